Background: an optimization exercise with open tools, aiming at small area and a short achievable clock period. Do not read the settings as production practice. Function was checked by simulation only, so behaviour that the tests miss may differ from the original. Order is by start time. A run may have started before the one above it ended, and the first run may already hold edits. Some runs may be left out. An edit can pass the tests and still lose a function that they never use. Power figures rest on the tool's default switching activity, not on a simulated workload.

==> design.v <==
module buffer #(parameter size = 8)(
    input clk,
    input rst,
    input en,
    input [size-1:0] D,
    output reg [size-1:0] Q
);
always @(posedge clk)
begin
    if (rst)
        Q <= 'b0;
    else if (en)
        Q <= D;
end
endmodule
module CSA (
    input [63:0] in1, 
	input [63:0] in2,
	input [63:0] in3,
	output [63:0] sum,
	output [63:0] c
);
assign sum = in1 ^ in2 ^ in3;
assign c[0] = 0;
assign c[63:1] = (in1&in2) | (in2&in3) | (in3&in1);
endmodule
module simple_Adder (
    input  [63:0] a,
    input  [63:0] b,
    input cin,
    output [63:0] S
);
    wire [64:0] sum;
    assign sum = a + b + cin;
    assign S = sum[63:0];
endmodule
module wallace (
    input [31:0] a,
    input [31:0] b,
    output [63:0] c
);
reg [63:0] p [32:0];
integer i;
always @(*)
begin
    for(i = 0; i < 32; i = i + 1)begin
        if (i == 31) begin
            p[i] = 0;
			p[i + 1] = 0;
            if(b[i] == 1) begin
			    p[i] = {{1{!a[31]}}, ~a, 31'b0} ;
			    p[i + 1] = 0;
			    p[i + 1][31] = 1'b1;
		    end
        end
        else begin
            if (b[i] == 1) begin
                p[i] = {{32{a[31]}}, a};  
                p[i] = p[i] << i;  
            end
            else p[i] = 0;
        end
    end
end
wire [63:0] s1 [9:0];
wire [63:0] c1 [9:0];
CSA A1_1 (p[0], p[1], p[2], s1[0], c1[0]);
CSA A1_2 (p[3], p[4], p[5], s1[1], c1[1]);
CSA A1_3 (p[6], p[7], p[8], s1[2], c1[2]);
CSA A1_4 (p[9], p[10], p[11], s1[3], c1[3]);
CSA A1_5 (p[12], p[13], p[14], s1[4], c1[4]);
CSA A1_6 (p[15], p[16], p[17], s1[5], c1[5]);
CSA A1_7 (p[18], p[19], p[20], s1[6], c1[6]);
CSA A1_8 (p[21], p[22], p[23], s1[7], c1[7]);
CSA A1_9 (p[24], p[25], p[26], s1[8], c1[8]);
CSA A1_10 (p[27], p[28], p[29], s1[9], c1[9]);
wire [63:0] s2 [6:0];
wire [63:0] c2 [6:0];
CSA A2_1 (s1[0], c1[0], s1[1], s2[0], c2[0]);
CSA A2_2 (c1[1], s1[2], c1[2], s2[1], c2[1]);
CSA A2_3 (s1[3], c1[3], s1[4], s2[2], c2[2]);
CSA A2_4 (c1[4], s1[5], c1[5], s2[3], c2[3]);
CSA A2_5 (s1[6], c1[6], s1[7], s2[4], c2[4]);
CSA A2_6 (c1[7], s1[8], c1[8], s2[5], c2[5]);
CSA A2_7 (s1[9], c1[9], p[30], s2[6], c2[6]);
wire [63:0] s3 [4:0];
wire [63:0] c3 [4:0];
CSA A3_1 (s2[0], c2[0], s2[1], s3[0], c3[0]);
CSA A3_2 (c2[1], s2[2], c2[2], s3[1], c3[1]);
CSA A3_3 (s2[3], c2[3], s2[4], s3[2], c3[2]);
CSA A3_4 (c2[4], s2[5], c2[5], s3[3], c3[3]);
CSA A3_5 (s2[6], c2[6], p[31], s3[4], c3[4]);
wire [63:0] s4 [2:0];
wire [63:0] c4 [2:0];
CSA A4_1 (s3[0], c3[0], s3[1], s4[0], c4[0]);
CSA A4_2 (c3[1], s3[2], c3[2], s4[1], c4[1]);
CSA A4_3 (s3[3], c3[3], s3[4], s4[2], c4[2]);
wire [63:0] s5 [1:0];
wire [63:0] c5 [1:0];
CSA A5_1 (s4[0], c4[0], s4[1], s5[0], c5[0]);
CSA A5_2 (c4[1], s4[2], c4[2], s5[1], c5[1]);
wire [63:0] s6;
wire [63:0] c6;
CSA A6 (s5[0], c5[0], s5[1], s6, c6);
wire [63:0] s7;
wire [63:0] c7;
CSA A7 (s6, c6, c5[1], s7, c7);
wire [63:0] s8;
wire [63:0] c8;
CSA A8 (s7, c7, c3[4], s8, c8);
wire [63:0] s9;
wire [63:0] c9;
CSA A9 (s8, c8, p[32], s9, c9);
simple_Adder RESULT (s9, c9, 1'b0, c);
endmodule
module multiplierTree (
    input clk,
    input rst,
    input en,
    input [31:0] a,
    input [31:0] b,
    output [63:0] c
);
wire [31:0] a_out;
wire [31:0] b_out;
wire [63:0] c_out;
buffer #(32) inRegA (clk, rst, en, a, a_out);
buffer #(32) inRegB (clk, rst, en, b, b_out);
wallace M64 (a_out, b_out, c_out);
buffer #(64) outReg (clk, rst, en, c_out, c);
endmodule
==> run.sh <==
#!/bin/bash
# synth_recipe.tcl (not shown) runs the flow's synth.tcl, then flattens the netlist and writes it again
# the make line also repeats each setting of config.mk as NAME=value (left out here)
make -C /OpenROAD-flow-scripts/flow DESIGN_CONFIG=/design/flow/config.mk WORK_HOME=/design/flow/orfs CLKGATE_MAP_FILE= SYNTH_SCRIPT=/design/flow/synth_recipe.tcl finish
==> config.mk <==
export PLATFORM = sky130hd
export DESIGN_NAME = multiplierTree
export DESIGN_NICKNAME = multiplierTree
export VERILOG_FILES = /design/flow/design.v
export SDC_FILE = /design/flow/constraint.sdc
export NUM_CORES = 4
export LEC_CHECK = 0
export CAP_MARGIN = 20
export CORE_MARGIN = 2
export CORE_UTILIZATION = 40
export SLEW_MARGIN = 20
==> constraint.sdc <==
create_clock -name core_clock -period 9.0 [get_ports {clk}]
set_input_delay 1.8000 -clock core_clock [delete_from_list [all_inputs] [get_ports {clk}]]
set_output_delay 1.8000 -clock core_clock [all_outputs]
set_load 0.01 [all_outputs]
==> impl_metrics.json, run 1 <==
{
  "dr_total_vias": 28100,
  "postCtsSetupBuffers": 0,
  "final_nets": 5654,
  "fp.dieW_um": 323,
  "port-buffer-count": 130,
  "met3_usage": 0.0370,
  "cts_tree": "done",
  "grt_pass1_wl_um": 179000,
  "grt.met1_usage": 0.348,
  "pwr_density_cell_nw_per_um2": 160,
  "drt_first_iter_violations": 1873,
  "end_kind": "flip-flop",
  "synth_xor_xnor_area_share": 0.0110,
  "final_common_cell": "fa_1",
  "cp_max_fo": 13,
  "post_synth_arst_share": 0,
  "crit_type": "reg2reg",
  "route.detailed.wl_per_inst_um": 19.3,
  "yosys.area_share.simple": 0.170,
  "first_global_vias": 30100,
  "grt_start_max_net_pins": 56,
  "grtUsageTotal": 0.225,
  "cp_data_required_time_ns": 9.37,
  "gr-usage-met2": 0.336,
  "synthAdderAreaFrac": 0.580,
  "ys_warn_count": 5,
  "ant_nets": 0,
  "detail_route.drc_violations": 0,
  "synth.distinct_cells": 71,
  "detail_route.vias_per_cell": 4.92,
  "hp-class": "reg2reg",
  "post_synthesis_sequential_area_ratio": 0.0631,
  "post_synth_mux_area_share": 0.0232,
  "antenna_found_initial": 0,
  "synthesized_flop_and_latch_total": 128,
  "globalRoute.busiestLayer": "met1",
  "maxClockFrequency_mhz": 117,
  "post_synth_inst_count": 4327,
  "skew_ns": 0.0331,
  "design.die.area_um2": 104000,
  "drt_first_pass_iters": 6,
  "area_delta_synth_final_pct": 8.70,
  "cts_clock_pin_slew_for_the_worst_setup_and_hold_paths_ns": 0.11,
  "status": "no timing/DRC/antenna violations",
  "post-route-util": 0.440,
  "vdd.ir_drop.worst_mv": 0.194,
  "clock_sink_count": 128,
  "cp.arrival_ns": 8.94,
  "later_pin_clock_latency_in_the_skew_report_ns": 0.52,
  "rsz_0062_raised_after_global_routing": "no",
  "cts_repair_resized_insts": 0,
  "ys_dominant_reg_cell": "dfxtp_1",
  "drv_cap": 0,
  "core.rowCount": 116,
  "number_of_flops_mapped_to_enable_cells_by_yosys": 0,
  "worst_slew_margin_rel": 0.268,
  "routed_wirelength_um": 110000,
  "static-leakage-power_uw": 0.0197,
  "height_of_the_die_um": 323,
  "fin_hold_ws_ns": 0.471,
  "slew_viol_final": 0,
  "post_synth_instance_area_um2": 40600,
  "most-common-layout-cells": "1,050 x fa_1, 1,005 x inv_1, 657 x and2_1",
  "ctsHtreeMaxLevel": 4,
  "drive_gt1_frac": 0.0386,
  "timing.final.crit_period_ns": 8.57,
  "fin_setup_tns_ns": 0,
  "ctsHoldBuffers": 0,
  "gp_routability_congestion": 0.871,
  "place.detailed.hpwl_um": 92600,
  "synthesized_area_fraction_occupied_by_ao_oa_aoi_and_oai_cells": 0.0356,
  "timing.final.crit_share": 0.952,
  "report.final.hold_viol_count": 0,
  "cp-start-kind": "flip-flop",
  "synthesis.area_per_instance_um2": 9.38,
  "cts_bufs_inserted": 17,
  "design.portCount": 131,
  "cts.path.max_buffers": 2,
  "setup_viol": 0,
  "grt_overflow": 0,
  "cts-root-buf": "clkbuf_16",
  "synth_top_family_by_area": "adder cells",
  "initial_core_util": 0.405,
  "worstMarginPinSlew_ns": 1.10,
  "core_area_um2": 100000
}
## synthesized netlist by cell type (18+ instances only)
| cell | count | area, um2 |
|---|---|---|
| and2_1 | 657 | 4110 |
| fa_1 | 1050 | 21000 |
| inv_1 | 1005 | 3770 |
| a21o_1 | 18 | 135 |
| ha_1 | 203 | 2540 |
| nor2_1 | 133 | 499 |
| o21ai_0 | 58 | 290 |
| nand2b_1 | 35 | 219 |
| dfxtp_1 | 128 | 2560 |
| xnor2_1 | 38 | 333 |
| nand2_1 | 415 | 1560 |
| nand4_1 | 19 | 119 |
| mux2i_1 | 94 | 941 |
| clkbuf_1 | 228 | 856 |
| a21oi_1 | 71 | 355 |
## critical path, cell delays in order, from the launching register on
cell and delay, ns:
dfxtp_1 0.78, nand2_1 0.20, fa_1 0.54, fa_1 0.59, inv_1 0.06, fa_1 0.55, inv_1 0.14, fa_1 0.68
inv_1 0.28, fa_1 0.54, inv_1 0.05, fa_1 0.49, fa_1 0.43, fa_1 0.51, inv_1 0.08, ha_1 0.28
ha_1 0.42, inv_1 0.09, o21bai_1 0.07, a21oi_1 0.40, o211ai_1 0.16, a21oi_1 0.42, or3_1 0.17, o211ai_1 0.11
xnor2_1 0.24, o21ai_0 0.11
## final timing paths
path / from / end / slack [ns] / cells after the start
worst min register to register: outReg.Q[43] / outReg.Q[43] / 0.47 / 2
worst max register to register: inRegB.Q[4] / outReg.Q[57] / 0.43 / 25
worst max-delay path: inRegB.Q[4] / outReg.Q[57] / 0.43 / 25
worst min-delay path: outReg.Q[43] / outReg.Q[43] / 0.47 / 2
## metal layers
layer,up-vias,routed length [um],share of wire
met5,-,0,0
met3,60,7620,0.069
li1,12500,-,-
met4,0,990,0.0090
met2,817,48500,0.44
met1,14700,52800,0.48
## report_power, final
| part | switching [uW] | internal [uW] | total (uW) | leakage (uW) |
|---|---|---|---|---|
| clock | 399 | 402 | 801 | 0.000303 |
| combinational | 3360 | 2110 | 5470 | 0.0183 |
| sequential | 120 | 667 | 786 | 0.00105 |
## registers in the layout, summed over array words and instances (netlist names)
register / flops
outReg.Q: 64
inRegA.Q: 32
inRegB.Q: 32
## cell type report
cell class | count | area [um2]
antenna | 1 | 2.50
clock buffer | 17 | 425
clock inverter | 15 | 190
fill | 9795 | 56200
inverter | 1005 | 3770
multi-input combinational | 2943 | 33300
sequential | 128 | 2560
tap | 1357 | 1700
timing repair buffer | 239 | 2180
## cell families after synthesis
kind of cell | after synthesis
buffers and inverters | 1256
adder cells (fa/ha/maj) | 1253
flip-flops | 128
AO/OA/AOI/OAI | 226
AND/OR/NAND/NOR | 1319
multiplexers | 94
XOR/XNOR | 51
## through the flow
step	area, um2	std cells	worst slack [ns]	total power, uW
5_1_grt	44100	5704	0.110	7690
3_3_place_gp	43500	5672	0.355	6200
6_report	44100	5705	0.429	7060
2_1_floorplan	40600	4327	1.15	4330
4_1_cts	44100	5704	0.345	7080
3_5_place_dp	43500	5672	0.426	6170
==> inputs of run 2 (changes only) <==
==> design.v (replaced) <==
module booth_enc (
    input  b2,
    input  b1,
    input  b0,
    output one,
    output two,
    output neg
);
assign one = b1 ^ b0;
assign two = (b2 & ~b1 & ~b0) | (~b2 & b1 & b0);
assign neg = b2;
endmodule
module booth_sel (
    input  one,
    input  two,
    input  neg,
    input  x1,
    input  x0,
    output pp
);
assign pp = ((one & x1) | (two & x0)) ^ neg;
endmodule
module booth_sel_n (
    input  one,
    input  two,
    input  neg,
    input  x1,
    input  x0,
    output pp
);
assign pp = ~(((one & x1) | (two & x0)) ^ neg);
endmodule
module CSA (
    input  x,
    input  y,
    input  z,
    output sum,
    output c
);
assign sum = x ^ y ^ z;
assign c = (x & y) | (y & z) | (z & x);
endmodule
module HADD (
    input  x,
    input  y,
    output sum,
    output c
);
assign sum = x ^ y;
assign c = x & y;
endmodule
module simple_Adder (
    input  [63:0] a,
    input  [63:0] b,
    output [63:0] S
);
assign S = a + b;
endmodule
module wallace (
    input [31:0] a,
    input [31:0] b,
    output [63:0] c
);
wire one0;
wire two0;
wire neg0;
booth_enc e0 (b[1], b[0], 1'b0, one0, two0, neg0);
wire pp0_0;
booth_sel s0_0 (one0, two0, neg0, a[0], 1'b0, pp0_0);
wire pp0_1;
booth_sel s0_1 (one0, two0, neg0, a[1], a[0], pp0_1);
wire pp0_2;
booth_sel s0_2 (one0, two0, neg0, a[2], a[1], pp0_2);
wire pp0_3;
booth_sel s0_3 (one0, two0, neg0, a[3], a[2], pp0_3);
wire pp0_4;
booth_sel s0_4 (one0, two0, neg0, a[4], a[3], pp0_4);
wire pp0_5;
booth_sel s0_5 (one0, two0, neg0, a[5], a[4], pp0_5);
wire pp0_6;
booth_sel s0_6 (one0, two0, neg0, a[6], a[5], pp0_6);
wire pp0_7;
booth_sel s0_7 (one0, two0, neg0, a[7], a[6], pp0_7);
wire pp0_8;
booth_sel s0_8 (one0, two0, neg0, a[8], a[7], pp0_8);
wire pp0_9;
booth_sel s0_9 (one0, two0, neg0, a[9], a[8], pp0_9);
wire pp0_10;
booth_sel s0_10 (one0, two0, neg0, a[10], a[9], pp0_10);
wire pp0_11;
booth_sel s0_11 (one0, two0, neg0, a[11], a[10], pp0_11);
wire pp0_12;
booth_sel s0_12 (one0, two0, neg0, a[12], a[11], pp0_12);
wire pp0_13;
booth_sel s0_13 (one0, two0, neg0, a[13], a[12], pp0_13);
wire pp0_14;
booth_sel s0_14 (one0, two0, neg0, a[14], a[13], pp0_14);
wire pp0_15;
booth_sel s0_15 (one0, two0, neg0, a[15], a[14], pp0_15);
wire pp0_16;
booth_sel s0_16 (one0, two0, neg0, a[16], a[15], pp0_16);
wire pp0_17;
booth_sel s0_17 (one0, two0, neg0, a[17], a[16], pp0_17);
wire pp0_18;
booth_sel s0_18 (one0, two0, neg0, a[18], a[17], pp0_18);
wire pp0_19;
booth_sel s0_19 (one0, two0, neg0, a[19], a[18], pp0_19);
wire pp0_20;
booth_sel s0_20 (one0, two0, neg0, a[20], a[19], pp0_20);
wire pp0_21;
booth_sel s0_21 (one0, two0, neg0, a[21], a[20], pp0_21);
wire pp0_22;
booth_sel s0_22 (one0, two0, neg0, a[22], a[21], pp0_22);
wire pp0_23;
booth_sel s0_23 (one0, two0, neg0, a[23], a[22], pp0_23);
wire pp0_24;
booth_sel s0_24 (one0, two0, neg0, a[24], a[23], pp0_24);
wire pp0_25;
booth_sel s0_25 (one0, two0, neg0, a[25], a[24], pp0_25);
wire pp0_26;
booth_sel s0_26 (one0, two0, neg0, a[26], a[25], pp0_26);
wire pp0_27;
booth_sel s0_27 (one0, two0, neg0, a[27], a[26], pp0_27);
wire pp0_28;
booth_sel s0_28 (one0, two0, neg0, a[28], a[27], pp0_28);
wire pp0_29;
booth_sel s0_29 (one0, two0, neg0, a[29], a[28], pp0_29);
wire pp0_30;
booth_sel s0_30 (one0, two0, neg0, a[30], a[29], pp0_30);
wire pp0_31;
booth_sel s0_31 (one0, two0, neg0, a[31], a[30], pp0_31);
wire pp0_32;
booth_sel_n s0_32 (one0, two0, neg0, a[31], a[31], pp0_32);
wire one1;
wire two1;
wire neg1;
booth_enc e1 (b[3], b[2], b[1], one1, two1, neg1);
wire pp1_0;
booth_sel s1_0 (one1, two1, neg1, a[0], 1'b0, pp1_0);
wire pp1_1;
booth_sel s1_1 (one1, two1, neg1, a[1], a[0], pp1_1);
wire pp1_2;
booth_sel s1_2 (one1, two1, neg1, a[2], a[1], pp1_2);
wire pp1_3;
booth_sel s1_3 (one1, two1, neg1, a[3], a[2], pp1_3);
wire pp1_4;
booth_sel s1_4 (one1, two1, neg1, a[4], a[3], pp1_4);
wire pp1_5;
booth_sel s1_5 (one1, two1, neg1, a[5], a[4], pp1_5);
wire pp1_6;
booth_sel s1_6 (one1, two1, neg1, a[6], a[5], pp1_6);
wire pp1_7;
booth_sel s1_7 (one1, two1, neg1, a[7], a[6], pp1_7);
wire pp1_8;
booth_sel s1_8 (one1, two1, neg1, a[8], a[7], pp1_8);
wire pp1_9;
booth_sel s1_9 (one1, two1, neg1, a[9], a[8], pp1_9);
wire pp1_10;
booth_sel s1_10 (one1, two1, neg1, a[10], a[9], pp1_10);
wire pp1_11;
booth_sel s1_11 (one1, two1, neg1, a[11], a[10], pp1_11);
wire pp1_12;
booth_sel s1_12 (one1, two1, neg1, a[12], a[11], pp1_12);
wire pp1_13;
booth_sel s1_13 (one1, two1, neg1, a[13], a[12], pp1_13);
wire pp1_14;
booth_sel s1_14 (one1, two1, neg1, a[14], a[13], pp1_14);
wire pp1_15;
booth_sel s1_15 (one1, two1, neg1, a[15], a[14], pp1_15);
wire pp1_16;
booth_sel s1_16 (one1, two1, neg1, a[16], a[15], pp1_16);
wire pp1_17;
booth_sel s1_17 (one1, two1, neg1, a[17], a[16], pp1_17);
wire pp1_18;
booth_sel s1_18 (one1, two1, neg1, a[18], a[17], pp1_18);
wire pp1_19;
booth_sel s1_19 (one1, two1, neg1, a[19], a[18], pp1_19);
wire pp1_20;
booth_sel s1_20 (one1, two1, neg1, a[20], a[19], pp1_20);
wire pp1_21;
booth_sel s1_21 (one1, two1, neg1, a[21], a[20], pp1_21);
wire pp1_22;
booth_sel s1_22 (one1, two1, neg1, a[22], a[21], pp1_22);
wire pp1_23;
booth_sel s1_23 (one1, two1, neg1, a[23], a[22], pp1_23);
wire pp1_24;
booth_sel s1_24 (one1, two1, neg1, a[24], a[23], pp1_24);
wire pp1_25;
booth_sel s1_25 (one1, two1, neg1, a[25], a[24], pp1_25);
wire pp1_26;
booth_sel s1_26 (one1, two1, neg1, a[26], a[25], pp1_26);
wire pp1_27;
booth_sel s1_27 (one1, two1, neg1, a[27], a[26], pp1_27);
wire pp1_28;
booth_sel s1_28 (one1, two1, neg1, a[28], a[27], pp1_28);
wire pp1_29;
booth_sel s1_29 (one1, two1, neg1, a[29], a[28], pp1_29);
wire pp1_30;
booth_sel s1_30 (one1, two1, neg1, a[30], a[29], pp1_30);
wire pp1_31;
booth_sel s1_31 (one1, two1, neg1, a[31], a[30], pp1_31);
wire pp1_32;
booth_sel_n s1_32 (one1, two1, neg1, a[31], a[31], pp1_32);
wire one2;
wire two2;
wire neg2;
booth_enc e2 (b[5], b[4], b[3], one2, two2, neg2);
wire pp2_0;
booth_sel s2_0 (one2, two2, neg2, a[0], 1'b0, pp2_0);
wire pp2_1;
booth_sel s2_1 (one2, two2, neg2, a[1], a[0], pp2_1);
wire pp2_2;
booth_sel s2_2 (one2, two2, neg2, a[2], a[1], pp2_2);
wire pp2_3;
booth_sel s2_3 (one2, two2, neg2, a[3], a[2], pp2_3);
wire pp2_4;
booth_sel s2_4 (one2, two2, neg2, a[4], a[3], pp2_4);
wire pp2_5;
booth_sel s2_5 (one2, two2, neg2, a[5], a[4], pp2_5);
wire pp2_6;
booth_sel s2_6 (one2, two2, neg2, a[6], a[5], pp2_6);
wire pp2_7;
booth_sel s2_7 (one2, two2, neg2, a[7], a[6], pp2_7);
wire pp2_8;
booth_sel s2_8 (one2, two2, neg2, a[8], a[7], pp2_8);
wire pp2_9;
booth_sel s2_9 (one2, two2, neg2, a[9], a[8], pp2_9);
wire pp2_10;
booth_sel s2_10 (one2, two2, neg2, a[10], a[9], pp2_10);
wire pp2_11;
booth_sel s2_11 (one2, two2, neg2, a[11], a[10], pp2_11);
wire pp2_12;
booth_sel s2_12 (one2, two2, neg2, a[12], a[11], pp2_12);
wire pp2_13;
booth_sel s2_13 (one2, two2, neg2, a[13], a[12], pp2_13);
wire pp2_14;
booth_sel s2_14 (one2, two2, neg2, a[14], a[13], pp2_14);
wire pp2_15;
booth_sel s2_15 (one2, two2, neg2, a[15], a[14], pp2_15);
wire pp2_16;
booth_sel s2_16 (one2, two2, neg2, a[16], a[15], pp2_16);
wire pp2_17;
booth_sel s2_17 (one2, two2, neg2, a[17], a[16], pp2_17);
wire pp2_18;
booth_sel s2_18 (one2, two2, neg2, a[18], a[17], pp2_18);
wire pp2_19;
booth_sel s2_19 (one2, two2, neg2, a[19], a[18], pp2_19);
wire pp2_20;
booth_sel s2_20 (one2, two2, neg2, a[20], a[19], pp2_20);
wire pp2_21;
booth_sel s2_21 (one2, two2, neg2, a[21], a[20], pp2_21);
wire pp2_22;
booth_sel s2_22 (one2, two2, neg2, a[22], a[21], pp2_22);
wire pp2_23;
booth_sel s2_23 (one2, two2, neg2, a[23], a[22], pp2_23);
wire pp2_24;
booth_sel s2_24 (one2, two2, neg2, a[24], a[23], pp2_24);
wire pp2_25;
booth_sel s2_25 (one2, two2, neg2, a[25], a[24], pp2_25);
wire pp2_26;
booth_sel s2_26 (one2, two2, neg2, a[26], a[25], pp2_26);
wire pp2_27;
booth_sel s2_27 (one2, two2, neg2, a[27], a[26], pp2_27);
wire pp2_28;
booth_sel s2_28 (one2, two2, neg2, a[28], a[27], pp2_28);
wire pp2_29;
booth_sel s2_29 (one2, two2, neg2, a[29], a[28], pp2_29);
wire pp2_30;
booth_sel s2_30 (one2, two2, neg2, a[30], a[29], pp2_30);
wire pp2_31;
booth_sel s2_31 (one2, two2, neg2, a[31], a[30], pp2_31);
wire pp2_32;
booth_sel_n s2_32 (one2, two2, neg2, a[31], a[31], pp2_32);
wire one3;
wire two3;
wire neg3;
booth_enc e3 (b[7], b[6], b[5], one3, two3, neg3);
wire pp3_0;
booth_sel s3_0 (one3, two3, neg3, a[0], 1'b0, pp3_0);
wire pp3_1;
booth_sel s3_1 (one3, two3, neg3, a[1], a[0], pp3_1);
wire pp3_2;
booth_sel s3_2 (one3, two3, neg3, a[2], a[1], pp3_2);
wire pp3_3;
booth_sel s3_3 (one3, two3, neg3, a[3], a[2], pp3_3);
wire pp3_4;
booth_sel s3_4 (one3, two3, neg3, a[4], a[3], pp3_4);
wire pp3_5;
booth_sel s3_5 (one3, two3, neg3, a[5], a[4], pp3_5);
wire pp3_6;
booth_sel s3_6 (one3, two3, neg3, a[6], a[5], pp3_6);
wire pp3_7;
booth_sel s3_7 (one3, two3, neg3, a[7], a[6], pp3_7);
wire pp3_8;
booth_sel s3_8 (one3, two3, neg3, a[8], a[7], pp3_8);
wire pp3_9;
booth_sel s3_9 (one3, two3, neg3, a[9], a[8], pp3_9);
wire pp3_10;
booth_sel s3_10 (one3, two3, neg3, a[10], a[9], pp3_10);
wire pp3_11;
booth_sel s3_11 (one3, two3, neg3, a[11], a[10], pp3_11);
wire pp3_12;
booth_sel s3_12 (one3, two3, neg3, a[12], a[11], pp3_12);
wire pp3_13;
booth_sel s3_13 (one3, two3, neg3, a[13], a[12], pp3_13);
wire pp3_14;
booth_sel s3_14 (one3, two3, neg3, a[14], a[13], pp3_14);
wire pp3_15;
booth_sel s3_15 (one3, two3, neg3, a[15], a[14], pp3_15);
wire pp3_16;
booth_sel s3_16 (one3, two3, neg3, a[16], a[15], pp3_16);
wire pp3_17;
booth_sel s3_17 (one3, two3, neg3, a[17], a[16], pp3_17);
wire pp3_18;
booth_sel s3_18 (one3, two3, neg3, a[18], a[17], pp3_18);
wire pp3_19;
booth_sel s3_19 (one3, two3, neg3, a[19], a[18], pp3_19);
wire pp3_20;
booth_sel s3_20 (one3, two3, neg3, a[20], a[19], pp3_20);
wire pp3_21;
booth_sel s3_21 (one3, two3, neg3, a[21], a[20], pp3_21);
wire pp3_22;
booth_sel s3_22 (one3, two3, neg3, a[22], a[21], pp3_22);
wire pp3_23;
booth_sel s3_23 (one3, two3, neg3, a[23], a[22], pp3_23);
wire pp3_24;
booth_sel s3_24 (one3, two3, neg3, a[24], a[23], pp3_24);
wire pp3_25;
booth_sel s3_25 (one3, two3, neg3, a[25], a[24], pp3_25);
wire pp3_26;
booth_sel s3_26 (one3, two3, neg3, a[26], a[25], pp3_26);
wire pp3_27;
booth_sel s3_27 (one3, two3, neg3, a[27], a[26], pp3_27);
wire pp3_28;
booth_sel s3_28 (one3, two3, neg3, a[28], a[27], pp3_28);
wire pp3_29;
booth_sel s3_29 (one3, two3, neg3, a[29], a[28], pp3_29);
wire pp3_30;
booth_sel s3_30 (one3, two3, neg3, a[30], a[29], pp3_30);
wire pp3_31;
booth_sel s3_31 (one3, two3, neg3, a[31], a[30], pp3_31);
wire pp3_32;
booth_sel_n s3_32 (one3, two3, neg3, a[31], a[31], pp3_32);
wire one4;
wire two4;
wire neg4;
booth_enc e4 (b[9], b[8], b[7], one4, two4, neg4);
wire pp4_0;
booth_sel s4_0 (one4, two4, neg4, a[0], 1'b0, pp4_0);
wire pp4_1;
booth_sel s4_1 (one4, two4, neg4, a[1], a[0], pp4_1);
wire pp4_2;
booth_sel s4_2 (one4, two4, neg4, a[2], a[1], pp4_2);
wire pp4_3;
booth_sel s4_3 (one4, two4, neg4, a[3], a[2], pp4_3);
wire pp4_4;
booth_sel s4_4 (one4, two4, neg4, a[4], a[3], pp4_4);
wire pp4_5;
booth_sel s4_5 (one4, two4, neg4, a[5], a[4], pp4_5);
wire pp4_6;
booth_sel s4_6 (one4, two4, neg4, a[6], a[5], pp4_6);
wire pp4_7;
booth_sel s4_7 (one4, two4, neg4, a[7], a[6], pp4_7);
wire pp4_8;
booth_sel s4_8 (one4, two4, neg4, a[8], a[7], pp4_8);
wire pp4_9;
booth_sel s4_9 (one4, two4, neg4, a[9], a[8], pp4_9);
wire pp4_10;
booth_sel s4_10 (one4, two4, neg4, a[10], a[9], pp4_10);
wire pp4_11;
booth_sel s4_11 (one4, two4, neg4, a[11], a[10], pp4_11);
wire pp4_12;
booth_sel s4_12 (one4, two4, neg4, a[12], a[11], pp4_12);
wire pp4_13;
booth_sel s4_13 (one4, two4, neg4, a[13], a[12], pp4_13);
wire pp4_14;
booth_sel s4_14 (one4, two4, neg4, a[14], a[13], pp4_14);
wire pp4_15;
booth_sel s4_15 (one4, two4, neg4, a[15], a[14], pp4_15);
wire pp4_16;
booth_sel s4_16 (one4, two4, neg4, a[16], a[15], pp4_16);
wire pp4_17;
booth_sel s4_17 (one4, two4, neg4, a[17], a[16], pp4_17);
wire pp4_18;
booth_sel s4_18 (one4, two4, neg4, a[18], a[17], pp4_18);
wire pp4_19;
booth_sel s4_19 (one4, two4, neg4, a[19], a[18], pp4_19);
wire pp4_20;
booth_sel s4_20 (one4, two4, neg4, a[20], a[19], pp4_20);
wire pp4_21;
booth_sel s4_21 (one4, two4, neg4, a[21], a[20], pp4_21);
wire pp4_22;
booth_sel s4_22 (one4, two4, neg4, a[22], a[21], pp4_22);
wire pp4_23;
booth_sel s4_23 (one4, two4, neg4, a[23], a[22], pp4_23);
wire pp4_24;
booth_sel s4_24 (one4, two4, neg4, a[24], a[23], pp4_24);
wire pp4_25;
booth_sel s4_25 (one4, two4, neg4, a[25], a[24], pp4_25);
wire pp4_26;
booth_sel s4_26 (one4, two4, neg4, a[26], a[25], pp4_26);
wire pp4_27;
booth_sel s4_27 (one4, two4, neg4, a[27], a[26], pp4_27);
wire pp4_28;
booth_sel s4_28 (one4, two4, neg4, a[28], a[27], pp4_28);
wire pp4_29;
booth_sel s4_29 (one4, two4, neg4, a[29], a[28], pp4_29);
wire pp4_30;
booth_sel s4_30 (one4, two4, neg4, a[30], a[29], pp4_30);
wire pp4_31;
booth_sel s4_31 (one4, two4, neg4, a[31], a[30], pp4_31);
wire pp4_32;
booth_sel_n s4_32 (one4, two4, neg4, a[31], a[31], pp4_32);
wire one5;
wire two5;
wire neg5;
booth_enc e5 (b[11], b[10], b[9], one5, two5, neg5);
wire pp5_0;
booth_sel s5_0 (one5, two5, neg5, a[0], 1'b0, pp5_0);
wire pp5_1;
booth_sel s5_1 (one5, two5, neg5, a[1], a[0], pp5_1);
wire pp5_2;
booth_sel s5_2 (one5, two5, neg5, a[2], a[1], pp5_2);
wire pp5_3;
booth_sel s5_3 (one5, two5, neg5, a[3], a[2], pp5_3);
wire pp5_4;
booth_sel s5_4 (one5, two5, neg5, a[4], a[3], pp5_4);
wire pp5_5;
booth_sel s5_5 (one5, two5, neg5, a[5], a[4], pp5_5);
wire pp5_6;
booth_sel s5_6 (one5, two5, neg5, a[6], a[5], pp5_6);
wire pp5_7;
booth_sel s5_7 (one5, two5, neg5, a[7], a[6], pp5_7);
wire pp5_8;
booth_sel s5_8 (one5, two5, neg5, a[8], a[7], pp5_8);
wire pp5_9;
booth_sel s5_9 (one5, two5, neg5, a[9], a[8], pp5_9);
wire pp5_10;
booth_sel s5_10 (one5, two5, neg5, a[10], a[9], pp5_10);
wire pp5_11;
booth_sel s5_11 (one5, two5, neg5, a[11], a[10], pp5_11);
wire pp5_12;
booth_sel s5_12 (one5, two5, neg5, a[12], a[11], pp5_12);
wire pp5_13;
booth_sel s5_13 (one5, two5, neg5, a[13], a[12], pp5_13);
wire pp5_14;
booth_sel s5_14 (one5, two5, neg5, a[14], a[13], pp5_14);
wire pp5_15;
booth_sel s5_15 (one5, two5, neg5, a[15], a[14], pp5_15);
wire pp5_16;
booth_sel s5_16 (one5, two5, neg5, a[16], a[15], pp5_16);
wire pp5_17;
booth_sel s5_17 (one5, two5, neg5, a[17], a[16], pp5_17);
wire pp5_18;
booth_sel s5_18 (one5, two5, neg5, a[18], a[17], pp5_18);
wire pp5_19;
booth_sel s5_19 (one5, two5, neg5, a[19], a[18], pp5_19);
wire pp5_20;
booth_sel s5_20 (one5, two5, neg5, a[20], a[19], pp5_20);
wire pp5_21;
booth_sel s5_21 (one5, two5, neg5, a[21], a[20], pp5_21);
wire pp5_22;
booth_sel s5_22 (one5, two5, neg5, a[22], a[21], pp5_22);
wire pp5_23;
booth_sel s5_23 (one5, two5, neg5, a[23], a[22], pp5_23);
wire pp5_24;
booth_sel s5_24 (one5, two5, neg5, a[24], a[23], pp5_24);
wire pp5_25;
booth_sel s5_25 (one5, two5, neg5, a[25], a[24], pp5_25);
wire pp5_26;
booth_sel s5_26 (one5, two5, neg5, a[26], a[25], pp5_26);
wire pp5_27;
booth_sel s5_27 (one5, two5, neg5, a[27], a[26], pp5_27);
wire pp5_28;
booth_sel s5_28 (one5, two5, neg5, a[28], a[27], pp5_28);
wire pp5_29;
booth_sel s5_29 (one5, two5, neg5, a[29], a[28], pp5_29);
wire pp5_30;
booth_sel s5_30 (one5, two5, neg5, a[30], a[29], pp5_30);
wire pp5_31;
booth_sel s5_31 (one5, two5, neg5, a[31], a[30], pp5_31);
wire pp5_32;
booth_sel_n s5_32 (one5, two5, neg5, a[31], a[31], pp5_32);
wire one6;
wire two6;
wire neg6;
booth_enc e6 (b[13], b[12], b[11], one6, two6, neg6);
wire pp6_0;
booth_sel s6_0 (one6, two6, neg6, a[0], 1'b0, pp6_0);
wire pp6_1;
booth_sel s6_1 (one6, two6, neg6, a[1], a[0], pp6_1);
wire pp6_2;
booth_sel s6_2 (one6, two6, neg6, a[2], a[1], pp6_2);
wire pp6_3;
booth_sel s6_3 (one6, two6, neg6, a[3], a[2], pp6_3);
wire pp6_4;
booth_sel s6_4 (one6, two6, neg6, a[4], a[3], pp6_4);
wire pp6_5;
booth_sel s6_5 (one6, two6, neg6, a[5], a[4], pp6_5);
wire pp6_6;
booth_sel s6_6 (one6, two6, neg6, a[6], a[5], pp6_6);
wire pp6_7;
booth_sel s6_7 (one6, two6, neg6, a[7], a[6], pp6_7);
wire pp6_8;
booth_sel s6_8 (one6, two6, neg6, a[8], a[7], pp6_8);
wire pp6_9;
booth_sel s6_9 (one6, two6, neg6, a[9], a[8], pp6_9);
wire pp6_10;
booth_sel s6_10 (one6, two6, neg6, a[10], a[9], pp6_10);
wire pp6_11;
booth_sel s6_11 (one6, two6, neg6, a[11], a[10], pp6_11);
wire pp6_12;
booth_sel s6_12 (one6, two6, neg6, a[12], a[11], pp6_12);
wire pp6_13;
booth_sel s6_13 (one6, two6, neg6, a[13], a[12], pp6_13);
wire pp6_14;
booth_sel s6_14 (one6, two6, neg6, a[14], a[13], pp6_14);
wire pp6_15;
booth_sel s6_15 (one6, two6, neg6, a[15], a[14], pp6_15);
wire pp6_16;
booth_sel s6_16 (one6, two6, neg6, a[16], a[15], pp6_16);
wire pp6_17;
booth_sel s6_17 (one6, two6, neg6, a[17], a[16], pp6_17);
wire pp6_18;
booth_sel s6_18 (one6, two6, neg6, a[18], a[17], pp6_18);
wire pp6_19;
booth_sel s6_19 (one6, two6, neg6, a[19], a[18], pp6_19);
wire pp6_20;
booth_sel s6_20 (one6, two6, neg6, a[20], a[19], pp6_20);
wire pp6_21;
booth_sel s6_21 (one6, two6, neg6, a[21], a[20], pp6_21);
wire pp6_22;
booth_sel s6_22 (one6, two6, neg6, a[22], a[21], pp6_22);
wire pp6_23;
booth_sel s6_23 (one6, two6, neg6, a[23], a[22], pp6_23);
wire pp6_24;
booth_sel s6_24 (one6, two6, neg6, a[24], a[23], pp6_24);
wire pp6_25;
booth_sel s6_25 (one6, two6, neg6, a[25], a[24], pp6_25);
wire pp6_26;
booth_sel s6_26 (one6, two6, neg6, a[26], a[25], pp6_26);
wire pp6_27;
booth_sel s6_27 (one6, two6, neg6, a[27], a[26], pp6_27);
wire pp6_28;
booth_sel s6_28 (one6, two6, neg6, a[28], a[27], pp6_28);
wire pp6_29;
booth_sel s6_29 (one6, two6, neg6, a[29], a[28], pp6_29);
wire pp6_30;
booth_sel s6_30 (one6, two6, neg6, a[30], a[29], pp6_30);
wire pp6_31;
booth_sel s6_31 (one6, two6, neg6, a[31], a[30], pp6_31);
wire pp6_32;
booth_sel_n s6_32 (one6, two6, neg6, a[31], a[31], pp6_32);
wire one7;
wire two7;
wire neg7;
booth_enc e7 (b[15], b[14], b[13], one7, two7, neg7);
wire pp7_0;
booth_sel s7_0 (one7, two7, neg7, a[0], 1'b0, pp7_0);
wire pp7_1;
booth_sel s7_1 (one7, two7, neg7, a[1], a[0], pp7_1);
wire pp7_2;
booth_sel s7_2 (one7, two7, neg7, a[2], a[1], pp7_2);
wire pp7_3;
booth_sel s7_3 (one7, two7, neg7, a[3], a[2], pp7_3);
wire pp7_4;
booth_sel s7_4 (one7, two7, neg7, a[4], a[3], pp7_4);
wire pp7_5;
booth_sel s7_5 (one7, two7, neg7, a[5], a[4], pp7_5);
wire pp7_6;
booth_sel s7_6 (one7, two7, neg7, a[6], a[5], pp7_6);
wire pp7_7;
booth_sel s7_7 (one7, two7, neg7, a[7], a[6], pp7_7);
wire pp7_8;
booth_sel s7_8 (one7, two7, neg7, a[8], a[7], pp7_8);
wire pp7_9;
booth_sel s7_9 (one7, two7, neg7, a[9], a[8], pp7_9);
wire pp7_10;
booth_sel s7_10 (one7, two7, neg7, a[10], a[9], pp7_10);
wire pp7_11;
booth_sel s7_11 (one7, two7, neg7, a[11], a[10], pp7_11);
wire pp7_12;
booth_sel s7_12 (one7, two7, neg7, a[12], a[11], pp7_12);
wire pp7_13;
booth_sel s7_13 (one7, two7, neg7, a[13], a[12], pp7_13);
wire pp7_14;
booth_sel s7_14 (one7, two7, neg7, a[14], a[13], pp7_14);
wire pp7_15;
booth_sel s7_15 (one7, two7, neg7, a[15], a[14], pp7_15);
wire pp7_16;
booth_sel s7_16 (one7, two7, neg7, a[16], a[15], pp7_16);
wire pp7_17;
booth_sel s7_17 (one7, two7, neg7, a[17], a[16], pp7_17);
wire pp7_18;
booth_sel s7_18 (one7, two7, neg7, a[18], a[17], pp7_18);
wire pp7_19;
booth_sel s7_19 (one7, two7, neg7, a[19], a[18], pp7_19);
wire pp7_20;
booth_sel s7_20 (one7, two7, neg7, a[20], a[19], pp7_20);
wire pp7_21;
booth_sel s7_21 (one7, two7, neg7, a[21], a[20], pp7_21);
wire pp7_22;
booth_sel s7_22 (one7, two7, neg7, a[22], a[21], pp7_22);
wire pp7_23;
booth_sel s7_23 (one7, two7, neg7, a[23], a[22], pp7_23);
wire pp7_24;
booth_sel s7_24 (one7, two7, neg7, a[24], a[23], pp7_24);
wire pp7_25;
booth_sel s7_25 (one7, two7, neg7, a[25], a[24], pp7_25);
wire pp7_26;
booth_sel s7_26 (one7, two7, neg7, a[26], a[25], pp7_26);
wire pp7_27;
booth_sel s7_27 (one7, two7, neg7, a[27], a[26], pp7_27);
wire pp7_28;
booth_sel s7_28 (one7, two7, neg7, a[28], a[27], pp7_28);
wire pp7_29;
booth_sel s7_29 (one7, two7, neg7, a[29], a[28], pp7_29);
wire pp7_30;
booth_sel s7_30 (one7, two7, neg7, a[30], a[29], pp7_30);
wire pp7_31;
booth_sel s7_31 (one7, two7, neg7, a[31], a[30], pp7_31);
wire pp7_32;
booth_sel_n s7_32 (one7, two7, neg7, a[31], a[31], pp7_32);
wire one8;
wire two8;
wire neg8;
booth_enc e8 (b[17], b[16], b[15], one8, two8, neg8);
wire pp8_0;
booth_sel s8_0 (one8, two8, neg8, a[0], 1'b0, pp8_0);
wire pp8_1;
booth_sel s8_1 (one8, two8, neg8, a[1], a[0], pp8_1);
wire pp8_2;
booth_sel s8_2 (one8, two8, neg8, a[2], a[1], pp8_2);
wire pp8_3;
booth_sel s8_3 (one8, two8, neg8, a[3], a[2], pp8_3);
wire pp8_4;
booth_sel s8_4 (one8, two8, neg8, a[4], a[3], pp8_4);
wire pp8_5;
booth_sel s8_5 (one8, two8, neg8, a[5], a[4], pp8_5);
wire pp8_6;
booth_sel s8_6 (one8, two8, neg8, a[6], a[5], pp8_6);
wire pp8_7;
booth_sel s8_7 (one8, two8, neg8, a[7], a[6], pp8_7);
wire pp8_8;
booth_sel s8_8 (one8, two8, neg8, a[8], a[7], pp8_8);
wire pp8_9;
booth_sel s8_9 (one8, two8, neg8, a[9], a[8], pp8_9);
wire pp8_10;
booth_sel s8_10 (one8, two8, neg8, a[10], a[9], pp8_10);
wire pp8_11;
booth_sel s8_11 (one8, two8, neg8, a[11], a[10], pp8_11);
wire pp8_12;
booth_sel s8_12 (one8, two8, neg8, a[12], a[11], pp8_12);
wire pp8_13;
booth_sel s8_13 (one8, two8, neg8, a[13], a[12], pp8_13);
wire pp8_14;
booth_sel s8_14 (one8, two8, neg8, a[14], a[13], pp8_14);
wire pp8_15;
booth_sel s8_15 (one8, two8, neg8, a[15], a[14], pp8_15);
wire pp8_16;
booth_sel s8_16 (one8, two8, neg8, a[16], a[15], pp8_16);
wire pp8_17;
booth_sel s8_17 (one8, two8, neg8, a[17], a[16], pp8_17);
wire pp8_18;
booth_sel s8_18 (one8, two8, neg8, a[18], a[17], pp8_18);
wire pp8_19;
booth_sel s8_19 (one8, two8, neg8, a[19], a[18], pp8_19);
wire pp8_20;
booth_sel s8_20 (one8, two8, neg8, a[20], a[19], pp8_20);
wire pp8_21;
booth_sel s8_21 (one8, two8, neg8, a[21], a[20], pp8_21);
wire pp8_22;
booth_sel s8_22 (one8, two8, neg8, a[22], a[21], pp8_22);
wire pp8_23;
booth_sel s8_23 (one8, two8, neg8, a[23], a[22], pp8_23);
wire pp8_24;
booth_sel s8_24 (one8, two8, neg8, a[24], a[23], pp8_24);
wire pp8_25;
booth_sel s8_25 (one8, two8, neg8, a[25], a[24], pp8_25);
wire pp8_26;
booth_sel s8_26 (one8, two8, neg8, a[26], a[25], pp8_26);
wire pp8_27;
booth_sel s8_27 (one8, two8, neg8, a[27], a[26], pp8_27);
wire pp8_28;
booth_sel s8_28 (one8, two8, neg8, a[28], a[27], pp8_28);
wire pp8_29;
booth_sel s8_29 (one8, two8, neg8, a[29], a[28], pp8_29);
wire pp8_30;
booth_sel s8_30 (one8, two8, neg8, a[30], a[29], pp8_30);
wire pp8_31;
booth_sel s8_31 (one8, two8, neg8, a[31], a[30], pp8_31);
wire pp8_32;
booth_sel_n s8_32 (one8, two8, neg8, a[31], a[31], pp8_32);
wire one9;
wire two9;
wire neg9;
booth_enc e9 (b[19], b[18], b[17], one9, two9, neg9);
wire pp9_0;
booth_sel s9_0 (one9, two9, neg9, a[0], 1'b0, pp9_0);
wire pp9_1;
booth_sel s9_1 (one9, two9, neg9, a[1], a[0], pp9_1);
wire pp9_2;
booth_sel s9_2 (one9, two9, neg9, a[2], a[1], pp9_2);
wire pp9_3;
booth_sel s9_3 (one9, two9, neg9, a[3], a[2], pp9_3);
wire pp9_4;
booth_sel s9_4 (one9, two9, neg9, a[4], a[3], pp9_4);
wire pp9_5;
booth_sel s9_5 (one9, two9, neg9, a[5], a[4], pp9_5);
wire pp9_6;
booth_sel s9_6 (one9, two9, neg9, a[6], a[5], pp9_6);
wire pp9_7;
booth_sel s9_7 (one9, two9, neg9, a[7], a[6], pp9_7);
wire pp9_8;
booth_sel s9_8 (one9, two9, neg9, a[8], a[7], pp9_8);
wire pp9_9;
booth_sel s9_9 (one9, two9, neg9, a[9], a[8], pp9_9);
wire pp9_10;
booth_sel s9_10 (one9, two9, neg9, a[10], a[9], pp9_10);
wire pp9_11;
booth_sel s9_11 (one9, two9, neg9, a[11], a[10], pp9_11);
wire pp9_12;
booth_sel s9_12 (one9, two9, neg9, a[12], a[11], pp9_12);
wire pp9_13;
booth_sel s9_13 (one9, two9, neg9, a[13], a[12], pp9_13);
wire pp9_14;
booth_sel s9_14 (one9, two9, neg9, a[14], a[13], pp9_14);
wire pp9_15;
booth_sel s9_15 (one9, two9, neg9, a[15], a[14], pp9_15);
wire pp9_16;
booth_sel s9_16 (one9, two9, neg9, a[16], a[15], pp9_16);
wire pp9_17;
booth_sel s9_17 (one9, two9, neg9, a[17], a[16], pp9_17);
wire pp9_18;
booth_sel s9_18 (one9, two9, neg9, a[18], a[17], pp9_18);
wire pp9_19;
booth_sel s9_19 (one9, two9, neg9, a[19], a[18], pp9_19);
wire pp9_20;
booth_sel s9_20 (one9, two9, neg9, a[20], a[19], pp9_20);
wire pp9_21;
booth_sel s9_21 (one9, two9, neg9, a[21], a[20], pp9_21);
wire pp9_22;
booth_sel s9_22 (one9, two9, neg9, a[22], a[21], pp9_22);
wire pp9_23;
booth_sel s9_23 (one9, two9, neg9, a[23], a[22], pp9_23);
wire pp9_24;
booth_sel s9_24 (one9, two9, neg9, a[24], a[23], pp9_24);
wire pp9_25;
booth_sel s9_25 (one9, two9, neg9, a[25], a[24], pp9_25);
wire pp9_26;
booth_sel s9_26 (one9, two9, neg9, a[26], a[25], pp9_26);
wire pp9_27;
booth_sel s9_27 (one9, two9, neg9, a[27], a[26], pp9_27);
wire pp9_28;
booth_sel s9_28 (one9, two9, neg9, a[28], a[27], pp9_28);
wire pp9_29;
booth_sel s9_29 (one9, two9, neg9, a[29], a[28], pp9_29);
wire pp9_30;
booth_sel s9_30 (one9, two9, neg9, a[30], a[29], pp9_30);
wire pp9_31;
booth_sel s9_31 (one9, two9, neg9, a[31], a[30], pp9_31);
wire pp9_32;
booth_sel_n s9_32 (one9, two9, neg9, a[31], a[31], pp9_32);
wire one10;
wire two10;
wire neg10;
booth_enc e10 (b[21], b[20], b[19], one10, two10, neg10);
wire pp10_0;
booth_sel s10_0 (one10, two10, neg10, a[0], 1'b0, pp10_0);
wire pp10_1;
booth_sel s10_1 (one10, two10, neg10, a[1], a[0], pp10_1);
wire pp10_2;
booth_sel s10_2 (one10, two10, neg10, a[2], a[1], pp10_2);
wire pp10_3;
booth_sel s10_3 (one10, two10, neg10, a[3], a[2], pp10_3);
wire pp10_4;
booth_sel s10_4 (one10, two10, neg10, a[4], a[3], pp10_4);
wire pp10_5;
booth_sel s10_5 (one10, two10, neg10, a[5], a[4], pp10_5);
wire pp10_6;
booth_sel s10_6 (one10, two10, neg10, a[6], a[5], pp10_6);
wire pp10_7;
booth_sel s10_7 (one10, two10, neg10, a[7], a[6], pp10_7);
wire pp10_8;
booth_sel s10_8 (one10, two10, neg10, a[8], a[7], pp10_8);
wire pp10_9;
booth_sel s10_9 (one10, two10, neg10, a[9], a[8], pp10_9);
wire pp10_10;
booth_sel s10_10 (one10, two10, neg10, a[10], a[9], pp10_10);
wire pp10_11;
booth_sel s10_11 (one10, two10, neg10, a[11], a[10], pp10_11);
wire pp10_12;
booth_sel s10_12 (one10, two10, neg10, a[12], a[11], pp10_12);
wire pp10_13;
booth_sel s10_13 (one10, two10, neg10, a[13], a[12], pp10_13);
wire pp10_14;
booth_sel s10_14 (one10, two10, neg10, a[14], a[13], pp10_14);
wire pp10_15;
booth_sel s10_15 (one10, two10, neg10, a[15], a[14], pp10_15);
wire pp10_16;
booth_sel s10_16 (one10, two10, neg10, a[16], a[15], pp10_16);
wire pp10_17;
booth_sel s10_17 (one10, two10, neg10, a[17], a[16], pp10_17);
wire pp10_18;
booth_sel s10_18 (one10, two10, neg10, a[18], a[17], pp10_18);
wire pp10_19;
booth_sel s10_19 (one10, two10, neg10, a[19], a[18], pp10_19);
wire pp10_20;
booth_sel s10_20 (one10, two10, neg10, a[20], a[19], pp10_20);
wire pp10_21;
booth_sel s10_21 (one10, two10, neg10, a[21], a[20], pp10_21);
wire pp10_22;
booth_sel s10_22 (one10, two10, neg10, a[22], a[21], pp10_22);
wire pp10_23;
booth_sel s10_23 (one10, two10, neg10, a[23], a[22], pp10_23);
wire pp10_24;
booth_sel s10_24 (one10, two10, neg10, a[24], a[23], pp10_24);
wire pp10_25;
booth_sel s10_25 (one10, two10, neg10, a[25], a[24], pp10_25);
wire pp10_26;
booth_sel s10_26 (one10, two10, neg10, a[26], a[25], pp10_26);
wire pp10_27;
booth_sel s10_27 (one10, two10, neg10, a[27], a[26], pp10_27);
wire pp10_28;
booth_sel s10_28 (one10, two10, neg10, a[28], a[27], pp10_28);
wire pp10_29;
booth_sel s10_29 (one10, two10, neg10, a[29], a[28], pp10_29);
wire pp10_30;
booth_sel s10_30 (one10, two10, neg10, a[30], a[29], pp10_30);
wire pp10_31;
booth_sel s10_31 (one10, two10, neg10, a[31], a[30], pp10_31);
wire pp10_32;
booth_sel_n s10_32 (one10, two10, neg10, a[31], a[31], pp10_32);
wire one11;
wire two11;
wire neg11;
booth_enc e11 (b[23], b[22], b[21], one11, two11, neg11);
wire pp11_0;
booth_sel s11_0 (one11, two11, neg11, a[0], 1'b0, pp11_0);
wire pp11_1;
booth_sel s11_1 (one11, two11, neg11, a[1], a[0], pp11_1);
wire pp11_2;
booth_sel s11_2 (one11, two11, neg11, a[2], a[1], pp11_2);
wire pp11_3;
booth_sel s11_3 (one11, two11, neg11, a[3], a[2], pp11_3);
wire pp11_4;
booth_sel s11_4 (one11, two11, neg11, a[4], a[3], pp11_4);
wire pp11_5;
booth_sel s11_5 (one11, two11, neg11, a[5], a[4], pp11_5);
wire pp11_6;
booth_sel s11_6 (one11, two11, neg11, a[6], a[5], pp11_6);
wire pp11_7;
booth_sel s11_7 (one11, two11, neg11, a[7], a[6], pp11_7);
wire pp11_8;
booth_sel s11_8 (one11, two11, neg11, a[8], a[7], pp11_8);
wire pp11_9;
booth_sel s11_9 (one11, two11, neg11, a[9], a[8], pp11_9);
wire pp11_10;
booth_sel s11_10 (one11, two11, neg11, a[10], a[9], pp11_10);
wire pp11_11;
booth_sel s11_11 (one11, two11, neg11, a[11], a[10], pp11_11);
wire pp11_12;
booth_sel s11_12 (one11, two11, neg11, a[12], a[11], pp11_12);
wire pp11_13;
booth_sel s11_13 (one11, two11, neg11, a[13], a[12], pp11_13);
wire pp11_14;
booth_sel s11_14 (one11, two11, neg11, a[14], a[13], pp11_14);
wire pp11_15;
booth_sel s11_15 (one11, two11, neg11, a[15], a[14], pp11_15);
wire pp11_16;
booth_sel s11_16 (one11, two11, neg11, a[16], a[15], pp11_16);
wire pp11_17;
booth_sel s11_17 (one11, two11, neg11, a[17], a[16], pp11_17);
wire pp11_18;
booth_sel s11_18 (one11, two11, neg11, a[18], a[17], pp11_18);
wire pp11_19;
booth_sel s11_19 (one11, two11, neg11, a[19], a[18], pp11_19);
wire pp11_20;
booth_sel s11_20 (one11, two11, neg11, a[20], a[19], pp11_20);
wire pp11_21;
booth_sel s11_21 (one11, two11, neg11, a[21], a[20], pp11_21);
wire pp11_22;
booth_sel s11_22 (one11, two11, neg11, a[22], a[21], pp11_22);
wire pp11_23;
booth_sel s11_23 (one11, two11, neg11, a[23], a[22], pp11_23);
wire pp11_24;
booth_sel s11_24 (one11, two11, neg11, a[24], a[23], pp11_24);
wire pp11_25;
booth_sel s11_25 (one11, two11, neg11, a[25], a[24], pp11_25);
wire pp11_26;
booth_sel s11_26 (one11, two11, neg11, a[26], a[25], pp11_26);
wire pp11_27;
booth_sel s11_27 (one11, two11, neg11, a[27], a[26], pp11_27);
wire pp11_28;
booth_sel s11_28 (one11, two11, neg11, a[28], a[27], pp11_28);
wire pp11_29;
booth_sel s11_29 (one11, two11, neg11, a[29], a[28], pp11_29);
wire pp11_30;
booth_sel s11_30 (one11, two11, neg11, a[30], a[29], pp11_30);
wire pp11_31;
booth_sel s11_31 (one11, two11, neg11, a[31], a[30], pp11_31);
wire pp11_32;
booth_sel_n s11_32 (one11, two11, neg11, a[31], a[31], pp11_32);
wire one12;
wire two12;
wire neg12;
booth_enc e12 (b[25], b[24], b[23], one12, two12, neg12);
wire pp12_0;
booth_sel s12_0 (one12, two12, neg12, a[0], 1'b0, pp12_0);
wire pp12_1;
booth_sel s12_1 (one12, two12, neg12, a[1], a[0], pp12_1);
wire pp12_2;
booth_sel s12_2 (one12, two12, neg12, a[2], a[1], pp12_2);
wire pp12_3;
booth_sel s12_3 (one12, two12, neg12, a[3], a[2], pp12_3);
wire pp12_4;
booth_sel s12_4 (one12, two12, neg12, a[4], a[3], pp12_4);
wire pp12_5;
booth_sel s12_5 (one12, two12, neg12, a[5], a[4], pp12_5);
wire pp12_6;
booth_sel s12_6 (one12, two12, neg12, a[6], a[5], pp12_6);
wire pp12_7;
booth_sel s12_7 (one12, two12, neg12, a[7], a[6], pp12_7);
wire pp12_8;
booth_sel s12_8 (one12, two12, neg12, a[8], a[7], pp12_8);
wire pp12_9;
booth_sel s12_9 (one12, two12, neg12, a[9], a[8], pp12_9);
wire pp12_10;
booth_sel s12_10 (one12, two12, neg12, a[10], a[9], pp12_10);
wire pp12_11;
booth_sel s12_11 (one12, two12, neg12, a[11], a[10], pp12_11);
wire pp12_12;
booth_sel s12_12 (one12, two12, neg12, a[12], a[11], pp12_12);
wire pp12_13;
booth_sel s12_13 (one12, two12, neg12, a[13], a[12], pp12_13);
wire pp12_14;
booth_sel s12_14 (one12, two12, neg12, a[14], a[13], pp12_14);
wire pp12_15;
booth_sel s12_15 (one12, two12, neg12, a[15], a[14], pp12_15);
wire pp12_16;
booth_sel s12_16 (one12, two12, neg12, a[16], a[15], pp12_16);
wire pp12_17;
booth_sel s12_17 (one12, two12, neg12, a[17], a[16], pp12_17);
wire pp12_18;
booth_sel s12_18 (one12, two12, neg12, a[18], a[17], pp12_18);
wire pp12_19;
booth_sel s12_19 (one12, two12, neg12, a[19], a[18], pp12_19);
wire pp12_20;
booth_sel s12_20 (one12, two12, neg12, a[20], a[19], pp12_20);
wire pp12_21;
booth_sel s12_21 (one12, two12, neg12, a[21], a[20], pp12_21);
wire pp12_22;
booth_sel s12_22 (one12, two12, neg12, a[22], a[21], pp12_22);
wire pp12_23;
booth_sel s12_23 (one12, two12, neg12, a[23], a[22], pp12_23);
wire pp12_24;
booth_sel s12_24 (one12, two12, neg12, a[24], a[23], pp12_24);
wire pp12_25;
booth_sel s12_25 (one12, two12, neg12, a[25], a[24], pp12_25);
wire pp12_26;
booth_sel s12_26 (one12, two12, neg12, a[26], a[25], pp12_26);
wire pp12_27;
booth_sel s12_27 (one12, two12, neg12, a[27], a[26], pp12_27);
wire pp12_28;
booth_sel s12_28 (one12, two12, neg12, a[28], a[27], pp12_28);
wire pp12_29;
booth_sel s12_29 (one12, two12, neg12, a[29], a[28], pp12_29);
wire pp12_30;
booth_sel s12_30 (one12, two12, neg12, a[30], a[29], pp12_30);
wire pp12_31;
booth_sel s12_31 (one12, two12, neg12, a[31], a[30], pp12_31);
wire pp12_32;
booth_sel_n s12_32 (one12, two12, neg12, a[31], a[31], pp12_32);
wire one13;
wire two13;
wire neg13;
booth_enc e13 (b[27], b[26], b[25], one13, two13, neg13);
wire pp13_0;
booth_sel s13_0 (one13, two13, neg13, a[0], 1'b0, pp13_0);
wire pp13_1;
booth_sel s13_1 (one13, two13, neg13, a[1], a[0], pp13_1);
wire pp13_2;
booth_sel s13_2 (one13, two13, neg13, a[2], a[1], pp13_2);
wire pp13_3;
booth_sel s13_3 (one13, two13, neg13, a[3], a[2], pp13_3);
wire pp13_4;
booth_sel s13_4 (one13, two13, neg13, a[4], a[3], pp13_4);
wire pp13_5;
booth_sel s13_5 (one13, two13, neg13, a[5], a[4], pp13_5);
wire pp13_6;
booth_sel s13_6 (one13, two13, neg13, a[6], a[5], pp13_6);
wire pp13_7;
booth_sel s13_7 (one13, two13, neg13, a[7], a[6], pp13_7);
wire pp13_8;
booth_sel s13_8 (one13, two13, neg13, a[8], a[7], pp13_8);
wire pp13_9;
booth_sel s13_9 (one13, two13, neg13, a[9], a[8], pp13_9);
wire pp13_10;
booth_sel s13_10 (one13, two13, neg13, a[10], a[9], pp13_10);
wire pp13_11;
booth_sel s13_11 (one13, two13, neg13, a[11], a[10], pp13_11);
wire pp13_12;
booth_sel s13_12 (one13, two13, neg13, a[12], a[11], pp13_12);
wire pp13_13;
booth_sel s13_13 (one13, two13, neg13, a[13], a[12], pp13_13);
wire pp13_14;
booth_sel s13_14 (one13, two13, neg13, a[14], a[13], pp13_14);
wire pp13_15;
booth_sel s13_15 (one13, two13, neg13, a[15], a[14], pp13_15);
wire pp13_16;
booth_sel s13_16 (one13, two13, neg13, a[16], a[15], pp13_16);
wire pp13_17;
booth_sel s13_17 (one13, two13, neg13, a[17], a[16], pp13_17);
wire pp13_18;
booth_sel s13_18 (one13, two13, neg13, a[18], a[17], pp13_18);
wire pp13_19;
booth_sel s13_19 (one13, two13, neg13, a[19], a[18], pp13_19);
wire pp13_20;
booth_sel s13_20 (one13, two13, neg13, a[20], a[19], pp13_20);
wire pp13_21;
booth_sel s13_21 (one13, two13, neg13, a[21], a[20], pp13_21);
wire pp13_22;
booth_sel s13_22 (one13, two13, neg13, a[22], a[21], pp13_22);
wire pp13_23;
booth_sel s13_23 (one13, two13, neg13, a[23], a[22], pp13_23);
wire pp13_24;
booth_sel s13_24 (one13, two13, neg13, a[24], a[23], pp13_24);
wire pp13_25;
booth_sel s13_25 (one13, two13, neg13, a[25], a[24], pp13_25);
wire pp13_26;
booth_sel s13_26 (one13, two13, neg13, a[26], a[25], pp13_26);
wire pp13_27;
booth_sel s13_27 (one13, two13, neg13, a[27], a[26], pp13_27);
wire pp13_28;
booth_sel s13_28 (one13, two13, neg13, a[28], a[27], pp13_28);
wire pp13_29;
booth_sel s13_29 (one13, two13, neg13, a[29], a[28], pp13_29);
wire pp13_30;
booth_sel s13_30 (one13, two13, neg13, a[30], a[29], pp13_30);
wire pp13_31;
booth_sel s13_31 (one13, two13, neg13, a[31], a[30], pp13_31);
wire pp13_32;
booth_sel_n s13_32 (one13, two13, neg13, a[31], a[31], pp13_32);
wire one14;
wire two14;
wire neg14;
booth_enc e14 (b[29], b[28], b[27], one14, two14, neg14);
wire pp14_0;
booth_sel s14_0 (one14, two14, neg14, a[0], 1'b0, pp14_0);
wire pp14_1;
booth_sel s14_1 (one14, two14, neg14, a[1], a[0], pp14_1);
wire pp14_2;
booth_sel s14_2 (one14, two14, neg14, a[2], a[1], pp14_2);
wire pp14_3;
booth_sel s14_3 (one14, two14, neg14, a[3], a[2], pp14_3);
wire pp14_4;
booth_sel s14_4 (one14, two14, neg14, a[4], a[3], pp14_4);
wire pp14_5;
booth_sel s14_5 (one14, two14, neg14, a[5], a[4], pp14_5);
wire pp14_6;
booth_sel s14_6 (one14, two14, neg14, a[6], a[5], pp14_6);
wire pp14_7;
booth_sel s14_7 (one14, two14, neg14, a[7], a[6], pp14_7);
wire pp14_8;
booth_sel s14_8 (one14, two14, neg14, a[8], a[7], pp14_8);
wire pp14_9;
booth_sel s14_9 (one14, two14, neg14, a[9], a[8], pp14_9);
wire pp14_10;
booth_sel s14_10 (one14, two14, neg14, a[10], a[9], pp14_10);
wire pp14_11;
booth_sel s14_11 (one14, two14, neg14, a[11], a[10], pp14_11);
wire pp14_12;
booth_sel s14_12 (one14, two14, neg14, a[12], a[11], pp14_12);
wire pp14_13;
booth_sel s14_13 (one14, two14, neg14, a[13], a[12], pp14_13);
wire pp14_14;
booth_sel s14_14 (one14, two14, neg14, a[14], a[13], pp14_14);
wire pp14_15;
booth_sel s14_15 (one14, two14, neg14, a[15], a[14], pp14_15);
wire pp14_16;
booth_sel s14_16 (one14, two14, neg14, a[16], a[15], pp14_16);
wire pp14_17;
booth_sel s14_17 (one14, two14, neg14, a[17], a[16], pp14_17);
wire pp14_18;
booth_sel s14_18 (one14, two14, neg14, a[18], a[17], pp14_18);
wire pp14_19;
booth_sel s14_19 (one14, two14, neg14, a[19], a[18], pp14_19);
wire pp14_20;
booth_sel s14_20 (one14, two14, neg14, a[20], a[19], pp14_20);
wire pp14_21;
booth_sel s14_21 (one14, two14, neg14, a[21], a[20], pp14_21);
wire pp14_22;
booth_sel s14_22 (one14, two14, neg14, a[22], a[21], pp14_22);
wire pp14_23;
booth_sel s14_23 (one14, two14, neg14, a[23], a[22], pp14_23);
wire pp14_24;
booth_sel s14_24 (one14, two14, neg14, a[24], a[23], pp14_24);
wire pp14_25;
booth_sel s14_25 (one14, two14, neg14, a[25], a[24], pp14_25);
wire pp14_26;
booth_sel s14_26 (one14, two14, neg14, a[26], a[25], pp14_26);
wire pp14_27;
booth_sel s14_27 (one14, two14, neg14, a[27], a[26], pp14_27);
wire pp14_28;
booth_sel s14_28 (one14, two14, neg14, a[28], a[27], pp14_28);
wire pp14_29;
booth_sel s14_29 (one14, two14, neg14, a[29], a[28], pp14_29);
wire pp14_30;
booth_sel s14_30 (one14, two14, neg14, a[30], a[29], pp14_30);
wire pp14_31;
booth_sel s14_31 (one14, two14, neg14, a[31], a[30], pp14_31);
wire pp14_32;
booth_sel_n s14_32 (one14, two14, neg14, a[31], a[31], pp14_32);
wire one15;
wire two15;
wire neg15;
booth_enc e15 (b[31], b[30], b[29], one15, two15, neg15);
wire pp15_0;
booth_sel s15_0 (one15, two15, neg15, a[0], 1'b0, pp15_0);
wire pp15_1;
booth_sel s15_1 (one15, two15, neg15, a[1], a[0], pp15_1);
wire pp15_2;
booth_sel s15_2 (one15, two15, neg15, a[2], a[1], pp15_2);
wire pp15_3;
booth_sel s15_3 (one15, two15, neg15, a[3], a[2], pp15_3);
wire pp15_4;
booth_sel s15_4 (one15, two15, neg15, a[4], a[3], pp15_4);
wire pp15_5;
booth_sel s15_5 (one15, two15, neg15, a[5], a[4], pp15_5);
wire pp15_6;
booth_sel s15_6 (one15, two15, neg15, a[6], a[5], pp15_6);
wire pp15_7;
booth_sel s15_7 (one15, two15, neg15, a[7], a[6], pp15_7);
wire pp15_8;
booth_sel s15_8 (one15, two15, neg15, a[8], a[7], pp15_8);
wire pp15_9;
booth_sel s15_9 (one15, two15, neg15, a[9], a[8], pp15_9);
wire pp15_10;
booth_sel s15_10 (one15, two15, neg15, a[10], a[9], pp15_10);
wire pp15_11;
booth_sel s15_11 (one15, two15, neg15, a[11], a[10], pp15_11);
wire pp15_12;
booth_sel s15_12 (one15, two15, neg15, a[12], a[11], pp15_12);
wire pp15_13;
booth_sel s15_13 (one15, two15, neg15, a[13], a[12], pp15_13);
wire pp15_14;
booth_sel s15_14 (one15, two15, neg15, a[14], a[13], pp15_14);
wire pp15_15;
booth_sel s15_15 (one15, two15, neg15, a[15], a[14], pp15_15);
wire pp15_16;
booth_sel s15_16 (one15, two15, neg15, a[16], a[15], pp15_16);
wire pp15_17;
booth_sel s15_17 (one15, two15, neg15, a[17], a[16], pp15_17);
wire pp15_18;
booth_sel s15_18 (one15, two15, neg15, a[18], a[17], pp15_18);
wire pp15_19;
booth_sel s15_19 (one15, two15, neg15, a[19], a[18], pp15_19);
wire pp15_20;
booth_sel s15_20 (one15, two15, neg15, a[20], a[19], pp15_20);
wire pp15_21;
booth_sel s15_21 (one15, two15, neg15, a[21], a[20], pp15_21);
wire pp15_22;
booth_sel s15_22 (one15, two15, neg15, a[22], a[21], pp15_22);
wire pp15_23;
booth_sel s15_23 (one15, two15, neg15, a[23], a[22], pp15_23);
wire pp15_24;
booth_sel s15_24 (one15, two15, neg15, a[24], a[23], pp15_24);
wire pp15_25;
booth_sel s15_25 (one15, two15, neg15, a[25], a[24], pp15_25);
wire pp15_26;
booth_sel s15_26 (one15, two15, neg15, a[26], a[25], pp15_26);
wire pp15_27;
booth_sel s15_27 (one15, two15, neg15, a[27], a[26], pp15_27);
wire pp15_28;
booth_sel s15_28 (one15, two15, neg15, a[28], a[27], pp15_28);
wire pp15_29;
booth_sel s15_29 (one15, two15, neg15, a[29], a[28], pp15_29);
wire pp15_30;
booth_sel s15_30 (one15, two15, neg15, a[30], a[29], pp15_30);
wire pp15_31;
booth_sel s15_31 (one15, two15, neg15, a[31], a[30], pp15_31);
wire pp15_32;
booth_sel_n s15_32 (one15, two15, neg15, a[31], a[31], pp15_32);
wire s1;
wire c2;
HADD hs1 (neg1, pp0_2, s1, c2);
wire s3;
wire c4;
HADD hs3 (pp0_3, pp1_1, s3, c4);
wire s5;
wire c6;
CSA us5 (neg2, pp0_4, pp1_2, s5, c6);
wire s7;
wire c8;
HADD hs7 (pp2_0, c4, s7, c8);
wire s9;
wire c10;
CSA us9 (pp0_5, pp1_3, pp2_1, s9, c10);
wire s11;
wire c12;
HADD hs11 (c6, c8, s11, c12);
wire s13;
wire c14;
CSA us13 (neg3, pp0_6, pp1_4, s13, c14);
wire s15;
wire c16;
CSA us15 (pp2_2, pp3_0, c10, s15, c16);
wire s17;
wire c18;
HADD hs17 (s13, c12, s17, c18);
wire s19;
wire c20;
CSA us19 (pp0_7, pp1_5, pp2_3, s19, c20);
wire s21;
wire c22;
CSA us21 (pp3_1, c14, s19, s21, c22);
wire s23;
wire c24;
HADD hs23 (c16, c18, s23, c24);
wire s25;
wire c26;
CSA us25 (neg4, pp0_8, pp1_6, s25, c26);
wire s27;
wire c28;
CSA us27 (pp2_4, pp3_2, pp4_0, s27, c28);
wire s29;
wire c30;
CSA us29 (c20, s25, s27, s29, c30);
wire s31;
wire c32;
HADD hs31 (c22, s29, s31, c32);
wire s33;
wire c34;
CSA us33 (pp0_9, pp1_7, pp2_5, s33, c34);
wire s35;
wire c36;
CSA us35 (pp3_3, pp4_1, c26, s35, c36);
wire s37;
wire c38;
CSA us37 (c28, s33, c30, s37, c38);
wire s39;
wire c40;
HADD hs39 (s35, c32, s39, c40);
wire s41;
wire c42;
CSA us41 (neg5, pp0_10, pp1_8, s41, c42);
wire s43;
wire c44;
CSA us43 (pp2_6, pp3_4, pp4_2, s43, c44);
wire s45;
wire c46;
CSA us45 (pp5_0, c34, s41, s45, c46);
wire s47;
wire c48;
CSA us47 (s43, c36, s45, s47, c48);
wire s49;
wire c50;
HADD hs49 (c38, c40, s49, c50);
wire s51;
wire c52;
CSA us51 (pp0_11, pp1_9, pp2_7, s51, c52);
wire s53;
wire c54;
CSA us53 (pp3_5, pp4_3, pp5_1, s53, c54);
wire s55;
wire c56;
CSA us55 (c42, c44, s51, s55, c56);
wire s57;
wire c58;
CSA us57 (s53, c46, s55, s57, c58);
wire s59;
wire c60;
HADD hs59 (c48, s57, s59, c60);
wire s61;
wire c62;
CSA us61 (neg6, pp0_12, pp1_10, s61, c62);
wire s63;
wire c64;
CSA us63 (pp2_8, pp3_6, pp4_4, s63, c64);
wire s65;
wire c66;
CSA us65 (pp5_2, pp6_0, c52, s65, c66);
wire s67;
wire c68;
CSA us67 (c54, s61, s63, s67, c68);
wire s69;
wire c70;
CSA us69 (c56, s65, s67, s69, c70);
wire s71;
wire c72;
HADD hs71 (c58, s69, s71, c72);
wire s73;
wire c74;
CSA us73 (pp0_13, pp1_11, pp2_9, s73, c74);
wire s75;
wire c76;
CSA us75 (pp3_7, pp4_5, pp5_3, s75, c76);
wire s77;
wire c78;
CSA us77 (pp6_1, c62, c64, s77, c78);
wire s79;
wire c80;
CSA us79 (s73, s75, c66, s79, c80);
wire s81;
wire c82;
CSA us81 (c68, s77, s79, s81, c82);
wire s83;
wire c84;
HADD hs83 (c70, c72, s83, c84);
wire s85;
wire c86;
CSA us85 (neg7, pp0_14, pp1_12, s85, c86);
wire s87;
wire c88;
CSA us87 (pp2_10, pp3_8, pp4_6, s87, c88);
wire s89;
wire c90;
CSA us89 (pp5_4, pp6_2, pp7_0, s89, c90);
wire s91;
wire c92;
CSA us91 (c74, c76, s85, s91, c92);
wire s93;
wire c94;
CSA us93 (s87, s89, c78, s93, c94);
wire s95;
wire c96;
CSA us95 (s91, c80, s93, s95, c96);
wire s97;
wire c98;
HADD hs97 (c82, s95, s97, c98);
wire s99;
wire c100;
CSA us99 (pp0_15, pp1_13, pp2_11, s99, c100);
wire s101;
wire c102;
CSA us101 (pp3_9, pp4_7, pp5_5, s101, c102);
wire s103;
wire c104;
CSA us103 (pp6_3, pp7_1, c86, s103, c104);
wire s105;
wire c106;
CSA us105 (c88, c90, s101, s105, c106);
wire s107;
wire c108;
CSA us107 (s99, c92, s103, s107, c108);
wire s109;
wire c110;
CSA us109 (s105, c94, s107, s109, c110);
wire s111;
wire c112;
HADD hs111 (c96, s109, s111, c112);
wire s113;
wire c114;
CSA us113 (neg8, pp0_16, pp1_14, s113, c114);
wire s115;
wire c116;
CSA us115 (pp2_12, pp3_10, pp4_8, s115, c116);
wire s117;
wire c118;
CSA us117 (pp5_6, pp6_4, pp7_2, s117, c118);
wire s119;
wire c120;
CSA us119 (pp8_0, c100, c102, s119, c120);
wire s121;
wire c122;
CSA us121 (s113, s115, s117, s121, c122);
wire s123;
wire c124;
CSA us123 (c104, c106, s119, s123, c124);
wire s125;
wire c126;
CSA us125 (s121, c108, s123, s125, c126);
wire s127;
wire c128;
HADD hs127 (c110, s125, s127, c128);
wire s129;
wire c130;
CSA us129 (pp0_17, pp1_15, pp2_13, s129, c130);
wire s131;
wire c132;
CSA us131 (pp3_11, pp4_9, pp5_7, s131, c132);
wire s133;
wire c134;
CSA us133 (pp6_5, pp7_3, pp8_1, s133, c134);
wire s135;
wire c136;
CSA us135 (c114, c116, c118, s135, c136);
wire s137;
wire c138;
CSA us137 (s129, s131, s133, s137, c138);
wire s139;
wire c140;
CSA us139 (c120, c122, s135, s139, c140);
wire s141;
wire c142;
CSA us141 (s137, c124, s139, s141, c142);
wire s143;
wire c144;
HADD hs143 (c126, s141, s143, c144);
wire s145;
wire c146;
CSA us145 (neg9, pp0_18, pp1_16, s145, c146);
wire s147;
wire c148;
CSA us147 (pp2_14, pp3_12, pp4_10, s147, c148);
wire s149;
wire c150;
CSA us149 (pp5_8, pp6_6, pp7_4, s149, c150);
wire s151;
wire c152;
CSA us151 (pp8_2, pp9_0, c130, s151, c152);
wire s153;
wire c154;
CSA us153 (c132, c134, s145, s153, c154);
wire s155;
wire c156;
CSA us155 (s147, s149, c136, s155, c156);
wire s157;
wire c158;
CSA us157 (c138, s151, s153, s157, c158);
wire s159;
wire c160;
CSA us159 (s155, c140, s157, s159, c160);
wire s161;
wire c162;
HADD hs161 (c142, s159, s161, c162);
wire s163;
wire c164;
CSA us163 (pp0_19, pp1_17, pp2_15, s163, c164);
wire s165;
wire c166;
CSA us165 (pp3_13, pp4_11, pp5_9, s165, c166);
wire s167;
wire c168;
CSA us167 (pp6_7, pp7_5, pp8_3, s167, c168);
wire s169;
wire c170;
CSA us169 (pp9_1, c146, c148, s169, c170);
wire s171;
wire c172;
CSA us171 (c150, s163, s165, s171, c172);
wire s173;
wire c174;
CSA us173 (s167, c152, c154, s173, c174);
wire s175;
wire c176;
CSA us175 (s169, s171, c156, s175, c176);
wire s177;
wire c178;
CSA us177 (c158, s173, s175, s177, c178);
wire s179;
wire c180;
HADD hs179 (c160, c162, s179, c180);
wire s181;
wire c182;
CSA us181 (neg10, pp0_20, pp10_0, s181, c182);
wire s183;
wire c184;
CSA us183 (pp1_18, pp2_16, pp3_14, s183, c184);
wire s185;
wire c186;
CSA us185 (pp4_12, pp5_10, pp6_8, s185, c186);
wire s187;
wire c188;
CSA us187 (pp7_6, pp8_4, pp9_2, s187, c188);
wire s189;
wire c190;
CSA us189 (c164, c166, c168, s189, c190);
wire s191;
wire c192;
CSA us191 (s181, s183, s185, s191, c192);
wire s193;
wire c194;
CSA us193 (s187, c170, c172, s193, c194);
wire s195;
wire c196;
CSA us195 (s189, s191, c174, s195, c196);
wire s197;
wire c198;
CSA us197 (s193, c176, s195, s197, c198);
wire s199;
wire c200;
HADD hs199 (c178, s197, s199, c200);
wire s201;
wire c202;
CSA us201 (pp0_21, pp10_1, pp1_19, s201, c202);
wire s203;
wire c204;
CSA us203 (pp2_17, pp3_15, pp4_13, s203, c204);
wire s205;
wire c206;
CSA us205 (pp5_11, pp6_9, pp7_7, s205, c206);
wire s207;
wire c208;
CSA us207 (pp8_5, pp9_3, c182, s207, c208);
wire s209;
wire c210;
CSA us209 (c184, c186, c188, s209, c210);
wire s211;
wire c212;
CSA us211 (s201, s203, s205, s211, c212);
wire s213;
wire c214;
CSA us213 (c190, c192, s207, s213, c214);
wire s215;
wire c216;
CSA us215 (s209, s211, c194, s215, c216);
wire s217;
wire c218;
CSA us217 (s213, c196, s215, s217, c218);
wire s219;
wire c220;
HADD hs219 (c198, s217, s219, c220);
wire s221;
wire c222;
CSA us221 (neg11, pp0_22, pp10_2, s221, c222);
wire s223;
wire c224;
CSA us223 (pp11_0, pp1_20, pp2_18, s223, c224);
wire s225;
wire c226;
CSA us225 (pp3_16, pp4_14, pp5_12, s225, c226);
wire s227;
wire c228;
CSA us227 (pp6_10, pp7_8, pp8_6, s227, c228);
wire s229;
wire c230;
CSA us229 (pp9_4, c202, c204, s229, c230);
wire s231;
wire c232;
CSA us231 (c206, s221, s223, s231, c232);
wire s233;
wire c234;
CSA us233 (s225, s227, c208, s233, c234);
wire s235;
wire c236;
CSA us235 (c210, c212, s229, s235, c236);
wire s237;
wire c238;
CSA us237 (s231, s233, c214, s237, c238);
wire s239;
wire c240;
CSA us239 (s235, c216, s237, s239, c240);
wire s241;
wire c242;
HADD hs241 (c218, s239, s241, c242);
wire s243;
wire c244;
CSA us243 (pp0_23, pp10_3, pp11_1, s243, c244);
wire s245;
wire c246;
CSA us245 (pp1_21, pp2_19, pp3_17, s245, c246);
wire s247;
wire c248;
CSA us247 (pp4_15, pp5_13, pp6_11, s247, c248);
wire s249;
wire c250;
CSA us249 (pp7_9, pp8_7, pp9_5, s249, c250);
wire s251;
wire c252;
CSA us251 (c222, c224, c226, s251, c252);
wire s253;
wire c254;
CSA us253 (c228, s243, s245, s253, c254);
wire s255;
wire c256;
CSA us255 (s247, s249, c230, s255, c256);
wire s257;
wire c258;
CSA us257 (c232, s251, s253, s257, c258);
wire s259;
wire c260;
CSA us259 (c234, s255, c236, s259, c260);
wire s261;
wire c262;
CSA us261 (s257, c238, s259, s261, c262);
wire s263;
wire c264;
HADD hs263 (c240, s261, s263, c264);
wire s265;
wire c266;
CSA us265 (neg12, pp0_24, pp10_4, s265, c266);
wire s267;
wire c268;
CSA us267 (pp11_2, pp12_0, pp1_22, s267, c268);
wire s269;
wire c270;
CSA us269 (pp2_20, pp3_18, pp4_16, s269, c270);
wire s271;
wire c272;
CSA us271 (pp5_14, pp6_12, pp7_10, s271, c272);
wire s273;
wire c274;
CSA us273 (pp8_8, pp9_6, c244, s273, c274);
wire s275;
wire c276;
CSA us275 (c246, c248, c250, s275, c276);
wire s277;
wire c278;
CSA us277 (s265, s267, s269, s277, c278);
wire s279;
wire c280;
CSA us279 (s271, c252, c254, s279, c280);
wire s281;
wire c282;
CSA us281 (s273, s275, s277, s281, c282);
wire s283;
wire c284;
CSA us283 (c256, c258, s279, s283, c284);
wire s285;
wire c286;
CSA us285 (s281, c260, s283, s285, c286);
wire s287;
wire c288;
HADD hs287 (c262, s285, s287, c288);
wire s289;
wire c290;
CSA us289 (pp0_25, pp10_5, pp11_3, s289, c290);
wire s291;
wire c292;
CSA us291 (pp12_1, pp1_23, pp2_21, s291, c292);
wire s293;
wire c294;
CSA us293 (pp3_19, pp4_17, pp5_15, s293, c294);
wire s295;
wire c296;
CSA us295 (pp6_13, pp7_11, pp8_9, s295, c296);
wire s297;
wire c298;
CSA us297 (pp9_7, c266, c268, s297, c298);
wire s299;
wire c300;
CSA us299 (c270, c272, s289, s299, c300);
wire s301;
wire c302;
CSA us301 (s291, s293, s295, s301, c302);
wire s303;
wire c304;
CSA us303 (c274, c276, c278, s303, c304);
wire s305;
wire c306;
CSA us305 (s297, s299, s301, s305, c306);
wire s307;
wire c308;
CSA us307 (c280, c282, s303, s307, c308);
wire s309;
wire c310;
CSA us309 (s305, c284, s307, s309, c310);
wire s311;
wire c312;
HADD hs311 (c286, s309, s311, c312);
wire s313;
wire c314;
CSA us313 (neg13, pp0_26, pp10_6, s313, c314);
wire s315;
wire c316;
CSA us315 (pp11_4, pp12_2, pp13_0, s315, c316);
wire s317;
wire c318;
CSA us317 (pp1_24, pp2_22, pp3_20, s317, c318);
wire s319;
wire c320;
CSA us319 (pp4_18, pp5_16, pp6_14, s319, c320);
wire s321;
wire c322;
CSA us321 (pp7_12, pp8_10, pp9_8, s321, c322);
wire s323;
wire c324;
CSA us323 (c290, c292, c294, s323, c324);
wire s325;
wire c326;
CSA us325 (c296, s313, s315, s325, c326);
wire s327;
wire c328;
CSA us327 (s317, s319, s321, s327, c328);
wire s329;
wire c330;
CSA us329 (c298, c300, c302, s329, c330);
wire s331;
wire c332;
CSA us331 (s323, s325, s327, s331, c332);
wire s333;
wire c334;
CSA us333 (c304, c306, s329, s333, c334);
wire s335;
wire c336;
CSA us335 (s331, c308, s333, s335, c336);
wire s337;
wire c338;
HADD hs337 (c310, s335, s337, c338);
wire s339;
wire c340;
CSA us339 (pp0_27, pp10_7, pp11_5, s339, c340);
wire s341;
wire c342;
CSA us341 (pp12_3, pp13_1, pp1_25, s341, c342);
wire s343;
wire c344;
CSA us343 (pp2_23, pp3_21, pp4_19, s343, c344);
wire s345;
wire c346;
CSA us345 (pp5_17, pp6_15, pp7_13, s345, c346);
wire s347;
wire c348;
CSA us347 (pp8_11, pp9_9, c314, s347, c348);
wire s349;
wire c350;
CSA us349 (c316, c318, c320, s349, c350);
wire s351;
wire c352;
CSA us351 (c322, s339, s341, s351, c352);
wire s353;
wire c354;
CSA us353 (s343, s345, c324, s353, c354);
wire s355;
wire c356;
CSA us355 (c326, c328, s347, s355, c356);
wire s357;
wire c358;
CSA us357 (s349, s351, s353, s357, c358);
wire s359;
wire c360;
CSA us359 (c330, c332, s355, s359, c360);
wire s361;
wire c362;
CSA us361 (s357, c334, s359, s361, c362);
wire s363;
wire c364;
HADD hs363 (c336, s361, s363, c364);
wire s365;
wire c366;
CSA us365 (neg14, pp0_28, pp10_8, s365, c366);
wire s367;
wire c368;
CSA us367 (pp11_6, pp12_4, pp13_2, s367, c368);
wire s369;
wire c370;
CSA us369 (pp14_0, pp1_26, pp2_24, s369, c370);
wire s371;
wire c372;
CSA us371 (pp3_22, pp4_20, pp5_18, s371, c372);
wire s373;
wire c374;
CSA us373 (pp6_16, pp7_14, pp8_12, s373, c374);
wire s375;
wire c376;
CSA us375 (pp9_10, c340, c342, s375, c376);
wire s377;
wire c378;
CSA us377 (c344, c346, s365, s377, c378);
wire s379;
wire c380;
CSA us379 (s367, s369, s371, s379, c380);
wire s381;
wire c382;
CSA us381 (s373, c348, c350, s381, c382);
wire s383;
wire c384;
CSA us383 (c352, s375, s377, s383, c384);
wire s385;
wire c386;
CSA us385 (s379, c354, s381, s385, c386);
wire s387;
wire c388;
CSA us387 (c356, s383, c358, s387, c388);
wire s389;
wire c390;
CSA us389 (s385, c360, s387, s389, c390);
wire s391;
wire c392;
HADD hs391 (c362, c364, s391, c392);
wire s393;
wire c394;
CSA us393 (pp0_29, pp10_9, pp11_7, s393, c394);
wire s395;
wire c396;
CSA us395 (pp12_5, pp13_3, pp14_1, s395, c396);
wire s397;
wire c398;
CSA us397 (pp1_27, pp2_25, pp3_23, s397, c398);
wire s399;
wire c400;
CSA us399 (pp4_21, pp5_19, pp6_17, s399, c400);
wire s401;
wire c402;
CSA us401 (pp7_15, pp8_13, pp9_11, s401, c402);
wire s403;
wire c404;
CSA us403 (c366, c368, c370, s403, c404);
wire s405;
wire c406;
CSA us405 (c372, c374, s393, s405, c406);
wire s407;
wire c408;
CSA us407 (s395, s397, s399, s407, c408);
wire s409;
wire c410;
CSA us409 (s401, c376, c378, s409, c410);
wire s411;
wire c412;
CSA us411 (c380, s403, s405, s411, c412);
wire s413;
wire c414;
CSA us413 (s407, c382, c384, s413, c414);
wire s415;
wire c416;
CSA us415 (s409, s411, c386, s415, c416);
wire s417;
wire c418;
CSA us417 (s413, c388, s415, s417, c418);
wire s419;
wire c420;
HADD hs419 (c390, s417, s419, c420);
wire s421;
wire c422;
CSA us421 (neg15, pp0_30, pp10_10, s421, c422);
wire s423;
wire c424;
CSA us423 (pp11_8, pp12_6, pp13_4, s423, c424);
wire s425;
wire c426;
CSA us425 (pp14_2, pp15_0, pp1_28, s425, c426);
wire s427;
wire c428;
CSA us427 (pp2_26, pp3_24, pp4_22, s427, c428);
wire s429;
wire c430;
CSA us429 (pp5_20, pp6_18, pp7_16, s429, c430);
wire s431;
wire c432;
CSA us431 (pp8_14, pp9_12, c394, s431, c432);
wire s433;
wire c434;
CSA us433 (c396, c398, c400, s433, c434);
wire s435;
wire c436;
CSA us435 (c402, s421, s423, s435, c436);
wire s437;
wire c438;
CSA us437 (s425, s427, s429, s437, c438);
wire s439;
wire c440;
CSA us439 (c404, c406, c408, s439, c440);
wire s441;
wire c442;
CSA us441 (s431, s433, s435, s441, c442);
wire s443;
wire c444;
CSA us443 (s437, c410, c412, s443, c444);
wire s445;
wire c446;
CSA us445 (s439, s441, c414, s445, c446);
wire s447;
wire c448;
CSA us447 (s443, c416, s445, s447, c448);
wire s449;
wire c450;
HADD hs449 (c418, s447, s449, c450);
wire s451;
wire c452;
CSA us451 (pp0_31, pp10_11, pp11_9, s451, c452);
wire s453;
wire c454;
CSA us453 (pp12_7, pp13_5, pp14_3, s453, c454);
wire s455;
wire c456;
CSA us455 (pp15_1, pp1_29, pp2_27, s455, c456);
wire s457;
wire c458;
CSA us457 (pp3_25, pp4_23, pp5_21, s457, c458);
wire s459;
wire c460;
CSA us459 (pp6_19, pp7_17, pp8_15, s459, c460);
wire s461;
wire c462;
CSA us461 (pp9_13, c422, c424, s461, c462);
wire s463;
wire c464;
CSA us463 (c426, c428, c430, s463, c464);
wire s465;
wire c466;
CSA us465 (s451, s453, s455, s465, c466);
wire s467;
wire c468;
CSA us467 (s457, s459, c432, s467, c468);
wire s469;
wire c470;
CSA us469 (c434, c436, c438, s469, c470);
wire s471;
wire c472;
CSA us471 (s461, s463, s465, s471, c472);
wire s473;
wire c474;
CSA us473 (s467, c440, c442, s473, c474);
wire s475;
wire c476;
CSA us475 (s469, s471, c444, s475, c476);
wire s477;
wire c478;
CSA us477 (s473, c446, s475, s477, c478);
wire s479;
wire c480;
HADD hs479 (c448, s477, s479, c480);
wire s481;
wire c482;
assign s481 = ~(pp0_32 ^ pp10_12);
assign c482 = pp0_32 | pp10_12;
wire s483;
wire c484;
CSA us483 (pp11_10, pp12_8, pp13_6, s483, c484);
wire s485;
wire c486;
CSA us485 (pp14_4, pp15_2, pp1_30, s485, c486);
wire s487;
wire c488;
CSA us487 (pp2_28, pp3_26, pp4_24, s487, c488);
wire s489;
wire c490;
CSA us489 (pp5_22, pp6_20, pp7_18, s489, c490);
wire s491;
wire c492;
CSA us491 (pp8_16, pp9_14, s481, s491, c492);
wire s493;
wire c494;
CSA us493 (c452, c454, c456, s493, c494);
wire s495;
wire c496;
CSA us495 (c458, c460, s483, s495, c496);
wire s497;
wire c498;
CSA us497 (s485, s487, s489, s497, c498);
wire s499;
wire c500;
CSA us499 (s491, c462, c464, s499, c500);
wire s501;
wire c502;
CSA us501 (c466, s493, s495, s501, c502);
wire s503;
wire c504;
CSA us503 (s497, c468, s499, s503, c504);
wire s505;
wire c506;
CSA us505 (c470, c472, s501, s505, c506);
wire s507;
wire c508;
CSA us507 (s503, c474, s505, s507, c508);
wire s509;
wire c510;
CSA us509 (c476, s507, c478, s509, c510);
wire s511;
wire c512;
assign s511 = ~(pp10_13 ^ pp11_11);
assign c512 = pp10_13 | pp11_11;
wire s513;
wire c514;
CSA us513 (pp12_9, pp13_7, pp14_5, s513, c514);
wire s515;
wire c516;
CSA us515 (pp15_3, pp1_31, pp2_29, s515, c516);
wire s517;
wire c518;
CSA us517 (pp3_27, pp4_25, pp5_23, s517, c518);
wire s519;
wire c520;
CSA us519 (pp6_21, pp7_19, pp8_17, s519, c520);
wire s521;
wire c522;
CSA us521 (pp9_15, c482, s511, s521, c522);
wire s523;
wire c524;
CSA us523 (c484, c486, c488, s523, c524);
wire s525;
wire c526;
CSA us525 (c490, s513, s515, s525, c526);
wire s527;
wire c528;
CSA us527 (s517, s519, c492, s527, c528);
wire s529;
wire c530;
CSA us529 (s521, c494, c496, s529, c530);
wire s531;
wire c532;
CSA us531 (c498, s523, s525, s531, c532);
wire s533;
wire c534;
CSA us533 (s527, c500, c502, s533, c534);
wire s535;
wire c536;
CSA us535 (s529, s531, c504, s535, c536);
wire s537;
wire c538;
CSA us537 (s533, c506, s535, s537, c538);
wire s539;
wire c540;
HADD hs539 (c508, s537, s539, c540);
wire s541;
wire c542;
CSA us541 (pp10_14, pp11_12, pp12_10, s541, c542);
wire s543;
wire c544;
CSA us543 (pp13_8, pp14_6, pp15_4, s543, c544);
wire s545;
wire c546;
CSA us545 (pp1_32, pp2_30, pp3_28, s545, c546);
wire s547;
wire c548;
CSA us547 (pp4_26, pp5_24, pp6_22, s547, c548);
wire s549;
wire c550;
CSA us549 (pp7_20, pp8_18, pp9_16, s549, c550);
wire s551;
wire c552;
CSA us551 (c512, c514, c516, s551, c552);
wire s553;
wire c554;
CSA us553 (c518, c520, s541, s553, c554);
wire s555;
wire c556;
CSA us555 (s543, s545, s547, s555, c556);
wire s557;
wire c558;
CSA us557 (s549, c522, c524, s557, c558);
wire s559;
wire c560;
CSA us559 (c526, s551, s553, s559, c560);
wire s561;
wire c562;
CSA us561 (s555, c528, s557, s561, c562);
wire s563;
wire c564;
CSA us563 (c530, c532, s559, s563, c564);
wire s565;
wire c566;
CSA us565 (s561, c534, s563, s565, c566);
wire s567;
wire c568;
CSA us567 (c536, s565, c538, s567, c568);
wire s569;
wire c570;
assign s569 = ~(pp10_15 ^ pp11_13);
assign c570 = pp10_15 | pp11_13;
wire s571;
wire c572;
CSA us571 (pp12_11, pp13_9, pp14_7, s571, c572);
wire s573;
wire c574;
CSA us573 (pp15_5, pp2_31, pp3_29, s573, c574);
wire s575;
wire c576;
CSA us575 (pp4_27, pp5_25, pp6_23, s575, c576);
wire s577;
wire c578;
CSA us577 (pp7_21, pp8_19, pp9_17, s577, c578);
wire s579;
wire c580;
CSA us579 (s569, c542, c544, s579, c580);
wire s581;
wire c582;
CSA us581 (c546, c548, c550, s581, c582);
wire s583;
wire c584;
CSA us583 (s571, s573, s575, s583, c584);
wire s585;
wire c586;
CSA us585 (s577, c552, c554, s585, c586);
wire s587;
wire c588;
CSA us587 (c556, s579, s581, s587, c588);
wire s589;
wire c590;
CSA us589 (s583, c558, c560, s589, c590);
wire s591;
wire c592;
CSA us591 (s585, s587, c562, s591, c592);
wire s593;
wire c594;
CSA us593 (s589, c564, s591, s593, c594);
wire s595;
wire c596;
HADD hs595 (c566, s593, s595, c596);
wire s597;
wire c598;
CSA us597 (pp10_16, pp11_14, pp12_12, s597, c598);
wire s599;
wire c600;
CSA us599 (pp13_10, pp14_8, pp15_6, s599, c600);
wire s601;
wire c602;
CSA us601 (pp2_32, pp3_30, pp4_28, s601, c602);
wire s603;
wire c604;
CSA us603 (pp5_26, pp6_24, pp7_22, s603, c604);
wire s605;
wire c606;
CSA us605 (pp8_20, pp9_18, c570, s605, c606);
wire s607;
wire c608;
CSA us607 (c572, c574, c576, s607, c608);
wire s609;
wire c610;
CSA us609 (c578, s597, s599, s609, c610);
wire s611;
wire c612;
CSA us611 (s601, s603, s605, s611, c612);
wire s613;
wire c614;
CSA us613 (c580, c582, c584, s613, c614);
wire s615;
wire c616;
CSA us615 (s607, s609, s611, s615, c616);
wire s617;
wire c618;
CSA us617 (c586, c588, s613, s617, c618);
wire s619;
wire c620;
CSA us619 (s615, c590, s617, s619, c620);
wire s621;
wire c622;
CSA us621 (c592, s619, c594, s621, c622);
wire s623;
wire c624;
assign s623 = ~(pp10_17 ^ pp11_15);
assign c624 = pp10_17 | pp11_15;
wire s625;
wire c626;
CSA us625 (pp12_13, pp13_11, pp14_9, s625, c626);
wire s627;
wire c628;
CSA us627 (pp15_7, pp3_31, pp4_29, s627, c628);
wire s629;
wire c630;
CSA us629 (pp5_27, pp6_25, pp7_23, s629, c630);
wire s631;
wire c632;
CSA us631 (pp8_21, pp9_19, s623, s631, c632);
wire s633;
wire c634;
CSA us633 (c598, c600, c602, s633, c634);
wire s635;
wire c636;
CSA us635 (c604, s625, s627, s635, c636);
wire s637;
wire c638;
CSA us637 (s629, c606, s631, s637, c638);
wire s639;
wire c640;
CSA us639 (c608, c610, s633, s639, c640);
wire s641;
wire c642;
CSA us641 (s635, c612, s637, s641, c642);
wire s643;
wire c644;
CSA us643 (c614, s639, c616, s643, c644);
wire s645;
wire c646;
CSA us645 (s641, c618, s643, s645, c646);
wire s647;
wire c648;
HADD hs647 (c620, s645, s647, c648);
wire s649;
wire c650;
CSA us649 (pp10_18, pp11_16, pp12_14, s649, c650);
wire s651;
wire c652;
CSA us651 (pp13_12, pp14_10, pp15_8, s651, c652);
wire s653;
wire c654;
CSA us653 (pp3_32, pp4_30, pp5_28, s653, c654);
wire s655;
wire c656;
CSA us655 (pp6_26, pp7_24, pp8_22, s655, c656);
wire s657;
wire c658;
CSA us657 (pp9_20, c624, c626, s657, c658);
wire s659;
wire c660;
CSA us659 (c628, c630, s649, s659, c660);
wire s661;
wire c662;
CSA us661 (s651, s653, s655, s661, c662);
wire s663;
wire c664;
CSA us663 (c632, c634, c636, s663, c664);
wire s665;
wire c666;
CSA us665 (s657, s659, s661, s665, c666);
wire s667;
wire c668;
CSA us667 (c638, c640, s663, s667, c668);
wire s669;
wire c670;
CSA us669 (s665, c642, s667, s669, c670);
wire s671;
wire c672;
CSA us671 (c644, s669, c646, s671, c672);
wire s673;
wire c674;
assign s673 = ~(pp10_19 ^ pp11_17);
assign c674 = pp10_19 | pp11_17;
wire s675;
wire c676;
CSA us675 (pp12_15, pp13_13, pp14_11, s675, c676);
wire s677;
wire c678;
CSA us677 (pp15_9, pp4_31, pp5_29, s677, c678);
wire s679;
wire c680;
CSA us679 (pp6_27, pp7_25, pp8_23, s679, c680);
wire s681;
wire c682;
CSA us681 (pp9_21, s673, c650, s681, c682);
wire s683;
wire c684;
CSA us683 (c652, c654, c656, s683, c684);
wire s685;
wire c686;
CSA us685 (s675, s677, s679, s685, c686);
wire s687;
wire c688;
CSA us687 (c658, c660, c662, s687, c688);
wire s689;
wire c690;
CSA us689 (s681, s683, s685, s689, c690);
wire s691;
wire c692;
CSA us691 (c664, c666, s687, s691, c692);
wire s693;
wire c694;
CSA us693 (s689, c668, s691, s693, c694);
wire s695;
wire c696;
HADD hs695 (c670, s693, s695, c696);
wire s697;
wire c698;
CSA us697 (pp10_20, pp11_18, pp12_16, s697, c698);
wire s699;
wire c700;
CSA us699 (pp13_14, pp14_12, pp15_10, s699, c700);
wire s701;
wire c702;
CSA us701 (pp4_32, pp5_30, pp6_28, s701, c702);
wire s703;
wire c704;
CSA us703 (pp7_26, pp8_24, pp9_22, s703, c704);
wire s705;
wire c706;
CSA us705 (c674, c676, c678, s705, c706);
wire s707;
wire c708;
CSA us707 (c680, s697, s699, s707, c708);
wire s709;
wire c710;
CSA us709 (s701, s703, c682, s709, c710);
wire s711;
wire c712;
CSA us711 (c684, c686, s705, s711, c712);
wire s713;
wire c714;
CSA us713 (s707, s709, c688, s713, c714);
wire s715;
wire c716;
CSA us715 (c690, s711, c692, s715, c716);
wire s717;
wire c718;
CSA us717 (s713, c694, s715, s717, c718);
wire s719;
wire c720;
assign s719 = ~(pp10_21 ^ pp11_19);
assign c720 = pp10_21 | pp11_19;
wire s721;
wire c722;
CSA us721 (pp12_17, pp13_15, pp14_13, s721, c722);
wire s723;
wire c724;
CSA us723 (pp15_11, pp5_31, pp6_29, s723, c724);
wire s725;
wire c726;
CSA us725 (pp7_27, pp8_25, pp9_23, s725, c726);
wire s727;
wire c728;
CSA us727 (s719, c698, c700, s727, c728);
wire s729;
wire c730;
CSA us729 (c702, c704, s721, s729, c730);
wire s731;
wire c732;
CSA us731 (s723, s725, c706, s731, c732);
wire s733;
wire c734;
CSA us733 (c708, s727, s729, s733, c734);
wire s735;
wire c736;
CSA us735 (c710, s731, c712, s735, c736);
wire s737;
wire c738;
CSA us737 (s733, c714, s735, s737, c738);
wire s739;
wire c740;
HADD hs739 (c716, s737, s739, c740);
wire s741;
wire c742;
CSA us741 (pp10_22, pp11_20, pp12_18, s741, c742);
wire s743;
wire c744;
CSA us743 (pp13_16, pp14_14, pp15_12, s743, c744);
wire s745;
wire c746;
CSA us745 (pp5_32, pp6_30, pp7_28, s745, c746);
wire s747;
wire c748;
CSA us747 (pp8_26, pp9_24, c720, s747, c748);
wire s749;
wire c750;
CSA us749 (c722, c724, c726, s749, c750);
wire s751;
wire c752;
CSA us751 (s741, s743, s745, s751, c752);
wire s753;
wire c754;
CSA us753 (s747, c728, c730, s753, c754);
wire s755;
wire c756;
CSA us755 (s749, s751, c732, s755, c756);
wire s757;
wire c758;
CSA us757 (c734, s753, s755, s757, c758);
wire s759;
wire c760;
CSA us759 (c736, s757, c738, s759, c760);
wire s761;
wire c762;
assign s761 = ~(pp10_23 ^ pp11_21);
assign c762 = pp10_23 | pp11_21;
wire s763;
wire c764;
CSA us763 (pp12_19, pp13_17, pp14_15, s763, c764);
wire s765;
wire c766;
CSA us765 (pp15_13, pp6_31, pp7_29, s765, c766);
wire s767;
wire c768;
CSA us767 (pp8_27, pp9_25, s761, s767, c768);
wire s769;
wire c770;
CSA us769 (c742, c744, c746, s769, c770);
wire s771;
wire c772;
CSA us771 (s763, s765, c748, s771, c772);
wire s773;
wire c774;
CSA us773 (s767, c750, c752, s773, c774);
wire s775;
wire c776;
CSA us775 (s769, s771, c754, s775, c776);
wire s777;
wire c778;
CSA us777 (s773, c756, s775, s777, c778);
wire s779;
wire c780;
HADD hs779 (c758, s777, s779, c780);
wire s781;
wire c782;
CSA us781 (pp10_24, pp11_22, pp12_20, s781, c782);
wire s783;
wire c784;
CSA us783 (pp13_18, pp14_16, pp15_14, s783, c784);
wire s785;
wire c786;
CSA us785 (pp6_32, pp7_30, pp8_28, s785, c786);
wire s787;
wire c788;
CSA us787 (pp9_26, c762, c764, s787, c788);
wire s789;
wire c790;
CSA us789 (c766, s781, s783, s789, c790);
wire s791;
wire c792;
CSA us791 (s785, c768, c770, s791, c792);
wire s793;
wire c794;
CSA us793 (s787, s789, c772, s793, c794);
wire s795;
wire c796;
CSA us795 (s791, c774, s793, s795, c796);
wire s797;
wire c798;
CSA us797 (c776, s795, c778, s797, c798);
wire s799;
wire c800;
assign s799 = ~(pp10_25 ^ pp11_23);
assign c800 = pp10_25 | pp11_23;
wire s801;
wire c802;
CSA us801 (pp12_21, pp13_19, pp14_17, s801, c802);
wire s803;
wire c804;
CSA us803 (pp15_15, pp7_31, pp8_29, s803, c804);
wire s805;
wire c806;
CSA us805 (pp9_27, s799, c782, s805, c806);
wire s807;
wire c808;
CSA us807 (c784, c786, s801, s807, c808);
wire s809;
wire c810;
CSA us809 (s803, c788, c790, s809, c810);
wire s811;
wire c812;
CSA us811 (s805, s807, c792, s811, c812);
wire s813;
wire c814;
CSA us813 (s809, c794, s811, s813, c814);
wire s815;
wire c816;
HADD hs815 (c796, s813, s815, c816);
wire s817;
wire c818;
CSA us817 (pp10_26, pp11_24, pp12_22, s817, c818);
wire s819;
wire c820;
CSA us819 (pp13_20, pp14_18, pp15_16, s819, c820);
wire s821;
wire c822;
CSA us821 (pp7_32, pp8_30, pp9_28, s821, c822);
wire s823;
wire c824;
CSA us823 (c800, c802, c804, s823, c824);
wire s825;
wire c826;
CSA us825 (s817, s819, s821, s825, c826);
wire s827;
wire c828;
CSA us827 (c806, c808, s823, s827, c828);
wire s829;
wire c830;
CSA us829 (s825, c810, s827, s829, c830);
wire s831;
wire c832;
CSA us831 (c812, s829, c814, s831, c832);
wire s833;
wire c834;
assign s833 = ~(pp10_27 ^ pp11_25);
assign c834 = pp10_27 | pp11_25;
wire s835;
wire c836;
CSA us835 (pp12_23, pp13_21, pp14_19, s835, c836);
wire s837;
wire c838;
CSA us837 (pp15_17, pp8_31, pp9_29, s837, c838);
wire s839;
wire c840;
CSA us839 (s833, c818, c820, s839, c840);
wire s841;
wire c842;
CSA us841 (c822, s835, s837, s841, c842);
wire s843;
wire c844;
CSA us843 (c824, c826, s839, s843, c844);
wire s845;
wire c846;
CSA us845 (s841, c828, s843, s845, c846);
wire s847;
wire c848;
HADD hs847 (c830, s845, s847, c848);
wire s849;
wire c850;
CSA us849 (pp10_28, pp11_26, pp12_24, s849, c850);
wire s851;
wire c852;
CSA us851 (pp13_22, pp14_20, pp15_18, s851, c852);
wire s853;
wire c854;
CSA us853 (pp8_32, pp9_30, c834, s853, c854);
wire s855;
wire c856;
CSA us855 (c836, c838, s849, s855, c856);
wire s857;
wire c858;
CSA us857 (s851, s853, c840, s857, c858);
wire s859;
wire c860;
CSA us859 (c842, s855, s857, s859, c860);
wire s861;
wire c862;
CSA us861 (c844, s859, c846, s861, c862);
wire s863;
wire c864;
assign s863 = ~(pp10_29 ^ pp11_27);
assign c864 = pp10_29 | pp11_27;
wire s865;
wire c866;
CSA us865 (pp12_25, pp13_23, pp14_21, s865, c866);
wire s867;
wire c868;
CSA us867 (pp15_19, pp9_31, s863, s867, c868);
wire s869;
wire c870;
CSA us869 (c850, c852, s865, s869, c870);
wire s871;
wire c872;
CSA us871 (c854, s867, c856, s871, c872);
wire s873;
wire c874;
CSA us873 (s869, c858, s871, s873, c874);
wire s875;
wire c876;
HADD hs875 (c860, s873, s875, c876);
wire s877;
wire c878;
CSA us877 (pp10_30, pp11_28, pp12_26, s877, c878);
wire s879;
wire c880;
CSA us879 (pp13_24, pp14_22, pp15_20, s879, c880);
wire s881;
wire c882;
CSA us881 (pp9_32, c864, c866, s881, c882);
wire s883;
wire c884;
CSA us883 (s877, s879, c868, s883, c884);
wire s885;
wire c886;
CSA us885 (c870, s881, s883, s885, c886);
wire s887;
wire c888;
CSA us887 (c872, s885, c874, s887, c888);
wire s889;
wire c890;
assign s889 = ~(pp10_31 ^ pp11_29);
assign c890 = pp10_31 | pp11_29;
wire s891;
wire c892;
CSA us891 (pp12_27, pp13_25, pp14_23, s891, c892);
wire s893;
wire c894;
CSA us893 (pp15_21, s889, c878, s893, c894);
wire s895;
wire c896;
CSA us895 (c880, s891, c882, s895, c896);
wire s897;
wire c898;
CSA us897 (s893, c884, s895, s897, c898);
wire s899;
wire c900;
HADD hs899 (c886, s897, s899, c900);
wire s901;
wire c902;
CSA us901 (pp10_32, pp11_30, pp12_28, s901, c902);
wire s903;
wire c904;
CSA us903 (pp13_26, pp14_24, pp15_22, s903, c904);
wire s905;
wire c906;
CSA us905 (c890, c892, s901, s905, c906);
wire s907;
wire c908;
CSA us907 (s903, c894, s905, s907, c908);
wire s909;
wire c910;
CSA us909 (c896, s907, c898, s909, c910);
wire s911;
wire c912;
assign s911 = ~(pp11_31 ^ pp12_29);
assign c912 = pp11_31 | pp12_29;
wire s913;
wire c914;
CSA us913 (pp13_27, pp14_25, pp15_23, s913, c914);
wire s915;
wire c916;
CSA us915 (s911, c902, c904, s915, c916);
wire s917;
wire c918;
CSA us917 (s913, c906, s915, s917, c918);
wire s919;
wire c920;
HADD hs919 (c908, s917, s919, c920);
wire s921;
wire c922;
CSA us921 (pp11_32, pp12_30, pp13_28, s921, c922);
wire s923;
wire c924;
CSA us923 (pp14_26, pp15_24, c912, s923, c924);
wire s925;
wire c926;
CSA us925 (c914, s921, s923, s925, c926);
wire s927;
wire c928;
CSA us927 (c916, s925, c918, s927, c928);
wire s929;
wire c930;
assign s929 = ~(pp12_31 ^ pp13_29);
assign c930 = pp12_31 | pp13_29;
wire s931;
wire c932;
CSA us931 (pp14_27, pp15_25, s929, s931, c932);
wire s933;
wire c934;
CSA us933 (c922, c924, s931, s933, c934);
wire s935;
wire c936;
HADD hs935 (c926, s933, s935, c936);
wire s937;
wire c938;
CSA us937 (pp12_32, pp13_30, pp14_28, s937, c938);
wire s939;
wire c940;
CSA us939 (pp15_26, c930, s937, s939, c940);
wire s941;
wire c942;
CSA us941 (c932, s939, c934, s941, c942);
wire s943;
wire c944;
assign s943 = ~(pp13_31 ^ pp14_29);
assign c944 = pp13_31 | pp14_29;
wire s945;
wire c946;
CSA us945 (pp15_27, s943, c938, s945, c946);
wire s947;
wire c948;
HADD hs947 (c940, s945, s947, c948);
wire s949;
wire c950;
CSA us949 (pp13_32, pp14_30, pp15_28, s949, c950);
wire s951;
wire c952;
CSA us951 (c944, s949, c946, s951, c952);
wire s953;
wire c954;
assign s953 = ~(pp14_31 ^ pp15_29);
assign c954 = pp14_31 | pp15_29;
wire s955;
wire c956;
HADD hs955 (s953, c950, s955, c956);
wire s957;
wire c958;
CSA us957 (pp14_32, pp15_30, c954, s957, c958);
wire s959;
wire c960;
assign s959 = ~(pp15_31 ^ c958);
assign c960 = pp15_31 | c958;
wire [63:0] x = {1'b1, pp15_32, s959, c956, s955, c948, s947, c936, s935, c920, s919, c900, s899, c876, s875, c848, s847, c816, s815, c780, s779, c740, s739, c696, s695, c648, s647, c596, s595, c540, s539, c480, c450, c420, c392, s389, c338, c312, c288, c264, c242, c220, c200, c180, s177, c144, c128, c112, c98, c84, s81, c60, c50, s47, s37, c24, s21, s15, s9, s5, c2, pp1_0, pp0_1, neg0};
wire [63:0] y = {1'b0, c960, 1'b0, s957, c952, s951, c942, s941, c928, s927, c910, s909, c888, s887, c862, s861, c832, s831, c798, s797, c760, s759, c718, s717, c672, s671, c622, s621, c568, s567, c510, s509, s479, s449, s419, s391, s363, s337, s311, s287, s263, s241, s219, s199, s179, s161, s143, s127, s111, s97, s83, s71, s59, s49, s39, s31, s23, s17, s11, s7, s3, s1, 1'b0, pp0_0};
simple_Adder cpa (.a(x), .b(y), .S(c));
endmodule
module multiplierTree (
    input clk,
    input rst,
    input en,
    input [31:0] a,
    input [31:0] b,
    output reg [63:0] c
);
reg [31:0] A;
reg [31:0] B;
wire [63:0] prod;
always @(posedge clk)
begin
    if (rst) begin
        A <= 32'b0;
        B <= 32'b0;
        c <= 64'b0;
    end
    else if (en) begin
        A <= a;
        B <= b;
        c <= prod;
    end
end
wallace M64 (A, B, prod);
endmodule
--- a/config.mk
+++ b/config.mk
@@ -11 +11,2 @@
 export SLEW_MARGIN = 20
+export SYNTH_HIERARCHICAL = 1
==> run 2 against run 1 <==
Net effect:
- still clean on timing, DRC and antenna
- area after synthesis is 27% lower
- first-iteration DRC count down 6.1%
- worst setup slack gained 0.40 ns
- sequential share of layout area grew 2.0 points
- non-clock buffer count is 11 higher
- global-route usage up 4.1 points
- clock skew decreased by 0.014 ns
- final area is 24% lower
- worst hold slack better by 0.019 ns
- flip-flop and latch count unchanged
==> impl_metrics.json, run 2 <==
{
  "status": "no timing/DRC/antenna violations",
  "ctsHoldBuffers": 0,
  "ys_dominant_reg_cell": "dfxtp_1",
  "setup_viol": 0,
  "finalNonFillerCells": 3847,
  "fillers": 6761,
  "holdPathStages": 2,
  "end_point_of_the_most_critical_hold_path": "c[58]",
  "hold_start": "c[58]",
  "skew_ns": 0.0192,
  "final_nets": 3486,
  "final_common_cell": "xnor2_1",
  "post_synth_inst_count": 2649,
  "synthTopCellsByArea": "fa_1 28%, a22oi_2 22%, xnor2_1 16%, dfxtp_1 8.6%, ha_1 5.2%",
  "number_of_flops_mapped_to_enable_cells_by_yosys": 0,
  "dpl_cell_area_um2": 33200,
  "cts-root-buf": "clkbuf_16",
  "topRoutingLayerUsed": "met4",
  "cp_data_required_time_ns": 9.40,
  "worstRegToRegCells": 23,
  "report.final.hold_viol_count": 0,
  "cp.arrival_ns": 8.57,
  "core_area_um2": 73200,
  "area_delta_synth_final_pct": 13.5,
  "place.detailed.hpwl_um": 78200,
  "ys_warn_count": 7,
  "height_of_the_die_um": 277,
  "seq_cell_area_um2": 2620,
  "antenna_cells_inserted": 0,
  "most-common-layout-cells": "549 x xnor2_1, 528 x a22oi_2, 421 x fa_1",
  "cp_cell_sequence": "buf_4, xor2_4, buf_4, a22oi_2, xnor2_1, fa_1, fa_1, fa_1, fa_1, fa_1, ha_1, ha_1, nand2_2, nor2_2, nand3_1, a311oi_1, o31ai_2, a21boi_2, a21boi_2, o21ai_1, xor2_1, mux2i_1, nor2_1",
  "design.portCount": 131,
  "cts_bufs_inserted": 17,
  "drv_cap": 0,
  "detail_route.drc_violations": 0,
  "synthMostInstantiatedCell": "xnor2_1",
  "route.detailed.wl_per_inst_um": 26.5,
  "worstMarginPinSlew_ns": 1.12,
  "placed_cells": 3814,
  "largest_reg_flops": 64,
  "later_pin_clock_latency_in_the_skew_report_ns": 0.48,
  "cts_clock_pin_slew_for_the_worst_setup_and_hold_paths_ns": 0.07,
  "detailroute.wirelength.met2_um": 49800,
  "post_synth_arst_share": 0,
  "synthesized_flop_and_latch_total": 128,
  "ctsHtreeMaxLevel": 4,
  "rsz_0062_raised_after_global_routing": "no",
  "wl_met1_um": 40000,
  "multi_input_area_um2": 26800,
  "worst_path_largest_cell_delay_ns": 0.73,
  "core.rowCount": 99,
  "post_synthesis_sequential_area_ratio": 0.0862,
  "detail_route.vias_per_cell": 6.04,
  "postCtsSetupBuffers": 0,
  "hp-class": "reg2reg",
  "yosysTopAreaCell": "fa_1",
  "slew_viol_final": 0,
  "clock_sink_count": 128,
  "r2r_end": "c[49]",
  "timing.final.crit_share": 0.908,
  "wl_met3_um": 6150,
  "antenna_found_initial": 0,
  "rr_startpoint": "B[3]",
  "drt_first_iter_violations": 1759,
  "fin_area_um2": 33700,
  "grt_pass1_wl_um": 156000,
  "cp_max_fo": 30,
  "end_kind": "flip-flop",
  "ant_nets": 0,
  "cts_repair_resized_insts": 0,
  "cts.path.max_buffers": 2,
  "timing.final.crit_period_ns": 8.17,
  "worstPathBufferInverterCount": 2,
  "routed_wirelength_um": 102000,
  "synth_top_area_frac": 0.284,
  "maxClockFrequency_mhz": 122,
  "drt_first_pass_iters": 6,
  "grt_overflow": 0,
  "dr_total_vias": 23300,
  "commonest_cells_post_synth": "549 x xnor2_1, 528 x a22oi_2, 421 x fa_1, 167 x nor2_1",
  "grtUsageTotal": 0.266,
  "drive_gt1_frac": 0.272,
  "registers.top_by_ff_count": "c",
  "path_common_cell": "fa_1",
  "synthesis.area_per_instance_um2": 11.2,
  "cp-start-kind": "flip-flop",
  "port-buffer-count": 130,
  "synth.distinct_cells": 72,
  "crit_type": "reg2reg",
  "design.die.area_um2": 76500,
  "gp_routability_congestion": 0.933,
  "grt_start_max_net_pins": 83,
  "regToRegSetupSlack_ns": 0.83,
  "critPathSlowestCell": "xor2_4",
  "worst_slew_margin_rel": 0.253,
  "largest_registers": "c x64, A x32, B x32",
  "initial_core_util": 0.406,
  "post-route-util": 0.461,
  "cp_top_family": "adder cells",
  "fin_setup_tns_ns": 0,
  "cts_tree": "done",
  "critPathLaunch": "B[3]",
  "post_synth_instance_area_um2": 29700,
  "fp.dieW_um": 277,
  "first_global_vias": 24800
}
## run 2: cell count changes after synthesis, moves of 18 or more
cell      before  now
a22oi_2        0  528
nand2_1      415   68
xnor2_1       38  549
mux2i_1       94  128
ha_1         203  123
o21ai_0       58   23
xor2_1        13   55
clkbuf_1     228   15
buf_4          1   19
nor2_1       133  167
inv_1       1005   78
fa_1        1050  421
and2_1       657    3
## run 2: worst max path at each step
stage | end | cells past startpoint
2_1_floorplan | c[60] | 22
4_1_cts | c[49] | 23
3_3_place_gp | c[49] | 23
6_report | c[49] | 23
5_1_grt | c[49] | 23
3_5_place_dp | c[49] | 23
## run 2: worst register-to-register path: stages (launching register included)
cell and delay, ns:
dfxtp_2 0.53, buf_4 0.52, xor2_4 0.74, buf_4 0.30
a22oi_2 0.09, xnor2_1 0.20, fa_1 0.64, fa_1 0.47
fa_1 0.45, fa_1 0.48, fa_1 0.68, ha_1 0.27
ha_1 0.41, nand2_2 0.12, nor2_2 0.23, nand3_1 0.25
a311oi_1 0.56, o31ai_2 0.17, a21boi_2 0.30, a21boi_2 0.13
o21ai_1 0.17, xor2_1 0.19, mux2i_1 0.10, nor2_1 0.11
## run 2: per-layer routing
layer / up-vias / track usage
li1: 9985 / -
met1: 12000 / 0.328
met2: 1012 / 0.447
met3: 273 / 0.0384
met4: 0 / 0.149
met5: - / 0
## run 2: per-module statistics from Yosys (local to each module, per instance)
module | flip-flops and latches | times used
CSA | 0 | 420
booth_sel_n | 0 | 16
wallace | 0 | 1
HADD | 0 | 44
booth_enc | 0 | 16
simple_Adder | 0 | 1
multiplierTree | 128 | 1
booth_sel | 0 | 512
## run 2: per-stage QoR
step | setup WS [ns] | hold slack [ns]
finish | 0.832 | 0.491
global route | 0.586 | 0.520
CTS | 0.933 | 0.500
detailed placement | 0.964 | 0.485
global placement | 1.03 | 0.477
floorplan | 0.644 | 0.517
## run 2: kinds of logic (layout without fill, tap and decap cells)
logic type	Yosys count	after routing	synth area share
buffers and inverters	143	360	0.0285
multiplexers	128	128	0.0431
other	2	24	0.000253
XOR/XNOR	604	604	0.178
flip-flops	128	128	0.0862
adder cells (fa/ha/maj)	544	544	0.335
AND/OR/NAND/NOR	339	339	0.0519
AO/OA/AOI/OAI	761	761	0.277
## run 2: layout make-up
type | instances | share of cell area
well taps | 959 | 0.0356
clock buffers | 17 | 0.0126
inverters | 78 | 0.00868
clock inverters | 15 | 0.00408
repair buffers | 250 | 0.0666
flip-flops and latches | 128 | 0.0777
multi-input cells | 2400 | 0.795
Power of run 2 is left out: the tool's default activity adds up to more than one toggle a clock period on the data nets, which glitch-free logic cannot reach.
## Run 3: large edit since run 2, in outline
design.v: 2669 -> 3782 lines; modules unchanged: 5
  booth_enc0: new, 11 lines
  booth_sel0: new, 8 lines
  booth_sel_n: edited, 10 -> 9 lines
  CSA1: new, 9 lines
  simple_Adder: edited, 7 -> 1102 lines, not shown
  k_nand2: new, 1 line
  k_nor2: new, 1 line
  k_xor2: new, 1 line
  k_xnor2: new, 1 line
  k_inv: new, 1 line
  k_aoi21: new, 1 line
  k_oai21: new, 1 line
  wallace: edited, 2585 -> 2569 lines, shown in part
==> module booth_enc0 as of run 3 <==
module booth_enc0 (
    input  b2,
    input  b1,
    output one,
    output two,
    output neg
);
assign one = b1;
assign two = b2 & ~b1;
assign neg = b2;
endmodule
==> module booth_sel0 as of run 3 <==
module booth_sel0 (
    input  one,
    input  neg,
    input  x1,
    output pp
);
assign pp = (one & x1) ^ neg;
endmodule
==> module booth_sel_n as of run 3 <==
module booth_sel_n (
    input  one,
    input  two,
    input  neg,
    input  x,
    output pp
);
assign pp = ~(((one | two) & x) ^ neg);
endmodule
==> module CSA1 as of run 3 <==
module CSA1 (
    input  x,
    input  y,
    output sum,
    output c
);
assign sum = ~(x ^ y);
assign c = x | y;
endmodule
==> module k_nand2 as of run 3 <==
module k_nand2 (input a, input b, output y); assign y = ~(a & b); endmodule
==> module k_nor2 as of run 3 <==
module k_nor2 (input a, input b, output y); assign y = ~(a | b); endmodule
==> module k_xor2 as of run 3 <==
module k_xor2 (input a, input b, output y); assign y = a ^ b; endmodule
==> module k_xnor2 as of run 3 <==
module k_xnor2 (input a, input b, output y); assign y = ~(a ^ b); endmodule
==> module k_inv as of run 3 <==
module k_inv (input a, output y); assign y = ~a; endmodule
==> module k_aoi21 as of run 3 <==
module k_aoi21 (input a, input b, input c, output y); assign y = ~((a & b) | c); endmodule
==> module k_oai21 as of run 3 <==
module k_oai21 (input a, input b, input c, output y); assign y = ~((a | b) & c); endmodule
==> module wallace, changes in run 3, first 45 of 4424 lines <==
@@ -8,69 +8,69 @@
 wire neg0;
-booth_enc e0 (b[1], b[0], 1'b0, one0, two0, neg0);
+booth_enc0 u1 (b[1], b[0], one0, two0, neg0);
 wire pp0_0;
-booth_sel s0_0 (one0, two0, neg0, a[0], 1'b0, pp0_0);
+booth_sel0 u2 (one0, neg0, a[0], pp0_0);
 wire pp0_1;
-booth_sel s0_1 (one0, two0, neg0, a[1], a[0], pp0_1);
+booth_sel u3 (one0, two0, neg0, a[1], a[0], pp0_1);
 wire pp0_2;
-booth_sel s0_2 (one0, two0, neg0, a[2], a[1], pp0_2);
+booth_sel u4 (one0, two0, neg0, a[2], a[1], pp0_2);
 wire pp0_3;
-booth_sel s0_3 (one0, two0, neg0, a[3], a[2], pp0_3);
+booth_sel u5 (one0, two0, neg0, a[3], a[2], pp0_3);
 wire pp0_4;
-booth_sel s0_4 (one0, two0, neg0, a[4], a[3], pp0_4);
+booth_sel u6 (one0, two0, neg0, a[4], a[3], pp0_4);
 wire pp0_5;
-booth_sel s0_5 (one0, two0, neg0, a[5], a[4], pp0_5);
+booth_sel u7 (one0, two0, neg0, a[5], a[4], pp0_5);
 wire pp0_6;
-booth_sel s0_6 (one0, two0, neg0, a[6], a[5], pp0_6);
+booth_sel u8 (one0, two0, neg0, a[6], a[5], pp0_6);
 wire pp0_7;
-booth_sel s0_7 (one0, two0, neg0, a[7], a[6], pp0_7);
+booth_sel u9 (one0, two0, neg0, a[7], a[6], pp0_7);
 wire pp0_8;
-booth_sel s0_8 (one0, two0, neg0, a[8], a[7], pp0_8);
+booth_sel u10 (one0, two0, neg0, a[8], a[7], pp0_8);
 wire pp0_9;
-booth_sel s0_9 (one0, two0, neg0, a[9], a[8], pp0_9);
+booth_sel u11 (one0, two0, neg0, a[9], a[8], pp0_9);
 wire pp0_10;
-booth_sel s0_10 (one0, two0, neg0, a[10], a[9], pp0_10);
+booth_sel u12 (one0, two0, neg0, a[10], a[9], pp0_10);
 wire pp0_11;
-booth_sel s0_11 (one0, two0, neg0, a[11], a[10], pp0_11);
+booth_sel u13 (one0, two0, neg0, a[11], a[10], pp0_11);
 wire pp0_12;
-booth_sel s0_12 (one0, two0, neg0, a[12], a[11], pp0_12);
+booth_sel u14 (one0, two0, neg0, a[12], a[11], pp0_12);
 wire pp0_13;
-booth_sel s0_13 (one0, two0, neg0, a[13], a[12], pp0_13);
removed: run.sh
==> flow/run.sh (new file) <==
#!/bin/bash
# Standard synthesis and layout; before placement every cell is set to its
# smallest drive (flow/downsize.tcl) so that repair sizes up only what timing needs.
set -euo pipefail
here=$(pwd)
bash standard.sh synth > synth.log 2>&1
export POST_FLOORPLAN_TCL=$here/flow/downsize.tcl
bash standard.sh finish POST_FLOORPLAN_TCL=$here/flow/downsize.tcl > layout.log 2>&1
==> flow/downsize.tcl (new file) <==
# Set every standard cell to the smallest drive of its function before
# placement; repair_design and repair_timing then size up what needs it.
set db [ord::get_db]
set smallest [dict create]
foreach lib [$db getLibs] {
  foreach m [$lib getMasters] {
    set n [$m getName]
    if {![regexp {^(sky130_fd_sc_hd__[a-z0-9]+)_([0-9]+)$} $n -> base drv]} { continue }
    if {[string match "*lpflow*" $n] || [string match "*probe*" $n]} { continue }
    set a [expr {[$m getWidth] * [$m getHeight]}]
    if {![dict exists $smallest $base]} {
      dict set smallest $base [list $m $a $drv]
    } else {
      lassign [dict get $smallest $base] bm ba bd
      if {$a < $ba || ($a == $ba && $drv > $bd)} {
        dict set smallest $base [list $m $a $drv]
      }
    }
  }
}
set count 0
foreach inst [[ord::get_db_block] getInsts] {
  set m [$inst getMaster]
  set n [$m getName]
  if {![regexp {^(sky130_fd_sc_hd__[a-z0-9]+)_([0-9]+)$} $n -> base drv]} { continue }
  if {[string match "*df*" $base] || [string match "*clkbuf*" $base]} { continue }
  if {![dict exists $smallest $base]} { continue }
  set sm [lindex [dict get $smallest $base] 0]
  if {[$sm getName] ne $n} {
    $inst swapMaster $sm
    incr count
  }
}
puts "downsize: swapped $count instances"
==> standard.sh (new file) <==
#!/bin/bash
# synth_recipe.tcl (not shown) runs the flow's synth.tcl, then flattens the netlist and writes it again
# the make line also repeats each setting of config.mk as NAME=value (left out here)
make -C /OpenROAD-flow-scripts/flow DESIGN_CONFIG=/design/flow/config.mk WORK_HOME=/design/flow/orfs CLKGATE_MAP_FILE= SYNTH_SCRIPT=/design/flow/synth_recipe.tcl "${@:-finish}"
==> run 3 against run 2 <==
Net effect:
- core utilization shrank 4.9 points
- flip-flop and latch count is the same
- clock skew grew 0.00092 ns
- via count shrank 7.1%
- first-iteration DRC count grew 69%
- wire length shrank 11%
- still clean on timing, DRC and antenna
- sequential share of layout area grew 0.96 points
- global-route usage shrank 2.1 points
- die area shrank 2.0%
==> impl_metrics.json, run 3 <==
{
  "grt_overflow": 0,
  "first_global_vias": 21600,
  "postCtsSetupBuffers": 0,
  "clock_sink_count": 128,
  "critPathSlowestCell": "dfxtp_2",
  "wl_met1_um": 38000,
  "largest_registers": "c x64, A x32, B x32",
  "worstMarginPinSlew_ns": 1.13,
  "later_pin_clock_latency_in_the_skew_report_ns": 0.49,
  "post_synth_instance_area_um2": 29100,
  "ctsHoldBuffers": 0,
  "ant_nets": 0,
  "worst_slew_margin_rel": 0.244,
  "fin_area_um2": 29600,
  "most-common-layout-cells": "609 x xnor2_1, 496 x a22oi_1, 420 x fa_1",
  "route.detailed.wl_per_inst_um": 23.9,
  "cts.path.max_buffers": 2,
  "ys_warn_count": 7,
  "worst_path_largest_cell_delay_ns": 0.65,
  "drive_gt1_frac": 0.125,
  "rsz_0062_raised_after_global_routing": "no",
  "gp_routability_congestion": 0.908,
  "cp-start-kind": "flip-flop",
  "design.portCount": 131,
  "wl_met3_um": 8630,
  "topRoutingLayerUsed": "met4",
  "drt_first_iter_violations": 2972,
  "place.detailed.hpwl_um": 66300,
  "cts_clock_pin_slew_for_the_worst_setup_and_hold_paths_ns": 0.07,
  "fin_setup_tns_ns": 0,
  "skew_ns": 0.0201,
  "antenna_cells_inserted": 0,
  "setup_viol": 0,
  "cts-root-buf": "clkbuf_16",
  "largest_reg_flops": 64,
  "antenna_found_initial": 0,
  "initial_core_util": 0.406,
  "detail_route.vias_per_cell": 5.70,
  "report.final.hold_viol_count": 0,
  "core.rowCount": 98,
  "end_kind": "flip-flop",
  "grtUsageTotal": 0.245,
  "final_nets": 3375,
  "post_synth_inst_count": 2670,
  "timing.final.crit_period_ns": 7.97,
  "drt_first_pass_iters": 6,
  "hp-class": "reg2reg",
  "path_common_cell": "fa_1",
  "grt_start_max_net_pins": 89,
  "dr_total_vias": 21600,
  "fp.dieW_um": 274,
  "final_common_cell": "xnor2_1",
  "height_of_the_die_um": 274,
  "cp_max_fo": 23,
  "slew_viol_final": 0,
  "design.die.area_um2": 75000,
  "port-buffer-count": 130,
  "cp_cell_sequence": "nand2b_1, o22ai_2, buf_4, a22oi_1, xnor2_1, fa_1, fa_1, fa_1, fa_1, fa_1, fa_1, fa_1, xnor2_1, nor2_1, nand2_1, nor2_1, nand2_1, o21ai_1, buf_4, a21oi_1, xor2_1, mux2i_1, nor2_1",
  "synthesis.area_per_instance_um2": 10.9,
  "grt_pass1_wl_um": 139000,
  "detail_route.drc_violations": 0,
  "detailroute.wirelength.met2_um": 40700,
  "core_area_um2": 71700,
  "ctsHtreeMaxLevel": 4,
  "cts_bufs_inserted": 17,
  "drv_cap": 0,
  "registers.top_by_ff_count": "c",
  "maxClockFrequency_mhz": 125,
  "cts_tree": "done",
  "cp_data_required_time_ns": 9.34,
  "timing.final.crit_share": 0.886,
  "crit_type": "reg2reg",
  "status": "no timing/DRC/antenna violations",
  "area_delta_synth_final_pct": 1.50,
  "cts_repair_resized_insts": 0,
  "cp.arrival_ns": 8.31,
  "routed_wirelength_um": 90400,
  "dpl_cell_area_um2": 29000
}
==> run 3: worst max-delay path: cells and delay by family (launching register included) <==
family                   cells  cell delay [ns]
buffers and inverters        2             0.81
XOR/XNOR                     3             0.59
AO/OA/AOI/OAI                4             1.43
multiplexers                 1             0.17
flip-flops                   1             0.65
AND/OR/NAND/NOR              6             0.87
adder cells (fa/ha/maj)      7             3.27
==> run 3: stage by stage <==
step	setup slack (ns)	hold slack (ns)	cells	utilization
6_report	1.03	0.491	3791	0.412
5_1_grt	0.583	0.520	3791	0.412
4_1_cts	1.13	0.498	3791	0.412
3_5_place_dp	1.17	0.481	3759	0.404
3_3_place_gp	1.19	0.472	3759	0.404
2_1_floorplan	0.0138	0.517	2670	-
==> run 3: worst paths after layout <==
kind	from	to	slack, ns	cells past startpoint
hold / removal	c[34]	c[34]	0.49	2
hold reg to reg	c[34]	c[34]	0.49	2
setup / recovery	B[17]	c[57]	1.03	23
setup reg to reg	B[17]	c[57]	1.03	23
==> run 3: area by class of cell <==
type                            instances  area (um2)
Inverter                              157         589
Tap cell                              950        1190
Multi-Input combinational cell       2276       22400
Timing Repair Buffer                  248        2200
Clock inverter                         14         171
Fill cell                            7074       42200
Clock buffer                           18         429
Sequential cell                       128        2580
==> run 3: per-layer routing <==
metal	vias to the layer above	track usage
li1	9491	-
met1	10700	0.339
met2	1192	0.380
met3	189	0.0485
met4	0	0.0863
met5	-	0
Power of run 3 is left out for the same reason.
==> inputs of run 4 (changes only) <==
==> run.sh (new file) <==
#!/bin/bash
# synth_recipe.tcl (not shown) runs the flow's synth.tcl, then flattens the netlist and writes it again
# the make line also repeats each setting of config.mk as NAME=value (left out here)
make -C /OpenROAD-flow-scripts/flow DESIGN_CONFIG=/design/flow/config.mk WORK_HOME=/design/flow/orfs CLKGATE_MAP_FILE= SYNTH_SCRIPT=/design/flow/synth_recipe.tcl finish
removed: flow/run.sh
removed: flow/downsize.tcl
removed: standard.sh
==> run 4 against run 3 <==
Net effect:
- synthesized cell count unchanged
- final area increased by 10%
- final cell count decreased by 0.11%
- sequential share of layout area decreased by 0.69 points
- flip-flop and latch count unchanged
- wire length increased by 7.6%
- critical path type unchanged
- largest cell class unchanged
==> impl_metrics.json, run 4 <==
{
  "drt_first_pass_iters": 5,
  "cp-start-kind": "flip-flop",
  "post_synth_inst_count": 2670,
  "holdPathStages": 2,
  "drv_cap": 0,
  "largest_registers": "c x64, A x32, B x32",
  "design.die.area_um2": 75000,
  "place.detailed.hpwl_um": 70600,
  "grt_overflow": 0,
  "setup_viol": 0,
  "ctsHtreeMaxLevel": 4,
  "antenna_cells_inserted": 0,
  "grtUsageTotal": 0.266,
  "cts_bufs_inserted": 17,
  "globalRoute.busiestLayer": "met2",
  "gp_routability_congestion": 0.918,
  "later_pin_clock_latency_in_the_skew_report_ns": 0.51,
  "status": "no timing/DRC/antenna violations",
  "final.setup.worst_slack_ns": 1.07,
  "antenna_found_initial": 0,
  "largest_reg_flops": 64,
  "first_global_vias": 23700,
  "cts_repair_resized_insts": 0,
  "regToRegSetupSlack_ns": 1.07,
  "r2r_end": "c[53]",
  "detail_route.vias_per_cell": 5.85,
  "initial_core_util": 0.406,
  "drive_gt1_frac": 0.281,
  "rsz_0062_raised_after_global_routing": "no",
  "met3_usage": 0.0404,
  "cp_max_fo": 17,
  "rr_startpoint": "B[21]",
  "ys_warn_count": 7,
  "ant_nets": 0,
  "worst_path_largest_cell_delay_ns": 0.68,
  "worstMarginPinSlew_ns": 1.12,
  "end_point_of_the_most_critical_hold_path": "A[12]",
  "route.detailed.wl_per_inst_um": 25.7,
  "grt.met1_usage": 0.342,
  "registers.top_by_ff_count": "c",
  "postCtsSetupBuffers": 0,
  "skew_ns": 0.0352,
  "grt_pass1_wl_um": 150000,
  "final_nets": 3371,
  "hp-class": "reg2reg",
  "clock_sink_count": 128,
  "final_common_cell": "xnor2_1",
  "cts_tree": "done",
  "cp_data_required_time_ns": 9.35,
  "timing.final.crit_period_ns": 7.93,
  "ctsHoldBuffers": 0,
  "cts-root-buf": "clkbuf_16",
  "timing.final.crit_share": 0.882,
  "worst_slew_margin_rel": 0.253,
  "dr_total_vias": 22100,
  "multi_input_area_um2": 25400,
  "maxClockFrequency_mhz": 126,
  "grt_start_max_net_pins": 92,
  "fillers": 6714,
  "area_delta_synth_final_pct": 11.9,
  "fin_setup_tns_ns": 0,
  "core_area_um2": 71700,
  "critPathSlowestCell": "o22ai_4",
  "post_synth_instance_area_um2": 29100,
  "cp_cell_sequence": "buf_4, nand2b_1, o22ai_4, a22oi_2, xnor2_1, fa_1, fa_1, fa_1, fa_1, fa_1, fa_1, fa_1, xnor2_1, nor2_1, nand2_1, nor2_1, nand2_1, o21ai_2, inv_1, o21ai_1, xnor2_1, mux2i_1, nor2_1",
  "height_of_the_die_um": 274,
  "routed_wirelength_um": 97300,
  "hold_start": "A[12]",
  "cp.arrival_ns": 8.28,
  "report.final.hold_viol_count": 0,
  "port-buffer-count": 130,
  "design.portCount": 131,
  "end_kind": "flip-flop",
  "seq_cell_area_um2": 2620,
  "crit_type": "reg2reg",
  "path_common_cell": "fa_1",
  "most-common-layout-cells": "609 x xnor2_1, 496 x a22oi_2, 420 x fa_1",
  "slew_viol_final": 0,
  "cts.path.max_buffers": 2,
  "synthesis.area_per_instance_um2": 10.9,
  "drt_first_iter_violations": 1770,
  "core.rowCount": 98,
  "cts_clock_pin_slew_for_the_worst_setup_and_hold_paths_ns": 0.07,
  "worstRegToRegCells": 23,
  "gr-usage-met2": 0.431,
  "preCtsSetupSlack_ns": 1.14,
  "fp.dieW_um": 274,
  "cp_top_family": "adder cells",
  "worstPathBufferInverterCount": 2,
  "detail_route.drc_violations": 0
}
-- run 4: changes by cell type in the layout (fill, tap and decap cells not counted), sizes merged --
cell      change
buf           -4
clkinvlp      -2
bufinv        -1
inv           +2
clkinv        +2
clkbuf        -1
-- run 4: layout make-up --
type                       count  share of cell area
timing repair buffer         244              0.0668
clock buffer                  17              0.0131
tap                          950              0.0365
inverter                     157              0.0181
multi-input combinational   2276               0.780
clock inverter                15             0.00491
sequential                   128              0.0805
-- run 4: worst min-delay path: cells and delay by family (launching register included) --
family / cells / cell delay, ns
and+or+nand+nor: 1 / 0.07
muxes: 1 / 0.06
DFF: 1 / 0.33
-- run 4: how the worst max path moves through the flow --
stage	start	to	slack, ns	cells past startpoint
after floorplan	B[25]	c[47]	0.01	22
after global placement	B[9]	c[44]	1.26	22
after global routing	B[21]	c[53]	0.70	23
after detailed placement	B[21]	c[53]	1.14	23
after CTS	B[21]	c[53]	1.12	23
final	B[21]	c[53]	1.07	23
-- run 4: stage by stage --
stage               cell area, um2  instances  utilization  hold WS [ns]
finish                       32600       3787        0.454         0.494
global route                 32600       3787        0.454         0.505
CTS                          32600       3787        0.454         0.495
detailed placement           32000       3755        0.446         0.478
global placement             32000       3754        0.446         0.468
floorplan                    29100       2670            -         0.517
-- run 4: metal layers --
layer	vias up	routed length (um)	share of wire
met2	1025	45800	0.47
met5	-	0	0
li1	9500	-	-
met1	11300	39800	0.41
met4	0	5440	0.056
met3	285	6290	0.065
Power of run 4 is left out for the same reason.
## Run 5: large edit since run 4, in outline
design.v: 3782 -> 4812 lines; modules unchanged: 12
  booth_enc: edited, 12 -> 12 lines
  booth_enc0: edited, 11 -> 11 lines
  booth_xn: new, 7 lines
  booth_sel: edited, 10 -> 9 lines
  booth_sel0: edited, 8 -> 9 lines
  booth_sel_n: edited, 9 -> 8 lines
  wallace: edited, 2569 -> 3593 lines, shown in part
==> module booth_enc as of run 5 <==
module booth_enc (
    input  b2,
    input  b1,
    input  b0,
    output onen,
    output twon,
    output negc
);
assign onen = ~(b1 ^ b0);
assign twon = ~((b2 ^ b1) & ~(b1 ^ b0));
assign negc = b2 & ~(b1 & b0);
endmodule
==> module booth_enc0 as of run 5 <==
module booth_enc0 (
    input  b2,
    input  b1,
    output onen,
    output twon,
    output negc
);
assign onen = ~b1;
assign twon = ~(b2 & ~b1);
assign negc = b2;
endmodule
==> module booth_xn as of run 5 <==
module booth_xn (
    input  a,
    input  neg,
    output xn
);
assign xn = ~(a ^ neg);
endmodule
==> module booth_sel as of run 5 <==
module booth_sel (
    input  onen,
    input  twon,
    input  xn1,
    input  xn0,
    output pp
);
assign pp = ~((onen | xn1) & (twon | xn0));
endmodule
==> module booth_sel0 as of run 5 <==
module booth_sel0 (
    input  onen,
    input  twon,
    input  xn1,
    input  neg,
    output pp
);
assign pp = ~((onen | xn1) & (twon | ~neg));
endmodule
==> module booth_sel_n as of run 5 <==
module booth_sel_n (
    input  onen,
    input  twon,
    input  xn,
    output pp
);
assign pp = (onen | xn) & (twon | xn);
endmodule
==> module wallace, changes in run 5, first 74 of 5623 lines <==
@@ -5,2564 +5,3588 @@
 );
-wire one0;
-wire two0;
-wire neg0;
-booth_enc0 u1 (b[1], b[0], one0, two0, neg0);
+wire onen0;
+wire twon0;
+wire negc0;
+booth_enc0 u1 (b[1], b[0], onen0, twon0, negc0);
+wire xn0_0;
+booth_xn u2 (a[0], b[1], xn0_0);
+wire xn0_1;
+booth_xn u3 (a[1], b[1], xn0_1);
+wire xn0_2;
+booth_xn u4 (a[2], b[1], xn0_2);
+wire xn0_3;
+booth_xn u5 (a[3], b[1], xn0_3);
+wire xn0_4;
+booth_xn u6 (a[4], b[1], xn0_4);
+wire xn0_5;
+booth_xn u7 (a[5], b[1], xn0_5);
+wire xn0_6;
+booth_xn u8 (a[6], b[1], xn0_6);
+wire xn0_7;
+booth_xn u9 (a[7], b[1], xn0_7);
+wire xn0_8;
+booth_xn u10 (a[8], b[1], xn0_8);
+wire xn0_9;
+booth_xn u11 (a[9], b[1], xn0_9);
+wire xn0_10;
+booth_xn u12 (a[10], b[1], xn0_10);
+wire xn0_11;
+booth_xn u13 (a[11], b[1], xn0_11);
+wire xn0_12;
+booth_xn u14 (a[12], b[1], xn0_12);
+wire xn0_13;
+booth_xn u15 (a[13], b[1], xn0_13);
+wire xn0_14;
+booth_xn u16 (a[14], b[1], xn0_14);
+wire xn0_15;
+booth_xn u17 (a[15], b[1], xn0_15);
+wire xn0_16;
+booth_xn u18 (a[16], b[1], xn0_16);
+wire xn0_17;
+booth_xn u19 (a[17], b[1], xn0_17);
+wire xn0_18;
+booth_xn u20 (a[18], b[1], xn0_18);
+wire xn0_19;
+booth_xn u21 (a[19], b[1], xn0_19);
+wire xn0_20;
+booth_xn u22 (a[20], b[1], xn0_20);
+wire xn0_21;
+booth_xn u23 (a[21], b[1], xn0_21);
+wire xn0_22;
+booth_xn u24 (a[22], b[1], xn0_22);
+wire xn0_23;
+booth_xn u25 (a[23], b[1], xn0_23);
+wire xn0_24;
+booth_xn u26 (a[24], b[1], xn0_24);
+wire xn0_25;
+booth_xn u27 (a[25], b[1], xn0_25);
+wire xn0_26;
+booth_xn u28 (a[26], b[1], xn0_26);
+wire xn0_27;
+booth_xn u29 (a[27], b[1], xn0_27);
+wire xn0_28;
+booth_xn u30 (a[28], b[1], xn0_28);
+wire xn0_29;
+booth_xn u31 (a[29], b[1], xn0_29);
+wire xn0_30;
+booth_xn u32 (a[30], b[1], xn0_30);
+wire xn0_31;
+booth_xn u33 (a[31], b[1], xn0_31);
removed: run.sh
==> flow/run.sh (new file) <==
#!/bin/bash
# Standard synthesis and layout; before placement every cell is set to its
# smallest drive (flow/downsize.tcl) so that repair sizes up only what timing needs.
set -euo pipefail
here=$(pwd)
bash standard.sh synth > synth.log 2>&1
export POST_FLOORPLAN_TCL=$here/flow/downsize.tcl
bash standard.sh finish POST_FLOORPLAN_TCL=$here/flow/downsize.tcl > layout.log 2>&1
==> flow/downsize.tcl (new file) <==
# Set every standard cell to the smallest drive of its function before
# placement; repair_design and repair_timing then size up what needs it.
set db [ord::get_db]
set smallest [dict create]
foreach lib [$db getLibs] {
  foreach m [$lib getMasters] {
    set n [$m getName]
    if {![regexp {^(sky130_fd_sc_hd__[a-z0-9]+)_([0-9]+)$} $n -> base drv]} { continue }
    if {[string match "*lpflow*" $n] || [string match "*probe*" $n]} { continue }
    set a [expr {[$m getWidth] * [$m getHeight]}]
    if {![dict exists $smallest $base]} {
      dict set smallest $base [list $m $a $drv]
    } else {
      lassign [dict get $smallest $base] bm ba bd
      if {$a < $ba || ($a == $ba && $drv > $bd)} {
        dict set smallest $base [list $m $a $drv]
      }
    }
  }
}
set count 0
foreach inst [[ord::get_db_block] getInsts] {
  set m [$inst getMaster]
  set n [$m getName]
  if {![regexp {^(sky130_fd_sc_hd__[a-z0-9]+)_([0-9]+)$} $n -> base drv]} { continue }
  if {[string match "*df*" $base] || [string match "*clkbuf*" $base]} { continue }
  if {![dict exists $smallest $base]} { continue }
  set sm [lindex [dict get $smallest $base] 0]
  if {[$sm getName] ne $n} {
    $inst swapMaster $sm
    incr count
  }
}
puts "downsize: swapped $count instances"
==> standard.sh (new file) <==
#!/bin/bash
# synth_recipe.tcl (not shown) runs the flow's synth.tcl, then flattens the netlist and writes it again
# the make line also repeats each setting of config.mk as NAME=value (left out here)
make -C /OpenROAD-flow-scripts/flow DESIGN_CONFIG=/design/flow/config.mk WORK_HOME=/design/flow/orfs CLKGATE_MAP_FILE= SYNTH_SCRIPT=/design/flow/synth_recipe.tcl "${@:-finish}"
==> run 5 against run 4 <==
Net effect:
- non-clock buffer count down 28
- first-iteration DRC count rose by 35%
- worst setup slack gained 0.030 ns
- final cell count down 2.8%
- final area down 13%
- flip-flop and latch count stayed put
- still clean on timing, DRC and antenna
- area after synthesis is 11% lower
- worst hold slack better by 0.0045 ns
- clock skew is 0.012 ns lower
==> impl_metrics.json, run 5 <==
{
  "worst_slew_margin_rel": 0.198,
  "cp_cell_sequence": "ha_1, inv_2, nand2_1, o22ai_1, fa_1, fa_1, fa_1, fa_1, fa_1, fa_1, fa_1, xnor2_1, nor2_1, nand2_1, nor2_1, nand2_1, o21ai_1, buf_4, inv_2, o21ai_1, xnor2_1, mux2i_1, nor2_1",
  "cts-root-buf": "clkbuf_16",
  "cp_max_fo": 34,
  "postCtsSetupBuffers": 0,
  "worstMarginPinSlew_ns": 1.20,
  "post_synth_inst_count": 2670,
  "design.die.area_um2": 67000,
  "final_nets": 3374,
  "setup_viol": 0,
  "drt_first_iter_violations": 2386,
  "detail_route.drc_violations": 0,
  "routed_wirelength_um": 85500,
  "gp_routability_congestion": 0.988,
  "cp_data_required_time_ns": 9.34,
  "ys_warn_count": 7,
  "end_kind": "flip-flop",
  "path_common_cell": "fa_1",
  "drt_first_pass_iters": 6,
  "skew_ns": 0.0234,
  "hp-class": "reg2reg",
  "drv_cap": 0,
  "ant_nets": 0,
  "largest_reg_flops": 64,
  "maxClockFrequency_mhz": 127,
  "fin_setup_tns_ns": 0,
  "core.rowCount": 93,
  "cp.arrival_ns": 8.25,
  "ctsHtreeMaxLevel": 4,
  "timing.final.crit_share": 0.878,
  "cts.path.max_buffers": 2,
  "drive_gt1_frac": 0.118,
  "fillers": 6157,
  "synthesis.area_per_instance_um2": 9.73,
  "crit_type": "reg2reg",
  "worst_path_largest_cell_delay_ns": 0.73,
  "area_delta_synth_final_pct": 9.67,
  "cts_clock_pin_slew_for_the_worst_setup_and_hold_paths_ns": 0.08,
  "place.detailed.hpwl_um": 66900,
  "grt_pass1_wl_um": 133000,
  "fp.dieW_um": 259,
  "initial_core_util": 0.404,
  "final_common_cell": "xnor2_1",
  "regToRegSetupSlack_ns": 1.10,
  "post_synth_instance_area_um2": 26000,
  "cts_repair_resized_insts": 0,
  "later_pin_clock_latency_in_the_skew_report_ns": 0.50,
  "antenna_found_initial": 1,
  "core_area_um2": 64300,
  "grt_overflow": 0,
  "cp-start-kind": "flip-flop",
  "timing.final.crit_period_ns": 7.90,
  "dr_total_vias": 21700,
  "slew_viol_final": 0,
  "multi_input_area_um2": 21600,
  "grtUsageTotal": 0.259,
  "grt_start_max_net_pins": 86,
  "cts_bufs_inserted": 17,
  "critPathSlowestCell": "nand2_1",
  "largest_registers": "c x64, A x32, B x32",
  "most-common-layout-cells": "609 x xnor2_1, 512 x o22ai_1, 420 x fa_1",
  "worstPathBufferInverterCount": 3,
  "port-buffer-count": 130,
  "rsz_0062_raised_after_global_routing": "no",
  "cp_top_family": "adder cells",
  "detail_route.vias_per_cell": 5.90,
  "first_global_vias": 22300,
  "seq_cell_area_um2": 2590,
  "registers.top_by_ff_count": "c",
  "height_of_the_die_um": 259,
  "report.final.hold_viol_count": 0,
  "route.detailed.wl_per_inst_um": 23.2,
  "clock_sink_count": 128,
  "cts_tree": "done",
  "status": "no timing/DRC/antenna violations",
  "ctsHoldBuffers": 0,
  "design.portCount": 131
}
run 5: metal layers:
metal	wire [um]	GRT usage	vias up
met5	0	0	-
met4	3970	0.118	0
met3	7150	0.0508	253
met2	39800	0.420	1213
met1	34600	0.333	10700
li1	-	-	9549
run 5: tightest hold or removal path: cells and delay by family, from the launching register on:
family        cells  cell delay, ns
mux               1            0.06
simple gates      1            0.07
flops             1            0.33
run 5: worst paths after layout:
| path | start | end | cells past startpoint |
|---|---|---|---|
| setup / recovery | B[2] | c[53] | 23 |
| hold / removal | c[57] | c[57] | 2 |
| setup reg to reg | B[2] | c[53] | 23 |
| hold reg to reg | c[57] | c[57] | 2 |
run 5: metrics by stage:
| step | util | instances | hold WS (ns) | worst slack, ns | area (um2) |
|---|---|---|---|---|---|
| after detailed placement | 0.434 | 3648 | 0.483 | 1.14 | 27900 |
| after global placement | 0.434 | 3648 | 0.475 | 1.24 | 27900 |
| after global routing | 0.443 | 3681 | 0.518 | 0.500 | 28500 |
| after CTS | 0.443 | 3680 | 0.502 | 1.08 | 28500 |
| after floorplan | - | 2670 | 0.474 | 0.0609 | 26000 |
| final | 0.443 | 3681 | 0.499 | 1.10 | 28500 |
run 5: area by class of cell:
type                    instances  area share
well taps                     855      0.0375
clock inverters                13     0.00483
multi-input cells            2260       0.758
inverters                     189      0.0249
clock buffers                  19      0.0159
repair buffers                216      0.0683
flip-flops and latches        128      0.0909
diodes                          1   0.0000878
Power of run 5 is not shown: the default activity estimate is doubtful for this run.
==> inputs of run 6 (changes only) <==
--- a/config.mk
+++ b/config.mk
@@ -10,2 +10,3 @@
 export CORE_UTILIZATION = 40
+export SETUP_SLACK_MARGIN = 2.0
 export SLEW_MARGIN = 20
==> run 6 against run 5 <==
Net effect:
- sequential share of layout area is 0.17 points lower
- area after synthesis stayed put
- first-iteration DRC count is 1.2% lower
- global-route usage is 0.95 points higher
- flip-flop and latch count stayed put
- wire length is 5.4% higher
==> impl_metrics.json, run 6 <==
{
  "status": "no timing/DRC/antenna violations",
  "maxClockFrequency_mhz": 149,
  "registers.top_by_ff_count": "c",
  "globalRoute.busiestLayer": "met2",
  "holdPathStages": 2,
  "fp.dieW_um": 259,
  "critPathSlowestCell": "fa_1",
  "drive_gt1_frac": 0.152,
  "route.detailed.wl_per_inst_um": 24.2,
  "worstRegToRegCells": 23,
  "timing.final.crit_period_ns": 6.72,
  "worstMarginPinSlew_ns": 1.04,
  "later_pin_clock_latency_in_the_skew_report_ns": 0.50,
  "place.detailed.hpwl_um": 67400,
  "most-common-layout-cells": "595 x xnor2_1, 508 x o22ai_1, 420 x fa_1",
  "grt_start_max_net_pins": 86,
  "dr_total_vias": 22300,
  "core.rowCount": 93,
  "area_delta_synth_final_pct": 13.9,
  "grt_pass1_wl_um": 137000,
  "antenna_found_initial": 7,
  "post_synth_instance_area_um2": 26000,
  "port-buffer-count": 130,
  "hp-class": "reg2reg",
  "met3_usage": 0.0532,
  "cp_max_fo": 33,
  "core_area_um2": 64300,
  "cp_top_family": "adder cells",
  "gr-usage-met2": 0.423,
  "ctsHoldBuffers": 0,
  "cts_tree": "done",
  "drt_first_pass_iters": 6,
  "rr_startpoint": "B[28]",
  "grtUsageTotal": 0.268,
  "cts_bufs_inserted": 17,
  "ant_nets": 0,
  "final_nets": 3408,
  "cts_clock_pin_slew_for_the_worst_setup_and_hold_paths_ns": 0.08,
  "hold_start": "c[26]",
  "cp-start-kind": "flip-flop",
  "path_common_cell": "fa_1",
  "report.final.hold_viol_count": 0,
  "crit_type": "reg2reg",
  "worstPathBufferInverterCount": 4,
  "cp_data_required_time_ns": 9.37,
  "design.portCount": 131,
  "timing.final.crit_share": 0.747,
  "fin_setup_tns_ns": 0,
  "cp.arrival_ns": 7.09,
  "synthesis.area_per_instance_um2": 9.73,
  "largest_registers": "c x64, A x32, B x32",
  "drv_cap": 0,
  "drt_first_iter_violations": 2358,
  "r2r_end": "c[56]",
  "cts.path.max_buffers": 2,
  "grt_overflow": 0,
  "slew_viol_final": 0,
  "worst_slew_margin_rel": 0.304,
  "height_of_the_die_um": 259,
  "clock_sink_count": 128,
  "setup_viol": 0,
  "routed_wirelength_um": 90100,
  "rsz_0062_raised_after_global_routing": "no",
  "end_point_of_the_most_critical_hold_path": "c[26]",
  "critPathLaunch": "B[28]",
  "largest_reg_flops": 64,
  "design.die.area_um2": 67000,
  "regToRegSetupSlack_ns": 2.28,
  "detail_route.vias_per_cell": 5.99,
  "post_synth_inst_count": 2670,
  "gp_routability_congestion": 0.991,
  "ctsHtreeMaxLevel": 4,
  "skew_ns": 0.0209,
  "grt.met1_usage": 0.344,
  "final_common_cell": "xnor2_1",
  "detail_route.drc_violations": 0,
  "cp_cell_sequence": "ha_1, clkinvlp_2, buf_6, o22ai_1, fa_1, fa_1, fa_1, fa_1, fa_1, fa_1, fa_1, xnor2_2, o21ai_1, a21oi_2, o21ai_4, a21oi_2, o21ai_4, buf_8, inv_4, o21ai_1, xnor2_1, mux2i_1, nor2_1",
  "worst_path_largest_cell_delay_ns": 0.55,
  "end_kind": "flip-flop",
  "initial_core_util": 0.404,
  "first_global_vias": 22800,
  "ys_warn_count": 7,
  "cts-root-buf": "clkbuf_16"
}
-- run 6: worst max path at each step --
stage,end,slack (ns),cells past startpoint
6_report,c[56],2.28,23
5_1_grt,c[49],1.98,24
4_1_cts,c[56],2.03,24
3_5_place_dp,c[56],0.95,24
3_3_place_gp,c[44],1.09,24
2_1_floorplan,c[59],2.04,23
-- run 6: area by class of cell --
class                           instances  area, um2
Fill cell                            6076      34700
Tap cell                              855       1070
Antenna cell                            7       17.5
Clock buffer                           17        425
Timing Repair Buffer                  247       2500
Sequential cell                       128       2640
Multi-Input combinational cell       2263      22000
Inverter                              189        741
Clock inverter                         15        183
-- run 6: worst register-to-register path: stages, from the launching register on --
cell,delay [ns]
dfxtp_1,0.40
ha_1,0.33
clkinvlp_2,0.11
buf_6,0.21
o22ai_1,0.42
fa_1,0.55
fa_1,0.45
fa_1,0.40
fa_1,0.45
fa_1,0.50
fa_1,0.43
fa_1,0.52
xnor2_2,0.26
o21ai_1,0.17
a21oi_2,0.19
o21ai_4,0.11
a21oi_2,0.18
o21ai_4,0.11
buf_8,0.18
inv_4,0.15
o21ai_1,0.11
xnor2_1,0.13
mux2i_1,0.15
nor2_1,0.07
-- run 6: repair_timing --
| item | 4_1_cts | 5_1_grt |
|---|---|---|
| resized for setup | 61 | 89 |
| setup endpoints to repair | 37 | 37 |
| cloned | 0 | 4 |
| pin swaps | 1 | 11 |
| buffers inserted | 8 | 23 |
-- run 6: metal layers --
layer,wire length [um],part of all wire
met5,0,0
met4,5280,0.059
met3,8960,0.099
met2,40900,0.45
met1,34900,0.39
-- run 6: through the flow --
stage | worst slack [ns] | instances | area [um2] | hold WS [ns] | util
finish | 2.28 | 3721 | 29600 | 0.493 | 0.460
CTS | 2.03 | 3686 | 28900 | 0.499 | 0.450
detailed placement | 0.947 | 3646 | 27900 | 0.482 | 0.434
floorplan | 2.04 | 2670 | 26300 | 0.474 | -
global placement | 1.09 | 3646 | 27900 | 0.474 | 0.434
global route | 1.98 | 3721 | 29600 | 0.521 | 0.460
Power of run 6 is not shown: the default activity estimate is doubtful for this run.
==> inputs of run 7 (changes only) <==
--- a/design.v
+++ b/design.v
@@ -8,4 +8,13 @@
 );
+booth_onen u_one (b1, b0, onen);
+booth_twon u_two (b2, b1, b0, twon);
+booth_negc u_neg (b2, b1, b0, negc);
+endmodule
+module booth_onen (input b1, input b0, output onen);
 assign onen = ~(b1 ^ b0);
+endmodule
+module booth_twon (input b2, input b1, input b0, output twon);
 assign twon = ~((b2 ^ b1) & ~(b1 ^ b0));
+endmodule
+module booth_negc (input b2, input b1, input b0, output negc);
 assign negc = b2 & ~(b1 & b0);
@@ -374,813 +383,763 @@
 wire w285;
-k_inv u286 (w283, w285);
+k_oai21 u286 (w47, w41, w45, w285);
 wire w287;
-k_oai21 u288 (w43, w285, w41, w287);
+k_nor2 u288 (w47, w43, w287);
 wire w289;
-k_inv u290 (w287, w289);
+k_oai21 u290 (w55, w49, w53, w289);
 wire w291;
-k_oai21 u292 (w47, w289, w45, w291);
+k_nor2 u292 (w55, w51, w291);
 wire w293;
-k_oai21 u294 (w55, w49, w53, w293);
+k_oai21 u294 (w63, w57, w61, w293);
 wire w295;
-k_nor2 u296 (w55, w51, w295);
+k_nor2 u296 (w63, w59, w295);
 wire w297;
-k_oai21 u298 (w63, w57, w61, w297);
+k_oai21 u298 (w71, w65, w69, w297);
 wire w299;
-k_nor2 u300 (w63, w59, w299);
+k_nor2 u300 (w71, w67, w299);
 wire w301;
-k_oai21 u302 (w71, w65, w69, w301);
+k_oai21 u302 (w79, w73, w77, w301);
 wire w303;
-k_nor2 u304 (w71, w67, w303);
+k_nor2 u304 (w79, w75, w303);
 wire w305;
-k_oai21 u306 (w79, w73, w77, w305);
+k_oai21 u306 (w87, w81, w85, w305);
 wire w307;
-k_nor2 u308 (w79, w75, w307);
+k_nor2 u308 (w87, w83, w307);
 wire w309;
-k_oai21 u310 (w87, w81, w85, w309);
+k_oai21 u310 (w95, w89, w93, w309);
 wire w311;
-k_nor2 u312 (w87, w83, w311);
+k_nor2 u312 (w95, w91, w311);
 wire w313;
-k_oai21 u314 (w95, w89, w93, w313);
+k_oai21 u314 (w103, w97, w101, w313);
 wire w315;
-k_nor2 u316 (w95, w91, w315);
+k_nor2 u316 (w103, w99, w315);
 wire w317;
-k_oai21 u318 (w103, w97, w101, w317);
+k_oai21 u318 (w111, w105, w109, w317);
 wire w319;
-k_nor2 u320 (w103, w99, w319);
+k_nor2 u320 (w111, w107, w319);
 wire w321;
-k_oai21 u322 (w111, w105, w109, w321);
+k_oai21 u322 (w119, w113, w117, w321);
 wire w323;
-k_nor2 u324 (w111, w107, w323);
+k_nor2 u324 (w119, w115, w323);
 wire w325;
-k_oai21 u326 (w119, w113, w117, w325);
+k_oai21 u326 (w127, w121, w125, w325);
 wire w327;
-k_nor2 u328 (w119, w115, w327);
+k_nor2 u328 (w127, w123, w327);
 wire w329;
-k_oai21 u330 (w127, w121, w125, w329);
+k_oai21 u330 (w135, w129, w133, w329);
 wire w331;
-k_nor2 u332 (w127, w123, w331);
+k_nor2 u332 (w135, w131, w331);
 wire w333;
-k_oai21 u334 (w135, w129, w133, w333);
+k_oai21 u334 (w143, w137, w141, w333);
 wire w335;
-k_nor2 u336 (w135, w131, w335);
+k_nor2 u336 (w143, w139, w335);
 wire w337;
-k_oai21 u338 (w143, w137, w141, w337);
+k_oai21 u338 (w151, w145, w149, w337);
 wire w339;
-k_nor2 u340 (w143, w139, w339);
+k_nor2 u340 (w147, w151, w339);
 wire w341;
-k_oai21 u342 (w151, w145, w149, w341);
+k_oai21 u342 (w159, w153, w157, w341);
 wire w343;
-k_nor2 u344 (w147, w151, w343);
+k_nor2 u344 (w155, w159, w343);
 wire w345;
-k_oai21 u346 (w159, w153, w157, w345);
+k_oai21 u346 (w167, w161, w165, w345);
 wire w347;
-k_nor2 u348 (w155, w159, w347);
+k_nor2 u348 (w167, w163, w347);
 wire w349;
-k_oai21 u350 (w167, w161, w165, w349);
+k_oai21 u350 (w175, w169, w173, w349);
 wire w351;
-k_nor2 u352 (w167, w163, w351);
+k_nor2 u352 (w175, w171, w351);
 wire w353;
-k_oai21 u354 (w175, w169, w173, w353);
+k_oai21 u354 (w183, w177, w181, w353);
 wire w355;
-k_nor2 u356 (w175, w171, w355);
+k_nor2 u356 (w183, w179, w355);
 wire w357;
-k_oai21 u358 (w183, w177, w181, w357);
+k_oai21 u358 (w191, w185, w189, w357);
 wire w359;
-k_nor2 u360 (w183, w179, w359);
+k_nor2 u360 (w187, w191, w359);
 wire w361;
-k_oai21 u362 (w191, w185, w189, w361);
+k_oai21 u362 (w199, w193, w197, w361);
 wire w363;
-k_nor2 u364 (w187, w191, w363);
+k_nor2 u364 (w199, w195, w363);
 wire w365;
-k_oai21 u366 (w199, w193, w197, w365);
+k_oai21 u366 (w207, w201, w205, w365);
 wire w367;
-k_nor2 u368 (w199, w195, w367);
+k_nor2 u368 (w203, w207, w367);
 wire w369;
-k_oai21 u370 (w207, w201, w205, w369);
+k_oai21 u370 (w215, w209, w213, w369);
 wire w371;
-k_nor2 u372 (w203, w207, w371);
+k_nor2 u372 (w211, w215, w371);
 wire w373;
-k_oai21 u374 (w215, w209, w213, w373);
+k_oai21 u374 (w223, w217, w221, w373);
 wire w375;
-k_nor2 u376 (w211, w215, w375);
+k_nor2 u376 (w219, w223, w375);
 wire w377;
-k_oai21 u378 (w223, w217, w221, w377);
+k_oai21 u378 (w231, w225, w229, w377);
 wire w379;
-k_nor2 u380 (w219, w223, w379);
+k_nor2 u380 (w227, w231, w379);
 wire w381;
-k_oai21 u382 (w231, w225, w229, w381);
+k_oai21 u382 (w239, w233, w237, w381);
 wire w383;
-k_nor2 u384 (w227, w231, w383);
+k_nor2 u384 (w235, w239, w383);
 wire w385;
-k_oai21 u386 (w239, w233, w237, w385);
+k_inv u386 (a[61], w385);
 wire w387;
-k_nor2 u388 (w235, w239, w387);
+k_nor2 u388 (w243, w385, w387);
 wire w389;
-k_inv u390 (a[61], w389);
+k_aoi21 u390 (w287, w283, w285, w389);
 wire w391;
-k_nor2 u392 (w243, w389, w391);
+k_aoi21 u392 (w291, w285, w289, w391);
 wire w393;
-k_inv u394 (w291, w393);
+k_nand2 u394 (w291, w287, w393);
 wire w395;
-k_oai21 u396 (w51, w393, w49, w395);
+k_aoi21 u396 (w295, w289, w293, w395);
 wire w397;
-k_aoi21 u398 (w295, w291, w293, w397);
+k_nand2 u398 (w295, w291, w397);
 wire w399;
-k_inv u400 (w297, w399);
+k_aoi21 u400 (w299, w293, w297, w399);
 wire w401;
-k_oai21 u402 (w67, w399, w65, w401);
+k_nand2 u402 (w299, w295, w401);
 wire w403;
-k_inv u404 (w67, w403);
+k_aoi21 u404 (w303, w297, w301, w403);
 wire w405;
-k_nand2 u406 (w299, w403, w405);
+k_nand2 u406 (w303, w299, w405);
 wire w407;
-k_aoi21 u408 (w303, w297, w301, w407);
+k_aoi21 u408 (w307, w301, w305, w407);
 wire w409;
-k_nand2 u410 (w303, w299, w409);
+k_nand2 u410 (w307, w303, w409);
 wire w411;
-k_inv u412 (w305, w411);
+k_aoi21 u412 (w311, w305, w309, w411);
 wire w413;
-k_oai21 u414 (w83, w411, w81, w413);
+k_nand2 u414 (w311, w307, w413);
 wire w415;
-k_inv u416 (w83, w415);
+k_aoi21 u416 (w315, w309, w313, w415);
 wire w417;
-k_nand2 u418 (w307, w415, w417);
+k_nand2 u418 (w315, w311, w417);
 wire w419;
-k_aoi21 u420 (w311, w305, w309, w419);
+k_aoi21 u420 (w319, w313, w317, w419);
 wire w421;
-k_nand2 u422 (w311, w307, w421);
+k_nand2 u422 (w319, w315, w421);
 wire w423;
-k_inv u424 (w313, w423);
+k_aoi21 u424 (w323, w317, w321, w423);
 wire w425;
-k_oai21 u426 (w99, w423, w97, w425);
+k_nand2 u426 (w323, w319, w425);
 wire w427;
-k_inv u428 (w99, w427);
+k_aoi21 u428 (w327, w321, w325, w427);
 wire w429;
-k_nand2 u430 (w315, w427, w429);
+k_nand2 u430 (w327, w323, w429);
 wire w431;
-k_aoi21 u432 (w319, w313, w317, w431);
+k_aoi21 u432 (w331, w325, w329, w431);
 wire w433;
-k_nand2 u434 (w319, w315, w433);
+k_nand2 u434 (w327, w331, w433);
 wire w435;
-k_inv u436 (w321, w435);
+k_aoi21 u436 (w335, w329, w333, w435);
 wire w437;
-k_oai21 u438 (w115, w435, w113, w437);
+k_nand2 u438 (w335, w331, w437);
 wire w439;
-k_inv u440 (w323, w439);
+k_aoi21 u440 (w339, w333, w337, w439);
 wire w441;
-k_nor2 u442 (w115, w439, w441);
+k_nand2 u442 (w335, w339, w441);
 wire w443;
-k_aoi21 u444 (w327, w321, w325, w443);
+k_aoi21 u444 (w343, w337, w341, w443);
 wire w445;
-k_nand2 u446 (w327, w323, w445);
+k_nand2 u446 (w339, w343, w445);
 wire w447;
-k_inv u448 (w329, w447);
+k_aoi21 u448 (w347, w341, w345, w447);
 wire w449;
-k_oai21 u450 (w131, w447, w129, w449);
+k_nand2 u450 (w343, w347, w449);
 wire w451;
-k_inv u452 (w131, w451);
+k_aoi21 u452 (w351, w345, w349, w451);
 wire w453;
-k_nand2 u454 (w331, w451, w453);
+k_nand2 u454 (w351, w347, w453);
 wire w455;
-k_aoi21 u456 (w335, w329, w333, w455);
+k_aoi21 u456 (w355, w349, w353, w455);
 wire w457;
-k_nand2 u458 (w331, w335, w457);
+k_nand2 u458 (w351, w355, w457);
 wire w459;
-k_inv u460 (w337, w459);
+k_aoi21 u460 (w359, w353, w357, w459);
 wire w461;
-k_oai21 u462 (w147, w459, w145, w461);
+k_nand2 u462 (w355, w359, w461);
 wire w463;
-k_inv u464 (w147, w463);
+k_aoi21 u464 (w363, w357, w361, w463);
 wire w465;
-k_nand2 u466 (w339, w463, w465);
+k_nand2 u466 (w359, w363, w465);
 wire w467;
-k_aoi21 u468 (w343, w337, w341, w467);
+k_aoi21 u468 (w367, w361, w365, w467);
 wire w469;
-k_nand2 u470 (w339, w343, w469);
+k_nand2 u470 (w363, w367, w469);
 wire w471;
-k_inv u472 (w345, w471);
+k_aoi21 u472 (w371, w365, w369, w471);
 wire w473;
-k_oai21 u474 (w163, w471, w161, w473);
+k_nand2 u474 (w367, w371, w473);
 wire w475;
-k_inv u476 (w163, w475);
+k_aoi21 u476 (w375, w369, w373, w475);
 wire w477;
-k_nand2 u478 (w347, w475, w477);
+k_nand2 u478 (w371, w375, w477);
 wire w479;
-k_aoi21 u480 (w351, w345, w349, w479);
+k_aoi21 u480 (w379, w373, w377, w479);
 wire w481;
-k_nand2 u482 (w347, w351, w481);
+k_nand2 u482 (w375, w379, w481);
 wire w483;
-k_inv u484 (w353, w483);
+k_aoi21 u484 (w383, w377, w381, w483);
 wire w485;
-k_oai21 u486 (w179, w483, w177, w485);
+k_nand2 u486 (w379, w383, w485);
 wire w487;
-k_inv u488 (w179, w487);
+k_inv u488 (w387, w487);
 wire w489;
-k_nand2 u490 (w355, w487, w489);
+k_inv u490 (w381, w489);
 wire w491;
-k_aoi21 u492 (w359, w353, w357, w491);
+k_oai21 u492 (w487, w489, w241, w491);
 wire w493;
-k_nand2 u494 (w355, w359, w493);
+k_nand2 u494 (w383, w387, w493);
 wire w495;
-k_inv u496 (w361, w495);
+k_inv u496 (w283, w495);
 wire w497;
-k_oai21 u498 (w195, w495, w193, w497);
+k_oai21 u498 (w393, w495, w391, w497);
 wire w499;
-k_inv u500 (w195, w499);
+k_oai21 u500 (w397, w389, w395, w499);
 wire w501;
-k_nand2 u502 (w363, w499, w501);
+k_oai21 u502 (w401, w391, w399, w501);
 wire w503;
-k_aoi21 u504 (w367, w361, w365, w503);
+k_nor2 u504 (w401, w393, w503);
 wire w505;
-k_nand2 u506 (w363, w367, w505);
+k_oai21 u506 (w405, w395, w403, w505);
 wire w507;
-k_inv u508 (w369, w507);
+k_nor2 u508 (w405, w397, w507);
 wire w509;
-k_oai21 u510 (w211, w507, w209, w509);
+k_oai21 u510 (w409, w399, w407, w509);
 wire w511;
-k_inv u512 (w211, w511);
+k_nor2 u512 (w409, w401, w511);
 wire w513;
-k_nand2 u514 (w371, w511, w513);
+k_oai21 u514 (w413, w403, w411, w513);
 wire w515;
-k_aoi21 u516 (w375, w369, w373, w515);
+k_nor2 u516 (w413, w405, w515);
 wire w517;
-k_nand2 u518 (w371, w375, w517);
+k_oai21 u518 (w417, w407, w415, w517);
 wire w519;
-k_inv u520 (w377, w519);
+k_nor2 u520 (w417, w409, w519);
 wire w521;
-k_oai21 u522 (w227, w519, w225, w521);
+k_oai21 u522 (w421, w411, w419, w521);
 wire w523;
-k_inv u524 (w227, w523);
+k_nor2 u524 (w421, w413, w523);
 wire w525;
-k_nand2 u526 (w379, w523, w525);
+k_oai21 u526 (w425, w415, w423, w525);
 wire w527;
-k_aoi21 u528 (w383, w377, w381, w527);
+k_nor2 u528 (w425, w417, w527);
 wire w529;
-k_nand2 u530 (w379, w383, w529);
+k_oai21 u530 (w429, w419, w427, w529);
 wire w531;
-k_nand2 u532 (w385, a[61], w531);
+k_nor2 u532 (w429, w421, w531);
 wire w533;
-k_nand2 u534 (w387, a[61], w533);
+k_oai21 u534 (w433, w423, w431, w533);
 wire w535;
-k_inv u536 (w391, w535);
+k_nor2 u536 (w433, w425, w535);
 wire w537;
-k_inv u538 (w385, w537);
+k_oai21 u538 (w437, w427, w435, w537);
 wire w539;
-k_oai21 u540 (w535, w537, w241, w539);
+k_nor2 u540 (w429, w437, w539);
 wire w541;
-k_nand2 u542 (w387, w391, w541);
+k_oai21 u542 (w441, w431, w439, w541);
 wire w543;
-k_oai21 u544 (w59, w397, w57, w543);
+k_nor2 u544 (w433, w441, w543);
 wire w545;
-k_inv u546 (w397, w545);
+k_oai21 u546 (w445, w435, w443, w545);
 wire w547;
-k_aoi21 u548 (w299, w545, w297, w547);
+k_nor2 u548 (w437, w445, w547);
 wire w549;
-k_inv u550 (w405, w549);
+k_oai21 u550 (w449, w439, w447, w549);
 wire w551;
-k_aoi21 u552 (w549, w545, w401, w551);
+k_nor2 u552 (w441, w449, w551);
 wire w553;
-k_oai21 u554 (w409, w397, w407, w553);
+k_oai21 u554 (w453, w443, w451, w553);
 wire w555;
-k_oai21 u556 (w91, w419, w89, w555);
+k_nor2 u556 (w445, w453, w555);
 wire w557;
-k_nor2 u558 (w421, w91, w557);
+k_oai21 u558 (w457, w447, w455, w557);
 wire w559;
-k_inv u560 (w419, w559);
+k_nor2 u560 (w449, w457, w559);
 wire w561;
-k_aoi21 u562 (w315, w559, w313, w561);
+k_oai21 u562 (w461, w451, w459, w561);
 wire w563;
-k_inv u564 (w315, w563);
+k_nor2 u564 (w453, w461, w563);
 wire w565;
-k_nor2 u566 (w421, w563, w565);
+k_oai21 u566 (w465, w455, w463, w565);
 wire w567;
-k_inv u568 (w429, w567);
+k_nor2 u568 (w457, w465, w567);
 wire w569;
-k_aoi21 u570 (w567, w559, w425, w569);
+k_oai21 u570 (w469, w459, w467, w569);
 wire w571;
-k_nor2 u572 (w429, w421, w571);
+k_nor2 u572 (w461, w469, w571);
 wire w573;
-k_oai21 u574 (w433, w419, w431, w573);
+k_oai21 u574 (w473, w463, w471, w573);
 wire w575;
-k_nor2 u576 (w433, w421, w575);
+k_nor2 u576 (w465, w473, w575);
 wire w577;
-k_oai21 u578 (w123, w443, w121, w577);
+k_oai21 u578 (w477, w467, w475, w577);
 wire w579;
-k_nor2 u580 (w445, w123, w579);
+k_nor2 u580 (w469, w477, w579);
 wire w581;
-k_inv u582 (w443, w581);
+k_oai21 u582 (w481, w471, w479, w581);
 wire w583;
-k_aoi21 u584 (w331, w581, w329, w583);
+k_nor2 u584 (w473, w481, w583);
 wire w585;
-k_inv u586 (w331, w585);
+k_oai21 u586 (w485, w475, w483, w585);
 wire w587;
-k_nor2 u588 (w445, w585, w587);
+k_nor2 u588 (w477, w485, w587);
 wire w589;
-k_inv u590 (w453, w589);
+k_inv u590 (w493, w589);
 wire w591;
-k_aoi21 u592 (w589, w581, w449, w591);
+k_inv u592 (w479, w591);
 wire w593;
-k_nor2 u594 (w453, w445, w593);
+k_aoi21 u594 (w589, w591, w491, w593);
 wire w595;
-k_oai21 u596 (w457, w443, w455, w595);
+k_nor2 u596 (w481, w493, w595);
 wire w597;
-k_nor2 u598 (w457, w445, w597);
+k_aoi21 u598 (w503, w283, w501, w597);
 wire w599;
-k_oai21 u600 (w155, w467, w153, w599);
+k_inv u600 (w389, w599);
 wire w601;
-k_nor2 u602 (w469, w155, w601);
+k_aoi21 u602 (w507, w599, w505, w601);
 wire w603;
-k_inv u604 (w467, w603);
+k_aoi21 u604 (w511, w497, w509, w603);
 wire w605;
-k_aoi21 u606 (w347, w603, w345, w605);
+k_aoi21 u606 (w515, w499, w513, w605);
 wire w607;
-k_inv u608 (w347, w607);
+k_aoi21 u608 (w519, w501, w517, w607);
 wire w609;
-k_nor2 u610 (w469, w607, w609);
+k_nand2 u610 (w519, w503, w609);
 wire w611;
-k_inv u612 (w477, w611);
+k_aoi21 u612 (w523, w505, w521, w611);
 wire w613;
-k_aoi21 u614 (w611, w603, w473, w613);
+k_nand2 u614 (w523, w507, w613);
 wire w615;
-k_nor2 u616 (w469, w477, w615);
+k_aoi21 u616 (w527, w509, w525, w615);
 wire w617;
-k_oai21 u618 (w481, w467, w479, w617);
+k_nand2 u618 (w527, w511, w617);
 wire w619;
-k_nor2 u620 (w469, w481, w619);
+k_aoi21 u620 (w531, w513, w529, w619);
 wire w621;
-k_oai21 u622 (w187, w491, w185, w621);
+k_nand2 u622 (w531, w515, w621);
 wire w623;
-k_nor2 u624 (w493, w187, w623);
+k_aoi21 u624 (w535, w517, w533, w623);
 wire w625;
-k_inv u626 (w491, w625);
+k_nand2 u626 (w535, w519, w625);
 wire w627;
-k_aoi21 u628 (w363, w625, w361, w627);
+k_aoi21 u628 (w539, w521, w537, w627);
 wire w629;
-k_inv u630 (w363, w629);
+k_nand2 u630 (w539, w523, w629);
 wire w631;
-k_nor2 u632 (w493, w629, w631);
+k_aoi21 u632 (w543, w525, w541, w631);
 wire w633;
-k_inv u634 (w501, w633);
+k_nand2 u634 (w543, w527, w633);
 wire w635;
-k_aoi21 u636 (w633, w625, w497, w635);
+k_aoi21 u636 (w547, w529, w545, w635);
 wire w637;
-k_nor2 u638 (w493, w501, w637);
+k_nand2 u638 (w531, w547, w637);
 wire w639;
-k_oai21 u640 (w505, w491, w503, w639);
+k_aoi21 u640 (w551, w533, w549, w639);
 wire w641;
-k_nor2 u642 (w493, w505, w641);
+k_nand2 u642 (w535, w551, w641);
 wire w643;
-k_oai21 u644 (w219, w515, w217, w643);
+k_aoi21 u644 (w555, w537, w553, w643);
 wire w645;
-k_nor2 u646 (w517, w219, w645);
+k_nand2 u646 (w539, w555, w645);
 wire w647;
-k_inv u648 (w515, w647);
+k_aoi21 u648 (w559, w541, w557, w647);
 wire w649;
-k_aoi21 u650 (w379, w647, w377, w649);
+k_nand2 u650 (w543, w559, w649);
 wire w651;
-k_inv u652 (w379, w651);
+k_aoi21 u652 (w563, w545, w561, w651);
 wire w653;
-k_nor2 u654 (w517, w651, w653);
+k_nand2 u654 (w547, w563, w653);
 wire w655;
-k_inv u656 (w525, w655);
+k_aoi21 u656 (w567, w549, w565, w655);
 wire w657;
-k_aoi21 u658 (w655, w647, w521, w657);
+k_nand2 u658 (w551, w567, w657);
 wire w659;
-k_nor2 u660 (w517, w525, w659);
+k_aoi21 u660 (w571, w553, w569, w659);
 wire w661;
-k_oai21 u662 (w529, w515, w527, w661);
+k_nand2 u662 (w555, w571, w661);
 wire w663;
-k_nor2 u664 (w517, w529, w663);
+k_aoi21 u664 (w575, w557, w573, w663);
 wire w665;
-k_inv u666 (w553, w665);
+k_nand2 u666 (w559, w575, w665);
 wire w667;
-k_oai21 u668 (w75, w665, w73, w667);
+k_aoi21 u668 (w579, w561, w577, w667);
 wire w669;
-k_aoi21 u670 (w307, w553, w305, w669);
+k_nand2 u670 (w563, w579, w669);
 wire w671;
-k_inv u672 (w417, w671);
+k_aoi21 u672 (w583, w565, w581, w671);
 wire w673;
-k_aoi21 u674 (w671, w553, w413, w673);
+k_nand2 u674 (w567, w583, w673);
 wire w675;
-k_oai21 u676 (w421, w665, w419, w675);
+k_aoi21 u676 (w587, w569, w585, w675);
 wire w677;
-k_aoi21 u678 (w557, w553, w555, w677);
+k_nand2 u678 (w571, w587, w677);
 wire w679;
-k_inv u680 (w565, w679);
+k_inv u680 (w595, w679);
 wire w681;
-k_oai21 u682 (w679, w665, w561, w681);
+k_inv u682 (w573, w681);
 wire w683;
-k_inv u684 (w571, w683);
+k_oai21 u684 (w679, w681, w593, w683);
 wire w685;
-k_oai21 u686 (w683, w665, w569, w685);
+k_nand2 u686 (w575, w595, w685);
 wire w687;
-k_aoi21 u688 (w575, w553, w573, w687);
+k_oai21 u688 (w609, w495, w607, w687);
 wire w689;
-k_inv u690 (w595, w689);
+k_oai21 u690 (w613, w389, w611, w689);
 wire w691;
-k_oai21 u692 (w139, w689, w137, w691);
+k_inv u692 (w497, w691);
 wire w693;
-k_inv u694 (w139, w693);
+k_oai21 u694 (w617, w691, w615, w693);
 wire w695;
-k_nand2 u696 (w597, w693, w695);
+k_inv u696 (w499, w695);
 wire w697;
-k_aoi21 u698 (w339, w595, w337, w697);
+k_oai21 u698 (w621, w695, w619, w697);
 wire w699;
-k_nand2 u700 (w597, w339, w699);
+k_oai21 u700 (w625, w597, w623, w699);
 wire w701;
-k_inv u702 (w465, w701);
+k_oai21 u702 (w629, w601, w627, w701);
 wire w703;
-k_aoi21 u704 (w701, w595, w461, w703);
+k_oai21 u704 (w633, w603, w631, w703);
 wire w705;
-k_nand2 u706 (w597, w701, w705);
+k_oai21 u706 (w637, w605, w635, w705);
 wire w707;
-k_oai21 u708 (w469, w689, w467, w707);
+k_oai21 u708 (w641, w607, w639, w707);
 wire w709;
-k_inv u710 (w469, w709);
+k_nor2 u710 (w641, w609, w709);
 wire w711;
-k_nand2 u712 (w597, w709, w711);
+k_oai21 u712 (w645, w611, w643, w711);
 wire w713;
-k_aoi21 u714 (w601, w595, w599, w713);
+k_nor2 u714 (w645, w613, w713);
 wire w715;
-k_nand2 u716 (w597, w601, w715);
+k_oai21 u716 (w649, w615, w647, w715);
 wire w717;
-k_inv u718 (w609, w717);
+k_nor2 u718 (w649, w617, w717);
 wire w719;
-k_oai21 u720 (w717, w689, w605, w719);
+k_oai21 u720 (w653, w619, w651, w719);
 wire w721;
-k_nand2 u722 (w597, w609, w721);
+k_nor2 u722 (w621, w653, w721);
 wire w723;
-k_inv u724 (w615, w723);
+k_oai21 u724 (w657, w623, w655, w723);
 wire w725;
-k_oai21 u726 (w723, w689, w613, w725);
+k_nor2 u726 (w625, w657, w725);
 wire w727;
-k_nand2 u728 (w597, w615, w727);
+k_oai21 u728 (w661, w627, w659, w727);
 wire w729;
-k_aoi21 u730 (w619, w595, w617, w729);
+k_nor2 u730 (w629, w661, w729);
 wire w731;
-k_nand2 u732 (w597, w619, w731);
+k_oai21 u732 (w665, w631, w663, w731);
 wire w733;
-k_inv u734 (w639, w733);
+k_nor2 u734 (w633, w665, w733);
 wire w735;
-k_oai21 u736 (w203, w733, w201, w735);
+k_oai21 u736 (w669, w635, w667, w735);
 wire w737;
-k_inv u738 (w203, w737);
+k_nor2 u738 (w637, w669, w737);
 wire w739;
-k_nand2 u740 (w641, w737, w739);
+k_oai21 u740 (w673, w639, w671, w739);
 wire w741;
-k_aoi21 u742 (w371, w639, w369, w741);
+k_nor2 u742 (w641, w673, w741);
 wire w743;
-k_nand2 u744 (w641, w371, w743);
+k_oai21 u744 (w677, w643, w675, w743);
 wire w745;
-k_inv u746 (w513, w745);
+k_nor2 u746 (w645, w677, w745);
 wire w747;
-k_aoi21 u748 (w745, w639, w509, w747);
+k_inv u748 (w685, w747);
 wire w749;
-k_nand2 u750 (w641, w745, w749);
+k_inv u750 (w647, w749);
 wire w751;
-k_oai21 u752 (w517, w733, w515, w751);
+k_aoi21 u752 (w747, w749, w683, w751);
 wire w753;
-k_inv u754 (w517, w753);
+k_nor2 u754 (w649, w685, w753);
 wire w755;
-k_nand2 u756 (w641, w753, w755);
+k_aoi21 u756 (w709, w283, w707, w755);
 wire w757;
-k_aoi21 u758 (w645, w639, w643, w757);
+k_aoi21 u758 (w713, w599, w711, w757);
 wire w759;
-k_nand2 u760 (w641, w645, w759);
+k_aoi21 u760 (w717, w497, w715, w759);
 wire w761;
-k_inv u762 (w653, w761);
+k_aoi21 u762 (w721, w499, w719, w761);
 wire w763;
-k_oai21 u764 (w761, w733, w649, w763);
+k_inv u764 (w597, w763);
 wire w765;
-k_nand2 u766 (w641, w653, w765);
+k_aoi21 u766 (w725, w763, w723, w765);
 wire w767;
-k_inv u768 (w659, w767);
+k_inv u768 (w601, w767);
 wire w769;
-k_oai21 u770 (w767, w733, w657, w769);
+k_aoi21 u770 (w729, w767, w727, w769);
 wire w771;
-k_nand2 u772 (w641, w659, w771);
+k_inv u772 (w603, w771);
 wire w773;
-k_aoi21 u774 (w663, w639, w661, w773);
+k_aoi21 u774 (w733, w771, w731, w773);
 wire w775;
-k_nand2 u776 (w641, w663, w775);
+k_inv u776 (w605, w775);
 wire w777;
-k_oai21 u778 (w107, w687, w105, w777);
+k_aoi21 u778 (w737, w775, w735, w777);
 wire w779;
-k_inv u780 (w687, w779);
+k_aoi21 u780 (w741, w687, w739, w779);
 wire w781;
-k_aoi21 u782 (w323, w779, w321, w781);
+k_aoi21 u782 (w745, w689, w743, w781);
 wire w783;
-k_aoi21 u784 (w441, w779, w437, w783);
+k_inv u784 (w753, w783);
 wire w785;
-k_oai21 u786 (w445, w687, w443, w785);
+k_inv u786 (w693, w785);
 wire w787;
-k_aoi21 u788 (w579, w779, w577, w787);
+k_oai21 u788 (w783, w785, w751, w787);
 wire w789;
-k_inv u790 (w587, w789);
+k_oai21 u790 (w43, w495, w41, w789);
 wire w791;
-k_oai21 u792 (w789, w687, w583, w791);
+k_oai21 u792 (w51, w389, w49, w791);
 wire w793;
-k_inv u794 (w593, w793);
+k_oai21 u794 (w59, w691, w57, w793);
 wire w795;
-k_oai21 u796 (w793, w687, w591, w795);
+k_oai21 u796 (w67, w695, w65, w795);
 wire w797;
-k_aoi21 u798 (w597, w779, w595, w797);
+k_oai21 u798 (w75, w597, w73, w797);
 wire w799;
-k_inv u800 (w695, w799);
+k_oai21 u800 (w83, w601, w81, w799);
 wire w801;
-k_aoi21 u802 (w799, w779, w691, w801);
+k_oai21 u802 (w91, w603, w89, w801);
 wire w803;
-k_oai21 u804 (w699, w687, w697, w803);
+k_oai21 u804 (w99, w605, w97, w803);
 wire w805;
-k_oai21 u806 (w705, w687, w703, w805);
+k_inv u806 (w687, w805);
 wire w807;
-k_inv u808 (w711, w807);
+k_oai21 u808 (w107, w805, w105, w807);
 wire w809;
-k_aoi21 u810 (w807, w779, w707, w809);
+k_inv u810 (w689, w809);
 wire w811;
-k_oai21 u812 (w715, w687, w713, w811);
+k_oai21 u812 (w115, w809, w113, w811);
 wire w813;
-k_inv u814 (w721, w813);
+k_oai21 u814 (w123, w785, w121, w813);
 wire w815;
-k_aoi21 u816 (w813, w779, w719, w815);
+k_inv u816 (w697, w815);
 wire w817;
-k_inv u818 (w727, w817);
+k_oai21 u818 (w131, w815, w129, w817);
 wire w819;
-k_aoi21 u820 (w817, w779, w725, w819);
+k_inv u820 (w699, w819);
 wire w821;
-k_oai21 u822 (w731, w687, w729, w821);
+k_oai21 u822 (w139, w819, w137, w821);
 wire w823;
-k_oai21 u824 (w235, w773, w233, w823);
+k_inv u824 (w701, w823);
 wire w825;
-k_nor2 u826 (w775, w235, w825);
+k_oai21 u826 (w147, w823, w145, w825);
 wire w827;
-k_inv u828 (w773, w827);
+k_inv u828 (w703, w827);
 wire w829;
-k_aoi21 u830 (w387, w827, w385, w829);
+k_oai21 u830 (w155, w827, w153, w829);
 wire w831;
-k_inv u832 (w387, w831);
+k_inv u832 (w705, w831);
 wire w833;
-k_nor2 u834 (w775, w831, w833);
+k_oai21 u834 (w163, w831, w161, w833);
 wire w835;
-k_oai21 u836 (w533, w773, w531, w835);
+k_oai21 u836 (w171, w755, w169, w835);
 wire w837;
-k_nor2 u838 (w775, w533, w837);
+k_oai21 u838 (w179, w757, w177, w837);
 wire w839;
-k_inv u840 (w541, w839);
+k_oai21 u840 (w187, w759, w185, w839);
 wire w841;
-k_aoi21 u842 (w839, w827, w539, w841);
+k_oai21 u842 (w195, w761, w193, w841);
 wire w843;
-k_nor2 u844 (w775, w541, w843);
+k_oai21 u844 (w203, w765, w201, w843);
 wire w845;
-k_inv u846 (w821, w845);
+k_oai21 u846 (w211, w769, w209, w845);
 wire w847;
-k_oai21 u848 (w171, w845, w169, w847);
+k_oai21 u848 (w219, w773, w217, w847);
 wire w849;
-k_aoi21 u850 (w355, w821, w353, w849);
+k_oai21 u850 (w227, w777, w225, w849);
 wire w851;
-k_inv u852 (w489, w851);
+k_oai21 u852 (w235, w779, w233, w851);
 wire w853;
-k_aoi21 u854 (w851, w821, w485, w853);
+k_nor2 u854 (w781, w385, w853);
 wire w855;
-k_oai21 u856 (w493, w845, w491, w855);
+k_inv u856 (w3, w855);
 wire w857;
-k_aoi21 u858 (w623, w821, w621, w857);
+k_xnor2 u858 (a[1], w1, w857);
 wire w859;
-k_inv u860 (w631, w859);
+k_xnor2 u860 (w7, w247, w859);
 wire w861;
-k_oai21 u862 (w859, w845, w627, w861);
+k_xnor2 u862 (w11, w251, w861);
 wire w863;
-k_inv u864 (w637, w863);
+k_xnor2 u864 (w15, w255, w863);
 wire w865;
-k_oai21 u866 (w863, w845, w635, w865);
+k_xnor2 u866 (w19, w259, w865);
 wire w867;
-k_aoi21 u868 (w641, w821, w639, w867);
+k_xnor2 u868 (w23, w263, w867);
 wire w869;
-k_inv u870 (w739, w869);
+k_xnor2 u870 (w27, w267, w869);
 wire w871;
-k_aoi21 u872 (w869, w821, w735, w871);
+k_xnor2 u872 (w31, w271, w871);
 wire w873;
-k_oai21 u874 (w743, w845, w741, w873);
+k_xnor2 u874 (w35, w275, w873);
 wire w875;
-k_oai21 u876 (w749, w845, w747, w875);
+k_xnor2 u876 (w39, w279, w875);
 wire w877;
-k_inv u878 (w755, w877);
+k_xnor2 u878 (w43, w283, w877);
 wire w879;
-k_aoi21 u880 (w877, w821, w751, w879);
+k_xnor2 u880 (w47, w789, w879);
 wire w881;
-k_oai21 u882 (w759, w845, w757, w881);
+k_xor2 u882 (w51, w389, w881);
 wire w883;
-k_inv u884 (w765, w883);
+k_xnor2 u884 (w55, w791, w883);
 wire w885;
-k_aoi21 u886 (w883, w821, w763, w885);
+k_xnor2 u886 (w59, w497, w885);
 wire w887;
-k_inv u888 (w771, w887);
+k_xnor2 u888 (w63, w793, w887);
 wire w889;
-k_aoi21 u890 (w887, w821, w769, w889);
+k_xnor2 u890 (w67, w499, w889);
 wire w891;
-k_oai21 u892 (w775, w845, w773, w891);
+k_xnor2 u892 (w71, w795, w891);
 wire w893;
-k_aoi21 u894 (w825, w821, w823, w893);
+k_xor2 u894 (w75, w597, w893);
 wire w895;
-k_inv u896 (w833, w895);
+k_xnor2 u896 (w79, w797, w895);
 wire w897;
-k_oai21 u898 (w895, w845, w829, w897);
+k_xor2 u898 (w83, w601, w897);
 wire w899;
-k_aoi21 u900 (w837, w821, w835, w899);
+k_xnor2 u900 (w87, w799, w899);
 wire w901;
-k_inv u902 (w843, w901);
+k_xor2 u902 (w91, w603, w901);
 wire w903;
-k_oai21 u904 (w901, w845, w841, w903);
+k_xnor2 u904 (w95, w801, w903);
 wire w905;
-k_inv u906 (w3, w905);
+k_xor2 u906 (w99, w605, w905);
 wire w907;
-k_xnor2 u908 (a[1], w1, w907);
+k_xnor2 u908 (w103, w803, w907);
 wire w909;
-k_xnor2 u910 (w7, w247, w909);
+k_xnor2 u910 (w107, w687, w909);
 wire w911;
-k_xnor2 u912 (w11, w251, w911);
+k_xnor2 u912 (w111, w807, w911);
 wire w913;
-k_xnor2 u914 (w15, w255, w913);
+k_xnor2 u914 (w115, w689, w913);
 wire w915;
-k_xnor2 u916 (w19, w259, w915);
+k_xnor2 u916 (w119, w811, w915);
 wire w917;
-k_xnor2 u918 (w23, w263, w917);
+k_xnor2 u918 (w123, w693, w917);
 wire w919;
-k_xnor2 u920 (w27, w267, w919);
+k_xnor2 u920 (w127, w813, w919);
 wire w921;
-k_xnor2 u922 (w31, w271, w921);
+k_xnor2 u922 (w131, w697, w921);
 wire w923;
-k_xnor2 u924 (w35, w275, w923);
+k_xnor2 u924 (w135, w817, w923);
 wire w925;
-k_xnor2 u926 (w39, w279, w925);
+k_xnor2 u926 (w139, w699, w925);
 wire w927;
-k_xnor2 u928 (w43, w283, w927);
+k_xnor2 u928 (w143, w821, w927);
 wire w929;
-k_xnor2 u930 (w47, w287, w929);
+k_xnor2 u930 (w147, w701, w929);
 wire w931;
-k_xnor2 u932 (w51, w291, w931);
+k_xnor2 u932 (w151, w825, w931);
 wire w933;
-k_xnor2 u934 (w55, w395, w933);
+k_xnor2 u934 (w155, w703, w933);
 wire w935;
-k_xor2 u936 (w59, w397, w935);
+k_xnor2 u936 (w159, w829, w935);
 wire w937;
-k_xnor2 u938 (w63, w543, w937);
+k_xnor2 u938 (w163, w705, w937);
 wire w939;
-k_xor2 u940 (w67, w547, w939);
+k_xnor2 u940 (w167, w833, w939);
 wire w941;
-k_xor2 u942 (w71, w551, w941);
+k_xor2 u942 (w171, w755, w941);
 wire w943;
-k_xnor2 u944 (w75, w553, w943);
+k_xnor2 u944 (w175, w835, w943);
 wire w945;
-k_xnor2 u946 (w79, w667, w945);
+k_xor2 u946 (w179, w757, w945);
 wire w947;
-k_xor2 u948 (w83, w669, w947);
+k_xnor2 u948 (w183, w837, w947);
 wire w949;
-k_xor2 u950 (w87, w673, w949);
+k_xor2 u950 (w187, w759, w949);
 wire w951;
-k_xnor2 u952 (w91, w675, w951);
+k_xnor2 u952 (w191, w839, w951);
 wire w953;
-k_xor2 u954 (w95, w677, w953);
+k_xor2 u954 (w195, w761, w953);
 wire w955;
-k_xnor2 u956 (w99, w681, w955);
+k_xnor2 u956 (w199, w841, w955);
 wire w957;
-k_xnor2 u958 (w103, w685, w957);
+k_xor2 u958 (w203, w765, w957);
 wire w959;
-k_xor2 u960 (w107, w687, w959);
+k_xnor2 u960 (w207, w843, w959);
 wire w961;
-k_xnor2 u962 (w111, w777, w961);
+k_xor2 u962 (w211, w769, w961);
 wire w963;
-k_xor2 u964 (w115, w781, w963);
+k_xnor2 u964 (w215, w845, w963);
 wire w965;
-k_xor2 u966 (w119, w783, w965);
+k_xor2 u966 (w219, w773, w965);
 wire w967;
-k_xnor2 u968 (w123, w785, w967);
+k_xnor2 u968 (w223, w847, w967);
 wire w969;
-k_xor2 u970 (w127, w787, w969);
+k_xor2 u970 (w227, w777, w969);
 wire w971;
-k_xnor2 u972 (w131, w791, w971);
+k_xnor2 u972 (w231, w849, w971);
 wire w973;
-k_xnor2 u974 (w135, w795, w973);
+k_xor2 u974 (w235, w779, w973);
 wire w975;
-k_xor2 u976 (w139, w797, w975);
+k_xnor2 u976 (w239, w851, w975);
 wire w977;
-k_xor2 u978 (w143, w801, w977);
+k_xnor2 u978 (a[61], w781, w977);
 wire w979;
-k_xnor2 u980 (w147, w803, w979);
+k_xnor2 u980 (w243, w853, w979);
 wire w981;
-k_xnor2 u982 (w151, w805, w981);
-wire w983;
-k_xor2 u984 (w155, w809, w983);
-wire w985;
-k_xnor2 u986 (w159, w811, w985);
-wire w987;
-k_xor2 u988 (w163, w815, w987);
-wire w989;
-k_xor2 u990 (w167, w819, w989);
-wire w991;
-k_xnor2 u992 (w171, w821, w991);
-wire w993;
-k_xnor2 u994 (w175, w847, w993);
-wire w995;
-k_xor2 u996 (w179, w849, w995);
-wire w997;
-k_xor2 u998 (w183, w853, w997);
-wire w999;
-k_xnor2 u1000 (w187, w855, w999);
-wire w1001;
-k_xor2 u1002 (w191, w857, w1001);
-wire w1003;
-k_xnor2 u1004 (w195, w861, w1003);
-wire w1005;
-k_xnor2 u1006 (w199, w865, w1005);
-wire w1007;
-k_xor2 u1008 (w203, w867, w1007);
-wire w1009;
-k_xor2 u1010 (w207, w871, w1009);
-wire w1011;
-k_xnor2 u1012 (w211, w873, w1011);
-wire w1013;
-k_xnor2 u1014 (w215, w875, w1013);
-wire w1015;
-k_xor2 u1016 (w219, w879, w1015);
-wire w1017;
-k_xnor2 u1018 (w223, w881, w1017);
-wire w1019;
-k_xor2 u1020 (w227, w885, w1019);
-wire w1021;
-k_xor2 u1022 (w231, w889, w1021);
-wire w1023;
-k_xnor2 u1024 (w235, w891, w1023);
-wire w1025;
-k_xor2 u1026 (w239, w893, w1025);
-wire w1027;
-k_xor2 u1028 (a[61], w897, w1027);
-wire w1029;
-k_xor2 u1030 (w243, w899, w1029);
-wire w1031;
-k_inv u1032 (w903, w1031);
-assign S[0] = w905;
-assign S[1] = w907;
-assign S[2] = w909;
-assign S[3] = w911;
-assign S[4] = w913;
-assign S[5] = w915;
-assign S[6] = w917;
-assign S[7] = w919;
-assign S[8] = w921;
-assign S[9] = w923;
-assign S[10] = w925;
-assign S[11] = w927;
-assign S[12] = w929;
-assign S[13] = w931;
-assign S[14] = w933;
-assign S[15] = w935;
-assign S[16] = w937;
-assign S[17] = w939;
-assign S[18] = w941;
-assign S[19] = w943;
-assign S[20] = w945;
-assign S[21] = w947;
-assign S[22] = w949;
-assign S[23] = w951;
-assign S[24] = w953;
-assign S[25] = w955;
-assign S[26] = w957;
-assign S[27] = w959;
-assign S[28] = w961;
-assign S[29] = w963;
-assign S[30] = w965;
-assign S[31] = w967;
-assign S[32] = w969;
-assign S[33] = w971;
-assign S[34] = w973;
-assign S[35] = w975;
-assign S[36] = w977;
-assign S[37] = w979;
-assign S[38] = w981;
-assign S[39] = w983;
-assign S[40] = w985;
-assign S[41] = w987;
-assign S[42] = w989;
-assign S[43] = w991;
-assign S[44] = w993;
-assign S[45] = w995;
-assign S[46] = w997;
-assign S[47] = w999;
-assign S[48] = w1001;
-assign S[49] = w1003;
-assign S[50] = w1005;
-assign S[51] = w1007;
-assign S[52] = w1009;
-assign S[53] = w1011;
-assign S[54] = w1013;
-assign S[55] = w1015;
-assign S[56] = w1017;
-assign S[57] = w1019;
-assign S[58] = w1021;
-assign S[59] = w1023;
-assign S[60] = w1025;
-assign S[61] = w1027;
-assign S[62] = w1029;
-assign S[63] = w1031;
+k_inv u982 (w787, w981);
+assign S[0] = w855;
+assign S[1] = w857;
+assign S[2] = w859;
+assign S[3] = w861;
+assign S[4] = w863;
+assign S[5] = w865;
+assign S[6] = w867;
+assign S[7] = w869;
+assign S[8] = w871;
+assign S[9] = w873;
+assign S[10] = w875;
+assign S[11] = w877;
+assign S[12] = w879;
+assign S[13] = w881;
+assign S[14] = w883;
+assign S[15] = w885;
+assign S[16] = w887;
+assign S[17] = w889;
+assign S[18] = w891;
+assign S[19] = w893;
+assign S[20] = w895;
+assign S[21] = w897;
+assign S[22] = w899;
+assign S[23] = w901;
+assign S[24] = w903;
+assign S[25] = w905;
+assign S[26] = w907;
+assign S[27] = w909;
+assign S[28] = w911;
+assign S[29] = w913;
+assign S[30] = w915;
+assign S[31] = w917;
+assign S[32] = w919;
+assign S[33] = w921;
+assign S[34] = w923;
+assign S[35] = w925;
+assign S[36] = w927;
+assign S[37] = w929;
+assign S[38] = w931;
+assign S[39] = w933;
+assign S[40] = w935;
+assign S[41] = w937;
+assign S[42] = w939;
+assign S[43] = w941;
+assign S[44] = w943;
+assign S[45] = w945;
+assign S[46] = w947;
+assign S[47] = w949;
+assign S[48] = w951;
+assign S[49] = w953;
+assign S[50] = w955;
+assign S[51] = w957;
+assign S[52] = w959;
+assign S[53] = w961;
+assign S[54] = w963;
+assign S[55] = w965;
+assign S[56] = w967;
+assign S[57] = w969;
+assign S[58] = w971;
+assign S[59] = w973;
+assign S[60] = w975;
+assign S[61] = w977;
+assign S[62] = w979;
+assign S[63] = w981;
 endmodule
--- a/config.mk
+++ b/config.mk
@@ -10,3 +10,3 @@
 export CORE_UTILIZATION = 40
-export SETUP_SLACK_MARGIN = 2.0
+export SETUP_SLACK_MARGIN = 2.5
 export SLEW_MARGIN = 20
==> run 7 against run 6 <==
Net effect:
- final cell count is 1.9% higher
- worst setup slack better by 0.31 ns
- via count is 5.2% higher
- highest routed layer unchanged
- core utilization is 3.0 points higher
- worst hold slack better by 0.0019 ns
- fmax is 4.8% higher
- non-clock buffer count is 98 higher
- first-iteration DRC count is 26% higher
==> impl_metrics.json, run 7 <==
{
  "final_common_cell": "xnor2_1",
  "end_kind": "flip-flop",
  "first_global_vias": 23500,
  "drv_cap": 0,
  "antenna_found_initial": 1,
  "cp_max_fo": 17,
  "path_common_cell": "fa_1",
  "drive_gt1_frac": 0.200,
  "core_area_um2": 64300,
  "maxClockFrequency_mhz": 156,
  "rsz_0062_raised_after_global_routing": "yes",
  "clock_sink_count": 128,
  "drt_first_pass_iters": 8,
  "rr_startpoint": "A[7]",
  "place.detailed.hpwl_um": 75800,
  "hp-class": "reg2reg",
  "largest_registers": "c x64, A x32, B x32",
  "worst_slew_margin_rel": 0.445,
  "synthesis.area_per_instance_um2": 9.82,
  "gp_routability_congestion": 1.01,
  "height_of_the_die_um": 259,
  "detail_route.vias_per_cell": 6.18,
  "seq_cell_area_um2": 2740,
  "hold_start": "c[59]",
  "cts.path.max_buffers": 2,
  "route.detailed.wl_per_inst_um": 28.0,
  "fin_area_um2": 31500,
  "largest_reg_flops": 64,
  "critPathLaunch": "A[7]",
  "timing.final.crit_share": 0.713,
  "fp.dieW_um": 259,
  "crit_type": "reg2reg",
  "cts_bufs_inserted": 17,
  "timing.final.crit_period_ns": 6.41,
  "slew_viol_final": 0,
  "worst_path_largest_cell_delay_ns": 0.66,
  "registers.top_by_ff_count": "c",
  "critPathSlowestCell": "dfxtp_4",
  "drt_first_iter_violations": 2980,
  "fillers": 5879,
  "later_pin_clock_latency_in_the_skew_report_ns": 0.49,
  "grtUsageTotal": 0.313,
  "cp.arrival_ns": 6.77,
  "fin_setup_tns_ns": 0,
  "design.die.area_um2": 67000,
  "core.rowCount": 93,
  "cts_clock_pin_slew_for_the_worst_setup_and_hold_paths_ns": 0.07,
  "port-buffer-count": 130,
  "status": "no timing/DRC/antenna violations",
  "ys_warn_count": 7,
  "cp_cell_sequence": "xnor2_1, o22ai_1, fa_1, fa_1, fa_1, fa_1, fa_1, fa_2, fa_2, xnor2_2, o21ai_1, a21oi_2, o21ai_1, a21oi_2, o21ai_1, a21oi_2, o21ai_1, xnor2_1, mux2i_1, nor2_1",
  "post-route-util": 0.490,
  "ctsHtreeMaxLevel": 4,
  "detail_route.drc_violations": 0,
  "grt_overflow": 0,
  "setup_viol": 0,
  "post_synth_instance_area_um2": 26000,
  "design.portCount": 131,
  "initial_core_util": 0.404,
  "routed_wirelength_um": 106000,
  "most-common-layout-cells": "585 x xnor2_1, 502 x o22ai_1, 412 x fa_1",
  "ant_nets": 0,
  "grt_start_max_net_pins": 72,
  "preCtsSetupSlack_ns": 1.28,
  "grt_pass1_wl_um": 155000,
  "report.final.hold_viol_count": 0,
  "worstMarginPinSlew_ns": 0.833,
  "post_synth_inst_count": 2645,
  "area_delta_synth_final_pct": 21.3,
  "final_nets": 3471,
  "cp-start-kind": "flip-flop",
  "multi_input_area_um2": 23000,
  "cts-root-buf": "clkbuf_16",
  "final.setup.worst_slack_ns": 2.59,
  "skew_ns": 0.0121,
  "dpl_cell_area_um2": 28000,
  "dr_total_vias": 23500,
  "cp_data_required_time_ns": 9.36,
  "cts_tree": "done"
}
==> run 7: cell count changes in the layout (fill, tap and decap cells not counted), sizes merged, moves of 12 or more <==
cell      before  now
o21ai         92  104
buf          116  214
xnor2        609  638
xor2          41   14
a21boi         0   15
inv          185  131
a21oi         56   80
nand2        119  105
clkinvlp      15    0
nor3b          0   15
ha            75   60
==> run 7: final cells by class <==
class                           instances  share of cell area
Multi-Input combinational cell       2313               0.731
Clock buffer                           18              0.0143
Antenna cell                            1           0.0000794
Clock inverter                         14             0.00496
Sequential cell                       128              0.0868
Timing Repair Buffer                  345               0.115
Inverter                              119              0.0143
Tap cell                              855              0.0339
==> run 7: final timing paths <==
| path | end | slack [ns] | cells past startpoint |
|---|---|---|---|
| worst max-delay path | c[52] | 2.59 | 20 |
| worst min register to register | c[59] | 0.49 | 2 |
| worst max register to register | c[52] | 2.59 | 20 |
| worst min-delay path | c[59] | 0.49 | 2 |
==> run 7: what timing repair did <==
action / CTS / global route
setup endpoints to repair: 44 / 40
pin swaps: 19 / 21
endpoints found under the hold margin: 0 / 0
hold buffers: 0 / 0
buffers inserted: 83 / 63
gates resized for setup: 155 / 131
cloned: 8 / 2
==> run 7: critical path: cells and delay by family, from the launching register on <==
family          cells  cell delay [ns]
fa+ha+maj           7             3.52
compound gates      8             1.35
flops               1             0.66
xor+xnor            3             0.53
mux                 1             0.14
simple gates        1             0.05
==> run 7: through the flow <==
step / instances / hold slack [ns]
finish: 3793 / 0.494
global route: 3792 / 0.530
CTS: 3727 / 0.502
detailed placement: 3604 / 0.486
global placement: 3604 / 0.471
floorplan: 2645 / 0.474
==> run 7: per-layer routing <==
| layer | global-route usage | share of wire |
|---|---|---|
| met1 | 0.411 | 0.39 |
| met2 | 0.464 | 0.42 |
| met3 | 0.117 | 0.14 |
| met4 | 0.130 | 0.052 |
| met5 | 0 | 0 |
Power of run 7 is not shown: the default activity estimate is doubtful for this run.
==> inputs of run 8 (changes only) <==
--- a/config.mk
+++ b/config.mk
@@ -10,3 +10,3 @@
 export CORE_UTILIZATION = 40
-export SETUP_SLACK_MARGIN = 2.5
+export SETUP_SLACK_MARGIN = 3.0
 export SLEW_MARGIN = 20
==> run 8 against run 7 <==
Net effect:
- area after synthesis is the same
- via count grew 3.0%
- critical path depth grew 2
- die area is the same
- flip-flop and latch count is the same
- register-to-register slack gained 0.16 ns
- worst setup slack gained 0.16 ns
- final area grew 6.7%
- first-iteration DRC count grew 11%
- highest routed layer unchanged
==> impl_metrics.json, run 8 <==
{
  "status": "no timing/DRC/antenna violations",
  "ys_warn_count": 7,
  "cts-root-buf": "clkbuf_16",
  "registers.top_by_ff_count": "c",
  "grt_start_max_net_pins": 80,
  "critPathSlowestCell": "fa_2",
  "design.portCount": 131,
  "ctsHtreeMaxLevel": 4,
  "end_kind": "flip-flop",
  "cp_max_fo": 11,
  "antenna_cells_inserted": 0,
  "area_delta_synth_final_pct": 29.4,
  "final_common_cell": "xnor2_1",
  "cp.arrival_ns": 6.61,
  "cp_cell_sequence": "buf_4, buf_8, xnor2_2, o22ai_1, fa_1, fa_2, fa_1, fa_1, fa_2, fa_2, xnor2_4, o21ai_4, a21oi_4, o21ai_2, a21oi_2, o21ai_2, a21oi_2, buf_4, o21ai_1, xnor2_1, mux2i_1, nor2_1",
  "antenna_found_initial": 0,
  "slew_viol_final": 0,
  "core.rowCount": 93,
  "routed_wirelength_um": 108000,
  "timing.final.crit_share": 0.694,
  "height_of_the_die_um": 259,
  "cts_clock_pin_slew_for_the_worst_setup_and_hold_paths_ns": 0.09,
  "most-common-layout-cells": "556 x xnor2_1, 464 x o22ai_1, 357 x fa_1",
  "drt_first_pass_iters": 7,
  "timing.final.crit_period_ns": 6.25,
  "fin_area_um2": 33600,
  "cts.path.max_buffers": 2,
  "largest_registers": "c x64, A x32, B x32",
  "drive_gt1_frac": 0.291,
  "post_synth_inst_count": 2645,
  "grtUsageTotal": 0.315,
  "fin_setup_tns_ns": 0,
  "largest_reg_flops": 64,
  "grt_pass1_wl_um": 157000,
  "post_synth_instance_area_um2": 26000,
  "crit_type": "reg2reg",
  "worst_path_largest_cell_delay_ns": 0.64,
  "first_global_vias": 24400,
  "design.die.area_um2": 67000,
  "ant_nets": 0,
  "drv_cap": 0,
  "cts_tree": "done",
  "multi_input_area_um2": 24400,
  "dr_total_vias": 24200,
  "place.detailed.hpwl_um": 72200,
  "later_pin_clock_latency_in_the_skew_report_ns": 0.53,
  "worst_slew_margin_rel": 0.329,
  "fp.dieW_um": 259,
  "route.detailed.wl_per_inst_um": 28.0,
  "drt_first_iter_violations": 3297,
  "rsz_0062_raised_after_global_routing": "yes",
  "core_area_um2": 64300,
  "seq_cell_area_um2": 2720,
  "detail_route.vias_per_cell": 6.29,
  "final_nets": 3520,
  "worstMarginPinSlew_ns": 1.01,
  "grt_overflow": 0,
  "fillers": 5515,
  "clock_sink_count": 128,
  "dpl_cell_area_um2": 27900,
  "cp-start-kind": "flip-flop",
  "gp_routability_congestion": 1.04,
  "cp_data_required_time_ns": 9.36,
  "synthesis.area_per_instance_um2": 9.82,
  "initial_core_util": 0.404,
  "skew_ns": 0.0372,
  "report.final.hold_viol_count": 0,
  "post-route-util": 0.523,
  "hp-class": "reg2reg",
  "cts_bufs_inserted": 17,
  "maxClockFrequency_mhz": 160,
  "detail_route.drc_violations": 0,
  "port-buffer-count": 130,
  "setup_viol": 0
}
==> run 8: path summary, 6_finish.rpt <==
path | start | endpoint | slack (ns) | depth (start not counted)
worst max-delay path | B[25] | c[44] | 2.75 | 22
worst min-delay path | c[35] | c[35] | 0.50 | 2
worst max register to register | B[25] | c[44] | 2.75 | 22
worst min register to register | c[35] | c[35] | 0.50 | 2
==> run 8: per-layer routing <==
metal  wire (um)  up-vias  track usage
li1            -    10000            -
met4        6580        0        0.157
met2       45100     1892        0.462
met3       15000      456        0.112
met5           0        -            0
met1       41100    11800        0.410
==> run 8: cell type report <==
class	instances	share of cell area
multi-input combinational	2308	0.726
timing repair buffer	399	0.131
sequential	128	0.0809
tap	855	0.0318
inverter	119	0.0134
clock buffer	17	0.0127
clock inverter	15	0.00521
==> run 8: metrics by stage <==
stage	cells	setup WS, ns	hold WS [ns]
3_5_place_dp	3600	1.41	0.484
4_1_cts	3792	2.86	0.505
5_1_grt	3841	2.56	0.527
2_1_floorplan	2645	2.90	0.474
3_3_place_gp	3600	1.43	0.475
6_report	3841	2.75	0.497
==> run 8: critical path, delay by kind of cell (launching register included) <==
kind / cells / cell delay [ns]
fa+ha+maj: 6 / 3.24
compound gates: 8 / 1.22
buf+inv: 3 / 0.53
flops: 1 / 0.45
xor+xnor: 3 / 0.44
mux: 1 / 0.13
simple gates: 1 / 0.05
==> run 8: timing repair <==
item,CTS,global route
pin swaps,85,112
buffers inserted,153,48
setup endpoints to repair,51,47
hold buffers,0,0
resized for setup,347,254
endpoints found under the hold margin,0,0
cloned,7,1
Power of run 8 is not shown: the default activity estimate is doubtful for this run.
==> inputs of run 9 (changes only) <==
--- a/design.v
+++ b/design.v
@@ -4756,14 +4756,15 @@
 wire [63:0] prod;
+wire load = en & ~rst;
+wire hold = ~en & ~rst;
+wire [31:0] nA;
+wire [31:0] nB;
+wire [63:0] nc;
+regnext #(32) nxA (load, hold, a, A, nA);
+regnext #(32) nxB (load, hold, b, B, nB);
+regnext #(64) nxc (load, hold, prod, c, nc);
 always @(posedge clk)
 begin
-    if (rst) begin
-        A <= 32'b0;
-        B <= 32'b0;
-        c <= 64'b0;
-    end
-    else if (en) begin
-        A <= a;
-        B <= b;
-        c <= prod;
-    end
+    A <= nA;
+    B <= nB;
+    c <= nc;
 end
@@ -4771 +4772,10 @@
 endmodule
+module regnext #(parameter size = 8) (
+    input load,
+    input hold,
+    input [size-1:0] d,
+    input [size-1:0] q,
+    output [size-1:0] n
+);
+assign n = ({size{load}} & d) | ({size{hold}} & q);
+endmodule
--- a/config.mk
+++ b/config.mk
@@ -10,3 +10,3 @@
 export CORE_UTILIZATION = 40
-export SETUP_SLACK_MARGIN = 3.0
+export SETUP_SLACK_MARGIN = 2.0
 export SLEW_MARGIN = 20
==> run 9 against run 8 <==
Net effect:
- area after synthesis fell by 2.5%
- non-clock buffer count down 163
- critical path type unchanged
- via count fell by 7.9%
- flip-flop and latch count stayed put
- die area decreased by 2.5%
==> impl_metrics.json, run 9 <==
{
  "status": "no timing/DRC/antenna violations",
  "end_kind": "flip-flop",
  "cp_max_fo": 19,
  "ant_nets": 0,
  "dr_total_vias": 22200,
  "maxClockFrequency_mhz": 147,
  "core.rowCount": 92,
  "ctsHtreeMaxLevel": 4,
  "clock_sink_count": 128,
  "drt_first_pass_iters": 6,
  "fp.dieW_um": 256,
  "final_nets": 3234,
  "gp_routability_congestion": 1.02,
  "multi_input_area_um2": 21800,
  "cp_data_required_time_ns": 9.36,
  "seq_cell_area_um2": 2650,
  "report.final.hold_viol_count": 0,
  "timing.final.crit_period_ns": 6.82,
  "cts-root-buf": "clkbuf_16",
  "route.detailed.wl_per_inst_um": 28.3,
  "design.die.area_um2": 65400,
  "area_delta_synth_final_pct": 13.7,
  "drv_cap": 0,
  "holdPathStages": 1,
  "ys_warn_count": 7,
  "worst_slew_margin_rel": 0.350,
  "height_of_the_die_um": 256,
  "later_pin_clock_latency_in_the_skew_report_ns": 0.48,
  "crit_type": "reg2reg",
  "cp.arrival_ns": 7.19,
  "cts_tree": "done",
  "grt_pass1_wl_um": 148000,
  "cp-start-kind": "flip-flop",
  "antenna_found_initial": 0,
  "ctsHoldBuffers": 0,
  "drive_gt1_frac": 0.136,
  "registers.top_by_ff_count": "c",
  "initial_core_util": 0.403,
  "detail_route.drc_violations": 0,
  "rsz_0062_raised_after_global_routing": "yes",
  "timing.final.crit_share": 0.758,
  "first_global_vias": 22800,
  "drt_first_iter_violations": 2709,
  "detail_route.vias_per_cell": 6.27,
  "largest_reg_flops": 64,
  "worstRegToRegCells": 20,
  "antenna_cells_inserted": 0,
  "fin_setup_tns_ns": 0,
  "post_synth_inst_count": 2517,
  "core_area_um2": 62900,
  "cts_bufs_inserted": 17,
  "skew_ns": 0.0210,
  "grt_overflow": 0,
  "grtUsageTotal": 0.302,
  "fillers": 6049,
  "final_common_cell": "xnor2_1",
  "cts.path.max_buffers": 2,
  "cts_clock_pin_slew_for_the_worst_setup_and_hold_paths_ns": 0.06,
  "place.detailed.hpwl_um": 74800,
  "slew_viol_final": 0,
  "port-buffer-count": 130,
  "grt_start_max_net_pins": 59,
  "largest_registers": "c x64, A x32, B x32",
  "post_synth_instance_area_um2": 25300,
  "routed_wirelength_um": 100000,
  "worstMarginPinSlew_ns": 0.975,
  "most-common-layout-cells": "614 x xnor2_1, 510 x o22ai_1, 420 x fa_1",
  "setup_viol": 0,
  "synthesis.area_per_instance_um2": 10.1,
  "design.portCount": 131,
  "hp-class": "reg2reg"
}
run 9: worst paths after layout:
kind,from,to,slack (ns)
worst max register to register,B[15],c[60],2.18
worst min register to register,c[25],c[25],0.47
worst min-delay path,c[25],c[25],0.47
worst max-delay path,B[15],c[60],2.18
run 9: cell type report:
class,instances,share of cell area
timing repair buffer,236,0.0801
clock buffer,17,0.0148
tap,846,0.0368
sequential,128,0.0921
multi-input combinational,2185,0.756
inverter,119,0.0155
clock inverter,15,0.00443
run 9: per-layer routing:
layer / track usage / vias to the layer above / wire (um)
li1: - / 9418 / -
met3: 0.116 / 334 / 13700
met2: 0.434 / 1575 / 40700
met5: 0 / - / 0
met4: 0.123 / 0 / 4850
met1: 0.406 / 10900 / 41100
run 9: what timing repair did:
action	in CTS	in global routing
pin swaps	7	4
endpoints found under the setup margin	32	31
gates resized for setup	49	59
gates cloned	6	0
setup buffers	17	13
run 9: per-stage QoR:
| step | hold slack (ns) | std cells | utilization | setup slack (ns) | area (um2) |
|---|---|---|---|---|---|
| floorplan | 0.453 | 2517 | - | 2.05 | 25500 |
| global placement | 0.451 | 3477 | 0.436 | 1.37 | 27400 |
| detailed placement | 0.456 | 3477 | 0.436 | 1.40 | 27400 |
| CTS | 0.475 | 3532 | 0.452 | 1.96 | 28400 |
| global route | 0.486 | 3546 | 0.458 | 1.97 | 28800 |
| finish | 0.470 | 3546 | 0.458 | 2.18 | 28800 |
run 9: worst max-delay path, stage by stage (launching register included):
cell and delay [ns]:
dfxtp_4 0.56, nor2b_2 0.15, a21oi_4 0.48, buf_4 0.29
o22ai_1 0.11, fa_1 0.45, fa_1 0.43, fa_1 0.44
fa_1 0.50, fa_1 0.44, fa_1 0.64, xnor2_1 0.42
nor2_1 0.14, a21oi_1 0.27, o21ai_1 0.16, a21oi_1 0.28
o21ai_1 0.13, a21oi_2 0.25, o21ai_1 0.14, xnor2_1 0.15
a22o_1 0.24
Power of run 9 is not shown: the default activity estimate is doubtful for this run.
==> inputs of run 10 (changes only) <==
--- a/config.mk
+++ b/config.mk
@@ -9,3 +9,3 @@
 export CORE_MARGIN = 2
-export CORE_UTILIZATION = 40
+export CORE_UTILIZATION = 60
 export SETUP_SLACK_MARGIN = 2.0
==> run 10 against run 9 <==
Net effect:
- still clean on timing, DRC and antenna
- fmax about the same
- register-to-register slack about the same
- worst hold slack worse by 0.0034 ns
- via count up 1.0%
- critical endpoint is now c[48]
- largest cell class unchanged
==> impl_metrics.json, run 10 <==
{
  "status": "no timing/DRC/antenna violations",
  "ctsHoldBuffers": 0,
  "cp_data_required_time_ns": 9.37,
  "grt_start_max_net_pins": 85,
  "registers.top_by_ff_count": "c",
  "core_area_um2": 41900,
  "rsz_0062_raised_after_global_routing": "no",
  "end_point_of_the_most_critical_hold_path": "c[43]",
  "gp_routability_congestion": 1.09,
  "fin_setup_tns_ns": 0,
  "cts_clock_pin_slew_for_the_worst_setup_and_hold_paths_ns": 0.07,
  "design.portCount": 131,
  "post_synth_inst_count": 2517,
  "area_delta_synth_final_pct": 11.3,
  "ctsHtreeMaxLevel": 4,
  "met3_usage": 0.162,
  "maxClockFrequency_mhz": 146,
  "regToRegSetupSlack_ns": 2.17,
  "skew_ns": 0.0110,
  "cp_top_family": "adder cells",
  "report.final.hold_viol_count": 0,
  "core.rowCount": 75,
  "largest_registers": "c x64, A x32, B x32",
  "ys_warn_count": 7,
  "drv_cap": 0,
  "initial_core_util": 0.605,
  "ant_nets": 0,
  "hold_start": "c[43]",
  "cp-start-kind": "flip-flop",
  "cts.path.max_buffers": 2,
  "synthesis.area_per_instance_um2": 10.1,
  "hp-class": "reg2reg",
  "drive_gt1_frac": 0.123,
  "design.die.area_um2": 43900,
  "detail_route.vias_per_cell": 6.96,
  "timing.final.crit_share": 0.759,
  "path_common_cell": "fa_1",
  "cp_cell_sequence": "xnor2_4, buf_4, o22ai_1, fa_1, fa_1, fa_1, fa_1, fa_1, fa_1, ha_1, xnor2_2, nor2_1, a21oi_1, o21ai_1, a21oi_2, o21ai_1, a21oi_1, o21ai_1, xnor2_1, a22o_1",
  "post_synth_instance_area_um2": 25300,
  "fp.dieW_um": 209,
  "globalRoute.busiestLayer": "met2",
  "worst_path_largest_cell_delay_ns": 0.55,
  "holdPathStages": 1,
  "end_kind": "flip-flop",
  "seq_cell_area_um2": 2620,
  "largest_reg_flops": 64,
  "worstRegToRegCells": 20,
  "worst_slew_margin_rel": 0.357,
  "later_pin_clock_latency_in_the_skew_report_ns": 0.48,
  "detail_route.drc_violations": 0,
  "r2r_end": "c[48]",
  "worstPathBufferInverterCount": 1,
  "crit_type": "reg2reg",
  "critPathSlowestCell": "fa_1",
  "post-route-util": 0.674,
  "most-common-layout-cells": "615 x xnor2_1, 512 x o22ai_1, 420 x fa_1",
  "cts_bufs_inserted": 17,
  "port-buffer-count": 130,
  "cts-root-buf": "clkbuf_16",
  "clock_sink_count": 128,
  "grt.met1_usage": 0.572,
  "worstMarginPinSlew_ns": 0.964,
  "final_common_cell": "xnor2_1",
  "multi_input_area_um2": 21600,
  "gr-usage-met2": 0.575,
  "timing.final.crit_period_ns": 6.83,
  "route.detailed.wl_per_inst_um": 28.2,
  "antenna_found_initial": 0,
  "height_of_the_die_um": 209,
  "cts_tree": "done",
  "final_nets": 3225,
  "grt_pass1_wl_um": 135000,
  "drt_first_pass_iters": 10,
  "cp.arrival_ns": 7.20,
  "dr_total_vias": 22500,
  "routed_wirelength_um": 91000,
  "rr_startpoint": "B[10]",
  "setup_viol": 0,
  "first_global_vias": 22500,
  "cp_max_fo": 23,
  "antenna_cells_inserted": 0,
  "grtUsageTotal": 0.411,
  "grt_overflow": 0,
  "fillers": 3427,
  "drt_first_iter_violations": 2917,
  "place.detailed.hpwl_um": 68600,
  "slew_viol_final": 0
}
==> run 10: final cells by class <==
cell class	instances	share of cell area
sequential	128	0.0928
inverter	119	0.0158
tap	539	0.0239
clock buffer	17	0.0151
clock inverter	15	0.00599
multi-input combinational	2181	0.766
timing repair buffer	231	0.0805
==> run 10: per-layer routing <==
| metal | part of all wire | wire, um |
|---|---|---|
| met1 | 0.39 | 35500 |
| met5 | 0 | 0 |
| met3 | 0.16 | 14800 |
| met2 | 0.40 | 36100 |
| met4 | 0.051 | 4660 |
==> run 10: through the flow <==
| step | worst slack (ns) | hold slack (ns) | instance area [um2] | std cells |
|---|---|---|---|---|
| final | 2.17 | 0.467 | 28200 | 3230 |
| after global routing | 1.98 | 0.482 | 28200 | 3230 |
| after CTS | 2.00 | 0.471 | 27700 | 3209 |
| after detailed placement | 1.73 | 0.453 | 27000 | 3177 |
| after global placement | 1.84 | 0.451 | 27000 | 3177 |
| after floorplan | 2.05 | 0.453 | 25500 | 2517 |
==> run 10: how the worst max path moves through the flow <==
stage | start | to | slack, ns | depth (start not counted)
finish | B[10] | c[48] | 2.17 | 20
global route | B[23] | c[48] | 1.98 | 21
CTS | B[5] | c[50] | 2.00 | 20
detailed placement | B[23] | c[52] | 1.73 | 20
global placement | B[9] | c[48] | 1.84 | 22
floorplan | B[21] | c[48] | 2.05 | 21
==> run 10: worst register-to-register path, stage by stage (launching register included) <==
cell	delay [ns]
dfxtp_1	0.40
xnor2_4	0.47
buf_4	0.42
o22ai_1	0.20
fa_1	0.55
fa_1	0.46
fa_1	0.47
fa_1	0.43
fa_1	0.55
fa_1	0.45
ha_1	0.37
xnor2_2	0.25
nor2_1	0.13
a21oi_1	0.24
o21ai_1	0.19
a21oi_2	0.23
o21ai_1	0.10
a21oi_1	0.30
o21ai_1	0.15
xnor2_1	0.14
a22o_1	0.22
==> run 10: repair_timing <==
item / CTS / global route
resized for setup: 23 / 60
gates cloned: 0 / 4
endpoints found under the setup margin: 24 / 36
pin swaps: 1 / 5
buffers inserted: 0 / 17
Power of run 10 is not shown: the default activity estimate is doubtful for this run.
==> run 11: too many edits to list; what changed since run 10 <==
design.v: 4781 -> 4823 lines; modules unchanged: 21
  simple_Adder: edited, 1052 -> 1100 lines, not shown
  wallace: edited, 3593 -> 3587 lines, shown in part
==> module wallace, changes in run 11, first 59 of 2601 lines <==
@@ -2151,1442 +2151,1436 @@
 wire c1058;
-HADD u1059 (negc1, pp0_2, s1057, c1058);
+HADD u1059 (negc12, pp0_24, s1057, c1058);
 wire s1060;
 wire c1061;
-HADD u1062 (pp0_3, pp1_1, s1060, c1061);
+HADD u1062 (pp0_25, pp10_5, s1060, c1061);
 wire s1063;
 wire c1064;
-CSA u1065 (negc2, pp0_4, pp1_2, s1063, c1064);
+CSA u1065 (negc13, pp0_26, pp10_6, s1063, c1064);
 wire s1066;
 wire c1067;
-HADD u1068 (pp2_0, c1061, s1066, c1067);
+HADD u1068 (pp11_4, pp12_2, s1066, c1067);
 wire s1069;
 wire c1070;
-CSA u1071 (pp0_5, pp1_3, pp2_1, s1069, c1070);
+CSA u1071 (pp0_27, pp10_7, pp11_5, s1069, c1070);
 wire s1072;
 wire c1073;
-HADD u1074 (c1064, c1067, s1072, c1073);
+HADD u1074 (pp12_3, pp13_1, s1072, c1073);
 wire s1075;
 wire c1076;
-CSA u1077 (negc3, pp0_6, pp1_4, s1075, c1076);
+CSA u1077 (negc14, pp0_28, pp10_8, s1075, c1076);
 wire s1078;
 wire c1079;
-CSA u1080 (pp2_2, pp3_0, c1070, s1078, c1079);
+CSA u1080 (pp11_6, pp12_4, pp13_2, s1078, c1079);
 wire s1081;
 wire c1082;
-HADD u1083 (s1075, c1073, s1081, c1082);
+HADD u1083 (pp14_0, pp1_26, s1081, c1082);
 wire s1084;
 wire c1085;
-CSA u1086 (pp0_7, pp1_5, pp2_3, s1084, c1085);
+CSA u1086 (pp0_29, pp10_9, pp11_7, s1084, c1085);
 wire s1087;
 wire c1088;
-CSA u1089 (pp3_1, c1076, s1084, s1087, c1088);
+CSA u1089 (pp12_5, pp13_3, pp14_1, s1087, c1088);
 wire s1090;
 wire c1091;
-HADD u1092 (c1079, c1082, s1090, c1091);
+HADD u1092 (pp1_27, pp2_25, s1090, c1091);
 wire s1093;
 wire c1094;
-CSA u1095 (negc4, pp0_8, pp1_6, s1093, c1094);
+CSA u1095 (negc15, pp0_30, pp10_10, s1093, c1094);
 wire s1096;
 wire c1097;
-CSA u1098 (pp2_4, pp3_2, pp4_0, s1096, c1097);
+CSA u1098 (pp11_8, pp12_6, pp13_4, s1096, c1097);
 wire s1099;
 wire c1100;
-CSA u1101 (c1085, s1093, s1096, s1099, c1100);
--- a/config.mk
+++ b/config.mk
@@ -9,3 +9,3 @@
 export CORE_MARGIN = 2
-export CORE_UTILIZATION = 60
+export CORE_UTILIZATION = 40
 export SETUP_SLACK_MARGIN = 2.0
==> run 11 against run 10 <==
Net effect:
- clock skew is 0.013 ns higher
- worst hold slack improved by 0.0030 ns
- count of clock-buffer cells in the layout unchanged
- area after synthesis grew 0.26%
- sequential share of layout area fell by 0.056 points
- worst setup slack improved by 0.079 ns
- first-iteration DRC count down 30%
- register-to-register slack gained 0.08 ns
- non-clock buffer count fell by 17
==> impl_metrics.json, run 11 <==
{
  "status": "no timing/DRC/antenna violations",
  "cp_cell_sequence": "clkbuf_8, xnor2_2, buf_4, o22ai_1, fa_1, fa_1, fa_1, fa_1, fa_1, fa_1, xnor2_1, nor2_1, a21oi_1, o21ai_1, a21oi_1, o21ai_1, a21oi_1, o21ai_1, xnor2_1, a22o_1",
  "worstMarginPinSlew_ns": 0.977,
  "cts-root-buf": "clkbuf_16",
  "later_pin_clock_latency_in_the_skew_report_ns": 0.50,
  "maxClockFrequency_mhz": 148,
  "drt_first_pass_iters": 7,
  "critPathLaunch": "B[7]",
  "first_global_vias": 22700,
  "dr_total_vias": 21700,
  "grt_pass1_wl_um": 139000,
  "detail_route.vias_per_cell": 6.17,
  "post_synth_inst_count": 2517,
  "cts_bufs_inserted": 17,
  "cp.arrival_ns": 7.12,
  "cts_clock_pin_slew_for_the_worst_setup_and_hold_paths_ns": 0.07,
  "ctsHoldBuffers": 0,
  "cp_max_fo": 36,
  "most-common-layout-cells": "607 x xnor2_1, 512 x o22ai_1, 425 x fa_1",
  "critPathSlowestCell": "fa_1",
  "detail_route.drc_violations": 0,
  "grtUsageTotal": 0.278,
  "initial_core_util": 0.403,
  "cts_tree": "done",
  "core.rowCount": 92,
  "hp-class": "reg2reg",
  "end_point_of_the_most_critical_hold_path": "c[16]",
  "post_synth_instance_area_um2": 25400,
  "timing.final.crit_period_ns": 6.75,
  "slew_viol_final": 0,
  "drv_cap": 0,
  "ant_nets": 0,
  "worst_slew_margin_rel": 0.349,
  "antenna_cells_inserted": 0,
  "regToRegSetupSlack_ns": 2.25,
  "place.detailed.hpwl_um": 72900,
  "antenna_found_initial": 0,
  "port-buffer-count": 130,
  "grt_overflow": 0,
  "hold_start": "c[16]",
  "core_area_um2": 63000,
  "final.setup.worst_slack_ns": 2.25,
  "rr_startpoint": "B[7]",
  "cts.path.max_buffers": 2,
  "route.detailed.wl_per_inst_um": 25.9,
  "cp-start-kind": "flip-flop",
  "design.portCount": 131,
  "path_common_cell": "fa_1",
  "preCtsSetupSlack_ns": 1.61,
  "height_of_the_die_um": 256,
  "drt_first_iter_violations": 2040,
  "report.final.hold_viol_count": 0,
  "timing.final.crit_share": 0.750,
  "final_nets": 3200,
  "synthesis.area_per_instance_um2": 10.1,
  "fin_hold_ws_ns": 0.470,
  "largest_registers": "c x64, A x32, B x32",
  "area_delta_synth_final_pct": 11.1,
  "end_kind": "flip-flop",
  "fin_setup_tns_ns": 0,
  "drive_gt1_frac": 0.100,
  "crit_type": "reg2reg",
  "skew_ns": 0.0241,
  "ys_warn_count": 7,
  "ctsHtreeMaxLevel": 4,
  "design.die.area_um2": 65500,
  "gp_routability_congestion": 0.996,
  "final_common_cell": "xnor2_1",
  "post-route-util": 0.448,
  "setup_viol": 0,
  "cp_data_required_time_ns": 9.37,
  "clock_sink_count": 128,
  "routed_wirelength_um": 91200,
  "rsz_0062_raised_after_global_routing": "no",
  "worst_path_largest_cell_delay_ns": 0.58,
  "holdPathStages": 1,
  "fp.dieW_um": 256,
  "fillers": 5952,
  "largest_reg_flops": 64,
  "grt_start_max_net_pins": 77,
  "registers.top_by_ff_count": "c",
  "worstRegToRegCells": 20,
  "r2r_end": "c[41]"
}
==> run 11: what timing repair did <==
action                     CTS  global route
setup endpoints to repair   23            32
setup buffers                0             3
pin swaps                    0             2
resized for setup           11            35
==> run 11: routing by layer <==
layer  vias to the layer above  GRT usage  share of wire  routed length (um)
met3                       247     0.0714           0.10                9110
met5                         -          0              0                   0
li1                       9392          -              -                   -
met2                      1255      0.437           0.44               40500
met1                     10800      0.365           0.42               37900
met4                         0      0.109          0.041                3710
==> run 11: worst max path at each step <==
stage | slack (ns) | cells after the start | to
2_1_floorplan | 2.03 | 19 | c[39]
3_3_place_gp | 1.62 | 21 | c[45]
3_5_place_dp | 1.61 | 21 | c[45]
4_1_cts | 2.01 | 21 | c[47]
5_1_grt | 2.01 | 18 | c[61]
6_report | 2.25 | 20 | c[41]
==> run 11: per-stage QoR <==
stage / cells / area [um2]
2_1_floorplan: 2517 / 25500
3_3_place_gp: 3483 / 27400
3_5_place_dp: 3483 / 27400
4_1_cts: 3515 / 28000
5_1_grt: 3518 / 28200
6_report: 3518 / 28200
==> run 11: final cells by class <==
type	instances	area (um2)	share of cell area
Tap cell	846	1060	0.0375
Inverter	82	308	0.0109
Sequential cell	128	2600	0.0922
Multi-Input combinational cell	2216	21600	0.767
Clock inverter	15	189	0.00670
Clock buffer	17	425	0.0151
Timing Repair Buffer	214	2000	0.0709
==> run 11: critical path: cells and delay by family (launching register included) <==
| kind | cells | cell delay [ns] |
|---|---|---|
| AO/OA/AOI/OAI | 8 | 1.58 |
| buffers and inverters | 2 | 0.79 |
| adder cells (fa/ha/maj) | 6 | 3.04 |
| XOR/XNOR | 3 | 0.66 |
| AND/OR/NAND/NOR | 1 | 0.13 |
| flip-flops | 1 | 0.38 |
Power of run 11 is not shown: the default activity estimate is doubtful for this run.
==> inputs of run 12 (changes only) <==
--- a/config.mk
+++ b/config.mk
@@ -9,4 +9,5 @@
 export CORE_MARGIN = 2
-export CORE_UTILIZATION = 40
-export SETUP_SLACK_MARGIN = 2.0
+export CORE_UTILIZATION = 60
+export CTS_BUF_LIST = sky130_fd_sc_hd__clkbuf_8
+export SETUP_SLACK_MARGIN = 2.3
 export SLEW_MARGIN = 20
==> run 12 against run 11 <==
Net effect:
- die area is 33% lower
- via count is 2.8% higher
- sequential share of layout area hardly changed
- register-to-register slack gained 0.21 ns
- clock skew grew 0.0031 ns
- worst hold slack got worse by 0.00060 ns
- first-iteration DRC count rose by 46%
- wire length is 3.4% lower
- synthesized cell count unchanged
- highest routed layer unchanged
- final area shrank 0.55%
- non-clock buffer count is 18 higher
==> impl_metrics.json, run 12 <==
{
  "final_nets": 3220,
  "rsz_0062_raised_after_global_routing": "yes",
  "drt_first_pass_iters": 9,
  "cp.arrival_ns": 6.99,
  "route.detailed.wl_per_inst_um": 27.3,
  "most-common-layout-cells": "601 x xnor2_1, 512 x o22ai_1, 425 x fa_1",
  "routed_wirelength_um": 88100,
  "ant_nets": 0,
  "later_pin_clock_latency_in_the_skew_report_ns": 0.55,
  "grtUsageTotal": 0.408,
  "preCtsSetupSlack_ns": 1.58,
  "setup_viol": 0,
  "fin_setup_tns_ns": 0,
  "gp_routability_congestion": 1.01,
  "slew_viol_final": 0,
  "cp-start-kind": "flip-flop",
  "final_common_cell": "xnor2_1",
  "detail_route.drc_violations": 0,
  "antenna_found_initial": 1,
  "cp_data_required_time_ns": 9.45,
  "timing.final.crit_share": 0.727,
  "hp-class": "reg2reg",
  "place.detailed.hpwl_um": 67800,
  "registers.top_by_ff_count": "c",
  "cts_tree": "done",
  "skew_ns": 0.0272,
  "placed_cells": 3176,
  "drive_gt1_frac": 0.112,
  "port-buffer-count": 130,
  "area_delta_synth_final_pct": 10.5,
  "largest_registers": "c x64, A x32, B x32",
  "timing.final.crit_period_ns": 6.54,
  "cts_bufs_inserted": 17,
  "synthesis.area_per_instance_um2": 10.1,
  "crit_type": "reg2reg",
  "core_area_um2": 41900,
  "clock_sink_count": 128,
  "cts_clock_pin_slew_for_the_worst_setup_and_hold_paths_ns": 0.10,
  "fp.dieW_um": 210,
  "ctsHtreeMaxLevel": 4,
  "critPathLaunch": "B[19]",
  "cp_max_fo": 29,
  "status": "no timing/DRC/antenna violations",
  "worst_slew_margin_rel": 0.417,
  "grt_overflow": 0,
  "fillers": 3416,
  "drt_first_iter_violations": 2986,
  "report.final.hold_viol_count": 0,
  "maxClockFrequency_mhz": 153,
  "drv_cap": 0,
  "largest_reg_flops": 64,
  "end_point_of_the_most_critical_hold_path": "c[0]",
  "rr_startpoint": "B[19]",
  "finalNonFillerCells": 3232,
  "detail_route.vias_per_cell": 6.90,
  "worstRegToRegCells": 17,
  "height_of_the_die_um": 210,
  "design.die.area_um2": 44000,
  "end_kind": "flip-flop",
  "grt_pass1_wl_um": 135000,
  "first_global_vias": 22500,
  "design.portCount": 131,
  "initial_core_util": 0.607,
  "ys_warn_count": 7,
  "ctsHoldBuffers": 0,
  "worstMarginPinSlew_ns": 0.875,
  "post_synth_instance_area_um2": 25400,
  "final.setup.worst_slack_ns": 2.46,
  "cts-root-buf": "clkbuf_8",
  "cts.path.max_buffers": 2,
  "regToRegSetupSlack_ns": 2.46,
  "core.rowCount": 75,
  "post_synth_inst_count": 2517,
  "holdPathStages": 1,
  "dr_total_vias": 22300,
  "grt_start_max_net_pins": 78,
  "hold_start": "c[0]",
  "r2r_end": "c[53]"
}
## run 12: layout make-up
class / instances / area (um2) / share of cell area
inverters: 82 / 308 / 0.0110
flip-flops and latches: 128 / 2600 / 0.0927
clock buffers: 19 / 262 / 0.00932
multi-input cells: 2218 / 21800 / 0.776
well taps: 539 / 674 / 0.0240
clock inverters: 13 / 116 / 0.00415
repair buffers: 232 / 2330 / 0.0831
diodes: 1 / 2.50 / 0.0000892
## run 12: critical path: stages (launching register included)
cell	delay, ns
dfxtp_4	0.50
buf_4	0.52
a21boi_1	0.51
fa_1	0.53
fa_1	0.51
fa_1	0.43
fa_1	0.50
fa_1	0.54
xnor2_1	0.20
nor2_1	0.41
nand2_1	0.18
nor2_1	0.23
nand2_1	0.11
o21ai_1	0.56
a21oi_2	0.18
o21ai_1	0.20
xnor2_1	0.11
a22o_1	0.24
## run 12: timing repair
item,4_1_cts,5_1_grt
pin swaps,3,3
gates resized for setup,32,64
gates cloned,1,3
buffers inserted,9,9
setup endpoints to repair,45,40
## run 12: worst max-delay path by stage
stage	to	slack (ns)	depth (start not counted)
2_1_floorplan	c[39]	2.32	20
5_1_grt	c[39]	2.26	21
6_report	c[53]	2.46	17
3_3_place_gp	c[39]	1.66	19
4_1_cts	c[39]	2.33	21
3_5_place_dp	c[39]	1.58	19
## run 12: routing by layer
| layer | part of all wire | vias up | GRT usage |
|---|---|---|---|
| met5 | 0 | - | 0 |
| met4 | 0.053 | 0 | 0.184 |
| met3 | 0.14 | 324 | 0.130 |
| met2 | 0.42 | 1686 | 0.599 |
| met1 | 0.39 | 10900 | 0.552 |
| li1 | - | 9424 | - |
## run 12: stage by stage
stage / cell area [um2] / hold WS [ns] / utilization
detailed placement: 27000 / 0.454 / 0.644
global route: 28100 / 0.488 / 0.670
global placement: 27000 / 0.451 / 0.644
floorplan: 25500 / 0.453 / -
CTS: 27600 / 0.474 / 0.660
finish: 28100 / 0.469 / 0.671
Power of run 12 is not shown: the default activity estimate is doubtful for this run.
==> inputs of run 13 (changes only) <==
--- a/config.mk
+++ b/config.mk
@@ -11,3 +11,3 @@
 export CTS_BUF_LIST = sky130_fd_sc_hd__clkbuf_8
-export SETUP_SLACK_MARGIN = 2.3
+export SETUP_SLACK_MARGIN = 2.6
 export SLEW_MARGIN = 20
==> run 13 against run 12 <==
Net effect:
- final area is 2.7% higher
- flip-flop and latch count stayed put
- register-to-register slack better by 0.32 ns
- count of clock-buffer cells in the layout is 1 lower
- fmax is 5.1% higher
- worst setup slack better by 0.32 ns
- largest cell class unchanged
==> impl_metrics.json, run 13 <==
{
  "slew_viol_final": 0,
  "hp-class": "reg2reg",
  "drt_first_pass_iters": 8,
  "route.detailed.wl_per_inst_um": 29.0,
  "post-route-util": 0.689,
  "final_nets": 3262,
  "place.detailed.hpwl_um": 70400,
  "clock_sink_count": 128,
  "cts-root-buf": "clkbuf_8",
  "largest_reg_flops": 64,
  "cp_cell_sequence": "buf_12, nor3b_4, a21oi_4, o22ai_1, fa_1, fa_1, fa_1, fa_1, fa_1, fa_1, xnor2_2, nor2_1, nand2_1, nor2_1, a21oi_1, o21ai_1, a21oi_2, o21ai_1, xnor2_1, a22o_1",
  "area_delta_synth_final_pct": 13.5,
  "cts_clock_pin_slew_for_the_worst_setup_and_hold_paths_ns": 0.08,
  "drive_gt1_frac": 0.144,
  "ys_warn_count": 7,
  "ant_nets": 0,
  "core.rowCount": 75,
  "design.portCount": 131,
  "setup_viol": 0,
  "worst_slew_margin_rel": 0.309,
  "most-common-layout-cells": "590 x xnor2_1, 504 x o22ai_1, 424 x fa_1",
  "cp_max_fo": 36,
  "cts.path.max_buffers": 2,
  "later_pin_clock_latency_in_the_skew_report_ns": 0.56,
  "design.die.area_um2": 44000,
  "critPathLaunch": "B[31]",
  "fin_setup_tns_ns": 0,
  "cp_data_required_time_ns": 9.44,
  "ctsHtreeMaxLevel": 4,
  "post_synth_inst_count": 2517,
  "core_area_um2": 41900,
  "dr_total_vias": 22900,
  "height_of_the_die_um": 210,
  "grt_overflow": 0,
  "final_common_cell": "xnor2_1",
  "worst_path_largest_cell_delay_ns": 0.61,
  "grt_start_max_net_pins": 82,
  "port-buffer-count": 130,
  "grtUsageTotal": 0.428,
  "hold_start": "c[60]",
  "fp.dieW_um": 210,
  "drv_cap": 0,
  "registers.top_by_ff_count": "c",
  "synthesis.area_per_instance_um2": 10.1,
  "path_common_cell": "fa_1",
  "skew_ns": 0.0223,
  "cp-start-kind": "flip-flop",
  "antenna_found_initial": 0,
  "critPathSlowestCell": "fa_1",
  "detail_route.drc_violations": 0,
  "post_synth_instance_area_um2": 25400,
  "end_kind": "flip-flop",
  "rsz_0062_raised_after_global_routing": "yes",
  "ctsHoldBuffers": 0,
  "routed_wirelength_um": 94900,
  "detail_route.vias_per_cell": 7.01,
  "worstMarginPinSlew_ns": 1.03,
  "first_global_vias": 22700,
  "cts_bufs_inserted": 17,
  "drt_first_iter_violations": 3038,
  "status": "no timing/DRC/antenna violations",
  "gp_routability_congestion": 1.08,
  "crit_type": "reg2reg",
  "maxClockFrequency_mhz": 161,
  "initial_core_util": 0.607,
  "largest_registers": "c x64, A x32, B x32",
  "rr_startpoint": "B[31]",
  "cp.arrival_ns": 6.66,
  "antenna_cells_inserted": 0,
  "report.final.hold_viol_count": 0,
  "timing.final.crit_share": 0.691,
  "cts_tree": "done",
  "timing.final.crit_period_ns": 6.22,
  "grt_pass1_wl_um": 140000
}
## run 13: routing by layer
| layer | global-route usage | vias up | wire (um) |
|---|---|---|---|
| met2 | 0.621 | 1872 | 39100 |
| met1 | 0.580 | 11200 | 36700 |
| li1 | - | 9532 | - |
| met4 | 0.201 | 0 | 5350 |
| met3 | 0.145 | 353 | 13800 |
| met5 | 0 | - | 0 |
## run 13: worst max-delay path, delay by kind of cell (launching register included)
kind / cells / cell delay [ns]
flops: 1 / 0.35
simple gates: 4 / 0.88
xor+xnor: 2 / 0.30
buf+inv: 1 / 0.20
fa+ha+maj: 6 / 3.03
compound gates: 7 / 1.34
## run 13: layout make-up
cell class / instances / area (um2)
clock buffer: 18 / 248
tap: 539 / 674
sequential: 128 / 2640
fill: 3340 / 13000
clock inverter: 13 / 139
multi-input combinational: 2217 / 22000
inverter: 82 / 308
timing repair buffer: 275 / 2780
## run 13: worst paths after layout
check / cells after the start / end / slack, ns
max: 20 / c[55] / 2.78
min: 1 / c[60] / 0.47
max reg2reg: 20 / c[55] / 2.78
min reg2reg: 1 / c[60] / 0.47
## run 13: per-stage QoR
stage / hold slack, ns / setup slack, ns / area, um2 / cells
after floorplan: 0.453 / 2.61 / 25700 / 2517
after global placement: 0.450 / 1.76 / 27000 / 3172
after detailed placement: 0.455 / 1.72 / 27000 / 3172
after CTS: 0.476 / 2.60 / 28000 / 3234
after global routing: 0.490 / 2.55 / 28800 / 3272
final: 0.468 / 2.78 / 28800 / 3272
## run 13: what timing repair did
item | 4_1_cts | 5_1_grt
endpoints found under the setup margin | 44 | 39
gates resized for setup | 55 | 94
pin swaps | 5 | 7
setup buffers | 31 | 35
cloned | 0 | 2
Power of run 13 is not shown: the default activity estimate is doubtful for this run.
==> inputs of run 14 (changes only) <==
==> flow/run.sh (replaced) <==
#!/bin/bash
# Standard synthesis and layout, with two changes: before placement every
# cell is set to its smallest drive (flow/downsize.tcl) so that repair sizes
# up only what timing needs, and the port buffers are buf_1 cells.
set -euo pipefail
here=$(pwd)
bash standard.sh synth > synth.log 2>&1
export POST_FLOORPLAN_TCL=$here/flow/downsize.tcl
export BUFFER_PORTS_ARGS="-buffer_cell sky130_fd_sc_hd__buf_1"
bash standard.sh finish "POST_FLOORPLAN_TCL=$POST_FLOORPLAN_TCL" "BUFFER_PORTS_ARGS=$BUFFER_PORTS_ARGS" > layout.log 2>&1
--- a/config.mk
+++ b/config.mk
@@ -11,3 +11,3 @@
 export CTS_BUF_LIST = sky130_fd_sc_hd__clkbuf_8
-export SETUP_SLACK_MARGIN = 2.6
+export SETUP_SLACK_MARGIN = 2.3
 export SLEW_MARGIN = 20
==> run 14 against run 13 <==
Net effect:
- count of clock-buffer cells in the layout up 1
- non-clock buffer count down 45
- wire length down 2.6%
- still clean on timing, DRC and antenna
- critical endpoint is now c[51]
- critical path type unchanged
- worst setup slack worse by 0.30 ns
- register-to-register slack worse by 0.30 ns
- core utilization down 3.8 points
- via count down 3.2%
- final cell count down 1.4%
- final area down 5.5%
- area after synthesis unchanged
- global-route usage down 0.25 points
==> impl_metrics.json, run 14 <==
{
  "crit_type": "reg2reg",
  "skew_ns": 0.0199,
  "end_kind": "flip-flop",
  "grtUsageTotal": 0.426,
  "place.detailed.hpwl_um": 71000,
  "later_pin_clock_latency_in_the_skew_report_ns": 0.54,
  "ctsHoldBuffers": 0,
  "initial_core_util": 0.607,
  "worst_slew_margin_rel": 0.332,
  "fillers": 3496,
  "largest_reg_flops": 64,
  "timing.final.crit_share": 0.725,
  "placed_cells": 3178,
  "grt_overflow": 0,
  "rsz_0062_raised_after_global_routing": "yes",
  "cts.path.max_buffers": 2,
  "drt_first_iter_violations": 2734,
  "post_synth_instance_area_um2": 25400,
  "design.portCount": 131,
  "cp_max_fo": 36,
  "hp-class": "reg2reg",
  "post-route-util": 0.651,
  "final_nets": 3217,
  "antenna_found_initial": 0,
  "drv_cap": 0,
  "timing.final.crit_period_ns": 6.52,
  "worst_path_largest_cell_delay_ns": 0.55,
  "regToRegSetupSlack_ns": 2.48,
  "clock_sink_count": 128,
  "finalNonFillerCells": 3227,
  "largest_registers": "c x64, A x32, B x32",
  "area_delta_synth_final_pct": 7.27,
  "drt_first_pass_iters": 6,
  "cts_bufs_inserted": 17,
  "cp-start-kind": "flip-flop",
  "path_common_cell": "fa_1",
  "core.rowCount": 75,
  "grt_pass1_wl_um": 139000,
  "fp.dieW_um": 210,
  "core_area_um2": 41900,
  "critPathSlowestCell": "fa_1",
  "status": "no timing/DRC/antenna violations",
  "route.detailed.wl_per_inst_um": 28.7,
  "antenna_cells_inserted": 0,
  "ys_warn_count": 7,
  "post_synth_inst_count": 2517,
  "cts-root-buf": "clkbuf_8",
  "cp.arrival_ns": 6.96,
  "cp_data_required_time_ns": 9.44,
  "worstMarginPinSlew_ns": 0.999,
  "registers.top_by_ff_count": "c",
  "maxClockFrequency_mhz": 153,
  "grt_start_max_net_pins": 82,
  "routed_wirelength_um": 92500,
  "final_common_cell": "xnor2_1",
  "ctsHtreeMaxLevel": 4,
  "dr_total_vias": 22200,
  "synthesis.area_per_instance_um2": 10.1,
  "drive_gt1_frac": 0.115,
  "cp_cell_sequence": "clkbuf_8, nor3b_2, a21oi_4, o22ai_1, fa_1, fa_1, fa_1, fa_1, fa_1, fa_1, xnor2_1, nor2_1, a21oi_2, o21ai_1, a21oi_1, o21ai_1, a21oi_1, o21ai_1, xnor2_1, a22o_1",
  "cts_clock_pin_slew_for_the_worst_setup_and_hold_paths_ns": 0.08,
  "detail_route.drc_violations": 0,
  "report.final.hold_viol_count": 0,
  "port-buffer-count": 130,
  "gp_routability_congestion": 1.11,
  "most-common-layout-cells": "597 x xnor2_1, 510 x o22ai_1, 425 x fa_1",
  "design.die.area_um2": 44000,
  "fin_setup_tns_ns": 0,
  "first_global_vias": 22400,
  "cts_tree": "done",
  "detail_route.vias_per_cell": 6.88,
  "slew_viol_final": 0,
  "ant_nets": 0,
  "setup_viol": 0,
  "height_of_the_die_um": 210
}
## run 14: cell types whose count changed in the layout (fill, tap and decap cells not counted), sizes merged
cell,previous run,this run
buf,142,228
clkinv,3,2
clkdlybuf4s50,130,0
## run 14: path summary, 6_finish.rpt
path,start,to,cells after the start
worst min-delay path,c[38],c[38],1
worst min register to register,c[38],c[38],1
worst max register to register,B[31],c[51],20
worst max-delay path,B[31],c[51],20
## run 14: timing repair
| item | in CTS | in global routing |
|---|---|---|
| cloned | 0 | 2 |
| pin swaps | 2 | 3 |
| setup endpoints to repair | 36 | 37 |
| endpoints found under the hold margin | 0 | 0 |
| buffers inserted | 6 | 10 |
| resized for setup | 43 | 64 |
## run 14: layout make-up
type,instances,area (um2),share of cell area
clock buffer,19,262,0.00960
clock inverter,12,134,0.00491
inverter,82,308,0.0113
multi-input combinational,2217,21800,0.802
sequential,128,2610,0.0958
tap,539,674,0.0248
timing repair buffer,230,1410,0.0516
## run 14: per-layer routing
layer  part of all wire  up-vias  routed length (um)  global-route usage
li1                   -     9437                   -                   -
met4              0.042        0                3880               0.157
met5                  0        -                   0                   0
met2               0.42     1641               39100               0.626
met3               0.15      285               13500               0.166
met1               0.39    10800               35900               0.571
## run 14: stage by stage
step | worst slack, ns | hold WS [ns] | instance area (um2)
floorplan | 2.32 | 0.453 | 25500
global placement | 1.84 | 0.444 | 26200
detailed placement | 1.79 | 0.445 | 26200
CTS | 2.26 | 0.475 | 26800
global route | 2.21 | 0.481 | 27200
finish | 2.48 | 0.470 | 27200
## run 14: critical path, delay by kind of cell, from the launching register on
family          cells  cell delay, ns
fa+ha+maj           6            3.04
compound gates      9            1.94
xor+xnor            2            0.44
simple gates        2            0.41
flops               1            0.32
buf+inv             1            0.29
Power of run 14 is not shown: the default activity estimate is doubtful for this run.
==> inputs of run 15 (changes only) <==
--- a/design.v
+++ b/design.v
@@ -96,3 +96,7 @@
     input  [63:0] b,
-    output [63:0] S
+    input  load,
+    input  loadn,
+    input  hold,
+    input  [63:0] q,
+    output [63:0] n
 );
@@ -1003,191 +1007,443 @@
 wire w905;
-k_xnor2 u906 (a[1], w1, w905);
+k_a22o u906 (load, w903, hold, q[0], w905);
 wire w907;
-k_xnor2 u908 (w7, w251, w907);
+k_a22o u908 (load, a[1], hold, q[1], w907);
 wire w909;
-k_xnor2 u910 (w11, w825, w909);
+k_nor2 u910 (loadn, w1, w909);
 wire w911;
-k_xor2 u912 (w15, w373, w911);
+k_xor2 u912 (w907, w909, w911);
 wire w913;
-k_xnor2 u914 (w19, w827, w913);
+k_a22o u914 (load, w7, hold, q[2], w913);
 wire w915;
-k_xnor2 u916 (w23, w493, w915);
+k_nor2 u916 (loadn, w251, w915);
 wire w917;
-k_xnor2 u918 (w27, w829, w917);
+k_xor2 u918 (w913, w915, w917);
 wire w919;
-k_xnor2 u920 (w31, w495, w919);
+k_a22o u920 (load, w11, hold, q[3], w919);
 wire w921;
-k_xnor2 u922 (w35, w831, w921);
+k_nor2 u922 (loadn, w825, w921);
 wire w923;
-k_xor2 u924 (w39, w605, w923);
+k_xor2 u924 (w919, w921, w923);
 wire w925;
-k_xnor2 u926 (w43, w833, w925);
+k_a22o u926 (load, w15, hold, q[4], w925);
 wire w927;
-k_xor2 u928 (w47, w609, w927);
+k_nand2 u928 (load, w373, w927);
 wire w929;
-k_xnor2 u930 (w51, w835, w929);
+k_xnor2 u930 (w925, w927, w929);
 wire w931;
-k_xor2 u932 (w55, w611, w931);
+k_a22o u932 (load, w19, hold, q[5], w931);
 wire w933;
-k_xnor2 u934 (w59, w837, w933);
+k_nor2 u934 (loadn, w827, w933);
 wire w935;
-k_xor2 u936 (w63, w613, w935);
+k_xor2 u936 (w931, w933, w935);
 wire w937;
-k_xnor2 u938 (w67, w839, w937);
+k_a22o u938 (load, w23, hold, q[6], w937);
 wire w939;
-k_xnor2 u940 (w71, w707, w939);
+k_nor2 u940 (loadn, w493, w939);
 wire w941;
-k_xnor2 u942 (w75, w843, w941);
+k_xor2 u942 (w937, w939, w941);
 wire w943;
-k_xnor2 u944 (w79, w709, w943);
+k_a22o u944 (load, w27, hold, q[7], w943);
 wire w945;
-k_xnor2 u946 (w83, w847, w945);
+k_nor2 u946 (loadn, w829, w945);
 wire w947;
-k_xnor2 u948 (w87, w713, w947);
+k_xor2 u948 (w943, w945, w947);
 wire w949;
-k_xnor2 u950 (w91, w851, w949);
+k_a22o u950 (load, w31, hold, q[8], w949);
 wire w951;
-k_xnor2 u952 (w95, w717, w951);
+k_nor2 u952 (loadn, w495, w951);
 wire w953;
-k_xnor2 u954 (w99, w855, w953);
+k_xor2 u954 (w949, w951, w953);
 wire w955;
-k_xnor2 u956 (w103, w719, w955);
+k_a22o u956 (load, w35, hold, q[9], w955);
 wire w957;
-k_xnor2 u958 (w107, w859, w957);
+k_nor2 u958 (loadn, w831, w957);
 wire w959;
-k_xnor2 u960 (w111, w721, w959);
+k_xor2 u960 (w955, w957, w959);
 wire w961;
-k_xnor2 u962 (w115, w863, w961);
+k_a22o u962 (load, w39, hold, q[10], w961);
 wire w963;
-k_xnor2 u964 (w119, w723, w963);
+k_nand2 u964 (load, w605, w963);
 wire w965;
-k_xnor2 u966 (w123, w867, w965);
+k_xnor2 u966 (w961, w963, w965);
 wire w967;
-k_xnor2 u968 (w127, w725, w967);
+k_a22o u968 (load, w43, hold, q[11], w967);
 wire w969;
-k_xnor2 u970 (w131, w871, w969);
+k_nor2 u970 (loadn, w833, w969);
 wire w971;
-k_xor2 u972 (w135, w787, w971);
+k_xor2 u972 (w967, w969, w971);
 wire w973;
-k_xnor2 u974 (w139, w873, w973);
+k_a22o u974 (load, w47, hold, q[12], w973);
 wire w975;
-k_xor2 u976 (w143, w789, w975);
+k_nand2 u976 (load, w609, w975);
 wire w977;
-k_xnor2 u978 (w147, w875, w977);
+k_xnor2 u978 (w973, w975, w977);
 wire w979;
-k_xor2 u980 (w151, w791, w979);
+k_a22o u980 (load, w51, hold, q[13], w979);
 wire w981;
-k_xnor2 u982 (w155, w877, w981);
+k_nor2 u982 (loadn, w835, w981);
 wire w983;
-k_xor2 u984 (w159, w793, w983);
+k_xor2 u984 (w979, w981, w983);
 wire w985;
-k_xnor2 u986 (w163, w879, w985);
+k_a22o u986 (load, w55, hold, q[14], w985);
 wire w987;
-k_xor2 u988 (w167, w797, w987);
+k_nand2 u988 (load, w611, w987);
 wire w989;
-k_xnor2 u990 (w171, w881, w989);
+k_xnor2 u990 (w985, w987, w989);
 wire w991;
-k_xor2 u992 (w175, w801, w991);
+k_a22o u992 (load, w59, hold, q[15], w991);
 wire w993;
-k_xnor2 u994 (w179, w883, w993);
+k_nor2 u994 (loadn, w837, w993);
 wire w995;
-k_xor2 u996 (w183, w805, w995);
+k_xor2 u996 (w991, w993, w995);
 wire w997;
-k_xnor2 u998 (w187, w885, w997);
+k_a22o u998 (load, w63, hold, q[16], w997);
 wire w999;
-k_xor2 u1000 (w191, w809, w999);
+k_nand2 u1000 (load, w613, w999);
 wire w1001;
-k_xnor2 u1002 (w195, w887, w1001);
+k_xnor2 u1002 (w997, w999, w1001);
 wire w1003;
-k_xor2 u1004 (w199, w811, w1003);
+k_a22o u1004 (load, w67, hold, q[17], w1003);
 wire w1005;
-k_xnor2 u1006 (w203, w889, w1005);
+k_nor2 u1006 (loadn, w839, w1005);
 wire w1007;
-k_xor2 u1008 (w207, w813, w1007);
+k_xor2 u1008 (w1003, w1005, w1007);
 wire w1009;
-k_xnor2 u1010 (w211, w891, w1009);
+k_a22o u1010 (load, w71, hold, q[18], w1009);
 wire w1011;
-k_xor2 u1012 (w215, w815, w1011);
+k_nor2 u1012 (loadn, w707, w1011);
 wire w1013;
-k_xnor2 u1014 (w219, w893, w1013);
+k_xor2 u1014 (w1009, w1011, w1013);
 wire w1015;
-k_xor2 u1016 (w223, w817, w1015);
+k_a22o u1016 (load, w75, hold, q[19], w1015);
 wire w1017;
-k_xnor2 u1018 (w227, w895, w1017);
+k_nor2 u1018 (loadn, w843, w1017);
 wire w1019;
-k_xor2 u1020 (w231, w819, w1019);
+k_xor2 u1020 (w1015, w1017, w1019);
 wire w1021;
-k_xnor2 u1022 (w235, w897, w1021);
+k_a22o u1022 (load, w79, hold, q[20], w1021);
 wire w1023;
-k_xor2 u1024 (w239, w821, w1023);
+k_nor2 u1024 (loadn, w709, w1023);
 wire w1025;
-k_xnor2 u1026 (w243, w899, w1025);
+k_xor2 u1026 (w1021, w1023, w1025);
 wire w1027;
-k_xor2 u1028 (w247, w823, w1027);
+k_a22o u1028 (load, w83, hold, q[21], w1027);
 wire w1029;
-k_inv u1030 (w901, w1029);
-assign S[0] = w903;
-assign S[1] = w905;
-assign S[2] = w907;
-assign S[3] = w909;
-assign S[4] = w911;
-assign S[5] = w913;
-assign S[6] = w915;
-assign S[7] = w917;
-assign S[8] = w919;
-assign S[9] = w921;
-assign S[10] = w923;
-assign S[11] = w925;
-assign S[12] = w927;
-assign S[13] = w929;
-assign S[14] = w931;
-assign S[15] = w933;
-assign S[16] = w935;
-assign S[17] = w937;
-assign S[18] = w939;
-assign S[19] = w941;
-assign S[20] = w943;
-assign S[21] = w945;
-assign S[22] = w947;
-assign S[23] = w949;
-assign S[24] = w951;
-assign S[25] = w953;
-assign S[26] = w955;
-assign S[27] = w957;
-assign S[28] = w959;
-assign S[29] = w961;
-assign S[30] = w963;
-assign S[31] = w965;
-assign S[32] = w967;
-assign S[33] = w969;
-assign S[34] = w971;
-assign S[35] = w973;
-assign S[36] = w975;
-assign S[37] = w977;
-assign S[38] = w979;
-assign S[39] = w981;
-assign S[40] = w983;
-assign S[41] = w985;
-assign S[42] = w987;
-assign S[43] = w989;
-assign S[44] = w991;
-assign S[45] = w993;
-assign S[46] = w995;
-assign S[47] = w997;
-assign S[48] = w999;
-assign S[49] = w1001;
-assign S[50] = w1003;
-assign S[51] = w1005;
-assign S[52] = w1007;
-assign S[53] = w1009;
-assign S[54] = w1011;
-assign S[55] = w1013;
-assign S[56] = w1015;
-assign S[57] = w1017;
-assign S[58] = w1019;
-assign S[59] = w1021;
-assign S[60] = w1023;
-assign S[61] = w1025;
-assign S[62] = w1027;
-assign S[63] = w1029;
+k_nor2 u1030 (loadn, w847, w1029);
+wire w1031;
+k_xor2 u1032 (w1027, w1029, w1031);
+wire w1033;
+k_a22o u1034 (load, w87, hold, q[22], w1033);
+wire w1035;
+k_nor2 u1036 (loadn, w713, w1035);
+wire w1037;
+k_xor2 u1038 (w1033, w1035, w1037);
+wire w1039;
+k_a22o u1040 (load, w91, hold, q[23], w1039);
+wire w1041;
+k_nor2 u1042 (loadn, w851, w1041);
+wire w1043;
+k_xor2 u1044 (w1039, w1041, w1043);
+wire w1045;
+k_a22o u1046 (load, w95, hold, q[24], w1045);
+wire w1047;
+k_nor2 u1048 (loadn, w717, w1047);
+wire w1049;
+k_xor2 u1050 (w1045, w1047, w1049);
+wire w1051;
+k_a22o u1052 (load, w99, hold, q[25], w1051);
+wire w1053;
+k_nor2 u1054 (loadn, w855, w1053);
+wire w1055;
+k_xor2 u1056 (w1051, w1053, w1055);
+wire w1057;
+k_a22o u1058 (load, w103, hold, q[26], w1057);
+wire w1059;
+k_nor2 u1060 (loadn, w719, w1059);
+wire w1061;
+k_xor2 u1062 (w1057, w1059, w1061);
+wire w1063;
+k_a22o u1064 (load, w107, hold, q[27], w1063);
+wire w1065;
+k_nor2 u1066 (loadn, w859, w1065);
+wire w1067;
+k_xor2 u1068 (w1063, w1065, w1067);
+wire w1069;
+k_a22o u1070 (load, w111, hold, q[28], w1069);
+wire w1071;
+k_nor2 u1072 (loadn, w721, w1071);
+wire w1073;
+k_xor2 u1074 (w1069, w1071, w1073);
+wire w1075;
+k_a22o u1076 (load, w115, hold, q[29], w1075);
+wire w1077;
+k_nor2 u1078 (loadn, w863, w1077);
+wire w1079;
+k_xor2 u1080 (w1075, w1077, w1079);
+wire w1081;
+k_a22o u1082 (load, w119, hold, q[30], w1081);
+wire w1083;
+k_nor2 u1084 (loadn, w723, w1083);
+wire w1085;
+k_xor2 u1086 (w1081, w1083, w1085);
+wire w1087;
+k_a22o u1088 (load, w123, hold, q[31], w1087);
+wire w1089;
+k_nor2 u1090 (loadn, w867, w1089);
+wire w1091;
+k_xor2 u1092 (w1087, w1089, w1091);
+wire w1093;
+k_a22o u1094 (load, w127, hold, q[32], w1093);
+wire w1095;
+k_nor2 u1096 (loadn, w725, w1095);
+wire w1097;
+k_xor2 u1098 (w1093, w1095, w1097);
+wire w1099;
+k_a22o u1100 (load, w131, hold, q[33], w1099);
+wire w1101;
+k_nor2 u1102 (loadn, w871, w1101);
+wire w1103;
+k_xor2 u1104 (w1099, w1101, w1103);
+wire w1105;
+k_a22o u1106 (load, w135, hold, q[34], w1105);
+wire w1107;
+k_nand2 u1108 (load, w787, w1107);
+wire w1109;
+k_xnor2 u1110 (w1105, w1107, w1109);
+wire w1111;
+k_a22o u1112 (load, w139, hold, q[35], w1111);
+wire w1113;
+k_nor2 u1114 (loadn, w873, w1113);
+wire w1115;
+k_xor2 u1116 (w1111, w1113, w1115);
+wire w1117;
+k_a22o u1118 (load, w143, hold, q[36], w1117);
+wire w1119;
+k_nand2 u1120 (load, w789, w1119);
+wire w1121;
+k_xnor2 u1122 (w1117, w1119, w1121);
+wire w1123;
+k_a22o u1124 (load, w147, hold, q[37], w1123);
+wire w1125;
+k_nor2 u1126 (loadn, w875, w1125);
+wire w1127;
+k_xor2 u1128 (w1123, w1125, w1127);
+wire w1129;
+k_a22o u1130 (load, w151, hold, q[38], w1129);
+wire w1131;
+k_nand2 u1132 (load, w791, w1131);
+wire w1133;
+k_xnor2 u1134 (w1129, w1131, w1133);
+wire w1135;
+k_a22o u1136 (load, w155, hold, q[39], w1135);
+wire w1137;
+k_nor2 u1138 (loadn, w877, w1137);
+wire w1139;
+k_xor2 u1140 (w1135, w1137, w1139);
+wire w1141;
+k_a22o u1142 (load, w159, hold, q[40], w1141);
+wire w1143;
+k_nand2 u1144 (load, w793, w1143);
+wire w1145;
+k_xnor2 u1146 (w1141, w1143, w1145);
+wire w1147;
+k_a22o u1148 (load, w163, hold, q[41], w1147);
+wire w1149;
+k_nor2 u1150 (loadn, w879, w1149);
+wire w1151;
+k_xor2 u1152 (w1147, w1149, w1151);
+wire w1153;
+k_a22o u1154 (load, w167, hold, q[42], w1153);
+wire w1155;
+k_nand2 u1156 (load, w797, w1155);
+wire w1157;
+k_xnor2 u1158 (w1153, w1155, w1157);
+wire w1159;
+k_a22o u1160 (load, w171, hold, q[43], w1159);
+wire w1161;
+k_nor2 u1162 (loadn, w881, w1161);
+wire w1163;
+k_xor2 u1164 (w1159, w1161, w1163);
+wire w1165;
+k_a22o u1166 (load, w175, hold, q[44], w1165);
+wire w1167;
+k_nand2 u1168 (load, w801, w1167);
+wire w1169;
+k_xnor2 u1170 (w1165, w1167, w1169);
+wire w1171;
+k_a22o u1172 (load, w179, hold, q[45], w1171);
+wire w1173;
+k_nor2 u1174 (loadn, w883, w1173);
+wire w1175;
+k_xor2 u1176 (w1171, w1173, w1175);
+wire w1177;
+k_a22o u1178 (load, w183, hold, q[46], w1177);
+wire w1179;
+k_nand2 u1180 (load, w805, w1179);
+wire w1181;
+k_xnor2 u1182 (w1177, w1179, w1181);
+wire w1183;
+k_a22o u1184 (load, w187, hold, q[47], w1183);
+wire w1185;
+k_nor2 u1186 (loadn, w885, w1185);
+wire w1187;
+k_xor2 u1188 (w1183, w1185, w1187);
+wire w1189;
+k_a22o u1190 (load, w191, hold, q[48], w1189);
+wire w1191;
+k_nand2 u1192 (load, w809, w1191);
+wire w1193;
+k_xnor2 u1194 (w1189, w1191, w1193);
+wire w1195;
+k_a22o u1196 (load, w195, hold, q[49], w1195);
+wire w1197;
+k_nor2 u1198 (loadn, w887, w1197);
+wire w1199;
+k_xor2 u1200 (w1195, w1197, w1199);
+wire w1201;
+k_a22o u1202 (load, w199, hold, q[50], w1201);
+wire w1203;
+k_nand2 u1204 (load, w811, w1203);
+wire w1205;
+k_xnor2 u1206 (w1201, w1203, w1205);
+wire w1207;
+k_a22o u1208 (load, w203, hold, q[51], w1207);
+wire w1209;
+k_nor2 u1210 (loadn, w889, w1209);
+wire w1211;
+k_xor2 u1212 (w1207, w1209, w1211);
+wire w1213;
+k_a22o u1214 (load, w207, hold, q[52], w1213);
+wire w1215;
+k_nand2 u1216 (load, w813, w1215);
+wire w1217;
+k_xnor2 u1218 (w1213, w1215, w1217);
+wire w1219;
+k_a22o u1220 (load, w211, hold, q[53], w1219);
+wire w1221;
+k_nor2 u1222 (loadn, w891, w1221);
+wire w1223;
+k_xor2 u1224 (w1219, w1221, w1223);
+wire w1225;
+k_a22o u1226 (load, w215, hold, q[54], w1225);
+wire w1227;
+k_nand2 u1228 (load, w815, w1227);
+wire w1229;
+k_xnor2 u1230 (w1225, w1227, w1229);
+wire w1231;
+k_a22o u1232 (load, w219, hold, q[55], w1231);
+wire w1233;
+k_nor2 u1234 (loadn, w893, w1233);
+wire w1235;
+k_xor2 u1236 (w1231, w1233, w1235);
+wire w1237;
+k_a22o u1238 (load, w223, hold, q[56], w1237);
+wire w1239;
+k_nand2 u1240 (load, w817, w1239);
+wire w1241;
+k_xnor2 u1242 (w1237, w1239, w1241);
+wire w1243;
+k_a22o u1244 (load, w227, hold, q[57], w1243);
+wire w1245;
+k_nor2 u1246 (loadn, w895, w1245);
+wire w1247;
+k_xor2 u1248 (w1243, w1245, w1247);
+wire w1249;
+k_a22o u1250 (load, w231, hold, q[58], w1249);
+wire w1251;
+k_nand2 u1252 (load, w819, w1251);
+wire w1253;
+k_xnor2 u1254 (w1249, w1251, w1253);
+wire w1255;
+k_a22o u1256 (load, w235, hold, q[59], w1255);
+wire w1257;
+k_nor2 u1258 (loadn, w897, w1257);
+wire w1259;
+k_xor2 u1260 (w1255, w1257, w1259);
+wire w1261;
+k_a22o u1262 (load, w239, hold, q[60], w1261);
+wire w1263;
+k_nand2 u1264 (load, w821, w1263);
+wire w1265;
+k_xnor2 u1266 (w1261, w1263, w1265);
+wire w1267;
+k_a22o u1268 (load, w243, hold, q[61], w1267);
+wire w1269;
+k_nor2 u1270 (loadn, w899, w1269);
+wire w1271;
+k_xor2 u1272 (w1267, w1269, w1271);
+wire w1273;
+k_a22o u1274 (load, w247, hold, q[62], w1273);
+wire w1275;
+k_nand2 u1276 (load, w823, w1275);
+wire w1277;
+k_xnor2 u1278 (w1273, w1275, w1277);
+wire w1279;
+k_inv u1280 (w901, w1279);
+wire w1281;
+k_a22o u1282 (load, w1279, hold, q[63], w1281);
+assign n[0] = w905;
+assign n[1] = w911;
+assign n[2] = w917;
+assign n[3] = w923;
+assign n[4] = w929;
+assign n[5] = w935;
+assign n[6] = w941;
+assign n[7] = w947;
+assign n[8] = w953;
+assign n[9] = w959;
+assign n[10] = w965;
+assign n[11] = w971;
+assign n[12] = w977;
+assign n[13] = w983;
+assign n[14] = w989;
+assign n[15] = w995;
+assign n[16] = w1001;
+assign n[17] = w1007;
+assign n[18] = w1013;
+assign n[19] = w1019;
+assign n[20] = w1025;
+assign n[21] = w1031;
+assign n[22] = w1037;
+assign n[23] = w1043;
+assign n[24] = w1049;
+assign n[25] = w1055;
+assign n[26] = w1061;
+assign n[27] = w1067;
+assign n[28] = w1073;
+assign n[29] = w1079;
+assign n[30] = w1085;
+assign n[31] = w1091;
+assign n[32] = w1097;
+assign n[33] = w1103;
+assign n[34] = w1109;
+assign n[35] = w1115;
+assign n[36] = w1121;
+assign n[37] = w1127;
+assign n[38] = w1133;
+assign n[39] = w1139;
+assign n[40] = w1145;
+assign n[41] = w1151;
+assign n[42] = w1157;
+assign n[43] = w1163;
+assign n[44] = w1169;
+assign n[45] = w1175;
+assign n[46] = w1181;
+assign n[47] = w1187;
+assign n[48] = w1193;
+assign n[49] = w1199;
+assign n[50] = w1205;
+assign n[51] = w1211;
+assign n[52] = w1217;
+assign n[53] = w1223;
+assign n[54] = w1229;
+assign n[55] = w1235;
+assign n[56] = w1241;
+assign n[57] = w1247;
+assign n[58] = w1253;
+assign n[59] = w1259;
+assign n[60] = w1265;
+assign n[61] = w1271;
+assign n[62] = w1277;
+assign n[63] = w1281;
 endmodule
@@ -1200,2 +1456,5 @@
 module k_oai21 (input a, input b, input c, output y); assign y = ~((a | b) & c); endmodule
+module k_a22o (input a1, input a2, input b1, input b2, output y); assign y = (a1 & a2) | (b1 & b2); endmodule
+module k_and2 (input a, input b, output y); assign y = a & b; endmodule
+module k_or2 (input a, input b, output y); assign y = a | b; endmodule
 module wallace (
@@ -1203,3 +1462,7 @@
     input [31:0] b,
-    output [63:0] c
+    input load,
+    input loadn,
+    input hold,
+    input [63:0] q,
+    output [63:0] n
 );
@@ -4785,3 +5048,3 @@
 wire [63:0] y = {1'b0, pp15_32, c2487, c2484, c2481, c2478, c2475, s2474, c2469, s2468, s2465, s2462, s2459, c2454, s2453, s2450, s2447, s2444, s2441, s2438, c2433, c2430, c2427, s2426, s2423, s2420, s2417, s2414, s2411, s2408, s2405, s2402, s2399, s2396, s2393, s2390, s2387, s2384, s2381, s2378, s2375, s2372, s2369, s2366, s2363, s2360, s2357, s2354, s2351, s2348, s2345, s2342, s2339, s2336, s2333, s2330, s2327, s2324, s2321, s2318, s2315, s2312, 1'b0, pp0_0};
-simple_Adder cpa (.a(x), .b(y), .S(c));
+simple_Adder cpa (.a(x), .b(y), .load(load), .loadn(loadn), .hold(hold), .q(q), .n(n));
 endmodule
@@ -4797,3 +5060,2 @@
 reg [31:0] B;
-wire [63:0] prod;
 wire load = en & ~rst;
@@ -4803,5 +5065,5 @@
 wire [63:0] nc;
+wire loadn = ~load;
 regnext #(32) nxA (load, hold, a, A, nA);
 regnext #(32) nxB (load, hold, b, B, nB);
-regnext #(64) nxc (load, hold, prod, c, nc);
 always @(posedge clk)
@@ -4812,3 +5074,3 @@
 end
-wallace M64 (A, B, prod);
+wallace M64 (A, B, load, loadn, hold, c, nc);
 endmodule
--- a/config.mk
+++ b/config.mk
@@ -11,3 +11,3 @@
 export CTS_BUF_LIST = sky130_fd_sc_hd__clkbuf_8
-export SETUP_SLACK_MARGIN = 2.3
+export SETUP_SLACK_MARGIN = 2.6
 export SLEW_MARGIN = 20
==> run 15 against run 14 <==
Net effect:
- first-iteration DRC count grew 20%
- global-route usage is 0.47 points higher
- core utilization rose by 0.89 points
- critical path depth grew 1
- non-clock buffer count up 7
- wire length grew 1.8%
- largest cell class unchanged
==> impl_metrics.json, run 15 <==
{
  "status": "no timing/DRC/antenna violations",
  "grt_pass1_wl_um": 141000,
  "r2r_end": "c[39]",
  "later_pin_clock_latency_in_the_skew_report_ns": 0.57,
  "route.detailed.wl_per_inst_um": 28.5,
  "post_synth_instance_area_um2": 25500,
  "report.final.hold_viol_count": 0,
  "ys_warn_count": 7,
  "worst_slew_margin_rel": 0.400,
  "worstMarginPinSlew_ns": 0.900,
  "dr_total_vias": 23100,
  "final.setup.worst_slack_ns": 2.75,
  "drive_gt1_frac": 0.124,
  "fillers": 3471,
  "core_area_um2": 41900,
  "cts.path.max_buffers": 2,
  "synthesis.area_per_instance_um2": 9.93,
  "end_kind": "flip-flop",
  "critPathLaunch": "B[23]",
  "routed_wirelength_um": 94100,
  "registers.top_by_ff_count": "c",
  "largest_reg_flops": 64,
  "timing.final.crit_period_ns": 6.25,
  "cp_data_required_time_ns": 9.46,
  "fp.dieW_um": 210,
  "cts_bufs_inserted": 17,
  "design.die.area_um2": 44100,
  "maxClockFrequency_mhz": 160,
  "most-common-layout-cells": "579 x xnor2_1, 508 x o22ai_1, 423 x fa_1",
  "cts_tree": "done",
  "area_delta_synth_final_pct": 8.67,
  "crit_type": "reg2reg",
  "multi_input_area_um2": 22100,
  "placed_cells": 3242,
  "pwr_density_cell_nw_per_um2": 372,
  "cp_max_fo": 33,
  "worstRegToRegCells": 21,
  "initial_core_util": 0.607,
  "power.total_uw": 10300,
  "height_of_the_die_um": 210,
  "post_synth_inst_count": 2566,
  "setup_crit_end": "c[39]",
  "antenna_found_initial": 2,
  "rr_startpoint": "B[23]",
  "drt_first_iter_violations": 3283,
  "vdd.ir_drop.worst_mv": 0.341,
  "ctsHtreeMaxLevel": 4,
  "preCtsSetupSlack_ns": 1.59,
  "cts-root-buf": "clkbuf_8",
  "regToRegSetupSlack_ns": 2.75,
  "ant_nets": 0,
  "port-buffer-count": 130,
  "final_nets": 3286,
  "largest_registers": "c x64, A x32, B x32",
  "grtUsageTotal": 0.430,
  "slew_viol_final": 0,
  "rsz_0062_raised_after_global_routing": "yes",
  "timing.final.crit_share": 0.694,
  "detail_route.vias_per_cell": 6.99,
  "finalNonFillerCells": 3298,
  "static-leakage-power_uw": 0.00991,
  "final_common_cell": "xnor2_1",
  "grt_start_max_net_pins": 81,
  "cp-start-kind": "flip-flop",
  "drt_first_pass_iters": 7,
  "clock_sink_count": 128,
  "setup_viol": 0,
  "drv_cap": 0,
  "grt_overflow": 0,
  "fin_setup_tns_ns": 0,
  "design.portCount": 131,
  "first_global_vias": 23200,
  "cts_clock_pin_slew_for_the_worst_setup_and_hold_paths_ns": 0.09,
  "cp.arrival_ns": 6.71,
  "gp_routability_congestion": 1.04,
  "hp-class": "reg2reg",
  "seq_cell_area_um2": 2600,
  "core.rowCount": 75,
  "skew_ns": 0.0246,
  "place.detailed.hpwl_um": 70800,
  "detail_route.drc_violations": 0
}
run 15: changes by cell type in the layout (fill, tap and decap cells not counted), moves of 8 or more:
cell     delta
a21oi_1     -9
a21oi_2    +11
buf_12      +8
nand2_1    +20
nor2_1     +31
nor2_2     +10
xnor2_1    -18
xor2_1     +22
run 15: area by class of cell:
| class | count | area share |
|---|---|---|
| clock inverter | 13 | 0.00466 |
| tap | 539 | 0.0244 |
| clock buffer | 19 | 0.00945 |
| inverter | 82 | 0.0111 |
| antenna | 1 | 0.0000904 |
| sequential | 128 | 0.0941 |
| multi-input combinational | 2279 | 0.799 |
| timing repair buffer | 237 | 0.0572 |
run 15: critical path: stages (launching register included):
cell     delay, ns
dfxtp_2       0.46
buf_12        0.22
nor2b_1       0.08
a21oi_2       0.20
buf_12        0.22
o22ai_1       0.13
fa_1          0.59
fa_1          0.61
fa_1          0.45
fa_1          0.43
fa_1          0.49
fa_1          0.52
xnor2_2       0.18
nor2_1        0.21
nand2_1       0.19
nor2_2        0.23
nand2_1       0.17
o21ai_1       0.22
a21oi_2       0.09
o21ai_1       0.17
nor2_1        0.07
xor2_1        0.18
run 15: power breakdown:
part	leakage, uW	switching, uW	internal, uW
combinational	0.00864	5500	3360
sequential	0.00107	151	732
clock	0.000193	308	238
run 15: how the worst min path moves through the flow:
stage	start	endpoint	slack [ns]	depth (start not counted)
after CTS	c[0]	c[0]	0.48	1
after detailed placement	c[0]	c[0]	0.45	1
final	A[18]	A[18]	0.47	1
after global routing	c[0]	c[0]	0.49	1
after global placement	A[18]	A[18]	0.45	1
after floorplan	B[0]	B[0]	0.45	1
run 15: routing by layer:
layer	global-route usage	routed length, um	part of all wire
met5	0.0156	78	0.00083
met4	0.204	5200	0.055
met3	0.177	14100	0.15
met2	0.625	39100	0.42
met1	0.559	35600	0.38
run 15: metrics by stage:
step | hold WS, ns | utilization | area [um2]
after floorplan | 0.453 | - | 25700
after global placement | 0.453 | 0.630 | 26400
after detailed placement | 0.452 | 0.630 | 26400
after CTS | 0.478 | 0.648 | 27200
after global routing | 0.486 | 0.660 | 27700
final | 0.473 | 0.660 | 27700
run 15: timing repair:
item	in CTS	in global routing
gates resized for setup	43	88
pin swaps	2	3
hold buffers	0	0
buffers inserted	14	6
gates cloned	1	2
setup endpoints to repair	44	37
==> inputs of run 16 (changes only) <==
--- a/config.mk
+++ b/config.mk
@@ -11,3 +11,3 @@
 export CTS_BUF_LIST = sky130_fd_sc_hd__clkbuf_8
-export SETUP_SLACK_MARGIN = 2.6
+export SETUP_SLACK_MARGIN = 2.9
 export SLEW_MARGIN = 20
==> run 16 against run 15 <==
Net effect:
- combinational power rose by 6.5%
- critical path depth decreased by 2
- sequential share of layout area about the same
- critical endpoint is now c[46]
- synthesized cell count stayed put
- critical path type unchanged
- die area unchanged
- via count grew 2.4%
- clock skew barely moved
- count of clock-buffer cells in the layout fell by 1
==> impl_metrics.json, run 16 <==
{
  "cp_max_fo": 7,
  "grt_start_max_net_pins": 77,
  "ys_warn_count": 7,
  "final.setup.worst_slack_ns": 2.93,
  "report.final.hold_viol_count": 0,
  "critPathLaunch": "B[1]",
  "cp_cell_sequence": "buf_4, xnor2_1, o22ai_1, fa_1, fa_1, fa_1, fa_1, fa_1, fa_2, xnor2_2, o21ai_1, a21oi_2, o21ai_1, a21oi_2, o21ai_1, a21oi_2, buf_4, nand2_1, xnor2_1",
  "cp_data_required_time_ns": 9.46,
  "ant_nets": 0,
  "initial_core_util": 0.607,
  "hp-class": "reg2reg",
  "preCtsSetupSlack_ns": 1.77,
  "rsz_0062_raised_after_global_routing": "yes",
  "later_pin_clock_latency_in_the_skew_report_ns": 0.57,
  "skew_ns": 0.0250,
  "height_of_the_die_um": 210,
  "route.detailed.wl_per_inst_um": 29.9,
  "static-leakage-power_uw": 0.0103,
  "vdd.ir_drop.worst_mv": 0.270,
  "registers.top_by_ff_count": "c",
  "end_kind": "flip-flop",
  "pwr_density_cell_nw_per_um2": 383,
  "worstMarginPinSlew_ns": 0.949,
  "r2r_end": "c[46]",
  "design.portCount": 131,
  "clock_sink_count": 128,
  "cts_bufs_inserted": 17,
  "detail_route.vias_per_cell": 7.08,
  "regToRegSetupSlack_ns": 2.93,
  "path_common_cell": "fa_1",
  "synthesis.area_per_instance_um2": 9.93,
  "core_area_um2": 41900,
  "cp_top_family": "adder cells",
  "grt_pass1_wl_um": 147000,
  "holdPathStages": 1,
  "largest_reg_flops": 64,
  "drv_cap": 0,
  "ctsHtreeMaxLevel": 4,
  "area_delta_synth_final_pct": 11.7,
  "setup_viol": 0,
  "post_synth_instance_area_um2": 25500,
  "design.die.area_um2": 44100,
  "cts.path.max_buffers": 2,
  "crit_type": "reg2reg",
  "end_point_of_the_most_critical_hold_path": "A[16]",
  "routed_wirelength_um": 99600,
  "timing.final.crit_period_ns": 6.07,
  "status": "no timing/DRC/antenna violations",
  "grt_overflow": 0,
  "post-route-util": 0.678,
  "slew_viol_final": 0,
  "cts_clock_pin_slew_for_the_worst_setup_and_hold_paths_ns": 0.10,
  "place.detailed.hpwl_um": 71700,
  "worstPathBufferInverterCount": 2,
  "worst_path_largest_cell_delay_ns": 0.66,
  "worstRegToRegCells": 19,
  "maxClockFrequency_mhz": 165,
  "detail_route.drc_violations": 0,
  "dr_total_vias": 23600,
  "largest_registers": "c x64, A x32, B x32",
  "worst_slew_margin_rel": 0.367,
  "gp_routability_congestion": 1.02,
  "post_synth_inst_count": 2566,
  "cts-root-buf": "clkbuf_8",
  "fp.dieW_um": 210,
  "timing.final.crit_share": 0.675,
  "final_nets": 3321,
  "fin_setup_tns_ns": 0,
  "drive_gt1_frac": 0.151,
  "rr_startpoint": "B[1]",
  "first_global_vias": 24000,
  "cts_tree": "done",
  "drt_first_iter_violations": 3011,
  "most-common-layout-cells": "567 x xnor2_1, 505 x o22ai_1, 417 x fa_1",
  "core.rowCount": 75,
  "hold_start": "A[16]",
  "drt_first_pass_iters": 10,
  "final_common_cell": "xnor2_1",
  "ctsHoldBuffers": 0,
  "antenna_found_initial": 0,
  "critPathSlowestCell": "fa_1",
  "antenna_cells_inserted": 0,
  "port-buffer-count": 130,
  "cp.arrival_ns": 6.53,
  "grtUsageTotal": 0.453,
  "cp-start-kind": "flip-flop"
}
-- run 16: worst max-delay path by stage --
stage          endpoint  cells after the start
2_1_floorplan     c[39]                     19
3_5_place_dp      c[39]                     20
3_3_place_gp      c[39]                     20
6_report          c[46]                     19
4_1_cts           c[47]                     20
5_1_grt           c[55]                     19
-- run 16: power by group --
part / internal [uW] / switching [uW] / total [uW]
Combinational: 3630 / 5810 / 9440
Sequential: 731 / 160 / 891
Clock: 235 / 315 / 550
-- run 16: timing repair --
| item | 4_1_cts | 5_1_grt |
|---|---|---|
| pin swaps | 6 | 11 |
| setup endpoints to repair | 45 | 39 |
| setup buffers | 44 | 25 |
| cloned | 0 | 2 |
| gates resized for setup | 75 | 129 |
-- run 16: stage by stage --
step           hold slack, ns  std cells  instance area, um2  total power [uW]
2_1_floorplan           0.453       2566               25800              7330
3_3_place_gp            0.454       3229               26300              8810
3_5_place_dp            0.457       3229               26300              8950
4_1_cts                 0.481       3305               27700              9850
5_1_grt                 0.496       3332               28400             11600
6_report                0.482       3332               28400             10900
-- run 16: area by class of cell --
cell class | count | area [um2]
multi-input cells | 2279 | 22300
fillers | 3317 | 13500
flip-flops and latches | 128 | 2670
repair buffers | 272 | 2070
well taps | 539 | 674
inverters | 82 | 310
clock buffers | 18 | 248
clock inverters | 14 | 145
-- run 16: layer usage --
metal  global-route usage  up-vias  part of all wire
li1                     -     9696                 -
met1                0.586    11500              0.37
met2                0.648     1985              0.41
met3                0.189      433              0.15
met4                0.235        0             0.064
met5                    0        -                 0
--- run 17: outline of the changes from run 16 ---
design.v: 5085 -> 5108 lines; modules unchanged: 24
  wallace: edited, 3591 -> 3623 lines, shown in part
  removed: booth_sel0
==> module wallace, changes in run 17, first 47 of 6005 lines <==
@@ -78,67 +78,69 @@
 wire pp0_0;
-booth_sel0 u34 (onen0, twon0, xn0_0, b[1], pp0_0);
+wire negn0;
+k_inv u34 (b[1], negn0);
+booth_sel u35 (onen0, twon0, xn0_0, negn0, pp0_0);
 wire pp0_1;
-booth_sel u35 (onen0, twon0, xn0_1, xn0_0, pp0_1);
+booth_sel u36 (onen0, twon0, xn0_1, xn0_0, pp0_1);
 wire pp0_2;
-booth_sel u36 (onen0, twon0, xn0_2, xn0_1, pp0_2);
+booth_sel u37 (onen0, twon0, xn0_2, xn0_1, pp0_2);
 wire pp0_3;
-booth_sel u37 (onen0, twon0, xn0_3, xn0_2, pp0_3);
+booth_sel u38 (onen0, twon0, xn0_3, xn0_2, pp0_3);
 wire pp0_4;
-booth_sel u38 (onen0, twon0, xn0_4, xn0_3, pp0_4);
+booth_sel u39 (onen0, twon0, xn0_4, xn0_3, pp0_4);
 wire pp0_5;
-booth_sel u39 (onen0, twon0, xn0_5, xn0_4, pp0_5);
+booth_sel u40 (onen0, twon0, xn0_5, xn0_4, pp0_5);
 wire pp0_6;
-booth_sel u40 (onen0, twon0, xn0_6, xn0_5, pp0_6);
+booth_sel u41 (onen0, twon0, xn0_6, xn0_5, pp0_6);
 wire pp0_7;
-booth_sel u41 (onen0, twon0, xn0_7, xn0_6, pp0_7);
+booth_sel u42 (onen0, twon0, xn0_7, xn0_6, pp0_7);
 wire pp0_8;
-booth_sel u42 (onen0, twon0, xn0_8, xn0_7, pp0_8);
+booth_sel u43 (onen0, twon0, xn0_8, xn0_7, pp0_8);
 wire pp0_9;
-booth_sel u43 (onen0, twon0, xn0_9, xn0_8, pp0_9);
+booth_sel u44 (onen0, twon0, xn0_9, xn0_8, pp0_9);
 wire pp0_10;
-booth_sel u44 (onen0, twon0, xn0_10, xn0_9, pp0_10);
+booth_sel u45 (onen0, twon0, xn0_10, xn0_9, pp0_10);
 wire pp0_11;
-booth_sel u45 (onen0, twon0, xn0_11, xn0_10, pp0_11);
+booth_sel u46 (onen0, twon0, xn0_11, xn0_10, pp0_11);
 wire pp0_12;
-booth_sel u46 (onen0, twon0, xn0_12, xn0_11, pp0_12);
+booth_sel u47 (onen0, twon0, xn0_12, xn0_11, pp0_12);
 wire pp0_13;
-booth_sel u47 (onen0, twon0, xn0_13, xn0_12, pp0_13);
+booth_sel u48 (onen0, twon0, xn0_13, xn0_12, pp0_13);
 wire pp0_14;
-booth_sel u48 (onen0, twon0, xn0_14, xn0_13, pp0_14);
--- a/config.mk
+++ b/config.mk
@@ -11,3 +11,3 @@
 export CTS_BUF_LIST = sky130_fd_sc_hd__clkbuf_8
-export SETUP_SLACK_MARGIN = 2.9
+export SETUP_SLACK_MARGIN = 2.6
 export SLEW_MARGIN = 20
==> run 17 against run 16 <==
Net effect:
- critical endpoint is now c[63]
- wire length fell by 5.8%
- still clean
- largest cell class unchanged
- clock power fell by 1%
- worst hold slack got worse by 0.0089 ns
- largest power group unchanged
- area after synthesis fell by 0.39%
- total power fell by 6.3%
==> impl_metrics.json, run 17 <==
{
  "clock_sink_count": 128,
  "grt_pass1_wl_um": 139000,
  "cp_cell_sequence": "buf_8, xnor2_1, o22ai_1, fa_1, fa_1, fa_1, fa_1, fa_1, fa_1, xnor2_1, nor2_1, nand2_1, nor2_1, nand2_1, o21ai_1, a21oi_1, o21ai_1, inv_2, a22o_1",
  "gp_routability_congestion": 1.05,
  "worstMarginPinSlew_ns": 0.896,
  "worst_path_largest_cell_delay_ns": 0.67,
  "design.die.area_um2": 43900,
  "status": "no timing/DRC/antenna violations",
  "worstPathBufferInverterCount": 2,
  "ys_warn_count": 7,
  "fin_hold_ws_ns": 0.473,
  "fillers": 3531,
  "cp-start-kind": "flip-flop",
  "final_nets": 3289,
  "ant_nets": 0,
  "grt_overflow": 0,
  "end_kind": "flip-flop",
  "critPathSlowestCell": "fa_1",
  "dr_total_vias": 22900,
  "detail_route.drc_violations": 0,
  "place.detailed.hpwl_um": 71600,
  "grt_start_max_net_pins": 102,
  "largest_registers": "c x64, A x32, B x32",
  "timing.final.crit_share": 0.691,
  "fin_setup_tns_ns": 0,
  "cp_max_fo": 37,
  "cts.path.max_buffers": 2,
  "vdd.ir_drop.worst_mv": 0.362,
  "power_switching_uw": 5880,
  "drive_gt1_frac": 0.120,
  "drt_first_pass_iters": 6,
  "placed_cells": 3244,
  "ctsHtreeMaxLevel": 4,
  "largest_reg_flops": 64,
  "post_synth_instance_area_um2": 25400,
  "registers.top_by_ff_count": "c",
  "setup_viol": 0,
  "final_common_cell": "xnor2_1",
  "route.detailed.wl_per_inst_um": 28.4,
  "cts_clock_pin_slew_for_the_worst_setup_and_hold_paths_ns": 0.09,
  "worst_slew_margin_rel": 0.402,
  "detail_route.vias_per_cell": 6.93,
  "height_of_the_die_um": 210,
  "core.rowCount": 75,
  "static-leakage-power_uw": 0.00991,
  "skew_ns": 0.0262,
  "most-common-layout-cells": "577 x xnor2_1, 509 x o22ai_1, 424 x fa_1",
  "antenna_cells_inserted": 0,
  "antenna_found_initial": 0,
  "rsz_0062_raised_after_global_routing": "yes",
  "cts_bufs_inserted": 17,
  "post_synth_inst_count": 2566,
  "hp-class": "reg2reg",
  "port-buffer-count": 130,
  "path_common_cell": "fa_1",
  "cts-root-buf": "clkbuf_8",
  "routed_wirelength_um": 93800,
  "slew_viol_final": 0,
  "swShare": 0.576,
  "maxClockFrequency_mhz": 161,
  "critical_path_cell_count": 19,
  "later_pin_clock_latency_in_the_skew_report_ns": 0.58,
  "holdPathStages": 1,
  "fp.dieW_um": 210,
  "area_delta_synth_final_pct": 9.02,
  "cts_tree": "done",
  "grtUsageTotal": 0.425,
  "worstRegToRegCells": 19,
  "design.portCount": 131,
  "dpl_cell_area_um2": 26400,
  "finalNonFillerCells": 3300,
  "p_int_uw": 4320,
  "core_area_um2": 41900,
  "drt_first_iter_violations": 2931,
  "timing.final.crit_period_ns": 6.22,
  "crit_type": "reg2reg",
  "drv_cap": 0,
  "report.final.hold_viol_count": 0,
  "share_seq_of_total_power": 0.088,
  "cp_data_required_time_ns": 9.47,
  "power_frac_clock": 0.053,
  "combinationalPowerShare": 0.859,
  "fin_area_um2": 27700,
  "cp.arrival_ns": 6.69,
  "pwr_density_cell_nw_per_um2": 369,
  "synthesis.area_per_instance_um2": 9.89,
  "cp_top_family": "adder cells",
  "first_global_vias": 22800,
  "initial_core_util": 0.606
}
[run 17: cell count changes in the layout (fill, tap and decap cells not counted), moves of 5 or more]
cell and delta:
fa_2 -7, a21oi_2 -5, a21oi_1 +7, buf_8 -14
fa_1 +7, nor2_2 -6, buf_6 -17, dfxtp_1 +15
xnor2_2 -8, nor2_1 +7, xnor2_1 +10, dfxtp_4 -12
nor3b_1 +5
[run 17: stage by stage]
step	power, uW	worst slack (ns)	utilization
after floorplan	7320	2.61	-
after global placement	8670	1.79	0.632
after detailed placement	8830	1.76	0.632
after CTS	9520	2.57	0.647
after global routing	10900	2.53	0.661
final	10200	2.78	0.661
[run 17: per-layer routing]
| metal | GRT usage | vias to the layer above | share of wire |
|---|---|---|---|
| met1 | 0.585 | 11100 | 0.39 |
| li1 | - | 9628 | - |
| met3 | 0.152 | 307 | 0.15 |
| met5 | 0 | - | 0 |
| met2 | 0.610 | 1811 | 0.41 |
| met4 | 0.177 | 0 | 0.047 |
[run 17: final timing paths]
kind,startpoint,end,slack (ns)
max,B[1],c[63],2.78
min,c[0],c[0],0.47
max reg2reg,B[1],c[63],2.78
min reg2reg,c[0],c[0],0.47
[run 17: cell type report]
| class | count | area, um2 | area share |
|---|---|---|---|
| clock buffer | 17 | 234 | 0.00846 |
| clock inverter | 15 | 159 | 0.00575 |
| inverter | 82 | 308 | 0.0111 |
| multi-input combinational | 2280 | 22100 | 0.799 |
| sequential | 128 | 2620 | 0.0948 |
| tap | 539 | 674 | 0.0244 |
| timing repair buffer | 239 | 1570 | 0.0568 |
[run 17: power by group through the flow]
| stage | Sequential [uW] | Clock, uW | Combinational [uW] |
|---|---|---|---|
| 4_1_cts | 892 | 551 | 8080 |
| 3_5_place_dp | 901 | 0 | 7930 |
| 5_1_grt | 905 | 571 | 9440 |
| 6_report | 898 | 544 | 8750 |
| 2_1_floorplan | 973 | 0 | 6350 |
| 3_3_place_gp | 900 | 0 | 7770 |
[run 17: timing repair]
item                       4_1_cts  5_1_grt
resized for setup               42       86
setup endpoints to repair       44       40
setup buffers                    7       13
gates cloned                     0        4
hold endpoints to repair         0        0
pin swaps                        1        3
hold buffers                     0        0
## Run 18: large edit since run 17, in outline
design.v: 5108 -> 5471 lines; modules unchanged: 23
  booth_sel0: new, 9 lines
  simple_Adder: edited, 1356 -> 1742 lines, not shown
  wallace: edited, 3623 -> 3591 lines, shown in part
==> module booth_sel0 as of run 18 <==
module booth_sel0 (
    input  onen,
    input  twon,
    input  xn1,
    input  neg,
    output pp
);
assign pp = ~((onen | xn1) & (twon | ~neg));
endmodule
==> module wallace, changes in run 18, first 47 of 6005 lines <==
@@ -78,69 +78,67 @@
 wire pp0_0;
-wire negn0;
-k_inv u34 (b[1], negn0);
-booth_sel u35 (onen0, twon0, xn0_0, negn0, pp0_0);
+booth_sel0 u34 (onen0, twon0, xn0_0, b[1], pp0_0);
 wire pp0_1;
-booth_sel u36 (onen0, twon0, xn0_1, xn0_0, pp0_1);
+booth_sel u35 (onen0, twon0, xn0_1, xn0_0, pp0_1);
 wire pp0_2;
-booth_sel u37 (onen0, twon0, xn0_2, xn0_1, pp0_2);
+booth_sel u36 (onen0, twon0, xn0_2, xn0_1, pp0_2);
 wire pp0_3;
-booth_sel u38 (onen0, twon0, xn0_3, xn0_2, pp0_3);
+booth_sel u37 (onen0, twon0, xn0_3, xn0_2, pp0_3);
 wire pp0_4;
-booth_sel u39 (onen0, twon0, xn0_4, xn0_3, pp0_4);
+booth_sel u38 (onen0, twon0, xn0_4, xn0_3, pp0_4);
 wire pp0_5;
-booth_sel u40 (onen0, twon0, xn0_5, xn0_4, pp0_5);
+booth_sel u39 (onen0, twon0, xn0_5, xn0_4, pp0_5);
 wire pp0_6;
-booth_sel u41 (onen0, twon0, xn0_6, xn0_5, pp0_6);
+booth_sel u40 (onen0, twon0, xn0_6, xn0_5, pp0_6);
 wire pp0_7;
-booth_sel u42 (onen0, twon0, xn0_7, xn0_6, pp0_7);
+booth_sel u41 (onen0, twon0, xn0_7, xn0_6, pp0_7);
 wire pp0_8;
-booth_sel u43 (onen0, twon0, xn0_8, xn0_7, pp0_8);
+booth_sel u42 (onen0, twon0, xn0_8, xn0_7, pp0_8);
 wire pp0_9;
-booth_sel u44 (onen0, twon0, xn0_9, xn0_8, pp0_9);
+booth_sel u43 (onen0, twon0, xn0_9, xn0_8, pp0_9);
 wire pp0_10;
-booth_sel u45 (onen0, twon0, xn0_10, xn0_9, pp0_10);
+booth_sel u44 (onen0, twon0, xn0_10, xn0_9, pp0_10);
 wire pp0_11;
-booth_sel u46 (onen0, twon0, xn0_11, xn0_10, pp0_11);
+booth_sel u45 (onen0, twon0, xn0_11, xn0_10, pp0_11);
 wire pp0_12;
-booth_sel u47 (onen0, twon0, xn0_12, xn0_11, pp0_12);
+booth_sel u46 (onen0, twon0, xn0_12, xn0_11, pp0_12);
 wire pp0_13;
-booth_sel u48 (onen0, twon0, xn0_13, xn0_12, pp0_13);
+booth_sel u47 (onen0, twon0, xn0_13, xn0_12, pp0_13);
 wire pp0_14;
-booth_sel u49 (onen0, twon0, xn0_14, xn0_13, pp0_14);
--- a/config.mk
+++ b/config.mk
@@ -11,3 +11,3 @@
 export CTS_BUF_LIST = sky130_fd_sc_hd__clkbuf_8
-export SETUP_SLACK_MARGIN = 2.6
+export SETUP_SLACK_MARGIN = 2.9
 export SLEW_MARGIN = 20
==> run 18 against run 17 <==
Net effect:
- clock skew rose by 0.0033 ns
- final cell count grew 8.6%
- fmax is 3.9% higher
- global-route usage increased by 1.5 points
- first-iteration DRC count is 9.9% higher
- count of clock-buffer cells in the layout stayed put
- non-clock buffer count grew 39
==> impl_metrics.json, run 18 <==
{
  "status": "no timing/DRC/antenna violations",
  "rsz_0062_raised_after_global_routing": "yes",
  "dr_total_vias": 24700,
  "detail_route.vias_per_cell": 6.90,
  "later_pin_clock_latency_in_the_skew_report_ns": 0.59,
  "path_common_cell": "fa_1",
  "worstRegToRegCells": 17,
  "core.rowCount": 77,
  "first_global_vias": 25200,
  "critPathSlowestCell": "fa_1",
  "timing.final.crit_share": 0.665,
  "drive_gt1_frac": 0.132,
  "rr_startpoint": "A[21]",
  "worst_path_largest_cell_delay_ns": 0.71,
  "cts_tree": "done",
  "cp.arrival_ns": 6.47,
  "grtUsageTotal": 0.441,
  "crit_type": "reg2reg",
  "area_delta_synth_final_pct": 10.2,
  "post_synth_instance_area_um2": 26500,
  "slew_viol_final": 0,
  "cp_max_fo": 10,
  "gp_routability_congestion": 1.06,
  "clock_sink_count": 128,
  "maxClockFrequency_mhz": 167,
  "cp_cell_sequence": "buf_4, xnor2_1, o22ai_1, fa_1, fa_1, fa_1, fa_1, fa_1, xnor2_4, nor2_1, a21oi_1, o21ai_1, a21oi_1, o21ai_1, a21oi_1, nand2_1, xnor2_1",
  "placed_cells": 3478,
  "drv_cap": 0,
  "multi_input_area_um2": 23000,
  "largest_registers": "c x64, A x32, B x32",
  "critical_path_cell_count": 17,
  "design.die.area_um2": 45900,
  "end_point_of_the_most_critical_hold_path": "A[16]",
  "cts_bufs_inserted": 17,
  "cts-root-buf": "clkbuf_8",
  "registers.top_by_ff_count": "c",
  "report.final.hold_viol_count": 0,
  "r2r_end": "c[58]",
  "worstMarginPinSlew_ns": 0.982,
  "skew_ns": 0.0295,
  "worstPathBufferInverterCount": 1,
  "cp-start-kind": "flip-flop",
  "grt_overflow": 0,
  "routed_wirelength_um": 101000,
  "antenna_cells_inserted": 0,
  "detail_route.drc_violations": 0,
  "antenna_found_initial": 0,
  "regToRegSetupSlack_ns": 3.02,
  "grt_start_max_net_pins": 83,
  "final_nets": 3520,
  "fin_setup_tns_ns": 0,
  "largest_reg_flops": 64,
  "most-common-layout-cells": "580 x xnor2_1, 508 x o22ai_1, 417 x fa_1",
  "grt_pass1_wl_um": 153000,
  "seq_cell_area_um2": 2650,
  "fp.dieW_um": 214,
  "port-buffer-count": 130,
  "final_common_cell": "xnor2_1",
  "hold_start": "A[16]",
  "post_synth_inst_count": 2759,
  "route.detailed.wl_per_inst_um": 28.2,
  "core_area_um2": 43900,
  "place.detailed.hpwl_um": 74500,
  "holdPathStages": 1,
  "height_of_the_die_um": 214,
  "cp_data_required_time_ns": 9.49,
  "timing.final.crit_period_ns": 5.98,
  "end_kind": "flip-flop",
  "fillers": 3704,
  "cts.path.max_buffers": 2,
  "cp_top_family": "adder cells",
  "setup_viol": 0,
  "post-route-util": 0.665,
  "finalNonFillerCells": 3584,
  "ctsHtreeMaxLevel": 4,
  "hp-class": "reg2reg",
  "ant_nets": 0,
  "ys_warn_count": 7,
  "cts_clock_pin_slew_for_the_worst_setup_and_hold_paths_ns": 0.11,
  "synthesis.area_per_instance_um2": 9.61,
  "initial_core_util": 0.604,
  "drt_first_pass_iters": 7,
  "drt_first_iter_violations": 3222,
  "design.portCount": 131,
  "worst_slew_margin_rel": 0.346
}
## run 18: layer usage
metal / wire length (um) / up-vias / GRT usage
li1: - / 10400 / -
met1: 38500 / 12200 / 0.574
met2: 43700 / 1812 / 0.668
met3: 13500 / 375 / 0.140
met4: 5400 / 0 / 0.214
met5: 0 / - / 0
## run 18: stage by stage
stage / setup slack, ns / hold slack [ns] / cell area [um2]
floorplan: 2.93 / 0.453 / 26800
global placement: 2.09 / 0.453 / 27300
detailed placement: 2.07 / 0.455 / 27300
CTS: 2.91 / 0.481 / 28500
global route: 2.85 / 0.503 / 29200
finish: 3.02 / 0.475 / 29200
## run 18: repair_timing
action,4_1_cts,5_1_grt
pin swaps,8,13
gates resized for setup,44,103
endpoints found under the setup margin,44,40
buffers inserted,39,34
hold buffers,0,0
hold endpoints to repair,0,0
gates cloned,0,1
## run 18: final cells by class
| type | count | share of cell area |
|---|---|---|
| inverters | 87 | 0.0113 |
| flip-flops and latches | 128 | 0.0907 |
| well taps | 592 | 0.0253 |
| repair buffers | 278 | 0.0707 |
| multi-input cells | 2467 | 0.788 |
| clock buffers | 17 | 0.00801 |
| clock inverters | 15 | 0.00587 |
## run 18: how the worst max path moves through the flow
| stage | endpoint | start | slack [ns] |
|---|---|---|---|
| floorplan | c[62] | B[15] | 2.93 |
| global placement | c[56] | B[19] | 2.09 |
| detailed placement | c[56] | B[19] | 2.07 |
| CTS | c[48] | B[19] | 2.91 |
| global route | c[61] | B[8] | 2.85 |
| finish | c[58] | A[21] | 3.02 |
Power of run 18 is not shown: the default activity estimate is doubtful for this run.
==> run 19: too many edits to list; what changed since run 18 <==
design.v: 5471 -> 5150 lines; modules unchanged: 17
  booth_enc: edited, 12 -> 12 lines
  booth_negc: edited, 3 -> 8 lines
  simple_Adder: edited, 1742 -> 1356 lines, not shown
  wallace: edited, 3591 -> 3657 lines, shown in part
  multiplierTree: edited, 26 -> 46 lines
  removed: booth_onen, booth_twon, booth_enc0, booth_sel0
==> module booth_enc as of run 19 <==
module booth_enc (
    input  b2,
    input  b1,
    input  b0,
    output one,
    output two,
    output neg
);
assign one = b1 ^ b0;
assign two = (b2 ^ b1) & ~(b1 ^ b0);
assign neg = b2;
endmodule
==> module booth_negc as of run 19 <==
module booth_negc (
    input  neg,
    input  one,
    input  two,
    output negc
);
assign negc = neg & (one | two);
endmodule
==> module wallace, changes in run 19, first 63 of 5375 lines <==
@@ -2,3 +2,5 @@
     input [31:0] a,
-    input [31:0] b,
+    input [15:0] bone,
+    input [15:0] btwo,
+    input [15:0] bneg,
     input load,
@@ -12,133 +14,137 @@
 wire negc0;
-booth_enc0 u1 (b[1], b[0], onen0, twon0, negc0);
+k_inv u1 (bone[0], onen0);
+k_inv u2 (btwo[0], twon0);
+booth_negc u3 (bneg[0], bone[0], btwo[0], negc0);
 wire xn0_0;
-booth_xn u2 (a[0], b[1], xn0_0);
+booth_xn u4 (a[0], bneg[0], xn0_0);
 wire xn0_1;
-booth_xn u3 (a[1], b[1], xn0_1);
+booth_xn u5 (a[1], bneg[0], xn0_1);
 wire xn0_2;
-booth_xn u4 (a[2], b[1], xn0_2);
+booth_xn u6 (a[2], bneg[0], xn0_2);
 wire xn0_3;
-booth_xn u5 (a[3], b[1], xn0_3);
+booth_xn u7 (a[3], bneg[0], xn0_3);
 wire xn0_4;
-booth_xn u6 (a[4], b[1], xn0_4);
+booth_xn u8 (a[4], bneg[0], xn0_4);
 wire xn0_5;
-booth_xn u7 (a[5], b[1], xn0_5);
+booth_xn u9 (a[5], bneg[0], xn0_5);
 wire xn0_6;
-booth_xn u8 (a[6], b[1], xn0_6);
+booth_xn u10 (a[6], bneg[0], xn0_6);
 wire xn0_7;
-booth_xn u9 (a[7], b[1], xn0_7);
+booth_xn u11 (a[7], bneg[0], xn0_7);
 wire xn0_8;
-booth_xn u10 (a[8], b[1], xn0_8);
+booth_xn u12 (a[8], bneg[0], xn0_8);
 wire xn0_9;
-booth_xn u11 (a[9], b[1], xn0_9);
+booth_xn u13 (a[9], bneg[0], xn0_9);
 wire xn0_10;
-booth_xn u12 (a[10], b[1], xn0_10);
+booth_xn u14 (a[10], bneg[0], xn0_10);
 wire xn0_11;
-booth_xn u13 (a[11], b[1], xn0_11);
+booth_xn u15 (a[11], bneg[0], xn0_11);
 wire xn0_12;
-booth_xn u14 (a[12], b[1], xn0_12);
+booth_xn u16 (a[12], bneg[0], xn0_12);
 wire xn0_13;
-booth_xn u15 (a[13], b[1], xn0_13);
+booth_xn u17 (a[13], bneg[0], xn0_13);
 wire xn0_14;
-booth_xn u16 (a[14], b[1], xn0_14);
+booth_xn u18 (a[14], bneg[0], xn0_14);
 wire xn0_15;
-booth_xn u17 (a[15], b[1], xn0_15);
+booth_xn u19 (a[15], bneg[0], xn0_15);
 wire xn0_16;
-booth_xn u18 (a[16], b[1], xn0_16);
==> module multiplierTree as of run 19 <==
module multiplierTree (
    input clk,
    input rst,
    input en,
    input [31:0] a,
    input [31:0] b,
    output reg [63:0] c
);
reg [31:0] A;
reg [15:0] Bone;
reg [15:0] Btwo;
reg [15:0] Bneg;
wire load = en & ~rst;
wire hold = ~en & ~rst;
wire loadn = ~load;
wire [31:0] nA;
wire [15:0] one;
wire [15:0] two;
wire [15:0] neg;
wire [15:0] nBone;
wire [15:0] nBtwo;
wire [15:0] nBneg;
wire [63:0] nc;
genvar i;
generate
    for (i = 0; i < 16; i = i + 1) begin : rec
        if (i == 0)
            booth_enc e (b[1], b[0], 1'b0, one[0], two[0], neg[0]);
        else
            booth_enc e (b[2*i+1], b[2*i], b[2*i-1], one[i], two[i], neg[i]);
    end
endgenerate
regnext #(32) nxA (load, hold, a, A, nA);
regnext #(16) nxB1 (load, hold, one, Bone, nBone);
regnext #(16) nxB2 (load, hold, two, Btwo, nBtwo);
regnext #(16) nxBn (load, hold, neg, Bneg, nBneg);
always @(posedge clk)
begin
    A <= nA;
    Bone <= nBone;
    Btwo <= nBtwo;
    Bneg <= nBneg;
    c <= nc;
end
wallace M64 (A, Bone, Btwo, Bneg, load, loadn, hold, c, nc);
endmodule
--- a/config.mk
+++ b/config.mk
@@ -11,3 +11,3 @@
 export CTS_BUF_LIST = sky130_fd_sc_hd__clkbuf_8
-export SETUP_SLACK_MARGIN = 2.9
+export SETUP_SLACK_MARGIN = 2.6
 export SLEW_MARGIN = 20
==> run 19 against run 18 <==
Net effect:
- worst setup slack got worse by 0.31 ns
- sequential share of layout area grew 1.8 points
- largest cell class unchanged
- critical path depth increased by 2
- die area is 1.2% lower
- non-clock buffer count shrank 95
==> impl_metrics.json, run 19 <==
{
  "status": "no timing/DRC/antenna violations",
  "cp_max_fo": 9,
  "design.portCount": 131,
  "grt_start_max_net_pins": 86,
  "cts_clock_pin_slew_for_the_worst_setup_and_hold_paths_ns": 0.11,
  "setup_viol": 0,
  "routed_wirelength_um": 99200,
  "grtUsageTotal": 0.443,
  "vdd.ir_drop.worst_mv": 0.211,
  "static-leakage-power_uw": 0.00986,
  "pwr_density_cell_nw_per_um2": 233,
  "first_global_vias": 23300,
  "drt_first_iter_violations": 3314,
  "most-common-layout-cells": "584 x xnor2_1, 511 x o22ai_1, 425 x fa_1",
  "final_nets": 3302,
  "rsz_0062_raised_after_global_routing": "no",
  "fp.dieW_um": 213,
  "wl_met1_um": 37600,
  "ant_nets": 0,
  "cts-root-buf": "clkbuf_8",
  "critPathLaunch": "A[22]",
  "core_area_um2": 43100,
  "detailroute.wirelength.met2_um": 40200,
  "cts_tree": "done",
  "hold_start": "A[18]",
  "regToRegSetupSlack_ns": 2.70,
  "cts.path.max_buffers": 2,
  "maxClockFrequency_mhz": 159,
  "timing.final.crit_share": 0.700,
  "fin_setup_tns_ns": 0,
  "clock_sink_count": 144,
  "registers.top_by_ff_count": "c",
  "detail_route.vias_per_cell": 7.01,
  "drt_first_pass_iters": 6,
  "grt_pass1_wl_um": 146000,
  "later_pin_clock_latency_in_the_skew_report_ns": 0.59,
  "power.total_uw": 6400,
  "cp-start-kind": "flip-flop",
  "ys_warn_count": 7,
  "post_synth_instance_area_um2": 26200,
  "end_kind": "flip-flop",
  "largest_registers": "c x64, A x32",
  "fillers": 3751,
  "final_common_cell": "xnor2_1",
  "worst_path_largest_cell_delay_ns": 0.68,
  "wl_met3_um": 15700,
  "drv_cap": 0,
  "design.die.area_um2": 45300,
  "worstRegToRegCells": 19,
  "area_delta_synth_final_pct": 4.80,
  "port-buffer-count": 130,
  "antenna_found_initial": 2,
  "skew_ns": 0.0229,
  "height_of_the_die_um": 213,
  "cp_data_required_time_ns": 9.53,
  "largest_reg_flops": 64,
  "initial_core_util": 0.608,
  "ctsHtreeMaxLevel": 4,
  "path_common_cell": "fa_1",
  "holdPathStages": 1,
  "cts_bufs_inserted": 17,
  "slew_viol_final": 0,
  "rr_startpoint": "A[22]",
  "dr_total_vias": 23500,
  "crit_type": "reg2reg",
  "grt_overflow": 0,
  "report.final.hold_viol_count": 0,
  "worstMarginPinSlew_ns": 1.07,
  "cp.arrival_ns": 6.82,
  "critPathSlowestCell": "dfxtp_2",
  "cp_cell_sequence": "buf_4, xnor2_1, o22ai_1, ha_1, fa_1, fa_1, fa_1, fa_1, fa_1, xnor2_1, nor2_1, a21oi_1, o21ai_1, a21oi_1, o21ai_1, a21oi_1, o21ai_1, nor2_1, xor2_1",
  "post_synth_inst_count": 2655,
  "r2r_end": "c[39]",
  "end_point_of_the_most_critical_hold_path": "A[18]",
  "gp_routability_congestion": 1.02,
  "synthesis.area_per_instance_um2": 9.87,
  "drive_gt1_frac": 0.0963,
  "place.detailed.hpwl_um": 72500,
  "route.detailed.wl_per_inst_um": 29.5,
  "detail_route.drc_violations": 0,
  "topRoutingLayerUsed": "met5",
  "hp-class": "reg2reg",
  "timing.final.crit_period_ns": 6.30,
  "core.rowCount": 76,
  "worst_slew_margin_rel": 0.284
}
-- run 19: worst max-delay path: cells and delay by family (launching register included) --
kind,cells,cell delay [ns]
buffers and inverters,1,0.35
DFF,1,0.68
and+or+nand+nor,2,0.26
AOI/OAI and AO/OA,7,1.42
xor gates and xnor gates,3,0.68
adders and majority gates,6,2.83
-- run 19: timing repair --
item	4_1_cts	5_1_grt
pin swaps	0	0
gates cloned	0	0
hold buffers	0	0
setup buffers	7	2
setup endpoints to repair	32	33
resized for setup	45	51
hold endpoints to repair	0	0
-- run 19: power by group --
part	switching (uW)	total (uW)	leakage (uW)	internal [uW]
clock	330	556	0.000188	226
sequential	185	966	0.00122	782
combinational	3050	4880	0.00846	1820
total	3570	6400	0.00986	2830
-- run 19: cell type report --
type                       instances  area [um2]  area share
multi-input combinational       2302       21900       0.798
sequential                       144        2990       0.109
timing repair buffer             183        1010      0.0366
tap                              585         732      0.0267
inverter                         113         444      0.0162
clock buffer                      17         234     0.00852
clock inverter                    15         150     0.00547
antenna                            1        2.50   0.0000912
-- run 19: worst max path at each step --
stage / to / cells past startpoint
after floorplan: c[39] / 19
after global routing: c[51] / 19
after CTS: c[37] / 19
after global placement: c[45] / 18
final: c[39] / 19
after detailed placement: c[37] / 18
-- run 19: through the flow --
| step | util | std cells | hold slack [ns] | worst slack [ns] | instance area, um2 |
|---|---|---|---|---|---|
| after floorplan | - | 2657 | 0.463 | 2.75 | 26200 |
| after global placement | 0.618 | 3318 | 0.452 | 1.74 | 26600 |
| after detailed placement | 0.618 | 3318 | 0.458 | 1.79 | 26600 |
| after CTS | 0.633 | 3357 | 0.484 | 2.58 | 27300 |
| after global routing | 0.637 | 3359 | 0.495 | 2.60 | 27400 |
| final | 0.637 | 3360 | 0.479 | 2.70 | 27500 |
-- run 19: metal layers --
layer,global-route usage,vias up
li1,-,9739
met2,0.612,2018
met4,0.219,4
met3,0.184,367
met5,0,-
met1,0.597,11400
==> inputs of run 20 (changes only) <==
==> design.v: back to that of run 17 <==
--- a/config.mk
+++ b/config.mk
@@ -9,5 +9,5 @@
 export CORE_MARGIN = 2
-export CORE_UTILIZATION = 60
+export CORE_UTILIZATION = 70
 export CTS_BUF_LIST = sky130_fd_sc_hd__clkbuf_8
-export SETUP_SLACK_MARGIN = 2.6
+export SETUP_SLACK_MARGIN = 2.75
 export SLEW_MARGIN = 20
==> run 20 against run 19 <==
Net effect:
- wire length is 0.18% higher
- largest cell class unchanged
- worst setup slack got worse by 0.015 ns
- largest power group unchanged
- clock skew up 0.013 ns
- flip-flop and latch count is 16 lower
==> impl_metrics.json, run 20 <==
{
  "detail_route.drc_violations": 0,
  "fin_hold_ws_ns": 0.472,
  "cts-root-buf": "clkbuf_8",
  "vdd.ir_drop.worst_mv": 0.320,
  "most-common-layout-cells": "577 x xnor2_1, 499 x o22ai_1, 423 x fa_1",
  "antenna_found_initial": 0,
  "grt_overflow": 0,
  "worstRegToRegCells": 19,
  "post_synth_instance_area_um2": 25400,
  "gr-usage-met2": 0.719,
  "largest_registers": "c x64, A x32, B x32",
  "ctsHoldBuffers": 0,
  "fin_setup_tns_ns": 0,
  "cts_clock_pin_slew_for_the_worst_setup_and_hold_paths_ns": 0.10,
  "skew_ns": 0.0363,
  "drt_first_iter_violations": 4247,
  "setup_viol": 0,
  "port-buffer-count": 130,
  "cp.arrival_ns": 6.78,
  "design.portCount": 131,
  "cts_bufs_inserted": 17,
  "r2r_end": "c[59]",
  "maxClockFrequency_mhz": 158,
  "gp_routability_congestion": 1.10,
  "drv_cap": 0,
  "grt.met1_usage": 0.643,
  "hp-class": "reg2reg",
  "grt_pass1_wl_um": 144000,
  "slew_viol_final": 0,
  "regToRegSetupSlack_ns": 2.69,
  "rsz_0062_raised_after_global_routing": "no",
  "antenna_cells_inserted": 0,
  "ant_nets": 0,
  "height_of_the_die_um": 194,
  "holdPathStages": 1,
  "synthesis.area_per_instance_um2": 9.89,
  "first_global_vias": 24200,
  "core.rowCount": 69,
  "drive_gt1_frac": 0.138,
  "globalRoute.busiestLayer": "met2",
  "worst_slew_margin_rel": 0.306,
  "routed_wirelength_um": 99400,
  "later_pin_clock_latency_in_the_skew_report_ns": 0.54,
  "preCtsSetupSlack_ns": 1.87,
  "clock_sink_count": 128,
  "end_kind": "flip-flop",
  "worstMarginPinSlew_ns": 1.04,
  "initial_core_util": 0.712,
  "final.setup.worst_slack_ns": 2.69,
  "static-leakage-power_uw": 0.0102,
  "met3_usage": 0.227,
  "area_delta_synth_final_pct": 10.8,
  "timing.final.crit_period_ns": 6.31,
  "drt_first_pass_iters": 30,
  "final_nets": 3328,
  "cp_data_required_time_ns": 9.47,
  "dr_total_vias": 24600,
  "detail_route.vias_per_cell": 7.56,
  "hold_start": "c[0]",
  "crit_type": "reg2reg",
  "grtUsageTotal": 0.508,
  "cts.path.max_buffers": 2,
  "pwr_density_cell_nw_per_um2": 365,
  "cp-start-kind": "flip-flop",
  "final_common_cell": "xnor2_1",
  "post-route-util": 0.789,
  "place.detailed.hpwl_um": 68200,
  "cts_tree": "done",
  "largest_reg_flops": 64,
  "route.detailed.wl_per_inst_um": 30.5,
  "rr_startpoint": "B[23]",
  "ys_warn_count": 7,
  "report.final.hold_viol_count": 0,
  "cp_max_fo": 33,
  "core_area_um2": 35700,
  "post_synth_inst_count": 2566,
  "design.die.area_um2": 37800,
  "grt_start_max_net_pins": 90,
  "ctsHtreeMaxLevel": 4,
  "end_point_of_the_most_critical_hold_path": "c[0]",
  "timing.final.crit_share": 0.701,
  "status": "no timing/DRC/antenna violations",
  "registers.top_by_ff_count": "c",
  "fp.dieW_um": 194
}
[run 20: changes by cell type in the layout (fill, tap and decap cells not counted), moves of 16 or more]
cell,delta
buf_4,+58
inv_2,-24
nand3b_1,-16
xor2_1,-16
o21a_1,-16
o21ai_1,-19
a22o_1,-16
xnor2_2,+20
[run 20: critical path, stage by stage, from the launching register on]
cell     delay [ns]
dfxtp_4        0.46
nor3b_1        0.30
a21oi_2        0.08
buf_12         0.18
o22ai_1        0.49
fa_1           0.57
fa_1           0.51
fa_1           0.46
fa_1           0.60
fa_1           0.47
xnor2_1        0.30
o21ai_1        0.20
a21oi_1        0.26
o21ai_1        0.19
a21oi_1        0.33
o21ai_2        0.20
a21oi_1        0.28
o21ai_1        0.10
nor2_1         0.13
xor2_1         0.14
[run 20: through the flow]
stage / power [uW] / std cells / instance area, um2
after floorplan: 7320 / 2566 / 25700
after global placement: 8520 / 3153 / 26300
after detailed placement: 8700 / 3154 / 26300
after CTS: 9390 / 3219 / 27300
after global routing: 10900 / 3261 / 28100
final: 10300 / 3261 / 28100
[run 20: routing by layer]
layer | up-vias | share of wire
met5 | - | 0.00072
met4 | 4 | 0.087
met3 | 744 | 0.19
met2 | 2562 | 0.39
met1 | 11600 | 0.33
li1 | 9716 | -
[run 20: final cells by class]
| type | instances | area, um2 |
|---|---|---|
| Inverter | 82 | 310 |
| Sequential cell | 128 | 2640 |
| Clock buffer | 17 | 234 |
| Fill cell | 2355 | 7540 |
| Timing Repair Buffer | 279 | 2070 |
| Clock inverter | 15 | 136 |
| Tap cell | 461 | 577 |
| Multi-Input combinational cell | 2279 | 22200 |
[run 20: repair_timing]
item,CTS,global route
pin swaps,6,4
setup buffers,33,42
setup endpoints to repair,46,39
resized for setup,30,103
[run 20: how the worst max path moves through the flow]
stage	from	end	slack (ns)	cells after the start
finish	B[23]	c[59]	2.69	19
global route	B[23]	c[61]	2.53	19
CTS	B[21]	c[63]	2.75	20
detailed placement	B[25]	c[63]	1.87	19
global placement	B[25]	c[63]	2.00	19
floorplan	B[15]	c[59]	2.86	19
[run 20: where the power goes]
part	internal, uW	leakage (uW)	switching [uW]	total, uW
Sequential	732	0.00108	159	890
Clock	221	0.000181	314	534
Combinational	3380	0.00893	5440	8830
Total	4340	0.0102	5910	10300
==> inputs of run 21 (changes only) <==
--- a/config.mk
+++ b/config.mk
@@ -9,4 +9,5 @@
 export CORE_MARGIN = 2
-export CORE_UTILIZATION = 70
+export CORE_UTILIZATION = 60
 export CTS_BUF_LIST = sky130_fd_sc_hd__clkbuf_8
+export PLACE_DENSITY = 0.75
 export SETUP_SLACK_MARGIN = 2.75
==> run 21 against run 20 <==
Net effect:
- still clean on timing, DRC and antenna
- critical path depth down 1
- non-clock buffer count down 22
- critical endpoint unchanged
- worst setup slack better by 0.15 ns
- clock skew up 0.0038 ns
==> impl_metrics.json, run 21 <==
{
  "design.portCount": 131,
  "swShare": 0.575,
  "maxClockFrequency_mhz": 162,
  "registers.top_by_ff_count": "c",
  "cp_max_fo": 9,
  "cts_bufs_inserted": 17,
  "most-common-layout-cells": "576 x xnor2_1, 509 x o22ai_1, 423 x fa_1",
  "grt_overflow": 0,
  "final_nets": 3307,
  "place.detailed.hpwl_um": 69700,
  "drv_cap": 0,
  "height_of_the_die_um": 210,
  "cp-start-kind": "flip-flop",
  "r2r_end": "c[59]",
  "design.die.area_um2": 43900,
  "antenna_found_initial": 1,
  "pwr_density_cell_nw_per_um2": 363,
  "holdPathStages": 1,
  "rsz_0062_raised_after_global_routing": "yes",
  "dr_total_vias": 23400,
  "synthesis.area_per_instance_um2": 9.89,
  "cp_cell_sequence": "buf_4, xnor2_1, o22ai_1, fa_1, fa_1, fa_1, fa_1, fa_1, xnor2_2, o21ai_1, a21oi_1, o21ai_1, a21oi_1, o21ai_2, a21oi_1, o21ai_1, nor2_1, xor2_1",
  "grtUsageTotal": 0.436,
  "status": "no timing/DRC/antenna violations",
  "routed_wirelength_um": 94900,
  "largest_registers": "c x64, A x32, B x32",
  "cts_tree": "done",
  "post_synth_instance_area_um2": 25400,
  "drt_first_iter_violations": 3153,
  "final_common_cell": "xnor2_1",
  "hp-class": "reg2reg",
  "clock_sink_count": 128,
  "placed_cells": 3231,
  "cp_data_required_time_ns": 9.50,
  "cts.path.max_buffers": 2,
  "detail_route.vias_per_cell": 7.06,
  "drive_gt1_frac": 0.128,
  "end_kind": "flip-flop",
  "fillers": 3340,
  "gp_routability_congestion": 1.04,
  "timing.final.crit_period_ns": 6.16,
  "cp.arrival_ns": 6.66,
  "finalNonFillerCells": 3317,
  "share_seq_of_total_power": 0.089,
  "hold_start": "c[63]",
  "core.rowCount": 75,
  "later_pin_clock_latency_in_the_skew_report_ns": 0.61,
  "combinationalPowerShare": 0.863,
  "power_frac_clock": 0.048,
  "skew_ns": 0.0401,
  "ctsHtreeMaxLevel": 4,
  "ctsHoldBuffers": 0,
  "p_int_uw": 4310,
  "fin_setup_tns_ns": 0,
  "critPathSlowestCell": "dfxtp_1",
  "core_area_um2": 41900,
  "vdd.ir_drop.worst_mv": 0.306,
  "port-buffer-count": 130,
  "grt_start_max_net_pins": 81,
  "path_common_cell": "fa_1",
  "initial_core_util": 0.606,
  "route.detailed.wl_per_inst_um": 28.6,
  "report.final.hold_viol_count": 0,
  "worstMarginPinSlew_ns": 0.972,
  "largest_reg_flops": 64,
  "fp.dieW_um": 210,
  "worstRegToRegCells": 18,
  "power_switching_uw": 5840,
  "worst_path_largest_cell_delay_ns": 0.75,
  "regToRegSetupSlack_ns": 2.84,
  "cts-root-buf": "clkbuf_8",
  "worst_slew_margin_rel": 0.352,
  "ant_nets": 0,
  "drt_first_pass_iters": 6,
  "crit_type": "reg2reg",
  "slew_viol_final": 0,
  "first_global_vias": 23500,
  "cts_clock_pin_slew_for_the_worst_setup_and_hold_paths_ns": 0.08,
  "detail_route.drc_violations": 0,
  "ys_warn_count": 7,
  "end_point_of_the_most_critical_hold_path": "c[63]",
  "grt_pass1_wl_um": 142000,
  "area_delta_synth_final_pct": 10.1,
  "post_synth_inst_count": 2566,
  "static-leakage-power_uw": 0.0101,
  "setup_viol": 0,
  "rr_startpoint": "A[7]",
  "timing.final.crit_share": 0.684
}
## run 21: worst max path at each step
stage,start,to,slack [ns],cells after the start
6_report,A[7],c[59],2.84,18
5_1_grt,B[1],c[63],2.69,20
4_1_cts,B[31],c[45],2.77,20
3_5_place_dp,B[7],c[37],1.95,20
3_3_place_gp,B[7],c[47],2.05,20
2_1_floorplan,B[15],c[59],2.86,19
## run 21: layout make-up
cell class	instances	area [um2]	area share
Sequential cell	128	2650	0.0948
Clock inverter	10	65.1	0.00233
Antenna cell	1	2.50	0.0000896
Timing Repair Buffer	257	1830	0.0657
Multi-Input combinational cell	2280	22100	0.792
Tap cell	539	674	0.0242
Inverter	82	310	0.0111
Clock buffer	20	275	0.00986
## run 21: per-stage QoR
step	utilization	area, um2	setup slack, ns	hold WS, ns	power, uW
global placement	0.630	26400	2.05	0.453	8610
CTS	0.654	27400	2.77	0.473	9390
detailed placement	0.630	26400	1.95	0.455	8760
global route	0.667	27900	2.69	0.500	10800
finish	0.667	27900	2.84	0.466	10100
floorplan	-	25700	2.86	0.453	7320
## run 21: repair_timing
action,in CTS,in global routing
gates resized for setup,33,85
pin swaps,4,3
cloned,1,0
setup buffers,34,20
endpoints found under the setup margin,44,38
## run 21: power groups by stage
stage	Combinational, uW	Clock (uW)	Sequential [uW]
after floorplan	6350	0	972
after global routing	9400	518	908
after detailed placement	7820	0	941
after CTS	8000	499	896
final	8760	486	899
after global placement	7670	0	938
## run 21: worst max-delay path: cells and delay by family, from the launching register on
kind            cells  cell delay [ns]
buf+inv             1             0.38
compound gates      8             1.61
fa+ha+maj           5             2.53
simple gates        1             0.15
xor+xnor            3             0.66
flops               1             0.75
## run 21: per-layer routing
layer / GRT usage / share of wire
met5: 0 / 0
met2: 0.628 / 0.42
met3: 0.158 / 0.15
met1: 0.565 / 0.37
met4: 0.255 / 0.067
==> inputs of run 22 (changes only) <==
--- a/design.v
+++ b/design.v
@@ -3643,3 +3643,3 @@
 wire c1080;
-CSA u1081 (negc13, pp0_26, pp10_6, s1079, c1080);
+CSA u1081 (pp10_6, negc13, pp0_26, s1079, c1080);
 wire s1082;
@@ -3649,3 +3649,3 @@
 wire c1086;
-CSA u1087 (pp0_27, pp10_7, pp11_5, s1085, c1086);
+CSA u1087 (pp11_5, pp0_27, pp10_7, s1085, c1086);
 wire s1088;
@@ -3655,6 +3655,6 @@
 wire c1092;
-CSA u1093 (negc14, pp0_28, pp10_8, s1091, c1092);
+CSA u1093 (pp10_8, negc14, pp0_28, s1091, c1092);
 wire s1094;
 wire c1095;
-CSA u1096 (pp11_6, pp12_4, pp13_2, s1094, c1095);
+CSA u1096 (pp13_2, pp11_6, pp12_4, s1094, c1095);
 wire s1097;
@@ -3664,6 +3664,6 @@
 wire c1101;
-CSA u1102 (pp0_29, pp10_9, pp11_7, s1100, c1101);
+CSA u1102 (pp11_7, pp0_29, pp10_9, s1100, c1101);
 wire s1103;
 wire c1104;
-CSA u1105 (pp12_5, pp13_3, pp14_1, s1103, c1104);
+CSA u1105 (pp14_1, pp12_5, pp13_3, s1103, c1104);
 wire s1106;
@@ -3673,9 +3673,9 @@
 wire c1110;
-CSA u1111 (negc15, pp0_30, pp10_10, s1109, c1110);
+CSA u1111 (pp10_10, negc15, pp0_30, s1109, c1110);
 wire s1112;
 wire c1113;
-CSA u1114 (pp11_8, pp12_6, pp13_4, s1112, c1113);
+CSA u1114 (pp13_4, pp11_8, pp12_6, s1112, c1113);
 wire s1115;
 wire c1116;
-CSA u1117 (pp14_2, pp15_0, pp1_28, s1115, c1116);
+CSA u1117 (pp1_28, pp14_2, pp15_0, s1115, c1116);
 wire s1118;
@@ -3685,9 +3685,9 @@
 wire c1122;
-CSA u1123 (pp0_31, pp10_11, pp11_9, s1121, c1122);
+CSA u1123 (pp11_9, pp0_31, pp10_11, s1121, c1122);
 wire s1124;
 wire c1125;
-CSA u1126 (pp12_7, pp13_5, pp14_3, s1124, c1125);
+CSA u1126 (pp14_3, pp12_7, pp13_5, s1124, c1125);
 wire s1127;
 wire c1128;
-CSA u1129 (pp15_1, pp1_29, pp2_27, s1127, c1128);
+CSA u1129 (pp2_27, pp15_1, pp1_29, s1127, c1128);
 wire s1130;
@@ -3700,9 +3700,9 @@
 wire c1137;
-CSA u1138 (pp11_10, pp12_8, pp13_6, s1136, c1137);
+CSA u1138 (pp13_6, pp11_10, pp12_8, s1136, c1137);
 wire s1139;
 wire c1140;
-CSA u1141 (pp14_4, pp15_2, pp1_30, s1139, c1140);
+CSA u1141 (pp1_30, pp14_4, pp15_2, s1139, c1140);
 wire s1142;
 wire c1143;
-CSA u1144 (pp2_28, pp3_26, pp4_24, s1142, c1143);
+CSA u1144 (pp4_24, pp2_28, pp3_26, s1142, c1143);
 wire s1145;
@@ -3712,6 +3712,6 @@
 wire c1149;
-CSA u1150 (pp12_9, pp13_7, pp14_5, s1148, c1149);
+CSA u1150 (pp14_5, pp12_9, pp13_7, s1148, c1149);
 wire s1151;
 wire c1152;
-CSA u1153 (pp15_3, pp1_31, pp2_29, s1151, c1152);
+CSA u1153 (pp2_29, pp15_3, pp1_31, s1151, c1152);
 wire s1154;
@@ -3721,9 +3721,9 @@
 wire c1158;
-CSA u1159 (pp10_14, pp11_12, pp12_10, s1157, c1158);
+CSA u1159 (pp12_10, pp10_14, pp11_12, s1157, c1158);
 wire s1160;
 wire c1161;
-CSA u1162 (pp13_8, pp14_6, pp15_4, s1160, c1161);
+CSA u1162 (pp15_4, pp13_8, pp14_6, s1160, c1161);
 wire s1163;
 wire c1164;
-CSA u1165 (pp1_32, pp2_30, pp3_28, s1163, c1164);
+CSA u1165 (pp3_28, pp1_32, pp2_30, s1163, c1164);
 wire s1166;
@@ -3733,3 +3733,3 @@
 wire c1170;
-CSA u1171 (pp12_11, pp13_9, pp14_7, s1169, c1170);
+CSA u1171 (pp14_7, pp12_11, pp13_9, s1169, c1170);
 wire s1172;
@@ -3739,6 +3739,6 @@
 wire c1176;
-CSA u1177 (pp10_16, pp11_14, pp12_12, s1175, c1176);
+CSA u1177 (pp12_12, pp10_16, pp11_14, s1175, c1176);
 wire s1178;
 wire c1179;
-CSA u1180 (pp13_10, pp14_8, pp15_6, s1178, c1179);
+CSA u1180 (pp15_6, pp13_10, pp14_8, s1178, c1179);
 wire s1181;
@@ -3751,3 +3751,3 @@
 wire c1188;
-CSA u1189 (pp10_18, pp11_16, pp12_14, s1187, c1188);
+CSA u1189 (pp12_14, pp10_18, pp11_16, s1187, c1188);
 wire s1190;
@@ -3762,3 +3762,3 @@
 wire c1199;
-CSA u1200 (negc9, pp0_18, pp1_16, s1198, c1199);
+CSA u1200 (pp1_16, negc9, pp0_18, s1198, c1199);
 wire s1201;
@@ -3768,3 +3768,3 @@
 wire c1205;
-CSA u1206 (pp0_19, pp1_17, pp2_15, s1204, c1205);
+CSA u1206 (pp2_15, pp0_19, pp1_17, s1204, c1205);
 wire s1207;
@@ -3774,6 +3774,6 @@
 wire c1211;
-CSA u1212 (negc10, pp0_20, pp10_0, s1210, c1211);
+CSA u1212 (pp10_0, negc10, pp0_20, s1210, c1211);
 wire s1213;
 wire c1214;
-CSA u1215 (pp1_18, pp2_16, pp3_14, s1213, c1214);
+CSA u1215 (pp3_14, pp1_18, pp2_16, s1213, c1214);
 wire s1216;
@@ -3783,6 +3783,6 @@
 wire c1220;
-CSA u1221 (pp0_21, pp10_1, pp1_19, s1219, c1220);
+CSA u1221 (pp1_19, pp0_21, pp10_1, s1219, c1220);
 wire s1222;
 wire c1223;
-CSA u1224 (pp2_17, pp3_15, pp4_13, s1222, c1223);
+CSA u1224 (pp4_13, pp2_17, pp3_15, s1222, c1223);
 wire s1225;
@@ -3792,9 +3792,9 @@
 wire c1229;
-CSA u1230 (negc11, pp0_22, pp10_2, s1228, c1229);
+CSA u1230 (pp10_2, negc11, pp0_22, s1228, c1229);
 wire s1231;
 wire c1232;
-CSA u1233 (pp11_0, pp1_20, pp2_18, s1231, c1232);
+CSA u1233 (pp2_18, pp11_0, pp1_20, s1231, c1232);
 wire s1234;
 wire c1235;
-CSA u1236 (pp3_16, pp4_14, pp5_12, s1234, c1235);
+CSA u1236 (pp5_12, pp3_16, pp4_14, s1234, c1235);
 wire s1237;
@@ -3804,9 +3804,9 @@
 wire c1241;
-CSA u1242 (pp0_23, pp10_3, pp11_1, s1240, c1241);
+CSA u1242 (pp11_1, pp0_23, pp10_3, s1240, c1241);
 wire s1243;
 wire c1244;
-CSA u1245 (pp1_21, pp2_19, pp3_17, s1243, c1244);
+CSA u1245 (pp3_17, pp1_21, pp2_19, s1243, c1244);
 wire s1246;
 wire c1247;
-CSA u1248 (pp4_15, pp5_13, pp6_11, s1246, c1247);
+CSA u1248 (pp6_11, pp4_15, pp5_13, s1246, c1247);
 wire s1249;
@@ -3816,204 +3816,204 @@
 wire c1253;
-CSA u1254 (pp10_4, pp11_2, pp12_0, s1252, c1253);
+CSA u1254 (pp12_0, pp10_4, pp11_2, s1252, c1253);
 wire s1255;
 wire c1256;
-CSA u1257 (pp1_22, pp2_20, pp3_18, s1255, c1256);
+CSA u1257 (pp3_18, pp1_22, pp2_20, s1255, c1256);
 wire s1258;
 wire c1259;
-CSA u1260 (pp4_16, pp5_14, pp6_12, s1258, c1259);
+CSA u1260 (pp6_12, pp4_16, pp5_14, s1258, c1259);
 wire s1261;
 wire c1262;
-CSA u1263 (pp7_10, pp8_8, pp9_6, s1261, c1262);
+CSA u1263 (pp9_6, pp7_10, pp8_8, s1261, c1262);
 wire s1264;
 wire c1265;
-CSA u1266 (pp11_3, pp12_1, pp1_23, s1264, c1265);
+CSA u1266 (pp1_23, pp11_3, pp12_1, s1264, c1265);
 wire s1267;
 wire c1268;
-CSA u1269 (pp2_21, pp3_19, pp4_17, s1267, c1268);
+CSA u1269 (pp4_17, pp2_21, pp3_19, s1267, c1268);
 wire s1270;
 wire c1271;
-CSA u1272 (pp5_15, pp6_13, pp7_11, s1270, c1271);
+CSA u1272 (pp7_11, pp5_15, pp6_13, s1270, c1271);
 wire s1273;
 wire c1274;
-CSA u1275 (pp8_9, pp9_7, c1074, s1273, c1274);
+CSA u1275 (c1074, pp8_9, pp9_7, s1273, c1274);
 wire s1276;
 wire c1277;
-CSA u1278 (pp13_0, pp1_24, pp2_22, s1276, c1277);
+CSA u1278 (pp2_22, pp13_0, pp1_24, s1276, c1277);
 wire s1279;
 wire c1280;
-CSA u1281 (pp3_20, pp4_18, pp5_16, s1279, c1280);
+CSA u1281 (pp5_16, pp3_20, pp4_18, s1279, c1280);
 wire s1282;
 wire c1283;
-CSA u1284 (pp6_14, pp7_12, pp8_10, s1282, c1283);
+CSA u1284 (pp8_10, pp6_14, pp7_12, s1282, c1283);
 wire s1285;
 wire c1286;
-CSA u1287 (pp9_8, c1077, s1082, s1285, c1286);
+CSA u1287 (s1082, pp9_8, c1077, s1285, c1286);
 wire s1288;
 wire c1289;
-CSA u1290 (pp1_25, pp2_23, pp3_21, s1288, c1289);
+CSA u1290 (pp3_21, pp1_25, pp2_23, s1288, c1289);
 wire s1291;
 wire c1292;
-CSA u1293 (pp4_19, pp5_17, pp6_15, s1291, c1292);
+CSA u1293 (pp6_15, pp4_19, pp5_17, s1291, c1292);
 wire s1294;
 wire c1295;
-CSA u1296 (pp7_13, pp8_11, pp9_9, s1294, c1295);
+CSA u1296 (pp9_9, pp7_13, pp8_11, s1294, c1295);
 wire s1297;
 wire c1298;
-CSA u1299 (c1083, s1088, c1080, s1297, c1298);
+CSA u1299 (c1080, c1083, s1088, s1297, c1298);
 wire s1300;
 wire c1301;
-CSA u1302 (pp2_24, pp3_22, pp4_20, s1300, c1301);
+CSA u1302 (pp4_20, pp2_24, pp3_22, s1300, c1301);
 wire s1303;
 wire c1304;
-CSA u1305 (pp5_18, pp6_16, pp7_14, s1303, c1304);
+CSA u1305 (pp7_14, pp5_18, pp6_16, s1303, c1304);
 wire s1306;
 wire c1307;
-CSA u1308 (pp8_12, pp9_10, c1089, s1306, c1307);
+CSA u1308 (c1089, pp8_12, pp9_10, s1306, c1307);
 wire s1309;
 wire c1310;
-CSA u1311 (s1097, c1086, s1091, s1309, c1310);
+CSA u1311 (s1091, s1097, c1086, s1309, c1310);
 wire s1312;
 wire c1313;
-CSA u1314 (pp3_23, pp4_21, pp5_19, s1312, c1313);
+CSA u1314 (pp5_19, pp3_23, pp4_21, s1312, c1313);
 wire s1315;
 wire c1316;
-CSA u1317 (pp6_17, pp7_15, pp8_13, s1315, c1316);
+CSA u1317 (pp8_13, pp6_17, pp7_15, s1315, c1316);
 wire s1318;
 wire c1319;
-CSA u1320 (pp9_11, c1098, s1106, s1318, c1319);
+CSA u1320 (s1106, pp9_11, c1098, s1318, c1319);
 wire s1321;
 wire c1322;
-CSA u1323 (c1092, c1095, s1100, s1321, c1322);
+CSA u1323 (s1100, c1092, c1095, s1321, c1322);
 wire s1324;
 wire c1325;
-CSA u1326 (pp4_22, pp5_20, pp6_18, s1324, c1325);
+CSA u1326 (pp6_18, pp4_22, pp5_20, s1324, c1325);
 wire s1327;
 wire c1328;
-CSA u1329 (pp7_16, pp8_14, pp9_12, s1327, c1328);
+CSA u1329 (pp9_12, pp7_16, pp8_14, s1327, c1328);
 wire s1330;
 wire c1331;
-CSA u1332 (c1107, s1118, c1101, s1330, c1331);
+CSA u1332 (c1101, c1107, s1118, s1330, c1331);
 wire s1333;
 wire c1334;
-CSA u1335 (c1104, s1109, s1112, s1333, c1334);
+CSA u1335 (s1112, c1104, s1109, s1333, c1334);
 wire s1336;
 wire c1337;
-CSA u1338 (pp5_21, pp6_19, pp7_17, s1336, c1337);
+CSA u1338 (pp7_17, pp5_21, pp6_19, s1336, c1337);
 wire s1339;
 wire c1340;
-CSA u1341 (pp8_15, pp9_13, c1119, s1339, c1340);
+CSA u1341 (c1119, pp8_15, pp9_13, s1339, c1340);
 wire s1342;
 wire c1343;
-CSA u1344 (s1130, c1110, c1113, s1342, c1343);
+CSA u1344 (c1113, s1130, c1110, s1342, c1343);
 wire s1345;
 wire c1346;
-CSA u1347 (c1116, s1121, s1124, s1345, c1346);
+CSA u1347 (s1124, c1116, s1121, s1345, c1346);
 wire s1348;
 wire c1349;
-CSA u1350 (pp5_22, pp6_20, pp7_18, s1348, c1349);
+CSA u1350 (pp7_18, pp5_22, pp6_20, s1348, c1349);
 wire s1351;
 wire c1352;
-CSA u1353 (pp8_16, pp9_14, c1131, s1351, c1352);
+CSA u1353 (c1131, pp8_16, pp9_14, s1351, c1352);
 wire s1354;
 wire c1355;
-CSA u1356 (s1133, c1122, c1125, s1354, c1355);
+CSA u1356 (c1125, s1133, c1122, s1354, c1355);
 wire s1357;
 wire c1358;
-CSA u1359 (c1128, s1136, s1139, s1357, c1358);
+CSA u1359 (s1139, c1128, s1136, s1357, c1358);
 wire s1360;
 wire c1361;
-CSA u1362 (pp5_23, pp6_21, pp7_19, s1360, c1361);
+CSA u1362 (pp7_19, pp5_23, pp6_21, s1360, c1361);
 wire s1363;
 wire c1364;
-CSA u1365 (pp8_17, pp9_15, c1134, s1363, c1364);
+CSA u1365 (c1134, pp8_17, pp9_15, s1363, c1364);
 wire s1366;
 wire c1367;
-CSA u1368 (s1145, s1154, c1137, s1366, c1367);
+CSA u1368 (c1137, s1145, s1154, s1366, c1367);
 wire s1369;
 wire c1370;
-CSA u1371 (c1140, c1143, s1148, s1369, c1370);
+CSA u1371 (s1148, c1140, c1143, s1369, c1370);
 wire s1372;
 wire c1373;
-CSA u1374 (pp4_26, pp5_24, pp6_22, s1372, c1373);
+CSA u1374 (pp6_22, pp4_26, pp5_24, s1372, c1373);
 wire s1375;
 wire c1376;
-CSA u1377 (pp7_20, pp8_18, pp9_16, s1375, c1376);
+CSA u1377 (pp9_16, pp7_20, pp8_18, s1375, c1376);
 wire s1378;
 wire c1379;
-CSA u1380 (c1146, c1155, c1149, s1378, c1379);
+CSA u1380 (c1149, c1146, c1155, s1378, c1379);
 wire s1381;
 wire c1382;
-CSA u1383 (c1152, s1157, s1160, s1381, c1382);
+CSA u1383 (s1160, c1152, s1157, s1381, c1382);
 wire s1384;
 wire c1385;
-CSA u1386 (pp3_29, pp4_27, pp5_25, s1384, c1385);
+CSA u1386 (pp5_25, pp3_29, pp4_27, s1384, c1385);
 wire s1387;
 wire c1388;
-CSA u1389 (pp6_23, pp7_21, pp8_19, s1387, c1388);
+CSA u1389 (pp8_19, pp6_23, pp7_21, s1387, c1388);
 wire s1390;
 wire c1391;
-CSA u1392 (pp9_17, s1166, s1172, s1390, c1391);
+CSA u1392 (s1172, pp9_17, s1166, s1390, c1391);
 wire s1393;
 wire c1394;
-CSA u1395 (c1158, c1161, c1164, s1393, c1394);
+CSA u1395 (c1164, c1158, c1161, s1393, c1394);
 wire s1396;
 wire c1397;
-CSA u1398 (pp2_32, pp3_30, pp4_28, s1396, c1397);
+CSA u1398 (pp4_28, pp2_32, pp3_30, s1396, c1397);
 wire s1399;
 wire c1400;
-CSA u1401 (pp5_26, pp6_24, pp7_22, s1399, c1400);
+CSA u1401 (pp7_22, pp5_26, pp6_24, s1399, c1400);
 wire s1402;
 wire c1403;
-CSA u1404 (pp8_20, pp9_18, c1167, s1402, c1403);
+CSA u1404 (c1167, pp8_20, pp9_18, s1402, c1403);
 wire s1405;
 wire c1406;
-CSA u1407 (c1173, c1170, s1175, s1405, c1406);
+CSA u1407 (s1175, c1173, c1170, s1405, c1406);
 wire s1408;
 wire c1409;
-CSA u1410 (pp14_9, pp15_7, pp3_31, s1408, c1409);
+CSA u1410 (pp3_31, pp14_9, pp15_7, s1408, c1409);
 wire s1411;
 wire c1412;
-CSA u1413 (pp4_29, pp5_27, pp6_25, s1411, c1412);
+CSA u1413 (pp6_25, pp4_29, pp5_27, s1411, c1412);
 wire s1414;
 wire c1415;
-CSA u1416 (pp7_23, pp8_21, pp9_19, s1414, c1415);
+CSA u1416 (pp9_19, pp7_23, pp8_21, s1414, c1415);
 wire s1417;
 wire c1418;
-CSA u1419 (s1181, s1184, c1176, s1417, c1418);
+CSA u1419 (c1176, s1181, s1184, s1417, c1418);
 wire s1420;
 wire c1421;
-CSA u1422 (pp13_12, pp14_10, pp15_8, s1420, c1421);
+CSA u1422 (pp15_8, pp13_12, pp14_10, s1420, c1421);
 wire s1423;
 wire c1424;
-CSA u1425 (pp3_32, pp4_30, pp5_28, s1423, c1424);
+CSA u1425 (pp5_28, pp3_32, pp4_30, s1423, c1424);
 wire s1426;
 wire c1427;
-CSA u1428 (pp6_26, pp7_24, pp8_22, s1426, c1427);
+CSA u1428 (pp8_22, pp6_26, pp7_24, s1426, c1427);
 wire s1429;
 wire c1430;
-CSA u1431 (pp9_20, c1182, c1185, s1429, c1430);
+CSA u1431 (c1185, pp9_20, c1182, s1429, c1430);
 wire s1432;
 wire c1433;
-CSA u1434 (pp11_17, pp12_15, pp13_13, s1432, c1433);
+CSA u1434 (pp13_13, pp11_17, pp12_15, s1432, c1433);
 wire s1435;
 wire c1436;
-CSA u1437 (pp14_11, pp15_9, pp4_31, s1435, c1436);
+CSA u1437 (pp4_31, pp14_11, pp15_9, s1435, c1436);
 wire s1438;
 wire c1439;
-CSA u1440 (pp5_29, pp6_27, pp7_25, s1438, c1439);
+CSA u1440 (pp7_25, pp5_29, pp6_27, s1438, c1439);
 wire s1441;
 wire c1442;
-CSA u1443 (pp8_23, pp9_21, s1190, s1441, c1442);
+CSA u1443 (s1190, pp8_23, pp9_21, s1441, c1442);
 wire s1444;
 wire c1445;
-CSA u1446 (pp10_19, pp10_20, pp11_18, s1444, c1445);
+CSA u1446 (pp11_18, pp10_19, pp10_20, s1444, c1445);
 wire s1447;
 wire c1448;
-CSA u1449 (pp12_16, pp13_14, pp14_12, s1447, c1448);
+CSA u1449 (pp14_12, pp12_16, pp13_14, s1447, c1448);
 wire s1450;
 wire c1451;
-CSA u1452 (pp15_10, pp4_32, pp5_30, s1450, c1451);
+CSA u1452 (pp5_30, pp15_10, pp4_32, s1450, c1451);
 wire s1453;
 wire c1454;
-CSA u1455 (pp6_28, pp7_26, pp8_24, s1453, c1454);
+CSA u1455 (pp8_24, pp6_28, pp7_26, s1453, c1454);
 wire s1456;
@@ -4023,6 +4023,6 @@
 wire c1460;
-CSA u1461 (pp12_17, pp13_15, pp14_13, s1459, c1460);
+CSA u1461 (pp14_13, pp12_17, pp13_15, s1459, c1460);
 wire s1462;
 wire c1463;
-CSA u1464 (pp15_11, pp5_31, pp6_29, s1462, c1463);
+CSA u1464 (pp6_29, pp15_11, pp5_31, s1462, c1463);
 wire s1465;
@@ -4032,9 +4032,9 @@
 wire c1469;
-CSA u1470 (pp10_22, pp11_20, pp12_18, s1468, c1469);
+CSA u1470 (pp12_18, pp10_22, pp11_20, s1468, c1469);
 wire s1471;
 wire c1472;
-CSA u1473 (pp13_16, pp14_14, pp15_12, s1471, c1472);
+CSA u1473 (pp15_12, pp13_16, pp14_14, s1471, c1472);
 wire s1474;
 wire c1475;
-CSA u1476 (pp5_32, pp6_30, pp7_28, s1474, c1475);
+CSA u1476 (pp7_28, pp5_32, pp6_30, s1474, c1475);
 wire s1477;
@@ -4044,3 +4044,3 @@
 wire c1481;
-CSA u1482 (pp12_19, pp13_17, pp14_15, s1480, c1481);
+CSA u1482 (pp14_15, pp12_19, pp13_17, s1480, c1481);
 wire s1483;
@@ -4050,6 +4050,6 @@
 wire c1487;
-CSA u1488 (pp10_24, pp11_22, pp12_20, s1486, c1487);
+CSA u1488 (pp12_20, pp10_24, pp11_22, s1486, c1487);
 wire s1489;
 wire c1490;
-CSA u1491 (pp13_18, pp14_16, pp15_14, s1489, c1490);
+CSA u1491 (pp15_14, pp13_18, pp14_16, s1489, c1490);
 wire s1492;
@@ -4062,3 +4062,3 @@
 wire c1499;
-CSA u1500 (pp10_26, pp11_24, pp12_22, s1498, c1499);
+CSA u1500 (pp12_22, pp10_26, pp11_24, s1498, c1499);
 wire s1501;
@@ -4073,3 +4073,3 @@
 wire c1510;
-CSA u1511 (negc6, pp0_12, pp1_10, s1509, c1510);
+CSA u1511 (pp1_10, negc6, pp0_12, s1509, c1510);
 wire s1512;
@@ -4079,3 +4079,3 @@
 wire c1516;
-CSA u1517 (pp0_13, pp1_11, pp2_9, s1515, c1516);
+CSA u1517 (pp2_9, pp0_13, pp1_11, s1515, c1516);
 wire s1518;
@@ -4085,6 +4085,6 @@
 wire c1522;
-CSA u1523 (negc7, pp0_14, pp1_12, s1521, c1522);
+CSA u1523 (pp1_12, negc7, pp0_14, s1521, c1522);
 wire s1524;
 wire c1525;
-CSA u1526 (pp2_10, pp3_8, pp4_6, s1524, c1525);
+CSA u1526 (pp4_6, pp2_10, pp3_8, s1524, c1525);
 wire s1527;
@@ -4094,6 +4094,6 @@
 wire c1531;
-CSA u1532 (pp0_15, pp1_13, pp2_11, s1530, c1531);
+CSA u1532 (pp2_11, pp0_15, pp1_13, s1530, c1531);
 wire s1533;
 wire c1534;
-CSA u1535 (pp3_9, pp4_7, pp5_5, s1533, c1534);
+CSA u1535 (pp5_5, pp3_9, pp4_7, s1533, c1534);
 wire s1536;
@@ -4103,297 +4103,297 @@
 wire c1540;
-CSA u1541 (pp1_14, pp2_12, pp3_10, s1539, c1540);
+CSA u1541 (pp3_10, pp1_14, pp2_12, s1539, c1540);
 wire s1542;
 wire c1543;
-CSA u1544 (pp4_8, pp5_6, pp6_4, s1542, c1543);
+CSA u1544 (pp6_4, pp4_8, pp5_6, s1542, c1543);
 wire s1545;
 wire c1546;
-CSA u1547 (pp7_2, pp8_0, s1192, s1545, c1546);
+CSA u1547 (s1192, pp7_2, pp8_0, s1545, c1546);
 wire s1548;
 wire c1549;
-CSA u1550 (pp2_13, pp3_11, pp4_9, s1548, c1549);
+CSA u1550 (pp4_9, pp2_13, pp3_11, s1548, c1549);
 wire s1551;
 wire c1552;
-CSA u1553 (pp5_7, pp6_5, pp7_3, s1551, c1552);
+CSA u1553 (pp7_3, pp5_7, pp6_5, s1551, c1552);
 wire s1554;
 wire c1555;
-CSA u1556 (pp8_1, c1193, s1195, s1554, c1555);
+CSA u1556 (s1195, pp8_1, c1193, s1554, c1555);
 wire s1557;
 wire c1558;
-CSA u1559 (pp4_10, pp5_8, pp6_6, s1557, c1558);
+CSA u1559 (pp6_6, pp4_10, pp5_8, s1557, c1558);
 wire s1560;
 wire c1561;
-CSA u1562 (pp7_4, pp8_2, pp9_0, s1560, c1561);
+CSA u1562 (pp9_0, pp7_4, pp8_2, s1560, c1561);
 wire s1563;
 wire c1564;
-CSA u1565 (c1196, s1201, s1198, s1563, c1564);
+CSA u1565 (s1198, c1196, s1201, s1563, c1564);
 wire s1566;
 wire c1567;
-CSA u1568 (pp5_9, pp6_7, pp7_5, s1566, c1567);
+CSA u1568 (pp7_5, pp5_9, pp6_7, s1566, c1567);
 wire s1569;
 wire c1570;
-CSA u1571 (pp8_3, pp9_1, c1202, s1569, c1570);
+CSA u1571 (c1202, pp8_3, pp9_1, s1569, c1570);
 wire s1572;
 wire c1573;
-CSA u1574 (s1207, c1199, s1204, s1572, c1573);
+CSA u1574 (s1204, s1207, c1199, s1572, c1573);
 wire s1575;
 wire c1576;
-CSA u1577 (pp6_8, pp7_6, pp8_4, s1575, c1576);
+CSA u1577 (pp8_4, pp6_8, pp7_6, s1575, c1576);
 wire s1578;
 wire c1579;
-CSA u1580 (pp9_2, c1208, s1216, s1578, c1579);
+CSA u1580 (s1216, pp9_2, c1208, s1578, c1579);
 wire s1581;
 wire c1582;
-CSA u1583 (c1205, s1210, s1213, s1581, c1582);
+CSA u1583 (s1213, c1205, s1210, s1581, c1582);
 wire s1584;
 wire c1585;
-CSA u1586 (pp7_7, pp8_5, pp9_3, s1584, c1585);
+CSA u1586 (pp9_3, pp7_7, pp8_5, s1584, c1585);
 wire s1587;
 wire c1588;
-CSA u1589 (c1217, s1225, c1211, s1587, c1588);
+CSA u1589 (c1211, c1217, s1225, s1587, c1588);
 wire s1590;
 wire c1591;
-CSA u1592 (c1214, s1219, s1222, s1590, c1591);
+CSA u1592 (s1222, c1214, s1219, s1590, c1591);
 wire s1593;
 wire c1594;
-CSA u1595 (pp8_6, pp9_4, c1226, s1593, c1594);
+CSA u1595 (c1226, pp8_6, pp9_4, s1593, c1594);
 wire s1596;
 wire c1597;
-CSA u1598 (s1237, c1220, c1223, s1596, c1597);
+CSA u1598 (c1223, s1237, c1220, s1596, c1597);
 wire s1599;
 wire c1600;
-CSA u1601 (s1228, s1231, s1234, s1599, c1600);
+CSA u1601 (s1234, s1228, s1231, s1599, c1600);
 wire s1602;
 wire c1603;
-CSA u1604 (pp9_5, c1238, s1249, s1602, c1603);
+CSA u1604 (s1249, pp9_5, c1238, s1602, c1603);
 wire s1605;
 wire c1606;
-CSA u1607 (c1229, c1232, c1235, s1605, c1606);
+CSA u1607 (c1235, c1229, c1232, s1605, c1606);
 wire s1608;
 wire c1609;
-CSA u1610 (s1240, s1243, s1246, s1608, c1609);
+CSA u1610 (s1246, s1240, s1243, s1608, c1609);
 wire s1611;
 wire c1612;
-CSA u1613 (c1250, s1073, c1241, s1611, c1612);
+CSA u1613 (c1241, c1250, s1073, s1611, c1612);
 wire s1614;
 wire c1615;
-CSA u1616 (c1244, c1247, s1252, s1614, c1615);
+CSA u1616 (s1252, c1244, c1247, s1614, c1615);
 wire s1617;
 wire c1618;
-CSA u1619 (s1255, s1258, s1261, s1617, c1618);
+CSA u1619 (s1261, s1255, s1258, s1617, c1618);
 wire s1620;
 wire c1621;
-CSA u1622 (s1076, c1253, c1256, s1620, c1621);
+CSA u1622 (c1256, s1076, c1253, s1620, c1621);
 wire s1623;
 wire c1624;
-CSA u1625 (c1259, c1262, s1264, s1623, c1624);
+CSA u1625 (s1264, c1259, c1262, s1623, c1624);
 wire s1626;
 wire c1627;
-CSA u1628 (s1267, s1270, s1273, s1626, c1627);
+CSA u1628 (s1273, s1267, s1270, s1626, c1627);
 wire s1629;
 wire c1630;
-CSA u1631 (c1265, c1268, c1271, s1629, c1630);
+CSA u1631 (c1271, c1265, c1268, s1629, c1630);
 wire s1632;
 wire c1633;
-CSA u1634 (s1079, s1276, s1279, s1632, c1633);
+CSA u1634 (s1279, s1079, s1276, s1632, c1633);
 wire s1635;
 wire c1636;
-CSA u1637 (s1282, c1274, s1285, s1635, c1636);
+CSA u1637 (s1285, s1282, c1274, s1635, c1636);
 wire s1638;
 wire c1639;
-CSA u1640 (c1277, c1280, c1283, s1638, c1639);
+CSA u1640 (c1283, c1277, c1280, s1638, c1639);
 wire s1641;
 wire c1642;
-CSA u1643 (s1085, s1288, s1291, s1641, c1642);
+CSA u1643 (s1291, s1085, s1288, s1641, c1642);
 wire s1644;
 wire c1645;
-CSA u1646 (s1294, c1286, s1297, s1644, c1645);
+CSA u1646 (s1297, s1294, c1286, s1644, c1645);
 wire s1647;
 wire c1648;
-CSA u1649 (c1289, c1292, c1295, s1647, c1648);
+CSA u1649 (c1295, c1289, c1292, s1647, c1648);
 wire s1650;
 wire c1651;
-CSA u1652 (s1094, s1300, s1303, s1650, c1651);
+CSA u1652 (s1303, s1094, s1300, s1650, c1651);
 wire s1653;
 wire c1654;
-CSA u1655 (s1306, c1298, s1309, s1653, c1654);
+CSA u1655 (s1309, s1306, c1298, s1653, c1654);
 wire s1656;
 wire c1657;
-CSA u1658 (c1301, c1304, s1103, s1656, c1657);
+CSA u1658 (s1103, c1301, c1304, s1656, c1657);
 wire s1659;
 wire c1660;
-CSA u1661 (s1312, s1315, c1307, s1659, c1660);
+CSA u1661 (c1307, s1312, s1315, s1659, c1660);
 wire s1662;
 wire c1663;
-CSA u1664 (s1318, c1310, s1321, s1662, c1663);
+CSA u1664 (s1321, s1318, c1310, s1662, c1663);
 wire s1665;
 wire c1666;
-CSA u1667 (c1313, c1316, s1115, s1665, c1666);
+CSA u1667 (s1115, c1313, c1316, s1665, c1666);
 wire s1668;
 wire c1669;
-CSA u1670 (s1324, s1327, c1319, s1668, c1669);
+CSA u1670 (c1319, s1324, s1327, s1668, c1669);
 wire s1671;
 wire c1672;
-CSA u1673 (c1322, s1330, s1333, s1671, c1672);
+CSA u1673 (s1333, c1322, s1330, s1671, c1672);
 wire s1674;
 wire c1675;
-CSA u1676 (c1325, c1328, s1127, s1674, c1675);
+CSA u1676 (s1127, c1325, c1328, s1674, c1675);
 wire s1677;
 wire c1678;
-CSA u1679 (s1336, s1339, c1331, s1677, c1678);
+CSA u1679 (c1331, s1336, s1339, s1677, c1678);
 wire s1680;
 wire c1681;
-CSA u1682 (c1334, s1342, s1345, s1680, c1681);
+CSA u1682 (s1345, c1334, s1342, s1680, c1681);
 wire s1683;
 wire c1684;
-CSA u1685 (c1337, s1142, s1348, s1683, c1684);
+CSA u1685 (s1348, c1337, s1142, s1683, c1684);
 wire s1686;
 wire c1687;
-CSA u1688 (c1340, s1351, c1343, s1686, c1687);
+CSA u1688 (c1343, c1340, s1351, s1686, c1687);
 wire s1689;
 wire c1690;
-CSA u1691 (c1346, s1354, s1357, s1689, c1690);
+CSA u1691 (s1357, c1346, s1354, s1689, c1690);
 wire s1692;
 wire c1693;
-CSA u1694 (c1349, s1151, s1360, s1692, c1693);
+CSA u1694 (s1360, c1349, s1151, s1692, c1693);
 wire s1695;
 wire c1696;
-CSA u1697 (c1352, s1363, c1355, s1695, c1696);
+CSA u1697 (c1355, c1352, s1363, s1695, c1696);
 wire s1698;
 wire c1699;
-CSA u1700 (c1358, s1366, s1369, s1698, c1699);
+CSA u1700 (s1369, c1358, s1366, s1698, c1699);
 wire s1701;
 wire c1702;
-CSA u1703 (c1361, s1163, s1372, s1701, c1702);
+CSA u1703 (s1372, c1361, s1163, s1701, c1702);
 wire s1704;
 wire c1705;
-CSA u1706 (s1375, c1364, c1367, s1704, c1705);
+CSA u1706 (c1367, s1375, c1364, s1704, c1705);
 wire s1707;
 wire c1708;
-CSA u1709 (c1370, s1378, s1381, s1707, c1708);
+CSA u1709 (s1381, c1370, s1378, s1707, c1708);
 wire s1710;
 wire c1711;
-CSA u1712 (c1373, c1376, s1169, s1710, c1711);
+CSA u1712 (s1169, c1373, c1376, s1710, c1711);
 wire s1713;
 wire c1714;
-CSA u1715 (s1384, s1387, s1390, s1713, c1714);
+CSA u1715 (s1390, s1384, s1387, s1713, c1714);
 wire s1716;
 wire c1717;
-CSA u1718 (c1379, c1382, s1393, s1716, c1717);
+CSA u1718 (s1393, c1379, c1382, s1716, c1717);
 wire s1719;
 wire c1720;
-CSA u1721 (c1385, c1388, s1178, s1719, c1720);
+CSA u1721 (s1178, c1385, c1388, s1719, c1720);
 wire s1722;
 wire c1723;
-CSA u1724 (s1396, s1399, s1402, s1722, c1723);
+CSA u1724 (s1402, s1396, s1399, s1722, c1723);
 wire s1725;
 wire c1726;
-CSA u1727 (c1391, c1394, s1405, s1725, c1726);
+CSA u1727 (s1405, c1391, c1394, s1725, c1726);
 wire s1728;
 wire c1729;
-CSA u1730 (c1179, c1397, c1400, s1728, c1729);
+CSA u1730 (c1400, c1179, c1397, s1728, c1729);
 wire s1731;
 wire c1732;
-CSA u1733 (s1408, s1411, s1414, s1731, c1732);
+CSA u1733 (s1414, s1408, s1411, s1731, c1732);
 wire s1734;
 wire c1735;
-CSA u1736 (c1403, c1406, s1417, s1734, c1735);
+CSA u1736 (s1417, c1403, c1406, s1734, c1735);
 wire s1737;
 wire c1738;
-CSA u1739 (c1409, c1412, c1415, s1737, c1738);
+CSA u1739 (c1415, c1409, c1412, s1737, c1738);
 wire s1740;
 wire c1741;
-CSA u1742 (s1187, s1420, s1423, s1740, c1741);
+CSA u1742 (s1423, s1187, s1420, s1740, c1741);
 wire s1743;
 wire c1744;
-CSA u1745 (s1426, s1429, c1418, s1743, c1744);
+CSA u1745 (c1418, s1426, s1429, s1743, c1744);
 wire s1746;
 wire c1747;
-CSA u1748 (c1188, c1421, c1424, s1746, c1747);
+CSA u1748 (c1424, c1188, c1421, s1746, c1747);
 wire s1749;
 wire c1750;
-CSA u1751 (c1427, s1432, s1435, s1749, c1750);
+CSA u1751 (s1435, c1427, s1432, s1749, c1750);
 wire s1752;
 wire c1753;
-CSA u1754 (s1438, s1441, c1430, s1752, c1753);
+CSA u1754 (c1430, s1438, s1441, s1752, c1753);
 wire s1755;
 wire c1756;
-CSA u1757 (pp9_22, c1433, c1436, s1755, c1756);
+CSA u1757 (c1436, pp9_22, c1433, s1755, c1756);
 wire s1758;
 wire c1759;
-CSA u1760 (c1439, s1444, s1447, s1758, c1759);
+CSA u1760 (s1447, c1439, s1444, s1758, c1759);
 wire s1761;
 wire c1762;
-CSA u1763 (s1450, s1453, c1442, s1761, c1762);
+CSA u1763 (c1442, s1450, s1453, s1761, c1762);
 wire s1764;
 wire c1765;
-CSA u1766 (pp9_23, s1456, s1465, s1764, c1765);
+CSA u1766 (s1465, pp9_23, s1456, s1764, c1765);
 wire s1767;
 wire c1768;
-CSA u1769 (c1445, c1448, c1451, s1767, c1768);
+CSA u1769 (c1451, c1445, c1448, s1767, c1768);
 wire s1770;
 wire c1771;
-CSA u1772 (c1454, s1459, s1462, s1770, c1771);
+CSA u1772 (s1462, c1454, s1459, s1770, c1771);
 wire s1773;
 wire c1774;
-CSA u1775 (pp8_26, pp9_24, c1457, s1773, c1774);
+CSA u1775 (c1457, pp8_26, pp9_24, s1773, c1774);
 wire s1776;
 wire c1777;
-CSA u1778 (c1466, c1460, c1463, s1776, c1777);
+CSA u1778 (c1463, c1466, c1460, s1776, c1777);
 wire s1779;
 wire c1780;
-CSA u1781 (s1468, s1471, s1474, s1779, c1780);
+CSA u1781 (s1474, s1468, s1471, s1779, c1780);
 wire s1782;
 wire c1783;
-CSA u1784 (pp7_29, pp8_27, pp9_25, s1782, c1783);
+CSA u1784 (pp9_25, pp7_29, pp8_27, s1782, c1783);
 wire s1785;
 wire c1786;
-CSA u1787 (s1477, s1483, c1469, s1785, c1786);
+CSA u1787 (c1469, s1477, s1483, s1785, c1786);
 wire s1788;
 wire c1789;
-CSA u1790 (c1472, c1475, s1480, s1788, c1789);
+CSA u1790 (s1480, c1472, c1475, s1788, c1789);
 wire s1791;
 wire c1792;
-CSA u1793 (pp6_32, pp7_30, pp8_28, s1791, c1792);
+CSA u1793 (pp8_28, pp6_32, pp7_30, s1791, c1792);
 wire s1794;
 wire c1795;
-CSA u1796 (pp9_26, c1478, c1484, s1794, c1795);
+CSA u1796 (c1484, pp9_26, c1478, s1794, c1795);
 wire s1797;
 wire c1798;
-CSA u1799 (c1481, s1486, s1489, s1797, c1798);
+CSA u1799 (s1489, c1481, s1486, s1797, c1798);
 wire s1800;
 wire c1801;
-CSA u1802 (pp14_17, pp15_15, pp7_31, s1800, c1801);
+CSA u1802 (pp7_31, pp14_17, pp15_15, s1800, c1801);
 wire s1803;
 wire c1804;
-CSA u1805 (pp8_29, pp9_27, s1492, s1803, c1804);
+CSA u1805 (s1492, pp8_29, pp9_27, s1803, c1804);
 wire s1806;
 wire c1807;
-CSA u1808 (s1495, c1487, c1490, s1806, c1807);
+CSA u1808 (c1490, s1495, c1487, s1806, c1807);
 wire s1809;
 wire c1810;
-CSA u1811 (pp13_20, pp14_18, pp15_16, s1809, c1810);
+CSA u1811 (pp15_16, pp13_20, pp14_18, s1809, c1810);
 wire s1812;
 wire c1813;
-CSA u1814 (pp7_32, pp8_30, pp9_28, s1812, c1813);
+CSA u1814 (pp9_28, pp7_32, pp8_30, s1812, c1813);
 wire s1815;
 wire c1816;
-CSA u1817 (c1493, c1496, s1498, s1815, c1816);
+CSA u1817 (s1498, c1493, c1496, s1815, c1816);
 wire s1818;
 wire c1819;
-CSA u1820 (pp11_25, pp12_23, pp13_21, s1818, c1819);
+CSA u1820 (pp13_21, pp11_25, pp12_23, s1818, c1819);
 wire s1821;
 wire c1822;
-CSA u1823 (pp14_19, pp15_17, pp8_31, s1821, c1822);
+CSA u1823 (pp8_31, pp14_19, pp15_17, s1821, c1822);
 wire s1824;
 wire c1825;
-CSA u1826 (pp9_29, s1501, c1499, s1824, c1825);
+CSA u1826 (c1499, pp9_29, s1501, s1824, c1825);
 wire s1827;
 wire c1828;
-CSA u1829 (pp10_27, pp10_28, pp11_26, s1827, c1828);
+CSA u1829 (pp11_26, pp10_27, pp10_28, s1827, c1828);
 wire s1830;
 wire c1831;
-CSA u1832 (pp12_24, pp13_22, pp14_20, s1830, c1831);
+CSA u1832 (pp14_20, pp12_24, pp13_22, s1830, c1831);
 wire s1833;
 wire c1834;
-CSA u1835 (pp15_18, pp8_32, pp9_30, s1833, c1834);
+CSA u1835 (pp9_30, pp15_18, pp8_32, s1833, c1834);
 wire s1836;
@@ -4403,3 +4403,3 @@
 wire c1840;
-CSA u1841 (pp12_25, pp13_23, pp14_21, s1839, c1840);
+CSA u1841 (pp14_21, pp12_25, pp13_23, s1839, c1840);
 wire s1842;
@@ -4409,6 +4409,6 @@
 wire c1846;
-CSA u1847 (pp10_30, pp11_28, pp12_26, s1845, c1846);
+CSA u1847 (pp12_26, pp10_30, pp11_28, s1845, c1846);
 wire s1848;
 wire c1849;
-CSA u1850 (pp13_24, pp14_22, pp15_20, s1848, c1849);
+CSA u1850 (pp15_20, pp13_24, pp14_22, s1848, c1849);
 wire s1851;
@@ -4421,3 +4421,3 @@
 wire c1858;
-CSA u1859 (pp10_32, pp11_30, pp12_28, s1857, c1858);
+CSA u1859 (pp12_28, pp10_32, pp11_30, s1857, c1858);
 wire s1860;
@@ -4432,3 +4432,3 @@
 wire c1869;
-CSA u1870 (negc4, pp0_8, pp1_6, s1868, c1869);
+CSA u1870 (pp1_6, negc4, pp0_8, s1868, c1869);
 wire s1871;
@@ -4438,3 +4438,3 @@
 wire c1875;
-CSA u1876 (pp0_9, pp1_7, pp2_5, s1874, c1875);
+CSA u1876 (pp2_5, pp0_9, pp1_7, s1874, c1875);
 wire s1877;
@@ -4444,270 +4444,270 @@
 wire c1881;
-CSA u1882 (pp1_8, pp2_6, pp3_4, s1880, c1881);
+CSA u1882 (pp3_4, pp1_8, pp2_6, s1880, c1881);
 wire s1883;
 wire c1884;
-CSA u1885 (pp4_2, pp5_0, s1503, s1883, c1884);
+CSA u1885 (s1503, pp4_2, pp5_0, s1883, c1884);
 wire s1886;
 wire c1887;
-CSA u1888 (pp2_7, pp3_5, pp4_3, s1886, c1887);
+CSA u1888 (pp4_3, pp2_7, pp3_5, s1886, c1887);
 wire s1889;
 wire c1890;
-CSA u1891 (pp5_1, c1504, s1506, s1889, c1890);
+CSA u1891 (s1506, pp5_1, c1504, s1889, c1890);
 wire s1892;
 wire c1893;
-CSA u1894 (pp4_4, pp5_2, pp6_0, s1892, c1893);
+CSA u1894 (pp6_0, pp4_4, pp5_2, s1892, c1893);
 wire s1895;
 wire c1896;
-CSA u1897 (c1507, s1512, s1509, s1895, c1896);
+CSA u1897 (s1509, c1507, s1512, s1895, c1896);
 wire s1898;
 wire c1899;
-CSA u1900 (pp5_3, pp6_1, c1513, s1898, c1899);
+CSA u1900 (c1513, pp5_3, pp6_1, s1898, c1899);
 wire s1901;
 wire c1902;
-CSA u1903 (s1518, c1510, s1515, s1901, c1902);
+CSA u1903 (s1515, s1518, c1510, s1901, c1902);
 wire s1904;
 wire c1905;
-CSA u1906 (pp7_0, c1519, s1527, s1904, c1905);
+CSA u1906 (s1527, pp7_0, c1519, s1904, c1905);
 wire s1907;
 wire c1908;
-CSA u1909 (c1516, s1521, s1524, s1907, c1908);
+CSA u1909 (s1524, c1516, s1521, s1907, c1908);
 wire s1910;
 wire c1911;
-CSA u1912 (c1528, s1536, c1522, s1910, c1911);
+CSA u1912 (c1522, c1528, s1536, s1910, c1911);
 wire s1913;
 wire c1914;
-CSA u1915 (c1525, s1530, s1533, s1913, c1914);
+CSA u1915 (s1533, c1525, s1530, s1913, c1914);
 wire s1916;
 wire c1917;
-CSA u1918 (c1537, c1531, c1534, s1916, c1917);
+CSA u1918 (c1534, c1537, c1531, s1916, c1917);
 wire s1919;
 wire c1920;
-CSA u1921 (s1539, s1542, s1545, s1919, c1920);
+CSA u1921 (s1545, s1539, s1542, s1919, c1920);
 wire s1922;
 wire c1923;
-CSA u1924 (c1540, c1543, s1548, s1922, c1923);
+CSA u1924 (s1548, c1540, c1543, s1922, c1923);
 wire s1925;
 wire c1926;
-CSA u1927 (s1551, c1546, s1554, s1925, c1926);
+CSA u1927 (s1554, s1551, c1546, s1925, c1926);
 wire s1928;
 wire c1929;
-CSA u1930 (c1549, c1552, s1557, s1928, c1929);
+CSA u1930 (s1557, c1549, c1552, s1928, c1929);
 wire s1931;
 wire c1932;
-CSA u1933 (s1560, c1555, s1563, s1931, c1932);
+CSA u1933 (s1563, s1560, c1555, s1931, c1932);
 wire s1934;
 wire c1935;
-CSA u1936 (c1558, c1561, s1566, s1934, c1935);
+CSA u1936 (s1566, c1558, c1561, s1934, c1935);
 wire s1937;
 wire c1938;
-CSA u1939 (s1569, c1564, s1572, s1937, c1938);
+CSA u1939 (s1572, s1569, c1564, s1937, c1938);
 wire s1940;
 wire c1941;
-CSA u1942 (c1567, s1575, c1570, s1940, c1941);
+CSA u1942 (c1570, c1567, s1575, s1940, c1941);
 wire s1943;
 wire c1944;
-CSA u1945 (s1578, c1573, s1581, s1943, c1944);
+CSA u1945 (s1581, s1578, c1573, s1943, c1944);
 wire s1946;
 wire c1947;
-CSA u1948 (c1576, s1584, c1579, s1946, c1947);
+CSA u1948 (c1579, c1576, s1584, s1946, c1947);
 wire s1949;
 wire c1950;
-CSA u1951 (c1582, s1587, s1590, s1949, c1950);
+CSA u1951 (s1590, c1582, s1587, s1949, c1950);
 wire s1952;
 wire c1953;
-CSA u1954 (c1585, s1593, c1588, s1952, c1953);
+CSA u1954 (c1588, c1585, s1593, s1952, c1953);
 wire s1955;
 wire c1956;
-CSA u1957 (c1591, s1596, s1599, s1955, c1956);
+CSA u1957 (s1599, c1591, s1596, s1955, c1956);
 wire s1958;
 wire c1959;
-CSA u1960 (c1594, s1602, c1597, s1958, c1959);
+CSA u1960 (c1597, c1594, s1602, s1958, c1959);
 wire s1961;
 wire c1962;
-CSA u1963 (c1600, s1605, s1608, s1961, c1962);
+CSA u1963 (s1608, c1600, s1605, s1961, c1962);
 wire s1964;
 wire c1965;
-CSA u1966 (c1603, c1606, c1609, s1964, c1965);
+CSA u1966 (c1609, c1603, c1606, s1964, c1965);
 wire s1967;
 wire c1968;
-CSA u1969 (s1611, s1614, s1617, s1967, c1968);
+CSA u1969 (s1617, s1611, s1614, s1967, c1968);
 wire s1970;
 wire c1971;
-CSA u1972 (c1612, c1615, c1618, s1970, c1971);
+CSA u1972 (c1618, c1612, c1615, s1970, c1971);
 wire s1973;
 wire c1974;
-CSA u1975 (s1620, s1623, s1626, s1973, c1974);
+CSA u1975 (s1626, s1620, s1623, s1973, c1974);
 wire s1976;
 wire c1977;
-CSA u1978 (c1621, c1624, s1629, s1976, c1977);
+CSA u1978 (s1629, c1621, c1624, s1976, c1977);
 wire s1979;
 wire c1980;
-CSA u1981 (s1632, c1627, s1635, s1979, c1980);
+CSA u1981 (s1635, s1632, c1627, s1979, c1980);
 wire s1982;
 wire c1983;
-CSA u1984 (c1630, c1633, s1638, s1982, c1983);
+CSA u1984 (s1638, c1630, c1633, s1982, c1983);
 wire s1985;
 wire c1986;
-CSA u1987 (s1641, c1636, s1644, s1985, c1986);
+CSA u1987 (s1644, s1641, c1636, s1985, c1986);
 wire s1988;
 wire c1989;
-CSA u1990 (c1639, c1642, s1647, s1988, c1989);
+CSA u1990 (s1647, c1639, c1642, s1988, c1989);
 wire s1991;
 wire c1992;
-CSA u1993 (s1650, c1645, s1653, s1991, c1992);
+CSA u1993 (s1653, s1650, c1645, s1991, c1992);
 wire s1994;
 wire c1995;
-CSA u1996 (c1648, c1651, s1656, s1994, c1995);
+CSA u1996 (s1656, c1648, c1651, s1994, c1995);
 wire s1997;
 wire c1998;
-CSA u1999 (s1659, c1654, s1662, s1997, c1998);
+CSA u1999 (s1662, s1659, c1654, s1997, c1998);
 wire s2000;
 wire c2001;
-CSA u2002 (c1657, s1665, c1660, s2000, c2001);
+CSA u2002 (c1660, c1657, s1665, s2000, c2001);
 wire s2003;
 wire c2004;
-CSA u2005 (s1668, c1663, s1671, s2003, c2004);
+CSA u2005 (s1671, s1668, c1663, s2003, c2004);
 wire s2006;
 wire c2007;
-CSA u2008 (c1666, s1674, c1669, s2006, c2007);
+CSA u2008 (c1669, c1666, s1674, s2006, c2007);
 wire s2009;
 wire c2010;
-CSA u2011 (c1672, s1677, s1680, s2009, c2010);
+CSA u2011 (s1680, c1672, s1677, s2009, c2010);
 wire s2012;
 wire c2013;
-CSA u2014 (c1675, s1683, c1678, s2012, c2013);
+CSA u2014 (c1678, c1675, s1683, s2012, c2013);
 wire s2015;
 wire c2016;
-CSA u2017 (c1681, s1686, s1689, s2015, c2016);
+CSA u2017 (s1689, c1681, s1686, s2015, c2016);
 wire s2018;
 wire c2019;
-CSA u2020 (c1684, s1692, c1687, s2018, c2019);
+CSA u2020 (c1687, c1684, s1692, s2018, c2019);
 wire s2021;
 wire c2022;
-CSA u2023 (c1690, s1695, s1698, s2021, c2022);
+CSA u2023 (s1698, c1690, s1695, s2021, c2022);
 wire s2024;
 wire c2025;
-CSA u2026 (c1693, s1701, c1696, s2024, c2025);
+CSA u2026 (c1696, c1693, s1701, s2024, c2025);
 wire s2027;
 wire c2028;
-CSA u2029 (c1699, s1704, s1707, s2027, c2028);
+CSA u2029 (s1707, c1699, s1704, s2027, c2028);
 wire s2030;
 wire c2031;
-CSA u2032 (c1702, s1710, s1713, s2030, c2031);
+CSA u2032 (s1713, c1702, s1710, s2030, c2031);
 wire s2033;
 wire c2034;
-CSA u2035 (c1705, c1708, s1716, s2033, c2034);
+CSA u2035 (s1716, c1705, c1708, s2033, c2034);
 wire s2036;
 wire c2037;
-CSA u2038 (c1711, s1719, s1722, s2036, c2037);
+CSA u2038 (s1722, c1711, s1719, s2036, c2037);
 wire s2039;
 wire c2040;
-CSA u2041 (c1714, c1717, s1725, s2039, c2040);
+CSA u2041 (s1725, c1714, c1717, s2039, c2040);
 wire s2042;
 wire c2043;
-CSA u2044 (c1720, s1728, s1731, s2042, c2043);
+CSA u2044 (s1731, c1720, s1728, s2042, c2043);
 wire s2045;
 wire c2046;
-CSA u2047 (c1723, c1726, s1734, s2045, c2046);
+CSA u2047 (s1734, c1723, c1726, s2045, c2046);
 wire s2048;
 wire c2049;
-CSA u2050 (c1729, c1732, s1737, s2048, c2049);
+CSA u2050 (s1737, c1729, c1732, s2048, c2049);
 wire s2051;
 wire c2052;
-CSA u2053 (s1740, c1735, s1743, s2051, c2052);
+CSA u2053 (s1743, s1740, c1735, s2051, c2052);
 wire s2054;
 wire c2055;
-CSA u2056 (c1738, c1741, s1746, s2054, c2055);
+CSA u2056 (s1746, c1738, c1741, s2054, c2055);
 wire s2057;
 wire c2058;
-CSA u2059 (s1749, s1752, c1744, s2057, c2058);
+CSA u2059 (c1744, s1749, s1752, s2057, c2058);
 wire s2060;
 wire c2061;
-CSA u2062 (c1747, c1750, s1755, s2060, c2061);
+CSA u2062 (s1755, c1747, c1750, s2060, c2061);
 wire s2063;
 wire c2064;
-CSA u2065 (s1758, s1761, c1753, s2063, c2064);
+CSA u2065 (c1753, s1758, s1761, s2063, c2064);
 wire s2066;
 wire c2067;
-CSA u2068 (s1764, c1756, c1759, s2066, c2067);
+CSA u2068 (c1759, s1764, c1756, s2066, c2067);
 wire s2069;
 wire c2070;
-CSA u2071 (s1767, s1770, c1762, s2069, c2070);
+CSA u2071 (c1762, s1767, s1770, s2069, c2070);
 wire s2072;
 wire c2073;
-CSA u2074 (s1773, c1765, c1768, s2072, c2073);
+CSA u2074 (c1768, s1773, c1765, s2072, c2073);
 wire s2075;
 wire c2076;
-CSA u2077 (c1771, s1776, s1779, s2075, c2076);
+CSA u2077 (s1779, c1771, s1776, s2075, c2076);
 wire s2078;
 wire c2079;
-CSA u2080 (s1782, c1774, c1777, s2078, c2079);
+CSA u2080 (c1777, s1782, c1774, s2078, c2079);
 wire s2081;
 wire c2082;
-CSA u2083 (c1780, s1785, s1788, s2081, c2082);
+CSA u2083 (s1788, c1780, s1785, s2081, c2082);
 wire s2084;
 wire c2085;
-CSA u2086 (c1783, s1791, s1794, s2084, c2085);
+CSA u2086 (s1794, c1783, s1791, s2084, c2085);
 wire s2087;
 wire c2088;
-CSA u2089 (c1786, c1789, s1797, s2087, c2088);
+CSA u2089 (s1797, c1786, c1789, s2087, c2088);
 wire s2090;
 wire c2091;
-CSA u2092 (c1792, s1800, c1795, s2090, c2091);
+CSA u2092 (c1795, c1792, s1800, s2090, c2091);
 wire s2093;
 wire c2094;
-CSA u2095 (s1803, c1798, s1806, s2093, c2094);
+CSA u2095 (s1806, s1803, c1798, s2093, c2094);
 wire s2096;
 wire c2097;
-CSA u2098 (c1801, s1809, s1812, s2096, c2097);
+CSA u2098 (s1812, c1801, s1809, s2096, c2097);
 wire s2099;
 wire c2100;
-CSA u2101 (c1804, c1807, s1815, s2099, c2100);
+CSA u2101 (s1815, c1804, c1807, s2099, c2100);
 wire s2102;
 wire c2103;
-CSA u2104 (c1810, c1813, s1818, s2102, c2103);
+CSA u2104 (s1818, c1810, c1813, s2102, c2103);
 wire s2105;
 wire c2106;
-CSA u2107 (s1821, c1816, s1824, s2105, c2106);
+CSA u2107 (s1824, s1821, c1816, s2105, c2106);
 wire s2108;
 wire c2109;
-CSA u2110 (c1819, c1822, s1827, s2108, c2109);
+CSA u2110 (s1827, c1819, c1822, s2108, c2109);
 wire s2111;
 wire c2112;
-CSA u2113 (s1830, s1833, c1825, s2111, c2112);
+CSA u2113 (c1825, s1830, s1833, s2111, c2112);
 wire s2114;
 wire c2115;
-CSA u2116 (s1836, s1842, c1828, s2114, c2115);
+CSA u2116 (c1828, s1836, s1842, s2114, c2115);
 wire s2117;
 wire c2118;
-CSA u2119 (c1831, c1834, s1839, s2117, c2118);
+CSA u2119 (s1839, c1831, c1834, s2117, c2118);
 wire s2120;
 wire c2121;
-CSA u2122 (pp9_32, c1837, c1843, s2120, c2121);
+CSA u2122 (c1843, pp9_32, c1837, s2120, c2121);
 wire s2123;
 wire c2124;
-CSA u2125 (c1840, s1845, s1848, s2123, c2124);
+CSA u2125 (s1848, c1840, s1845, s2123, c2124);
 wire s2126;
 wire c2127;
-CSA u2128 (pp14_23, pp15_21, s1851, s2126, c2127);
+CSA u2128 (s1851, pp14_23, pp15_21, s2126, c2127);
 wire s2129;
 wire c2130;
-CSA u2131 (s1854, c1846, c1849, s2129, c2130);
+CSA u2131 (c1849, s1854, c1846, s2129, c2130);
 wire s2132;
 wire c2133;
-CSA u2134 (pp13_26, pp14_24, pp15_22, s2132, c2133);
+CSA u2134 (pp15_22, pp13_26, pp14_24, s2132, c2133);
 wire s2135;
 wire c2136;
-CSA u2137 (c1852, c1855, s1857, s2135, c2136);
+CSA u2137 (s1857, c1852, c1855, s2135, c2136);
 wire s2138;
 wire c2139;
-CSA u2140 (pp12_29, pp13_27, pp14_25, s2138, c2139);
+CSA u2140 (pp14_25, pp12_29, pp13_27, s2138, c2139);
 wire s2141;
 wire c2142;
-CSA u2143 (pp15_23, s1860, c1858, s2141, c2142);
+CSA u2143 (c1858, pp15_23, s1860, s2141, c2142);
 wire s2144;
 wire c2145;
-CSA u2146 (pp11_31, pp11_32, pp12_30, s2144, c2145);
+CSA u2146 (pp12_30, pp11_31, pp11_32, s2144, c2145);
 wire s2147;
 wire c2148;
-CSA u2149 (pp13_28, pp14_26, pp15_24, s2147, c2148);
+CSA u2149 (pp15_24, pp13_28, pp14_26, s2147, c2148);
 wire s2150;
@@ -4720,3 +4720,3 @@
 wire c2157;
-CSA u2158 (pp12_32, pp13_30, pp14_28, s2156, c2157);
+CSA u2158 (pp14_28, pp12_32, pp13_30, s2156, c2157);
 wire s2159;
@@ -4731,159 +4731,159 @@
 wire c2168;
-CSA u2169 (pp1_4, pp2_2, pp3_0, s2167, c2168);
+CSA u2169 (pp3_0, pp1_4, pp2_2, s2167, c2168);
 wire s2170;
 wire c2171;
-CSA u2172 (pp2_3, pp3_1, c1863, s2170, c2171);
+CSA u2172 (c1863, pp2_3, pp3_1, s2170, c2171);
 wire s2173;
 wire c2174;
-CSA u2175 (pp4_0, c1866, s1871, s2173, c2174);
+CSA u2175 (s1871, pp4_0, c1866, s2173, c2174);
 wire s2176;
 wire c2177;
-CSA u2178 (c1872, s1877, c1869, s2176, c2177);
+CSA u2178 (c1869, c1872, s1877, s2176, c2177);
 wire s2179;
 wire c2180;
-CSA u2181 (c1878, c1875, s1880, s2179, c2180);
+CSA u2181 (s1880, c1878, c1875, s2179, c2180);
 wire s2182;
 wire c2183;
-CSA u2184 (c1881, s1886, c1884, s2182, c2183);
+CSA u2184 (c1884, c1881, s1886, s2182, c2183);
 wire s2185;
 wire c2186;
-CSA u2187 (c1887, s1892, c1890, s2185, c2186);
+CSA u2187 (c1890, c1887, s1892, s2185, c2186);
 wire s2188;
 wire c2189;
-CSA u2190 (c1893, s1898, c1896, s2188, c2189);
+CSA u2190 (c1896, c1893, s1898, s2188, c2189);
 wire s2191;
 wire c2192;
-CSA u2193 (c1899, s1904, c1902, s2191, c2192);
+CSA u2193 (c1902, c1899, s1904, s2191, c2192);
 wire s2194;
 wire c2195;
-CSA u2196 (c1905, c1908, s1910, s2194, c2195);
+CSA u2196 (s1910, c1905, c1908, s2194, c2195);
 wire s2197;
 wire c2198;
-CSA u2199 (c1911, c1914, s1916, s2197, c2198);
+CSA u2199 (s1916, c1911, c1914, s2197, c2198);
 wire s2200;
 wire c2201;
-CSA u2202 (c1917, s1922, c1920, s2200, c2201);
+CSA u2202 (c1920, c1917, s1922, s2200, c2201);
 wire s2203;
 wire c2204;
-CSA u2205 (c1923, s1928, c1926, s2203, c2204);
+CSA u2205 (c1926, c1923, s1928, s2203, c2204);
 wire s2206;
 wire c2207;
-CSA u2208 (c1929, s1934, c1932, s2206, c2207);
+CSA u2208 (c1932, c1929, s1934, s2206, c2207);
 wire s2209;
 wire c2210;
-CSA u2211 (c1935, s1940, c1938, s2209, c2210);
+CSA u2211 (c1938, c1935, s1940, s2209, c2210);
 wire s2212;
 wire c2213;
-CSA u2214 (c1941, s1946, c1944, s2212, c2213);
+CSA u2214 (c1944, c1941, s1946, s2212, c2213);
 wire s2215;
 wire c2216;
-CSA u2217 (c1947, c1950, s1952, s2215, c2216);
+CSA u2217 (s1952, c1947, c1950, s2215, c2216);
 wire s2218;
 wire c2219;
-CSA u2220 (c1953, c1956, s1958, s2218, c2219);
+CSA u2220 (s1958, c1953, c1956, s2218, c2219);
 wire s2221;
 wire c2222;
-CSA u2223 (c1959, c1962, s1964, s2221, c2222);
+CSA u2223 (s1964, c1959, c1962, s2221, c2222);
 wire s2224;
 wire c2225;
-CSA u2226 (c1965, c1968, s1970, s2224, c2225);
+CSA u2226 (s1970, c1965, c1968, s2224, c2225);
 wire s2227;
 wire c2228;
-CSA u2229 (c1971, s1976, c1974, s2227, c2228);
+CSA u2229 (c1974, c1971, s1976, s2227, c2228);
 wire s2230;
 wire c2231;
-CSA u2232 (c1977, s1982, c1980, s2230, c2231);
+CSA u2232 (c1980, c1977, s1982, s2230, c2231);
 wire s2233;
 wire c2234;
-CSA u2235 (c1983, s1988, c1986, s2233, c2234);
+CSA u2235 (c1986, c1983, s1988, s2233, c2234);
 wire s2236;
 wire c2237;
-CSA u2238 (c1989, s1994, c1992, s2236, c2237);
+CSA u2238 (c1992, c1989, s1994, s2236, c2237);
 wire s2239;
 wire c2240;
-CSA u2241 (c1995, s2000, c1998, s2239, c2240);
+CSA u2241 (c1998, c1995, s2000, s2239, c2240);
 wire s2242;
 wire c2243;
-CSA u2244 (c2001, s2006, c2004, s2242, c2243);
+CSA u2244 (c2004, c2001, s2006, s2242, c2243);
 wire s2245;
 wire c2246;
-CSA u2247 (c2007, c2010, s2012, s2245, c2246);
+CSA u2247 (s2012, c2007, c2010, s2245, c2246);
 wire s2248;
 wire c2249;
-CSA u2250 (c2013, c2016, s2018, s2248, c2249);
+CSA u2250 (s2018, c2013, c2016, s2248, c2249);
 wire s2251;
 wire c2252;
-CSA u2253 (c2019, c2022, s2024, s2251, c2252);
+CSA u2253 (s2024, c2019, c2022, s2251, c2252);
 wire s2254;
 wire c2255;
-CSA u2256 (s2030, c2025, c2028, s2254, c2255);
+CSA u2256 (c2028, s2030, c2025, s2254, c2255);
 wire s2257;
 wire c2258;
-CSA u2259 (s2036, c2031, c2034, s2257, c2258);
+CSA u2259 (c2034, s2036, c2031, s2257, c2258);
 wire s2260;
 wire c2261;
-CSA u2262 (s2042, c2037, c2040, s2260, c2261);
+CSA u2262 (c2040, s2042, c2037, s2260, c2261);
 wire s2263;
 wire c2264;
-CSA u2265 (c2043, s2048, c2046, s2263, c2264);
+CSA u2265 (c2046, c2043, s2048, s2263, c2264);
 wire s2266;
 wire c2267;
-CSA u2268 (c2049, s2054, c2052, s2266, c2267);
+CSA u2268 (c2052, c2049, s2054, s2266, c2267);
 wire s2269;
 wire c2270;
-CSA u2271 (c2055, s2060, s2063, s2269, c2270);
+CSA u2271 (s2063, c2055, s2060, s2269, c2270);
 wire s2272;
 wire c2273;
-CSA u2274 (c2061, s2066, s2069, s2272, c2273);
+CSA u2274 (s2069, c2061, s2066, s2272, c2273);
 wire s2275;
 wire c2276;
-CSA u2277 (c2067, s2072, s2075, s2275, c2276);
+CSA u2277 (s2075, c2067, s2072, s2275, c2276);
 wire s2278;
 wire c2279;
-CSA u2280 (c2073, c2076, s2078, s2278, c2279);
+CSA u2280 (s2078, c2073, c2076, s2278, c2279);
 wire s2281;
 wire c2282;
-CSA u2283 (s2084, c2079, c2082, s2281, c2282);
+CSA u2283 (c2082, s2084, c2079, s2281, c2282);
 wire s2284;
 wire c2285;
-CSA u2286 (c2085, s2090, c2088, s2284, c2285);
+CSA u2286 (c2088, c2085, s2090, s2284, c2285);
 wire s2287;
 wire c2288;
-CSA u2289 (s2096, c2091, c2094, s2287, c2288);
+CSA u2289 (c2094, s2096, c2091, s2287, c2288);
 wire s2290;
 wire c2291;
-CSA u2292 (c2097, s2102, c2100, s2290, c2291);
+CSA u2292 (c2100, c2097, s2102, s2290, c2291);
 wire s2293;
 wire c2294;
-CSA u2295 (c2103, s2108, c2106, s2293, c2294);
+CSA u2295 (c2106, c2103, s2108, s2293, c2294);
 wire s2296;
 wire c2297;
-CSA u2298 (c2109, s2114, s2117, s2296, c2297);
+CSA u2298 (s2117, c2109, s2114, s2296, c2297);
 wire s2299;
 wire c2300;
-CSA u2301 (s2120, c2115, c2118, s2299, c2300);
+CSA u2301 (c2118, s2120, c2115, s2299, c2300);
 wire s2302;
 wire c2303;
-CSA u2304 (c2121, s2126, c2124, s2302, c2303);
+CSA u2304 (c2124, c2121, s2126, s2302, c2303);
 wire s2305;
 wire c2306;
-CSA u2307 (s2132, c2127, c2130, s2305, c2306);
+CSA u2307 (c2130, s2132, c2127, s2305, c2306);
 wire s2308;
 wire c2309;
-CSA u2310 (c2133, s2138, c2136, s2308, c2309);
+CSA u2310 (c2136, c2133, s2138, s2308, c2309);
 wire s2311;
 wire c2312;
-CSA u2313 (c2139, s2144, s2147, s2311, c2312);
+CSA u2313 (s2147, c2139, s2144, s2311, c2312);
 wire s2314;
 wire c2315;
-CSA u2316 (s2150, s2153, c2145, s2314, c2315);
+CSA u2316 (c2145, s2150, s2153, s2314, c2315);
 wire s2317;
 wire c2318;
-CSA u2319 (pp15_26, c2151, c2154, s2317, c2318);
+CSA u2319 (c2154, pp15_26, c2151, s2317, c2318);
 wire s2320;
 wire c2321;
-CSA u2322 (pp14_29, pp15_27, s2159, s2320, c2321);
+CSA u2322 (s2159, pp14_29, pp15_27, s2320, c2321);
 wire s2323;
 wire c2324;
-CSA u2325 (pp13_31, pp13_32, pp14_30, s2323, c2324);
+CSA u2325 (pp14_30, pp13_31, pp13_32, s2323, c2324);
 wire s2326;
@@ -4898,171 +4898,171 @@
 wire c2335;
-CSA u2336 (pp1_2, pp2_0, s2161, s2334, c2335);
+CSA u2336 (s2161, pp1_2, pp2_0, s2334, c2335);
 wire s2337;
 wire c2338;
-CSA u2339 (pp2_1, c2162, s2164, s2337, c2338);
+CSA u2339 (s2164, pp2_1, c2162, s2337, c2338);
 wire s2340;
 wire c2341;
-CSA u2342 (c2165, s1862, s2167, s2340, c2341);
+CSA u2342 (s2167, c2165, s1862, s2340, c2341);
 wire s2343;
 wire c2344;
-CSA u2345 (s1865, c2168, s2170, s2343, c2344);
+CSA u2345 (s2170, s1865, c2168, s2343, c2344);
 wire s2346;
 wire c2347;
-CSA u2348 (s1868, c2171, s2173, s2346, c2347);
+CSA u2348 (s2173, s1868, c2171, s2346, c2347);
 wire s2349;
 wire c2350;
-CSA u2351 (s1874, c2174, s2176, s2349, c2350);
+CSA u2351 (s2176, s1874, c2174, s2349, c2350);
 wire s2352;
 wire c2353;
-CSA u2354 (s1883, c2177, s2179, s2352, c2353);
+CSA u2354 (s2179, s1883, c2177, s2352, c2353);
 wire s2355;
 wire c2356;
-CSA u2357 (s1889, c2180, s2182, s2355, c2356);
+CSA u2357 (s2182, s1889, c2180, s2355, c2356);
 wire s2358;
 wire c2359;
-CSA u2360 (s1895, c2183, s2185, s2358, c2359);
+CSA u2360 (s2185, s1895, c2183, s2358, c2359);
 wire s2361;
 wire c2362;
-CSA u2363 (s1901, c2186, s2188, s2361, c2362);
+CSA u2363 (s2188, s1901, c2186, s2361, c2362);
 wire s2364;
 wire c2365;
-CSA u2366 (s1907, c2189, s2191, s2364, c2365);
+CSA u2366 (s2191, s1907, c2189, s2364, c2365);
 wire s2367;
 wire c2368;
-CSA u2369 (s1913, c2192, s2194, s2367, c2368);
+CSA u2369 (s2194, s1913, c2192, s2367, c2368);
 wire s2370;
 wire c2371;
-CSA u2372 (s1919, c2195, s2197, s2370, c2371);
+CSA u2372 (s2197, s1919, c2195, s2370, c2371);
 wire s2373;
 wire c2374;
-CSA u2375 (s1925, c2198, s2200, s2373, c2374);
+CSA u2375 (s2200, s1925, c2198, s2373, c2374);
 wire s2376;
 wire c2377;
-CSA u2378 (s1931, c2201, s2203, s2376, c2377);
+CSA u2378 (s2203, s1931, c2201, s2376, c2377);
 wire s2379;
 wire c2380;
-CSA u2381 (s1937, c2204, s2206, s2379, c2380);
+CSA u2381 (s2206, s1937, c2204, s2379, c2380);
 wire s2382;
 wire c2383;
-CSA u2384 (s1943, c2207, s2209, s2382, c2383);
+CSA u2384 (s2209, s1943, c2207, s2382, c2383);
 wire s2385;
 wire c2386;
-CSA u2387 (s1949, c2210, s2212, s2385, c2386);
+CSA u2387 (s2212, s1949, c2210, s2385, c2386);
 wire s2388;
 wire c2389;
-CSA u2390 (s1955, c2213, s2215, s2388, c2389);
+CSA u2390 (s2215, s1955, c2213, s2388, c2389);
 wire s2391;
 wire c2392;
-CSA u2393 (s1961, c2216, s2218, s2391, c2392);
+CSA u2393 (s2218, s1961, c2216, s2391, c2392);
 wire s2394;
 wire c2395;
-CSA u2396 (s1967, c2219, s2221, s2394, c2395);
+CSA u2396 (s2221, s1967, c2219, s2394, c2395);
 wire s2397;
 wire c2398;
-CSA u2399 (s1973, c2222, s2224, s2397, c2398);
+CSA u2399 (s2224, s1973, c2222, s2397, c2398);
 wire s2400;
 wire c2401;
-CSA u2402 (s1979, c2225, s2227, s2400, c2401);
+CSA u2402 (s2227, s1979, c2225, s2400, c2401);
 wire s2403;
 wire c2404;
-CSA u2405 (s1985, c2228, s2230, s2403, c2404);
+CSA u2405 (s2230, s1985, c2228, s2403, c2404);
 wire s2406;
 wire c2407;
-CSA u2408 (s1991, c2231, s2233, s2406, c2407);
+CSA u2408 (s2233, s1991, c2231, s2406, c2407);
 wire s2409;
 wire c2410;
-CSA u2411 (s1997, c2234, s2236, s2409, c2410);
+CSA u2411 (s2236, s1997, c2234, s2409, c2410);
 wire s2412;
 wire c2413;
-CSA u2414 (s2003, c2237, s2239, s2412, c2413);
+CSA u2414 (s2239, s2003, c2237, s2412, c2413);
 wire s2415;
 wire c2416;
-CSA u2417 (s2009, c2240, s2242, s2415, c2416);
+CSA u2417 (s2242, s2009, c2240, s2415, c2416);
 wire s2418;
 wire c2419;
-CSA u2420 (s2015, c2243, s2245, s2418, c2419);
+CSA u2420 (s2245, s2015, c2243, s2418, c2419);
 wire s2421;
 wire c2422;
-CSA u2423 (s2021, c2246, s2248, s2421, c2422);
+CSA u2423 (s2248, s2021, c2246, s2421, c2422);
 wire s2424;
 wire c2425;
-CSA u2426 (s2027, c2249, s2251, s2424, c2425);
+CSA u2426 (s2251, s2027, c2249, s2424, c2425);
 wire s2427;
 wire c2428;
-CSA u2429 (s2033, c2252, s2254, s2427, c2428);
+CSA u2429 (s2254, s2033, c2252, s2427, c2428);
 wire s2430;
 wire c2431;
-CSA u2432 (s2039, c2255, s2257, s2430, c2431);
+CSA u2432 (s2257, s2039, c2255, s2430, c2431);
 wire s2433;
 wire c2434;
-CSA u2435 (s2045, c2258, s2260, s2433, c2434);
+CSA u2435 (s2260, s2045, c2258, s2433, c2434);
 wire s2436;
 wire c2437;
-CSA u2438 (s2051, c2261, s2263, s2436, c2437);
+CSA u2438 (s2263, s2051, c2261, s2436, c2437);
 wire s2439;
 wire c2440;
-CSA u2441 (s2057, c2264, s2266, s2439, c2440);
+CSA u2441 (s2266, s2057, c2264, s2439, c2440);
 wire s2442;
 wire c2443;
-CSA u2444 (c2058, s2269, c2267, s2442, c2443);
+CSA u2444 (c2267, c2058, s2269, s2442, c2443);
 wire s2445;
 wire c2446;
-CSA u2447 (c2064, s2272, c2270, s2445, c2446);
+CSA u2447 (c2270, c2064, s2272, s2445, c2446);
 wire s2448;
 wire c2449;
-CSA u2450 (c2070, s2275, c2273, s2448, c2449);
+CSA u2450 (c2273, c2070, s2275, s2448, c2449);
 wire s2451;
 wire c2452;
-CSA u2453 (s2081, c2276, s2278, s2451, c2452);
+CSA u2453 (s2278, s2081, c2276, s2451, c2452);
 wire s2454;
 wire c2455;
-CSA u2456 (s2087, c2279, s2281, s2454, c2455);
+CSA u2456 (s2281, s2087, c2279, s2454, c2455);
 wire s2457;
 wire c2458;
-CSA u2459 (s2093, c2282, s2284, s2457, c2458);
+CSA u2459 (s2284, s2093, c2282, s2457, c2458);
 wire s2460;
 wire c2461;
-CSA u2462 (s2099, c2285, s2287, s2460, c2461);
+CSA u2462 (s2287, s2099, c2285, s2460, c2461);
 wire s2463;
 wire c2464;
-CSA u2465 (s2105, c2288, s2290, s2463, c2464);
+CSA u2465 (s2290, s2105, c2288, s2463, c2464);
 wire s2466;
 wire c2467;
-CSA u2468 (s2111, c2291, s2293, s2466, c2467);
+CSA u2468 (s2293, s2111, c2291, s2466, c2467);
 wire s2469;
 wire c2470;
-CSA u2471 (c2112, s2296, c2294, s2469, c2470);
+CSA u2471 (c2294, c2112, s2296, s2469, c2470);
 wire s2472;
 wire c2473;
-CSA u2474 (s2123, c2297, s2299, s2472, c2473);
+CSA u2474 (s2299, s2123, c2297, s2472, c2473);
 wire s2475;
 wire c2476;
-CSA u2477 (s2129, c2300, s2302, s2475, c2476);
+CSA u2477 (s2302, s2129, c2300, s2475, c2476);
 wire s2478;
 wire c2479;
-CSA u2480 (s2135, c2303, s2305, s2478, c2479);
+CSA u2480 (s2305, s2135, c2303, s2478, c2479);
 wire s2481;
 wire c2482;
-CSA u2483 (s2141, c2306, s2308, s2481, c2482);
+CSA u2483 (s2308, s2141, c2306, s2481, c2482);
 wire s2484;
 wire c2485;
-CSA u2486 (c2142, s2311, c2309, s2484, c2485);
+CSA u2486 (c2309, c2142, s2311, s2484, c2485);
 wire s2487;
 wire c2488;
-CSA u2489 (c2148, c2312, s2314, s2487, c2488);
+CSA u2489 (s2314, c2148, c2312, s2487, c2488);
 wire s2490;
 wire c2491;
-CSA u2492 (s2156, s2317, c2315, s2490, c2491);
+CSA u2492 (c2315, s2156, s2317, s2490, c2491);
 wire s2493;
 wire c2494;
-CSA u2495 (c2157, s2320, c2318, s2493, c2494);
+CSA u2495 (c2318, c2157, s2320, s2493, c2494);
 wire s2496;
 wire c2497;
-CSA u2498 (pp15_28, s2323, c2321, s2496, c2497);
+CSA u2498 (c2321, pp15_28, s2323, s2496, c2497);
 wire s2499;
 wire c2500;
-CSA u2501 (pp15_29, s2326, c2324, s2499, c2500);
+CSA u2501 (c2324, pp15_29, s2326, s2499, c2500);
 wire s2502;
 wire c2503;
-CSA u2504 (pp14_31, pp14_32, pp15_30, s2502, c2503);
+CSA u2504 (pp15_30, pp14_31, pp14_32, s2502, c2503);
 wire s2505;
--- a/config.mk
+++ b/config.mk
@@ -11,4 +11,3 @@
 export CTS_BUF_LIST = sky130_fd_sc_hd__clkbuf_8
-export PLACE_DENSITY = 0.75
-export SETUP_SLACK_MARGIN = 2.75
+export SETUP_SLACK_MARGIN = 2.6
 export SLEW_MARGIN = 20
==> run 22 against run 21 <==
Net effect:
- still clean
- critical path depth is the same
- sequential power shrank 2.3%
- area after synthesis is the same
- non-clock buffer count shrank 19
- final area shrank 1.6%
- count of clock-buffer cells in the layout shrank 2
- final cell count shrank 0.54%
- largest cell class unchanged
- highest routed layer is now met5
==> impl_metrics.json, run 22 <==
{
  "first_global_vias": 23200,
  "timing.final.crit_share": 0.696,
  "post_synth_inst_count": 2566,
  "route.detailed.wl_per_inst_um": 29.2,
  "placed_cells": 3240,
  "cp.arrival_ns": 6.79,
  "place.detailed.hpwl_um": 72000,
  "final_nets": 3287,
  "grt_start_max_net_pins": 80,
  "most-common-layout-cells": "585 x xnor2_1, 512 x o22ai_1, 425 x fa_1",
  "end_kind": "flip-flop",
  "final_common_cell": "xnor2_1",
  "synthesis.area_per_instance_um2": 9.89,
  "skew_ns": 0.0333,
  "later_pin_clock_latency_in_the_skew_report_ns": 0.61,
  "drv_cap": 0,
  "final.setup.worst_slack_ns": 2.73,
  "grt_pass1_wl_um": 144000,
  "height_of_the_die_um": 210,
  "design.portCount": 131,
  "crit_type": "reg2reg",
  "vdd.ir_drop.worst_mv": 0.331,
  "drt_first_iter_violations": 2947,
  "finalNonFillerCells": 3299,
  "gp_routability_congestion": 1.03,
  "clock_sink_count": 128,
  "worstMarginPinSlew_ns": 1.19,
  "fp.dieW_um": 210,
  "pwr_density_cell_nw_per_um2": 361,
  "dr_total_vias": 23100,
  "cts_bufs_inserted": 17,
  "core_area_um2": 41900,
  "slew_viol_final": 0,
  "worst_slew_margin_rel": 0.208,
  "fin_area_um2": 27500,
  "initial_core_util": 0.606,
  "drive_gt1_frac": 0.108,
  "grt_overflow": 0,
  "dpl_cell_area_um2": 26400,
  "ctsHtreeMaxLevel": 4,
  "report.final.hold_viol_count": 0,
  "cts.path.max_buffers": 2,
  "largest_reg_flops": 64,
  "cts_tree": "done",
  "routed_wirelength_um": 96300,
  "cp-start-kind": "flip-flop",
  "maxClockFrequency_mhz": 160,
  "core.rowCount": 75,
  "post_synth_instance_area_um2": 25400,
  "status": "no timing/DRC/antenna violations",
  "detail_route.vias_per_cell": 7.01,
  "rsz_0062_raised_after_global_routing": "yes",
  "antenna_found_initial": 0,
  "preCtsSetupSlack_ns": 1.89,
  "cp_data_required_time_ns": 9.53,
  "port-buffer-count": 130,
  "area_delta_synth_final_pct": 8.24,
  "ys_warn_count": 7,
  "registers.top_by_ff_count": "c",
  "cts-root-buf": "clkbuf_8",
  "timing.final.crit_period_ns": 6.27,
  "ant_nets": 0,
  "design.die.area_um2": 43900,
  "grtUsageTotal": 0.442,
  "largest_registers": "c x64, A x32, B x32",
  "setup_viol": 0,
  "detail_route.drc_violations": 0,
  "hp-class": "reg2reg",
  "static-leakage-power_uw": 0.00983,
  "cp_max_fo": 27,
  "fin_setup_tns_ns": 0,
  "drt_first_pass_iters": 7,
  "cts_clock_pin_slew_for_the_worst_setup_and_hold_paths_ns": 0.08
}
run 22: cell count changes in the layout (fill, tap and decap cells not counted), sizes merged:
| cell | before | now |
|---|---|---|
| inv | 87 | 89 |
| clkinv | 3 | 2 |
| bufinv | 0 | 2 |
| buf | 257 | 236 |
| a21oi | 88 | 87 |
| clkinvlp | 2 | 3 |
run 22: per-layer routing:
metal	part of all wire	wire length [um]	global-route usage
met1	0.38	36600	0.600
met2	0.41	39800	0.634
met3	0.15	14400	0.158
met4	0.056	5410	0.203
met5	0.00039	38	0
run 22: final cells by class:
cell class | instances | area, um2
Tap cell | 539 | 674
Sequential cell | 128 | 2610
Antenna cell | 1 | 2.50
Inverter | 82 | 308
Clock inverter | 14 | 153
Multi-Input combinational cell | 2279 | 21900
Fill cell | 3564 | 14400
Timing Repair Buffer | 238 | 1520
Clock buffer | 18 | 248
run 22: final timing paths:
check	startpoint	to	slack [ns]	cells past startpoint
max reg2reg	B[11]	c[47]	2.73	18
min reg2reg	c[0]	c[0]	0.47	1
max	B[11]	c[47]	2.73	18
min	c[0]	c[0]	0.47	1
run 22: metrics by stage:
stage           util  total power [uW]  hold WS, ns
2_1_floorplan      -              7290        0.453
3_3_place_gp   0.631              8610        0.453
3_5_place_dp   0.631              8760        0.460
4_1_cts        0.647              9400        0.480
5_1_grt        0.656             10600        0.503
6_report       0.656              9910        0.473
run 22: repair_timing:
item                       CTS  global route
hold buffers                 0             0
cloned                       0             2
gates resized for setup     38            47
setup endpoints to repair   42            35
buffers inserted            12            12
pin swaps                    1             3
run 22: critical path, stage by stage, from the launching register on:
cell	delay, ns
dfxtp_4	0.47
xnor2_2	0.54
buf_4	0.50
o22ai_1	0.19
fa_1	0.51
fa_1	0.48
fa_1	0.45
fa_1	0.45
fa_1	0.59
xnor2_1	0.44
nor2_1	0.18
a21oi_1	0.27
o21ai_1	0.13
a21oi_1	0.23
o21ai_1	0.12
a21oi_2	0.19
o21ai_1	0.12
nor2_1	0.14
xor2_1	0.15
run 22: power breakdown:
group	switching, uW	internal [uW]	total [uW]
clock	302	256	559
combinational	5270	3200	8480
sequential	145	732	878
total	5720	4190	9910

==> separate check: timing with driven ports <==
In the flow no input, the clock included, has a driving cell. The finished layouts below were timed again as built, in two steps.
Step 1, drivers: a clkbuf_16 drives clk and a buf_2 each remaining input, both assumed.
Step 2, shift: input delay + t, output delay - t, t = (earliest + latest rising clock arrival at the registers) / 2. This alone moves slack from input paths to output paths.
Slacks: ideal / step 1 / step 2; pairs: ideal / step 1.
| run | shift t [ns] | setup slack, ns | clock arrival spread, ns | worst slew at a driven data input, ns | cell pins on the clock port's net |
|---|---|---|---|---|---|
| run 1 | 0.575 | 0.429 / 0.429 / 0.429 | 0.033 / 0.033 | 0.07 | 1 |
| run 2 | 0.532 | 0.832 / 0.832 / 0.832 | 0.020 / 0.020 | 0.09 | 1 |
| run 3 | 0.545 | 1.025 / 1.025 / 1.025 | 0.021 / 0.020 | 0.10 | 1 |
| run 4 | 0.568 | 1.065 / 1.065 / 1.065 | 0.035 / 0.035 | 0.09 | 1 |
| run 5 | 0.550 | 1.096 / 1.096 / 1.096 | 0.023 / 0.024 | 0.09 | 1 |
| run 6 | 0.553 | 2.279 / 2.279 / 2.279 | 0.021 / 0.021 | 0.10 | 1 |
| run 7 | 0.546 | 2.587 / 2.587 / 2.587 | 0.015 / 0.015 | 0.06 | 1 |
| run 8 | 0.572 | 2.751 / 2.751 / 2.751 | 0.038 / 0.037 | 0.06 | 1 |
| run 9 | 0.532 | 2.176 / 2.176 / 2.176 | 0.021 / 0.021 | 0.05 | 1 |
| run 10 | 0.530 | 2.170 / 2.170 / 2.170 | 0.011 / 0.011 | 0.04 | 1 |
| run 11 | 0.552 | 2.250 / 2.250 / 2.250 | 0.025 / 0.024 | 0.04 | 1 |
| run 12 | 0.589 | 2.457 / 2.457 / 2.457 | 0.027 / 0.027 | 0.04 | 1 |
| run 13 | 0.604 | 2.777 / 2.777 / 2.777 | 0.022 / 0.022 | 0.04 | 1 |
| run 14 | 0.592 | 2.477 / 2.477 / 2.477 | 0.020 / 0.020 | 0.04 | 1 |
| run 15 | 0.621 | 2.753 / 2.753 / 2.753 | 0.031 / 0.031 | 0.04 | 1 |
| run 16 | 0.615 | 2.928 / 2.928 / 2.928 | 0.025 / 0.025 | 0.04 | 1 |
| run 17 | 0.617 | 2.784 / 2.784 / 2.784 | 0.028 / 0.027 | 0.04 | 1 |
| run 18 | 0.635 | 3.016 / 3.016 / 3.016 | 0.035 / 0.035 | 0.05 | 1 |
| run 19 | 0.643 | 2.703 / 2.703 / 2.703 | 0.023 / 0.023 | 0.05 | 1 |
| run 20 | 0.585 | 2.689 / 2.689 / 2.689 | 0.036 / 0.036 | 0.05 | 1 |
| run 21 | 0.644 | 2.842 / 2.842 / 2.842 | 0.040 / 0.040 | 0.07 | 1 |
| run 22 | 0.650 | 2.734 / 2.734 / 2.734 | 0.034 / 0.034 | 0.05 | 1 |
After both steps every run listed still meets setup and hold.
